Context: an optimization exercise on an open-source flow, tuned for small area. The choices shown serve that exercise and are no tape-out recipe. At most, simulation tests tie the RTL to the original design; equivalence was not proved. Order is by start time. A run may have started before the one above it ended, and the first run may already hold edits. Not every run is shown, and edits may drop behaviour that the tests do not exercise. The RTL of runs 3, 4, 10, 11, 13 to 17, 21 and 22 was laid out without a check of its function. Power figures rest on the tool's default switching activity, not on a simulated workload.

## design.v

```verilog
function integer min (
	input integer a, b
);
begin
	min = a < b ? a : b;
end
endfunction
function integer max (
	input integer a, b
);
begin
	max = a > b ? a : b;
end
endfunction
function integer flog2 (
	input integer number
);
integer i;
integer count;
begin
	flog2 = 0;
	for(i = 0; i < 32; i = i + 1)
	begin
		if(number&(1<<i))
			flog2 = i;
	end
end
endfunction
function integer clog2 (
	input integer number
);
integer i;
integer count;
begin
	clog2 = 0;
	count = 0;
	for(i = 0; i < 32; i = i + 1)
	begin
		if(number&(1<<i))
		begin
			clog2 = i;
			count = count + 1;
		end
	end
	if(count > 1)
		clog2 = clog2 + 1;
end
endfunction
function integer mux_sum (
	input integer width, select_width
);
integer i, number;
begin
	mux_sum = 0;
	number = 1;
	for(i = select_width; i > 0 && number <= width; i = i - 1)
	begin
		mux_sum = mux_sum + i*(number);
		number = number * 2;
	end
end
endfunction
`timescale 1ns / 1ps
module arbiter_x2 #(
	parameter width = 0,
	parameter select_width = 1
)(
	input enable,
	input [width-1:0] req,
	output reg [width-1:0] grant,
	output reg [select_width-1:0] select,
	output reg valid,
	input clock,
	input reset
);
function integer min (
	input integer a, b
);
begin
	min = a < b ? a : b;
end
endfunction
function integer max (
	input integer a, b
);
begin
	max = a > b ? a : b;
end
endfunction
function integer flog2 (
	input integer number
);
integer i;
integer count;
begin
	flog2 = 0;
	for(i = 0; i < 32; i = i + 1)
	begin
		if(number&(1<<i))
			flog2 = i;
	end
end
endfunction
function integer clog2 (
	input integer number
);
integer i;
integer count;
begin
	clog2 = 0;
	count = 0;
	for(i = 0; i < 32; i = i + 1)
	begin
		if(number&(1<<i))
		begin
			clog2 = i;
			count = count + 1;
		end
	end
	if(count > 1)
		clog2 = clog2 + 1;
end
endfunction
function integer mux_sum (
	input integer width, select_width
);
integer i, number;
begin
	mux_sum = 0;
	number = 1;
	for(i = select_width; i > 0 && number <= width; i = i - 1)
	begin
		mux_sum = mux_sum + i*(number);
		number = number * 2;
	end
end
endfunction
parameter width1 = 1 << ((clog2(width)/2) + (clog2(width)%2));
parameter select_width1 = clog2(width1);
parameter width0 = width/width1;
parameter select_width0 = clog2(width0);
genvar g;
wire [width-1:0] grant1;
wire [(width0*select_width1)-1:0] select1;
wire [width0-1:0] enable1;
wire [width0-1:0] req0;
wire [width0-1:0] grant0;
wire [select_width0-1:0] select0;
wire valid0;
wire [select_width1-1:0] select_mux[width0-1:0];
assign enable1 = grant0 & req0;
always @(posedge clock, posedge reset)
begin
	if(reset)
	begin
		valid <= 0;
		grant <= 0;
		select <= 0;
	end
	else
	begin
		valid <= valid0;
		grant <= grant1;
		select <= { select0, select_mux[select0] };
	end
end
arbiter #(
	.width(width1),
	.select_width(select_width1)
) stage1_arbs[width0-1:0] (
	.enable(enable1),
	.req(req),
	.grant(grant1),
	.select(select1),
	.valid(req0),
	.clock(clock),
	.reset(reset)
);
arbiter #(
	.width(width0),
	.select_width(select_width0)
) stage0_narb (
	.enable(enable),
	.req(req0),
	.grant(grant0),
	.select(select0),
	.valid(valid0),
	.clock(clock),
	.reset(reset)
);
generate
for(g = 0; g < width0; g = g + 1)
begin: gen_mux
	assign select_mux[g] = select1[((g+1)*select_width1)-1-:select_width1];
end
endgenerate
endmodule
module arbiter #(
	parameter width = 0,
	parameter select_width = 1
)(
	input enable,
	input [width-1:0] req,
	output reg [width-1:0] grant,
	output reg [select_width-1:0] select,
	output reg valid,
	input clock,
	input reset
);
function integer min (
	input integer a, b
);
begin
	min = a < b ? a : b;
end
endfunction
function integer max (
	input integer a, b
);
begin
	max = a > b ? a : b;
end
endfunction
function integer flog2 (
	input integer number
);
integer i;
integer count;
begin
	flog2 = 0;
	for(i = 0; i < 32; i = i + 1)
	begin
		if(number&(1<<i))
			flog2 = i;
	end
end
endfunction
function integer clog2 (
	input integer number
);
integer i;
integer count;
begin
	clog2 = 0;
	count = 0;
	for(i = 0; i < 32; i = i + 1)
	begin
		if(number&(1<<i))
		begin
			clog2 = i;
			count = count + 1;
		end
	end
	if(count > 1)
		clog2 = clog2 + 1;
end
endfunction
function integer mux_sum (
	input integer width, select_width
);
integer i, number;
begin
	mux_sum = 0;
	number = 1;
	for(i = select_width; i > 0 && number <= width; i = i - 1)
	begin
		mux_sum = mux_sum + i*(number);
		number = number * 2;
	end
end
endfunction
genvar g;
wire [2*width-2:0] interconnect_req;
wire [2*width-2:0] interconnect_grant;
wire [width-2:0] interconnect_select;
wire [mux_sum(width,clog2(width))-1:0] interconnect_mux;
assign interconnect_req[2*width-2-:width] = req;
assign interconnect_grant[0] = enable;
assign interconnect_mux[mux_sum(width,clog2(width))-1-:width/2] = interconnect_select[width-2-:width/2];
always @(posedge clock, posedge reset)
begin
	if(reset)
	begin
		valid <= 0;
		grant <= 0;
		select <= 0;
	end
	else
	begin
		valid <= interconnect_req[0];
		grant <= interconnect_grant[2*width-2-:width];
		select <= interconnect_mux[clog2(width)-1:0];
	end
end
generate
for(g = width; g >= 2; g = g / 2)
begin: gen_arb
	arbiter_node nodes[(g/2)-1:0] (
		.enable(interconnect_grant[g-2-:g/2]),
		.req(interconnect_req[2*g-2-:g]),
		.grant(interconnect_grant[2*g-2-:g]),
		.select(interconnect_select[g-2-:g/2]),
		.valid(interconnect_req[g-2-:g/2]),
		.clock(clock),
		.reset(reset)
	);
end
endgenerate
generate
for(g = width/2; g >= 2; g = g / 2)
begin: gen_mux
	mux_array #(
		.width(g/2)
	) mux_array[clog2(width/g)-1:0] (
		.in(interconnect_mux[mux_sum(g,clog2(width))-1-:clog2(width/g)*g]),
		.select(interconnect_select[g-2-:g/2]),
		.out(interconnect_mux[mux_sum(g/2,clog2(width))-(g/2)-1-:clog2(width/g)*g/2])
	);
	assign interconnect_mux[mux_sum(g/2,clog2(width))-1-:g/2] = interconnect_select[g-2-:g/2];
end
endgenerate
endmodule
module mux_array #(
	parameter width = 0
)(
	input [(2*width)-1:0] in,
	input [width-1:0] select,
	output [width-1:0] out
);
mux_node nodes[width-1:0] (
	.in(in),
	.select(select),
	.out(out)
	);
endmodule
module mux_node (
	input [1:0] in,
	input select,
	output out
);
assign out = select ?  in[1] : in[0];
endmodule
module arbiter_node (
	input enable,
	input [1:0] req,
	output [1:0] grant,
	output select,
	output valid,
	input clock,
	input reset
);
reg grant_state;
wire next_state;
assign grant[0] = req[0] & ~grant_state & enable;
assign grant[1] = req[1] & grant_state & enable;
assign select = grant_state;
assign valid = (req[0] & ~grant_state) | req[1];
assign next_state = (req[1] & ~req[0]) | (req[1] & grant_state);
always @(posedge clock, posedge reset)
begin
	if(reset)
		grant_state <= 0;
	else
		grant_state <= next_state;
end
endmodule
`timescale 1ns / 1ps
module arbiter256 (
	input enable,
	input [255:0] req,
	output [255:0] grant,
	output [7:0] select,
	output valid,
	input clock,
	input reset
);
arbiter #(
	.width(256),
	.select_width(8)
) arbiter (
	.enable(enable),
	.req(req),
	.grant(grant),
	.select(select),
	.valid(valid),
	.clock(clock),
	.reset(reset)
);
endmodule
```

## config.mk

```make
export PLATFORM = sky130hd
export DESIGN_NAME = arbiter256
export DESIGN_NICKNAME = arbiter256
export VERILOG_FILES = /design/flow/design.v
export SDC_FILE = /design/flow/constraint.sdc
export NUM_CORES = 4
export LEC_CHECK = 0
export CAP_MARGIN = 20
export CORE_MARGIN = 2
export CORE_UTILIZATION = 40
export SLEW_MARGIN = 20
```

## constraint.sdc

```tcl
create_clock -name core_clock -period 3.5 [get_ports {clock}]
set_input_delay 0.7000 -clock core_clock [delete_from_list [all_inputs] [get_ports {clock}]]
set_output_delay 0.7000 -clock core_clock [all_outputs]
set_load 0.01 [all_outputs]
```

## run.sh

```bash
#!/bin/bash
# synth_recipe.tcl (not shown) runs the flow's synth.tcl, then flattens the netlist and writes it again
# the make line also repeats each setting of config.mk as NAME=value (left out here)
make -C /OpenROAD-flow-scripts/flow DESIGN_CONFIG=/design/flow/config.mk WORK_HOME=/design/flow/orfs CLKGATE_MAP_FILE= SYNTH_SCRIPT=/design/flow/synth_recipe.tcl finish
```

==> flow_metrics.tcl, run 1 <==
set metrics [dict create \
    status "finished clean" \
    busiest_layer "met2" \
    postSynthCellCount 2208 \
    nets 3012 \
    clk_latency_ps 610 \
    io_pins 524 \
    core_area_sq_um 56200 \
    cts_sinks 520 \
    crit_arrival_ps 3220 \
    first_pass_iters 5 \
    die_w_um 242 \
    dp_hpwl_mm 53.6 \
    gp_congestion 0.887 \
    final_cell_mix "clkdlybuf4s50_1 (523), dfrtp_1 (520), nor2_1 (260)" \
    hold_depth 1 \
    die_h_um 242 \
    syn_avg_cell_area_sq_um 10.3 \
    slew-limit-headroom_pct 47.1 \
    min_period_ps 2700 \
    maxCapViolations 0 \
    syn_area_sq_um 22700 \
    post_drt_wl_per_cell_um 19.2 \
    grt_pass1_vias 18300 \
    p_per_area_nw_per_um2 541 \
    synth_edf_count 0 \
    post_cts_buffers 0 \
    totalWireLength_mm 68.6 \
    num_rows 87 \
    leakage_nw 13.6 \
    dpl_cell_area_sq_um 28900 \
    worst_pin_slew_ps 791 \
    grt.met1_usage_pct 28.9 \
    cp_slowest_cell "dfrtp_1" \
    r2r_setup_slack_ps 800 \
    clk_transition_reported_paths_ps 60 \
    cpLargestDelayFamily "simple AND/OR/NAND/NOR gates" \
    hold_start "arbiter.gen_arb[256].nodes[7].grant_state" \
    final_util_pct 55.1 \
    multi_input_area_sq_um 9040 \
    rsz0062_at_grt "false" \
    final_antenna_net_count 0 \
    finalClockSkew_ps 15.9 \
    cts_buffer_depth 3 \
    nFillCells 5010 \
    instances_no_fill 3568 \
    start_kind "flop" \
    dp_cells 3450 \
    use_met3_pct 6.11 \
    critPathCaptureType "flop" \
    post-route-drc-count 0 \
    hold_slack_ps 479 \
    syn2layout_area_growth_pct 36.5 \
    grt_remaining_overflow 0 \
    vias 18000 \
    fin_area_sq_um 30900 \
    reg2reg_to "arbiter.grant[192]" \
    required_ps 4020 \
    synth_cell_types 70 \
    irDropWorstVdd_mv 0.337 \
    final_common_cell "clkdlybuf4s50_1" \
    ys.flop_type "dfrtp_1" \
    synth-seq-cells 520 \
    holdPathEnd "arbiter.grant[14]" \
    grt_max_degree 96 \
    synthArstFlopShare_pct 100 \
    critPathMaxFanout 12 \
    yosysWarnings 2 \
    use_met2_pct 38.3 \
    grt_pass1_wl_mm 105 \
    hold_class "reg2reg" \
    cts_buffers 57 \
    antenna_found_initial 21 \
    drtIter0Drc 981 \
    htree_levels 2 \
    crit_start "arbiter.gen_arb[2].nodes[0].grant_state" \
    viasPerCell 5.04 \
    initial_core_util_pct 40.4 \
    critPathBufInv 1 \
    clock-root-buffer "clkbuf_16" \
    drive_above_1_share_pct 5.68 \
    syn-num-nets 2467 \
    hold_viol 0 \
    fin_crit_sh_pct 77.2 \
    maxSlewViolCount 0 \
    cp_cell_sequence "buf_4 > nand2_1 > or3_1 > nor3_1 > and2_1 > nor3b_1" \
    holdBufCountCts 0 \
    grt.total_usage_pct 23.1 \
    die_area_sq_um 58600 \
    ys_seq_area_share_pct 57.4 \
    crit_type "reg2reg" \
    setup_viol 0 \
    numPortBuffers 523 \
    r2r-start "arbiter.gen_arb[2].nodes[0].grant_state" \
    timing.fmax_ghz 0.370 \
    slowest_delay_ps 560 \
    worstRegToRegCells 6 \
    regArea_sq_um 13000 \
    cts_resized 0 \
    cts_tree "done" \
]
## flip-flops by register name (all words and copies together) (netlist names)
signal / cells
arbiter.select: 8
arbiter.grant: 256
arbiter.gen_arb.nodes.grant_state: 255
arbiter.valid: 1
## worst max-delay path by stage
stage	slack, ps	end	cells past startpoint
finish	800	arbiter.grant[192]	6
CTS	810	arbiter.grant[192]	6
floorplan	-4260	arbiter.gen_arb[128].nodes[0].grant_state	1
detailed placement	320	arbiter.grant[192]	6
global route	690	arbiter.grant[192]	6
global placement	400	arbiter.grant[192]	6
## per-layer routing
layer / wire length, um / part of all wire, %
met1: 28700 / 42
met2: 33000 / 48
met3: 4480 / 6.5
met4: 2260 / 3.3
met5: 81 / 0.12
## worst reg2reg max path: cells and delay by family, from the launching register on
kind / cells / cell delay, ps
buffers and inverters: 1 / 270
flip-flops: 1 / 560
AND/OR/NAND/NOR: 5 / 1770
## logic make-up (layout without fill, tap and decap cells)
kind of cell | count (synthesis) | after routing | synth area share (%)
flip-flops | 520 | 520 | 57.4
multiplexers | 82 | 82 | 3.65
AO/OA/AOI/OAI | 326 | 326 | 10.1
other | 0 | 14 | 0
buffers and inverters | 163 | 753 | 2.74
AND/OR/NAND/NOR | 1117 | 1117 | 26.1
## synthesized netlist by cell type, drive strengths merged, types with 6 or more instances
library cell  count  share of area, %
dfrtp           520                57
nor2            260               4.3
nor2b           166               4.6
nand2           162               2.7
a21oi           126               2.9
nand2b          122               3.5
and2            117               3.2
inv             100               1.7
nor3             95               2.1
a211oi           85               2.8
mux2i            76               3.4
clkbuf           54              0.89
nor4             45               1.3
nand3            42              0.93
a21o             38               1.3
and3             23              0.63
nand4            20              0.55
o21bai           19              0.71
nor3b            14              0.46
and4             12              0.46
buf               9              0.19
o21ai             9              0.20
a211o             8              0.31
o211ai            8              0.26
mux2              6              0.30
nand3b            6              0.20
nand4b            6              0.23
o21a              6              0.20
## stage by stage
stage / setup WS [ps] / power (W) / setup TNS (ps)
floorplan: -4260 / 0.00923 / -2217400
global placement: 395 / 0.0105 / 0
detailed placement: 319 / 0.0105 / 0
CTS: 806 / 0.0169 / 0
global route: 693 / 0.0176 / 0
finish: 798 / 0.0167 / 0
## power by group
| part | total [W] | switching, W | leakage [nW] | internal (W) |
|---|---|---|---|---|
| logic | 0.00304 | 0.00161 | 5.80 | 0.00142 |
| clock network | 0.00632 | 0.00245 | 0.983 | 0.00387 |
| registers | 0.00739 | 0.000933 | 6.84 | 0.00646 |
## cell type report
type	count	area share [%]
Sequential cell	520	42.0
Antenna cell	14	0.113
Timing Repair Buffer	549	17.9
Inverter	100	1.23
Multi-Input combinational cell	1525	29.2
Clock inverter	17	0.788
Tap cell	756	3.06
Clock buffer	87	5.66
==> run 2: changes to the inputs <==
==> design.v (replaced) <==
function integer min (
	input integer a, b
);
begin
	min = a < b ? a : b;
end
endfunction
function integer max (
	input integer a, b
);
begin
	max = a > b ? a : b;
end
endfunction
function integer flog2 (
	input integer number
);
integer i;
integer count;
begin
	flog2 = 0;
	for(i = 0; i < 32; i = i + 1)
	begin
		if(number&(1<<i))
			flog2 = i;
	end
end
endfunction
function integer clog2 (
	input integer number
);
integer i;
integer count;
begin
	clog2 = 0;
	count = 0;
	for(i = 0; i < 32; i = i + 1)
	begin
		if(number&(1<<i))
		begin
			clog2 = i;
			count = count + 1;
		end
	end
	if(count > 1)
		clog2 = clog2 + 1;
end
endfunction
function integer mux_sum (
	input integer width, select_width
);
integer i, number;
begin
	mux_sum = 0;
	number = 1;
	for(i = select_width; i > 0 && number <= width; i = i - 1)
	begin
		mux_sum = mux_sum + i*(number);
		number = number * 2;
	end
end
endfunction
`timescale 1ns / 1ps
module arbiter (
	input enable,
	input [255:0] req,
	output [255:0] grant,
	output reg [7:0] select,
	output reg valid,
	input clock,
	input reset
);
reg [255:1] s;
wire [511:1] v;
wire [255:1] s_next;
assign v[511:256] = req;
genvar h;
generate
for(h = 1; h < 256; h = h + 1)
begin: gen_node
	assign v[h] = (v[2*h] & ~s[h]) | v[2*h+1];
	assign s_next[h] = v[2*h+1] & (~v[2*h] | s[h]);
end
endgenerate
wire [7:0] p;
assign p[7] = s[1];
assign p[6] = s[{1'b1, p[7]}];
assign p[5] = s[{1'b1, p[7:6]}];
assign p[4] = s[{1'b1, p[7:5]}];
assign p[3] = s[{1'b1, p[7:4]}];
assign p[2] = s[{1'b1, p[7:3]}];
assign p[1] = s[{1'b1, p[7:2]}];
assign p[0] = s[{1'b1, p[7:1]}];
wire hit = req[p];
reg hit_q;
always @(posedge clock, posedge reset)
begin
	if(reset)
	begin
		s <= 0;
		select <= 0;
		valid <= 0;
		hit_q <= 0;
	end
	else
	begin
		s <= s_next;
		select <= p;
		valid <= v[1];
		hit_q <= hit & enable;
	end
end
assign grant = {255'd0, hit_q} << select;
endmodule
`timescale 1ns / 1ps
module arbiter256 (
	input enable,
	input [255:0] req,
	output [255:0] grant,
	output [7:0] select,
	output valid,
	input clock,
	input reset
);
arbiter arbiter (
	.enable(enable),
	.req(req),
	.grant(grant),
	.select(select),
	.valid(valid),
	.clock(clock),
	.reset(reset)
);
endmodule
==> run 2 against run 1 <==
  * Now fails the layout checks on negative setup slack
  * Critical path depth up 33
  * Routed wire length up 47%
  * Global-route usage up 18 points
==> flow_metrics.tcl, run 2 <==
set metrics [dict create \
    finalClockSkew_ps 33.7 \
    critPathMaxFanout 8 \
    slew-limit-headroom_pct 54.7 \
    cts_buffers 30 \
    min_period_ps 8770 \
    syn2layout_area_growth_pct 62.8 \
    dpl_cell_area_sq_um 27500 \
    numPortBuffers 523 \
    cpLargestDelayFamily "compound AO/OA/AOI/OAI gates" \
    vias 22300 \
    antenna_found_initial 6 \
    grt_pass1_wl_mm 144 \
    crit_arrival_ps 9250 \
    syn_avg_cell_area_sq_um 7.81 \
    hold_slack_ps 536 \
    multi_input_area_sq_um 11500 \
    cts_tree "done" \
    crit_start "arbiter.s[1]" \
    worst_slack_ps -5270 \
    ys.flop_type "dfrtp_1" \
    top_regs "arbiter.s (255), arbiter.select (8)" \
    cp_common_cell "buf_4" \
    htree_levels 1 \
    num_rows 78 \
    maxSlewViolCount 0 \
    fin_crit_sh_pct 251 \
    yosys.area.top_type_share_pct 36.4 \
    synth_common_cells "nor2_1 (672), nor2b_1 (284), dfrtp_1 (265)" \
    die_h_um 217 \
    synthArstFlopShare_pct 100 \
    critPathCaptureType "flop" \
    yosysMostFrequentCell "nor2_1" \
    violations "negative setup slack" \
    critPathBufInv 11 \
    hold_viol 0 \
    yosys-top-cells-area "dfrtp_1 (36%), nor2_1 (14%), nor2b_1 (9.8%)" \
    synth_top_area_cell "dfrtp_1" \
    instances_no_fill 3915 \
    hold_start "arbiter.s[59]" \
    clock-root-buffer "clkbuf_16" \
    final_util_pct 65.6 \
    synth_cell_types 107 \
    timing.fmax_ghz 0.114 \
    clk_latency_ps 610 \
    post_drt_wl_per_cell_um 25.7 \
    cts_sinks 265 \
    maxCapViolations 0 \
    dp_cells 3807 \
    hold_class "reg2reg" \
    post-route-drc-count 0 \
    dp_hpwl_mm 81.4 \
    totalWireLength_mm 101 \
    initial_core_util_pct 40.3 \
    core_area_sq_um 45200 \
    die_w_um 217 \
    synth-seq-cells 265 \
    start_kind "flop" \
    viasPerCell 5.71 \
    status "complete, but fails checks" \
    r2r-start "arbiter.s[1]" \
    io_pins 524 \
    top_register "arbiter.s" \
    synth_edf_count 0 \
    drive_above_1_share_pct 22.0 \
    ys_seq_area_share_pct 36.4 \
    grt_max_degree 96 \
    syn_area_sq_um 18200 \
    first_pass_iters 7 \
    worst_pin_slew_ps 672 \
    yosysWarnings 1 \
    final_cell_mix "nor2_1 (670), clkdlybuf4s50_1 (519), buf_4 (461)" \
    setup_viol 4 \
    grt.total_usage_pct 41.5 \
    gp_congestion 1.03 \
    final_antenna_net_count 0 \
    grt_remaining_overflow 0 \
    cts_buffer_depth 3 \
    slowest_delay_ps 520 \
    grt_pass1_vias 22100 \
    required_ps 3980 \
    final_common_cell "nor2_1" \
    fin_area_sq_um 29600 \
    nFillCells 3883 \
    drtIter0Drc 2199 \
    largest_reg_flops 255 \
    rsz0062_at_grt "true" \
    cp_slowest_cell "mux4_2" \
    die_area_sq_um 47200 \
    syn-num-nets 2592 \
    nets 3547 \
    regArea_sq_um 6640 \
    crit_type "reg2reg" \
    postSynthCellCount 2333 \
    clk_transition_reported_paths_ps 70 \
]
-- run 2: cells by family after synthesis --
logic type | after synthesis | synth area share, %
compound gates | 437 | 17.4
xor+xnor | 2 | 0.0962
buf+inv | 160 | 4.22
flops | 265 | 36.4
mux | 147 | 8.47
simple gates | 1322 | 33.4
-- run 2: what timing repair did --
| item | CTS | global route |
|---|---|---|
| cloned | 3 | 0 |
| gates resized for setup | 102 | 38 |
| buffers inserted | 37 | 12 |
| pin swaps | 39 | 23 |
| hold buffers | 0 | 0 |
| endpoints found under the setup margin | 119 | 155 |
-- run 2: worst paths after layout --
check	cells past startpoint	to	slack, ps
max in group asynchronous	4	arbiter.select[2]	2120
min in group asynchronous	3	arbiter.s[197]	590
worst min-delay path	2	arbiter.s[59]	540
worst max register to register	39	arbiter.hit_q	-5270
worst min register to register	2	arbiter.s[59]	540
worst max-delay path	39	arbiter.hit_q	-5270
-- run 2: tightest hold or removal path, delay by kind of cell, from the launching register on --
family / cells / cell delay, ps
flops: 1 / 350
simple gates: 2 / 150
-- run 2: final cells by class --
type | instances | share of cell area (%)
Inverter | 50 | 0.663
Clock buffer | 44 | 2.91
Antenna cell | 3 | 0.0253
Multi-Input combinational cell | 1908 | 38.9
Clock inverter | 12 | 0.506
Timing Repair Buffer | 1033 | 32.0
Sequential cell | 265 | 22.4
Tap cell | 600 | 2.53
-- run 2: metal layers --
layer,track usage [%],vias up,share of wire [%]
met3,8.08,354,8.4
li1,-,9909,-
met4,26.0,6,7.3
met1,47.7,10700,37
met2,71.0,1376,48
met5,0,-,0.036
-- run 2: metrics by stage --
step	setup TNS [ps]	setup slack, ps
floorplan	-195540	-4110
global placement	-12690	-5510
detailed placement	-13220	-5630
CTS	-11550	-5030
global route	-12980	-5540
finish	-12210	-5270
Power of run 2 is not shown: default switching activity piles up to over one toggle a cycle in this logic, so the estimate is an artifact.
--- run 3: outline of the changes from run 2 ---
design.v: 134 -> 2476 lines; modules unchanged: 0
  g_inv: new, 3 lines
  g_nand2: new, 3 lines
  g_nor2: new, 3 lines
  g_nand3: new, 3 lines
  g_nor3: new, 3 lines
  g_nand4: new, 3 lines
  g_xnor2: new, 3 lines
  g_xor2: new, 3 lines
  g_a21oi: new, 3 lines
  g_a21boi: new, 3 lines
  g_o21ai: new, 3 lines
  g_o22ai: new, 3 lines
  arbiter256: edited, 19 -> 2376 lines, shown in part
  removed: arbiter
==> module g_inv as of run 3 <==
module g_inv (input a, output y);
assign y = ~a;
endmodule
==> module g_nand2 as of run 3 <==
module g_nand2 (input a, input b, output y);
assign y = ~(a & b);
endmodule
==> module g_nor2 as of run 3 <==
module g_nor2 (input a, input b, output y);
assign y = ~(a | b);
endmodule
==> module g_nand3 as of run 3 <==
module g_nand3 (input a, input b, input c, output y);
assign y = ~(a & b & c);
endmodule
==> module g_nor3 as of run 3 <==
module g_nor3 (input a, input b, input c, output y);
assign y = ~(a | b | c);
endmodule
==> module g_nand4 as of run 3 <==
module g_nand4 (input a, input b, input c, input d, output y);
assign y = ~(a & b & c & d);
endmodule
==> module g_xnor2 as of run 3 <==
module g_xnor2 (input a, input b, output y);
assign y = ~(a ^ b);
endmodule
==> module g_xor2 as of run 3 <==
module g_xor2 (input a, input b, output y);
assign y = a ^ b;
endmodule
==> module g_a21oi as of run 3 <==
module g_a21oi (input a1, input a2, input b1, output y);
assign y = ~((a1 & a2) | b1);
endmodule
==> module g_a21boi as of run 3 <==
module g_a21boi (input a1, input a2, input b1_n, output y);
assign y = ~((a1 & a2) | ~b1_n);
endmodule
==> module g_o21ai as of run 3 <==
module g_o21ai (input a1, input a2, input b1, output y);
assign y = ~((a1 | a2) & b1);
endmodule
==> module g_o22ai as of run 3 <==
module g_o22ai (input a1, input a2, input b1, input b2, output y);
assign y = ~((a1 | a2) & (b1 | b2));
endmodule
==> module arbiter256, changes in run 3, first 139 of 2387 lines <==
@@ -2,18 +2,2375 @@
 	input enable,
 	input [255:0] req,
 	output [255:0] grant,
-	output [7:0] select,
-	output valid,
+	output reg [7:0] select,
+	output reg valid,
 	input clock,
 	input reset
 );
-arbiter arbiter (
-	.enable(enable),
-	.req(req),
-	.grant(grant),
-	.select(select),
-	.valid(valid),
-	.clock(clock),
-	.reset(reset)
-);
+reg [255:1] st;
+reg ev_n_q;
+wire [255:1] d_st;
+wire [7:0] d_sel;
+wire d_evn;
+wire sc1;
+wire sc2;
+wire sc3;
+wire sc4;
+wire sc5;
+wire sc6;
+wire sc7;
+wire sc8;
+wire sc9;
+wire sc10;
+wire sc11;
+wire sc12;
+wire sc13;
+wire sc14;
+wire sc15;
+wire sc16;
+wire sc17;
+wire sc18;
+wire sc19;
+wire sc20;
+wire sc21;
+wire sc22;
+wire sc23;
+wire sc24;
+wire sc25;
+wire sc26;
+wire sc27;
+wire sc28;
+wire sc29;
+wire sc30;
+wire sc31;
+wire sc32;
+wire sc33;
+wire sc34;
+wire sc35;
+wire sc36;
+wire sc37;
+wire sc38;
+wire sc39;
+wire sc40;
+wire sc41;
+wire sc42;
+wire sc43;
+wire sc44;
+wire sc45;
+wire sc46;
+wire sc47;
+wire sc48;
+wire sc49;
+wire sc50;
+wire sc51;
+wire sc52;
+wire sc53;
+wire sc54;
+wire sc55;
+wire sc56;
+wire sc57;
+wire sc58;
+wire sc59;
+wire sc60;
+wire sc61;
+wire sc62;
+wire sc63;
+wire sc64;
+wire sc65;
+wire sc66;
+wire sc67;
+wire sc68;
+wire sc69;
+wire sc70;
+wire sc71;
+wire sc72;
+wire sc73;
+wire sc74;
+wire sc75;
+wire sc76;
+wire sc77;
+wire sc78;
+wire sc79;
+wire sc80;
+wire sc81;
+wire sc82;
+wire sc83;
+wire sc84;
+wire sc85;
+wire sc86;
+wire sc87;
+wire sc88;
+wire sc89;
+wire sc90;
+wire sc91;
+wire sc92;
+wire sc93;
+wire sc94;
+wire sc95;
+wire sc96;
+wire sc97;
+wire sc98;
+wire sc99;
+wire sc100;
+wire sc101;
+wire sc102;
+wire sc103;
+wire sc104;
+wire sc105;
+wire sc106;
+wire sc107;
+wire sc108;
+wire sc109;
+wire sc110;
+wire sc111;
+wire sc112;
+wire sc113;
+wire sc114;
removed: run.sh
==> flow/run.sh (new file) <==
#!/bin/bash
# Standard layout, except that the port buffers are the smallest buffer
# cell instead of the one buffer_ports picks by default.
cp standard.sh standard_sh.txt
export BUFFER_PORTS_ARGS="-buffer_cell sky130_fd_sc_hd__buf_1"
bash standard.sh > standard.log 2>&1
==> standard.sh (new file) <==
#!/bin/bash
# synth_recipe.tcl (not shown) runs the flow's synth.tcl, then flattens the netlist and writes it again
# the make line also repeats each setting of config.mk as NAME=value (left out here)
make -C /OpenROAD-flow-scripts/flow DESIGN_CONFIG=/design/flow/config.mk WORK_HOME=/design/flow/orfs CLKGATE_MAP_FILE= SYNTH_SCRIPT=/design/flow/synth_recipe.tcl "${@:-finish}"
--- a/config.mk
+++ b/config.mk
@@ -9,3 +9,4 @@
 export CORE_MARGIN = 2
 export CORE_UTILIZATION = 40
 export SLEW_MARGIN = 20
+export SYNTH_HIERARCHICAL = 1
==> run 3 against run 2 <==
  * Worst hold slack worse by 340 ps
  * Sequential share of layout area is 11 points higher
  * Routed wire length fell by 50%
  * Flip-flop and latch count unchanged
  * First-iteration DRC count decreased by 56%
  * Critical path type is now reg2out
  * Via count is 32% lower
  * Largest cell class unchanged
  * Critical path depth shrank 23
  * Clock-buffer cell count rose by 10
  * Core utilization is 6.9 points lower
  * Non-clock buffer count is 234 lower
  * Register-to-register slack improved by 6600 ps
  * Still fails the layout checks on negative setup slack
==> flow_metrics.tcl, run 3 <==
set metrics [dict create \
    nets 2781 \
    top_register "st" \
    totalWireLength_mm 50.2 \
    crit_start "st[175]" \
    critPathMaxFanout 16 \
    min_period_ps 4240 \
    final_util_pct 58.8 \
    yosysMostFrequentCell "nor2_1" \
    synthArstFlopShare_pct 100 \
    synth_cell_types 14 \
    r2r-start "st[128]" \
    start_kind "flop" \
    final_antenna_net_count 0 \
    fin_crit_sh_pct 121 \
    core_area_sq_um 34600 \
    setup_viol 256 \
    cts_sinks 265 \
    p_int_w 0.00719 \
    post_drt_wl_per_cell_um 16.7 \
    final_cell_mix "nor2_1 (422), buf_1 (334), nand2_1 (273)" \
    yosysWarnings 7 \
    syn_area_sq_um 14100 \
    finalClockSkew_ps 10.6 \
    p_clk_share_pct 27.6 \
    synth-seq-cells 265 \
    grt_remaining_overflow 0 \
    worst_slack_ps -743 \
    dp_hpwl_mm 40.0 \
    initial_core_util_pct 40.8 \
    status "complete, but fails checks" \
    largest_reg_flops 255 \
    nFillCells 3249 \
    maxCapViolations 0 \
    netSwitchingFraction_pct 36.7 \
    violations "negative setup slack" \
    p_seq_share_pct 37.3 \
    io_pins 524 \
    grt.total_usage_pct 25.7 \
    worstRegToRegCells 10 \
    leakage_nw 9.05 \
    cts_buffers 31 \
    drtIter0Drc 971 \
    yosys.area.top_type_share_pct 24.1 \
    yosys-top-cells-area "dfrtp_1 (24%), dfstp_2 (24%), nor2_1 (12%)" \
    post-route-drc-count 0 \
    drive_above_1_share_pct 34.9 \
    die_w_um 192 \
    viasPerCell 5.07 \
    irDropWorstVdd_mv 0.379 \
    hold_viol 0 \
    reg2reg_to "ev_n_q" \
    clock-root-buffer "clkbuf_16" \
    clk_transition_reported_paths_ps 60 \
    grt_pass1_vias 14000 \
    grt_pass1_wl_mm 73.6 \
    crit_type "reg2out" \
    p_switching_w 0.00416 \
    die_h_um 192 \
    slew-limit-headroom_pct 33.8 \
    final_common_cell "nor2_1" \
    synth_edf_count 0 \
    p_per_area_nw_per_um2 558 \
    synth_top_area_cell "dfrtp_1" \
    cts_buffer_depth 3 \
    ys_seq_area_share_pct 48.1 \
    postSynthCellCount 1690 \
    antenna_found_initial 16 \
    hold_class "in2async" \
    r2r_setup_slack_ps 1360 \
    post_cts_buffers 0 \
    clk_latency_ps 560 \
    cts_tree "done" \
    num_rows 68 \
    top_regs "st (255), select (8)" \
    syn_avg_cell_area_sq_um 8.36 \
    gp_congestion 0.902 \
    critPathCaptureType "output pin" \
    numPortBuffers 523 \
    die_area_sq_um 36800 \
    htree_levels 1 \
    required_ps 2800 \
    ys.flop_type "dfrtp_1" \
    maxSlewViolCount 0 \
    hold_slack_ps 194 \
    syn2layout_area_growth_pct 44.1 \
    combPwrFrac_pct 35.1 \
    place_ws_ps -373 \
    syn-num-nets 1949 \
    timing.fmax_ghz 0.236 \
    grt_max_degree 107 \
    first_pass_iters 6 \
    vias 15300 \
    crit_arrival_ps 3540 \
    rsz0062_at_grt "true" \
    synth_common_cells "nor2_1 (439), nand2_1 (273), o22ai_1 (247)" \
    holdBufCountCts 0 \
    worst_pin_slew_ps 990 \
]
==> run 3: how the worst max path moves through the flow <==
stage	end	slack [ps]
2_1_floorplan	select[0]	-590
5_1_grt	grant[171]	-950
4_1_cts	grant[228]	-750
3_5_place_dp	grant[228]	-370
3_3_place_gp	grant[238]	-340
6_report	grant[251]	-740
==> run 3: timing repair <==
action	4_1_cts	5_1_grt
pin swaps	10	2
gates resized for setup	181	52
endpoints found under the setup margin	256	256
==> run 3: critical path: stages, from the launching register on <==
cell and delay (ps):
dfstp_2 530, o22ai_1 80, o22ai_1 210, o22ai_1 120
o22ai_1 210, o22ai_2 140, o22ai_2 260, o22ai_2 140
xnor2_1 170, nand4_1 120, nor2_2 150, buf_12 150
buf_4 120, nand3_1 120, buf_12 190, nor2_1 100
buf_2 160
==> run 3: cells by family (layout without fill, tap and decap cells) <==
| logic type | after synthesis | in the layout | share of synthesized area [%] |
|---|---|---|---|
| other | 0 | 12 | 0 |
| buffers and inverters | 139 | 995 | 3.69 |
| AOI/OAI and AO/OA | 544 | 544 | 27.8 |
| DFF | 265 | 265 | 48.1 |
| xor gates and xnor gates | 8 | 8 | 0.496 |
| and+or+nand+nor | 734 | 734 | 19.9 |
==> run 3: final cells by class <==
class	instances	area (sq um)	area share, %
tap	455	569	2.80
multi-input combinational	1286	6960	34.2
clock buffer	54	942	4.63
sequential	265	6790	33.4
antenna	12	30.0	0.148
timing repair buffer	799	4490	22.1
clock inverter	3	43.8	0.215
inverter	139	526	2.58
==> run 3: per-layer routing <==
metal	global-route usage (%)	vias to the layer above	share of wire, %
met5	0	-	0.098
met4	6.86	8	2.1
met2	41.3	561	46
li1	-	7503	-
met1	34.8	7135	43
met3	6.10	68	9.3
==> run 3: per-module statistics from Yosys, one instance, submodules excluded <==
module,flip-flops and latches,cells inside,area [sq um],times used
g_a21oi,0,1,8.76,170
g_a21boi,0,1,11.3,42
g_nor3,0,1,10.0,4
g_nand3,0,1,5.00,16
g_o22ai,0,1,6.26,247
g_o21ai,0,1,5.00,85
g_nand2,0,1,3.75,273
g_xnor2,0,1,8.76,5
arbiter256,265,266,6800,1
g_inv,0,1,3.75,138
g_nand4,0,1,6.26,2
g_nor2,0,1,3.75,439
g_xor2,0,1,8.76,3
==> run 3: power groups by stage <==
stage	Clock [W]	Sequential (W)	Combinational [W]
floorplan	0	0.00421	0.00217
global placement	0	0.00423	0.00371
detailed placement	0	0.00426	0.00382
CTS	0.00323	0.00423	0.00393
global route	0.00335	0.00433	0.00435
finish	0.00313	0.00424	0.00398
==> run 3: through the flow <==
stage	instances	cell area [sq um]	TNS (ps)	total power [W]
after global routing	3005	20300	-217210	0.0120
after floorplan	1690	14100	-80540	0.00638
after CTS	3001	20200	-174880	0.0114
after global placement	2944	18900	-51630	0.00795
after detailed placement	2944	18900	-65190	0.00809
final	3013	20300	-168780	0.0113
==> run 4: changes to the inputs <==
--- a/design.v
+++ b/design.v
@@ -79,6 +79,9 @@
 module g_nand4 (input a, input b, input c, input d, output y);
 assign y = ~(a & b & c & d);
 endmodule
+module g_nor4 (input a, input b, input c, input d, output y);
+assign y = ~(a | b | c | d);
+endmodule
 module g_xnor2 (input a, input b, output y);
 assign y = ~(a ^ b);
 endmodule
@@ -954,20 +957,14 @@
 wire m1_4;
 wire m1_5;
 wire m1_6;
-wire eq0;
-wire eq1;
-wire pt2;
-wire eq2;
-wire eq3;
-wire pt4;
-wire eq4;
-wire eq5;
-wire pt6;
-wire eq6;
-wire eq7;
-wire eqn_lo;
-wire eqn_hi;
-wire geq;
+wire pc0;
+wire pc1;
+wire pc2;
+wire pc3;
+wire pc4;
+wire pc5;
+wire pc6;
+wire pc7;
 wire selc0;
 wire selc1;
 wire selc2;
@@ -976,22 +973,23 @@
 wire selc5;
 wire selc6;
 wire selc7;
-wire d10_0;
-wire d32_0;
-wire d54_0;
-wire d76_0;
-wire d10_1;
-wire d32_1;
-wire d54_1;
-wire d76_1;
-wire d10_2;
-wire d32_2;
-wire d54_2;
-wire d76_2;
-wire d10_3;
-wire d32_3;
-wire d54_3;
-wire d76_3;
+wire d0_0;
+wire d0_1;
+wire d0_2;
+wire d0_3;
+wire d1_0;
+wire d1_1;
+wire d1_2;
+wire d1_3;
+wire d2_0;
+wire d2_1;
+wire d2_2;
+wire d2_3;
+wire d3_0;
+wire d3_1;
+wire d3_2;
+wire d3_3;
+wire evq;
 wire lb0;
 wire hb0;
 wire lb1;
@@ -2138,339 +2136,334 @@
 g_o22ai u1095 (.a1(sc1), .a2(m3_3), .b1(st[1]), .b2(m2_3), .y(m1_4));
 g_o22ai u1096 (.a1(sc1), .a2(m3_4), .b1(st[1]), .b2(m2_4), .y(m1_5));
 g_o22ai u1097 (.a1(sc1), .a2(m3_5), .b1(st[1]), .b2(m2_5), .y(m1_6));
+g_inv u1098 (.a(m1_6), .y(pc0));
 assign d_sel[0] = m1_6;
-g_xnor2 u1098 (.a(m1_6), .b(select[0]), .y(eq0));
+g_inv u1099 (.a(m1_5), .y(pc1));
 assign d_sel[1] = m1_5;
-g_xnor2 u1099 (.a(m1_5), .b(select[1]), .y(eq1));
-g_inv u1100 (.a(m1_4), .y(pt2));
-assign d_sel[2] = pt2;
-g_xor2 u1101 (.a(m1_4), .b(select[2]), .y(eq2));
+g_inv u1100 (.a(m1_4), .y(pc2));
+assign d_sel[2] = pc2;
+g_inv u1101 (.a(m1_3), .y(pc3));
 assign d_sel[3] = m1_3;
-g_xnor2 u1102 (.a(m1_3), .b(select[3]), .y(eq3));
-g_inv u1103 (.a(m1_2), .y(pt4));
-assign d_sel[4] = pt4;
-g_xor2 u1104 (.a(m1_2), .b(select[4]), .y(eq4));
+g_inv u1102 (.a(m1_2), .y(pc4));
+assign d_sel[4] = pc4;
+g_inv u1103 (.a(m1_1), .y(pc5));
 assign d_sel[5] = m1_1;
-g_xnor2 u1105 (.a(m1_1), .b(select[5]), .y(eq5));
-g_inv u1106 (.a(m1_0), .y(pt6));
-assign d_sel[6] = pt6;
-g_xor2 u1107 (.a(m1_0), .b(select[6]), .y(eq6));
+g_inv u1104 (.a(m1_0), .y(pc6));
+assign d_sel[6] = pc6;
+g_inv u1105 (.a(st[1]), .y(pc7));
 assign d_sel[7] = st[1];
-g_xnor2 u1108 (.a(st[1]), .b(select[7]), .y(eq7));
-g_nand4 u1109 (.a(eq0), .b(eq1), .c(eq2), .d(eq3), .y(eqn_lo));
-g_nand4 u1110 (.a(eq4), .b(eq5), .c(eq6), .d(eq7), .y(eqn_hi));
-g_nor2 u1111 (.a(eqn_lo), .b(eqn_hi), .y(geq));
-g_nand2 u1112 (.a(enable), .b(vt1), .y(d_evn));
-g_inv u1113 (.a(select[0]), .y(selc0));
-g_inv u1114 (.a(select[1]), .y(selc1));
-g_inv u1115 (.a(select[2]), .y(selc2));
-g_inv u1116 (.a(select[3]), .y(selc3));
-g_inv u1117 (.a(select[4]), .y(selc4));
-g_inv u1118 (.a(select[5]), .y(selc5));
-g_inv u1119 (.a(select[6]), .y(selc6));
-g_inv u1120 (.a(select[7]), .y(selc7));
-g_nor2 u1121 (.a(select[0]), .b(select[1]), .y(d10_0));
-g_nor2 u1122 (.a(select[2]), .b(select[3]), .y(d32_0));
-g_nor2 u1123 (.a(select[4]), .b(select[5]), .y(d54_0));
-g_nor3 u1124 (.a(select[6]), .b(select[7]), .c(ev_n_q), .y(d76_0));
-g_nor2 u1125 (.a(selc0), .b(select[1]), .y(d10_1));
-g_nor2 u1126 (.a(selc2), .b(select[3]), .y(d32_1));
-g_nor2 u1127 (.a(selc4), .b(select[5]), .y(d54_1));
-g_nor3 u1128 (.a(selc6), .b(select[7]), .c(ev_n_q), .y(d76_1));
-g_nor2 u1129 (.a(select[0]), .b(selc1), .y(d10_2));
-g_nor2 u1130 (.a(select[2]), .b(selc3), .y(d32_2));
-g_nor2 u1131 (.a(select[4]), .b(selc5), .y(d54_2));
-g_nor3 u1132 (.a(select[6]), .b(selc7), .c(ev_n_q), .y(d76_2));
-g_nor2 u1133 (.a(selc0), .b(selc1), .y(d10_3));
-g_nor2 u1134 (.a(selc2), .b(selc3), .y(d32_3));
-g_nor2 u1135 (.a(selc4), .b(selc5), .y(d54_3));
-g_nor3 u1136 (.a(selc6), .b(selc7), .c(ev_n_q), .y(d76_3));
-g_nand2 u1137 (.a(d10_0), .b(d32_0), .y(lb0));
-g_nand3 u1138 (.a(geq), .b(d54_0), .c(d76_0), .y(hb0));
-g_nand2 u1139 (.a(d10_1), .b(d32_0), .y(lb1));
-g_nand3 u1140 (.a(geq), .b(d54_1), .c(d76_0), .y(hb1));
-g_nand2 u1141 (.a(d10_2), .b(d32_0), .y(lb2));
-g_nand3 u1142 (.a(geq), .b(d54_2), .c(d76_0), .y(hb2));
-g_nand2 u1143 (.a(d10_3), .b(d32_0), .y(lb3));
-g_nand3 u1144 (.a(geq), .b(d54_3), .c(d76_0), .y(hb3));
-g_nand2 u1145 (.a(d10_0), .b(d32_1), .y(lb4));
-g_nand3 u1146 (.a(geq), .b(d54_0), .c(d76_1), .y(hb4));
-g_nand2 u1147 (.a(d10_1), .b(d32_1), .y(lb5));
-g_nand3 u1148 (.a(geq), .b(d54_1), .c(d76_1), .y(hb5));
-g_nand2 u1149 (.a(d10_2), .b(d32_1), .y(lb6));
-g_nand3 u1150 (.a(geq), .b(d54_2), .c(d76_1), .y(hb6));
-g_nand2 u1151 (.a(d10_3), .b(d32_1), .y(lb7));
-g_nand3 u1152 (.a(geq), .b(d54_3), .c(d76_1), .y(hb7));
-g_nand2 u1153 (.a(d10_0), .b(d32_2), .y(lb8));
-g_nand3 u1154 (.a(geq), .b(d54_0), .c(d76_2), .y(hb8));
-g_nand2 u1155 (.a(d10_1), .b(d32_2), .y(lb9));
-g_nand3 u1156 (.a(geq), .b(d54_1), .c(d76_2), .y(hb9));
-g_nand2 u1157 (.a(d10_2), .b(d32_2), .y(lb10));
-g_nand3 u1158 (.a(geq), .b(d54_2), .c(d76_2), .y(hb10));
-g_nand2 u1159 (.a(d10_3), .b(d32_2), .y(lb11));
-g_nand3 u1160 (.a(geq), .b(d54_3), .c(d76_2), .y(hb11));
-g_nand2 u1161 (.a(d10_0), .b(d32_3), .y(lb12));
-g_nand3 u1162 (.a(geq), .b(d54_0), .c(d76_3), .y(hb12));
-g_nand2 u1163 (.a(d10_1), .b(d32_3), .y(lb13));
-g_nand3 u1164 (.a(geq), .b(d54_1), .c(d76_3), .y(hb13));
-g_nand2 u1165 (.a(d10_2), .b(d32_3), .y(lb14));
-g_nand3 u1166 (.a(geq), .b(d54_2), .c(d76_3), .y(hb14));
-g_nand2 u1167 (.a(d10_3), .b(d32_3), .y(lb15));
-g_nand3 u1168 (.a(geq), .b(d54_3), .c(d76_3), .y(hb15));
-g_nor2 u1169 (.a(hb0), .b(lb0), .y(grant[0]));
-g_nor2 u1170 (.a(hb0), .b(lb1), .y(grant[1]));
-g_nor2 u1171 (.a(hb0), .b(lb2), .y(grant[2]));
-g_nor2 u1172 (.a(hb0), .b(lb3), .y(grant[3]));
-g_nor2 u1173 (.a(hb0), .b(lb4), .y(grant[4]));
-g_nor2 u1174 (.a(hb0), .b(lb5), .y(grant[5]));
-g_nor2 u1175 (.a(hb0), .b(lb6), .y(grant[6]));
-g_nor2 u1176 (.a(hb0), .b(lb7), .y(grant[7]));
-g_nor2 u1177 (.a(hb0), .b(lb8), .y(grant[8]));
-g_nor2 u1178 (.a(hb0), .b(lb9), .y(grant[9]));
-g_nor2 u1179 (.a(hb0), .b(lb10), .y(grant[10]));
-g_nor2 u1180 (.a(hb0), .b(lb11), .y(grant[11]));
-g_nor2 u1181 (.a(hb0), .b(lb12), .y(grant[12]));
-g_nor2 u1182 (.a(hb0), .b(lb13), .y(grant[13]));
-g_nor2 u1183 (.a(hb0), .b(lb14), .y(grant[14]));
-g_nor2 u1184 (.a(hb0), .b(lb15), .y(grant[15]));
-g_nor2 u1185 (.a(hb1), .b(lb0), .y(grant[16]));
-g_nor2 u1186 (.a(hb1), .b(lb1), .y(grant[17]));
-g_nor2 u1187 (.a(hb1), .b(lb2), .y(grant[18]));
-g_nor2 u1188 (.a(hb1), .b(lb3), .y(grant[19]));
-g_nor2 u1189 (.a(hb1), .b(lb4), .y(grant[20]));
-g_nor2 u1190 (.a(hb1), .b(lb5), .y(grant[21]));
-g_nor2 u1191 (.a(hb1), .b(lb6), .y(grant[22]));
-g_nor2 u1192 (.a(hb1), .b(lb7), .y(grant[23]));
-g_nor2 u1193 (.a(hb1), .b(lb8), .y(grant[24]));
-g_nor2 u1194 (.a(hb1), .b(lb9), .y(grant[25]));
-g_nor2 u1195 (.a(hb1), .b(lb10), .y(grant[26]));
-g_nor2 u1196 (.a(hb1), .b(lb11), .y(grant[27]));
-g_nor2 u1197 (.a(hb1), .b(lb12), .y(grant[28]));
-g_nor2 u1198 (.a(hb1), .b(lb13), .y(grant[29]));
-g_nor2 u1199 (.a(hb1), .b(lb14), .y(grant[30]));
-g_nor2 u1200 (.a(hb1), .b(lb15), .y(grant[31]));
-g_nor2 u1201 (.a(hb2), .b(lb0), .y(grant[32]));
-g_nor2 u1202 (.a(hb2), .b(lb1), .y(grant[33]));
-g_nor2 u1203 (.a(hb2), .b(lb2), .y(grant[34]));
-g_nor2 u1204 (.a(hb2), .b(lb3), .y(grant[35]));
-g_nor2 u1205 (.a(hb2), .b(lb4), .y(grant[36]));
-g_nor2 u1206 (.a(hb2), .b(lb5), .y(grant[37]));
-g_nor2 u1207 (.a(hb2), .b(lb6), .y(grant[38]));
-g_nor2 u1208 (.a(hb2), .b(lb7), .y(grant[39]));
-g_nor2 u1209 (.a(hb2), .b(lb8), .y(grant[40]));
-g_nor2 u1210 (.a(hb2), .b(lb9), .y(grant[41]));
-g_nor2 u1211 (.a(hb2), .b(lb10), .y(grant[42]));
-g_nor2 u1212 (.a(hb2), .b(lb11), .y(grant[43]));
-g_nor2 u1213 (.a(hb2), .b(lb12), .y(grant[44]));
-g_nor2 u1214 (.a(hb2), .b(lb13), .y(grant[45]));
-g_nor2 u1215 (.a(hb2), .b(lb14), .y(grant[46]));
-g_nor2 u1216 (.a(hb2), .b(lb15), .y(grant[47]));
-g_nor2 u1217 (.a(hb3), .b(lb0), .y(grant[48]));
-g_nor2 u1218 (.a(hb3), .b(lb1), .y(grant[49]));
-g_nor2 u1219 (.a(hb3), .b(lb2), .y(grant[50]));
-g_nor2 u1220 (.a(hb3), .b(lb3), .y(grant[51]));
-g_nor2 u1221 (.a(hb3), .b(lb4), .y(grant[52]));
-g_nor2 u1222 (.a(hb3), .b(lb5), .y(grant[53]));
-g_nor2 u1223 (.a(hb3), .b(lb6), .y(grant[54]));
-g_nor2 u1224 (.a(hb3), .b(lb7), .y(grant[55]));
-g_nor2 u1225 (.a(hb3), .b(lb8), .y(grant[56]));
-g_nor2 u1226 (.a(hb3), .b(lb9), .y(grant[57]));
-g_nor2 u1227 (.a(hb3), .b(lb10), .y(grant[58]));
-g_nor2 u1228 (.a(hb3), .b(lb11), .y(grant[59]));
-g_nor2 u1229 (.a(hb3), .b(lb12), .y(grant[60]));
-g_nor2 u1230 (.a(hb3), .b(lb13), .y(grant[61]));
-g_nor2 u1231 (.a(hb3), .b(lb14), .y(grant[62]));
-g_nor2 u1232 (.a(hb3), .b(lb15), .y(grant[63]));
-g_nor2 u1233 (.a(hb4), .b(lb0), .y(grant[64]));
-g_nor2 u1234 (.a(hb4), .b(lb1), .y(grant[65]));
-g_nor2 u1235 (.a(hb4), .b(lb2), .y(grant[66]));
-g_nor2 u1236 (.a(hb4), .b(lb3), .y(grant[67]));
-g_nor2 u1237 (.a(hb4), .b(lb4), .y(grant[68]));
-g_nor2 u1238 (.a(hb4), .b(lb5), .y(grant[69]));
-g_nor2 u1239 (.a(hb4), .b(lb6), .y(grant[70]));
-g_nor2 u1240 (.a(hb4), .b(lb7), .y(grant[71]));
-g_nor2 u1241 (.a(hb4), .b(lb8), .y(grant[72]));
-g_nor2 u1242 (.a(hb4), .b(lb9), .y(grant[73]));
-g_nor2 u1243 (.a(hb4), .b(lb10), .y(grant[74]));
-g_nor2 u1244 (.a(hb4), .b(lb11), .y(grant[75]));
-g_nor2 u1245 (.a(hb4), .b(lb12), .y(grant[76]));
-g_nor2 u1246 (.a(hb4), .b(lb13), .y(grant[77]));
-g_nor2 u1247 (.a(hb4), .b(lb14), .y(grant[78]));
-g_nor2 u1248 (.a(hb4), .b(lb15), .y(grant[79]));
-g_nor2 u1249 (.a(hb5), .b(lb0), .y(grant[80]));
-g_nor2 u1250 (.a(hb5), .b(lb1), .y(grant[81]));
-g_nor2 u1251 (.a(hb5), .b(lb2), .y(grant[82]));
-g_nor2 u1252 (.a(hb5), .b(lb3), .y(grant[83]));
-g_nor2 u1253 (.a(hb5), .b(lb4), .y(grant[84]));
-g_nor2 u1254 (.a(hb5), .b(lb5), .y(grant[85]));
-g_nor2 u1255 (.a(hb5), .b(lb6), .y(grant[86]));
-g_nor2 u1256 (.a(hb5), .b(lb7), .y(grant[87]));
-g_nor2 u1257 (.a(hb5), .b(lb8), .y(grant[88]));
-g_nor2 u1258 (.a(hb5), .b(lb9), .y(grant[89]));
-g_nor2 u1259 (.a(hb5), .b(lb10), .y(grant[90]));
-g_nor2 u1260 (.a(hb5), .b(lb11), .y(grant[91]));
-g_nor2 u1261 (.a(hb5), .b(lb12), .y(grant[92]));
-g_nor2 u1262 (.a(hb5), .b(lb13), .y(grant[93]));
-g_nor2 u1263 (.a(hb5), .b(lb14), .y(grant[94]));
-g_nor2 u1264 (.a(hb5), .b(lb15), .y(grant[95]));
-g_nor2 u1265 (.a(hb6), .b(lb0), .y(grant[96]));
-g_nor2 u1266 (.a(hb6), .b(lb1), .y(grant[97]));
-g_nor2 u1267 (.a(hb6), .b(lb2), .y(grant[98]));
-g_nor2 u1268 (.a(hb6), .b(lb3), .y(grant[99]));
-g_nor2 u1269 (.a(hb6), .b(lb4), .y(grant[100]));
-g_nor2 u1270 (.a(hb6), .b(lb5), .y(grant[101]));
-g_nor2 u1271 (.a(hb6), .b(lb6), .y(grant[102]));
-g_nor2 u1272 (.a(hb6), .b(lb7), .y(grant[103]));
-g_nor2 u1273 (.a(hb6), .b(lb8), .y(grant[104]));
-g_nor2 u1274 (.a(hb6), .b(lb9), .y(grant[105]));
-g_nor2 u1275 (.a(hb6), .b(lb10), .y(grant[106]));
-g_nor2 u1276 (.a(hb6), .b(lb11), .y(grant[107]));
-g_nor2 u1277 (.a(hb6), .b(lb12), .y(grant[108]));
-g_nor2 u1278 (.a(hb6), .b(lb13), .y(grant[109]));
-g_nor2 u1279 (.a(hb6), .b(lb14), .y(grant[110]));
-g_nor2 u1280 (.a(hb6), .b(lb15), .y(grant[111]));
-g_nor2 u1281 (.a(hb7), .b(lb0), .y(grant[112]));
-g_nor2 u1282 (.a(hb7), .b(lb1), .y(grant[113]));
-g_nor2 u1283 (.a(hb7), .b(lb2), .y(grant[114]));
-g_nor2 u1284 (.a(hb7), .b(lb3), .y(grant[115]));
-g_nor2 u1285 (.a(hb7), .b(lb4), .y(grant[116]));
-g_nor2 u1286 (.a(hb7), .b(lb5), .y(grant[117]));
-g_nor2 u1287 (.a(hb7), .b(lb6), .y(grant[118]));
-g_nor2 u1288 (.a(hb7), .b(lb7), .y(grant[119]));
-g_nor2 u1289 (.a(hb7), .b(lb8), .y(grant[120]));
-g_nor2 u1290 (.a(hb7), .b(lb9), .y(grant[121]));
-g_nor2 u1291 (.a(hb7), .b(lb10), .y(grant[122]));
-g_nor2 u1292 (.a(hb7), .b(lb11), .y(grant[123]));
-g_nor2 u1293 (.a(hb7), .b(lb12), .y(grant[124]));
-g_nor2 u1294 (.a(hb7), .b(lb13), .y(grant[125]));
-g_nor2 u1295 (.a(hb7), .b(lb14), .y(grant[126]));
-g_nor2 u1296 (.a(hb7), .b(lb15), .y(grant[127]));
-g_nor2 u1297 (.a(hb8), .b(lb0), .y(grant[128]));
-g_nor2 u1298 (.a(hb8), .b(lb1), .y(grant[129]));
-g_nor2 u1299 (.a(hb8), .b(lb2), .y(grant[130]));
-g_nor2 u1300 (.a(hb8), .b(lb3), .y(grant[131]));
-g_nor2 u1301 (.a(hb8), .b(lb4), .y(grant[132]));
-g_nor2 u1302 (.a(hb8), .b(lb5), .y(grant[133]));
-g_nor2 u1303 (.a(hb8), .b(lb6), .y(grant[134]));
-g_nor2 u1304 (.a(hb8), .b(lb7), .y(grant[135]));
-g_nor2 u1305 (.a(hb8), .b(lb8), .y(grant[136]));
-g_nor2 u1306 (.a(hb8), .b(lb9), .y(grant[137]));
-g_nor2 u1307 (.a(hb8), .b(lb10), .y(grant[138]));
-g_nor2 u1308 (.a(hb8), .b(lb11), .y(grant[139]));
-g_nor2 u1309 (.a(hb8), .b(lb12), .y(grant[140]));
-g_nor2 u1310 (.a(hb8), .b(lb13), .y(grant[141]));
-g_nor2 u1311 (.a(hb8), .b(lb14), .y(grant[142]));
-g_nor2 u1312 (.a(hb8), .b(lb15), .y(grant[143]));
-g_nor2 u1313 (.a(hb9), .b(lb0), .y(grant[144]));
-g_nor2 u1314 (.a(hb9), .b(lb1), .y(grant[145]));
-g_nor2 u1315 (.a(hb9), .b(lb2), .y(grant[146]));
-g_nor2 u1316 (.a(hb9), .b(lb3), .y(grant[147]));
-g_nor2 u1317 (.a(hb9), .b(lb4), .y(grant[148]));
-g_nor2 u1318 (.a(hb9), .b(lb5), .y(grant[149]));
-g_nor2 u1319 (.a(hb9), .b(lb6), .y(grant[150]));
-g_nor2 u1320 (.a(hb9), .b(lb7), .y(grant[151]));
-g_nor2 u1321 (.a(hb9), .b(lb8), .y(grant[152]));
-g_nor2 u1322 (.a(hb9), .b(lb9), .y(grant[153]));
-g_nor2 u1323 (.a(hb9), .b(lb10), .y(grant[154]));
-g_nor2 u1324 (.a(hb9), .b(lb11), .y(grant[155]));
-g_nor2 u1325 (.a(hb9), .b(lb12), .y(grant[156]));
-g_nor2 u1326 (.a(hb9), .b(lb13), .y(grant[157]));
-g_nor2 u1327 (.a(hb9), .b(lb14), .y(grant[158]));
-g_nor2 u1328 (.a(hb9), .b(lb15), .y(grant[159]));
-g_nor2 u1329 (.a(hb10), .b(lb0), .y(grant[160]));
-g_nor2 u1330 (.a(hb10), .b(lb1), .y(grant[161]));
-g_nor2 u1331 (.a(hb10), .b(lb2), .y(grant[162]));
-g_nor2 u1332 (.a(hb10), .b(lb3), .y(grant[163]));
-g_nor2 u1333 (.a(hb10), .b(lb4), .y(grant[164]));
-g_nor2 u1334 (.a(hb10), .b(lb5), .y(grant[165]));
-g_nor2 u1335 (.a(hb10), .b(lb6), .y(grant[166]));
-g_nor2 u1336 (.a(hb10), .b(lb7), .y(grant[167]));
-g_nor2 u1337 (.a(hb10), .b(lb8), .y(grant[168]));
-g_nor2 u1338 (.a(hb10), .b(lb9), .y(grant[169]));
-g_nor2 u1339 (.a(hb10), .b(lb10), .y(grant[170]));
-g_nor2 u1340 (.a(hb10), .b(lb11), .y(grant[171]));
-g_nor2 u1341 (.a(hb10), .b(lb12), .y(grant[172]));
-g_nor2 u1342 (.a(hb10), .b(lb13), .y(grant[173]));
-g_nor2 u1343 (.a(hb10), .b(lb14), .y(grant[174]));
-g_nor2 u1344 (.a(hb10), .b(lb15), .y(grant[175]));
-g_nor2 u1345 (.a(hb11), .b(lb0), .y(grant[176]));
-g_nor2 u1346 (.a(hb11), .b(lb1), .y(grant[177]));
-g_nor2 u1347 (.a(hb11), .b(lb2), .y(grant[178]));
-g_nor2 u1348 (.a(hb11), .b(lb3), .y(grant[179]));
-g_nor2 u1349 (.a(hb11), .b(lb4), .y(grant[180]));
-g_nor2 u1350 (.a(hb11), .b(lb5), .y(grant[181]));
-g_nor2 u1351 (.a(hb11), .b(lb6), .y(grant[182]));
-g_nor2 u1352 (.a(hb11), .b(lb7), .y(grant[183]));
-g_nor2 u1353 (.a(hb11), .b(lb8), .y(grant[184]));
-g_nor2 u1354 (.a(hb11), .b(lb9), .y(grant[185]));
-g_nor2 u1355 (.a(hb11), .b(lb10), .y(grant[186]));
-g_nor2 u1356 (.a(hb11), .b(lb11), .y(grant[187]));
-g_nor2 u1357 (.a(hb11), .b(lb12), .y(grant[188]));
-g_nor2 u1358 (.a(hb11), .b(lb13), .y(grant[189]));
-g_nor2 u1359 (.a(hb11), .b(lb14), .y(grant[190]));
-g_nor2 u1360 (.a(hb11), .b(lb15), .y(grant[191]));
-g_nor2 u1361 (.a(hb12), .b(lb0), .y(grant[192]));
-g_nor2 u1362 (.a(hb12), .b(lb1), .y(grant[193]));
-g_nor2 u1363 (.a(hb12), .b(lb2), .y(grant[194]));
-g_nor2 u1364 (.a(hb12), .b(lb3), .y(grant[195]));
-g_nor2 u1365 (.a(hb12), .b(lb4), .y(grant[196]));
-g_nor2 u1366 (.a(hb12), .b(lb5), .y(grant[197]));
-g_nor2 u1367 (.a(hb12), .b(lb6), .y(grant[198]));
-g_nor2 u1368 (.a(hb12), .b(lb7), .y(grant[199]));
-g_nor2 u1369 (.a(hb12), .b(lb8), .y(grant[200]));
-g_nor2 u1370 (.a(hb12), .b(lb9), .y(grant[201]));
-g_nor2 u1371 (.a(hb12), .b(lb10), .y(grant[202]));
-g_nor2 u1372 (.a(hb12), .b(lb11), .y(grant[203]));
-g_nor2 u1373 (.a(hb12), .b(lb12), .y(grant[204]));
-g_nor2 u1374 (.a(hb12), .b(lb13), .y(grant[205]));
-g_nor2 u1375 (.a(hb12), .b(lb14), .y(grant[206]));
-g_nor2 u1376 (.a(hb12), .b(lb15), .y(grant[207]));
-g_nor2 u1377 (.a(hb13), .b(lb0), .y(grant[208]));
-g_nor2 u1378 (.a(hb13), .b(lb1), .y(grant[209]));
-g_nor2 u1379 (.a(hb13), .b(lb2), .y(grant[210]));
-g_nor2 u1380 (.a(hb13), .b(lb3), .y(grant[211]));
-g_nor2 u1381 (.a(hb13), .b(lb4), .y(grant[212]));
-g_nor2 u1382 (.a(hb13), .b(lb5), .y(grant[213]));
-g_nor2 u1383 (.a(hb13), .b(lb6), .y(grant[214]));
-g_nor2 u1384 (.a(hb13), .b(lb7), .y(grant[215]));
-g_nor2 u1385 (.a(hb13), .b(lb8), .y(grant[216]));
-g_nor2 u1386 (.a(hb13), .b(lb9), .y(grant[217]));
-g_nor2 u1387 (.a(hb13), .b(lb10), .y(grant[218]));
-g_nor2 u1388 (.a(hb13), .b(lb11), .y(grant[219]));
-g_nor2 u1389 (.a(hb13), .b(lb12), .y(grant[220]));
-g_nor2 u1390 (.a(hb13), .b(lb13), .y(grant[221]));
-g_nor2 u1391 (.a(hb13), .b(lb14), .y(grant[222]));
-g_nor2 u1392 (.a(hb13), .b(lb15), .y(grant[223]));
-g_nor2 u1393 (.a(hb14), .b(lb0), .y(grant[224]));
-g_nor2 u1394 (.a(hb14), .b(lb1), .y(grant[225]));
-g_nor2 u1395 (.a(hb14), .b(lb2), .y(grant[226]));
-g_nor2 u1396 (.a(hb14), .b(lb3), .y(grant[227]));
-g_nor2 u1397 (.a(hb14), .b(lb4), .y(grant[228]));
-g_nor2 u1398 (.a(hb14), .b(lb5), .y(grant[229]));
-g_nor2 u1399 (.a(hb14), .b(lb6), .y(grant[230]));
-g_nor2 u1400 (.a(hb14), .b(lb7), .y(grant[231]));
-g_nor2 u1401 (.a(hb14), .b(lb8), .y(grant[232]));
-g_nor2 u1402 (.a(hb14), .b(lb9), .y(grant[233]));
-g_nor2 u1403 (.a(hb14), .b(lb10), .y(grant[234]));
-g_nor2 u1404 (.a(hb14), .b(lb11), .y(grant[235]));
-g_nor2 u1405 (.a(hb14), .b(lb12), .y(grant[236]));
-g_nor2 u1406 (.a(hb14), .b(lb13), .y(grant[237]));
-g_nor2 u1407 (.a(hb14), .b(lb14), .y(grant[238]));
-g_nor2 u1408 (.a(hb14), .b(lb15), .y(grant[239]));
-g_nor2 u1409 (.a(hb15), .b(lb0), .y(grant[240]));
-g_nor2 u1410 (.a(hb15), .b(lb1), .y(grant[241]));
-g_nor2 u1411 (.a(hb15), .b(lb2), .y(grant[242]));
-g_nor2 u1412 (.a(hb15), .b(lb3), .y(grant[243]));
-g_nor2 u1413 (.a(hb15), .b(lb4), .y(grant[244]));
-g_nor2 u1414 (.a(hb15), .b(lb5), .y(grant[245]));
-g_nor2 u1415 (.a(hb15), .b(lb6), .y(grant[246]));
-g_nor2 u1416 (.a(hb15), .b(lb7), .y(grant[247]));
-g_nor2 u1417 (.a(hb15), .b(lb8), .y(grant[248]));
-g_nor2 u1418 (.a(hb15), .b(lb9), .y(grant[249]));
-g_nor2 u1419 (.a(hb15), .b(lb10), .y(grant[250]));
-g_nor2 u1420 (.a(hb15), .b(lb11), .y(grant[251]));
-g_nor2 u1421 (.a(hb15), .b(lb12), .y(grant[252]));
-g_nor2 u1422 (.a(hb15), .b(lb13), .y(grant[253]));
-g_nor2 u1423 (.a(hb15), .b(lb14), .y(grant[254]));
-g_nor2 u1424 (.a(hb15), .b(lb15), .y(grant[255]));
+g_inv u1106 (.a(select[0]), .y(selc0));
+g_inv u1107 (.a(select[1]), .y(selc1));
+g_inv u1108 (.a(select[2]), .y(selc2));
+g_inv u1109 (.a(select[3]), .y(selc3));
+g_inv u1110 (.a(select[4]), .y(selc4));
+g_inv u1111 (.a(select[5]), .y(selc5));
+g_inv u1112 (.a(select[6]), .y(selc6));
+g_inv u1113 (.a(select[7]), .y(selc7));
+g_nand2 u1114 (.a(enable), .b(vt1), .y(d_evn));
+g_nor4 u1115 (.a(select[0]), .b(select[1]), .c(m1_6), .d(m1_5), .y(d0_0));
+g_nor4 u1116 (.a(selc0), .b(select[1]), .c(pc0), .d(m1_5), .y(d0_1));
+g_nor4 u1117 (.a(select[0]), .b(selc1), .c(m1_6), .d(pc1), .y(d0_2));
+g_nor4 u1118 (.a(selc0), .b(selc1), .c(pc0), .d(pc1), .y(d0_3));
+g_nor4 u1119 (.a(select[2]), .b(select[3]), .c(pc2), .d(m1_3), .y(d1_0));
+g_nor4 u1120 (.a(selc2), .b(select[3]), .c(m1_4), .d(m1_3), .y(d1_1));
+g_nor4 u1121 (.a(select[2]), .b(selc3), .c(pc2), .d(pc3), .y(d1_2));
+g_nor4 u1122 (.a(selc2), .b(selc3), .c(m1_4), .d(pc3), .y(d1_3));
+g_nor4 u1123 (.a(select[4]), .b(select[5]), .c(pc4), .d(m1_1), .y(d2_0));
+g_nor4 u1124 (.a(selc4), .b(select[5]), .c(m1_2), .d(m1_1), .y(d2_1));
+g_nor4 u1125 (.a(select[4]), .b(selc5), .c(pc4), .d(pc5), .y(d2_2));
+g_nor4 u1126 (.a(selc4), .b(selc5), .c(m1_2), .d(pc5), .y(d2_3));
+g_nor4 u1127 (.a(select[6]), .b(select[7]), .c(pc6), .d(st[1]), .y(d3_0));
+g_nor4 u1128 (.a(selc6), .b(select[7]), .c(m1_0), .d(st[1]), .y(d3_1));
+g_nor4 u1129 (.a(select[6]), .b(selc7), .c(pc6), .d(pc7), .y(d3_2));
+g_nor4 u1130 (.a(selc6), .b(selc7), .c(m1_0), .d(pc7), .y(d3_3));
+g_inv u1131 (.a(ev_n_q), .y(evq));
+g_nand2 u1132 (.a(d0_0), .b(d1_0), .y(lb0));
+g_nand3 u1133 (.a(evq), .b(d2_0), .c(d3_0), .y(hb0));
+g_nand2 u1134 (.a(d0_1), .b(d1_0), .y(lb1));
+g_nand3 u1135 (.a(evq), .b(d2_1), .c(d3_0), .y(hb1));
+g_nand2 u1136 (.a(d0_2), .b(d1_0), .y(lb2));
+g_nand3 u1137 (.a(evq), .b(d2_2), .c(d3_0), .y(hb2));
+g_nand2 u1138 (.a(d0_3), .b(d1_0), .y(lb3));
+g_nand3 u1139 (.a(evq), .b(d2_3), .c(d3_0), .y(hb3));
+g_nand2 u1140 (.a(d0_0), .b(d1_1), .y(lb4));
+g_nand3 u1141 (.a(evq), .b(d2_0), .c(d3_1), .y(hb4));
+g_nand2 u1142 (.a(d0_1), .b(d1_1), .y(lb5));
+g_nand3 u1143 (.a(evq), .b(d2_1), .c(d3_1), .y(hb5));
+g_nand2 u1144 (.a(d0_2), .b(d1_1), .y(lb6));
+g_nand3 u1145 (.a(evq), .b(d2_2), .c(d3_1), .y(hb6));
+g_nand2 u1146 (.a(d0_3), .b(d1_1), .y(lb7));
+g_nand3 u1147 (.a(evq), .b(d2_3), .c(d3_1), .y(hb7));
+g_nand2 u1148 (.a(d0_0), .b(d1_2), .y(lb8));
+g_nand3 u1149 (.a(evq), .b(d2_0), .c(d3_2), .y(hb8));
+g_nand2 u1150 (.a(d0_1), .b(d1_2), .y(lb9));
+g_nand3 u1151 (.a(evq), .b(d2_1), .c(d3_2), .y(hb9));
+g_nand2 u1152 (.a(d0_2), .b(d1_2), .y(lb10));
+g_nand3 u1153 (.a(evq), .b(d2_2), .c(d3_2), .y(hb10));
+g_nand2 u1154 (.a(d0_3), .b(d1_2), .y(lb11));
+g_nand3 u1155 (.a(evq), .b(d2_3), .c(d3_2), .y(hb11));
+g_nand2 u1156 (.a(d0_0), .b(d1_3), .y(lb12));
+g_nand3 u1157 (.a(evq), .b(d2_0), .c(d3_3), .y(hb12));
+g_nand2 u1158 (.a(d0_1), .b(d1_3), .y(lb13));
+g_nand3 u1159 (.a(evq), .b(d2_1), .c(d3_3), .y(hb13));
+g_nand2 u1160 (.a(d0_2), .b(d1_3), .y(lb14));
+g_nand3 u1161 (.a(evq), .b(d2_2), .c(d3_3), .y(hb14));
+g_nand2 u1162 (.a(d0_3), .b(d1_3), .y(lb15));
+g_nand3 u1163 (.a(evq), .b(d2_3), .c(d3_3), .y(hb15));
+g_nor2 u1164 (.a(hb0), .b(lb0), .y(grant[0]));
+g_nor2 u1165 (.a(hb0), .b(lb1), .y(grant[1]));
+g_nor2 u1166 (.a(hb0), .b(lb2), .y(grant[2]));
+g_nor2 u1167 (.a(hb0), .b(lb3), .y(grant[3]));
+g_nor2 u1168 (.a(hb0), .b(lb4), .y(grant[4]));
+g_nor2 u1169 (.a(hb0), .b(lb5), .y(grant[5]));
+g_nor2 u1170 (.a(hb0), .b(lb6), .y(grant[6]));
+g_nor2 u1171 (.a(hb0), .b(lb7), .y(grant[7]));
+g_nor2 u1172 (.a(hb0), .b(lb8), .y(grant[8]));
+g_nor2 u1173 (.a(hb0), .b(lb9), .y(grant[9]));
+g_nor2 u1174 (.a(hb0), .b(lb10), .y(grant[10]));
+g_nor2 u1175 (.a(hb0), .b(lb11), .y(grant[11]));
+g_nor2 u1176 (.a(hb0), .b(lb12), .y(grant[12]));
+g_nor2 u1177 (.a(hb0), .b(lb13), .y(grant[13]));
+g_nor2 u1178 (.a(hb0), .b(lb14), .y(grant[14]));
+g_nor2 u1179 (.a(hb0), .b(lb15), .y(grant[15]));
+g_nor2 u1180 (.a(hb1), .b(lb0), .y(grant[16]));
+g_nor2 u1181 (.a(hb1), .b(lb1), .y(grant[17]));
+g_nor2 u1182 (.a(hb1), .b(lb2), .y(grant[18]));
+g_nor2 u1183 (.a(hb1), .b(lb3), .y(grant[19]));
+g_nor2 u1184 (.a(hb1), .b(lb4), .y(grant[20]));
+g_nor2 u1185 (.a(hb1), .b(lb5), .y(grant[21]));
+g_nor2 u1186 (.a(hb1), .b(lb6), .y(grant[22]));
+g_nor2 u1187 (.a(hb1), .b(lb7), .y(grant[23]));
+g_nor2 u1188 (.a(hb1), .b(lb8), .y(grant[24]));
+g_nor2 u1189 (.a(hb1), .b(lb9), .y(grant[25]));
+g_nor2 u1190 (.a(hb1), .b(lb10), .y(grant[26]));
+g_nor2 u1191 (.a(hb1), .b(lb11), .y(grant[27]));
+g_nor2 u1192 (.a(hb1), .b(lb12), .y(grant[28]));
+g_nor2 u1193 (.a(hb1), .b(lb13), .y(grant[29]));
+g_nor2 u1194 (.a(hb1), .b(lb14), .y(grant[30]));
+g_nor2 u1195 (.a(hb1), .b(lb15), .y(grant[31]));
+g_nor2 u1196 (.a(hb2), .b(lb0), .y(grant[32]));
+g_nor2 u1197 (.a(hb2), .b(lb1), .y(grant[33]));
+g_nor2 u1198 (.a(hb2), .b(lb2), .y(grant[34]));
+g_nor2 u1199 (.a(hb2), .b(lb3), .y(grant[35]));
+g_nor2 u1200 (.a(hb2), .b(lb4), .y(grant[36]));
+g_nor2 u1201 (.a(hb2), .b(lb5), .y(grant[37]));
+g_nor2 u1202 (.a(hb2), .b(lb6), .y(grant[38]));
+g_nor2 u1203 (.a(hb2), .b(lb7), .y(grant[39]));
+g_nor2 u1204 (.a(hb2), .b(lb8), .y(grant[40]));
+g_nor2 u1205 (.a(hb2), .b(lb9), .y(grant[41]));
+g_nor2 u1206 (.a(hb2), .b(lb10), .y(grant[42]));
+g_nor2 u1207 (.a(hb2), .b(lb11), .y(grant[43]));
+g_nor2 u1208 (.a(hb2), .b(lb12), .y(grant[44]));
+g_nor2 u1209 (.a(hb2), .b(lb13), .y(grant[45]));
+g_nor2 u1210 (.a(hb2), .b(lb14), .y(grant[46]));
+g_nor2 u1211 (.a(hb2), .b(lb15), .y(grant[47]));
+g_nor2 u1212 (.a(hb3), .b(lb0), .y(grant[48]));
+g_nor2 u1213 (.a(hb3), .b(lb1), .y(grant[49]));
+g_nor2 u1214 (.a(hb3), .b(lb2), .y(grant[50]));
+g_nor2 u1215 (.a(hb3), .b(lb3), .y(grant[51]));
+g_nor2 u1216 (.a(hb3), .b(lb4), .y(grant[52]));
+g_nor2 u1217 (.a(hb3), .b(lb5), .y(grant[53]));
+g_nor2 u1218 (.a(hb3), .b(lb6), .y(grant[54]));
+g_nor2 u1219 (.a(hb3), .b(lb7), .y(grant[55]));
+g_nor2 u1220 (.a(hb3), .b(lb8), .y(grant[56]));
+g_nor2 u1221 (.a(hb3), .b(lb9), .y(grant[57]));
+g_nor2 u1222 (.a(hb3), .b(lb10), .y(grant[58]));
+g_nor2 u1223 (.a(hb3), .b(lb11), .y(grant[59]));
+g_nor2 u1224 (.a(hb3), .b(lb12), .y(grant[60]));
+g_nor2 u1225 (.a(hb3), .b(lb13), .y(grant[61]));
+g_nor2 u1226 (.a(hb3), .b(lb14), .y(grant[62]));
+g_nor2 u1227 (.a(hb3), .b(lb15), .y(grant[63]));
+g_nor2 u1228 (.a(hb4), .b(lb0), .y(grant[64]));
+g_nor2 u1229 (.a(hb4), .b(lb1), .y(grant[65]));
+g_nor2 u1230 (.a(hb4), .b(lb2), .y(grant[66]));
+g_nor2 u1231 (.a(hb4), .b(lb3), .y(grant[67]));
+g_nor2 u1232 (.a(hb4), .b(lb4), .y(grant[68]));
+g_nor2 u1233 (.a(hb4), .b(lb5), .y(grant[69]));
+g_nor2 u1234 (.a(hb4), .b(lb6), .y(grant[70]));
+g_nor2 u1235 (.a(hb4), .b(lb7), .y(grant[71]));
+g_nor2 u1236 (.a(hb4), .b(lb8), .y(grant[72]));
+g_nor2 u1237 (.a(hb4), .b(lb9), .y(grant[73]));
+g_nor2 u1238 (.a(hb4), .b(lb10), .y(grant[74]));
+g_nor2 u1239 (.a(hb4), .b(lb11), .y(grant[75]));
+g_nor2 u1240 (.a(hb4), .b(lb12), .y(grant[76]));
+g_nor2 u1241 (.a(hb4), .b(lb13), .y(grant[77]));
+g_nor2 u1242 (.a(hb4), .b(lb14), .y(grant[78]));
+g_nor2 u1243 (.a(hb4), .b(lb15), .y(grant[79]));
+g_nor2 u1244 (.a(hb5), .b(lb0), .y(grant[80]));
+g_nor2 u1245 (.a(hb5), .b(lb1), .y(grant[81]));
+g_nor2 u1246 (.a(hb5), .b(lb2), .y(grant[82]));
+g_nor2 u1247 (.a(hb5), .b(lb3), .y(grant[83]));
+g_nor2 u1248 (.a(hb5), .b(lb4), .y(grant[84]));
+g_nor2 u1249 (.a(hb5), .b(lb5), .y(grant[85]));
+g_nor2 u1250 (.a(hb5), .b(lb6), .y(grant[86]));
+g_nor2 u1251 (.a(hb5), .b(lb7), .y(grant[87]));
+g_nor2 u1252 (.a(hb5), .b(lb8), .y(grant[88]));
+g_nor2 u1253 (.a(hb5), .b(lb9), .y(grant[89]));
+g_nor2 u1254 (.a(hb5), .b(lb10), .y(grant[90]));
+g_nor2 u1255 (.a(hb5), .b(lb11), .y(grant[91]));
+g_nor2 u1256 (.a(hb5), .b(lb12), .y(grant[92]));
+g_nor2 u1257 (.a(hb5), .b(lb13), .y(grant[93]));
+g_nor2 u1258 (.a(hb5), .b(lb14), .y(grant[94]));
+g_nor2 u1259 (.a(hb5), .b(lb15), .y(grant[95]));
+g_nor2 u1260 (.a(hb6), .b(lb0), .y(grant[96]));
+g_nor2 u1261 (.a(hb6), .b(lb1), .y(grant[97]));
+g_nor2 u1262 (.a(hb6), .b(lb2), .y(grant[98]));
+g_nor2 u1263 (.a(hb6), .b(lb3), .y(grant[99]));
+g_nor2 u1264 (.a(hb6), .b(lb4), .y(grant[100]));
+g_nor2 u1265 (.a(hb6), .b(lb5), .y(grant[101]));
+g_nor2 u1266 (.a(hb6), .b(lb6), .y(grant[102]));
+g_nor2 u1267 (.a(hb6), .b(lb7), .y(grant[103]));
+g_nor2 u1268 (.a(hb6), .b(lb8), .y(grant[104]));
+g_nor2 u1269 (.a(hb6), .b(lb9), .y(grant[105]));
+g_nor2 u1270 (.a(hb6), .b(lb10), .y(grant[106]));
+g_nor2 u1271 (.a(hb6), .b(lb11), .y(grant[107]));
+g_nor2 u1272 (.a(hb6), .b(lb12), .y(grant[108]));
+g_nor2 u1273 (.a(hb6), .b(lb13), .y(grant[109]));
+g_nor2 u1274 (.a(hb6), .b(lb14), .y(grant[110]));
+g_nor2 u1275 (.a(hb6), .b(lb15), .y(grant[111]));
+g_nor2 u1276 (.a(hb7), .b(lb0), .y(grant[112]));
+g_nor2 u1277 (.a(hb7), .b(lb1), .y(grant[113]));
+g_nor2 u1278 (.a(hb7), .b(lb2), .y(grant[114]));
+g_nor2 u1279 (.a(hb7), .b(lb3), .y(grant[115]));
+g_nor2 u1280 (.a(hb7), .b(lb4), .y(grant[116]));
+g_nor2 u1281 (.a(hb7), .b(lb5), .y(grant[117]));
+g_nor2 u1282 (.a(hb7), .b(lb6), .y(grant[118]));
+g_nor2 u1283 (.a(hb7), .b(lb7), .y(grant[119]));
+g_nor2 u1284 (.a(hb7), .b(lb8), .y(grant[120]));
+g_nor2 u1285 (.a(hb7), .b(lb9), .y(grant[121]));
+g_nor2 u1286 (.a(hb7), .b(lb10), .y(grant[122]));
+g_nor2 u1287 (.a(hb7), .b(lb11), .y(grant[123]));
+g_nor2 u1288 (.a(hb7), .b(lb12), .y(grant[124]));
+g_nor2 u1289 (.a(hb7), .b(lb13), .y(grant[125]));
+g_nor2 u1290 (.a(hb7), .b(lb14), .y(grant[126]));
+g_nor2 u1291 (.a(hb7), .b(lb15), .y(grant[127]));
+g_nor2 u1292 (.a(hb8), .b(lb0), .y(grant[128]));
+g_nor2 u1293 (.a(hb8), .b(lb1), .y(grant[129]));
+g_nor2 u1294 (.a(hb8), .b(lb2), .y(grant[130]));
+g_nor2 u1295 (.a(hb8), .b(lb3), .y(grant[131]));
+g_nor2 u1296 (.a(hb8), .b(lb4), .y(grant[132]));
+g_nor2 u1297 (.a(hb8), .b(lb5), .y(grant[133]));
+g_nor2 u1298 (.a(hb8), .b(lb6), .y(grant[134]));
+g_nor2 u1299 (.a(hb8), .b(lb7), .y(grant[135]));
+g_nor2 u1300 (.a(hb8), .b(lb8), .y(grant[136]));
+g_nor2 u1301 (.a(hb8), .b(lb9), .y(grant[137]));
+g_nor2 u1302 (.a(hb8), .b(lb10), .y(grant[138]));
+g_nor2 u1303 (.a(hb8), .b(lb11), .y(grant[139]));
+g_nor2 u1304 (.a(hb8), .b(lb12), .y(grant[140]));
+g_nor2 u1305 (.a(hb8), .b(lb13), .y(grant[141]));
+g_nor2 u1306 (.a(hb8), .b(lb14), .y(grant[142]));
+g_nor2 u1307 (.a(hb8), .b(lb15), .y(grant[143]));
+g_nor2 u1308 (.a(hb9), .b(lb0), .y(grant[144]));
+g_nor2 u1309 (.a(hb9), .b(lb1), .y(grant[145]));
+g_nor2 u1310 (.a(hb9), .b(lb2), .y(grant[146]));
+g_nor2 u1311 (.a(hb9), .b(lb3), .y(grant[147]));
+g_nor2 u1312 (.a(hb9), .b(lb4), .y(grant[148]));
+g_nor2 u1313 (.a(hb9), .b(lb5), .y(grant[149]));
+g_nor2 u1314 (.a(hb9), .b(lb6), .y(grant[150]));
+g_nor2 u1315 (.a(hb9), .b(lb7), .y(grant[151]));
+g_nor2 u1316 (.a(hb9), .b(lb8), .y(grant[152]));
+g_nor2 u1317 (.a(hb9), .b(lb9), .y(grant[153]));
+g_nor2 u1318 (.a(hb9), .b(lb10), .y(grant[154]));
+g_nor2 u1319 (.a(hb9), .b(lb11), .y(grant[155]));
+g_nor2 u1320 (.a(hb9), .b(lb12), .y(grant[156]));
+g_nor2 u1321 (.a(hb9), .b(lb13), .y(grant[157]));
+g_nor2 u1322 (.a(hb9), .b(lb14), .y(grant[158]));
+g_nor2 u1323 (.a(hb9), .b(lb15), .y(grant[159]));
+g_nor2 u1324 (.a(hb10), .b(lb0), .y(grant[160]));
+g_nor2 u1325 (.a(hb10), .b(lb1), .y(grant[161]));
+g_nor2 u1326 (.a(hb10), .b(lb2), .y(grant[162]));
+g_nor2 u1327 (.a(hb10), .b(lb3), .y(grant[163]));
+g_nor2 u1328 (.a(hb10), .b(lb4), .y(grant[164]));
+g_nor2 u1329 (.a(hb10), .b(lb5), .y(grant[165]));
+g_nor2 u1330 (.a(hb10), .b(lb6), .y(grant[166]));
+g_nor2 u1331 (.a(hb10), .b(lb7), .y(grant[167]));
+g_nor2 u1332 (.a(hb10), .b(lb8), .y(grant[168]));
+g_nor2 u1333 (.a(hb10), .b(lb9), .y(grant[169]));
+g_nor2 u1334 (.a(hb10), .b(lb10), .y(grant[170]));
+g_nor2 u1335 (.a(hb10), .b(lb11), .y(grant[171]));
+g_nor2 u1336 (.a(hb10), .b(lb12), .y(grant[172]));
+g_nor2 u1337 (.a(hb10), .b(lb13), .y(grant[173]));
+g_nor2 u1338 (.a(hb10), .b(lb14), .y(grant[174]));
+g_nor2 u1339 (.a(hb10), .b(lb15), .y(grant[175]));
+g_nor2 u1340 (.a(hb11), .b(lb0), .y(grant[176]));
+g_nor2 u1341 (.a(hb11), .b(lb1), .y(grant[177]));
+g_nor2 u1342 (.a(hb11), .b(lb2), .y(grant[178]));
+g_nor2 u1343 (.a(hb11), .b(lb3), .y(grant[179]));
+g_nor2 u1344 (.a(hb11), .b(lb4), .y(grant[180]));
+g_nor2 u1345 (.a(hb11), .b(lb5), .y(grant[181]));
+g_nor2 u1346 (.a(hb11), .b(lb6), .y(grant[182]));
+g_nor2 u1347 (.a(hb11), .b(lb7), .y(grant[183]));
+g_nor2 u1348 (.a(hb11), .b(lb8), .y(grant[184]));
+g_nor2 u1349 (.a(hb11), .b(lb9), .y(grant[185]));
+g_nor2 u1350 (.a(hb11), .b(lb10), .y(grant[186]));
+g_nor2 u1351 (.a(hb11), .b(lb11), .y(grant[187]));
+g_nor2 u1352 (.a(hb11), .b(lb12), .y(grant[188]));
+g_nor2 u1353 (.a(hb11), .b(lb13), .y(grant[189]));
+g_nor2 u1354 (.a(hb11), .b(lb14), .y(grant[190]));
+g_nor2 u1355 (.a(hb11), .b(lb15), .y(grant[191]));
+g_nor2 u1356 (.a(hb12), .b(lb0), .y(grant[192]));
+g_nor2 u1357 (.a(hb12), .b(lb1), .y(grant[193]));
+g_nor2 u1358 (.a(hb12), .b(lb2), .y(grant[194]));
+g_nor2 u1359 (.a(hb12), .b(lb3), .y(grant[195]));
+g_nor2 u1360 (.a(hb12), .b(lb4), .y(grant[196]));
+g_nor2 u1361 (.a(hb12), .b(lb5), .y(grant[197]));
+g_nor2 u1362 (.a(hb12), .b(lb6), .y(grant[198]));
+g_nor2 u1363 (.a(hb12), .b(lb7), .y(grant[199]));
+g_nor2 u1364 (.a(hb12), .b(lb8), .y(grant[200]));
+g_nor2 u1365 (.a(hb12), .b(lb9), .y(grant[201]));
+g_nor2 u1366 (.a(hb12), .b(lb10), .y(grant[202]));
+g_nor2 u1367 (.a(hb12), .b(lb11), .y(grant[203]));
+g_nor2 u1368 (.a(hb12), .b(lb12), .y(grant[204]));
+g_nor2 u1369 (.a(hb12), .b(lb13), .y(grant[205]));
+g_nor2 u1370 (.a(hb12), .b(lb14), .y(grant[206]));
+g_nor2 u1371 (.a(hb12), .b(lb15), .y(grant[207]));
+g_nor2 u1372 (.a(hb13), .b(lb0), .y(grant[208]));
+g_nor2 u1373 (.a(hb13), .b(lb1), .y(grant[209]));
+g_nor2 u1374 (.a(hb13), .b(lb2), .y(grant[210]));
+g_nor2 u1375 (.a(hb13), .b(lb3), .y(grant[211]));
+g_nor2 u1376 (.a(hb13), .b(lb4), .y(grant[212]));
+g_nor2 u1377 (.a(hb13), .b(lb5), .y(grant[213]));
+g_nor2 u1378 (.a(hb13), .b(lb6), .y(grant[214]));
+g_nor2 u1379 (.a(hb13), .b(lb7), .y(grant[215]));
+g_nor2 u1380 (.a(hb13), .b(lb8), .y(grant[216]));
+g_nor2 u1381 (.a(hb13), .b(lb9), .y(grant[217]));
+g_nor2 u1382 (.a(hb13), .b(lb10), .y(grant[218]));
+g_nor2 u1383 (.a(hb13), .b(lb11), .y(grant[219]));
+g_nor2 u1384 (.a(hb13), .b(lb12), .y(grant[220]));
+g_nor2 u1385 (.a(hb13), .b(lb13), .y(grant[221]));
+g_nor2 u1386 (.a(hb13), .b(lb14), .y(grant[222]));
+g_nor2 u1387 (.a(hb13), .b(lb15), .y(grant[223]));
+g_nor2 u1388 (.a(hb14), .b(lb0), .y(grant[224]));
+g_nor2 u1389 (.a(hb14), .b(lb1), .y(grant[225]));
+g_nor2 u1390 (.a(hb14), .b(lb2), .y(grant[226]));
+g_nor2 u1391 (.a(hb14), .b(lb3), .y(grant[227]));
+g_nor2 u1392 (.a(hb14), .b(lb4), .y(grant[228]));
+g_nor2 u1393 (.a(hb14), .b(lb5), .y(grant[229]));
+g_nor2 u1394 (.a(hb14), .b(lb6), .y(grant[230]));
+g_nor2 u1395 (.a(hb14), .b(lb7), .y(grant[231]));
+g_nor2 u1396 (.a(hb14), .b(lb8), .y(grant[232]));
+g_nor2 u1397 (.a(hb14), .b(lb9), .y(grant[233]));
+g_nor2 u1398 (.a(hb14), .b(lb10), .y(grant[234]));
+g_nor2 u1399 (.a(hb14), .b(lb11), .y(grant[235]));
+g_nor2 u1400 (.a(hb14), .b(lb12), .y(grant[236]));
+g_nor2 u1401 (.a(hb14), .b(lb13), .y(grant[237]));
+g_nor2 u1402 (.a(hb14), .b(lb14), .y(grant[238]));
+g_nor2 u1403 (.a(hb14), .b(lb15), .y(grant[239]));
+g_nor2 u1404 (.a(hb15), .b(lb0), .y(grant[240]));
+g_nor2 u1405 (.a(hb15), .b(lb1), .y(grant[241]));
+g_nor2 u1406 (.a(hb15), .b(lb2), .y(grant[242]));
+g_nor2 u1407 (.a(hb15), .b(lb3), .y(grant[243]));
+g_nor2 u1408 (.a(hb15), .b(lb4), .y(grant[244]));
+g_nor2 u1409 (.a(hb15), .b(lb5), .y(grant[245]));
+g_nor2 u1410 (.a(hb15), .b(lb6), .y(grant[246]));
+g_nor2 u1411 (.a(hb15), .b(lb7), .y(grant[247]));
+g_nor2 u1412 (.a(hb15), .b(lb8), .y(grant[248]));
+g_nor2 u1413 (.a(hb15), .b(lb9), .y(grant[249]));
+g_nor2 u1414 (.a(hb15), .b(lb10), .y(grant[250]));
+g_nor2 u1415 (.a(hb15), .b(lb11), .y(grant[251]));
+g_nor2 u1416 (.a(hb15), .b(lb12), .y(grant[252]));
+g_nor2 u1417 (.a(hb15), .b(lb13), .y(grant[253]));
+g_nor2 u1418 (.a(hb15), .b(lb14), .y(grant[254]));
+g_nor2 u1419 (.a(hb15), .b(lb15), .y(grant[255]));
 endmodule
--- a/config.mk
+++ b/config.mk
@@ -8,5 +8,6 @@
 export CAP_MARGIN = 20
 export CORE_MARGIN = 2
 export CORE_UTILIZATION = 40
+export GPL_TIMING_DRIVEN = 0
 export SLEW_MARGIN = 20
 export SYNTH_HIERARCHICAL = 1
==> run 4 against run 3 <==
  * The layout still fails its checks (negative setup slack)
  * First-iteration DRC count up 9.5%
  * Worst setup slack got worse by 15 ps
  * Die area is 0.35% higher
  * Final cell count shrank 6.5%
  * Critical path type unchanged
==> flow_metrics.tcl, run 4 <==
set metrics [dict create \
    use_met3_pct 5.28 \
    grt_pass1_wl_mm 73.0 \
    cts_sinks 265 \
    maxSlewViolCount 0 \
    htree_levels 1 \
    syn-num-nets 1944 \
    totalWireLength_mm 54.3 \
    hold_viol 0 \
    grt_pass1_vias 13500 \
    critPathMaxFanout 8 \
    fin_crit_sh_pct 122 \
    grt_max_degree 33 \
    syn_avg_cell_area_sq_um 8.41 \
    irDropWorstVdd_mv 0.469 \
    num_rows 68 \
    hold_class "in2async" \
    setup_viol 256 \
    dp_hpwl_mm 37.7 \
    synthAdderAreaFrac_pct 0 \
    synthArstFlopShare_pct 100 \
    gp_congestion 0.839 \
    clk_transition_reported_paths_ps 60 \
    crit_type "reg2out" \
    yosysWarnings 7 \
    largest_reg_flops 255 \
    postSynthCellCount 1685 \
    rsz0062_at_grt "true" \
    synth_compound_area_share_pct 27.7 \
    p_seq_share_pct 35.8 \
    p_total_w 0.0123 \
    nets 2588 \
    grt_remaining_overflow 0 \
    combPwrFrac_pct 39.0 \
    synth_edf_count 0 \
    violations "negative setup slack" \
    status "complete, but fails checks" \
    clk_latency_ps 570 \
    grt.total_usage_pct 25.5 \
    ys_seq_area_share_pct 47.9 \
    fin_area_sq_um 20300 \
    die_h_um 192 \
    top_register "st" \
    cp_slowest_cell "dfrtp_1" \
    timing.fmax_ghz 0.235 \
    die_area_sq_um 37000 \
    worst_pin_slew_ps 957 \
    hold_slack_ps 163 \
    slowest_delay_ps 410 \
    die_w_um 192 \
    cp_cell_sequence "inv_1 > o22ai_2 > o22ai_1 > o22ai_1 > o22ai_1 > o22ai_2 > o22ai_2 > o22ai_4 > inv_2 > nor4_4 > buf_12 > nand2_4 > nor2_1 > buf_2" \
    finalClockSkew_ps 15.5 \
    syn_area_sq_um 14200 \
    busiest_layer "met2" \
    initial_core_util_pct 40.8 \
    maxCapViolations 0 \
    final_common_cell "nor2_1" \
    p_per_area_nw_per_um2 608 \
    p_clk_share_pct 25.2 \
    cts_tree "done" \
    synth_common_cells "nor2_1 (426), nand2_1 (273), o22ai_1 (247)" \
    yosys.area_share.simple_pct 20.5 \
    first_pass_iters 5 \
    synth-seq-cells 265 \
    final_antenna_net_count 0 \
    dpl_cell_area_sq_um 16900 \
    post-route-drc-count 0 \
    syn2layout_area_growth_pct 43.2 \
    crit_arrival_ps 3560 \
    antenna_found_initial 9 \
    required_ps 2800 \
    top_regs "st (255), select (8)" \
    synth_cell_types 11 \
    io_pins 524 \
    critPathCaptureType "output pin" \
    viasPerCell 5.34 \
    clock-root-buffer "clkbuf_16" \
    use_met2_pct 41.6 \
    vias 15000 \
    post_drt_wl_per_cell_um 19.3 \
    ys.flop_type "dfrtp_1" \
    synth_xor_area_share_pct 0 \
    yosysMostFrequentCell "nor2_1" \
    yosys-top-cells-area "dfrtp_1 (24%), dfstp_2 (24%), nor2_1 (11%)" \
    grt.met1_usage_pct 33.7 \
    yosys.area.top_type_share_pct 24.0 \
    drtIter0Drc 1063 \
    cts_buffer_depth 3 \
    worst_slack_ps -757 \
    p_switching_w 0.00496 \
    nFillCells 3071 \
    synth_top_family_by_area "compound AO/OA/AOI/OAI gates" \
    drive_above_1_share_pct 35.9 \
    final_cell_mix "nor2_1 (375), buf_1 (293), nand2_1 (257)" \
    dp_cells 2673 \
    numPortBuffers 523 \
    min_period_ps 4260 \
    instances_no_fill 2816 \
    core_area_sq_um 34700 \
    p_int_w 0.00737 \
    synth_top_area_cell "dfrtp_1" \
    start_kind "flop" \
    leakage_nw 8.32 \
    netSwitchingFraction_pct 40.2 \
    cts_buffers 30 \
    muxShareOfSynthArea_pct 0 \
    slew-limit-headroom_pct 35.7 \
]
## run 4: changes by cell type after synthesis
cell,delta
inv_1,+6
nor3_2,-4
nand4_1,-2
xor2_1,-3
nor4_2,+16
xnor2_1,-5
nor2_1,-13
## run 4: per-stage QoR
stage / utilization, % / setup slack [ps] / setup TNS [ps]
final: 58.5 / -757 / -130450
after global routing: 58.4 / -914 / -176120
after CTS: 55.4 / -555 / -126540
after detailed placement: 48.8 / -866 / -149610
after global placement: 48.1 / -2500 / -609180
after floorplan: - / -592 / -80540
## run 4: per-layer routing
layer	part of all wire [%]	wire length [um]
met5	0.083	45
met4	2.7	1490
met3	9.1	4940
met2	46	25000
met1	42	22800
## run 4: repair_timing
item / in CTS / in global routing
gates cloned: 2 / 10
resized for setup: 279 / 245
pin swaps: 87 / 51
endpoints found under the setup margin: 256 / 256
buffers inserted: 48 / 18
hold buffers: 0 / 0
## run 4: cell type report
cell class	instances	area, sq um	area share, %
Antenna cell	8	20.0	0.0987
Clock buffer	55	936	4.61
Clock inverter	1	30.0	0.148
Inverter	145	552	2.72
Multi-Input combinational cell	1287	8100	39.9
Sequential cell	265	6800	33.5
Tap cell	455	569	2.81
Timing Repair Buffer	600	3280	16.2
## run 4: modules after synthesis (local to each module, per instance)
module	copies in the design	cells inside
g_inv	144	1
g_o21ai	85	1
g_a21oi	170	1
g_nor2	426	1
g_a21boi	42	1
g_nor4	16	1
arbiter256	1	266
g_nand2	273	1
g_nand3	16	1
g_o22ai	247	1
## run 4: worst paths after layout
| path | start | endpoint | slack (ps) | depth (start not counted) |
|---|---|---|---|---|
| setup reg to reg | st[128] | ev_n_q | 1430 | 9 |
| max in group asynchronous | reset | st[207] | 2160 | 6 |
| min in group core_clock | enable | ev_n_q | 300 | 2 |
| hold / removal | reset | st[85] | 160 | 2 |
| setup / recovery | st[83] | grant[61] | -760 | 14 |
| hold reg to reg | st[175] | st[175] | 470 | 2 |
## run 4: cells by family (layout without fill, tap and decap cells)
family,after synthesis,after routing
other,0,8
and+or+nand+nor,731,743
AOI/OAI and AO/OA,544,544
DFF,265,265
buffers and inverters,145,801
## run 4: power by group through the flow
stage | registers, W | logic (W) | clock network (W)
after floorplan | 0.00421 | 0.00210 | 0
after global placement | 0.00432 | 0.00292 | 0
after detailed placement | 0.00436 | 0.00306 | 0
after CTS | 0.00437 | 0.00418 | 0.00319
after global routing | 0.00450 | 0.00512 | 0.00331
final | 0.00442 | 0.00481 | 0.00310
## run 4: critical path, delay by kind of cell (launching register included)
family / cells / cell delay (ps)
buf+inv: 4 / 650
simple gates: 3 / 700
compound gates: 7 / 1220
flops: 1 / 410
## Run 5: large edit since run 4, in outline
design.v: 2469 -> 2956 lines; modules unchanged: 8
  arbiter256: edited, 2366 -> 2868 lines, shown in part
  removed: g_nor3, g_nand4, g_nor4, g_xnor2, g_xor2
==> module arbiter256, changes in run 5, first 135 of 4003 lines <==
@@ -7,9 +7,9 @@
 	input clock,
 	input reset
 );
-reg [255:1] st;
+reg [255:1] s;
 reg ev_n_q;
-wire [255:1] d_st;
+wire [255:1] d_s;
 wire [7:0] d_sel;
 wire d_evn;
 wire sc1;
@@ -139,261 +139,261 @@
 wire sc125;
 wire sc126;
 wire sc127;
-wire tp255;
+wire sc128;
+wire sc129;
+wire sc130;
+wire sc131;
+wire sc132;
+wire sc133;
+wire sc134;
+wire sc135;
+wire sc136;
+wire sc137;
+wire sc138;
+wire sc139;
+wire sc140;
+wire sc141;
+wire sc142;
+wire sc143;
+wire sc144;
+wire sc145;
+wire sc146;
+wire sc147;
+wire sc148;
+wire sc149;
+wire sc150;
+wire sc151;
+wire sc152;
+wire sc153;
+wire sc154;
+wire sc155;
+wire sc156;
+wire sc157;
+wire sc158;
+wire sc159;
+wire sc160;
+wire sc161;
+wire sc162;
+wire sc163;
+wire sc164;
+wire sc165;
+wire sc166;
+wire sc167;
+wire sc168;
+wire sc169;
+wire sc170;
+wire sc171;
+wire sc172;
+wire sc173;
+wire sc174;
+wire sc175;
+wire sc176;
+wire sc177;
+wire sc178;
+wire sc179;
+wire sc180;
+wire sc181;
+wire sc182;
+wire sc183;
+wire sc184;
+wire sc185;
+wire sc186;
+wire sc187;
+wire sc188;
+wire sc189;
+wire sc190;
+wire sc191;
+wire sc192;
+wire sc193;
+wire sc194;
+wire sc195;
+wire sc196;
+wire sc197;
+wire sc198;
+wire sc199;
+wire sc200;
+wire sc201;
+wire sc202;
+wire sc203;
+wire sc204;
+wire sc205;
+wire sc206;
+wire sc207;
+wire sc208;
+wire sc209;
+wire sc210;
+wire sc211;
+wire sc212;
+wire sc213;
+wire sc214;
+wire sc215;
+wire sc216;
+wire sc217;
+wire sc218;
+wire sc219;
+wire sc220;
+wire sc221;
+wire sc222;
+wire sc223;
+wire sc224;
+wire sc225;
+wire sc226;
+wire sc227;
+wire sc228;
+wire sc229;
+wire sc230;
+wire sc231;
+wire sc232;
+wire sc233;
+wire sc234;
+wire sc235;
+wire sc236;
+wire sc237;
+wire sc238;
+wire sc239;
+wire sc240;
+wire sc241;
+wire sc242;
+wire sc243;
+wire sc244;
+wire sc245;
==> flow/run.sh (replaced) <==
#!/bin/bash
# The standard layout (standard.sh), with three changes:
#  - after synthesis, every combinational cell is sized down to the
#    smallest cell of its function (flow/downsize.tcl); timing repair
#    sizes up again where needed;
#  - the port buffers are the smallest buffer cell;
#  - clock tree synthesis options from flow/cts_args.txt, if present.
cp standard.sh standard_sh.txt
export POST_SYNTH_TCL="$PWD/flow/downsize.tcl"
export BUFFER_PORTS_ARGS="-buffer_cell sky130_fd_sc_hd__buf_1"
if [[ -f flow/cts_args.txt ]]; then
  export CTS_ARGS="$(cat flow/cts_args.txt)"
fi
bash standard.sh > standard.log 2>&1
==> flow/cts_args.txt (new file) <==
-sink_clustering_enable -repair_clock_nets -dont_use_dummy_load -buf_list {sky130_fd_sc_hd__clkbuf_4 sky130_fd_sc_hd__clkbuf_8} -sink_clustering_size 24
==> flow/downsize.tcl (new file) <==
# Size every combinational cell from synthesis down to the smallest cell of
# the same function (timing repair later sizes up where timing needs it).
set n 0
foreach inst [get_cells *] {
  set cell [get_property $inst ref_name]
  if {![regexp {^(sky130_fd_sc_hd__([a-z0-9]+))_([0-9]+)$} $cell -> base fn drive]} { continue }
  if {[regexp {^(df|dl|sdf|edf|sedf|clk|buf|conb|tap|fill|decap|diode)} $fn]} { continue }
  set best $cell
  set best_area [get_property [get_lib_cells $cell] area]
  foreach lc [get_lib_cells ${base}_*] {
    set name [get_property $lc name]
    if {![regexp "^${base}_\[0-9\]+\$" $name]} { continue }
    if {[get_property $lc dont_use]} { continue }
    set a [get_property $lc area]
    if {$a < $best_area - 1e-6} { set best $name; set best_area $a }
  }
  if {$best ne $cell} {
    replace_cell $inst $best
    incr n
  }
}
puts "downsize: replaced $n cells"
==> run 5 against run 4 <==
  * The run now finishes clean
  * Critical path depth shrank 9
  * Cell area shrank 7.9%
  * Worst setup slack gained 900 ps
  * Routed wire length grew 6.0%
  * Non-clock buffer count shrank 67
  * Largest power group is now sequential cells
==> flow_metrics.tcl, run 5 <==
set metrics [dict create \
    dp_hpwl_mm 44.8 \
    irDropWorstVdd_mv 0.275 \
    r2r_setup_slack_ps 1140 \
    hold_viol 0 \
    p_switching_w 0.00454 \
    final_cell_mix "buf_1 (523), o22ai_1 (502), nor2_1 (442)" \
    die_w_um 199 \
    setup_viol 0 \
    use_met2_pct 43.0 \
    syn_avg_cell_area_sq_um 7.82 \
    crit_start "select[3]" \
    post-route-drc-count 0 \
    top_regs "s (255), select (8)" \
    required_ps 2800 \
    gp_congestion 0.939 \
    final_common_cell "buf_1" \
    yosysWarnings 7 \
    drive_above_1_share_pct 2.58 \
    grt_remaining_overflow 0 \
    nFillCells 3763 \
    leakage_nw 7.36 \
    p_seq_share_pct 40.5 \
    drtIter0Drc 1380 \
    busiest_layer "met2" \
    netSwitchingFraction_pct 42.6 \
    syn_area_sq_um 15100 \
    worst_pin_slew_ps 1210 \
    clk_latency_ps 610 \
    start_kind "flop" \
    grt_pass1_vias 14800 \
    grt_max_degree 32 \
    place_ws_ps 762 \
    fin_crit_sh_pct 95.9 \
    clock-root-buffer "clkbuf_8" \
    grt.total_usage_pct 27.7 \
    p_int_w 0.00611 \
    antenna_found_initial 16 \
    viasPerCell 5.59 \
    syn2layout_area_growth_pct 23.4 \
    die_area_sq_um 39400 \
    initial_core_util_pct 40.4 \
    die_h_um 199 \
    combPwrFrac_pct 36.6 \
    crit_arrival_ps 2660 \
    numPortBuffers 523 \
    hold_class "in2async" \
    top_register "s" \
    slew-limit-headroom_pct 19.0 \
    maxSlewViolCount 0 \
    syn-num-nets 2195 \
    clk_transition_reported_paths_ps 60 \
    first_pass_iters 8 \
    endpoint "grant[73]" \
    cts_tree "done" \
    cts_buffers 49 \
    io_pins 524 \
    htree_levels 2 \
    status "finished clean" \
    cts_buffer_depth 3 \
    vias 17000 \
    worstRegToRegCells 10 \
    postSynthCellCount 1936 \
    use_met3_pct 7.09 \
    cts_sinks 265 \
    critPathMaxFanout 16 \
    largest_reg_flops 255 \
    rsz0062_at_grt "true" \
    p_per_area_nw_per_um2 570 \
    maxCapViolations 0 \
    grt_pass1_wl_mm 82.4 \
    p_total_w 0.0106 \
    finalClockSkew_ps 51.2 \
    critPathCaptureType "output pin" \
    worst_slack_ps 144 \
    holdBufCountCts 0 \
    totalWireLength_mm 57.6 \
    min_period_ps 3360 \
    core_area_sq_um 37500 \
    timing.fmax_ghz 0.298 \
    p_clk_share_pct 22.9 \
    crit_type "reg2out" \
    nets 2779 \
    r2r-start "s[247]" \
    grt.met1_usage_pct 36.6 \
    reg2reg_to "ev_n_q" \
    final_antenna_net_count 0 \
    num_rows 71 \
    post_drt_wl_per_cell_um 18.9 \
]
run 5: worst min-delay path by stage:
stage          slack (ps)  depth (start not counted)    from         to
6_report              130                          2   reset     s[118]
5_1_grt               120                          2   reset     s[118]
4_1_cts                80                          2   reset     s[118]
3_5_place_dp          580                          2  s[193]     s[193]
3_3_place_gp          570                          2  s[141]     s[141]
2_1_floorplan         540                          0    s[1]  select[7]
run 5: critical path: stages, from the launching register on:
cell and delay, ps:
dfrtp_1 400, inv_1 70, nor2_1 200, nand2_1 760, nor2_1 420, buf_1 190
run 5: repair_timing:
action                     in CTS  in global routing
buffers inserted                0                  0
setup endpoints to repair       0                  9
gates resized for setup         0                  3
run 5: per-layer routing:
layer / vias up / part of all wire, %
met3: 106 / 9.6
li1: 8253 / -
met5: - / 0.16
met1: 7923 / 42
met4: 12 / 3.3
met2: 702 / 45
run 5: area by class of cell:
| cell class | count | area (sq um) | area share, % |
|---|---|---|---|
| Inverter | 269 | 1010 | 5.42 |
| Clock buffer | 49 | 674 | 3.61 |
| Sequential cell | 265 | 6630 | 35.5 |
| Antenna cell | 9 | 22.5 | 0.121 |
| Timing Repair Buffer | 533 | 2190 | 11.7 |
| Multi-Input combinational cell | 1402 | 7510 | 40.2 |
| Tap cell | 511 | 639 | 3.42 |
run 5: per-stage QoR:
step                cell area [sq um]  hold slack (ps)  std cells  utilization (%)  TNS (ps)
floorplan                       15100              538       1936                -   -183930
finish                          18700              129       3038             49.8         0
CTS                             18600             81.5       3029             49.7         0
global placement                17700              572       2970             47.3   -721640
global route                    18700              119       3037             49.8     -21.2
detailed placement              18000              584       2980             47.9         0
run 5: power by group through the flow:
stage,Clock (W),Sequential (W),Combinational (W)
final,0.00244,0.00431,0.00390
after global routing,0.00268,0.00441,0.00421
after CTS,0.00255,0.00430,0.00382
after detailed placement,0,0.00435,0.00382
after global placement,0,0.00431,0.00368
after floorplan,0,0.00417,0.00246
==> run 6: changes to the inputs <==
removed: flow/cts_args.txt
==> run 6 against run 5 <==
  * Clock skew fell by 16 ps
  * First-iteration DRC count up 2.5%
  * Synthesized cell count did not move
  * Critical endpoint is now grant[254]
  * Total power is 9.2% higher
  * Sequential power hardly changed
  * Still clean on timing, DRC and antenna
  * Worst hold slack improved by 64 ps
  * Largest power group unchanged
  * Maximum frequency increased by 4.2%
  * Global-route usage decreased by 0.19 points
  * Clock-buffer cell count fell by 1
  * Core utilization grew 1.1 points
  * Flip-flop and latch count is the same
==> flow_metrics.tcl, run 6 <==
set metrics [dict create \
    antenna_found_initial 18 \
    grt_max_degree 32 \
    clock-root-buffer "clkbuf_16" \
    largest_reg_flops 255 \
    num_rows 71 \
    status "finished clean" \
    fin_crit_sh_pct 92.0 \
    post_drt_wl_per_cell_um 18.9 \
    holdBufCountCts 0 \
    slew-limit-headroom_pct 21.0 \
    setup_viol 0 \
    fin_area_sq_um 19100 \
    final_util_pct 50.9 \
    hold_viol 0 \
    top_regs "s (255), select (8)" \
    core_area_sq_um 37500 \
    grt_pass1_wl_mm 82.5 \
    syn-num-nets 2195 \
    crit_type "reg2out" \
    die_area_sq_um 39400 \
    leakage_nw 7.55 \
    worst_slack_ps 279 \
    cts_resized 0 \
    totalWireLength_mm 57.7 \
    htree_levels 2 \
    nets 2764 \
    grt_pass1_vias 14700 \
    cts_buffers 34 \
    drtIter0Drc 1415 \
    irDropWorstVdd_mv 0.351 \
    dpl_cell_area_sq_um 18000 \
    grt.total_usage_pct 27.5 \
    yosysWarnings 7 \
    cts_tree "done" \
    syn2layout_area_growth_pct 26.1 \
    numPortBuffers 523 \
    finalClockSkew_ps 35.6 \
    maxSlewViolCount 0 \
    final_cell_mix "buf_1 (523), o22ai_1 (502), nor2_1 (442)" \
    p_per_area_nw_per_um2 609 \
    cts_sinks 265 \
    crit_arrival_ps 2520 \
    postSynthCellCount 1936 \
    drive_above_1_share_pct 2.57 \
    first_pass_iters 7 \
    critPathCaptureType "output pin" \
    final_antenna_net_count 0 \
    instances_no_fill 3049 \
    clk_latency_ps 520 \
    maxCapViolations 0 \
    initial_core_util_pct 40.4 \
    start_kind "flop" \
    timing.fmax_ghz 0.310 \
    top_register "s" \
    post-route-drc-count 0 \
    required_ps 2800 \
    clk_transition_reported_paths_ps 60 \
    cts_buffer_depth 3 \
    final_common_cell "buf_1" \
    setup_tns_ps 0 \
    die_w_um 199 \
    dp_hpwl_mm 44.8 \
    syn_area_sq_um 15100 \
    hold_class "in2async" \
    critPathMaxFanout 16 \
    syn_avg_cell_area_sq_um 7.82 \
    min_period_ps 3220 \
    io_pins 524 \
    grt_remaining_overflow 0 \
    vias 17100 \
    die_h_um 199 \
    dp_cells 2980 \
    rsz0062_at_grt "false" \
    post_cts_buffers 0 \
    place_ws_ps 762 \
    viasPerCell 5.62 \
    worst_pin_slew_ps 1180 \
    gp_congestion 0.939 \
]
-- run 6: cell count changes in the layout (fill, tap and decap cells not counted) --
cell,previous run,this run
clkbuf_1,0,4
clkinv_4,0,1
nand3_1,13,16
bufinv_16,0,1
clkinv_2,0,5
clkinv_8,0,1
diode_2,9,13
clkbuf_16,0,34
nand3_2,3,0
clkbuf_8,49,10
-- run 6: final timing paths --
| kind | start | endpoint | slack [ps] | cells after the start |
|---|---|---|---|---|
| setup / recovery | select[5] | grant[254] | 280 | 5 |
| hold / removal | reset | s[252] | 190 | 2 |
| setup reg to reg | s[247] | ev_n_q | 1170 | 10 |
| hold reg to reg | s[132] | s[132] | 590 | 2 |
| max in group asynchronous | reset | s[129] | 2040 | 7 |
| min in group core_clock | req[20] | s[138] | 420 | 2 |
-- run 6: metrics by stage --
stage | power, W | hold slack [ps]
6_report | 0.0116 | 193
5_1_grt | 0.0123 | 197
4_1_cts | 0.0116 | 176
3_5_place_dp | 0.00817 | 584
3_3_place_gp | 0.00798 | 572
2_1_floorplan | 0.00663 | 538
-- run 6: routing by layer --
| layer | vias to the layer above | wire, um | part of all wire [%] | track usage, % |
|---|---|---|---|---|
| met4 | 10 | 1850 | 3.2 | 10.6 |
| met1 | 7995 | 24200 | 42 | 36.6 |
| li1 | 8258 | - | - | - |
| met5 | - | 78 | 0.14 | 0 |
| met2 | 760 | 25900 | 45 | 43.0 |
| met3 | 117 | 5680 | 9.8 | 7.05 |
-- run 6: power by group --
part           internal [W]  leakage, nW  switching, W
sequential          0.00356         3.24      0.000746
combinational       0.00132         3.77       0.00259
clock               0.00206        0.540       0.00135
-- run 6: critical path, cell delays in order, from the launching register on --
cell and delay (ps):
dfrtp_1 470, inv_1 90, nor2_1 250, nand3_1 630, nor2_1 280, buf_1 310
-- run 6: area by class of cell --
class	instances	area, sq um
Clock buffer	48	1000
Antenna cell	13	32.5
Inverter	269	1010
Clock inverter	8	80.1
Tap cell	511	639
Sequential cell	265	6630
Fill cell	3723	18400
Timing Repair Buffer	533	2190
Multi-Input combinational cell	1402	7500
==> run 7: changes to the inputs <==
==> flow/cts_args.txt (new file) <==
-sink_clustering_enable -repair_clock_nets -dont_use_dummy_load -buf_list {sky130_fd_sc_hd__clkbuf_16} -sink_clustering_size 30 -sink_clustering_max_diameter 100
==> run 7 against run 6 <==
  * Combinational power about the same
  * Sequential share of layout area is 1.4 points higher
  * Largest cell class unchanged
  * Clock-buffer cell count shrank 34
  * Still clean
  * Global-route usage down 0.33 points
==> flow_metrics.tcl, run 7 <==
set metrics [dict create \
    cts_tree "done" \
    place_ws_ps 762 \
    irDropWorstVdd_mv 0.316 \
    top_regs "s (255), select (8)" \
    largest_reg_flops 255 \
    hold_class "in2async" \
    dp_hpwl_mm 44.8 \
    antenna_found_initial 14 \
    grt_pass1_wl_mm 82.2 \
    timing.fmax_ghz 0.303 \
    grt_pass1_vias 14600 \
    hold_slack_ps 187 \
    drtIter0Drc 1390 \
    grt_remaining_overflow 0 \
    syn-num-nets 2195 \
    final_cell_mix "buf_1 (523), o22ai_1 (502), nor2_1 (442)" \
    critPathMaxFanout 16 \
    drive_above_1_share_pct 1.13 \
    clk_transition_reported_paths_ps 120 \
    reg2reg_to "ev_n_q" \
    die_area_sq_um 39400 \
    clock-root-buffer "clkbuf_16" \
    maxCapViolations 0 \
    cts_buffers 14 \
    post-route-drc-count 0 \
    maxSlewViolCount 0 \
    worst_pin_slew_ps 1250 \
    htree_levels 1 \
    setup_viol 0 \
    grt_max_degree 32 \
    vias 16900 \
    clk_latency_ps 520 \
    final_common_cell "buf_1" \
    post_drt_wl_per_cell_um 19.0 \
    totalWireLength_mm 57.0 \
    slew-limit-headroom_pct 16.8 \
    syn_avg_cell_area_sq_um 7.82 \
    syn2layout_area_growth_pct 21.2 \
    min_period_ps 3310 \
    critPathCaptureType "output pin" \
    finalClockSkew_ps 89.0 \
    cts_sinks 265 \
    crit_arrival_ps 2610 \
    leakage_nw 7.18 \
    final_util_pct 48.9 \
    worstRegToRegCells 10 \
    r2r-start "s[244]" \
    syn_area_sq_um 15100 \
    nets 2744 \
    die_h_um 199 \
    post_cts_buffers 0 \
    initial_core_util_pct 40.4 \
    rsz0062_at_grt "false" \
    start_kind "flop" \
    cts_buffer_depth 3 \
    io_pins 524 \
    nFillCells 3765 \
    numPortBuffers 523 \
    status "finished clean" \
    viasPerCell 5.62 \
    multi_input_area_sq_um 7500 \
    hold_viol 0 \
    fin_crit_sh_pct 94.5 \
    final_antenna_net_count 0 \
    r2r_setup_slack_ps 1140 \
    required_ps 2800 \
    regArea_sq_um 6630 \
    worst_slack_ps 194 \
    grt.total_usage_pct 27.2 \
    top_register "s" \
    postSynthCellCount 1936 \
    gp_congestion 0.939 \
    yosysWarnings 7 \
    p_per_area_nw_per_um2 542 \
    num_rows 71 \
    crit_type "reg2out" \
    core_area_sq_um 37500 \
    die_w_um 199 \
    first_pass_iters 6 \
]
-- run 7: layer usage --
metal	part of all wire, %	global-route usage (%)	vias to the layer above
met3	9.2	6.87	97
met2	45	43.4	640
met4	3.2	8.29	14
met1	43	36.3	7925
met5	0.17	0	-
li1	-	-	8175
-- run 7: per-stage QoR --
| stage | cells | area [sq um] | total power [W] | setup TNS, ps |
|---|---|---|---|---|
| floorplan | 1936 | 15100 | 0.00663 | -183930 |
| global placement | 2970 | 17700 | 0.00798 | -721640 |
| detailed placement | 2980 | 18000 | 0.00817 | 0 |
| CTS | 2994 | 18300 | 0.00993 | 0 |
| global route | 3000 | 18300 | 0.0105 | 0 |
| finish | 3001 | 18300 | 0.00995 | 0 |
-- run 7: cell type report --
type | instances | share of cell area [%]
Antenna cell | 7 | 0.0955
Clock buffer | 14 | 1.91
Inverter | 269 | 5.53
Multi-Input combinational cell | 1402 | 40.9
Sequential cell | 265 | 36.2
Tap cell | 511 | 3.49
Timing Repair Buffer | 533 | 11.9
-- run 7: report_power, final --
part,internal (W),switching (W)
sequential,0.00355,0.000751
combinational,0.00132,0.00257
clock,0.000724,0.00103
total,0.00559,0.00436
-- run 7: timing repair --
item	in CTS	in global routing
endpoints found under the setup margin	0	2
gates resized for setup	0	1
hold buffers	0	0
-- run 7: critical path: stages, from the launching register on --
cell and delay (ps):
dfrtp_1 420, inv_1 70, nor2_1 210, nand2_1 790
nor2_1 420, buf_1 190
-- run 7: worst max path at each step --
stage / start / endpoint / slack (ps) / depth (start not counted)
finish: select[0] / grant[73] / 190 / 5
global route: select[7] / grant[209] / 50 / 5
CTS: select[7] / grant[254] / 190 / 5
detailed placement: select[7] / grant[254] / 760 / 5
global placement: reset / s[169] / -2770 / 2
floorplan: reset / s[100] / -700 / 1
==> run 8: changes to the inputs <==
==> flow/cts_args.txt (replaced) <==
-sink_clustering_enable -repair_clock_nets -dont_use_dummy_load -buf_list {sky130_fd_sc_hd__clkbuf_8} -sink_clustering_size 16 -sink_clustering_max_diameter 80
==> run 8 against run 7 <==
  * Register-to-register slack improved by 20 ps
  * Final cell count rose by 0.30%
  * Largest power group unchanged
  * Critical path depth unchanged
  * Worst setup slack lost 14 ps
  * Global-route usage fell by 0.11 points
  * Clock-buffer cell count up 7
  * Total power decreased by 1.7%
  * Sequential power about the same
==> flow_metrics.tcl, run 8 <==
set metrics [dict create \
    min_period_ps 3320 \
    dp_cells 2980 \
    holdBufCountCts 0 \
    dp_hpwl_mm 44.8 \
    setup_viol 0 \
    slew-limit-headroom_pct 19.4 \
    grt_pass1_wl_mm 81.7 \
    p_seq_share_pct 43.9 \
    p_per_area_nw_per_um2 534 \
    finalClockSkew_ps 33.8 \
    timing.fmax_ghz 0.301 \
    netSwitchingFraction_pct 44.6 \
    post-route-drc-count 0 \
    final_antenna_net_count 0 \
    combPwrFrac_pct 40.0 \
    die_w_um 199 \
    p_clk_share_pct 16.1 \
    initial_core_util_pct 40.4 \
    final_cell_mix "buf_1 (523), o22ai_1 (502), nor2_1 (442)" \
    cts_buffer_depth 3 \
    hold_class "in2async" \
    antenna_found_initial 13 \
    top_regs "s (255), select (8)" \
    slowest_delay_ps 670 \
    core_area_sq_um 37500 \
    cts_buffers 21 \
    clk_transition_reported_paths_ps 110 \
    worst_pin_slew_ps 1210 \
    yosysWarnings 7 \
    largest_reg_flops 255 \
    gp_congestion 0.939 \
    worstRegToRegCells 10 \
    r2r_setup_slack_ps 1160 \
    instances_no_fill 3010 \
    irDropWorstVdd_mv 0.273 \
    maxCapViolations 0 \
    grt.total_usage_pct 27.0 \
    final_common_cell "buf_1" \
    grt_remaining_overflow 0 \
    cp_cell_sequence "inv_1 > nor2_1 > nand3_1 > nor2_1 > buf_1" \
    die_h_um 199 \
    critPathCaptureType "output pin" \
    vias 16900 \
    cts_tree "done" \
    nFillCells 3782 \
    num_rows 71 \
    drtIter0Drc 1273 \
    hold_slack_ps 144 \
    grt_pass1_vias 14600 \
    p_switching_w 0.00436 \
    rsz0062_at_grt "false" \
    maxSlewViolCount 0 \
    nets 2752 \
    first_pass_iters 6 \
    syn_avg_cell_area_sq_um 7.82 \
    postSynthCellCount 1936 \
    grt_max_degree 32 \
    io_pins 524 \
    cp_common_cell "nor2_1" \
    htree_levels 1 \
    required_ps 2800 \
    clk_latency_ps 550 \
    cts_sinks 265 \
    drive_above_1_share_pct 1.45 \
    die_area_sq_um 39400 \
    top_register "s" \
    cts_resized 0 \
    reg2reg_to "ev_n_q" \
    leakage_nw 7.17 \
    start_kind "flop" \
    final_util_pct 48.8 \
    p_int_w 0.00542 \
    fin_crit_sh_pct 94.9 \
    post_cts_buffers 0 \
    numPortBuffers 523 \
    syn2layout_area_growth_pct 20.9 \
    crit_type "reg2out" \
    viasPerCell 5.60 \
    syn_area_sq_um 15100 \
    cp_slowest_cell "nand3_1" \
    hold_viol 0 \
    clock-root-buffer "clkbuf_8" \
    post_drt_wl_per_cell_um 18.9 \
    syn-num-nets 2195 \
    status "finished clean" \
    crit_arrival_ps 2620 \
    r2r-start "s[247]" \
    totalWireLength_mm 56.9 \
    critPathMaxFanout 16 \
]
[run 8: changes by cell type in the layout (fill, tap and decap cells not counted), sizes merged]
cell / previous run / this run
buf: 533 / 534
diode: 7 / 8
clkbuf: 14 / 21
[run 8: final cells by class]
class / count / area [sq um] / area share [%]
sequential: 265 / 6630 / 36.2
tap: 511 / 639 / 3.49
clock buffer: 21 / 289 / 1.58
inverter: 269 / 1010 / 5.54
timing repair buffer: 534 / 2200 / 12.0
antenna: 8 / 20.0 / 0.109
multi-input combinational: 1402 / 7510 / 41.0
[run 8: worst max path at each step]
stage,start,to,slack [ps],depth (start not counted)
floorplan,reset,s[100],-700,1
global placement,reset,s[169],-2770,2
CTS,select[7],grant[254],130,5
detailed placement,select[7],grant[254],760,5
finish,select[7],grant[239],180,5
global route,select[7],grant[239],3,5
[run 8: critical path: cells and delay by family, from the launching register on]
kind | cells | cell delay [ps]
buffers and inverters | 2 | 270
AND/OR/NAND/NOR | 3 | 1270
flip-flops | 1 | 510
[run 8: power groups by stage]
stage                     sequential [W]  clock, W  combinational (W)
final                            0.00429   0.00157            0.00391
after CTS                        0.00429   0.00165            0.00383
after global routing             0.00440   0.00174            0.00421
after detailed placement         0.00435         0            0.00382
after floorplan                  0.00417         0            0.00246
after global placement           0.00431         0            0.00368
[run 8: layer usage]
metal | vias up | global-route usage, % | wire length [um] | share of wire (%)
met3 | 89 | 5.43 | 5070 | 8.9
met1 | 7894 | 37.2 | 24600 | 43
met4 | 10 | 8.13 | 1590 | 2.8
li1 | 8194 | - | - | -
met2 | 680 | 43.2 | 25600 | 45
met5 | - | 0 | 69 | 0.12
[run 8: through the flow]
| stage | setup TNS, ps | setup slack (ps) | cell area (sq um) | total power, W |
|---|---|---|---|---|
| finish | 0 | 180 | 18300 | 0.00977 |
| global route | 0 | 3.30 | 18300 | 0.0104 |
| CTS | 0 | 132 | 18300 | 0.00976 |
| detailed placement | 0 | 762 | 18000 | 0.00817 |
| global placement | -721640 | -2770 | 17700 | 0.00798 |
| floorplan | -183930 | -697 | 15100 | 0.00663 |
## Run 9: large edit since run 8, in outline
design.v: 2956 -> 2959 lines; modules unchanged: 8
  g_nor2b: new, 3 lines
  arbiter256: edited, 2868 -> 2868 lines, shown in part
==> module g_nor2b as of run 9 <==
module g_nor2b (input a, input b_n, output y);
assign y = ~(a | ~b_n);
endmodule
==> module arbiter256, changes in run 9, first 137 of 2555 lines <==
@@ -139,262 +139,390 @@
 wire sc125;
 wire sc126;
 wire sc127;
-wire sc128;
-wire sc129;
-wire sc130;
-wire sc131;
-wire sc132;
-wire sc133;
-wire sc134;
-wire sc135;
-wire sc136;
-wire sc137;
-wire sc138;
-wire sc139;
-wire sc140;
-wire sc141;
-wire sc142;
-wire sc143;
-wire sc144;
-wire sc145;
-wire sc146;
-wire sc147;
-wire sc148;
-wire sc149;
-wire sc150;
-wire sc151;
-wire sc152;
-wire sc153;
-wire sc154;
-wire sc155;
-wire sc156;
-wire sc157;
-wire sc158;
-wire sc159;
-wire sc160;
-wire sc161;
-wire sc162;
-wire sc163;
-wire sc164;
-wire sc165;
-wire sc166;
-wire sc167;
-wire sc168;
-wire sc169;
-wire sc170;
-wire sc171;
-wire sc172;
-wire sc173;
-wire sc174;
-wire sc175;
-wire sc176;
-wire sc177;
-wire sc178;
-wire sc179;
-wire sc180;
-wire sc181;
-wire sc182;
-wire sc183;
-wire sc184;
-wire sc185;
-wire sc186;
-wire sc187;
-wire sc188;
-wire sc189;
-wire sc190;
-wire sc191;
-wire sc192;
-wire sc193;
-wire sc194;
-wire sc195;
-wire sc196;
-wire sc197;
-wire sc198;
-wire sc199;
-wire sc200;
-wire sc201;
-wire sc202;
-wire sc203;
-wire sc204;
-wire sc205;
-wire sc206;
-wire sc207;
-wire sc208;
-wire sc209;
-wire sc210;
-wire sc211;
-wire sc212;
-wire sc213;
-wire sc214;
-wire sc215;
-wire sc216;
-wire sc217;
-wire sc218;
-wire sc219;
-wire sc220;
-wire sc221;
-wire sc222;
-wire sc223;
-wire sc224;
-wire sc225;
-wire sc226;
-wire sc227;
-wire sc228;
-wire sc229;
-wire sc230;
-wire sc231;
-wire sc232;
-wire sc233;
-wire sc234;
-wire sc235;
-wire sc236;
-wire sc237;
-wire sc238;
-wire sc239;
-wire sc240;
-wire sc241;
-wire sc242;
-wire sc243;
-wire sc244;
-wire sc245;
-wire sc246;
-wire sc247;
-wire sc248;
-wire sc249;
-wire sc250;
-wire sc251;
-wire sc252;
-wire sc253;
-wire sc254;
-wire sc255;
+wire t255;
 wire vc255;
+wire hc255;
+wire t254;
 wire vc254;
==> flow/run.sh (replaced) <==
#!/bin/bash
# The standard layout (standard.sh), with these changes:
#  - after synthesis, every combinational cell is sized down to the
#    smallest cell of its function (flow/downsize.tcl); timing repair
#    sizes up again where needed;
#  - the port buffers are the smallest buffer cell;
#  - repair_design after placement does not use the largest buffers
#    (flow/resize_dont_use.tcl);
#  - clock tree synthesis options from flow/cts_args.txt.
cp standard.sh standard_sh.txt
export POST_SYNTH_TCL="$PWD/flow/downsize.tcl"
export PRE_RESIZE_TCL="$PWD/flow/resize_dont_use.tcl"
export BUFFER_PORTS_ARGS="-buffer_cell sky130_fd_sc_hd__buf_1"
if [[ -f flow/cts_args.txt ]]; then
  export CTS_ARGS="$(cat flow/cts_args.txt)"
fi
bash standard.sh > standard.log 2>&1
==> flow/resize_dont_use.tcl (new file) <==
# Keep repair_design to the smaller buffers when it buffers the reset net.
set_dont_use [get_lib_cells {sky130_fd_sc_hd__buf_8 sky130_fd_sc_hd__buf_12 sky130_fd_sc_hd__buf_16}]
==> run 9 against run 8 <==
  * The layout now fails its checks (negative setup slack)
  * Largest power group unchanged
  * Total power shrank 0.92%
  * Largest cell class unchanged
  * Die area shrank 1.0%
  * Routed wire length shrank 3.7%
  * Core utilization is essentially flat
  * Highest routed layer unchanged
  * Flip-flop and latch count is the same
  * Final cell count shrank 1.5%
  * First-iteration DRC count shrank 8.2%
  * Synthesized area shrank 1.1%
==> flow_metrics.tcl, run 9 <==
set metrics [dict create \
    hold_viol 0 \
    yosysWarnings 7 \
    die_w_um 198 \
    numPortBuffers 523 \
    holdBufCountCts 0 \
    setup_viol 1 \
    postSynthCellCount 1936 \
    worstRegToRegCells 10 \
    nets 2751 \
    initial_core_util_pct 40.7 \
    violations "negative setup slack" \
    drive_above_1_share_pct 1.37 \
    largest_reg_flops 255 \
    grt_remaining_overflow 0 \
    critPathCaptureType "output pin" \
    status "complete, but fails checks" \
    irDropWorstVdd_mv 0.329 \
    final_antenna_net_count 0 \
    critPathMaxFanout 16 \
    clk_latency_ps 590 \
    nFillCells 3764 \
    cts_buffer_depth 3 \
    multi_input_area_sq_um 7820 \
    p_total_w 0.00968 \
    first_pass_iters 6 \
    antenna_found_initial 9 \
    post_drt_wl_per_cell_um 18.5 \
    vias 16100 \
    timing.fmax_ghz 0.285 \
    worst_slack_ps -13.0 \
    io_pins 524 \
    cts_sinks 265 \
    drtIter0Drc 1169 \
    grt.total_usage_pct 26.8 \
    top_register "s" \
    syn_avg_cell_area_sq_um 7.74 \
    hold_slack_ps 177 \
    dp_hpwl_mm 43.9 \
    maxSlewViolCount 0 \
    crit_type "reg2out" \
    grt_pass1_vias 14700 \
    finalClockSkew_ps 86.9 \
    top_regs "s (255), select (8)" \
    fin_crit_sh_pct 100 \
    die_area_sq_um 39000 \
    grt_pass1_wl_mm 81.0 \
    slew-limit-headroom_pct 24.0 \
    core_area_sq_um 36800 \
    min_period_ps 3510 \
    num_rows 70 \
    required_ps 2800 \
    crit_arrival_ps 2810 \
    post_cts_buffers 0 \
    cts_tree "done" \
    post-route-drc-count 0 \
    p_per_area_nw_per_um2 539 \
    hold_class "in2async" \
    cts_buffers 22 \
    rsz0062_at_grt "true" \
    clock-root-buffer "clkbuf_8" \
    clk_transition_reported_paths_ps 100 \
    leakage_nw 7.02 \
    final_common_cell "nor2_1" \
    syn2layout_area_growth_pct 19.9 \
    start_kind "flop" \
    htree_levels 1 \
    viasPerCell 5.44 \
    grt_max_degree 32 \
    maxCapViolations 0 \
    syn_area_sq_um 15000 \
    worst_pin_slew_ps 1140 \
    gp_congestion 0.914 \
    final_cell_mix "nor2_1 (570), buf_1 (523), o22ai_1 (374)" \
    syn-num-nets 2195 \
    die_h_um 198 \
    regArea_sq_um 6630 \
    cts_resized 0 \
    totalWireLength_mm 54.8 \
]
==> run 9: stage by stage <==
step / utilization [%] / worst slack [ps] / setup TNS (ps) / cells / cell area, sq um
6_report: 48.8 / -13.0 / -13.0 / 2964 / 18000
5_1_grt: 48.8 / -115 / -1660 / 2960 / 17900
4_1_cts: 48.8 / 60.8 / 0 / 2958 / 17900
3_5_place_dp: 47.9 / 652 / 0 / 2936 / 17600
3_3_place_gp: 47.7 / -2680 / -701450 / 2927 / 17500
2_1_floorplan: - / -697 / -183930 / 1936 / 15000
==> run 9: layer usage <==
metal  part of all wire (%)  GRT usage, %
met1                     43          34.7
met2                     44          41.8
met3                    9.5          8.37
met4                    3.3          10.6
met5                   0.11             0
==> run 9: path summary, 6_finish.rpt <==
check	from	endpoint	slack, ps
worst max-delay path	select[6]	grant[65]	-10
worst min-delay path	reset	s[216]	180
worst max register to register	s[245]	ev_n_q	1100
worst min register to register	s[202]	s[202]	570
max in group asynchronous	reset	s[187]	1980
min in group core_clock	req[159]	s[207]	350
==> run 9: where the power goes <==
group	internal [W]	total [W]	switching (W)	leakage, nW
Combinational	0.00131	0.00379	0.00248	3.63
Clock	0.000564	0.00158	0.00102	0.158
Sequential	0.00355	0.00431	0.000756	3.24
Total	0.00543	0.00968	0.00425	7.02
==> run 9: cell type report <==
| type | count | area share [%] |
|---|---|---|
| Antenna cell | 6 | 0.0836 |
| Clock buffer | 22 | 1.69 |
| Inverter | 141 | 2.97 |
| Multi-Input combinational cell | 1530 | 43.6 |
| Sequential cell | 265 | 36.9 |
| Tap cell | 468 | 3.26 |
| Timing Repair Buffer | 532 | 11.5 |
==> run 9: worst max-delay path, stage by stage, from the launching register on <==
cell and delay, ps:
dfrtp_1 460, inv_1 80, nor2_1 230, nand3_1 790
nor2_1 520, buf_1 200
==> run 10: too many edits to list; what changed since run 9 <==
design.v: 2959 -> 2635 lines; modules unchanged: 9
  g_nor3: new, 3 lines
  g_nand4: new, 3 lines
  g_nor4: new, 3 lines
  g_or4: new, 3 lines
  g_xor2: new, 3 lines
  g_xnor2: new, 3 lines
  arbiter256: edited, 2868 -> 2526 lines, shown in part
==> module g_nor3 as of run 10 <==
module g_nor3 (input a, input b, input c, output y);
assign y = ~(a | b | c);
endmodule
==> module g_nand4 as of run 10 <==
module g_nand4 (input a, input b, input c, input d, output y);
assign y = ~(a & b & c & d);
endmodule
==> module g_nor4 as of run 10 <==
module g_nor4 (input a, input b, input c, input d, output y);
assign y = ~(a | b | c | d);
endmodule
==> module g_or4 as of run 10 <==
module g_or4 (input a, input b, input c, input d, output y);
assign y = a | b | c | d;
endmodule
==> module g_xor2 as of run 10 <==
module g_xor2 (input a, input b, output y);
assign y = a ^ b;
endmodule
==> module g_xnor2 as of run 10 <==
module g_xnor2 (input a, input b, output y);
assign y = ~(a ^ b);
endmodule
==> module arbiter256 as of run 10, first 154 of 2526 lines <==
module arbiter256 (
	input enable,
	input [255:0] req,
	output [255:0] grant,
	output reg [7:0] select,
	output reg valid,
	input clock,
	input reset
);
reg [255:1] q;
reg ev_n_q;
wire [255:1] d_q;
wire [7:0] d_sel;
wire d_evn;
wire sc1;
wire sc2;
wire sc3;
wire sc4;
wire sc5;
wire sc6;
wire sc7;
wire sc8;
wire sc9;
wire sc10;
wire sc11;
wire sc12;
wire sc13;
wire sc14;
wire sc15;
wire sc16;
wire sc17;
wire sc18;
wire sc19;
wire sc20;
wire sc21;
wire sc22;
wire sc23;
wire sc24;
wire sc25;
wire sc26;
wire sc27;
wire sc28;
wire sc29;
wire sc30;
wire sc31;
wire sc32;
wire sc33;
wire sc34;
wire sc35;
wire sc36;
wire sc37;
wire sc38;
wire sc39;
wire sc40;
wire sc41;
wire sc42;
wire sc43;
wire sc44;
wire sc45;
wire sc46;
wire sc47;
wire sc48;
wire sc49;
wire sc50;
wire sc51;
wire sc52;
wire sc53;
wire sc54;
wire sc55;
wire sc56;
wire sc57;
wire sc58;
wire sc59;
wire sc60;
wire sc61;
wire sc62;
wire sc63;
wire sc64;
wire sc65;
wire sc66;
wire sc67;
wire sc68;
wire sc69;
wire sc70;
wire sc71;
wire sc72;
wire sc73;
wire sc74;
wire sc75;
wire sc76;
wire sc77;
wire sc78;
wire sc79;
wire sc80;
wire sc81;
wire sc82;
wire sc83;
wire sc84;
wire sc85;
wire sc86;
wire sc87;
wire sc88;
wire sc89;
wire sc90;
wire sc91;
wire sc92;
wire sc93;
wire sc94;
wire sc95;
wire sc96;
wire sc97;
wire sc98;
wire sc99;
wire sc100;
wire sc101;
wire sc102;
wire sc103;
wire sc104;
wire sc105;
wire sc106;
wire sc107;
wire sc108;
wire sc109;
wire sc110;
wire sc111;
wire sc112;
wire sc113;
wire sc114;
wire sc115;
wire sc116;
wire sc117;
wire sc118;
wire sc119;
wire sc120;
wire sc121;
wire sc122;
wire sc123;
wire sc124;
wire sc125;
wire sc126;
wire sc127;
wire t255;
wire vc255;
wire t254;
wire vc254;
wire t253;
wire vc253;
wire t252;
wire vc252;
wire t251;
wire vc251;
wire t250;
wire vc250;
wire t249;
--- a/config.mk
+++ b/config.mk
@@ -9,5 +9,6 @@
 export CORE_MARGIN = 2
 export CORE_UTILIZATION = 40
 export GPL_TIMING_DRIVEN = 0
+export SETUP_SLACK_MARGIN = 0.2
 export SLEW_MARGIN = 20
 export SYNTH_HIERARCHICAL = 1
==> run 10 against run 9 <==
  * Still fails the layout checks on negative setup slack
  * Routed wire length increased by 3.5%
  * Highest routed layer unchanged
  * Worst hold slack lost 40 ps
  * Global-route usage up 1.7 points
  * Synthesized area is 4.8% lower
  * Non-clock buffer count up 38
  * Die area fell by 4.7%
  * Combinational power increased by 36%
  * Sequential share of layout area down 2.6 points
  * Register-to-register slack gained 380 ps
==> flow_metrics.tcl, run 10 <==
set metrics [dict create \
    status "complete, but fails checks" \
    violations "negative setup slack" \
    clk_transition_reported_paths_ps 110 \
    final_common_cell "nor2_1" \
    fin_area_sq_um 19400 \
    critPathMaxFanout 8 \
    postSynthCellCount 1765 \
    hold_viol 0 \
    first_pass_iters 5 \
    maxCapViolations 0 \
    fin_crit_sh_pct 112 \
    start_kind "flop" \
    gp_congestion 0.855 \
    worst_slack_ps -425 \
    post_drt_wl_per_cell_um 20.1 \
    dp_hpwl_mm 39.5 \
    die_area_sq_um 37200 \
    final_util_pct 54.8 \
    final_cell_mix "nor2_1 (449), buf_1 (274), nor2b_1 (256)" \
    syn-num-nets 2024 \
    leakage_nw 8.27 \
    final_antenna_net_count 0 \
    drive_above_1_share_pct 21.8 \
    clk_latency_ps 580 \
    dp_cells 2760 \
    place_ws_ps -799 \
    numPortBuffers 523 \
    largest_reg_flops 255 \
    finalClockSkew_ps 67.8 \
    post-route-drc-count 0 \
    p_per_area_nw_per_um2 577 \
    timing.fmax_ghz 0.255 \
    dpl_cell_area_sq_um 17100 \
    die_w_um 193 \
    num_rows 69 \
    worst_pin_slew_ps 1250 \
    setup_viol 256 \
    top_register "q" \
    grt.total_usage_pct 28.5 \
    syn2layout_area_growth_pct 35.9 \
    required_ps 2800 \
    grt_max_degree 33 \
    grt_pass1_vias 13400 \
    viasPerCell 5.36 \
    clock-root-buffer "clkbuf_8" \
    slew-limit-headroom_pct 16.6 \
    cts_tree "done" \
    irDropWorstVdd_mv 0.533 \
    crit_type "reg2out" \
    vias 15200 \
    yosysWarnings 7 \
    io_pins 524 \
    drtIter0Drc 1298 \
    die_h_um 193 \
    grt_remaining_overflow 0 \
    syn_avg_cell_area_sq_um 8.08 \
    crit_arrival_ps 3230 \
    htree_levels 1 \
    totalWireLength_mm 56.8 \
    grt_pass1_wl_mm 79.1 \
    rsz0062_at_grt "true" \
    min_period_ps 3930 \
    syn_area_sq_um 14300 \
    diodes 0 \
    core_area_sq_um 35300 \
    hold_class "in2async" \
    nets 2627 \
    critPathCaptureType "output pin" \
    instances_no_fill 2827 \
    top_regs "q (255), select (8)" \
    cts_buffer_depth 3 \
    cts_sinks 265 \
    cts_buffers 21 \
    maxSlewViolCount 0 \
    initial_core_util_pct 40.4 \
    antenna_found_initial 1 \
    setup_tns_ps -83110 \
]
-- run 10: cell count changes in the layout (fill, tap and decap cells not counted), sizes merged --
| cell | before | now |
|---|---|---|
| xnor2 | 0 | 34 |
| clkinvlp | 1 | 2 |
| o22ai | 374 | 247 |
| or4 | 0 | 1 |
| nand3 | 16 | 26 |
| nor2 | 570 | 566 |
| diode | 6 | 0 |
| a21oi | 170 | 42 |
| xor2 | 0 | 34 |
| nor4 | 0 | 20 |
| buf | 532 | 540 |
| clkbuf | 22 | 51 |
| inv | 140 | 138 |
-- run 10: layout make-up --
cell class	instances	area, sq um
Sequential cell	265	6650
Tap cell	461	577
Inverter	140	533
Fill cell	3356	15900
Clock buffer	21	289
Timing Repair Buffer	570	3100
Multi-Input combinational cell	1370	8220
-- run 10: power by group --
group          leakage, nW  switching (W)  internal (W)
registers             3.23       0.000927       0.00355
clock network        0.151        0.00102      0.000539
logic                 4.90        0.00329       0.00185
-- run 10: metrics by stage --
| step | hold WS (ps) | power (W) |
|---|---|---|
| CTS | 141 | 0.0109 |
| finish | 137 | 0.0112 |
| global route | 171 | 0.0118 |
| floorplan | 499 | 0.00701 |
| detailed placement | 520 | 0.00853 |
| global placement | 515 | 0.00831 |
-- run 10: timing repair --
item | CTS | global route
gates resized for setup | 323 | 209
hold buffers | 0 | 0
endpoints found under the setup margin | 256 | 256
cloned | 11 | 0
pin swaps | 115 | 89
setup buffers | 35 | 0
hold endpoints to repair | 0 | 0
-- run 10: critical path: stages, from the launching register on --
cell and delay, ps:
dfrtp_2 430, inv_2 100, o22ai_4 180, o22ai_2 120, xor2_1 160, or4_4 570, nor4_4 210, buf_12 190
nand3_4 140, buf_16 240, nor2_1 110, buf_2 160
-- run 10: path summary, 6_finish.rpt --
kind,from,end,slack (ps),cells after the start
min in group core_clock,enable,ev_n_q,230,2
max in group asynchronous,reset,q[123],1640,6
max,q[2],grant[53],-430,11
max reg2reg,q[160],ev_n_q,1480,10
min,reset,q[72],140,2
min reg2reg,q[224],q[224],540,2
-- run 10: routing by layer --
metal	share of wire [%]	track usage, %	vias to the layer above
met1	41	38.3	7215
met4	2.8	6.69	2
met2	48	48.1	678
li1	-	-	7169
met5	0.023	0	-
met3	8.5	4.75	93
==> run 11: changes to the inputs <==
--- a/design.v
+++ b/design.v
@@ -85,6 +85,9 @@
 module g_or4 (input a, input b, input c, input d, output y);
 assign y = a | b | c | d;
 endmodule
+module g_nand3b (input a_n, input b, input c, output y);
+assign y = ~(~a_n & b & c);
+endmodule
 module g_xor2 (input a, input b, output y);
 assign y = a ^ b;
 endmodule
@@ -972,86 +975,86 @@
 wire x1105_5;
 wire x1106_4;
 wire ueqn;
-wire x1108_3;
-wire x1109_2;
-wire x1110_1;
-wire x1111_0;
-wire e16;
-wire x1113_3;
-wire x1114_2;
-wire x1115_1;
-wire x1116_0;
-wire e17;
-wire x1118_3;
-wire x1119_2;
-wire x1120_1;
-wire x1121_0;
-wire e18;
-wire x1123_3;
-wire x1124_2;
-wire x1125_1;
-wire x1126_0;
-wire e19;
-wire x1128_3;
-wire x1129_2;
-wire x1130_1;
-wire x1131_0;
-wire e20;
-wire x1133_3;
-wire x1134_2;
-wire x1135_1;
-wire x1136_0;
-wire e21;
-wire x1138_3;
-wire x1139_2;
-wire x1140_1;
-wire x1141_0;
-wire e22;
-wire x1143_3;
-wire x1144_2;
-wire x1145_1;
-wire x1146_0;
-wire e23;
-wire x1148_3;
-wire x1149_2;
-wire x1150_1;
-wire x1151_0;
-wire e24;
-wire x1153_3;
-wire x1154_2;
-wire x1155_1;
-wire x1156_0;
-wire e25;
-wire x1158_3;
-wire x1159_2;
-wire x1160_1;
-wire x1161_0;
-wire e26;
-wire x1163_3;
-wire x1164_2;
-wire x1165_1;
-wire x1166_0;
-wire e27;
-wire x1168_3;
-wire x1169_2;
-wire x1170_1;
-wire x1171_0;
-wire e28;
-wire x1173_3;
-wire x1174_2;
-wire x1175_1;
-wire x1176_0;
-wire e29;
-wire x1178_3;
-wire x1179_2;
-wire x1180_1;
-wire x1181_0;
-wire e30;
-wire x1183_3;
-wire x1184_2;
-wire x1185_1;
-wire x1186_0;
-wire e31;
+wire y1108_3;
+wire y1109_2;
+wire y1110_1;
+wire y1111_0;
+wire en16;
+wire y1113_3;
+wire y1114_2;
+wire y1115_1;
+wire y1116_0;
+wire en17;
+wire y1118_3;
+wire y1119_2;
+wire y1120_1;
+wire y1121_0;
+wire en18;
+wire y1123_3;
+wire y1124_2;
+wire y1125_1;
+wire y1126_0;
+wire en19;
+wire y1128_3;
+wire y1129_2;
+wire y1130_1;
+wire y1131_0;
+wire en20;
+wire y1133_3;
+wire y1134_2;
+wire y1135_1;
+wire y1136_0;
+wire en21;
+wire y1138_3;
+wire y1139_2;
+wire y1140_1;
+wire y1141_0;
+wire en22;
+wire y1143_3;
+wire y1144_2;
+wire y1145_1;
+wire y1146_0;
+wire en23;
+wire y1148_3;
+wire y1149_2;
+wire y1150_1;
+wire y1151_0;
+wire en24;
+wire y1153_3;
+wire y1154_2;
+wire y1155_1;
+wire y1156_0;
+wire en25;
+wire y1158_3;
+wire y1159_2;
+wire y1160_1;
+wire y1161_0;
+wire en26;
+wire y1163_3;
+wire y1164_2;
+wire y1165_1;
+wire y1166_0;
+wire en27;
+wire y1168_3;
+wire y1169_2;
+wire y1170_1;
+wire y1171_0;
+wire en28;
+wire y1173_3;
+wire y1174_2;
+wire y1175_1;
+wire y1176_0;
+wire en29;
+wire y1178_3;
+wire y1179_2;
+wire y1180_1;
+wire y1181_0;
+wire en30;
+wire y1183_3;
+wire y1184_2;
+wire y1185_1;
+wire y1186_0;
+wire en31;
 wire selc0;
 wire selc1;
 wire selc2;
@@ -2240,86 +2243,86 @@
 g_xor2 u1105 (.a(m1_1), .b(select[5]), .y(x1105_5));
 g_xnor2 u1106 (.a(m1_2), .b(select[4]), .y(x1106_4));
 g_or4 u1107 (.a(x1103_7), .b(x1104_6), .c(x1105_5), .d(x1106_4), .y(ueqn));
-g_xor2 u1108 (.a(q[16]), .b(select[3]), .y(x1108_3));
-g_xnor2 u1109 (.a(m16_0), .b(select[2]), .y(x1109_2));
-g_xor2 u1110 (.a(m16_1), .b(select[1]), .y(x1110_1));
-g_xnor2 u1111 (.a(m16_2), .b(select[0]), .y(x1111_0));
-g_nor4 u1112 (.a(x1108_3), .b(x1109_2), .c(x1110_1), .d(x1111_0), .y(e16));
-g_xor2 u1113 (.a(q[17]), .b(select[3]), .y(x1113_3));
-g_xnor2 u1114 (.a(m17_0), .b(select[2]), .y(x1114_2));
-g_xor2 u1115 (.a(m17_1), .b(select[1]), .y(x1115_1));
-g_xnor2 u1116 (.a(m17_2), .b(select[0]), .y(x1116_0));
-g_nor4 u1117 (.a(x1113_3), .b(x1114_2), .c(x1115_1), .d(x1116_0), .y(e17));
-g_xor2 u1118 (.a(q[18]), .b(select[3]), .y(x1118_3));
-g_xnor2 u1119 (.a(m18_0), .b(select[2]), .y(x1119_2));
-g_xor2 u1120 (.a(m18_1), .b(select[1]), .y(x1120_1));
-g_xnor2 u1121 (.a(m18_2), .b(select[0]), .y(x1121_0));
-g_nor4 u1122 (.a(x1118_3), .b(x1119_2), .c(x1120_1), .d(x1121_0), .y(e18));
-g_xor2 u1123 (.a(q[19]), .b(select[3]), .y(x1123_3));
-g_xnor2 u1124 (.a(m19_0), .b(select[2]), .y(x1124_2));
-g_xor2 u1125 (.a(m19_1), .b(select[1]), .y(x1125_1));
-g_xnor2 u1126 (.a(m19_2), .b(select[0]), .y(x1126_0));
-g_nor4 u1127 (.a(x1123_3), .b(x1124_2), .c(x1125_1), .d(x1126_0), .y(e19));
-g_xor2 u1128 (.a(q[20]), .b(select[3]), .y(x1128_3));
-g_xnor2 u1129 (.a(m20_0), .b(select[2]), .y(x1129_2));
-g_xor2 u1130 (.a(m20_1), .b(select[1]), .y(x1130_1));
-g_xnor2 u1131 (.a(m20_2), .b(select[0]), .y(x1131_0));
-g_nor4 u1132 (.a(x1128_3), .b(x1129_2), .c(x1130_1), .d(x1131_0), .y(e20));
-g_xor2 u1133 (.a(q[21]), .b(select[3]), .y(x1133_3));
-g_xnor2 u1134 (.a(m21_0), .b(select[2]), .y(x1134_2));
-g_xor2 u1135 (.a(m21_1), .b(select[1]), .y(x1135_1));
-g_xnor2 u1136 (.a(m21_2), .b(select[0]), .y(x1136_0));
-g_nor4 u1137 (.a(x1133_3), .b(x1134_2), .c(x1135_1), .d(x1136_0), .y(e21));
-g_xor2 u1138 (.a(q[22]), .b(select[3]), .y(x1138_3));
-g_xnor2 u1139 (.a(m22_0), .b(select[2]), .y(x1139_2));
-g_xor2 u1140 (.a(m22_1), .b(select[1]), .y(x1140_1));
-g_xnor2 u1141 (.a(m22_2), .b(select[0]), .y(x1141_0));
-g_nor4 u1142 (.a(x1138_3), .b(x1139_2), .c(x1140_1), .d(x1141_0), .y(e22));
-g_xor2 u1143 (.a(q[23]), .b(select[3]), .y(x1143_3));
-g_xnor2 u1144 (.a(m23_0), .b(select[2]), .y(x1144_2));
-g_xor2 u1145 (.a(m23_1), .b(select[1]), .y(x1145_1));
-g_xnor2 u1146 (.a(m23_2), .b(select[0]), .y(x1146_0));
-g_nor4 u1147 (.a(x1143_3), .b(x1144_2), .c(x1145_1), .d(x1146_0), .y(e23));
-g_xor2 u1148 (.a(q[24]), .b(select[3]), .y(x1148_3));
-g_xnor2 u1149 (.a(m24_0), .b(select[2]), .y(x1149_2));
-g_xor2 u1150 (.a(m24_1), .b(select[1]), .y(x1150_1));
-g_xnor2 u1151 (.a(m24_2), .b(select[0]), .y(x1151_0));
-g_nor4 u1152 (.a(x1148_3), .b(x1149_2), .c(x1150_1), .d(x1151_0), .y(e24));
-g_xor2 u1153 (.a(q[25]), .b(select[3]), .y(x1153_3));
-g_xnor2 u1154 (.a(m25_0), .b(select[2]), .y(x1154_2));
-g_xor2 u1155 (.a(m25_1), .b(select[1]), .y(x1155_1));
-g_xnor2 u1156 (.a(m25_2), .b(select[0]), .y(x1156_0));
-g_nor4 u1157 (.a(x1153_3), .b(x1154_2), .c(x1155_1), .d(x1156_0), .y(e25));
-g_xor2 u1158 (.a(q[26]), .b(select[3]), .y(x1158_3));
-g_xnor2 u1159 (.a(m26_0), .b(select[2]), .y(x1159_2));
-g_xor2 u1160 (.a(m26_1), .b(select[1]), .y(x1160_1));
-g_xnor2 u1161 (.a(m26_2), .b(select[0]), .y(x1161_0));
-g_nor4 u1162 (.a(x1158_3), .b(x1159_2), .c(x1160_1), .d(x1161_0), .y(e26));
-g_xor2 u1163 (.a(q[27]), .b(select[3]), .y(x1163_3));
-g_xnor2 u1164 (.a(m27_0), .b(select[2]), .y(x1164_2));
-g_xor2 u1165 (.a(m27_1), .b(select[1]), .y(x1165_1));
-g_xnor2 u1166 (.a(m27_2), .b(select[0]), .y(x1166_0));
-g_nor4 u1167 (.a(x1163_3), .b(x1164_2), .c(x1165_1), .d(x1166_0), .y(e27));
-g_xor2 u1168 (.a(q[28]), .b(select[3]), .y(x1168_3));
-g_xnor2 u1169 (.a(m28_0), .b(select[2]), .y(x1169_2));
-g_xor2 u1170 (.a(m28_1), .b(select[1]), .y(x1170_1));
-g_xnor2 u1171 (.a(m28_2), .b(select[0]), .y(x1171_0));
-g_nor4 u1172 (.a(x1168_3), .b(x1169_2), .c(x1170_1), .d(x1171_0), .y(e28));
-g_xor2 u1173 (.a(q[29]), .b(select[3]), .y(x1173_3));
-g_xnor2 u1174 (.a(m29_0), .b(select[2]), .y(x1174_2));
-g_xor2 u1175 (.a(m29_1), .b(select[1]), .y(x1175_1));
-g_xnor2 u1176 (.a(m29_2), .b(select[0]), .y(x1176_0));
-g_nor4 u1177 (.a(x1173_3), .b(x1174_2), .c(x1175_1), .d(x1176_0), .y(e29));
-g_xor2 u1178 (.a(q[30]), .b(select[3]), .y(x1178_3));
-g_xnor2 u1179 (.a(m30_0), .b(select[2]), .y(x1179_2));
-g_xor2 u1180 (.a(m30_1), .b(select[1]), .y(x1180_1));
-g_xnor2 u1181 (.a(m30_2), .b(select[0]), .y(x1181_0));
-g_nor4 u1182 (.a(x1178_3), .b(x1179_2), .c(x1180_1), .d(x1181_0), .y(e30));
-g_xor2 u1183 (.a(q[31]), .b(select[3]), .y(x1183_3));
-g_xnor2 u1184 (.a(m31_0), .b(select[2]), .y(x1184_2));
-g_xor2 u1185 (.a(m31_1), .b(select[1]), .y(x1185_1));
-g_xnor2 u1186 (.a(m31_2), .b(select[0]), .y(x1186_0));
-g_nor4 u1187 (.a(x1183_3), .b(x1184_2), .c(x1185_1), .d(x1186_0), .y(e31));
+g_xnor2 u1108 (.a(q[16]), .b(select[3]), .y(y1108_3));
+g_xor2 u1109 (.a(m16_0), .b(select[2]), .y(y1109_2));
+g_xnor2 u1110 (.a(m16_1), .b(select[1]), .y(y1110_1));
+g_xor2 u1111 (.a(m16_2), .b(select[0]), .y(y1111_0));
+g_nand4 u1112 (.a(y1108_3), .b(y1109_2), .c(y1110_1), .d(y1111_0), .y(en16));
+g_xnor2 u1113 (.a(q[17]), .b(select[3]), .y(y1113_3));
+g_xor2 u1114 (.a(m17_0), .b(select[2]), .y(y1114_2));
+g_xnor2 u1115 (.a(m17_1), .b(select[1]), .y(y1115_1));
+g_xor2 u1116 (.a(m17_2), .b(select[0]), .y(y1116_0));
+g_nand4 u1117 (.a(y1113_3), .b(y1114_2), .c(y1115_1), .d(y1116_0), .y(en17));
+g_xnor2 u1118 (.a(q[18]), .b(select[3]), .y(y1118_3));
+g_xor2 u1119 (.a(m18_0), .b(select[2]), .y(y1119_2));
+g_xnor2 u1120 (.a(m18_1), .b(select[1]), .y(y1120_1));
+g_xor2 u1121 (.a(m18_2), .b(select[0]), .y(y1121_0));
+g_nand4 u1122 (.a(y1118_3), .b(y1119_2), .c(y1120_1), .d(y1121_0), .y(en18));
+g_xnor2 u1123 (.a(q[19]), .b(select[3]), .y(y1123_3));
+g_xor2 u1124 (.a(m19_0), .b(select[2]), .y(y1124_2));
+g_xnor2 u1125 (.a(m19_1), .b(select[1]), .y(y1125_1));
+g_xor2 u1126 (.a(m19_2), .b(select[0]), .y(y1126_0));
+g_nand4 u1127 (.a(y1123_3), .b(y1124_2), .c(y1125_1), .d(y1126_0), .y(en19));
+g_xnor2 u1128 (.a(q[20]), .b(select[3]), .y(y1128_3));
+g_xor2 u1129 (.a(m20_0), .b(select[2]), .y(y1129_2));
+g_xnor2 u1130 (.a(m20_1), .b(select[1]), .y(y1130_1));
+g_xor2 u1131 (.a(m20_2), .b(select[0]), .y(y1131_0));
+g_nand4 u1132 (.a(y1128_3), .b(y1129_2), .c(y1130_1), .d(y1131_0), .y(en20));
+g_xnor2 u1133 (.a(q[21]), .b(select[3]), .y(y1133_3));
+g_xor2 u1134 (.a(m21_0), .b(select[2]), .y(y1134_2));
+g_xnor2 u1135 (.a(m21_1), .b(select[1]), .y(y1135_1));
+g_xor2 u1136 (.a(m21_2), .b(select[0]), .y(y1136_0));
+g_nand4 u1137 (.a(y1133_3), .b(y1134_2), .c(y1135_1), .d(y1136_0), .y(en21));
+g_xnor2 u1138 (.a(q[22]), .b(select[3]), .y(y1138_3));
+g_xor2 u1139 (.a(m22_0), .b(select[2]), .y(y1139_2));
+g_xnor2 u1140 (.a(m22_1), .b(select[1]), .y(y1140_1));
+g_xor2 u1141 (.a(m22_2), .b(select[0]), .y(y1141_0));
+g_nand4 u1142 (.a(y1138_3), .b(y1139_2), .c(y1140_1), .d(y1141_0), .y(en22));
+g_xnor2 u1143 (.a(q[23]), .b(select[3]), .y(y1143_3));
+g_xor2 u1144 (.a(m23_0), .b(select[2]), .y(y1144_2));
+g_xnor2 u1145 (.a(m23_1), .b(select[1]), .y(y1145_1));
+g_xor2 u1146 (.a(m23_2), .b(select[0]), .y(y1146_0));
+g_nand4 u1147 (.a(y1143_3), .b(y1144_2), .c(y1145_1), .d(y1146_0), .y(en23));
+g_xnor2 u1148 (.a(q[24]), .b(select[3]), .y(y1148_3));
+g_xor2 u1149 (.a(m24_0), .b(select[2]), .y(y1149_2));
+g_xnor2 u1150 (.a(m24_1), .b(select[1]), .y(y1150_1));
+g_xor2 u1151 (.a(m24_2), .b(select[0]), .y(y1151_0));
+g_nand4 u1152 (.a(y1148_3), .b(y1149_2), .c(y1150_1), .d(y1151_0), .y(en24));
+g_xnor2 u1153 (.a(q[25]), .b(select[3]), .y(y1153_3));
+g_xor2 u1154 (.a(m25_0), .b(select[2]), .y(y1154_2));
+g_xnor2 u1155 (.a(m25_1), .b(select[1]), .y(y1155_1));
+g_xor2 u1156 (.a(m25_2), .b(select[0]), .y(y1156_0));
+g_nand4 u1157 (.a(y1153_3), .b(y1154_2), .c(y1155_1), .d(y1156_0), .y(en25));
+g_xnor2 u1158 (.a(q[26]), .b(select[3]), .y(y1158_3));
+g_xor2 u1159 (.a(m26_0), .b(select[2]), .y(y1159_2));
+g_xnor2 u1160 (.a(m26_1), .b(select[1]), .y(y1160_1));
+g_xor2 u1161 (.a(m26_2), .b(select[0]), .y(y1161_0));
+g_nand4 u1162 (.a(y1158_3), .b(y1159_2), .c(y1160_1), .d(y1161_0), .y(en26));
+g_xnor2 u1163 (.a(q[27]), .b(select[3]), .y(y1163_3));
+g_xor2 u1164 (.a(m27_0), .b(select[2]), .y(y1164_2));
+g_xnor2 u1165 (.a(m27_1), .b(select[1]), .y(y1165_1));
+g_xor2 u1166 (.a(m27_2), .b(select[0]), .y(y1166_0));
+g_nand4 u1167 (.a(y1163_3), .b(y1164_2), .c(y1165_1), .d(y1166_0), .y(en27));
+g_xnor2 u1168 (.a(q[28]), .b(select[3]), .y(y1168_3));
+g_xor2 u1169 (.a(m28_0), .b(select[2]), .y(y1169_2));
+g_xnor2 u1170 (.a(m28_1), .b(select[1]), .y(y1170_1));
+g_xor2 u1171 (.a(m28_2), .b(select[0]), .y(y1171_0));
+g_nand4 u1172 (.a(y1168_3), .b(y1169_2), .c(y1170_1), .d(y1171_0), .y(en28));
+g_xnor2 u1173 (.a(q[29]), .b(select[3]), .y(y1173_3));
+g_xor2 u1174 (.a(m29_0), .b(select[2]), .y(y1174_2));
+g_xnor2 u1175 (.a(m29_1), .b(select[1]), .y(y1175_1));
+g_xor2 u1176 (.a(m29_2), .b(select[0]), .y(y1176_0));
+g_nand4 u1177 (.a(y1173_3), .b(y1174_2), .c(y1175_1), .d(y1176_0), .y(en29));
+g_xnor2 u1178 (.a(q[30]), .b(select[3]), .y(y1178_3));
+g_xor2 u1179 (.a(m30_0), .b(select[2]), .y(y1179_2));
+g_xnor2 u1180 (.a(m30_1), .b(select[1]), .y(y1180_1));
+g_xor2 u1181 (.a(m30_2), .b(select[0]), .y(y1181_0));
+g_nand4 u1182 (.a(y1178_3), .b(y1179_2), .c(y1180_1), .d(y1181_0), .y(en30));
+g_xnor2 u1183 (.a(q[31]), .b(select[3]), .y(y1183_3));
+g_xor2 u1184 (.a(m31_0), .b(select[2]), .y(y1184_2));
+g_xnor2 u1185 (.a(m31_1), .b(select[1]), .y(y1185_1));
+g_xor2 u1186 (.a(m31_2), .b(select[0]), .y(y1186_0));
+g_nand4 u1187 (.a(y1183_3), .b(y1184_2), .c(y1185_1), .d(y1186_0), .y(en31));
 g_inv u1188 (.a(select[0]), .y(selc0));
 g_inv u1189 (.a(select[1]), .y(selc1));
 g_inv u1190 (.a(select[2]), .y(selc2));
@@ -2345,37 +2348,37 @@
 g_nor4 u1210 (.a(select[6]), .b(selc7), .c(ev_n_q), .d(ueqn), .y(d3_2));
 g_nor4 u1211 (.a(selc6), .b(selc7), .c(ev_n_q), .d(ueqn), .y(d3_3));
 g_nand2 u1212 (.a(d0_0), .b(d1_0), .y(lb0));
-g_nand3 u1213 (.a(e16), .b(d2_0), .c(d3_0), .y(hb0));
+g_nand3b u1213 (.a_n(en16), .b(d2_0), .c(d3_0), .y(hb0));
 g_nand2 u1214 (.a(d0_1), .b(d1_0), .y(lb1));
-g_nand3 u1215 (.a(e17), .b(d2_1), .c(d3_0), .y(hb1));
+g_nand3b u1215 (.a_n(en17), .b(d2_1), .c(d3_0), .y(hb1));
 g_nand2 u1216 (.a(d0_2), .b(d1_0), .y(lb2));
-g_nand3 u1217 (.a(e18), .b(d2_2), .c(d3_0), .y(hb2));
+g_nand3b u1217 (.a_n(en18), .b(d2_2), .c(d3_0), .y(hb2));
 g_nand2 u1218 (.a(d0_3), .b(d1_0), .y(lb3));
-g_nand3 u1219 (.a(e19), .b(d2_3), .c(d3_0), .y(hb3));
+g_nand3b u1219 (.a_n(en19), .b(d2_3), .c(d3_0), .y(hb3));
 g_nand2 u1220 (.a(d0_0), .b(d1_1), .y(lb4));
-g_nand3 u1221 (.a(e20), .b(d2_0), .c(d3_1), .y(hb4));
+g_nand3b u1221 (.a_n(en20), .b(d2_0), .c(d3_1), .y(hb4));
 g_nand2 u1222 (.a(d0_1), .b(d1_1), .y(lb5));
-g_nand3 u1223 (.a(e21), .b(d2_1), .c(d3_1), .y(hb5));
+g_nand3b u1223 (.a_n(en21), .b(d2_1), .c(d3_1), .y(hb5));
 g_nand2 u1224 (.a(d0_2), .b(d1_1), .y(lb6));
-g_nand3 u1225 (.a(e22), .b(d2_2), .c(d3_1), .y(hb6));
+g_nand3b u1225 (.a_n(en22), .b(d2_2), .c(d3_1), .y(hb6));
 g_nand2 u1226 (.a(d0_3), .b(d1_1), .y(lb7));
-g_nand3 u1227 (.a(e23), .b(d2_3), .c(d3_1), .y(hb7));
+g_nand3b u1227 (.a_n(en23), .b(d2_3), .c(d3_1), .y(hb7));
 g_nand2 u1228 (.a(d0_0), .b(d1_2), .y(lb8));
-g_nand3 u1229 (.a(e24), .b(d2_0), .c(d3_2), .y(hb8));
+g_nand3b u1229 (.a_n(en24), .b(d2_0), .c(d3_2), .y(hb8));
 g_nand2 u1230 (.a(d0_1), .b(d1_2), .y(lb9));
-g_nand3 u1231 (.a(e25), .b(d2_1), .c(d3_2), .y(hb9));
+g_nand3b u1231 (.a_n(en25), .b(d2_1), .c(d3_2), .y(hb9));
 g_nand2 u1232 (.a(d0_2), .b(d1_2), .y(lb10));
-g_nand3 u1233 (.a(e26), .b(d2_2), .c(d3_2), .y(hb10));
+g_nand3b u1233 (.a_n(en26), .b(d2_2), .c(d3_2), .y(hb10));
 g_nand2 u1234 (.a(d0_3), .b(d1_2), .y(lb11));
-g_nand3 u1235 (.a(e27), .b(d2_3), .c(d3_2), .y(hb11));
+g_nand3b u1235 (.a_n(en27), .b(d2_3), .c(d3_2), .y(hb11));
 g_nand2 u1236 (.a(d0_0), .b(d1_3), .y(lb12));
-g_nand3 u1237 (.a(e28), .b(d2_0), .c(d3_3), .y(hb12));
+g_nand3b u1237 (.a_n(en28), .b(d2_0), .c(d3_3), .y(hb12));
 g_nand2 u1238 (.a(d0_1), .b(d1_3), .y(lb13));
-g_nand3 u1239 (.a(e29), .b(d2_1), .c(d3_3), .y(hb13));
+g_nand3b u1239 (.a_n(en29), .b(d2_1), .c(d3_3), .y(hb13));
 g_nand2 u1240 (.a(d0_2), .b(d1_3), .y(lb14));
-g_nand3 u1241 (.a(e30), .b(d2_2), .c(d3_3), .y(hb14));
+g_nand3b u1241 (.a_n(en30), .b(d2_2), .c(d3_3), .y(hb14));
 g_nand2 u1242 (.a(d0_3), .b(d1_3), .y(lb15));
-g_nand3 u1243 (.a(e31), .b(d2_3), .c(d3_3), .y(hb15));
+g_nand3b u1243 (.a_n(en31), .b(d2_3), .c(d3_3), .y(hb15));
 g_nor2 u1244 (.a(hb0), .b(lb0), .y(grant[0]));
 g_nor2 u1245 (.a(hb0), .b(lb1), .y(grant[1]));
 g_nor2 u1246 (.a(hb0), .b(lb2), .y(grant[2]));
==> flow/downsize.tcl (replaced) <==
# Size every combinational cell from synthesis down to the smallest cell of
# the same function; then give the cells that drive many pins a stronger
# drive (the platform keeps later resizing to the same footprint).
proc fn_variants {base} {
  set out {}
  foreach lc [get_lib_cells ${base}_*] {
    set name [get_property $lc name]
    if {![regexp "^${base}_(\[0-9\]+)\$" $name -> dr]} { continue }
    if {[get_property $lc dont_use]} { continue }
    lappend out [list $dr $name [get_property $lc area]]
  }
  return $out
}
set n 0
set m 0
foreach inst [get_cells *] {
  set cell [get_property $inst ref_name]
  if {![regexp {^(sky130_fd_sc_hd__([a-z0-9]+))_([0-9]+)$} $cell -> base fn drive]} { continue }
  if {[regexp {^(df|dl|sdf|edf|sedf|clk|buf|conb|tap|fill|decap|diode)} $fn]} { continue }
  set fanout 0
  foreach pin [get_pins -of_objects $inst -filter "direction == output"] {
    set net [get_nets -of_objects $pin]
    if {$net ne ""} {
      incr fanout [llength [get_pins -of_objects $net -filter "direction == input"]]
    }
  }
  set want 0
  if {$fanout >= 8} { set want 2 }
  set best $cell
  set best_area [get_property [get_lib_cells $cell] area]
  foreach v [fn_variants $base] {
    lassign $v dr name a
    if {$want > 0} {
      if {$dr == $want} { set best $name; set best_area 0 }
    } elseif {$a < $best_area - 1e-6} {
      set best $name; set best_area $a
    }
  }
  if {$best ne $cell} {
    replace_cell $inst $best
    if {$want > 0} { incr m } else { incr n }
  }
}
puts "downsize: sized $n cells down, $m high-fanout cells to drive 2"
==> run 11 against run 10 <==
  * The layout still fails its checks (negative setup slack)
  * Synthesized cell count did not move
  * Clock power barely moved
  * Largest cell class unchanged
  * Maximum frequency fell by 3.0%
  * Critical path type unchanged
==> flow_metrics.tcl, run 11 <==
set metrics [dict create \
    status "complete, but fails checks" \
    violations "negative setup slack" \
    critPathBufInv 3 \
    yosysWarnings 7 \
    critPathMaxFanout 16 \
    cts_buffers 21 \
    hold_viol 0 \
    leakage_nw 8.74 \
    clk_transition_reported_paths_ps 120 \
    timing.fmax_ghz 0.247 \
    htree_levels 1 \
    viasPerCell 5.35 \
    largest_reg_flops 255 \
    antenna_found_initial 1 \
    grt_remaining_overflow 0 \
    p_per_area_nw_per_um2 567 \
    hold_class "in2async" \
    worst_pin_slew_ps 959 \
    drive_above_1_share_pct 19.8 \
    final_common_cell "nor2_1" \
    nFillCells 3391 \
    clk_latency_ps 590 \
    rsz0062_at_grt "true" \
    gp_congestion 0.845 \
    crit_type "reg2out" \
    worst_slack_ps -545 \
    core_area_sq_um 35500 \
    start_kind "flop" \
    dp_hpwl_mm 38.9 \
    cp_common_cell "o22ai_2" \
    first_pass_iters 5 \
    cp_cell_sequence "inv_2 > o22ai_1 > o22ai_2 > o22ai_2 > xnor2_1 > or4_4 > nor4_4 > buf_12 > nand3b_4 > nor2_1 > buf_1" \
    clock-root-buffer "clkbuf_8" \
    maxCapViolations 0 \
    irDropWorstVdd_mv 0.366 \
    syn2layout_area_growth_pct 32.9 \
    syn_area_sq_um 14400 \
    num_rows 69 \
    slew-limit-headroom_pct 36.0 \
    top_regs "q (255), select (8)" \
    io_pins 524 \
    grt.total_usage_pct 28.5 \
    syn_avg_cell_area_sq_um 8.15 \
    cpLargestDelayFamily "simple AND/OR/NAND/NOR gates" \
    grt_pass1_vias 14800 \
    required_ps 2800 \
    nets 2618 \
    cp_slowest_cell "or4_4" \
    finalClockSkew_ps 61.5 \
    drtIter0Drc 1130 \
    final_cell_mix "nor2_1 (459), buf_1 (295), nor2b_1 (256)" \
    die_area_sq_um 37500 \
    post_drt_wl_per_cell_um 20.0 \
    cts_sinks 265 \
    top_register "q" \
    initial_core_util_pct 40.6 \
    slowest_delay_ps 520 \
    grt_pass1_wl_mm 83.0 \
    die_w_um 194 \
    setup_viol 256 \
    post-route-drc-count 0 \
    maxSlewViolCount 0 \
    postSynthCellCount 1765 \
    grt_max_degree 144 \
    critPathCaptureType "output pin" \
    syn-num-nets 2024 \
    totalWireLength_mm 56.3 \
    min_period_ps 4050 \
    final_antenna_net_count 0 \
    cts_buffer_depth 3 \
    fin_crit_sh_pct 116 \
    numPortBuffers 523 \
    vias 15100 \
    crit_arrival_ps 3350 \
    cts_tree "done" \
    hold_slack_ps 220 \
    die_h_um 194 \
    dpl_cell_area_sq_um 17000 \
    fin_area_sq_um 19100 \
]
[run 11: worst reg2reg max path, delay by kind of cell, from the launching register on]
kind            cells  cell delay, ps
compound gates      7            1300
flops               1             370
simple gates        3             300
[run 11: path summary, 6_finish.rpt]
check / startpoint / to / slack [ps] / cells past startpoint
max in group asynchronous: reset / q[28] / 1910 / 3
worst min-delay path: reset / q[156] / 220 / 2
worst max register to register: q[133] / ev_n_q / 1460 / 10
min in group core_clock: enable / ev_n_q / 240 / 2
worst min register to register: q[193] / q[193] / 540 / 2
worst max-delay path: q[7] / grant[1] / -550 / 11
[run 11: where the power goes]
group	internal (W)	switching [W]	leakage, nW
Sequential	0.00355	0.000901	3.22
Combinational	0.00188	0.00294	5.37
Clock	0.000540	0.00104	0.151
[run 11: timing repair]
item,CTS,global route
gates resized for setup,283,212
endpoints found under the setup margin,256,256
pin swaps,123,82
hold buffers,0,0
gates cloned,9,3
setup buffers,30,2
[run 11: stage by stage]
| step | setup WS, ps | cells | utilization, % | TNS (ps) | total power (W) |
|---|---|---|---|---|---|
| after floorplan | -120 | 1765 | - | -30710 | 0.00698 |
| after global placement | -1400 | 2749 | 47.7 | -445040 | 0.00822 |
| after CTS | -418 | 2810 | 51.8 | -87610 | 0.0107 |
| after global routing | -597 | 2819 | 53.9 | -132100 | 0.0115 |
| after detailed placement | -1460 | 2750 | 47.9 | -255540 | 0.00840 |
| final | -545 | 2820 | 53.9 | -110620 | 0.0108 |
[run 11: cell type report]
class                   count  area (sq um)  share of cell area, %
clock buffers              21           289                   1.51
diodes                      2          5.00                 0.0262
multi-input cells        1369          8100                   42.4
flip-flops and latches    265          6650                   34.8
inverters                 140           544                   2.85
well taps                 461           577                   3.02
repair buffers            562          2960                   15.5
[run 11: metal layers]
| layer | track usage (%) | vias up | part of all wire, % |
|---|---|---|---|
| met4 | 11.6 | 0 | 3.8 |
| met2 | 45.9 | 681 | 46 |
| met1 | 35.9 | 7122 | 40 |
| li1 | - | 7150 | - |
| met3 | 8.30 | 148 | 9.9 |
| met5 | 0.894 | - | 0 |
==> run 12: changes to the inputs <==
==> design.v: back to that of run 9 <==
==> run 12 against run 11 <==
  * The run now finishes clean
  * Combinational power down 19%
  * Synthesized area up 4.9%
  * Worst hold slack better by 34 ps
  * First-iteration DRC count up 6.1%
  * Register-to-register slack worse by 440 ps
  * Clock skew up 20 ps
  * Critical endpoint is now grant[251]
  * Largest power group is now sequential cells
==> flow_metrics.tcl, run 12 <==
set metrics [dict create \
    dp_hpwl_mm 43.4 \
    rsz0062_at_grt "true" \
    top_register "s" \
    maxCapViolations 0 \
    postSynthCellCount 1936 \
    grt_max_degree 137 \
    start_kind "flop" \
    worst_slack_ps 174 \
    p_total_w 0.00979 \
    fin_crit_sh_pct 95.0 \
    clock-root-buffer "clkbuf_8" \
    die_h_um 198 \
    crit_type "reg2out" \
    htree_levels 1 \
    hold_viol 0 \
    first_pass_iters 5 \
    viasPerCell 5.45 \
    syn_area_sq_um 15100 \
    yosysWarnings 7 \
    clk_latency_ps 580 \
    cts_sinks 265 \
    drive_above_1_share_pct 2.46 \
    nets 2742 \
    num_rows 71 \
    final_cell_mix "nor2_1 (569), buf_1 (523), o22ai_1 (374)" \
    reg2reg_to "ev_n_q" \
    grt_pass1_vias 14300 \
    critPathMaxFanout 16 \
    cts_buffer_depth 3 \
    die_w_um 198 \
    timing.fmax_ghz 0.301 \
    syn2layout_area_growth_pct 19.6 \
    holdBufCountCts 0 \
    post-route-drc-count 0 \
    grt_remaining_overflow 0 \
    worstRegToRegCells 10 \
    clk_transition_reported_paths_ps 110 \
    min_period_ps 3330 \
    syn_avg_cell_area_sq_um 7.80 \
    setup_tns_ps 0 \
    totalWireLength_mm 55.4 \
    r2r_setup_slack_ps 1020 \
    maxSlewViolCount 0 \
    final_common_cell "nor2_1" \
    initial_core_util_pct 40.4 \
    critPathCaptureType "output pin" \
    die_area_sq_um 39300 \
    numPortBuffers 523 \
    post_cts_buffers 0 \
    place_ws_ps 652 \
    p_per_area_nw_per_um2 542 \
    top_regs "s (255), select (8)" \
    syn-num-nets 2195 \
    hold_class "in2async" \
    cts_buffers 21 \
    post_drt_wl_per_cell_um 18.5 \
    grt_pass1_wl_mm 79.6 \
    required_ps 2800 \
    worst_pin_slew_ps 727 \
    largest_reg_flops 255 \
    finalClockSkew_ps 81.0 \
    antenna_found_initial 6 \
    setup_viol 0 \
    crit_arrival_ps 2630 \
    gp_congestion 0.903 \
    grt.total_usage_pct 26.4 \
    core_area_sq_um 37400 \
    status "finished clean" \
    cp_cell_sequence "inv_1 > nor2_1 > nand3_2 > nor2_2 > buf_1" \
    irDropWorstVdd_mv 0.311 \
    slew-limit-headroom_pct 51.6 \
    drtIter0Drc 1199 \
    cp_slowest_cell "dfrtp_1" \
    slowest_delay_ps 560 \
    r2r-start "s[255]" \
    leakage_nw 7.00 \
    vias 16300 \
    cts_tree "done" \
    io_pins 524 \
    final_antenna_net_count 0 \
]
run 12: critical path, delay by kind of cell (launching register included):
family,cells,cell delay (ps)
flops,1,560
buf+inv,2,290
simple gates,3,1230
run 12: worst max path at each step:
stage	startpoint	to	slack (ps)
finish	select[4]	grant[251]	170
global route	select[6]	grant[246]	70
CTS	select[4]	grant[251]	150
detailed placement	select[4]	grant[251]	650
global placement	reset	s[250]	-740
floorplan	reset	s[100]	550
run 12: cell type report:
type | count | area, sq um
Tap cell | 511 | 639
Multi-Input combinational cell | 1530 | 7950
Inverter | 141 | 546
Antenna cell | 3 | 7.51
Timing Repair Buffer | 524 | 2000
Sequential cell | 265 | 6630
Clock buffer | 21 | 289
Fill cell | 3819 | 19300
run 12: layer usage:
layer	global-route usage [%]	routed length, um
met4	8.38	1620
met2	42.6	25400
met1	35.7	24000
met3	5.35	4430
met5	0	49
run 12: through the flow:
step | std cells | util (%) | area, sq um | hold slack [ps]
final | 2995 | 48.3 | 18100 | 254
after global placement | 2970 | 47.3 | 17700 | 554
after floorplan | 1936 | - | 15100 | 534
after detailed placement | 2971 | 47.5 | 17700 | 562
after global routing | 2994 | 48.3 | 18100 | 304
after CTS | 2992 | 48.2 | 18000 | 280
run 12: power by group:
| part | leakage (nW) | internal [W] | switching (W) | total [W] |
|---|---|---|---|---|
| sequential | 3.24 | 0.00355 | 0.000770 | 0.00432 |
| clock | 0.151 | 0.000540 | 0.00102 | 0.00156 |
| combinational | 3.61 | 0.00133 | 0.00258 | 0.00391 |
| total | 7.00 | 0.00542 | 0.00437 | 0.00979 |
run 12: repair_timing:
item,4_1_cts,5_1_grt
pin swaps,0,0
setup endpoints to repair,4,35
gates resized for setup,1,2
==> run 13: too many edits to list; what changed since run 12 <==
design.v: 2959 -> 2684 lines; modules unchanged: 9
  g_nor3: new, 3 lines
  g_nand4: new, 3 lines
  g_nor4: new, 3 lines
  g_or4: new, 3 lines
  g_nand3b: new, 3 lines
  g_xor2: new, 3 lines
  g_xnor2: new, 3 lines
  arbiter256: edited, 2868 -> 2572 lines, shown in part
==> module g_nor3 as of run 13 <==
module g_nor3 (input a, input b, input c, output y);
assign y = ~(a | b | c);
endmodule
==> module g_nand4 as of run 13 <==
module g_nand4 (input a, input b, input c, input d, output y);
assign y = ~(a & b & c & d);
endmodule
==> module g_nor4 as of run 13 <==
module g_nor4 (input a, input b, input c, input d, output y);
assign y = ~(a | b | c | d);
endmodule
==> module g_or4 as of run 13 <==
module g_or4 (input a, input b, input c, input d, output y);
assign y = a | b | c | d;
endmodule
==> module g_nand3b as of run 13 <==
module g_nand3b (input a_n, input b, input c, output y);
assign y = ~(~a_n & b & c);
endmodule
==> module g_xor2 as of run 13 <==
module g_xor2 (input a, input b, output y);
assign y = a ^ b;
endmodule
==> module g_xnor2 as of run 13 <==
module g_xnor2 (input a, input b, output y);
assign y = ~(a ^ b);
endmodule
==> module arbiter256, changes in run 13, first 138 of 4254 lines <==
@@ -7,9 +7,9 @@
 	input clock,
 	input reset
 );
-reg [255:1] s;
+reg [255:1] q;
 reg ev_n_q;
-wire [255:1] d_s;
+wire [255:1] d_q;
 wire [7:0] d_sel;
 wire d_evn;
 wire sc1;
@@ -139,390 +139,262 @@
 wire sc125;
 wire sc126;
 wire sc127;
-wire t255;
+wire tp255;
 wire vc255;
-wire hc255;
-wire t254;
+wire tp254;
 wire vc254;
-wire hc254;
-wire t253;
+wire tp253;
 wire vc253;
-wire hc253;
-wire t252;
+wire tp252;
 wire vc252;
-wire hc252;
-wire t251;
+wire tp251;
 wire vc251;
-wire hc251;
-wire t250;
+wire tp250;
 wire vc250;
-wire hc250;
-wire t249;
+wire tp249;
 wire vc249;
-wire hc249;
-wire t248;
+wire tp248;
 wire vc248;
-wire hc248;
-wire t247;
+wire tp247;
 wire vc247;
-wire hc247;
-wire t246;
+wire tp246;
 wire vc246;
-wire hc246;
-wire t245;
+wire tp245;
 wire vc245;
-wire hc245;
-wire t244;
+wire tp244;
 wire vc244;
-wire hc244;
-wire t243;
+wire tp243;
 wire vc243;
-wire hc243;
-wire t242;
+wire tp242;
 wire vc242;
-wire hc242;
-wire t241;
+wire tp241;
 wire vc241;
-wire hc241;
-wire t240;
+wire tp240;
 wire vc240;
-wire hc240;
-wire t239;
+wire tp239;
 wire vc239;
-wire hc239;
-wire t238;
+wire tp238;
 wire vc238;
-wire hc238;
-wire t237;
+wire tp237;
 wire vc237;
-wire hc237;
-wire t236;
+wire tp236;
 wire vc236;
-wire hc236;
-wire t235;
+wire tp235;
 wire vc235;
-wire hc235;
-wire t234;
+wire tp234;
 wire vc234;
-wire hc234;
-wire t233;
+wire tp233;
 wire vc233;
-wire hc233;
-wire t232;
+wire tp232;
 wire vc232;
-wire hc232;
-wire t231;
+wire tp231;
 wire vc231;
-wire hc231;
-wire t230;
+wire tp230;
 wire vc230;
-wire hc230;
-wire t229;
+wire tp229;
 wire vc229;
-wire hc229;
-wire t228;
+wire tp228;
 wire vc228;
-wire hc228;
-wire t227;
+wire tp227;
 wire vc227;
-wire hc227;
-wire t226;
+wire tp226;
 wire vc226;
-wire hc226;
-wire t225;
+wire tp225;
==> run 13 against run 12 <==
  * Still clean
  * Flip-flop and latch count unchanged
  * Register-to-register slack got worse by 210 ps
  * Clock-buffer cell count unchanged
  * Worst setup slack better by 30 ps
  * Via count is 4.6% lower
  * Non-clock buffer count increased by 94
  * Routed wire length down 1.2%
  * Core utilization up 7.1 points
  * Synthesized area shrank 5.8%
  * Global-route usage fell by 1.3 points
  * Critical path type unchanged
  * Largest cell class unchanged
  * Largest power group is now combinational logic
==> flow_metrics.tcl, run 13 <==
set metrics [dict create \
    status "finished clean" \
    grt_max_degree 146 \
    numPortBuffers 523 \
    maxSlewViolCount 0 \
    slowest_delay_ps 570 \
    num_rows 69 \
    setup_viol 0 \
    crit_arrival_ps 2600 \
    hold_slack_ps 259 \
    syn_avg_cell_area_sq_um 7.96 \
    drive_above_1_share_pct 24.4 \
    reg2reg_to "ev_n_q" \
    clk_transition_reported_paths_ps 100 \
    cts_buffers 21 \
    final_util_pct 55.4 \
    cp_common_cell "o22ai_2" \
    dpl_cell_area_sq_um 16800 \
    syn2layout_area_growth_pct 37.4 \
    p_seq_share_pct 40.1 \
    combPwrFrac_pct 46.3 \
    post-route-drc-count 0 \
    rsz0062_at_grt "true" \
    grt_pass1_wl_mm 71.1 \
    timing.fmax_ghz 0.303 \
    post_drt_wl_per_cell_um 18.9 \
    largest_reg_flops 255 \
    p_per_area_nw_per_um2 587 \
    top_register "q" \
    die_h_um 193 \
    postSynthCellCount 1788 \
    io_pins 524 \
    r2r-start "q[248]" \
    grt_remaining_overflow 0 \
    gp_congestion 0.839 \
    clk_latency_ps 570 \
    initial_core_util_pct 40.3 \
    slew-limit-headroom_pct 50.5 \
    dp_hpwl_mm 37.5 \
    syn_area_sq_um 14200 \
    final_antenna_net_count 0 \
    die_w_um 193 \
    top_regs "q (255), select (8)" \
    critPathMaxFanout 8 \
    final_common_cell "buf_1" \
    cts_sinks 265 \
    p_switching_w 0.00517 \
    leakage_nw 8.53 \
    htree_levels 1 \
    critPathCaptureType "output pin" \
    final_cell_mix "buf_1 (420), nor2_1 (347), nand2_1 (263)" \
    hold_class "in2async" \
    nets 2695 \
    die_area_sq_um 37100 \
    p_clk_share_pct 13.5 \
    finalClockSkew_ps 67.6 \
    cts_tree "done" \
    p_int_w 0.00631 \
    first_pass_iters 5 \
    grt_pass1_vias 12700 \
    fin_area_sq_um 19600 \
    antenna_found_initial 1 \
    cts_buffer_depth 3 \
    required_ps 2800 \
    instances_no_fill 2896 \
    syn-num-nets 2047 \
    drtIter0Drc 1006 \
    grt.total_usage_pct 25.2 \
    hold_viol 0 \
    fin_crit_sh_pct 94.2 \
    min_period_ps 3300 \
    clock-root-buffer "clkbuf_8" \
    vias 15600 \
    maxCapViolations 0 \
    cp_cell_sequence "o22ai_2 > o22ai_2 > o22ai_2 > xnor2_1 > nand4_1 > buf_4 > nand3b_4 > nor2_1 > buf_1" \
    core_area_sq_um 35300 \
    start_kind "flop" \
    dp_cells 2773 \
    netSwitchingFraction_pct 45.0 \
    r2r_setup_slack_ps 810 \
    crit_type "reg2out" \
    worstRegToRegCells 13 \
    irDropWorstVdd_mv 0.420 \
    totalWireLength_mm 54.8 \
    cp_slowest_cell "dfstp_2" \
    yosysWarnings 7 \
    viasPerCell 5.37 \
    worst_pin_slew_ps 740 \
]
[run 13: changes by cell type in the layout (fill, tap and decap cells not counted), sizes merged, moves of 37 or more]
cell / previous run / this run
nor2: 570 / 438
clkbuf: 21 / 78
dfrtp: 264 / 136
buf: 523 / 560
dfstp: 1 / 129
nor2b: 256 / 0
xnor2: 0 / 55
o22ai: 374 / 254
nand2: 17 / 279
[run 13: cell type report]
class | count | area (sq um)
Tap cell | 461 | 577
Fill cell | 3364 | 15800
Sequential cell | 265 | 6830
Clock buffer | 21 | 289
Antenna cell | 1 | 2.50
Multi-Input combinational cell | 1391 | 8200
Timing Repair Buffer | 618 | 3110
Inverter | 139 | 538
[run 13: stage by stage]
stage / power, W / TNS (ps) / setup slack (ps)
floorplan: 0.00724 / 0 / 622
global placement: 0.00854 / -79080 / -610
detailed placement: 0.00871 / 0 / 312
CTS: 0.0105 / 0 / 74.9
global route: 0.0121 / 0 / 80.6
finish: 0.0115 / 0 / 204
[run 13: worst max-delay path by stage]
stage / from / to
finish: q[155] / grant[51]
global route: q[70] / grant[26]
CTS: select[0] / grant[17]
detailed placement: q[102] / grant[158]
global placement: reset / q[126]
floorplan: reset / q[100]
[run 13: routing by layer]
layer  track usage, %  vias up  wire length, um  share of wire (%)
met5                0        -                0                  0
met4             6.52        0             1400                2.6
met3             6.33       89             4040                7.4
met2             41.3      585            26400                 48
met1             33.2     7410            22900                 42
li1                 -     7475                -                  -
[run 13: power by group through the flow]
stage               Clock [W]  Combinational (W)  Sequential [W]
global placement            0            0.00393         0.00461
global route          0.00173            0.00567         0.00473
detailed placement          0            0.00405         0.00466
CTS                   0.00163            0.00422         0.00464
finish                0.00155            0.00532         0.00461
floorplan                   0            0.00286         0.00438
[run 13: timing repair]
| item | CTS | global route |
|---|---|---|
| endpoints found under the setup margin | 256 | 256 |
| cloned | 1 | 8 |
| hold buffers | 0 | 0 |
| setup buffers | 14 | 78 |
| pin swaps | 6 | 62 |
| resized for setup | 41 | 405 |
[run 13: worst max-delay path, delay by kind of cell (launching register included)]
family	cells	cell delay (ps)
simple gates	3	530
compound gates	3	420
flops	1	570
xor+xnor	1	140
buf+inv	2	360
==> run 14: changes to the inputs <==
--- a/config.mk
+++ b/config.mk
@@ -9,6 +9,5 @@
 export CORE_MARGIN = 2
 export CORE_UTILIZATION = 40
 export GPL_TIMING_DRIVEN = 0
-export SETUP_SLACK_MARGIN = 0.2
 export SLEW_MARGIN = 20
 export SYNTH_HIERARCHICAL = 1
==> run 14 against run 13 <==
  * Now fails the layout checks on negative setup slack
  * Clock power about the same
  * Die area unchanged
  * Maximum frequency decreased by 8.3%
==> flow_metrics.tcl, run 14 <==
set metrics [dict create \
    status "complete, but fails checks" \
    violations "negative setup slack" \
    cts_tree "done" \
    worstRegToRegCells 13 \
    top_regs "q (255), select (8)" \
    nets 2618 \
    cts_buffer_depth 3 \
    min_period_ps 3590 \
    syn-num-nets 2047 \
    hold_viol 0 \
    totalWireLength_mm 50.8 \
    syn_area_sq_um 14200 \
    use_met3_pct 5.96 \
    p_per_area_nw_per_um2 599 \
    initial_core_util_pct 40.3 \
    rsz0062_at_grt "true" \
    clk_transition_reported_paths_ps 100 \
    maxCapViolations 0 \
    num_rows 69 \
    hold_depth 2 \
    clk_latency_ps 570 \
    use_met2_pct 41.0 \
    hold_class "in2reg" \
    fin_area_sq_um 17800 \
    viasPerCell 5.27 \
    r2r_setup_slack_ps 820 \
    numPortBuffers 523 \
    die_w_um 193 \
    post_drt_wl_per_cell_um 18.0 \
    final_antenna_net_count 0 \
    syn2layout_area_growth_pct 25.5 \
    hold_start "req[51]" \
    leakage_nw 7.46 \
    maxSlewViolCount 0 \
    holdPathEnd "q[153]" \
    reg2reg_to "ev_n_q" \
    final_cell_mix "buf_1 (508), nor2_1 (413), nand2_1 (263)" \
    required_ps 2800 \
    grt.total_usage_pct 24.9 \
    clock-root-buffer "clkbuf_8" \
    p_total_w 0.0107 \
    finalClockSkew_ps 67.7 \
    grt_max_degree 146 \
    crit_start "select[0]" \
    antenna_found_initial 1 \
    top_register "q" \
    post-route-drc-count 0 \
    r2r-start "q[248]" \
    yosysWarnings 7 \
    drive_above_1_share_pct 12.2 \
    timing.fmax_ghz 0.278 \
    first_pass_iters 5 \
    slew-limit-headroom_pct 30.8 \
    irDropWorstVdd_mv 0.373 \
    dp_hpwl_mm 37.5 \
    cts_sinks 265 \
    final_common_cell "buf_1" \
    start_kind "flop" \
    worst_slack_ps -94.5 \
    drtIter0Drc 1126 \
    core_area_sq_um 35300 \
    grt_pass1_wl_mm 70.3 \
    setup_viol 24 \
    grt_remaining_overflow 0 \
    die_h_um 193 \
    dpl_cell_area_sq_um 16800 \
    io_pins 524 \
    critPathMaxFanout 20 \
    crit_arrival_ps 2890 \
    largest_reg_flops 255 \
    htree_levels 1 \
    worst_pin_slew_ps 1030 \
    place_ws_ps 312 \
    grt_pass1_vias 12500 \
    die_area_sq_um 37100 \
    syn_avg_cell_area_sq_um 7.96 \
    setup_tns_ps -535 \
    crit_type "reg2out" \
    busiest_layer "met2" \
    vias 14900 \
    gp_congestion 0.839 \
    postSynthCellCount 1788 \
    cts_buffers 21 \
    critPathCaptureType "output pin" \
    fin_crit_sh_pct 103 \
    grt.met1_usage_pct 32.9 \
]
[run 14: cell type report]
type | instances | area [sq um]
Antenna cell | 1 | 2.50
Clock buffer | 21 | 289
Fill cell | 3506 | 17500
Inverter | 139 | 538
Multi-Input combinational cell | 1387 | 7420
Sequential cell | 265 | 6810
Tap cell | 461 | 577
Timing Repair Buffer | 545 | 2210
[run 14: worst max-delay path by stage]
| stage | to | slack [ps] |
|---|---|---|
| after global routing | grant[211] | -170 |
| after CTS | grant[20] | -90 |
| after detailed placement | grant[158] | 310 |
| after floorplan | q[100] | 620 |
| after global placement | q[126] | -610 |
| final | grant[31] | -90 |
[run 14: worst max-delay path, cell delays in order (launching register included)]
cell     delay [ps]
dfrtp_4         720
inv_1           120
nor2_1          480
nand2_2         530
nor2_1          290
buf_1           180
[run 14: report_power, final]
part / total, W / switching (W) / internal (W)
Sequential: 0.00467 / 0.00102 / 0.00364
Clock: 0.00155 / 0.00101 / 0.000540
Combinational: 0.00448 / 0.00273 / 0.00176
[run 14: metal layers]
metal  routed length [um]  vias up  share of wire, %
li1                     -     7313                 -
met1                21600     6969                42
met2                24000      515                47
met3                 4080       58               8.0
met4                 1180        0               2.3
met5                    0        -                 0
[run 14: timing repair]
action / 4_1_cts / 5_1_grt
cloned: 0 / 3
setup endpoints to repair: 196 / 244
setup buffers: 2 / 19
gates resized for setup: 12 / 109
hold buffers: 0 / 0
pin swaps: 0 / 19
[run 14: metrics by stage]
step	hold slack [ps]	utilization [%]	instances
global route	239	50.5	2819
finish	264	50.5	2819
floorplan	442	-	1788
detailed placement	453	47.6	2773
global placement	448	47.5	2772
CTS	224	48.7	2796
==> run 15: changes to the inputs <==
--- a/config.mk
+++ b/config.mk
@@ -9,5 +9,6 @@
 export CORE_MARGIN = 2
 export CORE_UTILIZATION = 40
 export GPL_TIMING_DRIVEN = 0
+export SETUP_SLACK_MARGIN = 0.08
 export SLEW_MARGIN = 20
 export SYNTH_HIERARCHICAL = 1
==> run 15 against run 14 <==
  * Now clean on timing, DRC and antenna
  * Clock-buffer cell count is the same
  * Via count is 1.4% higher
  * Clock skew shrank 1.2 ps
  * Global-route usage barely moved
  * Final cell count increased by 0.82%
  * Critical endpoint is now grant[63]
  * Largest power group is now combinational logic
==> flow_metrics.tcl, run 15 <==
set metrics [dict create \
    status "finished clean" \
    die_area_sq_um 37100 \
    htree_levels 1 \
    r2r-start "q[250]" \
    viasPerCell 5.30 \
    postSynthCellCount 1788 \
    hold_start "req[51]" \
    setup_viol 0 \
    gp_congestion 0.839 \
    final_util_pct 51.5 \
    dpl_cell_area_sq_um 16800 \
    cts_sinks 265 \
    start_kind "flop" \
    leakage_nw 7.76 \
    dp_hpwl_mm 37.5 \
    core_area_sq_um 35300 \
    p_int_w 0.00605 \
    cts_buffers 21 \
    largest_reg_flops 255 \
    critPathCaptureType "output pin" \
    required_ps 2800 \
    min_period_ps 3360 \
    maxCapViolations 0 \
    numPortBuffers 523 \
    maxSlewViolCount 0 \
    grt_remaining_overflow 0 \
    cp_slowest_cell "dfstp_2" \
    drtIter0Drc 1179 \
    vias 15100 \
    post_drt_wl_per_cell_um 18.2 \
    fin_area_sq_um 18200 \
    critPathMaxFanout 8 \
    die_w_um 193 \
    drive_above_1_share_pct 15.3 \
    slew-limit-headroom_pct 41.5 \
    nFillCells 3495 \
    clk_transition_reported_paths_ps 100 \
    final_antenna_net_count 0 \
    crit_type "reg2out" \
    top_register "q" \
    hold_slack_ps 264 \
    cp_cell_sequence "o22ai_1 > o22ai_2 > o22ai_2 > xnor2_1 > nand4_1 > buf_4 > nand3b_2 > nor2_1 > buf_1" \
    critPathBufInv 2 \
    slowest_delay_ps 560 \
    post-route-drc-count 0 \
    clk_latency_ps 570 \
    top_regs "q (255), select (8)" \
    grt.total_usage_pct 24.9 \
    crit_start "q[155]" \
    syn_avg_cell_area_sq_um 7.96 \
    yosysWarnings 7 \
    netSwitchingFraction_pct 44.6 \
    cpLargestDelayFamily "simple AND/OR/NAND/NOR gates" \
    p_switching_w 0.00487 \
    irDropWorstVdd_mv 0.377 \
    fin_crit_sh_pct 96.1 \
    regArea_sq_um 6820 \
    num_rows 69 \
    worst_pin_slew_ps 875 \
    cts_buffer_depth 3 \
    clock-root-buffer "clkbuf_8" \
    holdBufCountCts 0 \
    cts_tree "done" \
    instances_no_fill 2842 \
    final_cell_mix "buf_1 (480), nor2_1 (390), nand2_1 (263)" \
    multi_input_area_sq_um 7560 \
    grt_max_degree 146 \
    dp_cells 2773 \
    initial_core_util_pct 40.3 \
    finalClockSkew_ps 66.5 \
    syn-num-nets 2047 \
    syn2layout_area_growth_pct 27.8 \
    hold_viol 0 \
    totalWireLength_mm 51.8 \
    p_clk_share_pct 14.1 \
    io_pins 524 \
    first_pass_iters 6 \
    p_per_area_nw_per_um2 601 \
    die_h_um 193 \
    hold_class "in2reg" \
    crit_arrival_ps 2660 \
    antenna_found_initial 2 \
    combPwrFrac_pct 43.4 \
    nets 2641 \
    grt_pass1_wl_mm 70.4 \
    grt_pass1_vias 12500 \
    syn_area_sq_um 14200 \
    cp_common_cell "o22ai_2" \
    p_seq_share_pct 42.5 \
    rsz0062_at_grt "true" \
    final_common_cell "buf_1" \
    timing.fmax_ghz 0.297 \
]
[run 15: cell types whose count changed in the layout (fill, tap and decap cells not counted), moves of 3 or more]
| cell | change |
|---|---|
| nand2_2 | -7 |
| nor2_1 | -23 |
| clkbuf_2 | +32 |
| o22ai_2 | +3 |
| buf_4 | +20 |
| nand2_4 | +7 |
| buf_1 | -28 |
| nor2_2 | +22 |
[run 15: through the flow]
step | power, W | setup TNS, ps | setup WS, ps
after global placement | 0.00854 | -79080 | -610
final | 0.0109 | 0 | 138
after CTS | 0.0104 | -1120 | -48.7
after global routing | 0.0116 | 0 | 10.9
after floorplan | 0.00724 | 0 | 622
after detailed placement | 0.00871 | 0 | 312
[run 15: path summary, 6_finish.rpt]
| path | slack, ps | endpoint | depth (start not counted) |
|---|---|---|---|
| hold / removal | 260 | q[153] | 2 |
| setup reg to reg | 790 | ev_n_q | 13 |
| setup / recovery | 140 | grant[63] | 9 |
| min in group asynchronous | 290 | q[96] | 2 |
| max in group asynchronous | 1950 | q[127] | 3 |
| hold reg to reg | 460 | q[220] | 2 |
[run 15: power by group through the flow]
stage          clock [W]  sequential [W]  combinational (W)
5_1_grt          0.00173         0.00476            0.00512
6_report         0.00154         0.00464            0.00474
4_1_cts          0.00163         0.00463            0.00415
2_1_floorplan          0         0.00438            0.00286
3_3_place_gp           0         0.00461            0.00393
3_5_place_dp           0         0.00466            0.00405
[run 15: area by class of cell]
| type | instances | area share [%] |
|---|---|---|
| Multi-Input combinational cell | 1389 | 41.6 |
| Sequential cell | 265 | 37.5 |
| Timing Repair Buffer | 566 | 13.2 |
| Tap cell | 461 | 3.17 |
| Inverter | 139 | 2.96 |
| Clock buffer | 21 | 1.59 |
| Antenna cell | 1 | 0.0138 |
[run 15: timing repair]
action	CTS	global route
resized for setup	26	152
setup buffers	2	40
setup endpoints to repair	255	250
gates cloned	0	5
pin swaps	0	30
[run 15: worst reg2reg max path, delay by kind of cell (launching register included)]
family           cells  cell delay [ps]
AND/OR/NAND/NOR      4              430
XOR/XNOR             1              120
flip-flops           1              570
AO/OA/AOI/OAI        8             1530
[run 15: metal layers]
metal / vias up / GRT usage [%] / wire, um
met5: - / 0 / 0
met4: 0 / 5.87 / 1310
met3: 70 / 5.84 / 4630
met2: 567 / 41.2 / 24500
met1: 7062 / 33.0 / 21400
li1: 7367 / - / -
==> run 16: changes to the inputs <==
--- a/config.mk
+++ b/config.mk
@@ -7,8 +7,9 @@
 export LEC_CHECK = 0
 export CAP_MARGIN = 20
 export CORE_MARGIN = 2
-export CORE_UTILIZATION = 40
-export GPL_TIMING_DRIVEN = 0
-export SETUP_SLACK_MARGIN = 0.08
+export CORE_UTILIZATION = 60
+export GPL_TIMING_DRIVEN = 1
+export PLACE_DENSITY = 0.8
+export SETUP_SLACK_MARGIN = 0.05
 export SLEW_MARGIN = 20
 export SYNTH_HIERARCHICAL = 1
==> run 16 against run 15 <==
  * The layout now fails its checks (negative setup slack)
  * Worst setup slack worse by 190 ps
  * Routed wire length down 2.0%
  * Worst hold slack worse by 10 ps
  * Combinational power down 1%
  * Die area down 33%
==> flow_metrics.tcl, run 16 <==
set metrics [dict create \
    drtIter0Drc 1677 \
    syn-num-nets 2047 \
    gp_congestion 0.919 \
    grt.met1_usage_pct 50.7 \
    top_register "q" \
    maxSlewViolCount 0 \
    initial_core_util_pct 60.8 \
    hold_class "in2async" \
    regArea_sq_um 6800 \
    drive_above_1_share_pct 10.1 \
    die_h_um 158 \
    clock-root-buffer "clkbuf_8" \
    slew-limit-headroom_pct 31.2 \
    viasPerCell 5.84 \
    irDropWorstVdd_mv 0.363 \
    cts_buffers 20 \
    busiest_layer "met2" \
    post_drt_wl_per_cell_um 19.0 \
    dp_hpwl_mm 36.5 \
    grt_pass1_vias 13700 \
    final_cell_mix "buf_1 (520), nor2_1 (429), nand2_1 (263)" \
    postSynthCellCount 1788 \
    setup_viol 18 \
    worst_slack_ps -56.5 \
    syn_area_sq_um 14200 \
    numPortBuffers 523 \
    hold_slack_ps 253 \
    top_regs "q (255), select (8)" \
    use_met3_pct 9.17 \
    cts_buffer_depth 3 \
    yosysWarnings 7 \
    cts_sinks 265 \
    final_util_pct 74.5 \
    antenna_found_initial 0 \
    htree_levels 1 \
    crit_start "select[0]" \
    hold_viol 0 \
    diodes 0 \
    cts_tree "done" \
    crit_arrival_ps 2860 \
    die_area_sq_um 25000 \
    critPathMaxFanout 16 \
    grt.total_usage_pct 37.5 \
    grt_pass1_wl_mm 72.0 \
    syn_avg_cell_area_sq_um 7.96 \
    status "complete, but fails checks" \
    r2r-start "q[228]" \
    start_kind "flop" \
    finalClockSkew_ps 52.9 \
    multi_input_area_sq_um 7270 \
    setup_tns_ps -209 \
    p_per_area_nw_per_um2 609 \
    maxCapViolations 0 \
    vias 15600 \
    final_common_cell "buf_1" \
    totalWireLength_mm 50.8 \
    min_period_ps 3560 \
    num_rows 56 \
    syn2layout_area_growth_pct 22.6 \
    rsz0062_at_grt "true" \
    io_pins 524 \
    fin_crit_sh_pct 102 \
    grt_remaining_overflow 0 \
    timing.fmax_ghz 0.281 \
    violations "negative setup slack" \
    required_ps 2800 \
    crit_type "reg2out" \
    nets 2616 \
    grt_max_degree 138 \
    die_w_um 158 \
    first_pass_iters 6 \
    worst_pin_slew_ps 1030 \
    clk_latency_ps 560 \
    core_area_sq_um 23400 \
    clk_transition_reported_paths_ps 110 \
    largest_reg_flops 255 \
    nFillCells 1893 \
    final_antenna_net_count 0 \
    holdBufCountCts 0 \
    leakage_nw 7.32 \
    post-route-drc-count 0 \
    use_met2_pct 57.9 \
    critPathCaptureType "output pin" \
]
run 16: cell types whose count changed in the layout (fill, tap and decap cells not counted), moves of 7 or more:
cell and delta:
buf_1 +40, buf_4 -22, clkbuf_2 -38, dfrtp_1 +7
nand2_2 +13, nand2_4 -13, nor2_1 +39, nor2_2 -36
o22ai_1 +12, o22ai_2 -12
run 16: path summary, 6_finish.rpt:
path	slack, ps	endpoint	depth (start not counted)
max	-60	grant[45]	6
min in group core_clock	280	q[180]	2
min	250	q[53]	2
min reg2reg	460	q[205]	2
max in group asynchronous	2300	q[239]	3
max reg2reg	810	ev_n_q	14
run 16: final cells by class:
class | instances | area share, %
flip-flops and latches | 265 | 39.0
inverters | 139 | 3.06
well taps | 319 | 2.29
repair buffers | 543 | 12.4
clock buffers | 20 | 1.58
multi-input cells | 1388 | 41.7
run 16: timing repair:
| item | in CTS | in global routing |
|---|---|---|
| setup buffers | 0 | 5 |
| gates cloned | 0 | 4 |
| setup endpoints to repair | 224 | 250 |
| pin swaps | 0 | 3 |
| gates resized for setup | 10 | 48 |
run 16: metrics by stage:
step	cells	power (W)	instance area [sq um]	setup WS, ps
after floorplan	1788	0.00724	14200	622
after global placement	2645	0.00852	16800	564
after detailed placement	2645	0.00871	16800	454
after CTS	2665	0.0102	17100	1.14
after global routing	2674	0.0112	17400	-131
final	2674	0.0106	17400	-56.5
run 16: metal layers:
layer | vias up | wire length, um
met2 | 811 | 23100
met3 | 129 | 4930
met4 | 0 | 2330
met5 | - | 0
met1 | 7387 | 20400
li1 | 7295 | -
run 16: critical path, stage by stage, from the launching register on:
cell and delay (ps):
dfrtp_2 620, buf_4 240, inv_1 70, nor2_1 380, nand2_2 560, nor2_1 270, buf_1 180
run 16: where the power goes:
group          switching [W]  leakage, nW  internal, W
combinational        0.00289         4.19      0.00179
clock               0.000964        0.144     0.000516
sequential          0.000828         2.98      0.00363
==> run 17: changes to the inputs <==
--- a/config.mk
+++ b/config.mk
@@ -8,7 +8,7 @@
 export CAP_MARGIN = 20
 export CORE_MARGIN = 2
 export CORE_UTILIZATION = 60
-export GPL_TIMING_DRIVEN = 1
+export GPL_TIMING_DRIVEN = 0
 export PLACE_DENSITY = 0.8
 export SETUP_SLACK_MARGIN = 0.05
 export SLEW_MARGIN = 20
==> run 17 against run 16 <==
  * The layout still fails its checks (negative setup slack)
  * Core utilization grew 0.73 points
  * Flip-flop and latch count is the same
  * Worst setup slack lost 46 ps
  * Critical path depth shrank 1
  * Clock power is essentially flat
  * Non-clock buffer count shrank 8
  * Total power grew 0.22%
  * Clock skew shrank 19 ps
  * Routed wire length grew 0.88%
  * Global-route usage shrank 0.65 points
  * Register-to-register slack is essentially flat
  * Sequential share of layout area shrank 0.30 points
==> flow_metrics.tcl, run 17 <==
set metrics [dict create \
    viasPerCell 5.86 \
    drive_above_1_share_pct 12.0 \
    grt_remaining_overflow 0 \
    dp_cells 2631 \
    p_int_w 0.00591 \
    maxSlewViolCount 0 \
    min_period_ps 3600 \
    antenna_found_initial 0 \
    htree_levels 1 \
    maxCapViolations 0 \
    syn-num-nets 2047 \
    leakage_nw 7.43 \
    grt_max_degree 136 \
    finalClockSkew_ps 34.2 \
    cp_slowest_cell "dfrtp_4" \
    totalWireLength_mm 51.3 \
    grt_pass1_wl_mm 70.9 \
    hold_class "in2reg" \
    vias 15600 \
    syn_avg_cell_area_sq_um 7.96 \
    dp_hpwl_mm 35.9 \
    core_area_sq_um 23400 \
    final_util_pct 75.2 \
    timing.fmax_ghz 0.278 \
    crit_type "reg2out" \
    nets 2609 \
    syn2layout_area_growth_pct 23.7 \
    hold_viol 0 \
    gp_congestion 0.932 \
    clk_transition_reported_paths_ps 120 \
    critPathBufInv 2 \
    grt_pass1_vias 13400 \
    required_ps 2800 \
    grt.total_usage_pct 36.8 \
    p_seq_share_pct 43.6 \
    io_pins 524 \
    numPortBuffers 523 \
    p_clk_share_pct 14.0 \
    top_register "q" \
    top_regs "q (255), select (8)" \
    slew-limit-headroom_pct 31.6 \
    cts_tree "done" \
    drtIter0Drc 1715 \
    worst_pin_slew_ps 1020 \
    cp_cell_sequence "inv_1 > nor2_1 > nand2_2 > nor2_1 > buf_1" \
    cts_buffer_depth 3 \
    first_pass_iters 6 \
    irDropWorstVdd_mv 0.383 \
    post-route-drc-count 0 \
    slowest_delay_ps 680 \
    final_antenna_net_count 0 \
    fin_area_sq_um 17600 \
    instances_no_fill 2667 \
    final_cell_mix "buf_1 (508), nor2_1 (413), nand2_1 (263)" \
    setup_tns_ps -1450 \
    r2r_setup_slack_ps 800 \
    violations "negative setup slack" \
    netSwitchingFraction_pct 44.5 \
    initial_core_util_pct 60.8 \
    num_rows 56 \
    die_w_um 158 \
    die_h_um 158 \
    syn_area_sq_um 14200 \
    status "complete, but fails checks" \
    cp_common_cell "nor2_1" \
    critPathCaptureType "output pin" \
    worst_slack_ps -103 \
    largest_reg_flops 255 \
    clock-root-buffer "clkbuf_8" \
    critPathMaxFanout 20 \
    p_switching_w 0.00473 \
    p_total_w 0.0106 \
    start_kind "flop" \
    rsz0062_at_grt "true" \
    p_per_area_nw_per_um2 605 \
    setup_viol 67 \
    cts_buffers 20 \
    post_drt_wl_per_cell_um 19.2 \
    clk_latency_ps 550 \
    crit_arrival_ps 2900 \
    final_common_cell "buf_1" \
    fin_crit_sh_pct 103 \
    combPwrFrac_pct 42.4 \
    dpl_cell_area_sq_um 16600 \
    cpLargestDelayFamily "simple AND/OR/NAND/NOR gates" \
    postSynthCellCount 1788 \
    cts_sinks 265 \
    yosysWarnings 7 \
    diodes 0 \
    die_area_sq_um 25000 \
]
run 17: routing by layer:
layer | wire, um | global-route usage [%] | share of wire (%) | up-vias
met2 | 23400 | 55.9 | 46 | 871
met5 | 0 | 1.45 | 0 | -
met3 | 5790 | 10.4 | 11 | 137
met4 | 2000 | 16.0 | 3.9 | 0
met1 | 20100 | 49.6 | 39 | 7337
li1 | - | - | - | 7280
run 17: layout make-up:
class | count | area, sq um
inverter | 139 | 538
clock buffer | 20 | 275
sequential | 265 | 6810
fill | 1875 | 5800
tap | 319 | 399
multi-input combinational | 1389 | 7470
timing repair buffer | 535 | 2110
run 17: worst register-to-register path: stages, from the launching register on:
cell	delay, ps
dfstp_2	400
a21oi_1	370
o21ai_1	150
a21oi_1	250
o21ai_1	120
a21oi_1	230
nor2_1	70
nor2_1	180
xnor2_1	140
nand2_1	80
o22ai_1	170
nand2_1	80
o22ai_1	190
nand2_1	60
nand3b_1	150
run 17: timing repair:
action | CTS | global route
gates resized for setup | 14 | 117
pin swaps | 0 | 16
hold buffers | 0 | 0
endpoints found under the setup margin | 256 | 250
buffers inserted | 0 | 11
gates cloned | 0 | 5
run 17: power by group through the flow:
stage	clock network, W	registers, W	logic (W)
6_report	0.00149	0.00464	0.00451
5_1_grt	0.00161	0.00474	0.00485
4_1_cts	0.00153	0.00457	0.00404
3_5_place_dp	0	0.00461	0.00400
3_3_place_gp	0	0.00455	0.00383
2_1_floorplan	0	0.00438	0.00286
run 17: final timing paths:
check / from / to / cells past startpoint
min in group asynchronous: reset / q[103] / 2
setup reg to reg: q[228] / ev_n_q / 14
max in group asynchronous: reset / select[2] / 3
setup / recovery: select[3] / grant[8] / 5
hold reg to reg: q[203] / q[203] / 2
hold / removal: req[149] / q[202] / 2
run 17: per-stage QoR:
step,worst slack [ps],hold slack [ps]
after floorplan,622,442
after detailed placement,71.5,453
after global placement,-451,447
final,-103,285
after CTS,-24.5,258
after global routing,-172,263
==> run 18: changes to the inputs <==
--- a/design.v
+++ b/design.v
@@ -998,85 +998,89 @@
 wire uq1;
 wire um1;
 wire xu1;
-wire y1131_3;
-wire y1132_2;
-wire y1133_1;
-wire y1134_0;
+wire selx0;
+wire selx1;
+wire selx2;
+wire selx3;
+wire y1135_3;
+wire y1136_2;
+wire y1137_1;
+wire y1138_0;
 wire en16;
-wire y1136_3;
-wire y1137_2;
-wire y1138_1;
-wire y1139_0;
+wire y1140_3;
+wire y1141_2;
+wire y1142_1;
+wire y1143_0;
 wire en17;
-wire y1141_3;
-wire y1142_2;
-wire y1143_1;
-wire y1144_0;
+wire y1145_3;
+wire y1146_2;
+wire y1147_1;
+wire y1148_0;
 wire en18;
-wire y1146_3;
-wire y1147_2;
-wire y1148_1;
-wire y1149_0;
+wire y1150_3;
+wire y1151_2;
+wire y1152_1;
+wire y1153_0;
 wire en19;
-wire y1151_3;
-wire y1152_2;
-wire y1153_1;
-wire y1154_0;
+wire y1155_3;
+wire y1156_2;
+wire y1157_1;
+wire y1158_0;
 wire en20;
-wire y1156_3;
-wire y1157_2;
-wire y1158_1;
-wire y1159_0;
+wire y1160_3;
+wire y1161_2;
+wire y1162_1;
+wire y1163_0;
 wire en21;
-wire y1161_3;
-wire y1162_2;
-wire y1163_1;
-wire y1164_0;
+wire y1165_3;
+wire y1166_2;
+wire y1167_1;
+wire y1168_0;
 wire en22;
-wire y1166_3;
-wire y1167_2;
-wire y1168_1;
-wire y1169_0;
+wire y1170_3;
+wire y1171_2;
+wire y1172_1;
+wire y1173_0;
 wire en23;
-wire y1171_3;
-wire y1172_2;
-wire y1173_1;
-wire y1174_0;
+wire y1175_3;
+wire y1176_2;
+wire y1177_1;
+wire y1178_0;
 wire en24;
-wire y1176_3;
-wire y1177_2;
-wire y1178_1;
-wire y1179_0;
+wire y1180_3;
+wire y1181_2;
+wire y1182_1;
+wire y1183_0;
 wire en25;
-wire y1181_3;
-wire y1182_2;
-wire y1183_1;
-wire y1184_0;
+wire y1185_3;
+wire y1186_2;
+wire y1187_1;
+wire y1188_0;
 wire en26;
-wire y1186_3;
-wire y1187_2;
-wire y1188_1;
-wire y1189_0;
+wire y1190_3;
+wire y1191_2;
+wire y1192_1;
+wire y1193_0;
 wire en27;
-wire y1191_3;
-wire y1192_2;
-wire y1193_1;
-wire y1194_0;
+wire y1195_3;
+wire y1196_2;
+wire y1197_1;
+wire y1198_0;
 wire en28;
-wire y1196_3;
-wire y1197_2;
-wire y1198_1;
-wire y1199_0;
+wire y1200_3;
+wire y1201_2;
+wire y1202_1;
+wire y1203_0;
 wire en29;
-wire y1201_3;
-wire y1202_2;
-wire y1203_1;
-wire y1204_0;
+wire y1205_3;
+wire y1206_2;
+wire y1207_1;
+wire y1208_0;
 wire en30;
-wire y1206_3;
-wire y1207_2;
-wire y1208_1;
-wire y1209_0;
+wire y1210_3;
+wire y1211_2;
+wire y1212_1;
+wire y1213_0;
 wire en31;
 wire selc0;
 wire selc1;
@@ -2289,396 +2293,400 @@
 g_o22ai u1128 (.a1(sc1), .a2(xu3), .b1(q[1]), .b2(xu2), .y(um1));
 g_nand2 u1129 (.a(uq1), .b(um1), .y(xu1));
 g_nand3b u1130 (.a_n(xu1), .b(enable), .c(vt1), .y(d_evn));
-g_xnor2 u1131 (.a(q[16]), .b(select[3]), .y(y1131_3));
-g_xor2 u1132 (.a(m16_0), .b(select[2]), .y(y1132_2));
-g_xnor2 u1133 (.a(m16_1), .b(select[1]), .y(y1133_1));
-g_xnor2 u1134 (.a(m16_2), .b(select[0]), .y(y1134_0));
-g_nand4 u1135 (.a(y1131_3), .b(y1132_2), .c(y1133_1), .d(y1134_0), .y(en16));
-g_xnor2 u1136 (.a(q[17]), .b(select[3]), .y(y1136_3));
-g_xor2 u1137 (.a(m17_0), .b(select[2]), .y(y1137_2));
-g_xnor2 u1138 (.a(m17_1), .b(select[1]), .y(y1138_1));
-g_xnor2 u1139 (.a(m17_2), .b(select[0]), .y(y1139_0));
-g_nand4 u1140 (.a(y1136_3), .b(y1137_2), .c(y1138_1), .d(y1139_0), .y(en17));
-g_xnor2 u1141 (.a(q[18]), .b(select[3]), .y(y1141_3));
-g_xor2 u1142 (.a(m18_0), .b(select[2]), .y(y1142_2));
-g_xnor2 u1143 (.a(m18_1), .b(select[1]), .y(y1143_1));
-g_xnor2 u1144 (.a(m18_2), .b(select[0]), .y(y1144_0));
-g_nand4 u1145 (.a(y1141_3), .b(y1142_2), .c(y1143_1), .d(y1144_0), .y(en18));
-g_xnor2 u1146 (.a(q[19]), .b(select[3]), .y(y1146_3));
-g_xor2 u1147 (.a(m19_0), .b(select[2]), .y(y1147_2));
-g_xnor2 u1148 (.a(m19_1), .b(select[1]), .y(y1148_1));
-g_xnor2 u1149 (.a(m19_2), .b(select[0]), .y(y1149_0));
-g_nand4 u1150 (.a(y1146_3), .b(y1147_2), .c(y1148_1), .d(y1149_0), .y(en19));
-g_xnor2 u1151 (.a(q[20]), .b(select[3]), .y(y1151_3));
-g_xor2 u1152 (.a(m20_0), .b(select[2]), .y(y1152_2));
-g_xnor2 u1153 (.a(m20_1), .b(select[1]), .y(y1153_1));
-g_xnor2 u1154 (.a(m20_2), .b(select[0]), .y(y1154_0));
-g_nand4 u1155 (.a(y1151_3), .b(y1152_2), .c(y1153_1), .d(y1154_0), .y(en20));
-g_xnor2 u1156 (.a(q[21]), .b(select[3]), .y(y1156_3));
-g_xor2 u1157 (.a(m21_0), .b(select[2]), .y(y1157_2));
-g_xnor2 u1158 (.a(m21_1), .b(select[1]), .y(y1158_1));
-g_xnor2 u1159 (.a(m21_2), .b(select[0]), .y(y1159_0));
-g_nand4 u1160 (.a(y1156_3), .b(y1157_2), .c(y1158_1), .d(y1159_0), .y(en21));
-g_xnor2 u1161 (.a(q[22]), .b(select[3]), .y(y1161_3));
-g_xor2 u1162 (.a(m22_0), .b(select[2]), .y(y1162_2));
-g_xnor2 u1163 (.a(m22_1), .b(select[1]), .y(y1163_1));
-g_xnor2 u1164 (.a(m22_2), .b(select[0]), .y(y1164_0));
-g_nand4 u1165 (.a(y1161_3), .b(y1162_2), .c(y1163_1), .d(y1164_0), .y(en22));
-g_xnor2 u1166 (.a(q[23]), .b(select[3]), .y(y1166_3));
-g_xor2 u1167 (.a(m23_0), .b(select[2]), .y(y1167_2));
-g_xnor2 u1168 (.a(m23_1), .b(select[1]), .y(y1168_1));
-g_xnor2 u1169 (.a(m23_2), .b(select[0]), .y(y1169_0));
-g_nand4 u1170 (.a(y1166_3), .b(y1167_2), .c(y1168_1), .d(y1169_0), .y(en23));
-g_xnor2 u1171 (.a(q[24]), .b(select[3]), .y(y1171_3));
-g_xor2 u1172 (.a(m24_0), .b(select[2]), .y(y1172_2));
-g_xnor2 u1173 (.a(m24_1), .b(select[1]), .y(y1173_1));
-g_xnor2 u1174 (.a(m24_2), .b(select[0]), .y(y1174_0));
-g_nand4 u1175 (.a(y1171_3), .b(y1172_2), .c(y1173_1), .d(y1174_0), .y(en24));
-g_xnor2 u1176 (.a(q[25]), .b(select[3]), .y(y1176_3));
-g_xor2 u1177 (.a(m25_0), .b(select[2]), .y(y1177_2));
-g_xnor2 u1178 (.a(m25_1), .b(select[1]), .y(y1178_1));
-g_xnor2 u1179 (.a(m25_2), .b(select[0]), .y(y1179_0));
-g_nand4 u1180 (.a(y1176_3), .b(y1177_2), .c(y1178_1), .d(y1179_0), .y(en25));
-g_xnor2 u1181 (.a(q[26]), .b(select[3]), .y(y1181_3));
-g_xor2 u1182 (.a(m26_0), .b(select[2]), .y(y1182_2));
-g_xnor2 u1183 (.a(m26_1), .b(select[1]), .y(y1183_1));
-g_xnor2 u1184 (.a(m26_2), .b(select[0]), .y(y1184_0));
-g_nand4 u1185 (.a(y1181_3), .b(y1182_2), .c(y1183_1), .d(y1184_0), .y(en26));
-g_xnor2 u1186 (.a(q[27]), .b(select[3]), .y(y1186_3));
-g_xor2 u1187 (.a(m27_0), .b(select[2]), .y(y1187_2));
-g_xnor2 u1188 (.a(m27_1), .b(select[1]), .y(y1188_1));
-g_xnor2 u1189 (.a(m27_2), .b(select[0]), .y(y1189_0));
-g_nand4 u1190 (.a(y1186_3), .b(y1187_2), .c(y1188_1), .d(y1189_0), .y(en27));
-g_xnor2 u1191 (.a(q[28]), .b(select[3]), .y(y1191_3));
-g_xor2 u1192 (.a(m28_0), .b(select[2]), .y(y1192_2));
-g_xnor2 u1193 (.a(m28_1), .b(select[1]), .y(y1193_1));
-g_xnor2 u1194 (.a(m28_2), .b(select[0]), .y(y1194_0));
-g_nand4 u1195 (.a(y1191_3), .b(y1192_2), .c(y1193_1), .d(y1194_0), .y(en28));
-g_xnor2 u1196 (.a(q[29]), .b(select[3]), .y(y1196_3));
-g_xor2 u1197 (.a(m29_0), .b(select[2]), .y(y1197_2));
-g_xnor2 u1198 (.a(m29_1), .b(select[1]), .y(y1198_1));
-g_xnor2 u1199 (.a(m29_2), .b(select[0]), .y(y1199_0));
-g_nand4 u1200 (.a(y1196_3), .b(y1197_2), .c(y1198_1), .d(y1199_0), .y(en29));
-g_xnor2 u1201 (.a(q[30]), .b(select[3]), .y(y1201_3));
-g_xor2 u1202 (.a(m30_0), .b(select[2]), .y(y1202_2));
-g_xnor2 u1203 (.a(m30_1), .b(select[1]), .y(y1203_1));
-g_xnor2 u1204 (.a(m30_2), .b(select[0]), .y(y1204_0));
-g_nand4 u1205 (.a(y1201_3), .b(y1202_2), .c(y1203_1), .d(y1204_0), .y(en30));
-g_xnor2 u1206 (.a(q[31]), .b(select[3]), .y(y1206_3));
-g_xor2 u1207 (.a(m31_0), .b(select[2]), .y(y1207_2));
-g_xnor2 u1208 (.a(m31_1), .b(select[1]), .y(y1208_1));
-g_xnor2 u1209 (.a(m31_2), .b(select[0]), .y(y1209_0));
-g_nand4 u1210 (.a(y1206_3), .b(y1207_2), .c(y1208_1), .d(y1209_0), .y(en31));
-g_inv u1211 (.a(select[0]), .y(selc0));
-g_inv u1212 (.a(select[1]), .y(selc1));
-g_inv u1213 (.a(select[2]), .y(selc2));
-g_inv u1214 (.a(select[3]), .y(selc3));
-g_inv u1215 (.a(select[4]), .y(selc4));
-g_inv u1216 (.a(select[5]), .y(selc5));
-g_inv u1217 (.a(select[6]), .y(selc6));
-g_inv u1218 (.a(select[7]), .y(selc7));
-g_nor2 u1219 (.a(select[0]), .b(select[1]), .y(d0_0));
-g_nor2 u1220 (.a(selc0), .b(select[1]), .y(d0_1));
-g_nor2 u1221 (.a(select[0]), .b(selc1), .y(d0_2));
-g_nor2 u1222 (.a(selc0), .b(selc1), .y(d0_3));
-g_nor2 u1223 (.a(select[2]), .b(select[3]), .y(d1_0));
-g_nor2 u1224 (.a(selc2), .b(select[3]), .y(d1_1));
-g_nor2 u1225 (.a(select[2]), .b(selc3), .y(d1_2));
-g_nor2 u1226 (.a(selc2), .b(selc3), .y(d1_3));
-g_nor2 u1227 (.a(select[4]), .b(select[5]), .y(d2_0));
-g_nor2 u1228 (.a(selc4), .b(select[5]), .y(d2_1));
-g_nor2 u1229 (.a(select[4]), .b(selc5), .y(d2_2));
-g_nor2 u1230 (.a(selc4), .b(selc5), .y(d2_3));
-g_nor3 u1231 (.a(select[6]), .b(select[7]), .c(ev_n_q), .y(d3_0));
-g_nor3 u1232 (.a(selc6), .b(select[7]), .c(ev_n_q), .y(d3_1));
-g_nor3 u1233 (.a(select[6]), .b(selc7), .c(ev_n_q), .y(d3_2));
-g_nor3 u1234 (.a(selc6), .b(selc7), .c(ev_n_q), .y(d3_3));
-g_nand2 u1235 (.a(d0_0), .b(d1_0), .y(lb0));
-g_nand3b u1236 (.a_n(en16), .b(d2_0), .c(d3_0), .y(hb0));
-g_nand2 u1237 (.a(d0_1), .b(d1_0), .y(lb1));
-g_nand3b u1238 (.a_n(en17), .b(d2_1), .c(d3_0), .y(hb1));
-g_nand2 u1239 (.a(d0_2), .b(d1_0), .y(lb2));
-g_nand3b u1240 (.a_n(en18), .b(d2_2), .c(d3_0), .y(hb2));
-g_nand2 u1241 (.a(d0_3), .b(d1_0), .y(lb3));
-g_nand3b u1242 (.a_n(en19), .b(d2_3), .c(d3_0), .y(hb3));
-g_nand2 u1243 (.a(d0_0), .b(d1_1), .y(lb4));
-g_nand3b u1244 (.a_n(en20), .b(d2_0), .c(d3_1), .y(hb4));
-g_nand2 u1245 (.a(d0_1), .b(d1_1), .y(lb5));
-g_nand3b u1246 (.a_n(en21), .b(d2_1), .c(d3_1), .y(hb5));
-g_nand2 u1247 (.a(d0_2), .b(d1_1), .y(lb6));
-g_nand3b u1248 (.a_n(en22), .b(d2_2), .c(d3_1), .y(hb6));
-g_nand2 u1249 (.a(d0_3), .b(d1_1), .y(lb7));
-g_nand3b u1250 (.a_n(en23), .b(d2_3), .c(d3_1), .y(hb7));
-g_nand2 u1251 (.a(d0_0), .b(d1_2), .y(lb8));
-g_nand3b u1252 (.a_n(en24), .b(d2_0), .c(d3_2), .y(hb8));
-g_nand2 u1253 (.a(d0_1), .b(d1_2), .y(lb9));
-g_nand3b u1254 (.a_n(en25), .b(d2_1), .c(d3_2), .y(hb9));
-g_nand2 u1255 (.a(d0_2), .b(d1_2), .y(lb10));
-g_nand3b u1256 (.a_n(en26), .b(d2_2), .c(d3_2), .y(hb10));
-g_nand2 u1257 (.a(d0_3), .b(d1_2), .y(lb11));
-g_nand3b u1258 (.a_n(en27), .b(d2_3), .c(d3_2), .y(hb11));
-g_nand2 u1259 (.a(d0_0), .b(d1_3), .y(lb12));
-g_nand3b u1260 (.a_n(en28), .b(d2_0), .c(d3_3), .y(hb12));
-g_nand2 u1261 (.a(d0_1), .b(d1_3), .y(lb13));
-g_nand3b u1262 (.a_n(en29), .b(d2_1), .c(d3_3), .y(hb13));
-g_nand2 u1263 (.a(d0_2), .b(d1_3), .y(lb14));
-g_nand3b u1264 (.a_n(en30), .b(d2_2), .c(d3_3), .y(hb14));
-g_nand2 u1265 (.a(d0_3), .b(d1_3), .y(lb15));
-g_nand3b u1266 (.a_n(en31), .b(d2_3), .c(d3_3), .y(hb15));
-g_nor2 u1267 (.a(hb0), .b(lb0), .y(grant[0]));
-g_nor2 u1268 (.a(hb0), .b(lb1), .y(grant[1]));
-g_nor2 u1269 (.a(hb0), .b(lb2), .y(grant[2]));
-g_nor2 u1270 (.a(hb0), .b(lb3), .y(grant[3]));
-g_nor2 u1271 (.a(hb0), .b(lb4), .y(grant[4]));
-g_nor2 u1272 (.a(hb0), .b(lb5), .y(grant[5]));
-g_nor2 u1273 (.a(hb0), .b(lb6), .y(grant[6]));
-g_nor2 u1274 (.a(hb0), .b(lb7), .y(grant[7]));
-g_nor2 u1275 (.a(hb0), .b(lb8), .y(grant[8]));
-g_nor2 u1276 (.a(hb0), .b(lb9), .y(grant[9]));
-g_nor2 u1277 (.a(hb0), .b(lb10), .y(grant[10]));
-g_nor2 u1278 (.a(hb0), .b(lb11), .y(grant[11]));
-g_nor2 u1279 (.a(hb0), .b(lb12), .y(grant[12]));
-g_nor2 u1280 (.a(hb0), .b(lb13), .y(grant[13]));
-g_nor2 u1281 (.a(hb0), .b(lb14), .y(grant[14]));
-g_nor2 u1282 (.a(hb0), .b(lb15), .y(grant[15]));
-g_nor2 u1283 (.a(hb1), .b(lb0), .y(grant[16]));
-g_nor2 u1284 (.a(hb1), .b(lb1), .y(grant[17]));
-g_nor2 u1285 (.a(hb1), .b(lb2), .y(grant[18]));
-g_nor2 u1286 (.a(hb1), .b(lb3), .y(grant[19]));
-g_nor2 u1287 (.a(hb1), .b(lb4), .y(grant[20]));
-g_nor2 u1288 (.a(hb1), .b(lb5), .y(grant[21]));
-g_nor2 u1289 (.a(hb1), .b(lb6), .y(grant[22]));
-g_nor2 u1290 (.a(hb1), .b(lb7), .y(grant[23]));
-g_nor2 u1291 (.a(hb1), .b(lb8), .y(grant[24]));
-g_nor2 u1292 (.a(hb1), .b(lb9), .y(grant[25]));
-g_nor2 u1293 (.a(hb1), .b(lb10), .y(grant[26]));
-g_nor2 u1294 (.a(hb1), .b(lb11), .y(grant[27]));
-g_nor2 u1295 (.a(hb1), .b(lb12), .y(grant[28]));
-g_nor2 u1296 (.a(hb1), .b(lb13), .y(grant[29]));
-g_nor2 u1297 (.a(hb1), .b(lb14), .y(grant[30]));
-g_nor2 u1298 (.a(hb1), .b(lb15), .y(grant[31]));
-g_nor2 u1299 (.a(hb2), .b(lb0), .y(grant[32]));
-g_nor2 u1300 (.a(hb2), .b(lb1), .y(grant[33]));
-g_nor2 u1301 (.a(hb2), .b(lb2), .y(grant[34]));
-g_nor2 u1302 (.a(hb2), .b(lb3), .y(grant[35]));
-g_nor2 u1303 (.a(hb2), .b(lb4), .y(grant[36]));
-g_nor2 u1304 (.a(hb2), .b(lb5), .y(grant[37]));
-g_nor2 u1305 (.a(hb2), .b(lb6), .y(grant[38]));
-g_nor2 u1306 (.a(hb2), .b(lb7), .y(grant[39]));
-g_nor2 u1307 (.a(hb2), .b(lb8), .y(grant[40]));
-g_nor2 u1308 (.a(hb2), .b(lb9), .y(grant[41]));
-g_nor2 u1309 (.a(hb2), .b(lb10), .y(grant[42]));
-g_nor2 u1310 (.a(hb2), .b(lb11), .y(grant[43]));
-g_nor2 u1311 (.a(hb2), .b(lb12), .y(grant[44]));
-g_nor2 u1312 (.a(hb2), .b(lb13), .y(grant[45]));
-g_nor2 u1313 (.a(hb2), .b(lb14), .y(grant[46]));
-g_nor2 u1314 (.a(hb2), .b(lb15), .y(grant[47]));
-g_nor2 u1315 (.a(hb3), .b(lb0), .y(grant[48]));
-g_nor2 u1316 (.a(hb3), .b(lb1), .y(grant[49]));
-g_nor2 u1317 (.a(hb3), .b(lb2), .y(grant[50]));
-g_nor2 u1318 (.a(hb3), .b(lb3), .y(grant[51]));
-g_nor2 u1319 (.a(hb3), .b(lb4), .y(grant[52]));
-g_nor2 u1320 (.a(hb3), .b(lb5), .y(grant[53]));
-g_nor2 u1321 (.a(hb3), .b(lb6), .y(grant[54]));
-g_nor2 u1322 (.a(hb3), .b(lb7), .y(grant[55]));
-g_nor2 u1323 (.a(hb3), .b(lb8), .y(grant[56]));
-g_nor2 u1324 (.a(hb3), .b(lb9), .y(grant[57]));
-g_nor2 u1325 (.a(hb3), .b(lb10), .y(grant[58]));
-g_nor2 u1326 (.a(hb3), .b(lb11), .y(grant[59]));
-g_nor2 u1327 (.a(hb3), .b(lb12), .y(grant[60]));
-g_nor2 u1328 (.a(hb3), .b(lb13), .y(grant[61]));
-g_nor2 u1329 (.a(hb3), .b(lb14), .y(grant[62]));
-g_nor2 u1330 (.a(hb3), .b(lb15), .y(grant[63]));
-g_nor2 u1331 (.a(hb4), .b(lb0), .y(grant[64]));
-g_nor2 u1332 (.a(hb4), .b(lb1), .y(grant[65]));
-g_nor2 u1333 (.a(hb4), .b(lb2), .y(grant[66]));
-g_nor2 u1334 (.a(hb4), .b(lb3), .y(grant[67]));
-g_nor2 u1335 (.a(hb4), .b(lb4), .y(grant[68]));
-g_nor2 u1336 (.a(hb4), .b(lb5), .y(grant[69]));
-g_nor2 u1337 (.a(hb4), .b(lb6), .y(grant[70]));
-g_nor2 u1338 (.a(hb4), .b(lb7), .y(grant[71]));
-g_nor2 u1339 (.a(hb4), .b(lb8), .y(grant[72]));
-g_nor2 u1340 (.a(hb4), .b(lb9), .y(grant[73]));
-g_nor2 u1341 (.a(hb4), .b(lb10), .y(grant[74]));
-g_nor2 u1342 (.a(hb4), .b(lb11), .y(grant[75]));
-g_nor2 u1343 (.a(hb4), .b(lb12), .y(grant[76]));
-g_nor2 u1344 (.a(hb4), .b(lb13), .y(grant[77]));
-g_nor2 u1345 (.a(hb4), .b(lb14), .y(grant[78]));
-g_nor2 u1346 (.a(hb4), .b(lb15), .y(grant[79]));
-g_nor2 u1347 (.a(hb5), .b(lb0), .y(grant[80]));
-g_nor2 u1348 (.a(hb5), .b(lb1), .y(grant[81]));
-g_nor2 u1349 (.a(hb5), .b(lb2), .y(grant[82]));
-g_nor2 u1350 (.a(hb5), .b(lb3), .y(grant[83]));
-g_nor2 u1351 (.a(hb5), .b(lb4), .y(grant[84]));
-g_nor2 u1352 (.a(hb5), .b(lb5), .y(grant[85]));
-g_nor2 u1353 (.a(hb5), .b(lb6), .y(grant[86]));
-g_nor2 u1354 (.a(hb5), .b(lb7), .y(grant[87]));
-g_nor2 u1355 (.a(hb5), .b(lb8), .y(grant[88]));
-g_nor2 u1356 (.a(hb5), .b(lb9), .y(grant[89]));
-g_nor2 u1357 (.a(hb5), .b(lb10), .y(grant[90]));
-g_nor2 u1358 (.a(hb5), .b(lb11), .y(grant[91]));
-g_nor2 u1359 (.a(hb5), .b(lb12), .y(grant[92]));
-g_nor2 u1360 (.a(hb5), .b(lb13), .y(grant[93]));
-g_nor2 u1361 (.a(hb5), .b(lb14), .y(grant[94]));
-g_nor2 u1362 (.a(hb5), .b(lb15), .y(grant[95]));
-g_nor2 u1363 (.a(hb6), .b(lb0), .y(grant[96]));
-g_nor2 u1364 (.a(hb6), .b(lb1), .y(grant[97]));
-g_nor2 u1365 (.a(hb6), .b(lb2), .y(grant[98]));
-g_nor2 u1366 (.a(hb6), .b(lb3), .y(grant[99]));
-g_nor2 u1367 (.a(hb6), .b(lb4), .y(grant[100]));
-g_nor2 u1368 (.a(hb6), .b(lb5), .y(grant[101]));
-g_nor2 u1369 (.a(hb6), .b(lb6), .y(grant[102]));
-g_nor2 u1370 (.a(hb6), .b(lb7), .y(grant[103]));
-g_nor2 u1371 (.a(hb6), .b(lb8), .y(grant[104]));
-g_nor2 u1372 (.a(hb6), .b(lb9), .y(grant[105]));
-g_nor2 u1373 (.a(hb6), .b(lb10), .y(grant[106]));
-g_nor2 u1374 (.a(hb6), .b(lb11), .y(grant[107]));
-g_nor2 u1375 (.a(hb6), .b(lb12), .y(grant[108]));
-g_nor2 u1376 (.a(hb6), .b(lb13), .y(grant[109]));
-g_nor2 u1377 (.a(hb6), .b(lb14), .y(grant[110]));
-g_nor2 u1378 (.a(hb6), .b(lb15), .y(grant[111]));
-g_nor2 u1379 (.a(hb7), .b(lb0), .y(grant[112]));
-g_nor2 u1380 (.a(hb7), .b(lb1), .y(grant[113]));
-g_nor2 u1381 (.a(hb7), .b(lb2), .y(grant[114]));
-g_nor2 u1382 (.a(hb7), .b(lb3), .y(grant[115]));
-g_nor2 u1383 (.a(hb7), .b(lb4), .y(grant[116]));
-g_nor2 u1384 (.a(hb7), .b(lb5), .y(grant[117]));
-g_nor2 u1385 (.a(hb7), .b(lb6), .y(grant[118]));
-g_nor2 u1386 (.a(hb7), .b(lb7), .y(grant[119]));
-g_nor2 u1387 (.a(hb7), .b(lb8), .y(grant[120]));
-g_nor2 u1388 (.a(hb7), .b(lb9), .y(grant[121]));
-g_nor2 u1389 (.a(hb7), .b(lb10), .y(grant[122]));
-g_nor2 u1390 (.a(hb7), .b(lb11), .y(grant[123]));
-g_nor2 u1391 (.a(hb7), .b(lb12), .y(grant[124]));
-g_nor2 u1392 (.a(hb7), .b(lb13), .y(grant[125]));
-g_nor2 u1393 (.a(hb7), .b(lb14), .y(grant[126]));
-g_nor2 u1394 (.a(hb7), .b(lb15), .y(grant[127]));
-g_nor2 u1395 (.a(hb8), .b(lb0), .y(grant[128]));
-g_nor2 u1396 (.a(hb8), .b(lb1), .y(grant[129]));
-g_nor2 u1397 (.a(hb8), .b(lb2), .y(grant[130]));
-g_nor2 u1398 (.a(hb8), .b(lb3), .y(grant[131]));
-g_nor2 u1399 (.a(hb8), .b(lb4), .y(grant[132]));
-g_nor2 u1400 (.a(hb8), .b(lb5), .y(grant[133]));
-g_nor2 u1401 (.a(hb8), .b(lb6), .y(grant[134]));
-g_nor2 u1402 (.a(hb8), .b(lb7), .y(grant[135]));
-g_nor2 u1403 (.a(hb8), .b(lb8), .y(grant[136]));
-g_nor2 u1404 (.a(hb8), .b(lb9), .y(grant[137]));
-g_nor2 u1405 (.a(hb8), .b(lb10), .y(grant[138]));
-g_nor2 u1406 (.a(hb8), .b(lb11), .y(grant[139]));
-g_nor2 u1407 (.a(hb8), .b(lb12), .y(grant[140]));
-g_nor2 u1408 (.a(hb8), .b(lb13), .y(grant[141]));
-g_nor2 u1409 (.a(hb8), .b(lb14), .y(grant[142]));
-g_nor2 u1410 (.a(hb8), .b(lb15), .y(grant[143]));
-g_nor2 u1411 (.a(hb9), .b(lb0), .y(grant[144]));
-g_nor2 u1412 (.a(hb9), .b(lb1), .y(grant[145]));
-g_nor2 u1413 (.a(hb9), .b(lb2), .y(grant[146]));
-g_nor2 u1414 (.a(hb9), .b(lb3), .y(grant[147]));
-g_nor2 u1415 (.a(hb9), .b(lb4), .y(grant[148]));
-g_nor2 u1416 (.a(hb9), .b(lb5), .y(grant[149]));
-g_nor2 u1417 (.a(hb9), .b(lb6), .y(grant[150]));
-g_nor2 u1418 (.a(hb9), .b(lb7), .y(grant[151]));
-g_nor2 u1419 (.a(hb9), .b(lb8), .y(grant[152]));
-g_nor2 u1420 (.a(hb9), .b(lb9), .y(grant[153]));
-g_nor2 u1421 (.a(hb9), .b(lb10), .y(grant[154]));
-g_nor2 u1422 (.a(hb9), .b(lb11), .y(grant[155]));
-g_nor2 u1423 (.a(hb9), .b(lb12), .y(grant[156]));
-g_nor2 u1424 (.a(hb9), .b(lb13), .y(grant[157]));
-g_nor2 u1425 (.a(hb9), .b(lb14), .y(grant[158]));
-g_nor2 u1426 (.a(hb9), .b(lb15), .y(grant[159]));
-g_nor2 u1427 (.a(hb10), .b(lb0), .y(grant[160]));
-g_nor2 u1428 (.a(hb10), .b(lb1), .y(grant[161]));
-g_nor2 u1429 (.a(hb10), .b(lb2), .y(grant[162]));
-g_nor2 u1430 (.a(hb10), .b(lb3), .y(grant[163]));
-g_nor2 u1431 (.a(hb10), .b(lb4), .y(grant[164]));
-g_nor2 u1432 (.a(hb10), .b(lb5), .y(grant[165]));
-g_nor2 u1433 (.a(hb10), .b(lb6), .y(grant[166]));
-g_nor2 u1434 (.a(hb10), .b(lb7), .y(grant[167]));
-g_nor2 u1435 (.a(hb10), .b(lb8), .y(grant[168]));
-g_nor2 u1436 (.a(hb10), .b(lb9), .y(grant[169]));
-g_nor2 u1437 (.a(hb10), .b(lb10), .y(grant[170]));
-g_nor2 u1438 (.a(hb10), .b(lb11), .y(grant[171]));
-g_nor2 u1439 (.a(hb10), .b(lb12), .y(grant[172]));
-g_nor2 u1440 (.a(hb10), .b(lb13), .y(grant[173]));
-g_nor2 u1441 (.a(hb10), .b(lb14), .y(grant[174]));
-g_nor2 u1442 (.a(hb10), .b(lb15), .y(grant[175]));
-g_nor2 u1443 (.a(hb11), .b(lb0), .y(grant[176]));
-g_nor2 u1444 (.a(hb11), .b(lb1), .y(grant[177]));
-g_nor2 u1445 (.a(hb11), .b(lb2), .y(grant[178]));
-g_nor2 u1446 (.a(hb11), .b(lb3), .y(grant[179]));
-g_nor2 u1447 (.a(hb11), .b(lb4), .y(grant[180]));
-g_nor2 u1448 (.a(hb11), .b(lb5), .y(grant[181]));
-g_nor2 u1449 (.a(hb11), .b(lb6), .y(grant[182]));
-g_nor2 u1450 (.a(hb11), .b(lb7), .y(grant[183]));
-g_nor2 u1451 (.a(hb11), .b(lb8), .y(grant[184]));
-g_nor2 u1452 (.a(hb11), .b(lb9), .y(grant[185]));
-g_nor2 u1453 (.a(hb11), .b(lb10), .y(grant[186]));
-g_nor2 u1454 (.a(hb11), .b(lb11), .y(grant[187]));
-g_nor2 u1455 (.a(hb11), .b(lb12), .y(grant[188]));
-g_nor2 u1456 (.a(hb11), .b(lb13), .y(grant[189]));
-g_nor2 u1457 (.a(hb11), .b(lb14), .y(grant[190]));
-g_nor2 u1458 (.a(hb11), .b(lb15), .y(grant[191]));
-g_nor2 u1459 (.a(hb12), .b(lb0), .y(grant[192]));
-g_nor2 u1460 (.a(hb12), .b(lb1), .y(grant[193]));
-g_nor2 u1461 (.a(hb12), .b(lb2), .y(grant[194]));
-g_nor2 u1462 (.a(hb12), .b(lb3), .y(grant[195]));
-g_nor2 u1463 (.a(hb12), .b(lb4), .y(grant[196]));
-g_nor2 u1464 (.a(hb12), .b(lb5), .y(grant[197]));
-g_nor2 u1465 (.a(hb12), .b(lb6), .y(grant[198]));
-g_nor2 u1466 (.a(hb12), .b(lb7), .y(grant[199]));
-g_nor2 u1467 (.a(hb12), .b(lb8), .y(grant[200]));
-g_nor2 u1468 (.a(hb12), .b(lb9), .y(grant[201]));
-g_nor2 u1469 (.a(hb12), .b(lb10), .y(grant[202]));
-g_nor2 u1470 (.a(hb12), .b(lb11), .y(grant[203]));
-g_nor2 u1471 (.a(hb12), .b(lb12), .y(grant[204]));
-g_nor2 u1472 (.a(hb12), .b(lb13), .y(grant[205]));
-g_nor2 u1473 (.a(hb12), .b(lb14), .y(grant[206]));
-g_nor2 u1474 (.a(hb12), .b(lb15), .y(grant[207]));
-g_nor2 u1475 (.a(hb13), .b(lb0), .y(grant[208]));
-g_nor2 u1476 (.a(hb13), .b(lb1), .y(grant[209]));
-g_nor2 u1477 (.a(hb13), .b(lb2), .y(grant[210]));
-g_nor2 u1478 (.a(hb13), .b(lb3), .y(grant[211]));
-g_nor2 u1479 (.a(hb13), .b(lb4), .y(grant[212]));
-g_nor2 u1480 (.a(hb13), .b(lb5), .y(grant[213]));
-g_nor2 u1481 (.a(hb13), .b(lb6), .y(grant[214]));
-g_nor2 u1482 (.a(hb13), .b(lb7), .y(grant[215]));
-g_nor2 u1483 (.a(hb13), .b(lb8), .y(grant[216]));
-g_nor2 u1484 (.a(hb13), .b(lb9), .y(grant[217]));
-g_nor2 u1485 (.a(hb13), .b(lb10), .y(grant[218]));
-g_nor2 u1486 (.a(hb13), .b(lb11), .y(grant[219]));
-g_nor2 u1487 (.a(hb13), .b(lb12), .y(grant[220]));
-g_nor2 u1488 (.a(hb13), .b(lb13), .y(grant[221]));
-g_nor2 u1489 (.a(hb13), .b(lb14), .y(grant[222]));
-g_nor2 u1490 (.a(hb13), .b(lb15), .y(grant[223]));
-g_nor2 u1491 (.a(hb14), .b(lb0), .y(grant[224]));
-g_nor2 u1492 (.a(hb14), .b(lb1), .y(grant[225]));
-g_nor2 u1493 (.a(hb14), .b(lb2), .y(grant[226]));
-g_nor2 u1494 (.a(hb14), .b(lb3), .y(grant[227]));
-g_nor2 u1495 (.a(hb14), .b(lb4), .y(grant[228]));
-g_nor2 u1496 (.a(hb14), .b(lb5), .y(grant[229]));
-g_nor2 u1497 (.a(hb14), .b(lb6), .y(grant[230]));
-g_nor2 u1498 (.a(hb14), .b(lb7), .y(grant[231]));
-g_nor2 u1499 (.a(hb14), .b(lb8), .y(grant[232]));
-g_nor2 u1500 (.a(hb14), .b(lb9), .y(grant[233]));
-g_nor2 u1501 (.a(hb14), .b(lb10), .y(grant[234]));
-g_nor2 u1502 (.a(hb14), .b(lb11), .y(grant[235]));
-g_nor2 u1503 (.a(hb14), .b(lb12), .y(grant[236]));
-g_nor2 u1504 (.a(hb14), .b(lb13), .y(grant[237]));
-g_nor2 u1505 (.a(hb14), .b(lb14), .y(grant[238]));
-g_nor2 u1506 (.a(hb14), .b(lb15), .y(grant[239]));
-g_nor2 u1507 (.a(hb15), .b(lb0), .y(grant[240]));
-g_nor2 u1508 (.a(hb15), .b(lb1), .y(grant[241]));
-g_nor2 u1509 (.a(hb15), .b(lb2), .y(grant[242]));
-g_nor2 u1510 (.a(hb15), .b(lb3), .y(grant[243]));
-g_nor2 u1511 (.a(hb15), .b(lb4), .y(grant[244]));
-g_nor2 u1512 (.a(hb15), .b(lb5), .y(grant[245]));
-g_nor2 u1513 (.a(hb15), .b(lb6), .y(grant[246]));
-g_nor2 u1514 (.a(hb15), .b(lb7), .y(grant[247]));
-g_nor2 u1515 (.a(hb15), .b(lb8), .y(grant[248]));
-g_nor2 u1516 (.a(hb15), .b(lb9), .y(grant[249]));
-g_nor2 u1517 (.a(hb15), .b(lb10), .y(grant[250]));
-g_nor2 u1518 (.a(hb15), .b(lb11), .y(grant[251]));
-g_nor2 u1519 (.a(hb15), .b(lb12), .y(grant[252]));
-g_nor2 u1520 (.a(hb15), .b(lb13), .y(grant[253]));
-g_nor2 u1521 (.a(hb15), .b(lb14), .y(grant[254]));
-g_nor2 u1522 (.a(hb15), .b(lb15), .y(grant[255]));
+g_inv u1131 (.a(select[0]), .y(selx0));
+g_inv u1132 (.a(select[1]), .y(selx1));
+g_inv u1133 (.a(select[2]), .y(selx2));
+g_inv u1134 (.a(select[3]), .y(selx3));
+g_xor2 u1135 (.a(q[16]), .b(selx3), .y(y1135_3));
+g_xnor2 u1136 (.a(m16_0), .b(selx2), .y(y1136_2));
+g_xor2 u1137 (.a(m16_1), .b(selx1), .y(y1137_1));
+g_xor2 u1138 (.a(m16_2), .b(selx0), .y(y1138_0));
+g_nand4 u1139 (.a(y1135_3), .b(y1136_2), .c(y1137_1), .d(y1138_0), .y(en16));
+g_xor2 u1140 (.a(q[17]), .b(selx3), .y(y1140_3));
+g_xnor2 u1141 (.a(m17_0), .b(selx2), .y(y1141_2));
+g_xor2 u1142 (.a(m17_1), .b(selx1), .y(y1142_1));
+g_xor2 u1143 (.a(m17_2), .b(selx0), .y(y1143_0));
+g_nand4 u1144 (.a(y1140_3), .b(y1141_2), .c(y1142_1), .d(y1143_0), .y(en17));
+g_xor2 u1145 (.a(q[18]), .b(selx3), .y(y1145_3));
+g_xnor2 u1146 (.a(m18_0), .b(selx2), .y(y1146_2));
+g_xor2 u1147 (.a(m18_1), .b(selx1), .y(y1147_1));
+g_xor2 u1148 (.a(m18_2), .b(selx0), .y(y1148_0));
+g_nand4 u1149 (.a(y1145_3), .b(y1146_2), .c(y1147_1), .d(y1148_0), .y(en18));
+g_xor2 u1150 (.a(q[19]), .b(selx3), .y(y1150_3));
+g_xnor2 u1151 (.a(m19_0), .b(selx2), .y(y1151_2));
+g_xor2 u1152 (.a(m19_1), .b(selx1), .y(y1152_1));
+g_xor2 u1153 (.a(m19_2), .b(selx0), .y(y1153_0));
+g_nand4 u1154 (.a(y1150_3), .b(y1151_2), .c(y1152_1), .d(y1153_0), .y(en19));
+g_xor2 u1155 (.a(q[20]), .b(selx3), .y(y1155_3));
+g_xnor2 u1156 (.a(m20_0), .b(selx2), .y(y1156_2));
+g_xor2 u1157 (.a(m20_1), .b(selx1), .y(y1157_1));
+g_xor2 u1158 (.a(m20_2), .b(selx0), .y(y1158_0));
+g_nand4 u1159 (.a(y1155_3), .b(y1156_2), .c(y1157_1), .d(y1158_0), .y(en20));
+g_xor2 u1160 (.a(q[21]), .b(selx3), .y(y1160_3));
+g_xnor2 u1161 (.a(m21_0), .b(selx2), .y(y1161_2));
+g_xor2 u1162 (.a(m21_1), .b(selx1), .y(y1162_1));
+g_xor2 u1163 (.a(m21_2), .b(selx0), .y(y1163_0));
+g_nand4 u1164 (.a(y1160_3), .b(y1161_2), .c(y1162_1), .d(y1163_0), .y(en21));
+g_xor2 u1165 (.a(q[22]), .b(selx3), .y(y1165_3));
+g_xnor2 u1166 (.a(m22_0), .b(selx2), .y(y1166_2));
+g_xor2 u1167 (.a(m22_1), .b(selx1), .y(y1167_1));
+g_xor2 u1168 (.a(m22_2), .b(selx0), .y(y1168_0));
+g_nand4 u1169 (.a(y1165_3), .b(y1166_2), .c(y1167_1), .d(y1168_0), .y(en22));
+g_xor2 u1170 (.a(q[23]), .b(selx3), .y(y1170_3));
+g_xnor2 u1171 (.a(m23_0), .b(selx2), .y(y1171_2));
+g_xor2 u1172 (.a(m23_1), .b(selx1), .y(y1172_1));
+g_xor2 u1173 (.a(m23_2), .b(selx0), .y(y1173_0));
+g_nand4 u1174 (.a(y1170_3), .b(y1171_2), .c(y1172_1), .d(y1173_0), .y(en23));
+g_xor2 u1175 (.a(q[24]), .b(selx3), .y(y1175_3));
+g_xnor2 u1176 (.a(m24_0), .b(selx2), .y(y1176_2));
+g_xor2 u1177 (.a(m24_1), .b(selx1), .y(y1177_1));
+g_xor2 u1178 (.a(m24_2), .b(selx0), .y(y1178_0));
+g_nand4 u1179 (.a(y1175_3), .b(y1176_2), .c(y1177_1), .d(y1178_0), .y(en24));
+g_xor2 u1180 (.a(q[25]), .b(selx3), .y(y1180_3));
+g_xnor2 u1181 (.a(m25_0), .b(selx2), .y(y1181_2));
+g_xor2 u1182 (.a(m25_1), .b(selx1), .y(y1182_1));
+g_xor2 u1183 (.a(m25_2), .b(selx0), .y(y1183_0));
+g_nand4 u1184 (.a(y1180_3), .b(y1181_2), .c(y1182_1), .d(y1183_0), .y(en25));
+g_xor2 u1185 (.a(q[26]), .b(selx3), .y(y1185_3));
+g_xnor2 u1186 (.a(m26_0), .b(selx2), .y(y1186_2));
+g_xor2 u1187 (.a(m26_1), .b(selx1), .y(y1187_1));
+g_xor2 u1188 (.a(m26_2), .b(selx0), .y(y1188_0));
+g_nand4 u1189 (.a(y1185_3), .b(y1186_2), .c(y1187_1), .d(y1188_0), .y(en26));
+g_xor2 u1190 (.a(q[27]), .b(selx3), .y(y1190_3));
+g_xnor2 u1191 (.a(m27_0), .b(selx2), .y(y1191_2));
+g_xor2 u1192 (.a(m27_1), .b(selx1), .y(y1192_1));
+g_xor2 u1193 (.a(m27_2), .b(selx0), .y(y1193_0));
+g_nand4 u1194 (.a(y1190_3), .b(y1191_2), .c(y1192_1), .d(y1193_0), .y(en27));
+g_xor2 u1195 (.a(q[28]), .b(selx3), .y(y1195_3));
+g_xnor2 u1196 (.a(m28_0), .b(selx2), .y(y1196_2));
+g_xor2 u1197 (.a(m28_1), .b(selx1), .y(y1197_1));
+g_xor2 u1198 (.a(m28_2), .b(selx0), .y(y1198_0));
+g_nand4 u1199 (.a(y1195_3), .b(y1196_2), .c(y1197_1), .d(y1198_0), .y(en28));
+g_xor2 u1200 (.a(q[29]), .b(selx3), .y(y1200_3));
+g_xnor2 u1201 (.a(m29_0), .b(selx2), .y(y1201_2));
+g_xor2 u1202 (.a(m29_1), .b(selx1), .y(y1202_1));
+g_xor2 u1203 (.a(m29_2), .b(selx0), .y(y1203_0));
+g_nand4 u1204 (.a(y1200_3), .b(y1201_2), .c(y1202_1), .d(y1203_0), .y(en29));
+g_xor2 u1205 (.a(q[30]), .b(selx3), .y(y1205_3));
+g_xnor2 u1206 (.a(m30_0), .b(selx2), .y(y1206_2));
+g_xor2 u1207 (.a(m30_1), .b(selx1), .y(y1207_1));
+g_xor2 u1208 (.a(m30_2), .b(selx0), .y(y1208_0));
+g_nand4 u1209 (.a(y1205_3), .b(y1206_2), .c(y1207_1), .d(y1208_0), .y(en30));
+g_xor2 u1210 (.a(q[31]), .b(selx3), .y(y1210_3));
+g_xnor2 u1211 (.a(m31_0), .b(selx2), .y(y1211_2));
+g_xor2 u1212 (.a(m31_1), .b(selx1), .y(y1212_1));
+g_xor2 u1213 (.a(m31_2), .b(selx0), .y(y1213_0));
+g_nand4 u1214 (.a(y1210_3), .b(y1211_2), .c(y1212_1), .d(y1213_0), .y(en31));
+g_inv u1215 (.a(select[0]), .y(selc0));
+g_inv u1216 (.a(select[1]), .y(selc1));
+g_inv u1217 (.a(select[2]), .y(selc2));
+g_inv u1218 (.a(select[3]), .y(selc3));
+g_inv u1219 (.a(select[4]), .y(selc4));
+g_inv u1220 (.a(select[5]), .y(selc5));
+g_inv u1221 (.a(select[6]), .y(selc6));
+g_inv u1222 (.a(select[7]), .y(selc7));
+g_nor2 u1223 (.a(select[0]), .b(select[1]), .y(d0_0));
+g_nor2 u1224 (.a(selc0), .b(select[1]), .y(d0_1));
+g_nor2 u1225 (.a(select[0]), .b(selc1), .y(d0_2));
+g_nor2 u1226 (.a(selc0), .b(selc1), .y(d0_3));
+g_nor2 u1227 (.a(select[2]), .b(select[3]), .y(d1_0));
+g_nor2 u1228 (.a(selc2), .b(select[3]), .y(d1_1));
+g_nor2 u1229 (.a(select[2]), .b(selc3), .y(d1_2));
+g_nor2 u1230 (.a(selc2), .b(selc3), .y(d1_3));
+g_nor2 u1231 (.a(select[4]), .b(select[5]), .y(d2_0));
+g_nor2 u1232 (.a(selc4), .b(select[5]), .y(d2_1));
+g_nor2 u1233 (.a(select[4]), .b(selc5), .y(d2_2));
+g_nor2 u1234 (.a(selc4), .b(selc5), .y(d2_3));
+g_nor3 u1235 (.a(select[6]), .b(select[7]), .c(ev_n_q), .y(d3_0));
+g_nor3 u1236 (.a(selc6), .b(select[7]), .c(ev_n_q), .y(d3_1));
+g_nor3 u1237 (.a(select[6]), .b(selc7), .c(ev_n_q), .y(d3_2));
+g_nor3 u1238 (.a(selc6), .b(selc7), .c(ev_n_q), .y(d3_3));
+g_nand2 u1239 (.a(d0_0), .b(d1_0), .y(lb0));
+g_nand3b u1240 (.a_n(en16), .b(d2_0), .c(d3_0), .y(hb0));
+g_nand2 u1241 (.a(d0_1), .b(d1_0), .y(lb1));
+g_nand3b u1242 (.a_n(en17), .b(d2_1), .c(d3_0), .y(hb1));
+g_nand2 u1243 (.a(d0_2), .b(d1_0), .y(lb2));
+g_nand3b u1244 (.a_n(en18), .b(d2_2), .c(d3_0), .y(hb2));
+g_nand2 u1245 (.a(d0_3), .b(d1_0), .y(lb3));
+g_nand3b u1246 (.a_n(en19), .b(d2_3), .c(d3_0), .y(hb3));
+g_nand2 u1247 (.a(d0_0), .b(d1_1), .y(lb4));
+g_nand3b u1248 (.a_n(en20), .b(d2_0), .c(d3_1), .y(hb4));
+g_nand2 u1249 (.a(d0_1), .b(d1_1), .y(lb5));
+g_nand3b u1250 (.a_n(en21), .b(d2_1), .c(d3_1), .y(hb5));
+g_nand2 u1251 (.a(d0_2), .b(d1_1), .y(lb6));
+g_nand3b u1252 (.a_n(en22), .b(d2_2), .c(d3_1), .y(hb6));
+g_nand2 u1253 (.a(d0_3), .b(d1_1), .y(lb7));
+g_nand3b u1254 (.a_n(en23), .b(d2_3), .c(d3_1), .y(hb7));
+g_nand2 u1255 (.a(d0_0), .b(d1_2), .y(lb8));
+g_nand3b u1256 (.a_n(en24), .b(d2_0), .c(d3_2), .y(hb8));
+g_nand2 u1257 (.a(d0_1), .b(d1_2), .y(lb9));
+g_nand3b u1258 (.a_n(en25), .b(d2_1), .c(d3_2), .y(hb9));
+g_nand2 u1259 (.a(d0_2), .b(d1_2), .y(lb10));
+g_nand3b u1260 (.a_n(en26), .b(d2_2), .c(d3_2), .y(hb10));
+g_nand2 u1261 (.a(d0_3), .b(d1_2), .y(lb11));
+g_nand3b u1262 (.a_n(en27), .b(d2_3), .c(d3_2), .y(hb11));
+g_nand2 u1263 (.a(d0_0), .b(d1_3), .y(lb12));
+g_nand3b u1264 (.a_n(en28), .b(d2_0), .c(d3_3), .y(hb12));
+g_nand2 u1265 (.a(d0_1), .b(d1_3), .y(lb13));
+g_nand3b u1266 (.a_n(en29), .b(d2_1), .c(d3_3), .y(hb13));
+g_nand2 u1267 (.a(d0_2), .b(d1_3), .y(lb14));
+g_nand3b u1268 (.a_n(en30), .b(d2_2), .c(d3_3), .y(hb14));
+g_nand2 u1269 (.a(d0_3), .b(d1_3), .y(lb15));
+g_nand3b u1270 (.a_n(en31), .b(d2_3), .c(d3_3), .y(hb15));
+g_nor2 u1271 (.a(hb0), .b(lb0), .y(grant[0]));
+g_nor2 u1272 (.a(hb0), .b(lb1), .y(grant[1]));
+g_nor2 u1273 (.a(hb0), .b(lb2), .y(grant[2]));
+g_nor2 u1274 (.a(hb0), .b(lb3), .y(grant[3]));
+g_nor2 u1275 (.a(hb0), .b(lb4), .y(grant[4]));
+g_nor2 u1276 (.a(hb0), .b(lb5), .y(grant[5]));
+g_nor2 u1277 (.a(hb0), .b(lb6), .y(grant[6]));
+g_nor2 u1278 (.a(hb0), .b(lb7), .y(grant[7]));
+g_nor2 u1279 (.a(hb0), .b(lb8), .y(grant[8]));
+g_nor2 u1280 (.a(hb0), .b(lb9), .y(grant[9]));
+g_nor2 u1281 (.a(hb0), .b(lb10), .y(grant[10]));
+g_nor2 u1282 (.a(hb0), .b(lb11), .y(grant[11]));
+g_nor2 u1283 (.a(hb0), .b(lb12), .y(grant[12]));
+g_nor2 u1284 (.a(hb0), .b(lb13), .y(grant[13]));
+g_nor2 u1285 (.a(hb0), .b(lb14), .y(grant[14]));
+g_nor2 u1286 (.a(hb0), .b(lb15), .y(grant[15]));
+g_nor2 u1287 (.a(hb1), .b(lb0), .y(grant[16]));
+g_nor2 u1288 (.a(hb1), .b(lb1), .y(grant[17]));
+g_nor2 u1289 (.a(hb1), .b(lb2), .y(grant[18]));
+g_nor2 u1290 (.a(hb1), .b(lb3), .y(grant[19]));
+g_nor2 u1291 (.a(hb1), .b(lb4), .y(grant[20]));
+g_nor2 u1292 (.a(hb1), .b(lb5), .y(grant[21]));
+g_nor2 u1293 (.a(hb1), .b(lb6), .y(grant[22]));
+g_nor2 u1294 (.a(hb1), .b(lb7), .y(grant[23]));
+g_nor2 u1295 (.a(hb1), .b(lb8), .y(grant[24]));
+g_nor2 u1296 (.a(hb1), .b(lb9), .y(grant[25]));
+g_nor2 u1297 (.a(hb1), .b(lb10), .y(grant[26]));
+g_nor2 u1298 (.a(hb1), .b(lb11), .y(grant[27]));
+g_nor2 u1299 (.a(hb1), .b(lb12), .y(grant[28]));
+g_nor2 u1300 (.a(hb1), .b(lb13), .y(grant[29]));
+g_nor2 u1301 (.a(hb1), .b(lb14), .y(grant[30]));
+g_nor2 u1302 (.a(hb1), .b(lb15), .y(grant[31]));
+g_nor2 u1303 (.a(hb2), .b(lb0), .y(grant[32]));
+g_nor2 u1304 (.a(hb2), .b(lb1), .y(grant[33]));
+g_nor2 u1305 (.a(hb2), .b(lb2), .y(grant[34]));
+g_nor2 u1306 (.a(hb2), .b(lb3), .y(grant[35]));
+g_nor2 u1307 (.a(hb2), .b(lb4), .y(grant[36]));
+g_nor2 u1308 (.a(hb2), .b(lb5), .y(grant[37]));
+g_nor2 u1309 (.a(hb2), .b(lb6), .y(grant[38]));
+g_nor2 u1310 (.a(hb2), .b(lb7), .y(grant[39]));
+g_nor2 u1311 (.a(hb2), .b(lb8), .y(grant[40]));
+g_nor2 u1312 (.a(hb2), .b(lb9), .y(grant[41]));
+g_nor2 u1313 (.a(hb2), .b(lb10), .y(grant[42]));
+g_nor2 u1314 (.a(hb2), .b(lb11), .y(grant[43]));
+g_nor2 u1315 (.a(hb2), .b(lb12), .y(grant[44]));
+g_nor2 u1316 (.a(hb2), .b(lb13), .y(grant[45]));
+g_nor2 u1317 (.a(hb2), .b(lb14), .y(grant[46]));
+g_nor2 u1318 (.a(hb2), .b(lb15), .y(grant[47]));
+g_nor2 u1319 (.a(hb3), .b(lb0), .y(grant[48]));
+g_nor2 u1320 (.a(hb3), .b(lb1), .y(grant[49]));
+g_nor2 u1321 (.a(hb3), .b(lb2), .y(grant[50]));
+g_nor2 u1322 (.a(hb3), .b(lb3), .y(grant[51]));
+g_nor2 u1323 (.a(hb3), .b(lb4), .y(grant[52]));
+g_nor2 u1324 (.a(hb3), .b(lb5), .y(grant[53]));
+g_nor2 u1325 (.a(hb3), .b(lb6), .y(grant[54]));
+g_nor2 u1326 (.a(hb3), .b(lb7), .y(grant[55]));
+g_nor2 u1327 (.a(hb3), .b(lb8), .y(grant[56]));
+g_nor2 u1328 (.a(hb3), .b(lb9), .y(grant[57]));
+g_nor2 u1329 (.a(hb3), .b(lb10), .y(grant[58]));
+g_nor2 u1330 (.a(hb3), .b(lb11), .y(grant[59]));
+g_nor2 u1331 (.a(hb3), .b(lb12), .y(grant[60]));
+g_nor2 u1332 (.a(hb3), .b(lb13), .y(grant[61]));
+g_nor2 u1333 (.a(hb3), .b(lb14), .y(grant[62]));
+g_nor2 u1334 (.a(hb3), .b(lb15), .y(grant[63]));
+g_nor2 u1335 (.a(hb4), .b(lb0), .y(grant[64]));
+g_nor2 u1336 (.a(hb4), .b(lb1), .y(grant[65]));
+g_nor2 u1337 (.a(hb4), .b(lb2), .y(grant[66]));
+g_nor2 u1338 (.a(hb4), .b(lb3), .y(grant[67]));
+g_nor2 u1339 (.a(hb4), .b(lb4), .y(grant[68]));
+g_nor2 u1340 (.a(hb4), .b(lb5), .y(grant[69]));
+g_nor2 u1341 (.a(hb4), .b(lb6), .y(grant[70]));
+g_nor2 u1342 (.a(hb4), .b(lb7), .y(grant[71]));
+g_nor2 u1343 (.a(hb4), .b(lb8), .y(grant[72]));
+g_nor2 u1344 (.a(hb4), .b(lb9), .y(grant[73]));
+g_nor2 u1345 (.a(hb4), .b(lb10), .y(grant[74]));
+g_nor2 u1346 (.a(hb4), .b(lb11), .y(grant[75]));
+g_nor2 u1347 (.a(hb4), .b(lb12), .y(grant[76]));
+g_nor2 u1348 (.a(hb4), .b(lb13), .y(grant[77]));
+g_nor2 u1349 (.a(hb4), .b(lb14), .y(grant[78]));
+g_nor2 u1350 (.a(hb4), .b(lb15), .y(grant[79]));
+g_nor2 u1351 (.a(hb5), .b(lb0), .y(grant[80]));
+g_nor2 u1352 (.a(hb5), .b(lb1), .y(grant[81]));
+g_nor2 u1353 (.a(hb5), .b(lb2), .y(grant[82]));
+g_nor2 u1354 (.a(hb5), .b(lb3), .y(grant[83]));
+g_nor2 u1355 (.a(hb5), .b(lb4), .y(grant[84]));
+g_nor2 u1356 (.a(hb5), .b(lb5), .y(grant[85]));
+g_nor2 u1357 (.a(hb5), .b(lb6), .y(grant[86]));
+g_nor2 u1358 (.a(hb5), .b(lb7), .y(grant[87]));
+g_nor2 u1359 (.a(hb5), .b(lb8), .y(grant[88]));
+g_nor2 u1360 (.a(hb5), .b(lb9), .y(grant[89]));
+g_nor2 u1361 (.a(hb5), .b(lb10), .y(grant[90]));
+g_nor2 u1362 (.a(hb5), .b(lb11), .y(grant[91]));
+g_nor2 u1363 (.a(hb5), .b(lb12), .y(grant[92]));
+g_nor2 u1364 (.a(hb5), .b(lb13), .y(grant[93]));
+g_nor2 u1365 (.a(hb5), .b(lb14), .y(grant[94]));
+g_nor2 u1366 (.a(hb5), .b(lb15), .y(grant[95]));
+g_nor2 u1367 (.a(hb6), .b(lb0), .y(grant[96]));
+g_nor2 u1368 (.a(hb6), .b(lb1), .y(grant[97]));
+g_nor2 u1369 (.a(hb6), .b(lb2), .y(grant[98]));
+g_nor2 u1370 (.a(hb6), .b(lb3), .y(grant[99]));
+g_nor2 u1371 (.a(hb6), .b(lb4), .y(grant[100]));
+g_nor2 u1372 (.a(hb6), .b(lb5), .y(grant[101]));
+g_nor2 u1373 (.a(hb6), .b(lb6), .y(grant[102]));
+g_nor2 u1374 (.a(hb6), .b(lb7), .y(grant[103]));
+g_nor2 u1375 (.a(hb6), .b(lb8), .y(grant[104]));
+g_nor2 u1376 (.a(hb6), .b(lb9), .y(grant[105]));
+g_nor2 u1377 (.a(hb6), .b(lb10), .y(grant[106]));
+g_nor2 u1378 (.a(hb6), .b(lb11), .y(grant[107]));
+g_nor2 u1379 (.a(hb6), .b(lb12), .y(grant[108]));
+g_nor2 u1380 (.a(hb6), .b(lb13), .y(grant[109]));
+g_nor2 u1381 (.a(hb6), .b(lb14), .y(grant[110]));
+g_nor2 u1382 (.a(hb6), .b(lb15), .y(grant[111]));
+g_nor2 u1383 (.a(hb7), .b(lb0), .y(grant[112]));
+g_nor2 u1384 (.a(hb7), .b(lb1), .y(grant[113]));
+g_nor2 u1385 (.a(hb7), .b(lb2), .y(grant[114]));
+g_nor2 u1386 (.a(hb7), .b(lb3), .y(grant[115]));
+g_nor2 u1387 (.a(hb7), .b(lb4), .y(grant[116]));
+g_nor2 u1388 (.a(hb7), .b(lb5), .y(grant[117]));
+g_nor2 u1389 (.a(hb7), .b(lb6), .y(grant[118]));
+g_nor2 u1390 (.a(hb7), .b(lb7), .y(grant[119]));
+g_nor2 u1391 (.a(hb7), .b(lb8), .y(grant[120]));
+g_nor2 u1392 (.a(hb7), .b(lb9), .y(grant[121]));
+g_nor2 u1393 (.a(hb7), .b(lb10), .y(grant[122]));
+g_nor2 u1394 (.a(hb7), .b(lb11), .y(grant[123]));
+g_nor2 u1395 (.a(hb7), .b(lb12), .y(grant[124]));
+g_nor2 u1396 (.a(hb7), .b(lb13), .y(grant[125]));
+g_nor2 u1397 (.a(hb7), .b(lb14), .y(grant[126]));
+g_nor2 u1398 (.a(hb7), .b(lb15), .y(grant[127]));
+g_nor2 u1399 (.a(hb8), .b(lb0), .y(grant[128]));
+g_nor2 u1400 (.a(hb8), .b(lb1), .y(grant[129]));
+g_nor2 u1401 (.a(hb8), .b(lb2), .y(grant[130]));
+g_nor2 u1402 (.a(hb8), .b(lb3), .y(grant[131]));
+g_nor2 u1403 (.a(hb8), .b(lb4), .y(grant[132]));
+g_nor2 u1404 (.a(hb8), .b(lb5), .y(grant[133]));
+g_nor2 u1405 (.a(hb8), .b(lb6), .y(grant[134]));
+g_nor2 u1406 (.a(hb8), .b(lb7), .y(grant[135]));
+g_nor2 u1407 (.a(hb8), .b(lb8), .y(grant[136]));
+g_nor2 u1408 (.a(hb8), .b(lb9), .y(grant[137]));
+g_nor2 u1409 (.a(hb8), .b(lb10), .y(grant[138]));
+g_nor2 u1410 (.a(hb8), .b(lb11), .y(grant[139]));
+g_nor2 u1411 (.a(hb8), .b(lb12), .y(grant[140]));
+g_nor2 u1412 (.a(hb8), .b(lb13), .y(grant[141]));
+g_nor2 u1413 (.a(hb8), .b(lb14), .y(grant[142]));
+g_nor2 u1414 (.a(hb8), .b(lb15), .y(grant[143]));
+g_nor2 u1415 (.a(hb9), .b(lb0), .y(grant[144]));
+g_nor2 u1416 (.a(hb9), .b(lb1), .y(grant[145]));
+g_nor2 u1417 (.a(hb9), .b(lb2), .y(grant[146]));
+g_nor2 u1418 (.a(hb9), .b(lb3), .y(grant[147]));
+g_nor2 u1419 (.a(hb9), .b(lb4), .y(grant[148]));
+g_nor2 u1420 (.a(hb9), .b(lb5), .y(grant[149]));
+g_nor2 u1421 (.a(hb9), .b(lb6), .y(grant[150]));
+g_nor2 u1422 (.a(hb9), .b(lb7), .y(grant[151]));
+g_nor2 u1423 (.a(hb9), .b(lb8), .y(grant[152]));
+g_nor2 u1424 (.a(hb9), .b(lb9), .y(grant[153]));
+g_nor2 u1425 (.a(hb9), .b(lb10), .y(grant[154]));
+g_nor2 u1426 (.a(hb9), .b(lb11), .y(grant[155]));
+g_nor2 u1427 (.a(hb9), .b(lb12), .y(grant[156]));
+g_nor2 u1428 (.a(hb9), .b(lb13), .y(grant[157]));
+g_nor2 u1429 (.a(hb9), .b(lb14), .y(grant[158]));
+g_nor2 u1430 (.a(hb9), .b(lb15), .y(grant[159]));
+g_nor2 u1431 (.a(hb10), .b(lb0), .y(grant[160]));
+g_nor2 u1432 (.a(hb10), .b(lb1), .y(grant[161]));
+g_nor2 u1433 (.a(hb10), .b(lb2), .y(grant[162]));
+g_nor2 u1434 (.a(hb10), .b(lb3), .y(grant[163]));
+g_nor2 u1435 (.a(hb10), .b(lb4), .y(grant[164]));
+g_nor2 u1436 (.a(hb10), .b(lb5), .y(grant[165]));
+g_nor2 u1437 (.a(hb10), .b(lb6), .y(grant[166]));
+g_nor2 u1438 (.a(hb10), .b(lb7), .y(grant[167]));
+g_nor2 u1439 (.a(hb10), .b(lb8), .y(grant[168]));
+g_nor2 u1440 (.a(hb10), .b(lb9), .y(grant[169]));
+g_nor2 u1441 (.a(hb10), .b(lb10), .y(grant[170]));
+g_nor2 u1442 (.a(hb10), .b(lb11), .y(grant[171]));
+g_nor2 u1443 (.a(hb10), .b(lb12), .y(grant[172]));
+g_nor2 u1444 (.a(hb10), .b(lb13), .y(grant[173]));
+g_nor2 u1445 (.a(hb10), .b(lb14), .y(grant[174]));
+g_nor2 u1446 (.a(hb10), .b(lb15), .y(grant[175]));
+g_nor2 u1447 (.a(hb11), .b(lb0), .y(grant[176]));
+g_nor2 u1448 (.a(hb11), .b(lb1), .y(grant[177]));
+g_nor2 u1449 (.a(hb11), .b(lb2), .y(grant[178]));
+g_nor2 u1450 (.a(hb11), .b(lb3), .y(grant[179]));
+g_nor2 u1451 (.a(hb11), .b(lb4), .y(grant[180]));
+g_nor2 u1452 (.a(hb11), .b(lb5), .y(grant[181]));
+g_nor2 u1453 (.a(hb11), .b(lb6), .y(grant[182]));
+g_nor2 u1454 (.a(hb11), .b(lb7), .y(grant[183]));
+g_nor2 u1455 (.a(hb11), .b(lb8), .y(grant[184]));
+g_nor2 u1456 (.a(hb11), .b(lb9), .y(grant[185]));
+g_nor2 u1457 (.a(hb11), .b(lb10), .y(grant[186]));
+g_nor2 u1458 (.a(hb11), .b(lb11), .y(grant[187]));
+g_nor2 u1459 (.a(hb11), .b(lb12), .y(grant[188]));
+g_nor2 u1460 (.a(hb11), .b(lb13), .y(grant[189]));
+g_nor2 u1461 (.a(hb11), .b(lb14), .y(grant[190]));
+g_nor2 u1462 (.a(hb11), .b(lb15), .y(grant[191]));
+g_nor2 u1463 (.a(hb12), .b(lb0), .y(grant[192]));
+g_nor2 u1464 (.a(hb12), .b(lb1), .y(grant[193]));
+g_nor2 u1465 (.a(hb12), .b(lb2), .y(grant[194]));
+g_nor2 u1466 (.a(hb12), .b(lb3), .y(grant[195]));
+g_nor2 u1467 (.a(hb12), .b(lb4), .y(grant[196]));
+g_nor2 u1468 (.a(hb12), .b(lb5), .y(grant[197]));
+g_nor2 u1469 (.a(hb12), .b(lb6), .y(grant[198]));
+g_nor2 u1470 (.a(hb12), .b(lb7), .y(grant[199]));
+g_nor2 u1471 (.a(hb12), .b(lb8), .y(grant[200]));
+g_nor2 u1472 (.a(hb12), .b(lb9), .y(grant[201]));
+g_nor2 u1473 (.a(hb12), .b(lb10), .y(grant[202]));
+g_nor2 u1474 (.a(hb12), .b(lb11), .y(grant[203]));
+g_nor2 u1475 (.a(hb12), .b(lb12), .y(grant[204]));
+g_nor2 u1476 (.a(hb12), .b(lb13), .y(grant[205]));
+g_nor2 u1477 (.a(hb12), .b(lb14), .y(grant[206]));
+g_nor2 u1478 (.a(hb12), .b(lb15), .y(grant[207]));
+g_nor2 u1479 (.a(hb13), .b(lb0), .y(grant[208]));
+g_nor2 u1480 (.a(hb13), .b(lb1), .y(grant[209]));
+g_nor2 u1481 (.a(hb13), .b(lb2), .y(grant[210]));
+g_nor2 u1482 (.a(hb13), .b(lb3), .y(grant[211]));
+g_nor2 u1483 (.a(hb13), .b(lb4), .y(grant[212]));
+g_nor2 u1484 (.a(hb13), .b(lb5), .y(grant[213]));
+g_nor2 u1485 (.a(hb13), .b(lb6), .y(grant[214]));
+g_nor2 u1486 (.a(hb13), .b(lb7), .y(grant[215]));
+g_nor2 u1487 (.a(hb13), .b(lb8), .y(grant[216]));
+g_nor2 u1488 (.a(hb13), .b(lb9), .y(grant[217]));
+g_nor2 u1489 (.a(hb13), .b(lb10), .y(grant[218]));
+g_nor2 u1490 (.a(hb13), .b(lb11), .y(grant[219]));
+g_nor2 u1491 (.a(hb13), .b(lb12), .y(grant[220]));
+g_nor2 u1492 (.a(hb13), .b(lb13), .y(grant[221]));
+g_nor2 u1493 (.a(hb13), .b(lb14), .y(grant[222]));
+g_nor2 u1494 (.a(hb13), .b(lb15), .y(grant[223]));
+g_nor2 u1495 (.a(hb14), .b(lb0), .y(grant[224]));
+g_nor2 u1496 (.a(hb14), .b(lb1), .y(grant[225]));
+g_nor2 u1497 (.a(hb14), .b(lb2), .y(grant[226]));
+g_nor2 u1498 (.a(hb14), .b(lb3), .y(grant[227]));
+g_nor2 u1499 (.a(hb14), .b(lb4), .y(grant[228]));
+g_nor2 u1500 (.a(hb14), .b(lb5), .y(grant[229]));
+g_nor2 u1501 (.a(hb14), .b(lb6), .y(grant[230]));
+g_nor2 u1502 (.a(hb14), .b(lb7), .y(grant[231]));
+g_nor2 u1503 (.a(hb14), .b(lb8), .y(grant[232]));
+g_nor2 u1504 (.a(hb14), .b(lb9), .y(grant[233]));
+g_nor2 u1505 (.a(hb14), .b(lb10), .y(grant[234]));
+g_nor2 u1506 (.a(hb14), .b(lb11), .y(grant[235]));
+g_nor2 u1507 (.a(hb14), .b(lb12), .y(grant[236]));
+g_nor2 u1508 (.a(hb14), .b(lb13), .y(grant[237]));
+g_nor2 u1509 (.a(hb14), .b(lb14), .y(grant[238]));
+g_nor2 u1510 (.a(hb14), .b(lb15), .y(grant[239]));
+g_nor2 u1511 (.a(hb15), .b(lb0), .y(grant[240]));
+g_nor2 u1512 (.a(hb15), .b(lb1), .y(grant[241]));
+g_nor2 u1513 (.a(hb15), .b(lb2), .y(grant[242]));
+g_nor2 u1514 (.a(hb15), .b(lb3), .y(grant[243]));
+g_nor2 u1515 (.a(hb15), .b(lb4), .y(grant[244]));
+g_nor2 u1516 (.a(hb15), .b(lb5), .y(grant[245]));
+g_nor2 u1517 (.a(hb15), .b(lb6), .y(grant[246]));
+g_nor2 u1518 (.a(hb15), .b(lb7), .y(grant[247]));
+g_nor2 u1519 (.a(hb15), .b(lb8), .y(grant[248]));
+g_nor2 u1520 (.a(hb15), .b(lb9), .y(grant[249]));
+g_nor2 u1521 (.a(hb15), .b(lb10), .y(grant[250]));
+g_nor2 u1522 (.a(hb15), .b(lb11), .y(grant[251]));
+g_nor2 u1523 (.a(hb15), .b(lb12), .y(grant[252]));
+g_nor2 u1524 (.a(hb15), .b(lb13), .y(grant[253]));
+g_nor2 u1525 (.a(hb15), .b(lb14), .y(grant[254]));
+g_nor2 u1526 (.a(hb15), .b(lb15), .y(grant[255]));
 endmodule
--- a/flow/downsize.tcl
+++ b/flow/downsize.tcl
@@ -25,7 +25,7 @@
     }
   }
   set want 0
-  if {$fanout >= 8} { set want 2 }
+  if {$fanout >= 4} { set want 2 }
   set best $cell
   set best_area [get_property [get_lib_cells $cell] area]
   foreach v [fn_variants $base] {
--- a/config.mk
+++ b/config.mk
@@ -7,9 +7,8 @@
 export LEC_CHECK = 0
 export CAP_MARGIN = 20
 export CORE_MARGIN = 2
-export CORE_UTILIZATION = 60
-export GPL_TIMING_DRIVEN = 0
-export PLACE_DENSITY = 0.8
+export CORE_UTILIZATION = 40
+export GPL_TIMING_DRIVEN = 1
 export SETUP_SLACK_MARGIN = 0.05
 export SLEW_MARGIN = 20
 export SYNTH_HIERARCHICAL = 1
==> run 18 against run 17 <==
  * The run now finishes clean
  * Maximum frequency increased by 6.5%
  * Non-clock buffer count increased by 25
  * Combinational power up 8.2%
  * Sequential share of layout area decreased by 1.4 points
  * Synthesized cell count is 0.22% higher
  * Critical path type unchanged
==> flow_metrics.tcl, run 18 <==
set metrics [dict create \
    grt_pass1_vias 12500 \
    grt.total_usage_pct 25.5 \
    nFillCells 3490 \
    hold_viol 0 \
    required_ps 2800 \
    rsz0062_at_grt "true" \
    reg2reg_to "ev_n_q" \
    final_common_cell "buf_1" \
    slew-limit-headroom_pct 32.5 \
    p_total_w 0.0109 \
    drive_above_1_share_pct 18.8 \
    vias 15000 \
    maxSlewViolCount 0 \
    start_kind "flop" \
    final_util_pct 51.6 \
    cp_cell_sequence "inv_2 > xor2_1 > nand4_1 > buf_4 > nand3b_4 > nor2_1 > buf_2" \
    worstRegToRegCells 13 \
    critPathCaptureType "output pin" \
    post_drt_wl_per_cell_um 18.7 \
    syn_avg_cell_area_sq_um 7.98 \
    first_pass_iters 6 \
    cp_slowest_cell "inv_2" \
    clk_transition_reported_paths_ps 100 \
    slowest_delay_ps 480 \
    diodes 0 \
    post-route-drc-count 0 \
    cts_sinks 265 \
    syn_area_sq_um 14300 \
    totalWireLength_mm 53.0 \
    htree_levels 1 \
    drtIter0Drc 1048 \
    numPortBuffers 523 \
    yosysWarnings 7 \
    syn2layout_area_growth_pct 27.7 \
    initial_core_util_pct 40.4 \
    crit_arrival_ps 2680 \
    final_cell_mix "buf_1 (466), nor2_1 (374), nand2_1 (263)" \
    gp_congestion 0.864 \
    final_antenna_net_count 0 \
    setup_tns_ps 0 \
    die_h_um 193 \
    grt_remaining_overflow 0 \
    multi_input_area_sq_um 7620 \
    r2r-start "q[248]" \
    largest_reg_flops 255 \
    cts_tree "done" \
    clock-root-buffer "clkbuf_8" \
    maxCapViolations 0 \
    grt_pass1_wl_mm 71.8 \
    die_w_um 193 \
    worst_pin_slew_ps 1010 \
    status "finished clean" \
    fin_crit_sh_pct 96.7 \
    die_area_sq_um 37300 \
    p_per_area_nw_per_um2 596 \
    finalClockSkew_ps 55.6 \
    cts_buffers 21 \
    io_pins 524 \
    timing.fmax_ghz 0.296 \
    num_rows 69 \
    min_period_ps 3380 \
    top_regs "q (255), select (8)" \
    setup_viol 0 \
    clk_latency_ps 570 \
    grt_max_degree 117 \
    dp_hpwl_mm 37.5 \
    nets 2639 \
    postSynthCellCount 1792 \
    core_area_sq_um 35400 \
    leakage_nw 7.75 \
    viasPerCell 5.30 \
    r2r_setup_slack_ps 890 \
    irDropWorstVdd_mv 0.363 \
    critPathMaxFanout 16 \
    cts_buffer_depth 3 \
    crit_type "reg2out" \
    syn-num-nets 2051 \
    regArea_sq_um 6800 \
    top_register "q" \
    antenna_found_initial 1 \
    hold_class "in2async" \
]
-- run 18: cell count changes in the layout (fill, tap and decap cells not counted), sizes merged --
cell and delta:
xor2 +32, xnor2 -32, inv +3, buf +1, clkinv +1, clkbuf +26, bufbuf -1
-- run 18: routing by layer --
layer  vias to the layer above  GRT usage (%)  wire length (um)
li1                       7350              -                 -
met1                      7042           36.4             23300
met2                       562           39.2             23900
met3                        86           3.95              3870
met4                         2           9.47              1840
met5                         -              0                14
-- run 18: critical path, delay by kind of cell (launching register included) --
| family | cells | cell delay (ps) |
|---|---|---|
| simple gates | 3 | 620 |
| buf+inv | 3 | 830 |
| xor+xnor | 1 | 200 |
| flops | 1 | 460 |
-- run 18: layout make-up --
type                            count  area share (%)
Multi-Input combinational cell   1389            41.8
Sequential cell                   265            37.3
Timing Repair Buffer              560            13.2
Tap cell                          461            3.16
Inverter                          143            3.02
Clock buffer                       21            1.58
-- run 18: per-stage QoR --
step	setup WS [ps]	cell area (sq um)	cells	hold WS, ps
finish	116	18300	2839	248
global route	-92.1	18300	2839	240
CTS	44.7	17300	2804	229
detailed placement	489	16900	2783	454
global placement	540	16900	2783	449
floorplan	622	14300	1792	442
-- run 18: where the power goes --
part	total [W]	internal (W)	switching, W
clock	0.00155	0.000540	0.00102
combinational	0.00488	0.00177	0.00311
sequential	0.00443	0.00363	0.000804
-- run 18: worst max-delay path by stage --
stage,from,endpoint,slack (ps)
after CTS,q[78],grant[57],40
after floorplan,reset,q[100],620
after detailed placement,q[78],grant[57],490
final,select[1],grant[145],120
after global placement,q[79],grant[58],540
after global routing,q[88],grant[107],-90
-- run 18: timing repair --
| item | CTS | global route |
|---|---|---|
| setup buffers | 0 | 29 |
| setup endpoints to repair | 141 | 236 |
| resized for setup | 13 | 206 |
| endpoints found under the hold margin | 0 | 0 |
| hold buffers | 0 | 0 |
| pin swaps | 0 | 26 |
| gates cloned | 0 | 6 |
==> run 19: changes to the inputs <==
--- a/config.mk
+++ b/config.mk
@@ -7,8 +7,9 @@
 export LEC_CHECK = 0
 export CAP_MARGIN = 20
 export CORE_MARGIN = 2
-export CORE_UTILIZATION = 40
+export CORE_UTILIZATION = 60
 export GPL_TIMING_DRIVEN = 1
+export PLACE_DENSITY = 0.8
 export SETUP_SLACK_MARGIN = 0.05
 export SLEW_MARGIN = 20
 export SYNTH_HIERARCHICAL = 1
==> run 19 against run 18 <==
  * Cell area down 4.6%
  * Via count up 3.7%
  * Core utilization up 23 points
  * Critical path depth up 3
  * First-iteration DRC count up 45%
  * Global-route usage up 12 points
  * Routed wire length down 4.3%
  * Synthesized cell count unchanged
  * Clock-buffer cell count down 1
  * Clock skew down 4.0 ps
  * Highest routed layer unchanged
==> flow_metrics.tcl, run 19 <==
set metrics [dict create \
    maxCapViolations 0 \
    top_layer_used "met5" \
    cts_buffer_depth 3 \
    regArea_sq_um 6800 \
    wl_met3_mm 5.45 \
    first_pass_iters 5 \
    status "finished clean" \
    reg2reg_to "ev_n_q" \
    grt_max_degree 123 \
    place_ws_ps 546 \
    crit_arrival_ps 2720 \
    r2r_setup_slack_ps 860 \
    syn_avg_cell_area_sq_um 7.98 \
    nets 2612 \
    setup_tns_ps 0 \
    grt_pass1_vias 13400 \
    setup_viol 0 \
    totalWireLength_mm 50.7 \
    top_register "q" \
    leakage_nw 7.30 \
    numPortBuffers 523 \
    drive_above_1_share_pct 13.2 \
    critPathBufInv 3 \
    yosysWarnings 7 \
    cp_common_cell "o22ai_1" \
    r2r-start "q[136]" \
    cp_cell_sequence "inv_1 > o22ai_1 > o22ai_1 > o22ai_2 > xor2_1 > nand4_1 > nand3b_2 > buf_8 > nor2_1 > clkbuf_2" \
    htree_levels 1 \
    worst_slack_ps 84.1 \
    p_per_area_nw_per_um2 600 \
    grt_remaining_overflow 0 \
    p_clk_share_pct 14.2 \
    cp_slowest_cell "dfrtp_1" \
    num_rows 56 \
    grt.total_usage_pct 37.1 \
    syn_area_sq_um 14300 \
    vias 15600 \
    cts_sinks 265 \
    combPwrFrac_pct 43.4 \
    p_int_w 0.00578 \
    start_kind "flop" \
    dp_hpwl_mm 36.7 \
    worstRegToRegCells 13 \
    post-route-drc-count 0 \
    timing.fmax_ghz 0.293 \
    final_common_cell "buf_1" \
    netSwitchingFraction_pct 44.7 \
    holdBufCountCts 0 \
    clk_transition_reported_paths_ps 100 \
    worst_pin_slew_ps 820 \
    postSynthCellCount 1792 \
    required_ps 2800 \
    io_pins 524 \
    min_period_ps 3420 \
    maxSlewViolCount 0 \
    final_antenna_net_count 0 \
    post_drt_wl_per_cell_um 19.0 \
    hold_class "in2async" \
    top_regs "q (255), select (8)" \
    viasPerCell 5.84 \
    dp_cells 2640 \
    rsz0062_at_grt "true" \
    die_area_sq_um 25100 \
    multi_input_area_sq_um 7260 \
    largest_reg_flops 255 \
    p_seq_share_pct 42.4 \
    cts_tree "done" \
    gp_congestion 0.924 \
    irDropWorstVdd_mv 0.433 \
    core_area_sq_um 23400 \
    die_h_um 158 \
    hold_slack_ps 227 \
    syn-num-nets 2051 \
    antenna_found_initial 2 \
    drtIter0Drc 1524 \
    grt_pass1_wl_mm 71.4 \
    hold_viol 0 \
    fin_crit_sh_pct 97.6 \
    met2_length_mm 22.6 \
    instances_no_fill 2672 \
    critPathMaxFanout 15 \
    initial_core_util_pct 61.1 \
    slowest_delay_ps 420 \
    crit_type "reg2out" \
    clock-root-buffer "clkbuf_8" \
    wl_met1_mm 20.2 \
    critPathCaptureType "output pin" \
    slew-limit-headroom_pct 45.0 \
    p_switching_w 0.00467 \
    die_w_um 158 \
    cpLargestDelayFamily "compound AO/OA/AOI/OAI gates" \
    finalClockSkew_ps 51.6 \
    cts_buffers 20 \
    clk_latency_ps 570 \
    final_cell_mix "buf_1 (507), nor2_1 (414), nand2_1 (263)" \
    syn2layout_area_growth_pct 21.8 \
    nFillCells 1873 \
]
## run 19: metrics by stage
stage / utilization, % / cell area (sq um) / power (W)
4_1_cts: 72.9 / 17100 / 0.0101
3_3_place_gp: 71.5 / 16700 / 0.00844
2_1_floorplan: - / 14300 / 0.00725
3_5_place_dp: 71.5 / 16700 / 0.00863
5_1_grt: 74.4 / 17400 / 0.0110
6_report: 74.4 / 17400 / 0.0105
## run 19: worst reg2reg max path, delay by kind of cell, from the launching register on
family	cells	cell delay [ps]
AO/OA/AOI/OAI	8	1470
AND/OR/NAND/NOR	4	420
flip-flops	1	550
XOR/XNOR	1	130
## run 19: routing by layer
| layer | global-route usage, % | vias to the layer above |
|---|---|---|
| met2 | 56.5 | 818 |
| met1 | 50.2 | 7344 |
| met5 | 0 | - |
| met3 | 10.0 | 136 |
| li1 | - | 7303 |
| met4 | 16.4 | 2 |
## run 19: layout make-up
| type | count | share of cell area, % |
|---|---|---|
| tap | 319 | 2.29 |
| clock buffer | 20 | 1.58 |
| sequential | 265 | 39.0 |
| antenna | 2 | 0.0287 |
| multi-input combinational | 1386 | 41.7 |
| timing repair buffer | 537 | 12.2 |
| inverter | 143 | 3.16 |
## run 19: power groups by stage
stage	clock (W)	sequential, W	combinational (W)
2_1_floorplan	0	0.00430	0.00296
3_3_place_gp	0	0.00440	0.00404
3_5_place_dp	0	0.00444	0.00418
4_1_cts	0.00152	0.00439	0.00423
5_1_grt	0.00162	0.00454	0.00484
6_report	0.00148	0.00443	0.00454
## run 19: timing repair
| action | CTS | global route |
|---|---|---|
| pin swaps | 0 | 6 |
| resized for setup | 8 | 63 |
| cloned | 0 | 2 |
| setup endpoints to repair | 94 | 226 |
| buffers inserted | 0 | 8 |
## run 19: how the worst max path moves through the flow
stage	from	endpoint	slack (ps)	depth (start not counted)
2_1_floorplan	reset	q[100]	620	1
5_1_grt	q[67]	grant[6]	-50	9
6_report	q[71]	grant[23]	80	10
3_5_place_dp	q[122]	grant[228]	550	9
4_1_cts	q[98]	grant[130]	50	9
3_3_place_gp	q[64]	grant[11]	640	9
==> run 20: changes to the inputs <==
--- a/config.mk
+++ b/config.mk
@@ -7,9 +7,9 @@
 export LEC_CHECK = 0
 export CAP_MARGIN = 20
 export CORE_MARGIN = 2
-export CORE_UTILIZATION = 60
+export CORE_UTILIZATION = 75
 export GPL_TIMING_DRIVEN = 1
-export PLACE_DENSITY = 0.8
+export PLACE_DENSITY = 0.9
 export SETUP_SLACK_MARGIN = 0.05
 export SLEW_MARGIN = 20
 export SYNTH_HIERARCHICAL = 1
==> run 20 against run 19 <==
  * Synthesized cell count did not move
  * Synthesized area did not move
  * The flow now stops in I/O pin placement
==> flow_metrics.tcl, run 20 <==
set metrics [dict create \
    status "stopped before the end" \
    stop_stage "I/O pin placement" \
    error_line "[ERROR PPL-0024] Number of IO pins (524) exceeds maximum number of available positions (508). Increase the die perimeter from 568.16um to 712.64um." \
    syn_avg_cell_area_sq_um 7.98 \
    yosysWarnings 7 \
    die_h_um 142 \
    syn-num-nets 2051 \
    initial_core_util_pct 76.4 \
    die_w_um 142 \
    syn_area_sq_um 14300 \
    num_rows 50 \
    postSynthCellCount 1792 \
]
==> run 21: changes to the inputs <==
--- a/design.v
+++ b/design.v
@@ -1107,37 +1107,53 @@
 wire d3_2;
 wire d3_3;
 wire lb0;
-wire hb0;
 wire lb1;
-wire hb1;
 wire lb2;
-wire hb2;
 wire lb3;
-wire hb3;
 wire lb4;
-wire hb4;
 wire lb5;
-wire hb5;
 wire lb6;
-wire hb6;
 wire lb7;
-wire hb7;
 wire lb8;
-wire hb8;
 wire lb9;
-wire hb9;
 wire lb10;
-wire hb10;
 wire lb11;
-wire hb11;
 wire lb12;
-wire hb12;
 wire lb13;
-wire hb13;
 wire lb14;
-wire hb14;
 wire lb15;
-wire hb15;
+wire hb0_0;
+wire hb0_1;
+wire hb1_0;
+wire hb1_1;
+wire hb2_0;
+wire hb2_1;
+wire hb3_0;
+wire hb3_1;
+wire hb4_0;
+wire hb4_1;
+wire hb5_0;
+wire hb5_1;
+wire hb6_0;
+wire hb6_1;
+wire hb7_0;
+wire hb7_1;
+wire hb8_0;
+wire hb8_1;
+wire hb9_0;
+wire hb9_1;
+wire hb10_0;
+wire hb10_1;
+wire hb11_0;
+wire hb11_1;
+wire hb12_0;
+wire hb12_1;
+wire hb13_0;
+wire hb13_1;
+wire hb14_0;
+wire hb14_1;
+wire hb15_0;
+wire hb15_1;
 always @(posedge clock, posedge reset)
 begin
 	if(reset)
@@ -2402,291 +2418,307 @@
 g_nor3 u1237 (.a(select[6]), .b(selc7), .c(ev_n_q), .y(d3_2));
 g_nor3 u1238 (.a(selc6), .b(selc7), .c(ev_n_q), .y(d3_3));
 g_nand2 u1239 (.a(d0_0), .b(d1_0), .y(lb0));
-g_nand3b u1240 (.a_n(en16), .b(d2_0), .c(d3_0), .y(hb0));
-g_nand2 u1241 (.a(d0_1), .b(d1_0), .y(lb1));
-g_nand3b u1242 (.a_n(en17), .b(d2_1), .c(d3_0), .y(hb1));
-g_nand2 u1243 (.a(d0_2), .b(d1_0), .y(lb2));
-g_nand3b u1244 (.a_n(en18), .b(d2_2), .c(d3_0), .y(hb2));
-g_nand2 u1245 (.a(d0_3), .b(d1_0), .y(lb3));
-g_nand3b u1246 (.a_n(en19), .b(d2_3), .c(d3_0), .y(hb3));
-g_nand2 u1247 (.a(d0_0), .b(d1_1), .y(lb4));
-g_nand3b u1248 (.a_n(en20), .b(d2_0), .c(d3_1), .y(hb4));
-g_nand2 u1249 (.a(d0_1), .b(d1_1), .y(lb5));
-g_nand3b u1250 (.a_n(en21), .b(d2_1), .c(d3_1), .y(hb5));
-g_nand2 u1251 (.a(d0_2), .b(d1_1), .y(lb6));
-g_nand3b u1252 (.a_n(en22), .b(d2_2), .c(d3_1), .y(hb6));
-g_nand2 u1253 (.a(d0_3), .b(d1_1), .y(lb7));
-g_nand3b u1254 (.a_n(en23), .b(d2_3), .c(d3_1), .y(hb7));
-g_nand2 u1255 (.a(d0_0), .b(d1_2), .y(lb8));
-g_nand3b u1256 (.a_n(en24), .b(d2_0), .c(d3_2), .y(hb8));
-g_nand2 u1257 (.a(d0_1), .b(d1_2), .y(lb9));
-g_nand3b u1258 (.a_n(en25), .b(d2_1), .c(d3_2), .y(hb9));
-g_nand2 u1259 (.a(d0_2), .b(d1_2), .y(lb10));
-g_nand3b u1260 (.a_n(en26), .b(d2_2), .c(d3_2), .y(hb10));
-g_nand2 u1261 (.a(d0_3), .b(d1_2), .y(lb11));
-g_nand3b u1262 (.a_n(en27), .b(d2_3), .c(d3_2), .y(hb11));
-g_nand2 u1263 (.a(d0_0), .b(d1_3), .y(lb12));
-g_nand3b u1264 (.a_n(en28), .b(d2_0), .c(d3_3), .y(hb12));
-g_nand2 u1265 (.a(d0_1), .b(d1_3), .y(lb13));
-g_nand3b u1266 (.a_n(en29), .b(d2_1), .c(d3_3), .y(hb13));
-g_nand2 u1267 (.a(d0_2), .b(d1_3), .y(lb14));
-g_nand3b u1268 (.a_n(en30), .b(d2_2), .c(d3_3), .y(hb14));
-g_nand2 u1269 (.a(d0_3), .b(d1_3), .y(lb15));
-g_nand3b u1270 (.a_n(en31), .b(d2_3), .c(d3_3), .y(hb15));
-g_nor2 u1271 (.a(hb0), .b(lb0), .y(grant[0]));
-g_nor2 u1272 (.a(hb0), .b(lb1), .y(grant[1]));
-g_nor2 u1273 (.a(hb0), .b(lb2), .y(grant[2]));
-g_nor2 u1274 (.a(hb0), .b(lb3), .y(grant[3]));
-g_nor2 u1275 (.a(hb0), .b(lb4), .y(grant[4]));
-g_nor2 u1276 (.a(hb0), .b(lb5), .y(grant[5]));
-g_nor2 u1277 (.a(hb0), .b(lb6), .y(grant[6]));
-g_nor2 u1278 (.a(hb0), .b(lb7), .y(grant[7]));
-g_nor2 u1279 (.a(hb0), .b(lb8), .y(grant[8]));
-g_nor2 u1280 (.a(hb0), .b(lb9), .y(grant[9]));
-g_nor2 u1281 (.a(hb0), .b(lb10), .y(grant[10]));
-g_nor2 u1282 (.a(hb0), .b(lb11), .y(grant[11]));
-g_nor2 u1283 (.a(hb0), .b(lb12), .y(grant[12]));
-g_nor2 u1284 (.a(hb0), .b(lb13), .y(grant[13]));
-g_nor2 u1285 (.a(hb0), .b(lb14), .y(grant[14]));
-g_nor2 u1286 (.a(hb0), .b(lb15), .y(grant[15]));
-g_nor2 u1287 (.a(hb1), .b(lb0), .y(grant[16]));
-g_nor2 u1288 (.a(hb1), .b(lb1), .y(grant[17]));
-g_nor2 u1289 (.a(hb1), .b(lb2), .y(grant[18]));
-g_nor2 u1290 (.a(hb1), .b(lb3), .y(grant[19]));
-g_nor2 u1291 (.a(hb1), .b(lb4), .y(grant[20]));
-g_nor2 u1292 (.a(hb1), .b(lb5), .y(grant[21]));
-g_nor2 u1293 (.a(hb1), .b(lb6), .y(grant[22]));
-g_nor2 u1294 (.a(hb1), .b(lb7), .y(grant[23]));
-g_nor2 u1295 (.a(hb1), .b(lb8), .y(grant[24]));
-g_nor2 u1296 (.a(hb1), .b(lb9), .y(grant[25]));
-g_nor2 u1297 (.a(hb1), .b(lb10), .y(grant[26]));
-g_nor2 u1298 (.a(hb1), .b(lb11), .y(grant[27]));
-g_nor2 u1299 (.a(hb1), .b(lb12), .y(grant[28]));
-g_nor2 u1300 (.a(hb1), .b(lb13), .y(grant[29]));
-g_nor2 u1301 (.a(hb1), .b(lb14), .y(grant[30]));
-g_nor2 u1302 (.a(hb1), .b(lb15), .y(grant[31]));
-g_nor2 u1303 (.a(hb2), .b(lb0), .y(grant[32]));
-g_nor2 u1304 (.a(hb2), .b(lb1), .y(grant[33]));
-g_nor2 u1305 (.a(hb2), .b(lb2), .y(grant[34]));
-g_nor2 u1306 (.a(hb2), .b(lb3), .y(grant[35]));
-g_nor2 u1307 (.a(hb2), .b(lb4), .y(grant[36]));
-g_nor2 u1308 (.a(hb2), .b(lb5), .y(grant[37]));
-g_nor2 u1309 (.a(hb2), .b(lb6), .y(grant[38]));
-g_nor2 u1310 (.a(hb2), .b(lb7), .y(grant[39]));
-g_nor2 u1311 (.a(hb2), .b(lb8), .y(grant[40]));
-g_nor2 u1312 (.a(hb2), .b(lb9), .y(grant[41]));
-g_nor2 u1313 (.a(hb2), .b(lb10), .y(grant[42]));
-g_nor2 u1314 (.a(hb2), .b(lb11), .y(grant[43]));
-g_nor2 u1315 (.a(hb2), .b(lb12), .y(grant[44]));
-g_nor2 u1316 (.a(hb2), .b(lb13), .y(grant[45]));
-g_nor2 u1317 (.a(hb2), .b(lb14), .y(grant[46]));
-g_nor2 u1318 (.a(hb2), .b(lb15), .y(grant[47]));
-g_nor2 u1319 (.a(hb3), .b(lb0), .y(grant[48]));
-g_nor2 u1320 (.a(hb3), .b(lb1), .y(grant[49]));
-g_nor2 u1321 (.a(hb3), .b(lb2), .y(grant[50]));
-g_nor2 u1322 (.a(hb3), .b(lb3), .y(grant[51]));
-g_nor2 u1323 (.a(hb3), .b(lb4), .y(grant[52]));
-g_nor2 u1324 (.a(hb3), .b(lb5), .y(grant[53]));
-g_nor2 u1325 (.a(hb3), .b(lb6), .y(grant[54]));
-g_nor2 u1326 (.a(hb3), .b(lb7), .y(grant[55]));
-g_nor2 u1327 (.a(hb3), .b(lb8), .y(grant[56]));
-g_nor2 u1328 (.a(hb3), .b(lb9), .y(grant[57]));
-g_nor2 u1329 (.a(hb3), .b(lb10), .y(grant[58]));
-g_nor2 u1330 (.a(hb3), .b(lb11), .y(grant[59]));
-g_nor2 u1331 (.a(hb3), .b(lb12), .y(grant[60]));
-g_nor2 u1332 (.a(hb3), .b(lb13), .y(grant[61]));
-g_nor2 u1333 (.a(hb3), .b(lb14), .y(grant[62]));
-g_nor2 u1334 (.a(hb3), .b(lb15), .y(grant[63]));
-g_nor2 u1335 (.a(hb4), .b(lb0), .y(grant[64]));
-g_nor2 u1336 (.a(hb4), .b(lb1), .y(grant[65]));
-g_nor2 u1337 (.a(hb4), .b(lb2), .y(grant[66]));
-g_nor2 u1338 (.a(hb4), .b(lb3), .y(grant[67]));
-g_nor2 u1339 (.a(hb4), .b(lb4), .y(grant[68]));
-g_nor2 u1340 (.a(hb4), .b(lb5), .y(grant[69]));
-g_nor2 u1341 (.a(hb4), .b(lb6), .y(grant[70]));
-g_nor2 u1342 (.a(hb4), .b(lb7), .y(grant[71]));
-g_nor2 u1343 (.a(hb4), .b(lb8), .y(grant[72]));
-g_nor2 u1344 (.a(hb4), .b(lb9), .y(grant[73]));
-g_nor2 u1345 (.a(hb4), .b(lb10), .y(grant[74]));
-g_nor2 u1346 (.a(hb4), .b(lb11), .y(grant[75]));
-g_nor2 u1347 (.a(hb4), .b(lb12), .y(grant[76]));
-g_nor2 u1348 (.a(hb4), .b(lb13), .y(grant[77]));
-g_nor2 u1349 (.a(hb4), .b(lb14), .y(grant[78]));
-g_nor2 u1350 (.a(hb4), .b(lb15), .y(grant[79]));
-g_nor2 u1351 (.a(hb5), .b(lb0), .y(grant[80]));
-g_nor2 u1352 (.a(hb5), .b(lb1), .y(grant[81]));
-g_nor2 u1353 (.a(hb5), .b(lb2), .y(grant[82]));
-g_nor2 u1354 (.a(hb5), .b(lb3), .y(grant[83]));
-g_nor2 u1355 (.a(hb5), .b(lb4), .y(grant[84]));
-g_nor2 u1356 (.a(hb5), .b(lb5), .y(grant[85]));
-g_nor2 u1357 (.a(hb5), .b(lb6), .y(grant[86]));
-g_nor2 u1358 (.a(hb5), .b(lb7), .y(grant[87]));
-g_nor2 u1359 (.a(hb5), .b(lb8), .y(grant[88]));
-g_nor2 u1360 (.a(hb5), .b(lb9), .y(grant[89]));
-g_nor2 u1361 (.a(hb5), .b(lb10), .y(grant[90]));
-g_nor2 u1362 (.a(hb5), .b(lb11), .y(grant[91]));
-g_nor2 u1363 (.a(hb5), .b(lb12), .y(grant[92]));
-g_nor2 u1364 (.a(hb5), .b(lb13), .y(grant[93]));
-g_nor2 u1365 (.a(hb5), .b(lb14), .y(grant[94]));
-g_nor2 u1366 (.a(hb5), .b(lb15), .y(grant[95]));
-g_nor2 u1367 (.a(hb6), .b(lb0), .y(grant[96]));
-g_nor2 u1368 (.a(hb6), .b(lb1), .y(grant[97]));
-g_nor2 u1369 (.a(hb6), .b(lb2), .y(grant[98]));
-g_nor2 u1370 (.a(hb6), .b(lb3), .y(grant[99]));
-g_nor2 u1371 (.a(hb6), .b(lb4), .y(grant[100]));
-g_nor2 u1372 (.a(hb6), .b(lb5), .y(grant[101]));
-g_nor2 u1373 (.a(hb6), .b(lb6), .y(grant[102]));
-g_nor2 u1374 (.a(hb6), .b(lb7), .y(grant[103]));
-g_nor2 u1375 (.a(hb6), .b(lb8), .y(grant[104]));
-g_nor2 u1376 (.a(hb6), .b(lb9), .y(grant[105]));
-g_nor2 u1377 (.a(hb6), .b(lb10), .y(grant[106]));
-g_nor2 u1378 (.a(hb6), .b(lb11), .y(grant[107]));
-g_nor2 u1379 (.a(hb6), .b(lb12), .y(grant[108]));
-g_nor2 u1380 (.a(hb6), .b(lb13), .y(grant[109]));
-g_nor2 u1381 (.a(hb6), .b(lb14), .y(grant[110]));
-g_nor2 u1382 (.a(hb6), .b(lb15), .y(grant[111]));
-g_nor2 u1383 (.a(hb7), .b(lb0), .y(grant[112]));
-g_nor2 u1384 (.a(hb7), .b(lb1), .y(grant[113]));
-g_nor2 u1385 (.a(hb7), .b(lb2), .y(grant[114]));
-g_nor2 u1386 (.a(hb7), .b(lb3), .y(grant[115]));
-g_nor2 u1387 (.a(hb7), .b(lb4), .y(grant[116]));
-g_nor2 u1388 (.a(hb7), .b(lb5), .y(grant[117]));
-g_nor2 u1389 (.a(hb7), .b(lb6), .y(grant[118]));
-g_nor2 u1390 (.a(hb7), .b(lb7), .y(grant[119]));
-g_nor2 u1391 (.a(hb7), .b(lb8), .y(grant[120]));
-g_nor2 u1392 (.a(hb7), .b(lb9), .y(grant[121]));
-g_nor2 u1393 (.a(hb7), .b(lb10), .y(grant[122]));
-g_nor2 u1394 (.a(hb7), .b(lb11), .y(grant[123]));
-g_nor2 u1395 (.a(hb7), .b(lb12), .y(grant[124]));
-g_nor2 u1396 (.a(hb7), .b(lb13), .y(grant[125]));
-g_nor2 u1397 (.a(hb7), .b(lb14), .y(grant[126]));
-g_nor2 u1398 (.a(hb7), .b(lb15), .y(grant[127]));
-g_nor2 u1399 (.a(hb8), .b(lb0), .y(grant[128]));
-g_nor2 u1400 (.a(hb8), .b(lb1), .y(grant[129]));
-g_nor2 u1401 (.a(hb8), .b(lb2), .y(grant[130]));
-g_nor2 u1402 (.a(hb8), .b(lb3), .y(grant[131]));
-g_nor2 u1403 (.a(hb8), .b(lb4), .y(grant[132]));
-g_nor2 u1404 (.a(hb8), .b(lb5), .y(grant[133]));
-g_nor2 u1405 (.a(hb8), .b(lb6), .y(grant[134]));
-g_nor2 u1406 (.a(hb8), .b(lb7), .y(grant[135]));
-g_nor2 u1407 (.a(hb8), .b(lb8), .y(grant[136]));
-g_nor2 u1408 (.a(hb8), .b(lb9), .y(grant[137]));
-g_nor2 u1409 (.a(hb8), .b(lb10), .y(grant[138]));
-g_nor2 u1410 (.a(hb8), .b(lb11), .y(grant[139]));
-g_nor2 u1411 (.a(hb8), .b(lb12), .y(grant[140]));
-g_nor2 u1412 (.a(hb8), .b(lb13), .y(grant[141]));
-g_nor2 u1413 (.a(hb8), .b(lb14), .y(grant[142]));
-g_nor2 u1414 (.a(hb8), .b(lb15), .y(grant[143]));
-g_nor2 u1415 (.a(hb9), .b(lb0), .y(grant[144]));
-g_nor2 u1416 (.a(hb9), .b(lb1), .y(grant[145]));
-g_nor2 u1417 (.a(hb9), .b(lb2), .y(grant[146]));
-g_nor2 u1418 (.a(hb9), .b(lb3), .y(grant[147]));
-g_nor2 u1419 (.a(hb9), .b(lb4), .y(grant[148]));
-g_nor2 u1420 (.a(hb9), .b(lb5), .y(grant[149]));
-g_nor2 u1421 (.a(hb9), .b(lb6), .y(grant[150]));
-g_nor2 u1422 (.a(hb9), .b(lb7), .y(grant[151]));
-g_nor2 u1423 (.a(hb9), .b(lb8), .y(grant[152]));
-g_nor2 u1424 (.a(hb9), .b(lb9), .y(grant[153]));
-g_nor2 u1425 (.a(hb9), .b(lb10), .y(grant[154]));
-g_nor2 u1426 (.a(hb9), .b(lb11), .y(grant[155]));
-g_nor2 u1427 (.a(hb9), .b(lb12), .y(grant[156]));
-g_nor2 u1428 (.a(hb9), .b(lb13), .y(grant[157]));
-g_nor2 u1429 (.a(hb9), .b(lb14), .y(grant[158]));
-g_nor2 u1430 (.a(hb9), .b(lb15), .y(grant[159]));
-g_nor2 u1431 (.a(hb10), .b(lb0), .y(grant[160]));
-g_nor2 u1432 (.a(hb10), .b(lb1), .y(grant[161]));
-g_nor2 u1433 (.a(hb10), .b(lb2), .y(grant[162]));
-g_nor2 u1434 (.a(hb10), .b(lb3), .y(grant[163]));
-g_nor2 u1435 (.a(hb10), .b(lb4), .y(grant[164]));
-g_nor2 u1436 (.a(hb10), .b(lb5), .y(grant[165]));
-g_nor2 u1437 (.a(hb10), .b(lb6), .y(grant[166]));
-g_nor2 u1438 (.a(hb10), .b(lb7), .y(grant[167]));
-g_nor2 u1439 (.a(hb10), .b(lb8), .y(grant[168]));
-g_nor2 u1440 (.a(hb10), .b(lb9), .y(grant[169]));
-g_nor2 u1441 (.a(hb10), .b(lb10), .y(grant[170]));
-g_nor2 u1442 (.a(hb10), .b(lb11), .y(grant[171]));
-g_nor2 u1443 (.a(hb10), .b(lb12), .y(grant[172]));
-g_nor2 u1444 (.a(hb10), .b(lb13), .y(grant[173]));
-g_nor2 u1445 (.a(hb10), .b(lb14), .y(grant[174]));
-g_nor2 u1446 (.a(hb10), .b(lb15), .y(grant[175]));
-g_nor2 u1447 (.a(hb11), .b(lb0), .y(grant[176]));
-g_nor2 u1448 (.a(hb11), .b(lb1), .y(grant[177]));
-g_nor2 u1449 (.a(hb11), .b(lb2), .y(grant[178]));
-g_nor2 u1450 (.a(hb11), .b(lb3), .y(grant[179]));
-g_nor2 u1451 (.a(hb11), .b(lb4), .y(grant[180]));
-g_nor2 u1452 (.a(hb11), .b(lb5), .y(grant[181]));
-g_nor2 u1453 (.a(hb11), .b(lb6), .y(grant[182]));
-g_nor2 u1454 (.a(hb11), .b(lb7), .y(grant[183]));
-g_nor2 u1455 (.a(hb11), .b(lb8), .y(grant[184]));
-g_nor2 u1456 (.a(hb11), .b(lb9), .y(grant[185]));
-g_nor2 u1457 (.a(hb11), .b(lb10), .y(grant[186]));
-g_nor2 u1458 (.a(hb11), .b(lb11), .y(grant[187]));
-g_nor2 u1459 (.a(hb11), .b(lb12), .y(grant[188]));
-g_nor2 u1460 (.a(hb11), .b(lb13), .y(grant[189]));
-g_nor2 u1461 (.a(hb11), .b(lb14), .y(grant[190]));
-g_nor2 u1462 (.a(hb11), .b(lb15), .y(grant[191]));
-g_nor2 u1463 (.a(hb12), .b(lb0), .y(grant[192]));
-g_nor2 u1464 (.a(hb12), .b(lb1), .y(grant[193]));
-g_nor2 u1465 (.a(hb12), .b(lb2), .y(grant[194]));
-g_nor2 u1466 (.a(hb12), .b(lb3), .y(grant[195]));
-g_nor2 u1467 (.a(hb12), .b(lb4), .y(grant[196]));
-g_nor2 u1468 (.a(hb12), .b(lb5), .y(grant[197]));
-g_nor2 u1469 (.a(hb12), .b(lb6), .y(grant[198]));
-g_nor2 u1470 (.a(hb12), .b(lb7), .y(grant[199]));
-g_nor2 u1471 (.a(hb12), .b(lb8), .y(grant[200]));
-g_nor2 u1472 (.a(hb12), .b(lb9), .y(grant[201]));
-g_nor2 u1473 (.a(hb12), .b(lb10), .y(grant[202]));
-g_nor2 u1474 (.a(hb12), .b(lb11), .y(grant[203]));
-g_nor2 u1475 (.a(hb12), .b(lb12), .y(grant[204]));
-g_nor2 u1476 (.a(hb12), .b(lb13), .y(grant[205]));
-g_nor2 u1477 (.a(hb12), .b(lb14), .y(grant[206]));
-g_nor2 u1478 (.a(hb12), .b(lb15), .y(grant[207]));
-g_nor2 u1479 (.a(hb13), .b(lb0), .y(grant[208]));
-g_nor2 u1480 (.a(hb13), .b(lb1), .y(grant[209]));
-g_nor2 u1481 (.a(hb13), .b(lb2), .y(grant[210]));
-g_nor2 u1482 (.a(hb13), .b(lb3), .y(grant[211]));
-g_nor2 u1483 (.a(hb13), .b(lb4), .y(grant[212]));
-g_nor2 u1484 (.a(hb13), .b(lb5), .y(grant[213]));
-g_nor2 u1485 (.a(hb13), .b(lb6), .y(grant[214]));
-g_nor2 u1486 (.a(hb13), .b(lb7), .y(grant[215]));
-g_nor2 u1487 (.a(hb13), .b(lb8), .y(grant[216]));
-g_nor2 u1488 (.a(hb13), .b(lb9), .y(grant[217]));
-g_nor2 u1489 (.a(hb13), .b(lb10), .y(grant[218]));
-g_nor2 u1490 (.a(hb13), .b(lb11), .y(grant[219]));
-g_nor2 u1491 (.a(hb13), .b(lb12), .y(grant[220]));
-g_nor2 u1492 (.a(hb13), .b(lb13), .y(grant[221]));
-g_nor2 u1493 (.a(hb13), .b(lb14), .y(grant[222]));
-g_nor2 u1494 (.a(hb13), .b(lb15), .y(grant[223]));
-g_nor2 u1495 (.a(hb14), .b(lb0), .y(grant[224]));
-g_nor2 u1496 (.a(hb14), .b(lb1), .y(grant[225]));
-g_nor2 u1497 (.a(hb14), .b(lb2), .y(grant[226]));
-g_nor2 u1498 (.a(hb14), .b(lb3), .y(grant[227]));
-g_nor2 u1499 (.a(hb14), .b(lb4), .y(grant[228]));
-g_nor2 u1500 (.a(hb14), .b(lb5), .y(grant[229]));
-g_nor2 u1501 (.a(hb14), .b(lb6), .y(grant[230]));
-g_nor2 u1502 (.a(hb14), .b(lb7), .y(grant[231]));
-g_nor2 u1503 (.a(hb14), .b(lb8), .y(grant[232]));
-g_nor2 u1504 (.a(hb14), .b(lb9), .y(grant[233]));
-g_nor2 u1505 (.a(hb14), .b(lb10), .y(grant[234]));
-g_nor2 u1506 (.a(hb14), .b(lb11), .y(grant[235]));
-g_nor2 u1507 (.a(hb14), .b(lb12), .y(grant[236]));
-g_nor2 u1508 (.a(hb14), .b(lb13), .y(grant[237]));
-g_nor2 u1509 (.a(hb14), .b(lb14), .y(grant[238]));
-g_nor2 u1510 (.a(hb14), .b(lb15), .y(grant[239]));
-g_nor2 u1511 (.a(hb15), .b(lb0), .y(grant[240]));
-g_nor2 u1512 (.a(hb15), .b(lb1), .y(grant[241]));
-g_nor2 u1513 (.a(hb15), .b(lb2), .y(grant[242]));
-g_nor2 u1514 (.a(hb15), .b(lb3), .y(grant[243]));
-g_nor2 u1515 (.a(hb15), .b(lb4), .y(grant[244]));
-g_nor2 u1516 (.a(hb15), .b(lb5), .y(grant[245]));
-g_nor2 u1517 (.a(hb15), .b(lb6), .y(grant[246]));
-g_nor2 u1518 (.a(hb15), .b(lb7), .y(grant[247]));
-g_nor2 u1519 (.a(hb15), .b(lb8), .y(grant[248]));
-g_nor2 u1520 (.a(hb15), .b(lb9), .y(grant[249]));
-g_nor2 u1521 (.a(hb15), .b(lb10), .y(grant[250]));
-g_nor2 u1522 (.a(hb15), .b(lb11), .y(grant[251]));
-g_nor2 u1523 (.a(hb15), .b(lb12), .y(grant[252]));
-g_nor2 u1524 (.a(hb15), .b(lb13), .y(grant[253]));
-g_nor2 u1525 (.a(hb15), .b(lb14), .y(grant[254]));
-g_nor2 u1526 (.a(hb15), .b(lb15), .y(grant[255]));
+g_nand2 u1240 (.a(d0_1), .b(d1_0), .y(lb1));
+g_nand2 u1241 (.a(d0_2), .b(d1_0), .y(lb2));
+g_nand2 u1242 (.a(d0_3), .b(d1_0), .y(lb3));
+g_nand2 u1243 (.a(d0_0), .b(d1_1), .y(lb4));
+g_nand2 u1244 (.a(d0_1), .b(d1_1), .y(lb5));
+g_nand2 u1245 (.a(d0_2), .b(d1_1), .y(lb6));
+g_nand2 u1246 (.a(d0_3), .b(d1_1), .y(lb7));
+g_nand2 u1247 (.a(d0_0), .b(d1_2), .y(lb8));
+g_nand2 u1248 (.a(d0_1), .b(d1_2), .y(lb9));
+g_nand2 u1249 (.a(d0_2), .b(d1_2), .y(lb10));
+g_nand2 u1250 (.a(d0_3), .b(d1_2), .y(lb11));
+g_nand2 u1251 (.a(d0_0), .b(d1_3), .y(lb12));
+g_nand2 u1252 (.a(d0_1), .b(d1_3), .y(lb13));
+g_nand2 u1253 (.a(d0_2), .b(d1_3), .y(lb14));
+g_nand2 u1254 (.a(d0_3), .b(d1_3), .y(lb15));
+g_nand3b u1255 (.a_n(en16), .b(d2_0), .c(d3_0), .y(hb0_0));
+g_nand3b u1256 (.a_n(en16), .b(d2_0), .c(d3_0), .y(hb0_1));
+g_nand3b u1257 (.a_n(en17), .b(d2_1), .c(d3_0), .y(hb1_0));
+g_nand3b u1258 (.a_n(en17), .b(d2_1), .c(d3_0), .y(hb1_1));
+g_nand3b u1259 (.a_n(en18), .b(d2_2), .c(d3_0), .y(hb2_0));
+g_nand3b u1260 (.a_n(en18), .b(d2_2), .c(d3_0), .y(hb2_1));
+g_nand3b u1261 (.a_n(en19), .b(d2_3), .c(d3_0), .y(hb3_0));
+g_nand3b u1262 (.a_n(en19), .b(d2_3), .c(d3_0), .y(hb3_1));
+g_nand3b u1263 (.a_n(en20), .b(d2_0), .c(d3_1), .y(hb4_0));
+g_nand3b u1264 (.a_n(en20), .b(d2_0), .c(d3_1), .y(hb4_1));
+g_nand3b u1265 (.a_n(en21), .b(d2_1), .c(d3_1), .y(hb5_0));
+g_nand3b u1266 (.a_n(en21), .b(d2_1), .c(d3_1), .y(hb5_1));
+g_nand3b u1267 (.a_n(en22), .b(d2_2), .c(d3_1), .y(hb6_0));
+g_nand3b u1268 (.a_n(en22), .b(d2_2), .c(d3_1), .y(hb6_1));
+g_nand3b u1269 (.a_n(en23), .b(d2_3), .c(d3_1), .y(hb7_0));
+g_nand3b u1270 (.a_n(en23), .b(d2_3), .c(d3_1), .y(hb7_1));
+g_nand3b u1271 (.a_n(en24), .b(d2_0), .c(d3_2), .y(hb8_0));
+g_nand3b u1272 (.a_n(en24), .b(d2_0), .c(d3_2), .y(hb8_1));
+g_nand3b u1273 (.a_n(en25), .b(d2_1), .c(d3_2), .y(hb9_0));
+g_nand3b u1274 (.a_n(en25), .b(d2_1), .c(d3_2), .y(hb9_1));
+g_nand3b u1275 (.a_n(en26), .b(d2_2), .c(d3_2), .y(hb10_0));
+g_nand3b u1276 (.a_n(en26), .b(d2_2), .c(d3_2), .y(hb10_1));
+g_nand3b u1277 (.a_n(en27), .b(d2_3), .c(d3_2), .y(hb11_0));
+g_nand3b u1278 (.a_n(en27), .b(d2_3), .c(d3_2), .y(hb11_1));
+g_nand3b u1279 (.a_n(en28), .b(d2_0), .c(d3_3), .y(hb12_0));
+g_nand3b u1280 (.a_n(en28), .b(d2_0), .c(d3_3), .y(hb12_1));
+g_nand3b u1281 (.a_n(en29), .b(d2_1), .c(d3_3), .y(hb13_0));
+g_nand3b u1282 (.a_n(en29), .b(d2_1), .c(d3_3), .y(hb13_1));
+g_nand3b u1283 (.a_n(en30), .b(d2_2), .c(d3_3), .y(hb14_0));
+g_nand3b u1284 (.a_n(en30), .b(d2_2), .c(d3_3), .y(hb14_1));
+g_nand3b u1285 (.a_n(en31), .b(d2_3), .c(d3_3), .y(hb15_0));
+g_nand3b u1286 (.a_n(en31), .b(d2_3), .c(d3_3), .y(hb15_1));
+g_nor2 u1287 (.a(hb0_0), .b(lb0), .y(grant[0]));
+g_nor2 u1288 (.a(hb0_0), .b(lb1), .y(grant[1]));
+g_nor2 u1289 (.a(hb0_0), .b(lb2), .y(grant[2]));
+g_nor2 u1290 (.a(hb0_0), .b(lb3), .y(grant[3]));
+g_nor2 u1291 (.a(hb0_0), .b(lb4), .y(grant[4]));
+g_nor2 u1292 (.a(hb0_0), .b(lb5), .y(grant[5]));
+g_nor2 u1293 (.a(hb0_0), .b(lb6), .y(grant[6]));
+g_nor2 u1294 (.a(hb0_0), .b(lb7), .y(grant[7]));
+g_nor2 u1295 (.a(hb0_1), .b(lb8), .y(grant[8]));
+g_nor2 u1296 (.a(hb0_1), .b(lb9), .y(grant[9]));
+g_nor2 u1297 (.a(hb0_1), .b(lb10), .y(grant[10]));
+g_nor2 u1298 (.a(hb0_1), .b(lb11), .y(grant[11]));
+g_nor2 u1299 (.a(hb0_1), .b(lb12), .y(grant[12]));
+g_nor2 u1300 (.a(hb0_1), .b(lb13), .y(grant[13]));
+g_nor2 u1301 (.a(hb0_1), .b(lb14), .y(grant[14]));
+g_nor2 u1302 (.a(hb0_1), .b(lb15), .y(grant[15]));
+g_nor2 u1303 (.a(hb1_0), .b(lb0), .y(grant[16]));
+g_nor2 u1304 (.a(hb1_0), .b(lb1), .y(grant[17]));
+g_nor2 u1305 (.a(hb1_0), .b(lb2), .y(grant[18]));
+g_nor2 u1306 (.a(hb1_0), .b(lb3), .y(grant[19]));
+g_nor2 u1307 (.a(hb1_0), .b(lb4), .y(grant[20]));
+g_nor2 u1308 (.a(hb1_0), .b(lb5), .y(grant[21]));
+g_nor2 u1309 (.a(hb1_0), .b(lb6), .y(grant[22]));
+g_nor2 u1310 (.a(hb1_0), .b(lb7), .y(grant[23]));
+g_nor2 u1311 (.a(hb1_1), .b(lb8), .y(grant[24]));
+g_nor2 u1312 (.a(hb1_1), .b(lb9), .y(grant[25]));
+g_nor2 u1313 (.a(hb1_1), .b(lb10), .y(grant[26]));
+g_nor2 u1314 (.a(hb1_1), .b(lb11), .y(grant[27]));
+g_nor2 u1315 (.a(hb1_1), .b(lb12), .y(grant[28]));
+g_nor2 u1316 (.a(hb1_1), .b(lb13), .y(grant[29]));
+g_nor2 u1317 (.a(hb1_1), .b(lb14), .y(grant[30]));
+g_nor2 u1318 (.a(hb1_1), .b(lb15), .y(grant[31]));
+g_nor2 u1319 (.a(hb2_0), .b(lb0), .y(grant[32]));
+g_nor2 u1320 (.a(hb2_0), .b(lb1), .y(grant[33]));
+g_nor2 u1321 (.a(hb2_0), .b(lb2), .y(grant[34]));
+g_nor2 u1322 (.a(hb2_0), .b(lb3), .y(grant[35]));
+g_nor2 u1323 (.a(hb2_0), .b(lb4), .y(grant[36]));
+g_nor2 u1324 (.a(hb2_0), .b(lb5), .y(grant[37]));
+g_nor2 u1325 (.a(hb2_0), .b(lb6), .y(grant[38]));
+g_nor2 u1326 (.a(hb2_0), .b(lb7), .y(grant[39]));
+g_nor2 u1327 (.a(hb2_1), .b(lb8), .y(grant[40]));
+g_nor2 u1328 (.a(hb2_1), .b(lb9), .y(grant[41]));
+g_nor2 u1329 (.a(hb2_1), .b(lb10), .y(grant[42]));
+g_nor2 u1330 (.a(hb2_1), .b(lb11), .y(grant[43]));
+g_nor2 u1331 (.a(hb2_1), .b(lb12), .y(grant[44]));
+g_nor2 u1332 (.a(hb2_1), .b(lb13), .y(grant[45]));
+g_nor2 u1333 (.a(hb2_1), .b(lb14), .y(grant[46]));
+g_nor2 u1334 (.a(hb2_1), .b(lb15), .y(grant[47]));
+g_nor2 u1335 (.a(hb3_0), .b(lb0), .y(grant[48]));
+g_nor2 u1336 (.a(hb3_0), .b(lb1), .y(grant[49]));
+g_nor2 u1337 (.a(hb3_0), .b(lb2), .y(grant[50]));
+g_nor2 u1338 (.a(hb3_0), .b(lb3), .y(grant[51]));
+g_nor2 u1339 (.a(hb3_0), .b(lb4), .y(grant[52]));
+g_nor2 u1340 (.a(hb3_0), .b(lb5), .y(grant[53]));
+g_nor2 u1341 (.a(hb3_0), .b(lb6), .y(grant[54]));
+g_nor2 u1342 (.a(hb3_0), .b(lb7), .y(grant[55]));
+g_nor2 u1343 (.a(hb3_1), .b(lb8), .y(grant[56]));
+g_nor2 u1344 (.a(hb3_1), .b(lb9), .y(grant[57]));
+g_nor2 u1345 (.a(hb3_1), .b(lb10), .y(grant[58]));
+g_nor2 u1346 (.a(hb3_1), .b(lb11), .y(grant[59]));
+g_nor2 u1347 (.a(hb3_1), .b(lb12), .y(grant[60]));
+g_nor2 u1348 (.a(hb3_1), .b(lb13), .y(grant[61]));
+g_nor2 u1349 (.a(hb3_1), .b(lb14), .y(grant[62]));
+g_nor2 u1350 (.a(hb3_1), .b(lb15), .y(grant[63]));
+g_nor2 u1351 (.a(hb4_0), .b(lb0), .y(grant[64]));
+g_nor2 u1352 (.a(hb4_0), .b(lb1), .y(grant[65]));
+g_nor2 u1353 (.a(hb4_0), .b(lb2), .y(grant[66]));
+g_nor2 u1354 (.a(hb4_0), .b(lb3), .y(grant[67]));
+g_nor2 u1355 (.a(hb4_0), .b(lb4), .y(grant[68]));
+g_nor2 u1356 (.a(hb4_0), .b(lb5), .y(grant[69]));
+g_nor2 u1357 (.a(hb4_0), .b(lb6), .y(grant[70]));
+g_nor2 u1358 (.a(hb4_0), .b(lb7), .y(grant[71]));
+g_nor2 u1359 (.a(hb4_1), .b(lb8), .y(grant[72]));
+g_nor2 u1360 (.a(hb4_1), .b(lb9), .y(grant[73]));
+g_nor2 u1361 (.a(hb4_1), .b(lb10), .y(grant[74]));
+g_nor2 u1362 (.a(hb4_1), .b(lb11), .y(grant[75]));
+g_nor2 u1363 (.a(hb4_1), .b(lb12), .y(grant[76]));
+g_nor2 u1364 (.a(hb4_1), .b(lb13), .y(grant[77]));
+g_nor2 u1365 (.a(hb4_1), .b(lb14), .y(grant[78]));
+g_nor2 u1366 (.a(hb4_1), .b(lb15), .y(grant[79]));
+g_nor2 u1367 (.a(hb5_0), .b(lb0), .y(grant[80]));
+g_nor2 u1368 (.a(hb5_0), .b(lb1), .y(grant[81]));
+g_nor2 u1369 (.a(hb5_0), .b(lb2), .y(grant[82]));
+g_nor2 u1370 (.a(hb5_0), .b(lb3), .y(grant[83]));
+g_nor2 u1371 (.a(hb5_0), .b(lb4), .y(grant[84]));
+g_nor2 u1372 (.a(hb5_0), .b(lb5), .y(grant[85]));
+g_nor2 u1373 (.a(hb5_0), .b(lb6), .y(grant[86]));
+g_nor2 u1374 (.a(hb5_0), .b(lb7), .y(grant[87]));
+g_nor2 u1375 (.a(hb5_1), .b(lb8), .y(grant[88]));
+g_nor2 u1376 (.a(hb5_1), .b(lb9), .y(grant[89]));
+g_nor2 u1377 (.a(hb5_1), .b(lb10), .y(grant[90]));
+g_nor2 u1378 (.a(hb5_1), .b(lb11), .y(grant[91]));
+g_nor2 u1379 (.a(hb5_1), .b(lb12), .y(grant[92]));
+g_nor2 u1380 (.a(hb5_1), .b(lb13), .y(grant[93]));
+g_nor2 u1381 (.a(hb5_1), .b(lb14), .y(grant[94]));
+g_nor2 u1382 (.a(hb5_1), .b(lb15), .y(grant[95]));
+g_nor2 u1383 (.a(hb6_0), .b(lb0), .y(grant[96]));
+g_nor2 u1384 (.a(hb6_0), .b(lb1), .y(grant[97]));
+g_nor2 u1385 (.a(hb6_0), .b(lb2), .y(grant[98]));
+g_nor2 u1386 (.a(hb6_0), .b(lb3), .y(grant[99]));
+g_nor2 u1387 (.a(hb6_0), .b(lb4), .y(grant[100]));
+g_nor2 u1388 (.a(hb6_0), .b(lb5), .y(grant[101]));
+g_nor2 u1389 (.a(hb6_0), .b(lb6), .y(grant[102]));
+g_nor2 u1390 (.a(hb6_0), .b(lb7), .y(grant[103]));
+g_nor2 u1391 (.a(hb6_1), .b(lb8), .y(grant[104]));
+g_nor2 u1392 (.a(hb6_1), .b(lb9), .y(grant[105]));
+g_nor2 u1393 (.a(hb6_1), .b(lb10), .y(grant[106]));
+g_nor2 u1394 (.a(hb6_1), .b(lb11), .y(grant[107]));
+g_nor2 u1395 (.a(hb6_1), .b(lb12), .y(grant[108]));
+g_nor2 u1396 (.a(hb6_1), .b(lb13), .y(grant[109]));
+g_nor2 u1397 (.a(hb6_1), .b(lb14), .y(grant[110]));
+g_nor2 u1398 (.a(hb6_1), .b(lb15), .y(grant[111]));
+g_nor2 u1399 (.a(hb7_0), .b(lb0), .y(grant[112]));
+g_nor2 u1400 (.a(hb7_0), .b(lb1), .y(grant[113]));
+g_nor2 u1401 (.a(hb7_0), .b(lb2), .y(grant[114]));
+g_nor2 u1402 (.a(hb7_0), .b(lb3), .y(grant[115]));
+g_nor2 u1403 (.a(hb7_0), .b(lb4), .y(grant[116]));
+g_nor2 u1404 (.a(hb7_0), .b(lb5), .y(grant[117]));
+g_nor2 u1405 (.a(hb7_0), .b(lb6), .y(grant[118]));
+g_nor2 u1406 (.a(hb7_0), .b(lb7), .y(grant[119]));
+g_nor2 u1407 (.a(hb7_1), .b(lb8), .y(grant[120]));
+g_nor2 u1408 (.a(hb7_1), .b(lb9), .y(grant[121]));
+g_nor2 u1409 (.a(hb7_1), .b(lb10), .y(grant[122]));
+g_nor2 u1410 (.a(hb7_1), .b(lb11), .y(grant[123]));
+g_nor2 u1411 (.a(hb7_1), .b(lb12), .y(grant[124]));
+g_nor2 u1412 (.a(hb7_1), .b(lb13), .y(grant[125]));
+g_nor2 u1413 (.a(hb7_1), .b(lb14), .y(grant[126]));
+g_nor2 u1414 (.a(hb7_1), .b(lb15), .y(grant[127]));
+g_nor2 u1415 (.a(hb8_0), .b(lb0), .y(grant[128]));
+g_nor2 u1416 (.a(hb8_0), .b(lb1), .y(grant[129]));
+g_nor2 u1417 (.a(hb8_0), .b(lb2), .y(grant[130]));
+g_nor2 u1418 (.a(hb8_0), .b(lb3), .y(grant[131]));
+g_nor2 u1419 (.a(hb8_0), .b(lb4), .y(grant[132]));
+g_nor2 u1420 (.a(hb8_0), .b(lb5), .y(grant[133]));
+g_nor2 u1421 (.a(hb8_0), .b(lb6), .y(grant[134]));
+g_nor2 u1422 (.a(hb8_0), .b(lb7), .y(grant[135]));
+g_nor2 u1423 (.a(hb8_1), .b(lb8), .y(grant[136]));
+g_nor2 u1424 (.a(hb8_1), .b(lb9), .y(grant[137]));
+g_nor2 u1425 (.a(hb8_1), .b(lb10), .y(grant[138]));
+g_nor2 u1426 (.a(hb8_1), .b(lb11), .y(grant[139]));
+g_nor2 u1427 (.a(hb8_1), .b(lb12), .y(grant[140]));
+g_nor2 u1428 (.a(hb8_1), .b(lb13), .y(grant[141]));
+g_nor2 u1429 (.a(hb8_1), .b(lb14), .y(grant[142]));
+g_nor2 u1430 (.a(hb8_1), .b(lb15), .y(grant[143]));
+g_nor2 u1431 (.a(hb9_0), .b(lb0), .y(grant[144]));
+g_nor2 u1432 (.a(hb9_0), .b(lb1), .y(grant[145]));
+g_nor2 u1433 (.a(hb9_0), .b(lb2), .y(grant[146]));
+g_nor2 u1434 (.a(hb9_0), .b(lb3), .y(grant[147]));
+g_nor2 u1435 (.a(hb9_0), .b(lb4), .y(grant[148]));
+g_nor2 u1436 (.a(hb9_0), .b(lb5), .y(grant[149]));
+g_nor2 u1437 (.a(hb9_0), .b(lb6), .y(grant[150]));
+g_nor2 u1438 (.a(hb9_0), .b(lb7), .y(grant[151]));
+g_nor2 u1439 (.a(hb9_1), .b(lb8), .y(grant[152]));
+g_nor2 u1440 (.a(hb9_1), .b(lb9), .y(grant[153]));
+g_nor2 u1441 (.a(hb9_1), .b(lb10), .y(grant[154]));
+g_nor2 u1442 (.a(hb9_1), .b(lb11), .y(grant[155]));
+g_nor2 u1443 (.a(hb9_1), .b(lb12), .y(grant[156]));
+g_nor2 u1444 (.a(hb9_1), .b(lb13), .y(grant[157]));
+g_nor2 u1445 (.a(hb9_1), .b(lb14), .y(grant[158]));
+g_nor2 u1446 (.a(hb9_1), .b(lb15), .y(grant[159]));
+g_nor2 u1447 (.a(hb10_0), .b(lb0), .y(grant[160]));
+g_nor2 u1448 (.a(hb10_0), .b(lb1), .y(grant[161]));
+g_nor2 u1449 (.a(hb10_0), .b(lb2), .y(grant[162]));
+g_nor2 u1450 (.a(hb10_0), .b(lb3), .y(grant[163]));
+g_nor2 u1451 (.a(hb10_0), .b(lb4), .y(grant[164]));
+g_nor2 u1452 (.a(hb10_0), .b(lb5), .y(grant[165]));
+g_nor2 u1453 (.a(hb10_0), .b(lb6), .y(grant[166]));
+g_nor2 u1454 (.a(hb10_0), .b(lb7), .y(grant[167]));
+g_nor2 u1455 (.a(hb10_1), .b(lb8), .y(grant[168]));
+g_nor2 u1456 (.a(hb10_1), .b(lb9), .y(grant[169]));
+g_nor2 u1457 (.a(hb10_1), .b(lb10), .y(grant[170]));
+g_nor2 u1458 (.a(hb10_1), .b(lb11), .y(grant[171]));
+g_nor2 u1459 (.a(hb10_1), .b(lb12), .y(grant[172]));
+g_nor2 u1460 (.a(hb10_1), .b(lb13), .y(grant[173]));
+g_nor2 u1461 (.a(hb10_1), .b(lb14), .y(grant[174]));
+g_nor2 u1462 (.a(hb10_1), .b(lb15), .y(grant[175]));
+g_nor2 u1463 (.a(hb11_0), .b(lb0), .y(grant[176]));
+g_nor2 u1464 (.a(hb11_0), .b(lb1), .y(grant[177]));
+g_nor2 u1465 (.a(hb11_0), .b(lb2), .y(grant[178]));
+g_nor2 u1466 (.a(hb11_0), .b(lb3), .y(grant[179]));
+g_nor2 u1467 (.a(hb11_0), .b(lb4), .y(grant[180]));
+g_nor2 u1468 (.a(hb11_0), .b(lb5), .y(grant[181]));
+g_nor2 u1469 (.a(hb11_0), .b(lb6), .y(grant[182]));
+g_nor2 u1470 (.a(hb11_0), .b(lb7), .y(grant[183]));
+g_nor2 u1471 (.a(hb11_1), .b(lb8), .y(grant[184]));
+g_nor2 u1472 (.a(hb11_1), .b(lb9), .y(grant[185]));
+g_nor2 u1473 (.a(hb11_1), .b(lb10), .y(grant[186]));
+g_nor2 u1474 (.a(hb11_1), .b(lb11), .y(grant[187]));
+g_nor2 u1475 (.a(hb11_1), .b(lb12), .y(grant[188]));
+g_nor2 u1476 (.a(hb11_1), .b(lb13), .y(grant[189]));
+g_nor2 u1477 (.a(hb11_1), .b(lb14), .y(grant[190]));
+g_nor2 u1478 (.a(hb11_1), .b(lb15), .y(grant[191]));
+g_nor2 u1479 (.a(hb12_0), .b(lb0), .y(grant[192]));
+g_nor2 u1480 (.a(hb12_0), .b(lb1), .y(grant[193]));
+g_nor2 u1481 (.a(hb12_0), .b(lb2), .y(grant[194]));
+g_nor2 u1482 (.a(hb12_0), .b(lb3), .y(grant[195]));
+g_nor2 u1483 (.a(hb12_0), .b(lb4), .y(grant[196]));
+g_nor2 u1484 (.a(hb12_0), .b(lb5), .y(grant[197]));
+g_nor2 u1485 (.a(hb12_0), .b(lb6), .y(grant[198]));
+g_nor2 u1486 (.a(hb12_0), .b(lb7), .y(grant[199]));
+g_nor2 u1487 (.a(hb12_1), .b(lb8), .y(grant[200]));
+g_nor2 u1488 (.a(hb12_1), .b(lb9), .y(grant[201]));
+g_nor2 u1489 (.a(hb12_1), .b(lb10), .y(grant[202]));
+g_nor2 u1490 (.a(hb12_1), .b(lb11), .y(grant[203]));
+g_nor2 u1491 (.a(hb12_1), .b(lb12), .y(grant[204]));
+g_nor2 u1492 (.a(hb12_1), .b(lb13), .y(grant[205]));
+g_nor2 u1493 (.a(hb12_1), .b(lb14), .y(grant[206]));
+g_nor2 u1494 (.a(hb12_1), .b(lb15), .y(grant[207]));
+g_nor2 u1495 (.a(hb13_0), .b(lb0), .y(grant[208]));
+g_nor2 u1496 (.a(hb13_0), .b(lb1), .y(grant[209]));
+g_nor2 u1497 (.a(hb13_0), .b(lb2), .y(grant[210]));
+g_nor2 u1498 (.a(hb13_0), .b(lb3), .y(grant[211]));
+g_nor2 u1499 (.a(hb13_0), .b(lb4), .y(grant[212]));
+g_nor2 u1500 (.a(hb13_0), .b(lb5), .y(grant[213]));
+g_nor2 u1501 (.a(hb13_0), .b(lb6), .y(grant[214]));
+g_nor2 u1502 (.a(hb13_0), .b(lb7), .y(grant[215]));
+g_nor2 u1503 (.a(hb13_1), .b(lb8), .y(grant[216]));
+g_nor2 u1504 (.a(hb13_1), .b(lb9), .y(grant[217]));
+g_nor2 u1505 (.a(hb13_1), .b(lb10), .y(grant[218]));
+g_nor2 u1506 (.a(hb13_1), .b(lb11), .y(grant[219]));
+g_nor2 u1507 (.a(hb13_1), .b(lb12), .y(grant[220]));
+g_nor2 u1508 (.a(hb13_1), .b(lb13), .y(grant[221]));
+g_nor2 u1509 (.a(hb13_1), .b(lb14), .y(grant[222]));
+g_nor2 u1510 (.a(hb13_1), .b(lb15), .y(grant[223]));
+g_nor2 u1511 (.a(hb14_0), .b(lb0), .y(grant[224]));
+g_nor2 u1512 (.a(hb14_0), .b(lb1), .y(grant[225]));
+g_nor2 u1513 (.a(hb14_0), .b(lb2), .y(grant[226]));
+g_nor2 u1514 (.a(hb14_0), .b(lb3), .y(grant[227]));
+g_nor2 u1515 (.a(hb14_0), .b(lb4), .y(grant[228]));
+g_nor2 u1516 (.a(hb14_0), .b(lb5), .y(grant[229]));
+g_nor2 u1517 (.a(hb14_0), .b(lb6), .y(grant[230]));
+g_nor2 u1518 (.a(hb14_0), .b(lb7), .y(grant[231]));
+g_nor2 u1519 (.a(hb14_1), .b(lb8), .y(grant[232]));
+g_nor2 u1520 (.a(hb14_1), .b(lb9), .y(grant[233]));
+g_nor2 u1521 (.a(hb14_1), .b(lb10), .y(grant[234]));
+g_nor2 u1522 (.a(hb14_1), .b(lb11), .y(grant[235]));
+g_nor2 u1523 (.a(hb14_1), .b(lb12), .y(grant[236]));
+g_nor2 u1524 (.a(hb14_1), .b(lb13), .y(grant[237]));
+g_nor2 u1525 (.a(hb14_1), .b(lb14), .y(grant[238]));
+g_nor2 u1526 (.a(hb14_1), .b(lb15), .y(grant[239]));
+g_nor2 u1527 (.a(hb15_0), .b(lb0), .y(grant[240]));
+g_nor2 u1528 (.a(hb15_0), .b(lb1), .y(grant[241]));
+g_nor2 u1529 (.a(hb15_0), .b(lb2), .y(grant[242]));
+g_nor2 u1530 (.a(hb15_0), .b(lb3), .y(grant[243]));
+g_nor2 u1531 (.a(hb15_0), .b(lb4), .y(grant[244]));
+g_nor2 u1532 (.a(hb15_0), .b(lb5), .y(grant[245]));
+g_nor2 u1533 (.a(hb15_0), .b(lb6), .y(grant[246]));
+g_nor2 u1534 (.a(hb15_0), .b(lb7), .y(grant[247]));
+g_nor2 u1535 (.a(hb15_1), .b(lb8), .y(grant[248]));
+g_nor2 u1536 (.a(hb15_1), .b(lb9), .y(grant[249]));
+g_nor2 u1537 (.a(hb15_1), .b(lb10), .y(grant[250]));
+g_nor2 u1538 (.a(hb15_1), .b(lb11), .y(grant[251]));
+g_nor2 u1539 (.a(hb15_1), .b(lb12), .y(grant[252]));
+g_nor2 u1540 (.a(hb15_1), .b(lb13), .y(grant[253]));
+g_nor2 u1541 (.a(hb15_1), .b(lb14), .y(grant[254]));
+g_nor2 u1542 (.a(hb15_1), .b(lb15), .y(grant[255]));
 endmodule
--- a/config.mk
+++ b/config.mk
@@ -7,9 +7,9 @@
 export LEC_CHECK = 0
 export CAP_MARGIN = 20
 export CORE_MARGIN = 2
-export CORE_UTILIZATION = 75
+export CORE_UTILIZATION = 60
 export GPL_TIMING_DRIVEN = 1
-export PLACE_DENSITY = 0.9
+export PLACE_DENSITY = 0.8
 export SETUP_SLACK_MARGIN = 0.05
 export SLEW_MARGIN = 20
 export SYNTH_HIERARCHICAL = 1
==> run 21 against run 20 <==
  * The run now finishes clean
  * Synthesized area up 1.3%
  * Synthesized cell count increased by 0.89%
==> flow_metrics.tcl, run 21 <==
set metrics [dict create \
    status "finished clean" \
    hold_class "in2async" \
    core_area_sq_um 23500 \
    final_util_pct 74.5 \
    start_kind "flop" \
    clk_transition_reported_paths_ps 110 \
    critPathCaptureType "output pin" \
    drtIter0Drc 1648 \
    drive_above_1_share_pct 12.6 \
    cts_tree "done" \
    dp_cells 2655 \
    num_rows 56 \
    cts_buffers 20 \
    rsz0062_at_grt "true" \
    irDropWorstVdd_mv 0.470 \
    nets 2621 \
    hold_slack_ps 282 \
    crit_start "q[75]" \
    grt_pass1_vias 14200 \
    post-route-drc-count 0 \
    vias 15500 \
    required_ps 2800 \
    diodes 0 \
    top_regs "q (255), select (8)" \
    fin_crit_sh_pct 96.6 \
    hold_viol 0 \
    largest_reg_flops 255 \
    postSynthCellCount 1808 \
    grt.total_usage_pct 37.3 \
    finalClockSkew_ps 35.9 \
    gp_congestion 0.954 \
    slowest_delay_ps 430 \
    maxSlewViolCount 0 \
    reg2reg_to "ev_n_q" \
    worst_pin_slew_ps 1030 \
    antenna_found_initial 1 \
    holdBufCountCts 0 \
    crit_type "reg2out" \
    top_register "q" \
    clock-root-buffer "clkbuf_8" \
    final_antenna_net_count 0 \
    grt_remaining_overflow 0 \
    place_ws_ps 532 \
    slew-limit-headroom_pct 31.4 \
    syn-num-nets 2067 \
    setup_viol 0 \
    htree_levels 1 \
    yosysWarnings 7 \
    endpoint "grant[40]" \
    worstRegToRegCells 14 \
    die_area_sq_um 25400 \
    cts_sinks 265 \
    instances_no_fill 2679 \
    syn2layout_area_growth_pct 21.3 \
    syn_avg_cell_area_sq_um 8.00 \
    cp_slowest_cell "dfrtp_1" \
    crit_arrival_ps 2680 \
    r2r-start "q[227]" \
    cp_common_cell "o22ai_2" \
    post_drt_wl_per_cell_um 18.7 \
    p_per_area_nw_per_um2 600 \
    die_h_um 159 \
    grt_max_degree 131 \
    numPortBuffers 523 \
    syn_area_sq_um 14500 \
    r2r_setup_slack_ps 870 \
    cp_cell_sequence "inv_1 > o22ai_1 > o22ai_2 > o22ai_2 > xor2_1 > nand4_1 > nand3b_4 > nor2_1 > buf_1" \
    timing.fmax_ghz 0.296 \
    final_common_cell "buf_1" \
    maxCapViolations 0 \
    first_pass_iters 6 \
    viasPerCell 5.78 \
    cts_buffer_depth 3 \
    dp_hpwl_mm 38.2 \
    clk_latency_ps 550 \
    min_period_ps 3380 \
    totalWireLength_mm 50.0 \
    final_cell_mix "buf_1 (521), nor2_1 (415), nand2_1 (263)" \
    leakage_nw 7.52 \
    initial_core_util_pct 61.5 \
    grt_pass1_wl_mm 75.5 \
    worst_slack_ps 120 \
    io_pins 524 \
    die_w_um 159 \
    critPathMaxFanout 8 \
]
run 21: cell type report:
class                      count  area, sq um
fill                        1891         5990
clock buffer                  20          275
inverter                     143          549
multi-input combinational   1400         7470
sequential                   265         6800
tap                          319          399
timing repair buffer         532         2060
run 21: metal layers:
metal | GRT usage [%] | up-vias | routed length (um)
li1 | - | 7318 | -
met1 | 50.9 | 7264 | 20300
met3 | 7.89 | 102 | 4800
met4 | 13.2 | 4 | 1750
met2 | 59.3 | 806 | 23100
met5 | 0 | - | 52
run 21: how the worst min path moves through the flow:
stage | endpoint | from | slack, ps | depth (start not counted)
2_1_floorplan | q[129] | q[129] | 440 | 2
3_3_place_gp | q[156] | q[156] | 450 | 2
3_5_place_dp | q[200] | q[200] | 450 | 2
4_1_cts | q[213] | req[171] | 270 | 2
5_1_grt | q[133] | req[11] | 280 | 2
6_report | q[101] | reset | 280 | 2
run 21: power breakdown:
| part | internal [W] | leakage, nW | switching, W | total (W) |
|---|---|---|---|---|
| sequential | 0.00363 | 2.99 | 0.000809 | 0.00444 |
| clock | 0.000517 | 0.144 | 0.000985 | 0.00150 |
| combinational | 0.00168 | 4.39 | 0.00291 | 0.00459 |
| total | 0.00583 | 7.52 | 0.00470 | 0.0105 |
run 21: worst max-delay path, delay by kind of cell (launching register included):
kind            cells  cell delay [ps]
compound gates      3              600
xor+xnor            1              200
buf+inv             2              240
simple gates        3              680
flops               1              430
run 21: repair_timing:
item | in CTS | in global routing
resized for setup | 4 | 50
pin swaps | 0 | 6
buffers inserted | 0 | 4
setup endpoints to repair | 28 | 219
run 21: per-stage QoR:
step	power (W)	TNS, ps	cell area (sq um)
after floorplan	0.00735	0	14500
after global placement	0.00851	0	16900
after detailed placement	0.00870	0	16900
after CTS	0.0102	0	17200
after global routing	0.0111	-54.0	17600
final	0.0105	0	17600
==> run 22: changes to the inputs <==
--- a/config.mk
+++ b/config.mk
@@ -10,6 +10,5 @@
 export CORE_UTILIZATION = 60
 export GPL_TIMING_DRIVEN = 1
 export PLACE_DENSITY = 0.8
-export SETUP_SLACK_MARGIN = 0.05
 export SLEW_MARGIN = 20
 export SYNTH_HIERARCHICAL = 1
==> run 22 against run 21 <==
  * Sequential power hardly changed
  * Final cell count is 0.15% lower
  * Largest power group unchanged
  * Non-clock buffer count is 4 lower
  * Clock power hardly changed
  * Die area stayed put
  * Routed wire length is 0.39% lower
  * Combinational power is 0.9% lower
==> flow_metrics.tcl, run 22 <==
set metrics [dict create \
    setup_tns_ps 0 \
    totalWireLength_mm 49.8 \
    dp_cells 2655 \
    critPathBufInv 2 \
    cts_resized 1 \
    dp_hpwl_mm 38.2 \
    drtIter0Drc 1712 \
    cts_sinks 265 \
    cts_tree "done" \
    start_kind "flop" \
    yosysWarnings 7 \
    hold_slack_ps 254 \
    die_w_um 159 \
    slew-limit-headroom_pct 34.9 \
    instances_no_fill 2675 \
    critPathCaptureType "output pin" \
    syn-num-nets 2067 \
    timing.fmax_ghz 0.295 \
    core_area_sq_um 23500 \
    status "finished clean" \
    postSynthCellCount 1808 \
    nFillCells 1919 \
    viasPerCell 5.82 \
    grt_remaining_overflow 0 \
    wl_met1_mm 20.0 \
    hold_viol 0 \
    setup_viol 0 \
    cts_buffer_depth 3 \
    critPathMaxFanout 8 \
    worst_pin_slew_ps 975 \
    final_cell_mix "buf_1 (523), nor2_1 (425), nand2_1 (263)" \
    cts_buffers 20 \
    syn2layout_area_growth_pct 20.3 \
    diodes 0 \
    drive_above_1_share_pct 11.8 \
    wl_met3_mm 5.02 \
    cp_cell_sequence "inv_1 > o22ai_1 > o22ai_1 > o22ai_2 > xor2_1 > nand4_1 > nand3b_2 > nor2_1 > buf_1" \
    top_regs "q (255), select (8)" \
    top_register "q" \
    gp_congestion 0.954 \
    required_ps 2800 \
    grt_pass1_wl_mm 75.5 \
    min_period_ps 3390 \
    fin_area_sq_um 17400 \
    num_rows 56 \
    post_drt_wl_per_cell_um 18.6 \
    grt_pass1_vias 14200 \
    io_pins 524 \
    cp_common_cell "o22ai_1" \
    r2r_setup_slack_ps 930 \
    die_area_sq_um 25400 \
    irDropWorstVdd_mv 0.467 \
    syn_avg_cell_area_sq_um 8.00 \
    cp_slowest_cell "dfrtp_1" \
    hold_class "in2async" \
    dpl_cell_area_sq_um 16900 \
    htree_levels 1 \
    post_cts_buffers 0 \
    finalClockSkew_ps 37.1 \
    largest_reg_flops 255 \
    clk_latency_ps 550 \
    post-route-drc-count 0 \
    slowest_delay_ps 410 \
    maxCapViolations 0 \
    grt_max_degree 131 \
    p_per_area_nw_per_um2 602 \
    first_pass_iters 8 \
    fin_crit_sh_pct 97.0 \
    top_layer_used "met4" \
    die_h_um 159 \
    vias 15600 \
    numPortBuffers 523 \
    maxSlewViolCount 0 \
    final_antenna_net_count 0 \
    grt.total_usage_pct 37.3 \
    final_common_cell "buf_1" \
    initial_core_util_pct 61.5 \
    met2_length_mm 22.9 \
    clock-root-buffer "clkbuf_8" \
    antenna_found_initial 0 \
    nets 2617 \
    crit_type "reg2out" \
    syn_area_sq_um 14500 \
    cpLargestDelayFamily "simple AND/OR/NAND/NOR gates" \
    crit_arrival_ps 2690 \
    holdBufCountCts 0 \
    clk_transition_reported_paths_ps 90 \
    leakage_nw 7.41 \
]
run 22: changes by cell type in the layout (fill, tap and decap cells not counted), sizes merged:
cell	before	now
clkbuf	21	20
buf	531	528
run 22: where the power goes:
| group | total (W) | switching [W] | internal [W] |
|---|---|---|---|
| combinational | 0.00455 | 0.00289 | 0.00166 |
| clock | 0.00150 | 0.000985 | 0.000516 |
| sequential | 0.00444 | 0.000810 | 0.00363 |
run 22: area by class of cell:
class | instances | area, sq um | area share [%]
multi-input combinational | 1400 | 7370 | 42.3
sequential | 265 | 6790 | 39.0
tap | 319 | 399 | 2.29
inverter | 143 | 549 | 3.15
clock buffer | 20 | 275 | 1.58
timing repair buffer | 528 | 2030 | 11.6
run 22: stage by stage:
stage               total power, W  setup slack (ps)  utilization (%)
finish                      0.0105               106             74.0
global placement           0.00851               569             71.8
global route                0.0110             -11.1             74.0
floorplan                  0.00735               622                -
detailed placement         0.00870               532             71.8
CTS                         0.0102              19.8             73.0
run 22: final timing paths:
kind,end,from,depth (start not counted)
worst min register to register,q[205],q[205],2
worst max-delay path,grant[157],q[103],9
max in group asynchronous,ev_n_q,reset,3
worst min-delay path,q[101],reset,2
worst max register to register,ev_n_q,q[227],14
min in group core_clock,q[134],req[13],2
run 22: per-layer routing:
metal	GRT usage, %	vias up
li1	-	7318
met1	50.9	7340
met2	59.3	798
met3	7.89	114
met4	13.2	0
met5	0	-
==> run 23: changes to the inputs <==
==> design.v: back to that of run 18 <==
==> flow/cts_args.txt (replaced) <==
-sink_clustering_enable -repair_clock_nets -dont_use_dummy_load -buf_list {sky130_fd_sc_hd__clkbuf_4 sky130_fd_sc_hd__clkbuf_8} -sink_clustering_size 10 -sink_clustering_max_diameter 50
--- a/config.mk
+++ b/config.mk
@@ -10,5 +10,6 @@
 export CORE_UTILIZATION = 60
 export GPL_TIMING_DRIVEN = 1
 export PLACE_DENSITY = 0.8
+export SETUP_SLACK_MARGIN = 0.05
 export SLEW_MARGIN = 20
 export SYNTH_HIERARCHICAL = 1
==> run 23 against run 22 <==
  * Maximum frequency increased by 1.4%
  * Synthesized area down 1.2%
  * Register-to-register slack about the same
  * Clock-buffer cell count grew 15
  * Largest cell class unchanged
==> flow_metrics.tcl, run 23 <==
set metrics [dict create \
    status "finished clean" \
    post_drt_wl_per_cell_um 18.5 \
    irDropWorstVdd_mv 0.422 \
    nets 2618 \
    drtIter0Drc 1442 \
    totalWireLength_mm 49.6 \
    htree_levels 2 \
    leakage_nw 7.23 \
    top_register "q" \
    p_switching_w 0.00470 \
    die_area_sq_um 25100 \
    postSynthCellCount 1792 \
    syn_area_sq_um 14300 \
    p_per_area_nw_per_um2 623 \
    nFillCells 1848 \
    cts_tree "done" \
    maxSlewViolCount 0 \
    cts_sinks 265 \
    cts_buffers 35 \
    grt.total_usage_pct 37.3 \
    num_rows 56 \
    vias 15500 \
    yosysWarnings 7 \
    grt_pass1_vias 13500 \
    grt_pass1_wl_mm 71.4 \
    required_ps 2800 \
    top_regs "q (255), select (8)" \
    finalClockSkew_ps 49.2 \
    initial_core_util_pct 61.1 \
    setup_tns_ps 0 \
    post-route-drc-count 0 \
    antenna_found_initial 1 \
    setup_viol 0 \
    p_seq_share_pct 40.9 \
    grt_remaining_overflow 0 \
    cts_buffer_depth 3 \
    drive_above_1_share_pct 11.8 \
    critPathCaptureType "output pin" \
    crit_type "reg2out" \
    final_antenna_net_count 0 \
    numPortBuffers 523 \
    io_pins 524 \
    viasPerCell 5.79 \
    min_period_ps 3350 \
    final_cell_mix "buf_1 (523), nor2_1 (425), nand2_1 (263)" \
    place_ws_ps 546 \
    die_w_um 158 \
    first_pass_iters 6 \
    timing.fmax_ghz 0.299 \
    syn_avg_cell_area_sq_um 7.98 \
    hold_viol 0 \
    slew-limit-headroom_pct 43.1 \
    worst_slack_ps 154 \
    p_int_w 0.00612 \
    p_clk_share_pct 18.1 \
    gp_congestion 0.924 \
    fin_crit_sh_pct 95.6 \
    hold_class "in2async" \
    clock-root-buffer "clkbuf_8" \
    die_h_um 158 \
    worst_pin_slew_ps 849 \
    rsz0062_at_grt "true" \
    syn2layout_area_growth_pct 21.7 \
    clk_latency_ps 550 \
    clk_transition_reported_paths_ps 70 \
    final_common_cell "buf_1" \
    maxCapViolations 0 \
    largest_reg_flops 255 \
    core_area_sq_um 23400 \
    dp_hpwl_mm 36.7 \
    grt_max_degree 123 \
    combPwrFrac_pct 41.0 \
    start_kind "flop" \
    crit_arrival_ps 2650 \
    netSwitchingFraction_pct 43.4 \
    syn-num-nets 2051 \
    critPathMaxFanout 16 \
]
## run 23: changes by cell type in the layout (fill, tap and decap cells not counted), sizes merged
cell / previous run / this run
clkbuf: 20 / 35
buf: 528 / 530
diode: 0 / 1
nand3b: 33 / 17
## run 23: final cells by class
cell class | instances | area, sq um | share of cell area [%]
tap | 319 | 399 | 2.30
multi-input combinational | 1384 | 7130 | 41.0
clock buffer | 35 | 482 | 2.77
inverter | 143 | 549 | 3.16
timing repair buffer | 530 | 2030 | 11.7
sequential | 265 | 6790 | 39.1
antenna | 1 | 2.50 | 0.0144
## run 23: stage by stage
| step | utilization [%] | power (W) | hold slack [ps] | cells | area, sq um |
|---|---|---|---|---|---|
| after global placement | 71.5 | 0.00844 | 447 | 2640 | 16700 |
| final | 74.3 | 0.0108 | 239 | 2677 | 17400 |
| after floorplan | - | 0.00725 | 442 | 1792 | 14300 |
| after global routing | 74.3 | 0.0114 | 287 | 2676 | 17400 |
| after detailed placement | 71.5 | 0.00863 | 452 | 2640 | 16700 |
| after CTS | 73.7 | 0.0106 | 275 | 2675 | 17200 |
## run 23: power groups by stage
stage               combinational (W)  sequential [W]  clock, W
floorplan                     0.00296         0.00430         0
CTS                           0.00422         0.00440   0.00199
finish                        0.00444         0.00443   0.00197
global route                  0.00473         0.00453   0.00211
global placement              0.00404         0.00440         0
detailed placement            0.00418         0.00444         0
## run 23: path summary, 6_finish.rpt
check                           slack (ps)         end  cells after the start     start
worst max-delay path                   150  grant[228]                      9    q[122]
worst max register to register         930      ev_n_q                     12    q[197]
worst min-delay path                   240      q[103]                      2     reset
worst min register to register         460      q[234]                      2    q[234]
min in group core_clock                300      q[215]                      2  req[175]
max in group asynchronous             2280      q[172]                      3     reset
## run 23: per-layer routing
layer | share of wire, % | vias up | wire [um] | GRT usage (%)
li1 | - | 7300 | - | -
met3 | 10 | 141 | 5080 | 8.55
met4 | 4.6 | 2 | 2280 | 16.3
met5 | 0.022 | - | 11 | 0
met2 | 45 | 784 | 22200 | 57.5
met1 | 40 | 7261 | 20100 | 51.0
## run 23: critical path, stage by stage, from the launching register on
cell and delay (ps):
dfrtp_1 410, inv_1 50, o22ai_1 170, o22ai_1 140, o22ai_2 260, xor2_1 220
nand4_1 130, nand3b_4 330, nor2_1 230, buf_1 190
## run 23: repair_timing
item | CTS | global route
setup buffers | 0 | 1
setup endpoints to repair | 42 | 185
resized for setup | 6 | 18
hold buffers | 0 | 0
pin swaps | 0 | 1

[port drivers added, routing unchanged]
Ports are ideal in the flow. The routed layouts listed here were re-timed in OpenROAD. Step 1 assumes that a clkbuf_16 drives the clock port and a buf_2 every other input. Step 2 also shifts input and output timing later by t, the mid clock arrival at the registers, as if the neighbouring blocks saw the same clock. Slacks: ideal ports / drivers / drivers and shift; pairs: ideal ports / drivers.
run | t (ns) | setup WS [ns] | hold slack, ns | worst setup path after step 2 | pins driven straight from the clock port
run 1 | 0.661 | 0.798 / 0.798 / 0.246 | 0.479 / 0.479 / 0.479 | input to register | 1
run 2 | 0.649 | -5.269 / -5.269 / -5.269 | 0.536 / 0.536 / 0.536 | register to register | 1
run 3 | 0.598 | -0.743 / -0.789 / -0.191 | 0.194 / 0.168 / 0.470 | register to output | 1
run 4 | 0.613 | -0.757 / -0.809 / -0.197 | 0.163 / 0.136 / 0.466 | register to output | 1
run 5 | 0.637 | 0.144 / 0.087 / 0.725 | 0.129 / 0.094 / 0.593 | register to output | 1
run 6 | 0.556 | 0.279 / 0.220 / 0.776 | 0.193 / 0.156 / 0.594 | register to output | 1
run 7 | 0.532 | 0.194 / 0.138 / 0.670 | 0.187 / 0.153 / 0.599 | register to output | 1
run 8 | 0.589 | 0.180 / 0.126 / 0.716 | 0.144 / 0.113 / 0.603 | register to output | 1
run 9 | 0.602 | -0.013 / -0.067 / 0.534 | 0.177 / 0.143 / 0.575 | register to output | 1
run 10 | 0.600 | -0.425 / -0.475 / 0.125 | 0.137 / 0.108 / 0.541 | register to output | 1
run 11 | 0.607 | -0.545 / -0.595 / 0.012 | 0.220 / 0.192 / 0.539 | register to output | 1
run 12 | 0.592 | 0.174 / 0.122 / 0.653 | 0.254 / 0.224 / 0.586 | input to register | 1
run 13 | 0.589 | 0.204 / 0.154 / 0.482 | 0.259 / 0.231 / 0.465 | input to register | 1
run 14 | 0.587 | -0.094 / -0.145 / 0.435 | 0.264 / 0.238 / 0.465 | input to register | 1
run 15 | 0.587 | 0.138 / 0.088 / 0.436 | 0.264 / 0.239 / 0.465 | input to register | 1
run 16 | 0.581 | -0.057 / -0.106 / 0.378 | 0.253 / 0.224 / 0.465 | input to register | 1
run 17 | 0.580 | -0.103 / -0.150 / 0.342 | 0.285 / 0.259 / 0.466 | input to register | 1
run 18 | 0.591 | 0.116 / 0.066 / 0.531 | 0.248 / 0.219 / 0.466 | input to register | 1
run 19 | 0.589 | 0.084 / 0.037 / 0.558 | 0.227 / 0.201 / 0.467 | input to register | 1
run 21 | 0.582 | 0.120 / 0.070 / 0.432 | 0.282 / 0.259 / 0.464 | input to register | 1
run 22 | 0.580 | 0.106 / 0.055 / 0.486 | 0.254 / 0.230 / 0.464 | input to register | 1
run 23 | 0.567 | 0.154 / 0.109 / 0.514 | 0.239 / 0.214 / 0.462 | input to register | 1
For run 1, which loses most, drivers alone change the setup slack by 0.000 ns; drivers and shift together by -0.552 ns.
